Context: an optimization exercise on an open-source flow, tuned for small area and a short achievable clock period. The choices shown serve that exercise and are no tape-out recipe. Where RTL was checked, it was by simulation tests only, not by an equivalence proof against the original. Order is by start time. A run may have started before the one above it ended, and the first run may already hold edits. Not every run is shown, and edits may drop behaviour that the tests do not exercise. Function not checked in runs 2 to 4, 11, 18, 22, 23 and 28: the RTL went through the layout flow alone. The clock cells of runs 8 to 29 come from the design's own scripts or RTL, not from TritonCTS. The flow treats the clock pin as an ideal source. Dropping or thinning the clock tree relies on that and would not hold on a real chip. No activity file was given, so power comes from the tool's default toggle rates.

==> flow/design.v <==
`timescale 1ns / 1ps
module CLA #(
    parameter DATA_WIDTH = 8
    )
    (   
    input [DATA_WIDTH-1:0] a,
    input [DATA_WIDTH-1:0] b,
    input  cin,
    output [DATA_WIDTH-1:0] sum,
    output cout
    );
    wire [DATA_WIDTH-1:0] g;
    wire [DATA_WIDTH-1:0] p;
    wire [DATA_WIDTH:0]   c;
    assign c[0] = cin;
    genvar i;
    generate
     for(i=0;i<DATA_WIDTH;i=i+1) begin
            assign sum[i] = a[i] ^ b[i] ^ c[i];
            assign p[i] = a[i] | b[i];
            assign g[i] = a[i] & b[i];
            assign c[i+1] = g[i] | (p[i] & c[i]);
            end
     endgenerate
     assign cout  = c[DATA_WIDTH];       
endmodule
`timescale 1ns / 1ps
module mul2x2(
    input [1:0] a,
    input [1:0] b,
    output [3:0] p
    );
  wire pp0, pp1, pp2, pp3;        
    wire sum1, carry1;
    assign pp0 = a[0] & b[0];       
    assign pp1 = a[1] & b[0];       
    assign pp2 = a[0] & b[1];       
    assign pp3 = a[1] & b[1];       
    assign sum1   = pp1 ^ pp2;
    assign carry1 = pp1 & pp2;
    assign p[0] = pp0;
    assign p[1] = sum1;
    assign p[2] = carry1 ^ pp3;
    assign p[3] = carry1 & pp3;
endmodule
`timescale 1ns / 1ps
module mul4x4 #(parameter N = 4)(
    input  [N-1:0] a,
    input  [N-1:0] b,
    output [2*N-1:0] p
);
    wire [3:0] pp_ah_bh, pp_al_bh, pp_ah_bl, pp_al_bl;
    wire [7:0] shifted_pp1, shifted_pp2, shifted_pp3, shifted_pp4;
    wire [7:0] sum1, sum2;
    wire c1, c2;
    mul2x2 u1(.a(a[3:2]), .b(b[3:2]), .p(pp_ah_bh));
    mul2x2 u2(.a(a[1:0]), .b(b[3:2]), .p(pp_al_bh));
    mul2x2 u3(.a(a[3:2]), .b(b[1:0]), .p(pp_ah_bl));
    mul2x2 u4(.a(a[1:0]), .b(b[1:0]), .p(pp_al_bl));
    assign shifted_pp1 = {pp_ah_bh, 4'b0000};
    assign shifted_pp2 = {2'b00, pp_al_bh, 2'b00};
    assign shifted_pp3 = {2'b00, pp_ah_bl, 2'b00};
    assign shifted_pp4 = {4'b0000, pp_al_bl};
    CLA #(.DATA_WIDTH(8)) cla1(.a(shifted_pp3), .b(shifted_pp4), .cin(1'b0), .sum(sum1), .cout(c1));
    CLA #(.DATA_WIDTH(8)) cla2(.a(shifted_pp1), .b(shifted_pp2), .cin(c1), .sum(sum2), .cout(c2));
    CLA #(.DATA_WIDTH(8)) cla3(.a(sum1), .b(sum2), .cin(c2), .sum(p), .cout());
endmodule
`timescale 1ns / 1ps
module mul8x8 (
    input  [7:0]  a,
    input  [7:0]  b,
    output [15:0] p
);
    wire [7:0] pp_hh;  
    wire [7:0] pp_lh;  
    wire [7:0] pp_hl;  
    wire [7:0] pp_ll;  
    wire [15:0] sum1, sum2;
    wire carry1, carry2;
    mul4x4 u_hh (.a(a[7:4]), .b(b[7:4]), .p(pp_hh));  
    mul4x4 u_lh (.a(a[3:0]), .b(b[7:4]), .p(pp_lh));
    mul4x4 u_hl (.a(a[7:4]), .b(b[3:0]), .p(pp_hl));
    mul4x4 u_ll (.a(a[3:0]), .b(b[3:0]), .p(pp_ll));  
    CLA #(.DATA_WIDTH(16)) cla1 (
        .a({4'b0000, pp_hl, 4'b0000}), 
        .b({8'b00000000, pp_ll}), 
        .cin(1'b0), 
        .sum(sum1), 
        .cout(carry1)
    );
    CLA #(.DATA_WIDTH(16)) cla2 (
        .a({pp_hh, 8'b00000000}), 
        .b({4'b0000, pp_lh, 4'b0000}), 
        .cin(carry1), 
        .sum(sum2), 
        .cout(carry2)
    );
    CLA #(.DATA_WIDTH(16)) cla3 (
        .a(sum1), 
        .b(sum2), 
        .cin(carry2), 
        .sum(p), 
        .cout()  
    );
endmodule
`timescale 1ns / 1ps
module mul16x16 (
    input  [15:0] a,
    input  [15:0] b,
    output [31:0] p
);
    wire [7:0] a_high = a[15:8];
    wire [7:0] a_low  = a[7:0];
    wire [7:0] b_high = b[15:8];
    wire [7:0] b_low  = b[7:0];
    wire [15:0] pp_hh, pp_lh, pp_hl, pp_ll;
    mul8x8 u_hh (.a(a_high), .b(b_high), .p(pp_hh));
    mul8x8 u_lh (.a(a_low),  .b(b_high), .p(pp_lh));
    mul8x8 u_hl (.a(a_high), .b(b_low),  .p(pp_hl));
    mul8x8 u_ll (.a(a_low),  .b(b_low),  .p(pp_ll));
    wire [31:0] term_ll = {16'b0, pp_ll};                 
    wire [31:0] term_lh = {8'b0, pp_lh, 8'b0};            
    wire [31:0] term_hl = {8'b0, pp_hl, 8'b0};            
    wire [31:0] term_hh = {pp_hh, 16'b0};                 
    assign p = term_ll + term_lh + term_hl + term_hh;
endmodule
    `timescale 1ns / 1ps
    module mac16 (
        input         clk,
        input         rst_n,
        input  [15:0] a,      
        input  [15:0] b,      
        input  [31:0] acc,    
        output reg [31:0] out  
    );
        wire [31:0] prod;
        mul16x16 mul_inst (
            .a(a),
            .b(b),
            .p(prod)   
        );
        reg [31:0] prod_d;
        always @(posedge clk or negedge rst_n) begin
            if (!rst_n)
                prod_d <= 0;
            else
                prod_d <= prod;
        end
        reg [31:0] reg_prod;
        always @(posedge clk or negedge rst_n) begin
            if (!rst_n)
                reg_prod <= 0;
            else
                reg_prod <= prod_d;   
        end
        reg [31:0] acc_d1, acc_d2;
        always @(posedge clk or negedge rst_n) begin
            if (!rst_n) begin
                acc_d1 <= 0;
                acc_d2 <= 0;
            end else begin
                acc_d1 <= acc;
                acc_d2 <= acc_d1;
            end
        end
        wire [31:0] sum;
        wire cout_dummy;
        CLA #(.DATA_WIDTH(32)) adder (
            .a(reg_prod),
            .b(acc_d2),
            .cin(1'b0),
            .sum(sum),
            .cout(cout_dummy)
        );
        always @(posedge clk or negedge rst_n) begin
            if (!rst_n)
                out <= 0;
            else
                out <= sum;
        end
    endmodule
==> flow/run.sh <==
#!/bin/bash
# synth_recipe.tcl (not shown) runs the flow's synth.tcl, then flattens the netlist and writes it again
# the make line also repeats each setting of config.mk as NAME=value (left out here)
make -C /OpenROAD-flow-scripts/flow DESIGN_CONFIG=/design/flow/config.mk WORK_HOME=/design/flow/orfs CLKGATE_MAP_FILE= SYNTH_SCRIPT=/design/flow/synth_recipe.tcl finish
==> flow/config.mk <==
export PLATFORM = sky130hd
export DESIGN_NAME = mac16
export DESIGN_NICKNAME = mac16
export VERILOG_FILES = /design/flow/design.v
export SDC_FILE = /design/flow/constraint.sdc
export NUM_CORES = 4
export LEC_CHECK = 0
export CAP_MARGIN = 20
export CORE_MARGIN = 2
export CORE_UTILIZATION = 40
export SLEW_MARGIN = 20
==> flow/constraint.sdc <==
create_clock -name core_clock -period 15.0 [get_ports {clk}]
set_input_delay 3.0000 -clock core_clock [delete_from_list [all_inputs] [get_ports {clk}]]
set_output_delay 3.0000 -clock core_clock [all_outputs]
set_load 0.01 [all_outputs]
==> impl_metrics.py, run 1 <==
metrics = {
    "drt": {
        "routedWlPerCell_um": 14.74,
        "route.detailed.drc": 0,
        "num_vias": 10972,
        "ant_nets": 0,
        "drt-total-wl_um": 35670,
        "via_per_inst": 4.534,
        "drt_iter0_markers": 397,
        "drt-pass1-iter-count": 4,
    },
    "floorplan": {
        "initial_core_util_pct": 40.69,
        "die_x_um": 213.8,
        "core.rowCount": 76,
        "io_pins": 98,
        "dieArea_um2": 45710,
        "die_h_um": 213.8,
        "core_area_um2": 43270,
    },
    "critical_path": {
        "slowest_stage": "fa_1",
        "crit_family": "adder cells",
        "worstSetupStartpointType": "input pin",
        "crit_fanout": 4,
        "r2r-end": "out[31]",
        "regToRegStartpoint": "acc_d2[0]",
        "required_ns": 15.30,
        "end_kind": "flop",
        "criticalPathCategory": "in2reg",
        "crit_buf_inv": 11,
        "rrSetupSlack_ns": 1.27,
        "worst_path_most_repeated_cell": "fa_2",
        "reg2reg_depth": 34,
        "cpPeakStageDelay_ns": 0.53,
        "cp.arrival_ns": 14.91,
    },
    "timing": {
        "finalCriticalPeriod_ns": 14.60,
        "maxSlewViolCount": 0,
        "hold_viol_final": 0,
        "clock.fmax_ghz": 0.06848,
        "final.period_utilization_pct": 97.36,
        "worst_slew_pin_slew_ns": 0.9531,
        "setup_violations": 0,
        "final.setup.tns_ns": 0,
        "relSlewSlack_pct": 36.46,
        "worst_clock_skew_ns": 0.01050,
    },
    "grt": {
        "grt_start_max_net_pins": 107,
        "grt_pass1_vias": 12357,
        "grtUsageMet1_pct": 21.47,
        "grt_util_all_layers_pct": 16.98,
        "grtUsageMet3_pct": 1.757,
        "grt_use_met2_pct": 30.75,
        "grt_overflow": 0,
        "grt-busiest-layer": "met2",
        "antenna_found_initial": 2,
        "grt_pass1_wl_um": 60280,
    },
    "cts": {
        "clkSlewWorstSetupHoldPaths_ns": 0.06,
        "cts-root-buf": "clkbuf_16",
        "cts.htree.levels": 4,
        "clock_sinks": 160,
        "clock_latency_ns": 0.42,
        "cts_tree": "yes",
        "cts_made_buffers": 17,
        "cts_max_path_buffers": 2,
    },
    "logic_synthesis": {
        "async_flop_share_pct": 100.0,
        "synth.area.top_cells": "fa_1 26%, ha_1 24%, dfrtp_1 23%, inv_1 8.5%, and2_1 8.2%",
        "yosys-top-cells-count": "399 x inv_1, 339 x ha_1, 232 x and2_1",
        "yosysMostFrequentCell": "inv_1",
        "netlist_instances": 1644,
        "synth_enable_flop_cells": 0,
        "ys_types": 47,
        "synth_flop_cell": "dfrtp_1",
        "ys_ff_latch": 160,
        "synth_area_leader_cell": "fa_1",
        "yosysTopAreaCellShare_pct": 26.04,
        "ys_warn_count": 1,
        "yosysSeqAreaShare_pct": 22.74,
        "syn_area_um2": 17610,
        "syn_avg_cell_area_um2": 10.71,
    },
    "flow_run": {
        "maxCapViolations": 0,
    },
    "final_layout": {
        "n_antenna_cell": 0,
        "fin_nets": 2458,
        "nFillCells": 3979,
        "drive_gt1_share_pct": 10.74,
        "areaGrowthSynthToFinish_pct": 18.05,
        "design_area_um2": 20780,
    },
    "outcome": {
        "status": "finished clean",
    },
    "worst_hold_path": {
        "min_path_cells": 0,
        "hold_end": "reg_prod[12]",
        "min_from": "prod_d[12]",
        "hp-class": "reg2reg",
    },
    "place": {
        "dpl.hpwl_um": 30070,
        "place_congestion": 0.8464,
        "place_area_um2": 19930,
        "portBuffers": 97,
    },
}
-- cells by family after synthesis --
logic type / synth area share, %
xor+xnor: 3.582
compound gates: 2.203
flops: 22.74
fa+ha+maj: 50.87
simple gates: 11.24
buf+inv: 9.360
-- layout by cell type, fill, tap and decap left out, drive strengths merged, types with 15 or more instances in the layout --
master / n
a21oi: 18
and2: 232
and3: 18
buf: 106
clkbuf: 19
clkdlybuf4s50: 88
dfrtp: 160
fa: 229
ha: 339
inv: 406
nand2: 40
nor2: 15
xnor2: 28
xor2: 44
-- what timing repair did --
| item | in CTS | in global routing |
|---|---|---|
| setup buffers | 1 | 1 |
| endpoints found under the hold margin | 0 | 0 |
| hold buffers | 0 | 0 |
| pin swaps | 7 | 27 |
| setup endpoints to repair | 14 | 15 |
| resized for setup | 22 | 51 |
-- metal layers --
metal / share of wire, % / vias to the layer above
met1: 45 / 5514
met4: 2.0 / 0
met2: 51 / 118
met5: 0 / -
li1: - / 5305
met3: 2.2 / 35
-- layout make-up --
type | count | area, µm² | share of cell area [%]
multi-input combinational | 1045 | 12240 | 58.88
tap | 585 | 732.0 | 3.522
timing repair buffer | 201 | 1758 | 8.458
clock inverter | 13 | 128.9 | 0.6201
inverter | 399 | 1498 | 7.206
clock buffer | 17 | 425.4 | 2.047
sequential | 160 | 4004 | 19.26
-- registers in the layout, summed over array words and instances, names as in the netlist --
signal / cells
acc_d1: 32
acc_d2: 32
out: 32
prod_d: 32
reg_prod: 32
-- how the worst max path moves through the flow --
stage,to,from,slack (ns),cells past startpoint
2_1_floorplan,prod_d[30],a[0],0.24,59
3_3_place_gp,prod_d[30],a[1],-0.69,60
3_5_place_dp,prod_d[30],a[0],-0.90,60
4_1_cts,prod_d[28],b[7],0.04,60
5_1_grt,prod_d[30],b[7],-0.05,61
6_report,prod_d[30],a[0],0.40,60
-- per-stage QoR --
stage / worst slack [ns] / cells / hold WS (ns) / utilization (%)
2_1_floorplan: 0.2352 / 1644 / 0.3312 / -
3_3_place_gp: -0.6851 / 2388 / 0.3314 / 46.05
3_5_place_dp: -0.8950 / 2388 / 0.3347 / 46.05
4_1_cts: 0.03529 / 2419 / 0.3454 / 47.58
5_1_grt: -0.05087 / 2420 / 0.3553 / 48.04
6_report: 0.3962 / 2420 / 0.3441 / 48.04
Power of run 1 is not shown: the default activity estimate is doubtful for this run.
==> run 2, diff against run 1 <==
==> flow/design.v (replaced) <==
`timescale 1ns / 1ps
module mac16 (
    input             clk,
    input             rst_n,
    input      [15:0] a,
    input      [15:0] b,
    input      [31:0] acc,
    output reg [31:0] out
);
    reg v1, v2;
    always @(posedge clk or negedge rst_n) begin
        if (!rst_n) begin
            v1 <= 1'b0;
            v2 <= 1'b0;
        end else begin
            v1 <= 1'b1;
            v2 <= v1;
        end
    end
    reg [15:0] a_r, b_r;
    reg [31:0] acc_r;
    always @(posedge clk) begin
        a_r   <= a;
        b_r   <= b;
        acc_r <= acc;
    end
    wire pp_0_0 = a_r[0] & b_r[0];
    wire pp_0_1 = a_r[0] & b_r[1];
    wire pp_0_2 = a_r[0] & b_r[2];
    wire pp_0_3 = a_r[0] & b_r[3];
    wire pp_0_4 = a_r[0] & b_r[4];
    wire pp_0_5 = a_r[0] & b_r[5];
    wire pp_0_6 = a_r[0] & b_r[6];
    wire pp_0_7 = a_r[0] & b_r[7];
    wire pp_0_8 = a_r[0] & b_r[8];
    wire pp_0_9 = a_r[0] & b_r[9];
    wire pp_0_10 = a_r[0] & b_r[10];
    wire pp_0_11 = a_r[0] & b_r[11];
    wire pp_0_12 = a_r[0] & b_r[12];
    wire pp_0_13 = a_r[0] & b_r[13];
    wire pp_0_14 = a_r[0] & b_r[14];
    wire pp_0_15 = a_r[0] & b_r[15];
    wire pp_1_0 = a_r[1] & b_r[0];
    wire pp_1_1 = a_r[1] & b_r[1];
    wire pp_1_2 = a_r[1] & b_r[2];
    wire pp_1_3 = a_r[1] & b_r[3];
    wire pp_1_4 = a_r[1] & b_r[4];
    wire pp_1_5 = a_r[1] & b_r[5];
    wire pp_1_6 = a_r[1] & b_r[6];
    wire pp_1_7 = a_r[1] & b_r[7];
    wire pp_1_8 = a_r[1] & b_r[8];
    wire pp_1_9 = a_r[1] & b_r[9];
    wire pp_1_10 = a_r[1] & b_r[10];
    wire pp_1_11 = a_r[1] & b_r[11];
    wire pp_1_12 = a_r[1] & b_r[12];
    wire pp_1_13 = a_r[1] & b_r[13];
    wire pp_1_14 = a_r[1] & b_r[14];
    wire pp_1_15 = a_r[1] & b_r[15];
    wire pp_2_0 = a_r[2] & b_r[0];
    wire pp_2_1 = a_r[2] & b_r[1];
    wire pp_2_2 = a_r[2] & b_r[2];
    wire pp_2_3 = a_r[2] & b_r[3];
    wire pp_2_4 = a_r[2] & b_r[4];
    wire pp_2_5 = a_r[2] & b_r[5];
    wire pp_2_6 = a_r[2] & b_r[6];
    wire pp_2_7 = a_r[2] & b_r[7];
    wire pp_2_8 = a_r[2] & b_r[8];
    wire pp_2_9 = a_r[2] & b_r[9];
    wire pp_2_10 = a_r[2] & b_r[10];
    wire pp_2_11 = a_r[2] & b_r[11];
    wire pp_2_12 = a_r[2] & b_r[12];
    wire pp_2_13 = a_r[2] & b_r[13];
    wire pp_2_14 = a_r[2] & b_r[14];
    wire pp_2_15 = a_r[2] & b_r[15];
    wire pp_3_0 = a_r[3] & b_r[0];
    wire pp_3_1 = a_r[3] & b_r[1];
    wire pp_3_2 = a_r[3] & b_r[2];
    wire pp_3_3 = a_r[3] & b_r[3];
    wire pp_3_4 = a_r[3] & b_r[4];
    wire pp_3_5 = a_r[3] & b_r[5];
    wire pp_3_6 = a_r[3] & b_r[6];
    wire pp_3_7 = a_r[3] & b_r[7];
    wire pp_3_8 = a_r[3] & b_r[8];
    wire pp_3_9 = a_r[3] & b_r[9];
    wire pp_3_10 = a_r[3] & b_r[10];
    wire pp_3_11 = a_r[3] & b_r[11];
    wire pp_3_12 = a_r[3] & b_r[12];
    wire pp_3_13 = a_r[3] & b_r[13];
    wire pp_3_14 = a_r[3] & b_r[14];
    wire pp_3_15 = a_r[3] & b_r[15];
    wire pp_4_0 = a_r[4] & b_r[0];
    wire pp_4_1 = a_r[4] & b_r[1];
    wire pp_4_2 = a_r[4] & b_r[2];
    wire pp_4_3 = a_r[4] & b_r[3];
    wire pp_4_4 = a_r[4] & b_r[4];
    wire pp_4_5 = a_r[4] & b_r[5];
    wire pp_4_6 = a_r[4] & b_r[6];
    wire pp_4_7 = a_r[4] & b_r[7];
    wire pp_4_8 = a_r[4] & b_r[8];
    wire pp_4_9 = a_r[4] & b_r[9];
    wire pp_4_10 = a_r[4] & b_r[10];
    wire pp_4_11 = a_r[4] & b_r[11];
    wire pp_4_12 = a_r[4] & b_r[12];
    wire pp_4_13 = a_r[4] & b_r[13];
    wire pp_4_14 = a_r[4] & b_r[14];
    wire pp_4_15 = a_r[4] & b_r[15];
    wire pp_5_0 = a_r[5] & b_r[0];
    wire pp_5_1 = a_r[5] & b_r[1];
    wire pp_5_2 = a_r[5] & b_r[2];
    wire pp_5_3 = a_r[5] & b_r[3];
    wire pp_5_4 = a_r[5] & b_r[4];
    wire pp_5_5 = a_r[5] & b_r[5];
    wire pp_5_6 = a_r[5] & b_r[6];
    wire pp_5_7 = a_r[5] & b_r[7];
    wire pp_5_8 = a_r[5] & b_r[8];
    wire pp_5_9 = a_r[5] & b_r[9];
    wire pp_5_10 = a_r[5] & b_r[10];
    wire pp_5_11 = a_r[5] & b_r[11];
    wire pp_5_12 = a_r[5] & b_r[12];
    wire pp_5_13 = a_r[5] & b_r[13];
    wire pp_5_14 = a_r[5] & b_r[14];
    wire pp_5_15 = a_r[5] & b_r[15];
    wire pp_6_0 = a_r[6] & b_r[0];
    wire pp_6_1 = a_r[6] & b_r[1];
    wire pp_6_2 = a_r[6] & b_r[2];
    wire pp_6_3 = a_r[6] & b_r[3];
    wire pp_6_4 = a_r[6] & b_r[4];
    wire pp_6_5 = a_r[6] & b_r[5];
    wire pp_6_6 = a_r[6] & b_r[6];
    wire pp_6_7 = a_r[6] & b_r[7];
    wire pp_6_8 = a_r[6] & b_r[8];
    wire pp_6_9 = a_r[6] & b_r[9];
    wire pp_6_10 = a_r[6] & b_r[10];
    wire pp_6_11 = a_r[6] & b_r[11];
    wire pp_6_12 = a_r[6] & b_r[12];
    wire pp_6_13 = a_r[6] & b_r[13];
    wire pp_6_14 = a_r[6] & b_r[14];
    wire pp_6_15 = a_r[6] & b_r[15];
    wire pp_7_0 = a_r[7] & b_r[0];
    wire pp_7_1 = a_r[7] & b_r[1];
    wire pp_7_2 = a_r[7] & b_r[2];
    wire pp_7_3 = a_r[7] & b_r[3];
    wire pp_7_4 = a_r[7] & b_r[4];
    wire pp_7_5 = a_r[7] & b_r[5];
    wire pp_7_6 = a_r[7] & b_r[6];
    wire pp_7_7 = a_r[7] & b_r[7];
    wire pp_7_8 = a_r[7] & b_r[8];
    wire pp_7_9 = a_r[7] & b_r[9];
    wire pp_7_10 = a_r[7] & b_r[10];
    wire pp_7_11 = a_r[7] & b_r[11];
    wire pp_7_12 = a_r[7] & b_r[12];
    wire pp_7_13 = a_r[7] & b_r[13];
    wire pp_7_14 = a_r[7] & b_r[14];
    wire pp_7_15 = a_r[7] & b_r[15];
    wire pp_8_0 = a_r[8] & b_r[0];
    wire pp_8_1 = a_r[8] & b_r[1];
    wire pp_8_2 = a_r[8] & b_r[2];
    wire pp_8_3 = a_r[8] & b_r[3];
    wire pp_8_4 = a_r[8] & b_r[4];
    wire pp_8_5 = a_r[8] & b_r[5];
    wire pp_8_6 = a_r[8] & b_r[6];
    wire pp_8_7 = a_r[8] & b_r[7];
    wire pp_8_8 = a_r[8] & b_r[8];
    wire pp_8_9 = a_r[8] & b_r[9];
    wire pp_8_10 = a_r[8] & b_r[10];
    wire pp_8_11 = a_r[8] & b_r[11];
    wire pp_8_12 = a_r[8] & b_r[12];
    wire pp_8_13 = a_r[8] & b_r[13];
    wire pp_8_14 = a_r[8] & b_r[14];
    wire pp_8_15 = a_r[8] & b_r[15];
    wire pp_9_0 = a_r[9] & b_r[0];
    wire pp_9_1 = a_r[9] & b_r[1];
    wire pp_9_2 = a_r[9] & b_r[2];
    wire pp_9_3 = a_r[9] & b_r[3];
    wire pp_9_4 = a_r[9] & b_r[4];
    wire pp_9_5 = a_r[9] & b_r[5];
    wire pp_9_6 = a_r[9] & b_r[6];
    wire pp_9_7 = a_r[9] & b_r[7];
    wire pp_9_8 = a_r[9] & b_r[8];
    wire pp_9_9 = a_r[9] & b_r[9];
    wire pp_9_10 = a_r[9] & b_r[10];
    wire pp_9_11 = a_r[9] & b_r[11];
    wire pp_9_12 = a_r[9] & b_r[12];
    wire pp_9_13 = a_r[9] & b_r[13];
    wire pp_9_14 = a_r[9] & b_r[14];
    wire pp_9_15 = a_r[9] & b_r[15];
    wire pp_10_0 = a_r[10] & b_r[0];
    wire pp_10_1 = a_r[10] & b_r[1];
    wire pp_10_2 = a_r[10] & b_r[2];
    wire pp_10_3 = a_r[10] & b_r[3];
    wire pp_10_4 = a_r[10] & b_r[4];
    wire pp_10_5 = a_r[10] & b_r[5];
    wire pp_10_6 = a_r[10] & b_r[6];
    wire pp_10_7 = a_r[10] & b_r[7];
    wire pp_10_8 = a_r[10] & b_r[8];
    wire pp_10_9 = a_r[10] & b_r[9];
    wire pp_10_10 = a_r[10] & b_r[10];
    wire pp_10_11 = a_r[10] & b_r[11];
    wire pp_10_12 = a_r[10] & b_r[12];
    wire pp_10_13 = a_r[10] & b_r[13];
    wire pp_10_14 = a_r[10] & b_r[14];
    wire pp_10_15 = a_r[10] & b_r[15];
    wire pp_11_0 = a_r[11] & b_r[0];
    wire pp_11_1 = a_r[11] & b_r[1];
    wire pp_11_2 = a_r[11] & b_r[2];
    wire pp_11_3 = a_r[11] & b_r[3];
    wire pp_11_4 = a_r[11] & b_r[4];
    wire pp_11_5 = a_r[11] & b_r[5];
    wire pp_11_6 = a_r[11] & b_r[6];
    wire pp_11_7 = a_r[11] & b_r[7];
    wire pp_11_8 = a_r[11] & b_r[8];
    wire pp_11_9 = a_r[11] & b_r[9];
    wire pp_11_10 = a_r[11] & b_r[10];
    wire pp_11_11 = a_r[11] & b_r[11];
    wire pp_11_12 = a_r[11] & b_r[12];
    wire pp_11_13 = a_r[11] & b_r[13];
    wire pp_11_14 = a_r[11] & b_r[14];
    wire pp_11_15 = a_r[11] & b_r[15];
    wire pp_12_0 = a_r[12] & b_r[0];
    wire pp_12_1 = a_r[12] & b_r[1];
    wire pp_12_2 = a_r[12] & b_r[2];
    wire pp_12_3 = a_r[12] & b_r[3];
    wire pp_12_4 = a_r[12] & b_r[4];
    wire pp_12_5 = a_r[12] & b_r[5];
    wire pp_12_6 = a_r[12] & b_r[6];
    wire pp_12_7 = a_r[12] & b_r[7];
    wire pp_12_8 = a_r[12] & b_r[8];
    wire pp_12_9 = a_r[12] & b_r[9];
    wire pp_12_10 = a_r[12] & b_r[10];
    wire pp_12_11 = a_r[12] & b_r[11];
    wire pp_12_12 = a_r[12] & b_r[12];
    wire pp_12_13 = a_r[12] & b_r[13];
    wire pp_12_14 = a_r[12] & b_r[14];
    wire pp_12_15 = a_r[12] & b_r[15];
    wire pp_13_0 = a_r[13] & b_r[0];
    wire pp_13_1 = a_r[13] & b_r[1];
    wire pp_13_2 = a_r[13] & b_r[2];
    wire pp_13_3 = a_r[13] & b_r[3];
    wire pp_13_4 = a_r[13] & b_r[4];
    wire pp_13_5 = a_r[13] & b_r[5];
    wire pp_13_6 = a_r[13] & b_r[6];
    wire pp_13_7 = a_r[13] & b_r[7];
    wire pp_13_8 = a_r[13] & b_r[8];
    wire pp_13_9 = a_r[13] & b_r[9];
    wire pp_13_10 = a_r[13] & b_r[10];
    wire pp_13_11 = a_r[13] & b_r[11];
    wire pp_13_12 = a_r[13] & b_r[12];
    wire pp_13_13 = a_r[13] & b_r[13];
    wire pp_13_14 = a_r[13] & b_r[14];
    wire pp_13_15 = a_r[13] & b_r[15];
    wire pp_14_0 = a_r[14] & b_r[0];
    wire pp_14_1 = a_r[14] & b_r[1];
    wire pp_14_2 = a_r[14] & b_r[2];
    wire pp_14_3 = a_r[14] & b_r[3];
    wire pp_14_4 = a_r[14] & b_r[4];
    wire pp_14_5 = a_r[14] & b_r[5];
    wire pp_14_6 = a_r[14] & b_r[6];
    wire pp_14_7 = a_r[14] & b_r[7];
    wire pp_14_8 = a_r[14] & b_r[8];
    wire pp_14_9 = a_r[14] & b_r[9];
    wire pp_14_10 = a_r[14] & b_r[10];
    wire pp_14_11 = a_r[14] & b_r[11];
    wire pp_14_12 = a_r[14] & b_r[12];
    wire pp_14_13 = a_r[14] & b_r[13];
    wire pp_14_14 = a_r[14] & b_r[14];
    wire pp_14_15 = a_r[14] & b_r[15];
    wire pp_15_0 = a_r[15] & b_r[0];
    wire pp_15_1 = a_r[15] & b_r[1];
    wire pp_15_2 = a_r[15] & b_r[2];
    wire pp_15_3 = a_r[15] & b_r[3];
    wire pp_15_4 = a_r[15] & b_r[4];
    wire pp_15_5 = a_r[15] & b_r[5];
    wire pp_15_6 = a_r[15] & b_r[6];
    wire pp_15_7 = a_r[15] & b_r[7];
    wire pp_15_8 = a_r[15] & b_r[8];
    wire pp_15_9 = a_r[15] & b_r[9];
    wire pp_15_10 = a_r[15] & b_r[10];
    wire pp_15_11 = a_r[15] & b_r[11];
    wire pp_15_12 = a_r[15] & b_r[12];
    wire pp_15_13 = a_r[15] & b_r[13];
    wire pp_15_14 = a_r[15] & b_r[14];
    wire pp_15_15 = a_r[15] & b_r[15];
    wire s1, c2;
    mac16_ha us1 (.a(acc_r[0]), .b(pp_0_0), .s(s1), .co(c2));
    wire s3, c4;
    mac16_fa us3 (.a(acc_r[1]), .b(pp_0_1), .c(pp_1_0), .s(s3), .co(c4));
    wire s5, c6;
    mac16_ha us5 (.a(c2), .b(s3), .s(s5), .co(c6));
    wire s7, c8;
    mac16_fa us7 (.a(acc_r[2]), .b(pp_0_2), .c(pp_1_1), .s(s7), .co(c8));
    wire s9, c10;
    mac16_fa us9 (.a(pp_2_0), .b(c4), .c(s7), .s(s9), .co(c10));
    wire s11, c12;
    mac16_ha us11 (.a(c6), .b(s9), .s(s11), .co(c12));
    wire s13, c14;
    mac16_fa us13 (.a(acc_r[3]), .b(pp_0_3), .c(pp_1_2), .s(s13), .co(c14));
    wire s15, c16;
    mac16_fa us15 (.a(pp_2_1), .b(pp_3_0), .c(c8), .s(s15), .co(c16));
    wire s17, c18;
    mac16_fa us17 (.a(s13), .b(c10), .c(s15), .s(s17), .co(c18));
    wire s19, c20;
    mac16_ha us19 (.a(c12), .b(s17), .s(s19), .co(c20));
    wire s21, c22;
    mac16_fa us21 (.a(acc_r[4]), .b(pp_0_4), .c(pp_1_3), .s(s21), .co(c22));
    wire s23, c24;
    mac16_fa us23 (.a(pp_2_2), .b(pp_3_1), .c(pp_4_0), .s(s23), .co(c24));
    wire s25, c26;
    mac16_fa us25 (.a(c14), .b(s21), .c(s23), .s(s25), .co(c26));
    wire s27, c28;
    mac16_fa us27 (.a(c16), .b(s25), .c(c18), .s(s27), .co(c28));
    wire s29, c30;
    mac16_ha us29 (.a(c20), .b(s27), .s(s29), .co(c30));
    wire s31, c32;
    mac16_fa us31 (.a(acc_r[5]), .b(pp_0_5), .c(pp_1_4), .s(s31), .co(c32));
    wire s33, c34;
    mac16_fa us33 (.a(pp_2_3), .b(pp_3_2), .c(pp_4_1), .s(s33), .co(c34));
    wire s35, c36;
    mac16_fa us35 (.a(pp_5_0), .b(c22), .c(c24), .s(s35), .co(c36));
    wire s37, c38;
    mac16_fa us37 (.a(s31), .b(s33), .c(c26), .s(s37), .co(c38));
    wire s39, c40;
    mac16_fa us39 (.a(s35), .b(s37), .c(c28), .s(s39), .co(c40));
    wire s41, c42;
    mac16_ha us41 (.a(c30), .b(s39), .s(s41), .co(c42));
    wire s43, c44;
    mac16_fa us43 (.a(acc_r[6]), .b(pp_0_6), .c(pp_1_5), .s(s43), .co(c44));
    wire s45, c46;
    mac16_fa us45 (.a(pp_2_4), .b(pp_3_3), .c(pp_4_2), .s(s45), .co(c46));
    wire s47, c48;
    mac16_fa us47 (.a(pp_5_1), .b(pp_6_0), .c(c32), .s(s47), .co(c48));
    wire s49, c50;
    mac16_fa us49 (.a(c34), .b(s43), .c(s45), .s(s49), .co(c50));
    wire s51, c52;
    mac16_fa us51 (.a(c36), .b(s47), .c(s49), .s(s51), .co(c52));
    wire s53, c54;
    mac16_fa us53 (.a(c38), .b(s51), .c(c40), .s(s53), .co(c54));
    wire s55, c56;
    mac16_ha us55 (.a(c42), .b(s53), .s(s55), .co(c56));
    wire s57, c58;
    mac16_fa us57 (.a(acc_r[7]), .b(pp_0_7), .c(pp_1_6), .s(s57), .co(c58));
    wire s59, c60;
    mac16_fa us59 (.a(pp_2_5), .b(pp_3_4), .c(pp_4_3), .s(s59), .co(c60));
    wire s61, c62;
    mac16_fa us61 (.a(pp_5_2), .b(pp_6_1), .c(pp_7_0), .s(s61), .co(c62));
    wire s63, c64;
    mac16_fa us63 (.a(c44), .b(c46), .c(s57), .s(s63), .co(c64));
    wire s65, c66;
    mac16_fa us65 (.a(s59), .b(s61), .c(c48), .s(s65), .co(c66));
    wire s67, c68;
    mac16_fa us67 (.a(c50), .b(s63), .c(s65), .s(s67), .co(c68));
    wire s69, c70;
    mac16_fa us69 (.a(c52), .b(s67), .c(c54), .s(s69), .co(c70));
    wire s71, c72;
    mac16_fa us71 (.a(acc_r[8]), .b(pp_0_8), .c(pp_1_7), .s(s71), .co(c72));
    wire s73, c74;
    mac16_fa us73 (.a(pp_2_6), .b(pp_3_5), .c(pp_4_4), .s(s73), .co(c74));
    wire s75, c76;
    mac16_fa us75 (.a(pp_5_3), .b(pp_6_2), .c(pp_7_1), .s(s75), .co(c76));
    wire s77, c78;
    mac16_fa us77 (.a(pp_8_0), .b(c58), .c(c60), .s(s77), .co(c78));
    wire s79, c80;
    mac16_fa us79 (.a(c62), .b(s71), .c(s73), .s(s79), .co(c80));
    wire s81, c82;
    mac16_fa us81 (.a(s75), .b(c64), .c(s77), .s(s81), .co(c82));
    wire s83, c84;
    mac16_fa us83 (.a(s79), .b(c66), .c(s81), .s(s83), .co(c84));
    wire s85, c86;
    mac16_ha us85 (.a(c68), .b(s83), .s(s85), .co(c86));
    wire s87, c88;
    mac16_fa us87 (.a(acc_r[9]), .b(pp_0_9), .c(pp_1_8), .s(s87), .co(c88));
    wire s89, c90;
    mac16_fa us89 (.a(pp_2_7), .b(pp_3_6), .c(pp_4_5), .s(s89), .co(c90));
    wire s91, c92;
    mac16_fa us91 (.a(pp_5_4), .b(pp_6_3), .c(pp_7_2), .s(s91), .co(c92));
    wire s93, c94;
    mac16_fa us93 (.a(pp_8_1), .b(pp_9_0), .c(c72), .s(s93), .co(c94));
    wire s95, c96;
    mac16_fa us95 (.a(c74), .b(c76), .c(s87), .s(s95), .co(c96));
    wire s97, c98;
    mac16_fa us97 (.a(s89), .b(s91), .c(c78), .s(s97), .co(c98));
    wire s99, c100;
    mac16_fa us99 (.a(s93), .b(c80), .c(s95), .s(s99), .co(c100));
    wire s101, c102;
    mac16_fa us101 (.a(c82), .b(s97), .c(s99), .s(s101), .co(c102));
    wire s103, c104;
    mac16_fa us103 (.a(c84), .b(s101), .c(c86), .s(s103), .co(c104));
    wire s105, c106;
    mac16_fa us105 (.a(acc_r[10]), .b(pp_0_10), .c(pp_10_0), .s(s105), .co(c106));
    wire s107, c108;
    mac16_fa us107 (.a(pp_1_9), .b(pp_2_8), .c(pp_3_7), .s(s107), .co(c108));
    wire s109, c110;
    mac16_fa us109 (.a(pp_4_6), .b(pp_5_5), .c(pp_6_4), .s(s109), .co(c110));
    wire s111, c112;
    mac16_fa us111 (.a(pp_7_3), .b(pp_8_2), .c(pp_9_1), .s(s111), .co(c112));
    wire s113, c114;
    mac16_fa us113 (.a(c88), .b(c90), .c(c92), .s(s113), .co(c114));
    wire s115, c116;
    mac16_fa us115 (.a(s105), .b(s107), .c(s109), .s(s115), .co(c116));
    wire s117, c118;
    mac16_fa us117 (.a(s111), .b(c94), .c(c96), .s(s117), .co(c118));
    wire s119, c120;
    mac16_fa us119 (.a(s113), .b(s115), .c(c98), .s(s119), .co(c120));
    wire s121, c122;
    mac16_fa us121 (.a(c100), .b(s117), .c(s119), .s(s121), .co(c122));
    wire s123, c124;
    mac16_fa us123 (.a(c102), .b(s121), .c(c104), .s(s123), .co(c124));
    wire s125, c126;
    mac16_fa us125 (.a(acc_r[11]), .b(pp_0_11), .c(pp_10_1), .s(s125), .co(c126));
    wire s127, c128;
    mac16_fa us127 (.a(pp_11_0), .b(pp_1_10), .c(pp_2_9), .s(s127), .co(c128));
    wire s129, c130;
    mac16_fa us129 (.a(pp_3_8), .b(pp_4_7), .c(pp_5_6), .s(s129), .co(c130));
    wire s131, c132;
    mac16_fa us131 (.a(pp_6_5), .b(pp_7_4), .c(pp_8_3), .s(s131), .co(c132));
    wire s133, c134;
    mac16_fa us133 (.a(pp_9_2), .b(c106), .c(c108), .s(s133), .co(c134));
    wire s135, c136;
    mac16_fa us135 (.a(c110), .b(c112), .c(s125), .s(s135), .co(c136));
    wire s137, c138;
    mac16_fa us137 (.a(s127), .b(s129), .c(s131), .s(s137), .co(c138));
    wire s139, c140;
    mac16_fa us139 (.a(c114), .b(s133), .c(c116), .s(s139), .co(c140));
    wire s141, c142;
    mac16_fa us141 (.a(s135), .b(s137), .c(c118), .s(s141), .co(c142));
    wire s143, c144;
    mac16_fa us143 (.a(s139), .b(c120), .c(s141), .s(s143), .co(c144));
    wire s145, c146;
    mac16_ha us145 (.a(c122), .b(s143), .s(s145), .co(c146));
    wire s147, c148;
    mac16_fa us147 (.a(acc_r[12]), .b(pp_0_12), .c(pp_10_2), .s(s147), .co(c148));
    wire s149, c150;
    mac16_fa us149 (.a(pp_11_1), .b(pp_12_0), .c(pp_1_11), .s(s149), .co(c150));
    wire s151, c152;
    mac16_fa us151 (.a(pp_2_10), .b(pp_3_9), .c(pp_4_8), .s(s151), .co(c152));
    wire s153, c154;
    mac16_fa us153 (.a(pp_5_7), .b(pp_6_6), .c(pp_7_5), .s(s153), .co(c154));
    wire s155, c156;
    mac16_fa us155 (.a(pp_8_4), .b(pp_9_3), .c(c126), .s(s155), .co(c156));
    wire s157, c158;
    mac16_fa us157 (.a(c128), .b(c130), .c(c132), .s(s157), .co(c158));
    wire s159, c160;
    mac16_fa us159 (.a(s147), .b(s149), .c(s151), .s(s159), .co(c160));
    wire s161, c162;
    mac16_fa us161 (.a(s153), .b(c134), .c(s155), .s(s161), .co(c162));
    wire s163, c164;
    mac16_fa us163 (.a(c136), .b(c138), .c(s157), .s(s163), .co(c164));
    wire s165, c166;
    mac16_fa us165 (.a(s159), .b(c140), .c(s161), .s(s165), .co(c166));
    wire s167, c168;
    mac16_fa us167 (.a(s163), .b(c142), .c(s165), .s(s167), .co(c168));
    wire s169, c170;
    mac16_fa us169 (.a(c144), .b(s167), .c(c146), .s(s169), .co(c170));
    wire s171, c172;
    mac16_fa us171 (.a(acc_r[13]), .b(pp_0_13), .c(pp_10_3), .s(s171), .co(c172));
    wire s173, c174;
    mac16_fa us173 (.a(pp_11_2), .b(pp_12_1), .c(pp_13_0), .s(s173), .co(c174));
    wire s175, c176;
    mac16_fa us175 (.a(pp_1_12), .b(pp_2_11), .c(pp_3_10), .s(s175), .co(c176));
    wire s177, c178;
    mac16_fa us177 (.a(pp_4_9), .b(pp_5_8), .c(pp_6_7), .s(s177), .co(c178));
    wire s179, c180;
    mac16_fa us179 (.a(pp_7_6), .b(pp_8_5), .c(pp_9_4), .s(s179), .co(c180));
    wire s181, c182;
    mac16_fa us181 (.a(c148), .b(c150), .c(c152), .s(s181), .co(c182));
    wire s183, c184;
    mac16_fa us183 (.a(c154), .b(s171), .c(s173), .s(s183), .co(c184));
    wire s185, c186;
    mac16_fa us185 (.a(s175), .b(s177), .c(s179), .s(s185), .co(c186));
    wire s187, c188;
    mac16_fa us187 (.a(c156), .b(c158), .c(c160), .s(s187), .co(c188));
    wire s189, c190;
    mac16_fa us189 (.a(s181), .b(s183), .c(s185), .s(s189), .co(c190));
    wire s191, c192;
    mac16_fa us191 (.a(c162), .b(c164), .c(s187), .s(s191), .co(c192));
    wire s193, c194;
    mac16_fa us193 (.a(s189), .b(c166), .c(s191), .s(s193), .co(c194));
    wire s195, c196;
    mac16_ha us195 (.a(c168), .b(s193), .s(s195), .co(c196));
    wire s197, c198;
    mac16_fa us197 (.a(acc_r[14]), .b(pp_0_14), .c(pp_10_4), .s(s197), .co(c198));
    wire s199, c200;
    mac16_fa us199 (.a(pp_11_3), .b(pp_12_2), .c(pp_13_1), .s(s199), .co(c200));
    wire s201, c202;
    mac16_fa us201 (.a(pp_14_0), .b(pp_1_13), .c(pp_2_12), .s(s201), .co(c202));
    wire s203, c204;
    mac16_fa us203 (.a(pp_3_11), .b(pp_4_10), .c(pp_5_9), .s(s203), .co(c204));
    wire s205, c206;
    mac16_fa us205 (.a(pp_6_8), .b(pp_7_7), .c(pp_8_6), .s(s205), .co(c206));
    wire s207, c208;
    mac16_fa us207 (.a(pp_9_5), .b(c172), .c(c174), .s(s207), .co(c208));
    wire s209, c210;
    mac16_fa us209 (.a(c176), .b(c178), .c(c180), .s(s209), .co(c210));
    wire s211, c212;
    mac16_fa us211 (.a(s197), .b(s199), .c(s201), .s(s211), .co(c212));
    wire s213, c214;
    mac16_fa us213 (.a(s203), .b(s205), .c(c182), .s(s213), .co(c214));
    wire s215, c216;
    mac16_fa us215 (.a(c184), .b(s207), .c(c186), .s(s215), .co(c216));
    wire s217, c218;
    mac16_fa us217 (.a(s209), .b(s211), .c(c188), .s(s217), .co(c218));
    wire s219, c220;
    mac16_fa us219 (.a(s213), .b(c190), .c(s215), .s(s219), .co(c220));
    wire s221, c222;
    mac16_fa us221 (.a(s217), .b(c192), .c(s219), .s(s221), .co(c222));
    wire s223, c224;
    mac16_ha us223 (.a(c194), .b(s221), .s(s223), .co(c224));
    wire s225, c226;
    mac16_ha us225 (.a(c196), .b(s223), .s(s225), .co(c226));
    wire s227, c228;
    mac16_fa us227 (.a(acc_r[15]), .b(pp_0_15), .c(pp_10_5), .s(s227), .co(c228));
    wire s229, c230;
    mac16_fa us229 (.a(pp_11_4), .b(pp_12_3), .c(pp_13_2), .s(s229), .co(c230));
    wire s231, c232;
    mac16_fa us231 (.a(pp_14_1), .b(pp_15_0), .c(pp_1_14), .s(s231), .co(c232));
    wire s233, c234;
    mac16_fa us233 (.a(pp_2_13), .b(pp_3_12), .c(pp_4_11), .s(s233), .co(c234));
    wire s235, c236;
    mac16_fa us235 (.a(pp_5_10), .b(pp_6_9), .c(pp_7_8), .s(s235), .co(c236));
    wire s237, c238;
    mac16_fa us237 (.a(pp_8_7), .b(pp_9_6), .c(c198), .s(s237), .co(c238));
    wire s239, c240;
    mac16_fa us239 (.a(c200), .b(c202), .c(c204), .s(s239), .co(c240));
    wire s241, c242;
    mac16_fa us241 (.a(c206), .b(s227), .c(s229), .s(s241), .co(c242));
    wire s243, c244;
    mac16_fa us243 (.a(s231), .b(s233), .c(s235), .s(s243), .co(c244));
    wire s245, c246;
    mac16_fa us245 (.a(c208), .b(s237), .c(c210), .s(s245), .co(c246));
    wire s247, c248;
    mac16_fa us247 (.a(c212), .b(s239), .c(s241), .s(s247), .co(c248));
    wire s249, c250;
    mac16_fa us249 (.a(s243), .b(c214), .c(c216), .s(s249), .co(c250));
    wire s251, c252;
    mac16_fa us251 (.a(s245), .b(s247), .c(c218), .s(s251), .co(c252));
    wire s253, c254;
    mac16_fa us253 (.a(c220), .b(s249), .c(s251), .s(s253), .co(c254));
    wire s255, c256;
    mac16_fa us255 (.a(c222), .b(s253), .c(c224), .s(s255), .co(c256));
    wire s257, c258;
    mac16_fa us257 (.a(acc_r[16]), .b(pp_10_6), .c(pp_11_5), .s(s257), .co(c258));
    wire s259, c260;
    mac16_fa us259 (.a(pp_12_4), .b(pp_13_3), .c(pp_14_2), .s(s259), .co(c260));
    wire s261, c262;
    mac16_fa us261 (.a(pp_15_1), .b(pp_1_15), .c(pp_2_14), .s(s261), .co(c262));
    wire s263, c264;
    mac16_fa us263 (.a(pp_3_13), .b(pp_4_12), .c(pp_5_11), .s(s263), .co(c264));
    wire s265, c266;
    mac16_fa us265 (.a(pp_6_10), .b(pp_7_9), .c(pp_8_8), .s(s265), .co(c266));
    wire s267, c268;
    mac16_fa us267 (.a(pp_9_7), .b(c228), .c(c230), .s(s267), .co(c268));
    wire s269, c270;
    mac16_fa us269 (.a(c232), .b(c234), .c(c236), .s(s269), .co(c270));
    wire s271, c272;
    mac16_fa us271 (.a(s257), .b(s259), .c(s261), .s(s271), .co(c272));
    wire s273, c274;
    mac16_fa us273 (.a(s263), .b(s265), .c(c238), .s(s273), .co(c274));
    wire s275, c276;
    mac16_fa us275 (.a(c240), .b(c242), .c(s267), .s(s275), .co(c276));
    wire s277, c278;
    mac16_fa us277 (.a(c244), .b(s269), .c(s271), .s(s277), .co(c278));
    wire s279, c280;
    mac16_fa us279 (.a(s273), .b(c246), .c(c248), .s(s279), .co(c280));
    wire s281, c282;
    mac16_fa us281 (.a(s275), .b(s277), .c(c250), .s(s281), .co(c282));
    wire s283, c284;
    mac16_fa us283 (.a(s279), .b(c252), .c(s281), .s(s283), .co(c284));
    wire s285, c286;
    mac16_ha us285 (.a(c254), .b(s283), .s(s285), .co(c286));
    wire s287, c288;
    mac16_fa us287 (.a(acc_r[17]), .b(pp_10_7), .c(pp_11_6), .s(s287), .co(c288));
    wire s289, c290;
    mac16_fa us289 (.a(pp_12_5), .b(pp_13_4), .c(pp_14_3), .s(s289), .co(c290));
    wire s291, c292;
    mac16_fa us291 (.a(pp_15_2), .b(pp_2_15), .c(pp_3_14), .s(s291), .co(c292));
    wire s293, c294;
    mac16_fa us293 (.a(pp_4_13), .b(pp_5_12), .c(pp_6_11), .s(s293), .co(c294));
    wire s295, c296;
    mac16_fa us295 (.a(pp_7_10), .b(pp_8_9), .c(pp_9_8), .s(s295), .co(c296));
    wire s297, c298;
    mac16_fa us297 (.a(c258), .b(c260), .c(c262), .s(s297), .co(c298));
    wire s299, c300;
    mac16_fa us299 (.a(c264), .b(c266), .c(s287), .s(s299), .co(c300));
    wire s301, c302;
    mac16_fa us301 (.a(s289), .b(s291), .c(s293), .s(s301), .co(c302));
    wire s303, c304;
    mac16_fa us303 (.a(s295), .b(c268), .c(c270), .s(s303), .co(c304));
    wire s305, c306;
    mac16_fa us305 (.a(c272), .b(s297), .c(s299), .s(s305), .co(c306));
    wire s307, c308;
    mac16_fa us307 (.a(s301), .b(c274), .c(c276), .s(s307), .co(c308));
    wire s309, c310;
    mac16_fa us309 (.a(s303), .b(c278), .c(s305), .s(s309), .co(c310));
    wire s311, c312;
    mac16_fa us311 (.a(c280), .b(s307), .c(s309), .s(s311), .co(c312));
    wire s313, c314;
    mac16_fa us313 (.a(c282), .b(s311), .c(c284), .s(s313), .co(c314));
    wire s315, c316;
    mac16_fa us315 (.a(acc_r[18]), .b(pp_10_8), .c(pp_11_7), .s(s315), .co(c316));
    wire s317, c318;
    mac16_fa us317 (.a(pp_12_6), .b(pp_13_5), .c(pp_14_4), .s(s317), .co(c318));
    wire s319, c320;
    mac16_fa us319 (.a(pp_15_3), .b(pp_3_15), .c(pp_4_14), .s(s319), .co(c320));
    wire s321, c322;
    mac16_fa us321 (.a(pp_5_13), .b(pp_6_12), .c(pp_7_11), .s(s321), .co(c322));
    wire s323, c324;
    mac16_fa us323 (.a(pp_8_10), .b(pp_9_9), .c(c288), .s(s323), .co(c324));
    wire s325, c326;
    mac16_fa us325 (.a(c290), .b(c292), .c(c294), .s(s325), .co(c326));
    wire s327, c328;
    mac16_fa us327 (.a(c296), .b(s315), .c(s317), .s(s327), .co(c328));
    wire s329, c330;
    mac16_fa us329 (.a(s319), .b(s321), .c(c298), .s(s329), .co(c330));
    wire s331, c332;
    mac16_fa us331 (.a(s323), .b(c300), .c(c302), .s(s331), .co(c332));
    wire s333, c334;
    mac16_fa us333 (.a(s325), .b(s327), .c(c304), .s(s333), .co(c334));
    wire s335, c336;
    mac16_fa us335 (.a(s329), .b(c306), .c(s331), .s(s335), .co(c336));
    wire s337, c338;
    mac16_fa us337 (.a(c308), .b(s333), .c(c310), .s(s337), .co(c338));
    wire s339, c340;
    mac16_fa us339 (.a(s335), .b(c312), .c(s337), .s(s339), .co(c340));
    wire s341, c342;
    mac16_fa us341 (.a(acc_r[19]), .b(pp_10_9), .c(pp_11_8), .s(s341), .co(c342));
    wire s343, c344;
    mac16_fa us343 (.a(pp_12_7), .b(pp_13_6), .c(pp_14_5), .s(s343), .co(c344));
    wire s345, c346;
    mac16_fa us345 (.a(pp_15_4), .b(pp_4_15), .c(pp_5_14), .s(s345), .co(c346));
    wire s347, c348;
    mac16_fa us347 (.a(pp_6_13), .b(pp_7_12), .c(pp_8_11), .s(s347), .co(c348));
    wire s349, c350;
    mac16_fa us349 (.a(pp_9_10), .b(c316), .c(c318), .s(s349), .co(c350));
    wire s351, c352;
    mac16_fa us351 (.a(c320), .b(c322), .c(s341), .s(s351), .co(c352));
    wire s353, c354;
    mac16_fa us353 (.a(s343), .b(s345), .c(s347), .s(s353), .co(c354));
    wire s355, c356;
    mac16_fa us355 (.a(c324), .b(c326), .c(c328), .s(s355), .co(c356));
    wire s357, c358;
    mac16_fa us357 (.a(s349), .b(s351), .c(s353), .s(s357), .co(c358));
    wire s359, c360;
    mac16_fa us359 (.a(c330), .b(c332), .c(s355), .s(s359), .co(c360));
    wire s361, c362;
    mac16_fa us361 (.a(s357), .b(c334), .c(c336), .s(s361), .co(c362));
    wire s363, c364;
    mac16_fa us363 (.a(s359), .b(c338), .c(s361), .s(s363), .co(c364));
    wire s365, c366;
    mac16_fa us365 (.a(acc_r[20]), .b(pp_10_10), .c(pp_11_9), .s(s365), .co(c366));
    wire s367, c368;
    mac16_fa us367 (.a(pp_12_8), .b(pp_13_7), .c(pp_14_6), .s(s367), .co(c368));
    wire s369, c370;
    mac16_fa us369 (.a(pp_15_5), .b(pp_5_15), .c(pp_6_14), .s(s369), .co(c370));
    wire s371, c372;
    mac16_fa us371 (.a(pp_7_13), .b(pp_8_12), .c(pp_9_11), .s(s371), .co(c372));
    wire s373, c374;
    mac16_fa us373 (.a(c342), .b(c344), .c(c346), .s(s373), .co(c374));
    wire s375, c376;
    mac16_fa us375 (.a(c348), .b(s365), .c(s367), .s(s375), .co(c376));
    wire s377, c378;
    mac16_fa us377 (.a(s369), .b(s371), .c(c350), .s(s377), .co(c378));
    wire s379, c380;
    mac16_fa us379 (.a(c352), .b(s373), .c(c354), .s(s379), .co(c380));
    wire s381, c382;
    mac16_fa us381 (.a(s375), .b(s377), .c(c356), .s(s381), .co(c382));
    wire s383, c384;
    mac16_fa us383 (.a(c358), .b(s379), .c(c360), .s(s383), .co(c384));
    wire s385, c386;
    mac16_fa us385 (.a(s381), .b(c362), .c(s383), .s(s385), .co(c386));
    wire s387, c388;
    mac16_ha us387 (.a(c364), .b(s385), .s(s387), .co(c388));
    wire s389, c390;
    mac16_fa us389 (.a(acc_r[21]), .b(pp_10_11), .c(pp_11_10), .s(s389), .co(c390));
    wire s391, c392;
    mac16_fa us391 (.a(pp_12_9), .b(pp_13_8), .c(pp_14_7), .s(s391), .co(c392));
    wire s393, c394;
    mac16_fa us393 (.a(pp_15_6), .b(pp_6_15), .c(pp_7_14), .s(s393), .co(c394));
    wire s395, c396;
    mac16_fa us395 (.a(pp_8_13), .b(pp_9_12), .c(c366), .s(s395), .co(c396));
    wire s397, c398;
    mac16_fa us397 (.a(c368), .b(c370), .c(c372), .s(s397), .co(c398));
    wire s399, c400;
    mac16_fa us399 (.a(s389), .b(s391), .c(s393), .s(s399), .co(c400));
    wire s401, c402;
    mac16_fa us401 (.a(c374), .b(s395), .c(c376), .s(s401), .co(c402));
    wire s403, c404;
    mac16_fa us403 (.a(s397), .b(s399), .c(c378), .s(s403), .co(c404));
    wire s405, c406;
    mac16_fa us405 (.a(c380), .b(s401), .c(s403), .s(s405), .co(c406));
    wire s407, c408;
    mac16_fa us407 (.a(c382), .b(s405), .c(c384), .s(s407), .co(c408));
    wire s409, c410;
    mac16_ha us409 (.a(c386), .b(s407), .s(s409), .co(c410));
    wire s411, c412;
    mac16_fa us411 (.a(acc_r[22]), .b(pp_10_12), .c(pp_11_11), .s(s411), .co(c412));
    wire s413, c414;
    mac16_fa us413 (.a(pp_12_10), .b(pp_13_9), .c(pp_14_8), .s(s413), .co(c414));
    wire s415, c416;
    mac16_fa us415 (.a(pp_15_7), .b(pp_7_15), .c(pp_8_14), .s(s415), .co(c416));
    wire s417, c418;
    mac16_fa us417 (.a(pp_9_13), .b(c390), .c(c392), .s(s417), .co(c418));
    wire s419, c420;
    mac16_fa us419 (.a(c394), .b(s411), .c(s413), .s(s419), .co(c420));
    wire s421, c422;
    mac16_fa us421 (.a(s415), .b(c396), .c(c398), .s(s421), .co(c422));
    wire s423, c424;
    mac16_fa us423 (.a(s417), .b(c400), .c(s419), .s(s423), .co(c424));
    wire s425, c426;
    mac16_fa us425 (.a(c402), .b(s421), .c(s423), .s(s425), .co(c426));
    wire s427, c428;
    mac16_fa us427 (.a(c404), .b(s425), .c(c406), .s(s427), .co(c428));
    wire s429, c430;
    mac16_ha us429 (.a(s427), .b(c408), .s(s429), .co(c430));
    wire s431, c432;
    mac16_fa us431 (.a(acc_r[23]), .b(pp_10_13), .c(pp_11_12), .s(s431), .co(c432));
    wire s433, c434;
    mac16_fa us433 (.a(pp_12_11), .b(pp_13_10), .c(pp_14_9), .s(s433), .co(c434));
    wire s435, c436;
    mac16_fa us435 (.a(pp_15_8), .b(pp_8_15), .c(pp_9_14), .s(s435), .co(c436));
    wire s437, c438;
    mac16_fa us437 (.a(c412), .b(c414), .c(c416), .s(s437), .co(c438));
    wire s439, c440;
    mac16_fa us439 (.a(s431), .b(s433), .c(s435), .s(s439), .co(c440));
    wire s441, c442;
    mac16_fa us441 (.a(c418), .b(c420), .c(s437), .s(s441), .co(c442));
    wire s443, c444;
    mac16_fa us443 (.a(s439), .b(c422), .c(c424), .s(s443), .co(c444));
    wire s445, c446;
    mac16_fa us445 (.a(s441), .b(c426), .c(s443), .s(s445), .co(c446));
    wire s447, c448;
    mac16_ha us447 (.a(s445), .b(c428), .s(s447), .co(c448));
    wire s449, c450;
    mac16_fa us449 (.a(acc_r[24]), .b(pp_10_14), .c(pp_11_13), .s(s449), .co(c450));
    wire s451, c452;
    mac16_fa us451 (.a(pp_12_12), .b(pp_13_11), .c(pp_14_10), .s(s451), .co(c452));
    wire s453, c454;
    mac16_fa us453 (.a(pp_15_9), .b(pp_9_15), .c(c432), .s(s453), .co(c454));
    wire s455, c456;
    mac16_fa us455 (.a(c434), .b(c436), .c(s449), .s(s455), .co(c456));
    wire s457, c458;
    mac16_fa us457 (.a(s451), .b(c438), .c(s453), .s(s457), .co(c458));
    wire s459, c460;
    mac16_fa us459 (.a(c440), .b(s455), .c(c442), .s(s459), .co(c460));
    wire s461, c462;
    mac16_fa us461 (.a(s457), .b(c444), .c(s459), .s(s461), .co(c462));
    wire s463, c464;
    mac16_ha us463 (.a(c446), .b(s461), .s(s463), .co(c464));
    wire s465, c466;
    mac16_fa us465 (.a(acc_r[25]), .b(pp_10_15), .c(pp_11_14), .s(s465), .co(c466));
    wire s467, c468;
    mac16_fa us467 (.a(pp_12_13), .b(pp_13_12), .c(pp_14_11), .s(s467), .co(c468));
    wire s469, c470;
    mac16_fa us469 (.a(pp_15_10), .b(c450), .c(c452), .s(s469), .co(c470));
    wire s471, c472;
    mac16_fa us471 (.a(s465), .b(s467), .c(c454), .s(s471), .co(c472));
    wire s473, c474;
    mac16_fa us473 (.a(c456), .b(s469), .c(s471), .s(s473), .co(c474));
    wire s475, c476;
    mac16_fa us475 (.a(c458), .b(c460), .c(s473), .s(s475), .co(c476));
    wire s477, c478;
    mac16_fa us477 (.a(c462), .b(s475), .c(c464), .s(s477), .co(c478));
    wire s479, c480;
    mac16_fa us479 (.a(acc_r[26]), .b(pp_11_15), .c(pp_12_14), .s(s479), .co(c480));
    wire s481, c482;
    mac16_fa us481 (.a(pp_13_13), .b(pp_14_12), .c(pp_15_11), .s(s481), .co(c482));
    wire s483, c484;
    mac16_fa us483 (.a(c466), .b(c468), .c(s479), .s(s483), .co(c484));
    wire s485, c486;
    mac16_fa us485 (.a(s481), .b(c470), .c(s483), .s(s485), .co(c486));
    wire s487, c488;
    mac16_fa us487 (.a(c472), .b(s485), .c(c474), .s(s487), .co(c488));
    wire s489, c490;
    mac16_ha us489 (.a(s487), .b(c476), .s(s489), .co(c490));
    wire s491, c492;
    mac16_fa us491 (.a(acc_r[27]), .b(pp_12_15), .c(pp_13_14), .s(s491), .co(c492));
    wire s493, c494;
    mac16_fa us493 (.a(pp_14_13), .b(pp_15_12), .c(c480), .s(s493), .co(c494));
    wire s495, c496;
    mac16_fa us495 (.a(c482), .b(s491), .c(c484), .s(s495), .co(c496));
    wire s497, c498;
    mac16_fa us497 (.a(s493), .b(c486), .c(s495), .s(s497), .co(c498));
    wire s499, c500;
    mac16_fa us499 (.a(s497), .b(c488), .c(c490), .s(s499), .co(c500));
    wire s501, c502;
    mac16_fa us501 (.a(acc_r[28]), .b(pp_13_15), .c(pp_14_14), .s(s501), .co(c502));
    wire s503, c504;
    mac16_fa us503 (.a(pp_15_13), .b(c492), .c(s501), .s(s503), .co(c504));
    wire s505, c506;
    mac16_fa us505 (.a(c494), .b(s503), .c(c496), .s(s505), .co(c506));
    wire s507, c508;
    mac16_ha us507 (.a(s505), .b(c498), .s(s507), .co(c508));
    wire s509, c510;
    mac16_fa us509 (.a(acc_r[29]), .b(pp_14_15), .c(pp_15_14), .s(s509), .co(c510));
    wire s511, c512;
    mac16_fa us511 (.a(c502), .b(s509), .c(c504), .s(s511), .co(c512));
    wire s513, c514;
    mac16_fa us513 (.a(s511), .b(c506), .c(c508), .s(s513), .co(c514));
    wire s515, c516;
    mac16_fa us515 (.a(acc_r[30]), .b(pp_15_15), .c(c510), .s(s515), .co(c516));
    wire s517, c518;
    mac16_fa us517 (.a(s515), .b(c512), .c(c514), .s(s517), .co(c518));
    wire s519 = acc_r[31] ^ c516 ^ c518;
    reg [31:0] x_r;
    reg [31:0] y_r;
    always @(posedge clk) begin
        x_r[0] <= s1;
        x_r[1] <= s5;
        x_r[2] <= s11;
        x_r[3] <= s19;
        x_r[4] <= s29;
        x_r[5] <= s41;
        x_r[6] <= s55;
        x_r[7] <= c56;
        x_r[8] <= s85;
        x_r[9] <= s103;
        x_r[10] <= s123;
        x_r[11] <= s145;
        x_r[12] <= s169;
        x_r[13] <= s195;
        x_r[14] <= s225;
        x_r[15] <= c226;
        x_r[16] <= s285;
        x_r[17] <= c286;
        x_r[18] <= s339;
        x_r[19] <= c340;
        x_r[20] <= s387;
        x_r[21] <= s409;
        x_r[22] <= s429;
        x_r[23] <= s447;
        x_r[24] <= s463;
        x_r[25] <= s477;
        x_r[26] <= s489;
        x_r[27] <= s499;
        x_r[28] <= s507;
        x_r[29] <= s513;
        x_r[30] <= s517;
        x_r[31] <= s519;
        y_r[7] <= s69;
        y_r[8] <= c70;
        y_r[11] <= c124;
        y_r[13] <= c170;
        y_r[15] <= s255;
        y_r[16] <= c256;
        y_r[17] <= s313;
        y_r[18] <= c314;
        y_r[19] <= s363;
        y_r[21] <= c388;
        y_r[22] <= c410;
        y_r[23] <= c430;
        y_r[24] <= c448;
        y_r[26] <= c478;
        y_r[28] <= c500;
    end
    wire [31:0] y_v = {1'b0, 1'b0, 1'b0, y_r[28], 1'b0, y_r[26], 1'b0, y_r[24], y_r[23], y_r[22], y_r[21], 1'b0, y_r[19], y_r[18], y_r[17], y_r[16], y_r[15], 1'b0, y_r[13], 1'b0, y_r[11], 1'b0, 1'b0, y_r[8], y_r[7], 1'b0, 1'b0, 1'b0, 1'b0, 1'b0, 1'b0, 1'b0};
    wire [31:0] sum = x_r + y_v;
    always @(posedge clk or negedge rst_n) begin
        if (!rst_n)
            out <= 32'd0;
        else
            out <= v2 ? sum : 32'd0;
    end
endmodule
module mac16_fa (input a, input b, input c, output s, output co);
    assign s  = a ^ b ^ c;
    assign co = (a & b) | (a & c) | (b & c);
endmodule
module mac16_ha (input a, input b, output s, output co);
    assign s  = a ^ b;
    assign co = a & b;
endmodule
--- a/flow/config.mk
+++ b/flow/config.mk
@@ -9,3 +9,5 @@
 export CORE_MARGIN = 2
 export CORE_UTILIZATION = 40
 export SLEW_MARGIN = 20
+export SYNTH_HIERARCHICAL = 1
+export SYNTH_MINIMUM_KEEP_SIZE = 0
==> impl_metrics.py, run 2 <==
metrics = {
    "outcome": {
        "status": "finished clean",
    },
    "critical_path": {
        "cp.arrival_ns": 4.62,
        "cpPeakStageDelay_ns": 0.78,
        "criticalPathCategory": "reg2reg",
        "crit_end": "y_r[17]",
        "worstSetupStartpointType": "flop",
        "end_kind": "flop",
        "reg2reg_depth": 8,
        "setup.worst_path.start": "a_r[0]",
        "crit_fanout": 16,
        "crit_chain": "and2_1 -> fa_1 -> fa_1 -> fa_1 -> fa_1 -> fa_1 -> fa_1 -> fa_1",
        "r2r-end": "y_r[17]",
        "worst_path_most_repeated_cell": "fa_1",
        "rrSetupSlack_ns": 10.68,
        "slowest_stage": "dfxtp_1",
        "required_ns": 15.31,
        "regToRegStartpoint": "a_r[0]",
    },
    "place": {
        "place_inst": 1266,
        "place_congestion": 0.8505,
        "dpl.hpwl_um": 18800,
        "place_area_um2": 12300,
        "portBuffers": 97,
    },
    "cts": {
        "clkSlewWorstSetupHoldPaths_ns": 0.07,
        "cts_max_path_buffers": 2,
        "cts_made_buffers": 17,
        "cts_resized": 0,
        "clock_latency_ns": 0.43,
        "cts.htree.levels": 4,
        "cts-root-buf": "clkbuf_16",
        "cts_tree": "yes",
        "clock_sinks": 145,
        "cts_hold_buf": 0,
        "cts_setup_buffers": 0,
    },
    "drt": {
        "route.detailed.drc": 0,
        "via_per_inst": 4.983,
        "drt_iter0_markers": 422,
        "drt-pass1-iter-count": 5,
        "num_vias": 6468,
        "ant_nets": 0,
        "routedWlPerCell_um": 19.60,
        "drt-total-wl_um": 25440,
    },
    "logic_synthesis": {
        "yosysMostFrequentCell": "and2_1",
        "netlist_instances": 862,
        "ys_ff_latch": 145,
        "synth.area.top_cells": "fa_1 44%, dfxtp_1 20%, and2_1 16%, dfrtp_1 7.7%, ha_1 4.0%",
        "syn_avg_cell_area_um2": 12.80,
        "yosysTopAreaCellShare_pct": 43.56,
        "yosys-top-cells-count": "277 x and2_1, 240 x fa_1, 111 x dfxtp_1",
        "yosysSeqAreaShare_pct": 27.86,
        "synth_area_leader_cell": "fa_1",
        "synth_flop_cell": "dfxtp_1",
        "ys_warn_count": 7,
        "syn_area_um2": 11030,
        "ys_types": 48,
        "synth_enable_flop_cells": 0,
        "async_flop_share_pct": 23.45,
    },
    "final_layout": {
        "drive_gt1_share_pct": 4.493,
        "final_common_cell": "and2_1",
        "areaGrowthSynthToFinish_pct": 16.79,
        "instances_no_fill": 1298,
        "design_area_um2": 12880,
        "n_antenna_cell": 0,
        "top_regs": "acc_r x32, out x32, x_r x32",
        "fin_nets": 1285,
        "most-common-layout-cells": "277 x and2_1, 240 x fa_1, 111 x dfxtp_1",
    },
    "floorplan": {
        "die_h_um": 170.1,
        "core_area_um2": 27030,
        "dieArea_um2": 28920,
        "core.rowCount": 60,
        "initial_core_util_pct": 40.81,
        "io_pins": 98,
        "die_x_um": 170.1,
    },
    "grt": {
        "grt_util_all_layers_pct": 18.70,
        "grt_pass1_vias": 7210,
        "grt-busiest-layer": "met2",
        "grtUsageMet3_pct": 4.907,
        "grt_start_max_net_pins": 43,
        "antenna_found_initial": 0,
        "grt_pass1_wl_um": 40590,
        "grt_use_met2_pct": 29.57,
        "grt_overflow": 0,
        "grtUsageMet1_pct": 25.87,
    },
    "timing": {
        "maxSlewViolCount": 0,
        "worst_slew_pin_slew_ns": 0.8033,
        "hold_ws_ns": 0.3497,
        "final.period_utilization_pct": 28.78,
        "rsz0062_at_grt": "false",
        "setup_violations": 0,
        "final.setup.tns_ns": 0,
        "relSlewSlack_pct": 46.37,
        "hold_viol_final": 0,
        "clock.fmax_ghz": 0.2317,
        "finalCriticalPeriod_ns": 4.316,
        "worst_clock_skew_ns": 0.01360,
    },
    "pwr": {
        "p_sw_mw": 0.7930,
        "powerDensity_nw_per_um2": 160.5,
        "power.total_mw": 2.067,
        "ir_drop_mv": 0.09928,
        "power_leakage_nw": 5.499,
        "seqPwrFrac_pct": 28.0,
        "p_int_mw": 1.274,
        "p_comb_share_pct": 51.7,
        "clockPowerShare_pct": 20.4,
        "swShare_pct": 38.36,
    },
    "worst_hold_path": {
        "hp-class": "reg2reg",
    },
    "flow_run": {
        "maxCapViolations": 0,
    },
}
==> run 2: cell types whose count changed in the layout (fill, tap and decap cells not counted), moves of 12 or more <==
cell / change
and2_1: +46
and3_1: -13
buf_4: -100
dfrtp_1: -126
dfxtp_1: +111
fa_1: +25
fa_2: -14
ha_1: -289
ha_4: -12
inv_1: -391
maj3_1: -13
nand2_1: -23
xnor2_1: -16
xor2_1: -39
==> run 2: worst min-delay path by stage <==
stage          start  endpoint  slack [ns]  cells after the start
2_1_floorplan     v1        v2        0.33                      0
3_3_place_gp      v1        v2        0.33                      0
3_5_place_dp      v1        v2        0.34                      0
4_1_cts           v1        v2        0.35                      0
5_1_grt           v1        v2        0.36                      0
6_report          v1        v2        0.35                      0
==> run 2: through the flow <==
stage | utilization (%) | setup slack [ns]
finish | 47.67 | 10.68
global route | 47.67 | 10.51
CTS | 47.67 | 10.66
detailed placement | 45.52 | 10.72
global placement | 45.52 | 10.76
floorplan | - | 11.16
==> run 2: area by class of cell <==
class | count | area (µm²)
clock buffer | 17 | 425.4
inverter | 6 | 22.52
timing repair buffer | 99 | 980.9
tap | 341 | 426.7
fill | 2456 | 14140
clock inverter | 15 | 153.9
sequential | 145 | 3073
multi-input combinational | 675 | 7800
==> run 2: power by group through the flow <==
stage | sequential (mW) | clock [mW] | combinational [mW]
2_1_floorplan | 0.573 | 0 | 0.733
3_3_place_gp | 0.588 | 0 | 1.05
3_5_place_dp | 0.588 | 0 | 1.08
4_1_cts | 0.580 | 0.434 | 1.09
5_1_grt | 0.592 | 0.451 | 1.23
6_report | 0.578 | 0.421 | 1.07
==> run 2: metal layers <==
metal | vias up | wire, µm
met2 | 229 | 11800
li1 | 2876 | -
met5 | - | 0
met4 | 0 | 385
met1 | 3331 | 11630
met3 | 32 | 1621
==> run 2: cells by family (layout without fill, tap and decap cells) <==
logic type                 after synthesis  in the layout  share of synthesized area (%)
DFF                                    145            145                          27.86
muxes                                    5              5                         0.4537
xor gates and xnor gates                15             15                          1.191
adders and majority gates              275            275                          47.53
other                                    1              1                        0.03400
AOI/OAI and AO/OA                       42             42                          2.620
and+or+nand+nor                        337            337                          18.89
buffers and inverters                   42            137                          1.429
==> run 2: modules after synthesis, one instance, submodules excluded <==
module	times used	area, µm²	flops+latches	cells inside
mac16	1	5996	145	603
mac16_fa	239	20.02	0	1
mac16_ha	20	12.51	0	1
==> run 2: critical path: cells and delay by family, from the launching register on <==
family,cells,cell delay [ns]
adder cells (fa/ha/maj),7,3.15
AND/OR/NAND/NOR,1,0.25
flip-flops,1,0.78
==> run 3: too many edits to list; what changed since run 2 <==
flow/design.v: 869 -> 1158 lines; modules unchanged: 2
  mac16: edited, 860 -> 1146 lines, shown in part
  mac16_pp: new, 3 lines
==> module mac16 as of run 3, first 57 of 1146 lines <==
module mac16 (
    input             clk,
    input             rst_n,
    input      [15:0] a,
    input      [15:0] b,
    input      [31:0] acc,
    output reg [31:0] out
);
    reg v1, v2;
    always @(posedge clk or negedge rst_n) begin
        if (!rst_n) begin
            v1 <= 1'b0;
            v2 <= 1'b0;
        end else begin
            v1 <= 1'b1;
            v2 <= v1;
        end
    end
    reg [15:0] a_r, b_r;
    reg [31:0] acc_r;
    always @(posedge clk) begin
        a_r   <= ~a;   
        b_r   <= ~b;
        acc_r <= acc;
    end
    wire pp_0_0;
    mac16_pp upp_0_0 (.a(a_r[0]), .b(b_r[0]), .p(pp_0_0));
    wire pp_0_1;
    mac16_pp upp_0_1 (.a(a_r[0]), .b(b_r[1]), .p(pp_0_1));
    wire pp_0_2;
    mac16_pp upp_0_2 (.a(a_r[0]), .b(b_r[2]), .p(pp_0_2));
    wire pp_0_3;
    mac16_pp upp_0_3 (.a(a_r[0]), .b(b_r[3]), .p(pp_0_3));
    wire pp_0_4;
    mac16_pp upp_0_4 (.a(a_r[0]), .b(b_r[4]), .p(pp_0_4));
    wire pp_0_5;
    mac16_pp upp_0_5 (.a(a_r[0]), .b(b_r[5]), .p(pp_0_5));
    wire pp_0_6;
    mac16_pp upp_0_6 (.a(a_r[0]), .b(b_r[6]), .p(pp_0_6));
    wire pp_0_7;
    mac16_pp upp_0_7 (.a(a_r[0]), .b(b_r[7]), .p(pp_0_7));
    wire pp_0_8;
    mac16_pp upp_0_8 (.a(a_r[0]), .b(b_r[8]), .p(pp_0_8));
    wire pp_0_9;
    mac16_pp upp_0_9 (.a(a_r[0]), .b(b_r[9]), .p(pp_0_9));
    wire pp_0_10;
    mac16_pp upp_0_10 (.a(a_r[0]), .b(b_r[10]), .p(pp_0_10));
    wire pp_0_11;
    mac16_pp upp_0_11 (.a(a_r[0]), .b(b_r[11]), .p(pp_0_11));
    wire pp_0_12;
    mac16_pp upp_0_12 (.a(a_r[0]), .b(b_r[12]), .p(pp_0_12));
    wire pp_0_13;
    mac16_pp upp_0_13 (.a(a_r[0]), .b(b_r[13]), .p(pp_0_13));
    wire pp_0_14;
    mac16_pp upp_0_14 (.a(a_r[0]), .b(b_r[14]), .p(pp_0_14));
    wire pp_0_15;
    mac16_pp upp_0_15 (.a(a_r[0]), .b(b_r[15]), .p(pp_0_15));
==> module mac16_pp as of run 3 <==
module mac16_pp (input a, input b, output p);
    assign p = ~(a | b);
endmodule
==> impl_metrics.py, run 3 <==
metrics = {
    "cts": {
        "cts_setup_buffers": 0,
        "cts.htree.levels": 4,
        "cts_hold_buf": 0,
        "cts_max_path_buffers": 2,
        "clkSlewWorstSetupHoldPaths_ns": 0.07,
        "cts_tree": "yes",
        "clock_sinks": 151,
        "cts-root-buf": "clkbuf_16",
        "cts_resized": 0,
        "cts_made_buffers": 17,
        "clock_latency_ns": 0.44,
    },
    "final_layout": {
        "most-common-layout-cells": "279 x nor2_1, 233 x fa_1, 117 x dfxtp_1",
        "top_regs": "acc_r x32, out x32, x_r x32",
        "final_common_cell": "nor2_1",
        "finalCoreUtilization_pct": 47.85,
        "fin_nets": 1397,
        "areaGrowthSynthToFinish_pct": 18.13,
        "n_antenna_cell": 0,
        "drive_gt1_share_pct": 4.091,
    },
    "timing": {
        "rsz0062_at_grt": "false",
        "clock.fmax_ghz": 0.2322,
        "finalCriticalPeriod_ns": 4.306,
        "setup_violations": 0,
        "relSlewSlack_pct": 35.46,
        "maxSlewViolCount": 0,
        "worst_clock_skew_ns": 0.01244,
        "final.setup.tns_ns": 0,
        "final.period_utilization_pct": 28.71,
        "worst_slew_pin_slew_ns": 0.9668,
        "finalWorstSetupSlack_ns": 10.69,
        "hold_viol_final": 0,
    },
    "critical_path": {
        "criticalPathCategory": "reg2out",
        "crit_chain": "clkdlybuf4s50_1",
        "cpPeakStageDelay_ns": 0.53,
        "regToRegStartpoint": "b_r[4]",
        "slowest_stage": "clkdlybuf4s50_1",
        "crit_buf_inv": 1,
        "worstSetupStartpointType": "flop",
        "crit_fanout": 1,
        "end_kind": "output port",
        "setup.worst_path.start": "out[5]",
        "cp.arrival_ns": 1.31,
        "required_ns": 12.00,
        "crit_family": "buffers and inverters",
    },
    "floorplan": {
        "core_area_um2": 26800,
        "dieArea_um2": 28470,
        "die_h_um": 168.7,
        "die_x_um": 168.7,
        "core.rowCount": 60,
        "io_pins": 98,
        "initial_core_util_pct": 40.50,
    },
    "logic_synthesis": {
        "ys_ff_latch": 151,
        "synth_flop_cell": "dfxtp_1",
        "yosysSeqAreaShare_pct": 29.41,
        "yosysTopAreaCellShare_pct": 42.97,
        "ys_types": 46,
        "synth.area.top_cells": "fa_1 43%, dfxtp_1 22%, nor2_1 9.6%, dfrtp_1 7.8%, ha_1 6.9%",
        "async_flop_share_pct": 22.52,
        "syn_avg_cell_area_um2": 11.67,
        "syn_area_um2": 10860,
        "yosys-top-cells-count": "279 x nor2_1, 233 x fa_1, 117 x dfxtp_1",
        "ys_warn_count": 7,
        "netlist_instances": 930,
        "synth_area_leader_cell": "fa_1",
        "synth_enable_flop_cells": 0,
        "yosysMostFrequentCell": "nor2_1",
    },
    "pwr": {
        "ir_drop_mv": 0.06863,
        "power_leakage_nw": 5.761,
        "powerDensity_nw_per_um2": 172.6,
    },
    "grt": {
        "grt_overflow": 0,
        "grt_start_max_net_pins": 35,
        "antenna_found_initial": 0,
        "grt_util_all_layers_pct": 19.88,
        "grt_pass1_vias": 7863,
        "grt_pass1_wl_um": 42890,
    },
    "flow_run": {
        "maxCapViolations": 0,
    },
    "drt": {
        "num_vias": 7122,
        "routedWlPerCell_um": 19.05,
        "drt_iter0_markers": 470,
        "drt-total-wl_um": 26520,
        "route.detailed.drc": 0,
        "ant_nets": 0,
        "drt-pass1-iter-count": 5,
        "via_per_inst": 5.116,
    },
    "place": {
        "portBuffers": 97,
        "place_congestion": 0.9299,
        "dpl.hpwl_um": 19840,
        "pre_cts_slack_ns": 10.77,
    },
    "worst_hold_path": {
        "hp-class": "reg2reg",
        "min_from": "v1",
    },
    "outcome": {
        "status": "finished clean",
    },
}
-- run 3: kinds of logic after synthesis --
group / after synthesis / synth area share, %
compound gates: 68 / 4.149
xor+xnor: 19 / 1.533
fa+ha+maj: 293 / 49.88
buf+inv: 48 / 1.706
flops: 151 / 29.41
mux: 3 / 0.2766
other cells: 1 / 0.03454
simple gates: 347 / 13.00
-- run 3: path summary, 6_finish.rpt --
path | endpoint | slack (ns) | depth (start not counted)
max | out[5] | 10.69 | 1
min | v2 | 0.35 | 0
max reg2reg | y_r[17] | 10.71 | 8
min reg2reg | v2 | 0.35 | 0
max in group asynchronous | out[27] | 11.91 | 1
min in group asynchronous | out[2] | 2.61 | 1
-- run 3: metal layers --
metal | part of all wire (%) | track usage (%) | up-vias
met4 | 2.3 | 6.934 | 0
met1 | 44 | 27.38 | 3595
met3 | 8.4 | 5.565 | 48
li1 | - | - | 3174
met5 | 0 | 0 | -
met2 | 45 | 30.36 | 305
-- run 3: area by class of cell --
| type | count | area, µm² |
|---|---|---|
| clock buffer | 17 | 425.4 |
| clock inverter | 15 | 181.4 |
| fill | 2431 | 13980 |
| inverter | 39 | 146.4 |
| multi-input combinational | 731 | 7477 |
| sequential | 151 | 3193 |
| tap | 341 | 426.7 |
| timing repair buffer | 98 | 973.4 |
-- run 3: through the flow --
stage	std cells	hold WS, ns	power [mW]	instance area (µm²)
floorplan	930	0.3312	1.386	10860
global placement	1360	0.3326	1.750	12220
detailed placement	1360	0.3410	1.777	12220
CTS	1392	0.3581	2.233	12820
global route	1392	0.3626	2.434	12820
finish	1392	0.3546	2.214	12820
-- run 3: report_power, final --
| part | internal [mW] | total [mW] | switching, mW |
|---|---|---|---|
| Sequential | 0.531 | 0.595 | 0.0640 |
| Combinational | 0.548 | 1.18 | 0.630 |
| Clock | 0.240 | 0.441 | 0.201 |
-- run 3: Yosys stat by module (local to each module, per instance) --
module    copies in the design  cells  flip-flops and latches
mac16_ha                    38      1                       0
mac16_pp                   256      1                       0
mac16_fa                   233      1                       0
mac16                        1    403                     151
==> run 4, diff against run 3 <==
==> flow/flow/run.sh (new file) <==
#!/bin/bash
# Own layout flow: the standard ORFS flow (standard.sh), with one hook before
# the placement resizer step (flow/resize_hook.tcl) that picks the port buffer
# cells and the drive strength of the operand flip-flops.  Everything else,
# synthesis included, is the standard flow.
set -euo pipefail
here=$(pwd)
export PRE_RESIZE_TCL=$here/flow/resize_hook.tcl
bash standard.sh > $here/standard_flow.log 2>&1
==> flow/flow/resize_hook.tcl (new file) <==
# Port buffers: a small buffer on inputs, a faster one on outputs (out[*] drives
# the 10 fF load and sits on the output timing path).
set n_in 0
set n_out 0
foreach inst [get_cells *] {
  set name [get_property $inst name]
  set ref [get_property $inst ref_name]
  if {[regexp {^input[0-9]+$} $name] && [string match "*buf*" $ref]
      && [get_property [get_nets -of_objects [get_pins $name/A]] name] ne "rst_n"} {
    replace_cell $inst sky130_fd_sc_hd__buf_1
    incr n_in
  } elseif {[regexp {^output[0-9]+$} $name] && [string match "*buf*" $ref]} {
    replace_cell $inst sky130_fd_sc_hd__buf_2
    incr n_out
  } elseif {[regexp {^[ab]_r\[[0-9]+\]} $name] && $ref eq "sky130_fd_sc_hd__dfxtp_1"} {
    replace_cell $inst sky130_fd_sc_hd__dfxtp_4
  }
}
puts "resize_hook: $n_in input and $n_out output buffers replaced"
==> flow/standard.sh (new file) <==
#!/bin/bash
# synth_recipe.tcl (not shown) runs the flow's synth.tcl, then flattens the netlist and writes it again
# the make line also repeats each setting of config.mk as NAME=value (left out here)
make -C /OpenROAD-flow-scripts/flow DESIGN_CONFIG=/design/flow/config.mk WORK_HOME=/design/flow/orfs CLKGATE_MAP_FILE= SYNTH_SCRIPT=/design/flow/synth_recipe.tcl "${@:-finish}"
removed: flow/run.sh
==> impl_metrics.py, run 4 <==
metrics = {
    "cts": {
        "cts_made_buffers": 17,
        "clock_sinks": 151,
        "cts_hold_buf": 0,
        "cts_resized": 0,
        "cts_setup_buffers": 0,
        "clkSlewWorstSetupHoldPaths_ns": 0.07,
        "cts-root-buf": "clkbuf_16",
        "cts_max_path_buffers": 2,
        "cts_tree": "yes",
        "clock_latency_ns": 0.44,
        "cts.htree.levels": 4,
    },
    "floorplan": {
        "dieArea_um2": 28470,
        "die_x_um": 168.7,
        "io_pins": 98,
        "die_h_um": 168.7,
        "core.rowCount": 60,
        "core_area_um2": 26800,
        "initial_core_util_pct": 40.50,
    },
    "place": {
        "dpl.hpwl_um": 19900,
        "portBuffers": 97,
        "place_congestion": 0.9299,
        "place_inst": 1360,
    },
    "timing": {
        "setup_violations": 0,
        "rsz0062_at_grt": "false",
        "clock.fmax_ghz": 0.2540,
        "hold_viol_final": 0,
        "final.setup.tns_ns": 0,
        "finalCriticalPeriod_ns": 3.936,
        "maxSlewViolCount": 0,
        "worst_clock_skew_ns": 0.01606,
        "worst_slew_pin_slew_ns": 0.7361,
        "final.period_utilization_pct": 26.24,
        "relSlewSlack_pct": 50.93,
        "hold_ws_ns": 0.3539,
    },
    "final_layout": {
        "drive_gt1_share_pct": 10.18,
        "fin_nets": 1397,
        "instances_no_fill": 1392,
        "nFillCells": 2493,
        "areaGrowthSynthToFinish_pct": 13.59,
        "finalCoreUtilization_pct": 46.01,
        "n_antenna_cell": 0,
        "most-common-layout-cells": "279 x nor2_1, 233 x fa_1, 85 x dfxtp_1",
        "top_regs": "acc_r x32, out x32, x_r x32",
        "final_common_cell": "nor2_1",
    },
    "worst_hold_path": {
        "min_from": "v1",
        "hold_end": "v2",
        "hp-class": "reg2reg",
        "min_path_cells": 0,
    },
    "pwr": {
        "powerDensity_nw_per_um2": 173.7,
        "ir_drop_mv": 0.06249,
        "power.total_mw": 2.142,
        "power_leakage_nw": 5.606,
    },
    "logic_synthesis": {
        "synth_area_leader_cell": "fa_1",
        "syn_area_um2": 10860,
        "yosysTopAreaCellShare_pct": 42.97,
        "ys_types": 46,
        "syn_avg_cell_area_um2": 11.67,
        "synth_enable_flop_cells": 0,
        "netlist_instances": 930,
        "yosysMostFrequentCell": "nor2_1",
        "yosysSeqAreaShare_pct": 29.41,
        "ys_warn_count": 7,
        "yosys-top-cells-count": "279 x nor2_1, 233 x fa_1, 117 x dfxtp_1",
        "async_flop_share_pct": 22.52,
        "synth_flop_cell": "dfxtp_1",
        "synth.area.top_cells": "fa_1 43%, dfxtp_1 22%, nor2_1 9.6%, dfrtp_1 7.8%, ha_1 6.9%",
        "ys_ff_latch": 151,
    },
    "grt": {
        "grt_pass1_wl_um": 42910,
        "antenna_found_initial": 0,
        "grt_overflow": 0,
        "grt_start_max_net_pins": 35,
        "grt_pass1_vias": 7849,
        "grt_util_all_layers_pct": 19.94,
    },
    "critical_path": {
        "crit_buf_inv": 1,
        "rrSetupSlack_ns": 11.13,
        "worstSetupStartpointType": "flop",
        "crit_family": "flip-flops",
        "crit_chain": "buf_2",
        "reg2reg_depth": 8,
        "regToRegStartpoint": "b_r[4]",
        "end_kind": "output port",
        "criticalPathCategory": "reg2out",
        "r2r-end": "y_r[17]",
        "required_ns": 12.00,
        "crit_fanout": 1,
        "slowest_stage": "dfrtp_1",
        "cp.arrival_ns": 0.94,
        "cpPeakStageDelay_ns": 0.37,
    },
    "drt": {
        "ant_nets": 0,
        "drt-total-wl_um": 26600,
        "route.detailed.drc": 0,
        "routedWlPerCell_um": 19.11,
        "drt-pass1-iter-count": 5,
        "via_per_inst": 5.029,
        "num_vias": 7000,
        "drt_iter0_markers": 475,
    },
    "outcome": {
        "status": "finished clean",
    },
    "flow_run": {
        "maxCapViolations": 0,
    },
}
==> run 4: cell types whose count changed in the layout (fill, tap and decap cells not counted), sizes merged <==
| cell | previous run | this run |
|---|---|---|
| clkdlybuf4s50 | 96 | 0 |
| clkinv | 4 | 1 |
| bufinv | 1 | 0 |
| clkinvlp | 1 | 3 |
| inv | 48 | 50 |
| buf | 2 | 98 |
==> run 4: per-layer routing <==
layer / wire length [µm] / up-vias / global-route usage (%)
met4: 520 / 0 / 6.597
li1: - / 3170 / -
met1: 11740 / 3516 / 27.08
met3: 2410 / 40 / 6.383
met2: 11930 / 274 / 30.47
met5: 0 / - / 0
==> run 4: Yosys stat by module, one instance, submodules excluded <==
| module | copies in the design | cells | cell area, µm² | flops+latches |
|---|---|---|---|---|
| mac16_fa | 233 | 1 | 20.02 | 0 |
| mac16 | 1 | 403 | 4755 | 151 |
| mac16_ha | 38 | 1 | 12.51 | 0 |
| mac16_pp | 256 | 1 | 3.754 | 0 |
==> run 4: how the worst max path moves through the flow <==
stage,from,to,depth (start not counted)
floorplan,b_r[3],y_r[16],8
global placement,b_r[5],y_r[19],8
detailed placement,b_r[5],y_r[19],8
CTS,out[5],out[5],1
global route,out[5],out[5],1
finish,out[5],out[5],1
==> run 4: cell type report <==
cell class,count,area [µm²],share of cell area [%]
flip-flops and latches,151,3313,26.87
multi-input cells,731,7477,60.64
repair buffers,98,412.9,3.349
inverters,39,146.4,1.187
clock buffers,17,425.4,3.450
clock inverters,15,128.9,1.045
well taps,341,426.7,3.460
==> run 4: logic make-up after synthesis <==
| kind of cell | Yosys count | synth area share, % |
|---|---|---|
| flip-flops | 151 | 29.41 |
| adder cells (fa/ha/maj) | 293 | 49.88 |
| multiplexers | 3 | 0.2766 |
| AO/OA/AOI/OAI | 68 | 4.149 |
| XOR/XNOR | 19 | 1.533 |
| buffers and inverters | 48 | 1.706 |
| AND/OR/NAND/NOR | 347 | 13.00 |
| other | 1 | 0.03454 |
==> run 4: through the flow <==
stage	area (µm²)	setup WS, ns
after floorplan	10860	11.25
after CTS	12330	11.03
final	12330	11.06
after global placement	12220	10.82
after detailed placement	11780	11.19
after global routing	12330	11.02
==> run 4: power breakdown <==
part / internal, mW / switching (mW)
clock network: 0.218 / 0.194
registers: 0.529 / 0.0641
logic: 0.507 / 0.630
==> run 5, diff against run 4 <==
--- a/flow/design.v
+++ b/flow/design.v
@@ -1028,116 +1028,74 @@
     mac16_fa us489 (.a(c426), .b(s427), .c(c488), .s(s489), .co(c490));
     wire s491, c492;
     mac16_fa us491 (.a(c428), .b(s429), .c(c490), .s(s491), .co(c492));
-    wire s493, c494;
-    mac16_ha us493 (.a(c430), .b(s431), .s(s493), .co(c494));
-    wire s495, c496;
-    mac16_fa us495 (.a(c432), .b(s433), .c(c494), .s(s495), .co(c496));
-    wire s497, c498;
-    mac16_fa us497 (.a(c434), .b(s435), .c(c496), .s(s497), .co(c498));
-    wire s499, c500;
-    mac16_ha us499 (.a(c436), .b(s437), .s(s499), .co(c500));
-    wire s501, c502;
-    mac16_fa us501 (.a(c438), .b(s439), .c(c500), .s(s501), .co(c502));
-    wire s503, c504;
-    mac16_ha us503 (.a(c440), .b(s441), .s(s503), .co(c504));
-    wire s505, c506;
-    mac16_ha us505 (.a(c442), .b(s443), .s(s505), .co(c506));
-    wire s507, c508;
-    mac16_ha us507 (.a(c444), .b(s445), .s(s507), .co(c508));
-    wire s509, c510;
-    mac16_ha us509 (.a(c446), .b(s447), .s(s509), .co(c510));
-    wire s511, c512;
-    mac16_ha us511 (.a(c448), .b(s449), .s(s511), .co(c512));
-    wire s513, c514;
-    mac16_ha us513 (.a(c450), .b(s451), .s(s513), .co(c514));
-    wire s515, c516;
-    mac16_ha us515 (.a(c452), .b(s453), .s(s515), .co(c516));
-    wire s517, c518;
-    mac16_ha us517 (.a(c454), .b(s455), .s(s517), .co(c518));
-    wire s519, c520;
-    mac16_ha us519 (.a(c456), .b(s457), .s(s519), .co(c520));
-    wire s521, c522;
-    mac16_ha us521 (.a(c458), .b(s459), .s(s521), .co(c522));
-    wire s523, c524;
-    mac16_ha us523 (.a(s461), .b(c460), .s(s523), .co(c524));
-    wire s525, c526;
-    mac16_ha us525 (.a(s463), .b(c462), .s(s525), .co(c526));
-    wire s527, c528;
-    mac16_ha us527 (.a(s465), .b(c464), .s(s527), .co(c528));
-    wire s529, c530;
-    mac16_ha us529 (.a(c466), .b(s467), .s(s529), .co(c530));
-    wire s531, c532;
-    mac16_ha us531 (.a(s469), .b(c468), .s(s531), .co(c532));
-    wire s533, c534;
-    mac16_ha us533 (.a(s471), .b(c470), .s(s533), .co(c534));
-    wire s535, c536;
-    mac16_ha us535 (.a(s473), .b(c472), .s(s535), .co(c536));
-    wire s537, c538;
-    mac16_ha us537 (.a(s475), .b(c474), .s(s537), .co(c538));
-    wire s539, c540;
-    mac16_fa us539 (.a(s477), .b(c476), .c(c538), .s(s539), .co(c540));
-    wire s541, c542;
-    mac16_ha us541 (.a(s479), .b(c478), .s(s541), .co(c542));
-    wire s543 = acc_r[31] ^ c480 ^ c542;
-    reg [31:0] x_r;
-    reg [31:0] y_r;
+    reg [5:0] lo_r;
+    reg [31:6] x_r;
+    reg [31:6] y_r;
+    reg z_r;
     always @(posedge clk) begin
-        x_r[0] <= s481;
-        x_r[1] <= s483;
-        x_r[2] <= s485;
-        x_r[3] <= s487;
-        x_r[4] <= s489;
-        x_r[5] <= s491;
-        x_r[6] <= c492;
-        x_r[7] <= s495;
-        x_r[8] <= s497;
-        x_r[9] <= c498;
-        x_r[10] <= s501;
-        x_r[11] <= c502;
-        x_r[12] <= c504;
-        x_r[13] <= c506;
-        x_r[14] <= c508;
-        x_r[15] <= c510;
-        x_r[16] <= c512;
-        x_r[17] <= c514;
-        x_r[18] <= c516;
-        x_r[19] <= c518;
-        x_r[20] <= c520;
-        x_r[21] <= c522;
-        x_r[22] <= c524;
-        x_r[23] <= c526;
-        x_r[24] <= c528;
-        x_r[25] <= c530;
-        x_r[26] <= c532;
-        x_r[27] <= c534;
-        x_r[28] <= c536;
-        x_r[29] <= s539;
-        x_r[30] <= c540;
-        x_r[31] <= s543;
-        y_r[6] <= s493;
-        y_r[9] <= s499;
-        y_r[11] <= s503;
-        y_r[12] <= s505;
-        y_r[13] <= s507;
-        y_r[14] <= s509;
-        y_r[15] <= s511;
-        y_r[16] <= s513;
-        y_r[17] <= s515;
-        y_r[18] <= s517;
-        y_r[19] <= s519;
-        y_r[20] <= s521;
-        y_r[21] <= s523;
-        y_r[22] <= s525;
-        y_r[23] <= s527;
-        y_r[24] <= s529;
-        y_r[25] <= s531;
-        y_r[26] <= s533;
-        y_r[27] <= s535;
-        y_r[28] <= s537;
-        y_r[30] <= s541;
+        lo_r[0] <= s481;
+        lo_r[1] <= s483;
+        lo_r[2] <= s485;
+        lo_r[3] <= s487;
+        lo_r[4] <= s489;
+        lo_r[5] <= s491;
+        x_r[6] <= c430;
+        x_r[7] <= s433;
+        x_r[8] <= s435;
+        x_r[9] <= s437;
+        x_r[10] <= s439;
+        x_r[11] <= s441;
+        x_r[12] <= s443;
+        x_r[13] <= s445;
+        x_r[14] <= s447;
+        x_r[15] <= s449;
+        x_r[16] <= s451;
+        x_r[17] <= s453;
+        x_r[18] <= s455;
+        x_r[19] <= s457;
+        x_r[20] <= s459;
+        x_r[21] <= s461;
+        x_r[22] <= s463;
+        x_r[23] <= s465;
+        x_r[24] <= s467;
+        x_r[25] <= s469;
+        x_r[26] <= s471;
+        x_r[27] <= s473;
+        x_r[28] <= s475;
+        x_r[29] <= s477;
+        x_r[30] <= s479;
+        x_r[31] <= acc_r[31];
+        y_r[6] <= s431;
+        y_r[7] <= c432;
+        y_r[8] <= c434;
+        y_r[9] <= c436;
+        y_r[10] <= c438;
+        y_r[11] <= c440;
+        y_r[12] <= c442;
+        y_r[13] <= c444;
+        y_r[14] <= c446;
+        y_r[15] <= c448;
+        y_r[16] <= c450;
+        y_r[17] <= c452;
+        y_r[18] <= c454;
+        y_r[19] <= c456;
+        y_r[20] <= c458;
+        y_r[21] <= c460;
+        y_r[22] <= c462;
+        y_r[23] <= c464;
+        y_r[24] <= c466;
+        y_r[25] <= c468;
+        y_r[26] <= c470;
+        y_r[27] <= c472;
+        y_r[28] <= c474;
+        y_r[29] <= c476;
+        y_r[30] <= c478;
+        y_r[31] <= c480;
+        z_r <= c492;
     end
-    wire [31:0] y_v = {1'b0, y_r[30], 1'b0, y_r[28], y_r[27], y_r[26], y_r[25], y_r[24], y_r[23], y_r[22], y_r[21], y_r[20], y_r[19], y_r[18], y_r[17], y_r[16], y_r[15], y_r[14], y_r[13], y_r[12], y_r[11], 1'b0, y_r[9], 1'b0, 1'b0, y_r[6], 1'b0, 1'b0, 1'b0, 1'b0, 1'b0, 1'b0};
-    wire [31:0] sum = x_r + y_v;
+    wire [31:6] y_v = {y_r[31], y_r[30], y_r[29], y_r[28], y_r[27], y_r[26], y_r[25], y_r[24], y_r[23], y_r[22], y_r[21], y_r[20], y_r[19], y_r[18], y_r[17], y_r[16], y_r[15], y_r[14], y_r[13], y_r[12], y_r[11], y_r[10], y_r[9], y_r[8], y_r[7], y_r[6]};
+    wire [31:6] hi = x_r + y_v + z_r;
+    wire [31:0] sum = {hi, lo_r};
     always @(posedge clk or negedge rst_n) begin
         if (!rst_n)
             out <= 32'd0;
--- a/flow/config.mk
+++ b/flow/config.mk
@@ -8,6 +8,8 @@
 export CAP_MARGIN = 20
 export CORE_MARGIN = 2
 export CORE_UTILIZATION = 40
+export CTS_CLUSTER_DIAMETER = 150
+export CTS_CLUSTER_SIZE = 40
 export SLEW_MARGIN = 20
 export SYNTH_HIERARCHICAL = 1
 export SYNTH_MINIMUM_KEEP_SIZE = 0
==> impl_metrics.py, run 5 <==
metrics = {
    "critical_path": {
        "required_ns": 12.00,
        "crit_family": "flip-flops",
        "crit_buf_inv": 1,
        "cp.arrival_ns": 0.94,
        "slowest_stage": "dfrtp_1",
        "criticalPathCategory": "reg2out",
        "crit_fanout": 1,
        "end_kind": "output port",
        "crit_chain": "buf_2",
        "cpPeakStageDelay_ns": 0.37,
        "worstSetupStartpointType": "flop",
    },
    "pwr": {
        "p_comb_share_pct": 53.4,
        "p_int_mw": 1.305,
        "clockPowerShare_pct": 19.3,
        "ir_drop_mv": 0.06823,
        "p_sw_mw": 0.9307,
        "swShare_pct": 41.63,
        "powerDensity_nw_per_um2": 180.0,
        "power.total_mw": 2.236,
        "power_leakage_nw": 5.646,
        "seqPwrFrac_pct": 27.3,
    },
    "floorplan": {
        "dieArea_um2": 28660,
        "core_area_um2": 26880,
        "die_x_um": 169.3,
        "initial_core_util_pct": 40.66,
        "core.rowCount": 60,
        "io_pins": 98,
        "die_h_um": 169.3,
    },
    "grt": {
        "grt_start_max_net_pins": 35,
        "grt_pass1_vias": 7719,
        "grt_util_all_layers_pct": 19.57,
        "antenna_found_initial": 0,
        "grt_pass1_wl_um": 42500,
        "grt_overflow": 0,
    },
    "drt": {
        "routedWlPerCell_um": 18.97,
        "via_per_inst": 5.133,
        "num_vias": 7166,
        "ant_nets": 0,
        "drt-pass1-iter-count": 6,
        "route.detailed.drc": 0,
        "drt_iter0_markers": 477,
        "drt-total-wl_um": 26490,
    },
    "logic_synthesis": {
        "async_flop_share_pct": 21.66,
        "ys_ff_latch": 157,
        "ys_warn_count": 7,
        "yosysTopAreaCellShare_pct": 42.32,
        "yosysMostFrequentCell": "nor2_1",
        "synth_enable_flop_cells": 0,
        "yosysSeqAreaShare_pct": 30.32,
        "synth_flop_cell": "dfxtp_1",
        "ys_types": 54,
        "yosys-top-cells-count": "275 x nor2_1, 231 x fa_1, 123 x dfxtp_1",
        "syn_area_um2": 10930,
        "synth.area.top_cells": "fa_1 42%, dfxtp_1 23%, nor2_1 9.4%, dfrtp_1 7.8%, ha_1 4.7%",
        "synth_area_leader_cell": "fa_1",
        "netlist_instances": 935,
        "syn_avg_cell_area_um2": 11.69,
    },
    "cts": {
        "cts_setup_buffers": 0,
        "cts_max_path_buffers": 2,
        "cts.htree.levels": 4,
        "cts_made_buffers": 17,
        "cts_resized": 0,
        "clock_sinks": 157,
        "clock_latency_ns": 0.43,
        "cts-root-buf": "clkbuf_16",
        "cts_tree": "yes",
        "cts_hold_buf": 0,
        "clkSlewWorstSetupHoldPaths_ns": 0.07,
    },
    "place": {
        "dpl.hpwl_um": 19160,
        "place_congestion": 0.8619,
        "portBuffers": 97,
    },
    "final_layout": {
        "most-common-layout-cells": "275 x nor2_1, 231 x fa_1, 91 x dfxtp_1",
        "n_antenna_cell": 0,
        "areaGrowthSynthToFinish_pct": 13.65,
        "top_regs": "acc_r x32, out x32",
        "fin_nets": 1380,
        "nFillCells": 2489,
        "drive_gt1_share_pct": 11.37,
        "final_common_cell": "nor2_1",
    },
    "timing": {
        "finalCriticalPeriod_ns": 3.939,
        "final.period_utilization_pct": 26.26,
        "worst_slew_pin_slew_ns": 0.7081,
        "worst_clock_skew_ns": 0.01399,
        "rsz0062_at_grt": "false",
        "hold_viol_final": 0,
        "relSlewSlack_pct": 52.80,
        "maxSlewViolCount": 0,
        "setup_violations": 0,
        "final.setup.tns_ns": 0,
        "clock.fmax_ghz": 0.2539,
    },
    "worst_hold_path": {
        "hp-class": "reg2reg",
    },
    "outcome": {
        "status": "finished clean",
    },
    "flow_run": {
        "maxCapViolations": 0,
    },
}
[run 5: cell count changes after synthesis, moves of 4 or more]
cell	delta
nand2b_1	+5
a21o_1	+5
ha_1	-19
dfxtp_1	+6
o21ai_0	-12
nor2_1	-4
mux2i_1	+6
nand2_1	+8
[run 5: metal layers]
metal  share of wire [%]  up-vias  track usage (%)
met1                  44     3612            27.01
met3                 8.2       51            5.434
met5                   0        -                0
met4                 2.8        0            7.172
li1                    -     3189                -
met2                  45      314            29.71
[run 5: stage by stage]
step                      worst slack [ns]  utilization [%]  hold slack, ns  cell area, µm²  cells
final                                11.06            46.21          0.3390           12420   1396
after global routing                 11.02            46.21          0.3567           12420   1396
after CTS                            11.04            46.21          0.3403           12420   1396
after detailed placement             11.39            44.03          0.3229           11830   1364
after global placement               11.12            45.67          0.3137           12270   1364
after floorplan                      11.52                -          0.3096           10930    935
[run 5: power by group through the flow]
stage	Combinational [mW]	Clock [mW]	Sequential, mW
floorplan	0.877	0	0.616
global placement	1.20	0	0.623
detailed placement	1.18	0	0.621
CTS	1.19	0.444	0.612
global route	1.35	0.459	0.624
finish	1.19	0.431	0.611
[run 5: layout make-up]
| class | count | area, µm² | area share, % |
|---|---|---|---|
| Inverter | 37 | 138.9 | 1.118 |
| Multi-Input combinational cell | 728 | 7400 | 59.59 |
| Timing Repair Buffer | 101 | 435.4 | 3.506 |
| Clock inverter | 14 | 155.1 | 1.249 |
| Tap cell | 341 | 426.7 | 3.436 |
| Clock buffer | 18 | 429.2 | 3.456 |
| Sequential cell | 157 | 3433 | 27.65 |
[run 5: cells by family (layout without fill, tap and decap cells)]
family	Yosys count	after routing	share of synthesized area [%]
AND/OR/NAND/NOR	351	351	12.93
adder cells (fa/ha/maj)	272	272	47.02
flip-flops	157	157	30.32
AO/OA/AOI/OAI	82	82	5.874
buffers and inverters	50	170	1.958
XOR/XNOR	13	13	1.042
multiplexers	9	9	0.8245
other	1	1	0.03432
[run 5: path summary, 6_finish.rpt]
check / endpoint / depth (start not counted) / slack, ns / start
worst max register to register: x_r[17] / 8 / 11.37 / b_r[6]
min in group asynchronous: out[29] / 1 / 2.61 / rst_n
max in group asynchronous: out[3] / 1 / 11.92 / rst_n
worst min-delay path: x_r[31] / 0 / 0.34 / acc_r[31]
worst min register to register: x_r[31] / 0 / 0.34 / acc_r[31]
worst max-delay path: out[6] / 1 / 11.06 / out[6]
[run 5: Yosys stat by module (local to each module, per instance)]
module	flip-flops and latches	cell area, µm²	copies in the design	cells
mac16_fa	0	20.02	229	1
mac16_ha	0	12.51	17	1
mac16_pp	0	3.754	256	1
mac16	157	5169	1	433
==> run 6, diff against run 5 <==
--- a/flow/config.mk
+++ b/flow/config.mk
@@ -8,8 +8,9 @@
 export CAP_MARGIN = 20
 export CORE_MARGIN = 2
 export CORE_UTILIZATION = 40
+export CTS_BUF_LIST = sky130_fd_sc_hd__clkbuf_8
 export CTS_CLUSTER_DIAMETER = 150
-export CTS_CLUSTER_SIZE = 40
+export CTS_CLUSTER_SIZE = 30
 export SLEW_MARGIN = 20
 export SYNTH_HIERARCHICAL = 1
 export SYNTH_MINIMUM_KEEP_SIZE = 0
==> impl_metrics.py, run 6 <==
metrics = {
    "logic_synthesis": {
        "ys_warn_count": 7,
        "synth_enable_flop_cells": 0,
        "netlist_instances": 935,
        "synth_flop_cell": "dfxtp_1",
        "syn_avg_cell_area_um2": 11.69,
        "yosysSeqAreaShare_pct": 30.32,
        "ys_types": 54,
        "async_flop_share_pct": 21.66,
        "synth_area_leader_cell": "fa_1",
        "syn_area_um2": 10930,
        "synth.area.top_cells": "fa_1 42%, dfxtp_1 23%, nor2_1 9.4%, dfrtp_1 7.8%, ha_1 4.7%",
        "yosysTopAreaCellShare_pct": 42.32,
        "ys_ff_latch": 157,
        "yosysMostFrequentCell": "nor2_1",
        "yosys-top-cells-count": "275 x nor2_1, 231 x fa_1, 123 x dfxtp_1",
    },
    "final_layout": {
        "nFillCells": 2511,
        "multi_input_area_um2": 7400,
        "drive_gt1_share_pct": 11.37,
        "n_antenna_cell": 0,
        "regArea_um2": 3433,
        "instances_no_fill": 1396,
        "finalCoreUtilization_pct": 45.49,
        "areaGrowthSynthToFinish_pct": 11.90,
        "top_regs": "acc_r x32, out x32",
        "most-common-layout-cells": "275 x nor2_1, 231 x fa_1, 91 x dfxtp_1",
        "final_common_cell": "nor2_1",
        "design_area_um2": 12230,
        "fin_nets": 1380,
    },
    "place": {
        "dpl.hpwl_um": 19160,
        "portBuffers": 97,
        "place_inst": 1364,
        "place_congestion": 0.8619,
        "place_area_um2": 11830,
        "pre_cts_slack_ns": 11.39,
    },
    "cts": {
        "cts_max_path_buffers": 2,
        "cts_made_buffers": 17,
        "clock_latency_ns": 0.47,
        "cts_hold_buf": 0,
        "clkSlewWorstSetupHoldPaths_ns": 0.10,
        "clock_sinks": 157,
        "cts-root-buf": "clkbuf_8",
        "cts_setup_buffers": 0,
        "cts_resized": 0,
        "cts.htree.levels": 4,
        "cts_tree": "yes",
    },
    "timing": {
        "clock.fmax_ghz": 0.2507,
        "finalCriticalPeriod_ns": 3.988,
        "rsz0062_at_grt": "false",
        "worst_slew_pin_slew_ns": 0.7079,
        "setup_violations": 0,
        "hold_ws_ns": 0.3464,
        "final.setup.tns_ns": 0,
        "worst_clock_skew_ns": 0.02338,
        "maxSlewViolCount": 0,
        "hold_viol_final": 0,
        "finalWorstSetupSlack_ns": 11.01,
        "relSlewSlack_pct": 52.81,
        "final.period_utilization_pct": 26.59,
    },
    "floorplan": {
        "dieArea_um2": 28660,
        "initial_core_util_pct": 40.66,
        "core_area_um2": 26880,
        "die_x_um": 169.3,
        "die_h_um": 169.3,
        "core.rowCount": 60,
        "io_pins": 98,
    },
    "drt": {
        "route.detailed.drc": 0,
        "drt_iter0_markers": 482,
        "drt-total-wl_um": 26210,
        "routedWlPerCell_um": 18.77,
        "ant_nets": 0,
        "via_per_inst": 5.110,
        "num_vias": 7134,
        "drt-pass1-iter-count": 5,
    },
    "pwr": {
        "powerDensity_nw_per_um2": 173.3,
        "p_int_mw": 1.206,
        "clockPowerShare_pct": 15.0,
        "seqPwrFrac_pct": 28.8,
        "p_comb_share_pct": 56.1,
        "power.total_mw": 2.119,
        "p_sw_mw": 0.9133,
        "power_leakage_nw": 5.562,
        "swShare_pct": 43.10,
        "ir_drop_mv": 0.06363,
    },
    "critical_path": {
        "required_ns": 12.00,
        "reg2reg_depth": 8,
        "slowest_stage": "dfrtp_1",
        "rrSetupSlack_ns": 11.37,
        "r2r-end": "x_r[20]",
        "worstSetupStartpointType": "flop",
        "cpPeakStageDelay_ns": 0.38,
        "crit_buf_inv": 1,
        "criticalPathCategory": "reg2out",
        "crit_fanout": 1,
        "crit_family": "flip-flops",
        "cp.arrival_ns": 0.99,
        "cp.depth": 1,
        "regToRegStartpoint": "b_r[6]",
        "end_kind": "output port",
        "crit_chain": "buf_2",
    },
    "flow_run": {
        "maxCapViolations": 0,
    },
    "grt": {
        "grt_overflow": 0,
        "grt_util_all_layers_pct": 19.39,
        "grt_pass1_vias": 7626,
        "antenna_found_initial": 0,
        "grt_start_max_net_pins": 35,
        "grt_pass1_wl_um": 42130,
    },
    "outcome": {
        "status": "finished clean",
    },
    "worst_hold_path": {
        "hold_end": "x_r[31]",
        "hp-class": "reg2reg",
        "min_path_cells": 0,
        "min_from": "acc_r[31]",
    },
}
run 6: changes by cell type in the layout (fill, tap and decap cells not counted), sizes merged:
cell,previous run,this run
inv,42,43
clkbuf,18,17
run 6: power by group through the flow:
stage | clock [mW] | combinational [mW] | sequential [mW]
4_1_cts | 0.330 | 1.19 | 0.612
3_3_place_gp | 0 | 1.20 | 0.623
2_1_floorplan | 0 | 0.877 | 0.616
6_report | 0.318 | 1.19 | 0.611
3_5_place_dp | 0 | 1.18 | 0.621
5_1_grt | 0.345 | 1.35 | 0.623
run 6: modules after synthesis (local to each module, per instance):
| module | times used | flip-flops and latches |
|---|---|---|
| mac16_ha | 17 | 0 |
| mac16_pp | 256 | 0 |
| mac16_fa | 229 | 0 |
| mac16 | 1 | 157 |
run 6: layout make-up:
type | instances | share of cell area, %
Clock buffer | 17 | 1.914
Clock inverter | 15 | 1.300
Inverter | 37 | 1.136
Multi-Input combinational cell | 728 | 60.52
Sequential cell | 157 | 28.08
Tap cell | 341 | 3.490
Timing Repair Buffer | 101 | 3.561
run 6: kinds of logic after synthesis:
| group | Yosys count | synth area share, % |
|---|---|---|
| multiplexers | 9 | 0.8245 |
| buffers and inverters | 50 | 1.958 |
| AO/OA/AOI/OAI | 82 | 5.874 |
| flip-flops | 157 | 30.32 |
| adder cells (fa/ha/maj) | 272 | 47.02 |
| AND/OR/NAND/NOR | 351 | 12.93 |
| XOR/XNOR | 13 | 1.042 |
| other | 1 | 0.03432 |
run 6: worst max-delay path by stage:
stage               slack [ns]  endpoint   start
floorplan                11.52   x_r[16]  b_r[3]
global placement         11.12   x_r[17]  b_r[4]
detailed placement       11.39    out[0]   rst_n
CTS                      10.98    out[6]  out[6]
global route             10.96    out[5]  out[5]
finish                   11.01    out[6]  out[6]
run 6: metal layers:
layer	up-vias	global-route usage, %	part of all wire (%)
met3	47	4.361	7.3
met4	0	7.321	2.6
met5	-	0	0
li1	3183	-	-
met1	3582	27.25	45
met2	322	29.53	45
==> run 7, diff against run 6 <==
==> flow/flow/run.sh (replaced) <==
#!/bin/bash
# Own layout flow: the standard ORFS flow (standard.sh, synthesis included)
# with two hooks:
#  - flow/resize_hook.tcl, before the placement resizer: port buffer cells and
#    the drive strength of the operand flip-flops;
#  - flow/cts_hook3.tcl, at the start of CTS: a one-level clock tree of four
#    clkbuf_16 (instead of TritonCTS's two-level H-tree).
set -euo pipefail
here=$(pwd)
export PRE_RESIZE_TCL=$here/flow/resize_hook.tcl
export PRE_CTS_TCL=$here/flow/cts_hook3.tcl
bash standard.sh > $here/standard_flow.log 2>&1
==> flow/flow/cts_hook.tcl (new file) <==
# Clock tree: the clock port drives four clkbuf_16 buffers, each placed at the
# centre of one quarter of the flip-flops (split at the median x, then at the
# median y within each half) and driving that quarter's clock pins.  This
# replaces TritonCTS's two-level H-tree; the tree stays balanced (one buffer
# between the port and every flip-flop).
set db [ord::get_db]
set block [ord::get_db_block]
set clk_net [$block findNet clk]
set master [$db findMaster sky130_fd_sc_hd__clkbuf_16]

set sinks {}
foreach it [$clk_net getITerms] {
  if {[$it isInputSignal]} {
    set loc [[$it getInst] getLocation]
    lappend sinks [list $it [lindex $loc 0] [lindex $loc 1]]
  }
}
proc split_half {items idx} {
  set s [lsort -real -index $idx $items]
  set h [expr {[llength $s] / 2}]
  return [list [lrange $s 0 [expr {$h - 1}]] [lrange $s $h end]]
}
set groups {}
foreach half [split_half $sinks 1] {
  foreach q [split_half $half 2] { lappend groups $q }
}
set i 0
foreach g $groups {
  set sx 0; set sy 0
  foreach s $g { set sx [expr {$sx + [lindex $s 1]}]; set sy [expr {$sy + [lindex $s 2]}] }
  set n [llength $g]
  set cx [expr {int($sx / $n)}]
  set cy [expr {int($sy / $n)}]
  set inst [odb::dbInst_create $block $master "clkbuf_q${i}"]
  set net [odb::dbNet_create $block "clknet_q${i}"]
  $net setSigType CLOCK
  [$inst findITerm A] connect $clk_net
  [$inst findITerm X] connect $net
  foreach s $g {
    set it [lindex $s 0]
    $it disconnect
    $it connect $net
  }
  $inst setLocation $cx $cy
  $inst setPlacementStatus PLACED
  puts "cts_hook: clkbuf_q${i} drives $n clock pins"
  incr i
}
$clk_net setSigType CLOCK

# cts.tcl calls clock_tree_synthesis next; the tree is already built.
rename clock_tree_synthesis my_unused_clock_tree_synthesis
proc clock_tree_synthesis {args} { puts "cts_hook: clock tree built by flow/cts_hook.tcl" }
==> flow/flow/cts_hook2.tcl (new file) <==
# Clock tree, two levels: the clock port drives four root buffers; each drives
# two leaf buffers, and each leaf buffer drives the clock pins of one eighth of
# the flip-flops (recursive halving at the median, alternating x and y).  Every
# flip-flop sees the same two buffers between it and the port.
set db [ord::get_db]
set block [ord::get_db_block]
set clk_net [$block findNet clk]
set leaf_master [$db findMaster sky130_fd_sc_hd__clkbuf_16]
set root_master [$db findMaster sky130_fd_sc_hd__clkbuf_8]

set sinks {}
foreach it [$clk_net getITerms] {
  if {[$it isInputSignal]} {
    set loc [[$it getInst] getLocation]
    lappend sinks [list $it [lindex $loc 0] [lindex $loc 1]]
  }
}
proc bisect {items idx depth} {
  if {$depth == 0} { return [list $items] }
  set s [lsort -real -index $idx $items]
  set h [expr {[llength $s] / 2}]
  set nidx [expr {$idx == 1 ? 2 : 1}]
  return [concat [bisect [lrange $s 0 [expr {$h - 1}]] $nidx [expr {$depth - 1}]] \
                 [bisect [lrange $s $h end] $nidx [expr {$depth - 1}]]]
}
proc centre {items} {
  set sx 0; set sy 0
  foreach s $items { set sx [expr {$sx + [lindex $s 1]}]; set sy [expr {$sy + [lindex $s 2]}] }
  set n [llength $items]
  return [list [expr {int($sx / $n)}] [expr {int($sy / $n)}]]
}
set groups [bisect $sinks 1 3]
for {set r 0} {$r < 4} {incr r} {
  set rinst [odb::dbInst_create $block $root_master "clkbuf_r${r}"]
  set rnet [odb::dbNet_create $block "clknet_r${r}"]
  $rnet setSigType CLOCK
  [$rinst findITerm A] connect $clk_net
  [$rinst findITerm X] connect $rnet
  set both [concat [lindex $groups [expr {2 * $r}]] [lindex $groups [expr {2 * $r + 1}]]]
  lassign [centre $both] cx cy
  $rinst setLocation $cx $cy
  $rinst setPlacementStatus PLACED
  foreach k {0 1} {
    set l [expr {2 * $r + $k}]
    set g [lindex $groups $l]
    set inst [odb::dbInst_create $block $leaf_master "clkbuf_l${l}"]
    set net [odb::dbNet_create $block "clknet_l${l}"]
    $net setSigType CLOCK
    [$inst findITerm A] connect $rnet
    [$inst findITerm X] connect $net
    foreach s $g {
      set it [lindex $s 0]
      $it disconnect
      $it connect $net
    }
    lassign [centre $g] cx cy
    $inst setLocation $cx $cy
    $inst setPlacementStatus PLACED
    puts "cts_hook: clkbuf_l${l} drives [llength $g] clock pins"
  }
}
$clk_net setSigType CLOCK

# cts.tcl calls clock_tree_synthesis next; the tree is already built.
rename clock_tree_synthesis my_unused_clock_tree_synthesis
proc clock_tree_synthesis {args} { puts "cts_hook: clock tree built by flow/cts_hook2.tcl" }
==> flow/flow/cts_hook3.tcl (new file) <==
# Clock tree of inverter pairs: the clock port drives four small clock
# inverters; each drives one clkinv_16, which drives the clock pins of one
# quarter of the flip-flops (halved at the median x, then at the median y).
# Every flip-flop sees the same two inverters between it and the port, so the
# clock keeps its polarity and the tree is balanced.
set db [ord::get_db]
set block [ord::get_db_block]
set clk_net [$block findNet clk]
set leaf_master [$db findMaster sky130_fd_sc_hd__clkinv_16]
set root_master [$db findMaster sky130_fd_sc_hd__clkinv_4]

set sinks {}
foreach it [$clk_net getITerms] {
  if {[$it isInputSignal]} {
    set loc [[$it getInst] getLocation]
    lappend sinks [list $it [lindex $loc 0] [lindex $loc 1]]
  }
}
proc bisect {items idx depth} {
  if {$depth == 0} { return [list $items] }
  set s [lsort -real -index $idx $items]
  set h [expr {[llength $s] / 2}]
  set nidx [expr {$idx == 1 ? 2 : 1}]
  return [concat [bisect [lrange $s 0 [expr {$h - 1}]] $nidx [expr {$depth - 1}]] \
                 [bisect [lrange $s $h end] $nidx [expr {$depth - 1}]]]
}
proc centre {items} {
  set sx 0; set sy 0
  foreach s $items { set sx [expr {$sx + [lindex $s 1]}]; set sy [expr {$sy + [lindex $s 2]}] }
  set n [llength $items]
  return [list [expr {int($sx / $n)}] [expr {int($sy / $n)}]]
}
set i 0
foreach g [bisect $sinks 1 2] {
  lassign [centre $g] cx cy
  set rinst [odb::dbInst_create $block $root_master "clkinv_r${i}"]
  set rnet [odb::dbNet_create $block "clknet_r${i}"]
  $rnet setSigType CLOCK
  [$rinst findITerm A] connect $clk_net
  [$rinst findITerm Y] connect $rnet
  $rinst setLocation $cx $cy
  $rinst setPlacementStatus PLACED
  set inst [odb::dbInst_create $block $leaf_master "clkinv_l${i}"]
  set net [odb::dbNet_create $block "clknet_l${i}"]
  $net setSigType CLOCK
  [$inst findITerm A] connect $rnet
  [$inst findITerm Y] connect $net
  foreach s $g {
    set it [lindex $s 0]
    $it disconnect
    $it connect $net
  }
  $inst setLocation $cx $cy
  $inst setPlacementStatus PLACED
  puts "cts_hook: clkinv_l${i} drives [llength $g] clock pins"
  incr i
}
$clk_net setSigType CLOCK

# cts.tcl calls clock_tree_synthesis next; the tree is already built.
rename clock_tree_synthesis my_unused_clock_tree_synthesis
proc clock_tree_synthesis {args} { puts "cts_hook: clock tree built by flow/cts_hook3.tcl" }
==> flow/config.mk (replaced) <==
export PLATFORM = sky130hd
export DESIGN_NAME = mac16
export DESIGN_NICKNAME = mac16
export VERILOG_FILES = /design/flow/design.v
export SDC_FILE = /design/flow/constraint.sdc
export NUM_CORES = 4
export LEC_CHECK = 0
export CAP_MARGIN = 20
export CORE_MARGIN = 2
export CORE_UTILIZATION = 65
export SLEW_MARGIN = 20
export SYNTH_HIERARCHICAL = 1
export SYNTH_MINIMUM_KEEP_SIZE = 0
==> impl_metrics.py, run 7 <==
metrics = {
    "logic_synthesis": {
        "yosysMostFrequentCell": "nor2_1",
        "ys_types": 54,
        "async_flop_share_pct": 21.66,
        "synth.area.top_cells": "fa_1 42%, dfxtp_1 23%, nor2_1 9.4%, dfrtp_1 7.8%, ha_1 4.7%",
        "syn_area_um2": 10930,
        "ys_warn_count": 7,
        "synth_flop_cell": "dfxtp_1",
        "syn_avg_cell_area_um2": 11.69,
        "ys_ff_latch": 157,
        "synth_area_leader_cell": "fa_1",
        "synth_enable_flop_cells": 0,
        "yosysSeqAreaShare_pct": 30.32,
        "yosysTopAreaCellShare_pct": 42.32,
        "yosys-top-cells-count": "275 x nor2_1, 231 x fa_1, 123 x dfxtp_1",
        "netlist_instances": 935,
    },
    "cts": {
        "cts_hold_buf": 0,
        "cts_resized": 0,
        "cts_setup_buffers": 0,
    },
    "floorplan": {
        "core.rowCount": 47,
        "die_h_um": 133.7,
        "die_x_um": 133.7,
        "io_pins": 98,
        "initial_core_util_pct": 66.12,
    },
    "place": {
        "portBuffers": 97,
        "place_congestion": 0.9662,
        "dpl.hpwl_um": 17990,
    },
    "outcome": {
        "error_line": "[ERROR DPL-0033] detailed placement checks failed during check placement.",
        "status": "did not finish",
        "stop_stage": "clock tree synthesis (4_1_cts)",
    },
}
[run 7: cell counts after synthesis]
Identical to the previous run, type by type.
[run 7: per-stage QoR]
| stage | area [µm²] | hold WS, ns | instances | utilization, % | setup slack, ns |
|---|---|---|---|---|---|
| after detailed placement | 11660 | 0.3307 | 1240 | 70.59 | 11.28 |
| after global placement | 12110 | 0.3163 | 1240 | 73.26 | 11.15 |
| after floorplan | 10930 | 0.3096 | 935 | - | 11.52 |
[run 7: per-module statistics from Yosys (local to each module, per instance)]
module    cells  times used
mac16_fa      1         229
mac16_ha      1          17
mac16_pp      1         256
mac16       433           1
[run 7: cells by family after synthesis]
group | count (synthesis) | share of synthesized area, %
DFF | 157 | 30.32
buffers and inverters | 50 | 1.958
muxes | 9 | 0.8245
and+or+nand+nor | 351 | 12.93
other | 1 | 0.03432
AOI/OAI and AO/OA | 82 | 5.874
adders and majority gates | 272 | 47.02
xor gates and xnor gates | 13 | 1.042
[run 7: how the worst max path moves through the flow]
| stage | endpoint | depth (start not counted) | start |
|---|---|---|---|
| 2_1_floorplan | x_r[16] | 7 | b_r[3] |
| 3_3_place_gp | x_r[16] | 7 | b_r[15] |
| 3_5_place_dp | out[2] | 2 | rst_n |
==> run 8, diff against run 7 <==
==> flow/flow/run.sh (replaced) <==
#!/bin/bash
# Own layout flow: the standard ORFS flow (standard.sh, synthesis included)
# with two hooks:
#  - flow/resize_hook.tcl, before the placement resizer: port buffer cells and
#    the drive strength of the operand flip-flops;
#  - flow/cts_hook2.tcl, at the start of CTS: a one-level clock tree of four
#    clkbuf_16 (instead of TritonCTS's two-level H-tree).
set -euo pipefail
here=$(pwd)
export PRE_RESIZE_TCL=$here/flow/resize_hook.tcl
export PRE_CTS_TCL=$here/flow/cts_hook2.tcl
bash standard.sh > $here/standard_flow.log 2>&1
==> impl_metrics.py, run 8 <==
metrics = {
    "logic_synthesis": {
        "yosysSeqAreaShare_pct": 30.32,
        "yosysTopAreaCellShare_pct": 42.32,
        "ys_types": 54,
        "ys_ff_latch": 157,
        "yosysMostFrequentCell": "nor2_1",
        "synth_enable_flop_cells": 0,
        "syn_area_um2": 10930,
        "async_flop_share_pct": 21.66,
        "synth.area.top_cells": "fa_1 42%, dfxtp_1 23%, nor2_1 9.4%, dfrtp_1 7.8%, ha_1 4.7%",
        "syn_avg_cell_area_um2": 11.69,
        "netlist_instances": 935,
        "synth_area_leader_cell": "fa_1",
        "synth_flop_cell": "dfxtp_1",
        "yosys-top-cells-count": "275 x nor2_1, 231 x fa_1, 123 x dfxtp_1",
        "ys_warn_count": 7,
    },
    "place": {
        "portBuffers": 97,
        "place_congestion": 0.9662,
        "dpl.hpwl_um": 17990,
    },
    "critical_path": {
        "end_kind": "output port",
        "rrSetupSlack_ns": 11.43,
        "slowest_stage": "dfrtp_1",
        "crit_chain": "buf_2",
        "cpPeakStageDelay_ns": 0.37,
        "criticalPathCategory": "reg2out",
        "crit_family": "flip-flops",
        "crit_fanout": 1,
        "crit_buf_inv": 1,
        "worstSetupStartpointType": "flop",
        "required_ns": 12.00,
        "cp.arrival_ns": 0.79,
    },
    "floorplan": {
        "core.rowCount": 47,
        "die_h_um": 133.7,
        "dieArea_um2": 17860,
        "io_pins": 98,
        "initial_core_util_pct": 66.12,
        "core_area_um2": 16520,
        "die_x_um": 133.7,
    },
    "timing": {
        "maxSlewViolCount": 0,
        "worst_slew_pin_slew_ns": 0.8416,
        "final.period_utilization_pct": 25.24,
        "rsz0062_at_grt": "false",
        "clock.fmax_ghz": 0.2641,
        "hold_viol_final": 0,
        "setup_violations": 0,
        "relSlewSlack_pct": 43.89,
        "finalCriticalPeriod_ns": 3.787,
        "worst_clock_skew_ns": 0.02758,
        "final.setup.tns_ns": 0,
    },
    "cts": {
        "clkSlewWorstSetupHoldPaths_ns": 0.07,
        "clock_latency_ns": 0.30,
        "cts_resized": 0,
        "cts_hold_buf": 0,
        "cts_setup_buffers": 0,
    },
    "drt": {
        "drt-total-wl_um": 24210,
        "num_vias": 7272,
        "routedWlPerCell_um": 19.32,
        "via_per_inst": 5.804,
        "drt-pass1-iter-count": 7,
        "route.detailed.drc": 0,
        "drt_iter0_markers": 748,
        "ant_nets": 0,
    },
    "grt": {
        "grt_util_all_layers_pct": 27.92,
        "grt_start_max_net_pins": 35,
        "antenna_found_initial": 1,
        "grt_overflow": 0,
        "grt_pass1_wl_um": 38580,
        "grt_pass1_vias": 7433,
    },
    "outcome": {
        "status": "finished clean",
    },
    "final_layout": {
        "areaGrowthSynthToFinish_pct": 9.115,
        "most-common-layout-cells": "275 x nor2_1, 231 x fa_1, 91 x dfxtp_1",
        "top_regs": "acc_r x32, out x32",
        "drive_gt1_share_pct": 9.399,
        "finalCoreUtilization_pct": 72.15,
        "final_common_cell": "nor2_1",
        "fin_nets": 1372,
    },
    "pwr": {
        "power_leakage_nw": 5.479,
        "powerDensity_nw_per_um2": 171.6,
        "ir_drop_mv": 0.1280,
    },
    "worst_hold_path": {
        "hp-class": "reg2reg",
    },
    "flow_run": {
        "maxCapViolations": 0,
    },
}
run 8: cell counts after synthesis:
No cell type changed its count.
run 8: power breakdown:
| group | leakage (nW) | switching, mW | internal [mW] | total (mW) |
|---|---|---|---|---|
| logic | 3.87 | 0.662 | 0.530 | 1.19 |
| clock network | 0.127 | 0.122 | 0.120 | 0.242 |
| registers | 1.48 | 0.0663 | 0.546 | 0.612 |
run 8: final timing paths:
kind / from / to / cells after the start
setup / recovery: out[5] / out[5] / 1
hold / removal: acc_r[31] / x_r[31] / 0
min in group asynchronous: rst_n / out[25] / 2
max in group asynchronous: rst_n / out[11] / 2
hold reg to reg: acc_r[31] / x_r[31] / 0
setup reg to reg: b_r[15] / x_r[17] / 7
run 8: logic make-up (layout without fill, tap and decap cells):
| kind of cell | count (synthesis) | in the layout | share of synthesized area [%] |
|---|---|---|---|
| AND/OR/NAND/NOR | 351 | 351 | 12.93 |
| adder cells (fa/ha/maj) | 272 | 272 | 47.02 |
| flip-flops | 157 | 157 | 30.32 |
| AO/OA/AOI/OAI | 82 | 82 | 5.874 |
| buffers and inverters | 50 | 147 | 1.958 |
| XOR/XNOR | 13 | 13 | 1.042 |
| multiplexers | 9 | 9 | 0.8245 |
| other | 1 | 2 | 0.03432 |
run 8: layout make-up:
class,instances,area (µm²)
multi-input combinational,728,7400
fill,1229,4602
sequential,157,3433
timing repair buffer,98,417.9
tap,220,275.3
buffer,12,255.2
inverter,37,138.9
antenna,1,2.502
run 8: metal layers:
layer  global-route usage, %  up-vias  share of wire [%]
li1                        -     3159                  -
met1                   41.39     3597                 41
met5                       0        -                  0
met4                   6.678        0                2.7
met3                   5.213       71                 10
met2                   43.81      445                 46
run 8: metrics by stage:
step	total power, mW	worst slack (ns)	cells	hold slack, ns	area (µm²)
3_5_place_dp	1.799	11.28	1240	0.3307	11660
6_report	2.046	11.21	1253	0.3465	11920
2_1_floorplan	1.493	11.52	935	0.3096	10930
3_3_place_gp	1.797	11.15	1240	0.3163	12110
5_1_grt	2.222	11.18	1252	0.3627	11920
4_1_cts	2.004	11.27	1252	0.3347	11920
run 8: per-module statistics from Yosys, one instance, submodules excluded:
module / flip-flops and latches / cell area (µm²)
mac16: 157 / 5169
mac16_fa: 0 / 20.02
mac16_ha: 0 / 12.51
mac16_pp: 0 / 3.754
==> run 9, diff against run 8 <==
==> flow/flow/run.sh (replaced) <==
#!/bin/bash
# Own layout flow: the standard ORFS flow (standard.sh, synthesis included)
# with two hooks:
#  - flow/resize_hook.tcl, before the placement resizer: port buffer cells and
#    the drive strength of the operand flip-flops;
#  - flow/cts_hook3.tcl, at the start of CTS: a one-level clock tree of four
#    clkbuf_16 (instead of TritonCTS's two-level H-tree).
set -euo pipefail
here=$(pwd)
export PRE_RESIZE_TCL=$here/flow/resize_hook.tcl
export PRE_CTS_TCL=$here/flow/cts_hook3.tcl
bash standard.sh > $here/standard_flow.log 2>&1
--- a/flow/flow/cts_hook3.tcl
+++ b/flow/flow/cts_hook3.tcl
@@ -57,6 +57,9 @@
 }
 $clk_net setSigType CLOCK
 
-# cts.tcl calls clock_tree_synthesis next; the tree is already built.
+# cts.tcl calls repair_clock_inverters and clock_tree_synthesis next; the tree
+# is already built (and its inverters must not be cloned per flip-flop).
+rename repair_clock_inverters my_unused_repair_clock_inverters
+proc repair_clock_inverters {args} { puts "cts_hook: clock inverters kept as built" }
 rename clock_tree_synthesis my_unused_clock_tree_synthesis
 proc clock_tree_synthesis {args} { puts "cts_hook: clock tree built by flow/cts_hook3.tcl" }
==> impl_metrics.py, run 9 <==
metrics = {
    "outcome": {
        "status": "finished clean",
    },
    "grt": {
        "antenna_found_initial": 1,
        "grt_pass1_wl_um": 38250,
        "grt_pass1_vias": 7427,
        "grt_util_all_layers_pct": 27.60,
        "grt_overflow": 0,
        "grt_start_max_net_pins": 41,
    },
    "critical_path": {
        "reg2reg_depth": 7,
        "slowest_stage": "dfrtp_1",
        "end_kind": "output port",
        "crit_family": "flip-flops",
        "r2r-end": "x_r[17]",
        "cp.arrival_ns": 0.68,
        "required_ns": 12.00,
        "regToRegStartpoint": "b_r[15]",
        "worstSetupStartpointType": "flop",
        "crit_fanout": 1,
        "cpPeakStageDelay_ns": 0.37,
        "setup.worst_path.start": "out[13]",
        "crit_buf_inv": 1,
        "criticalPathCategory": "reg2out",
        "crit_chain": "buf_2",
        "rrSetupSlack_ns": 11.44,
    },
    "pwr": {
        "p_comb_share_pct": 60.4,
        "p_sw_mw": 0.8614,
        "powerDensity_nw_per_um2": 166.1,
        "ir_drop_mv": 0.09839,
        "swShare_pct": 43.87,
        "seqPwrFrac_pct": 31.2,
        "p_int_mw": 1.102,
        "clockPowerShare_pct": 8.4,
        "power_leakage_nw": 5.414,
    },
    "final_layout": {
        "design_area_um2": 11820,
        "drive_gt1_share_pct": 9.047,
        "most-common-layout-cells": "275 x nor2_1, 231 x fa_1, 91 x dfxtp_1",
        "top_regs": "acc_r x32, out x32",
        "fin_nets": 1368,
        "finalCoreUtilization_pct": 71.55,
        "areaGrowthSynthToFinish_pct": 8.199,
        "nFillCells": 1229,
        "final_common_cell": "nor2_1",
    },
    "place": {
        "portBuffers": 97,
        "place_area_um2": 11660,
        "dpl.hpwl_um": 17990,
        "pre_cts_slack_ns": 11.28,
        "place_congestion": 0.9662,
    },
    "worst_hold_path": {
        "min_path_cells": 0,
        "min_from": "acc_r[31]",
        "hp-class": "reg2reg",
        "hold_end": "x_r[31]",
    },
    "drt": {
        "route.detailed.drc": 0,
        "drt-pass1-iter-count": 7,
        "drt-total-wl_um": 23940,
        "ant_nets": 0,
        "routedLengthMet1_um": 9925,
        "top_layer_used": "met4",
        "via_per_inst": 5.762,
        "num_vias": 7197,
        "wl_met2_um": 10950,
        "routedWlPerCell_um": 19.17,
        "drt_iter0_markers": 643,
        "met3WireLength_um": 2457,
    },
    "logic_synthesis": {
        "synth_flop_cell": "dfxtp_1",
        "yosysMostFrequentCell": "nor2_1",
        "synth.area.top_cells": "fa_1 42%, dfxtp_1 23%, nor2_1 9.4%, dfrtp_1 7.8%, ha_1 4.7%",
        "yosysSeqAreaShare_pct": 30.32,
        "yosys-top-cells-count": "275 x nor2_1, 231 x fa_1, 123 x dfxtp_1",
        "netlist_instances": 935,
        "ys_types": 54,
        "async_flop_share_pct": 21.66,
        "syn_avg_cell_area_um2": 11.69,
        "synth_enable_flop_cells": 0,
        "syn_area_um2": 10930,
        "ys_ff_latch": 157,
        "synth_area_leader_cell": "fa_1",
        "yosysTopAreaCellShare_pct": 42.32,
        "ys_warn_count": 7,
    },
    "floorplan": {
        "die_x_um": 133.7,
        "io_pins": 98,
        "dieArea_um2": 17860,
        "initial_core_util_pct": 66.12,
        "core_area_um2": 16520,
        "core.rowCount": 47,
        "die_h_um": 133.7,
    },
    "timing": {
        "worst_clock_skew_ns": 0.01461,
        "relSlewSlack_pct": 43.27,
        "final.setup.tns_ns": 0,
        "clock.fmax_ghz": 0.2719,
        "hold_viol_final": 0,
        "setup_violations": 0,
        "finalCriticalPeriod_ns": 3.678,
        "final.period_utilization_pct": 24.52,
        "finalWorstSetupSlack_ns": 11.32,
        "worst_slew_pin_slew_ns": 0.8510,
        "hold_ws_ns": 0.3497,
        "rsz0062_at_grt": "false",
        "maxSlewViolCount": 0,
    },
    "cts": {
        "cts_setup_buffers": 0,
        "cts_hold_buf": 0,
        "clkSlewWorstSetupHoldPaths_ns": 0.08,
        "clock_latency_ns": 0.18,
        "cts_resized": 0,
    },
    "flow_run": {
        "maxCapViolations": 0,
    },
}
==> run 9: cell counts after synthesis <==
No cell type changed its count.
==> run 9: metal layers <==
metal  vias up  track usage [%]
met1      3553            40.71
met5         -                0
li1       3145                -
met2       441            43.38
met3        58            5.594
met4         0            6.206
==> run 9: through the flow <==
step | total power [mW] | cells
after floorplan | 1.493 | 935
after global placement | 1.797 | 1240
after detailed placement | 1.799 | 1240
after CTS | 1.936 | 1248
after global routing | 2.144 | 1248
final | 1.964 | 1249
==> run 9: worst max path at each step <==
stage / slack, ns / cells after the start / end
after floorplan: 11.52 / 7 / x_r[16]
after global placement: 11.15 / 7 / x_r[16]
after detailed placement: 11.28 / 2 / out[2]
after CTS: 11.27 / 2 / out[2]
after global routing: 11.28 / 1 / out[13]
final: 11.32 / 1 / out[13]
==> run 9: power groups by stage <==
stage / combinational [mW] / sequential (mW) / clock [mW]
final: 1.19 / 0.612 / 0.166
after global routing: 1.33 / 0.623 / 0.188
after CTS: 1.18 / 0.622 / 0.131
after detailed placement: 1.18 / 0.621 / 0
after global placement: 1.18 / 0.622 / 0
after floorplan: 0.877 / 0.616 / 0
==> run 9: per-module statistics from Yosys (local to each module, per instance) <==
module,cells inside,times used
mac16_pp,1,256
mac16_ha,1,17
mac16,433,1
mac16_fa,1,229
==> run 9: layout make-up <==
type,instances,area (µm²),area share [%]
diodes,1,2.502,0.02117
multi-input cells,728,7400,62.59
flip-flops and latches,157,3433,29.04
repair buffers,98,417.9,3.535
inverters,45,294.0,2.487
well taps,220,275.3,2.328
==> run 9: logic make-up after synthesis <==
family	count (synthesis)	synth area share, %
simple gates	351	12.93
fa+ha+maj	272	47.02
flops	157	30.32
compound gates	82	5.874
buf+inv	50	1.958
xor+xnor	13	1.042
mux	9	0.8245
other cells	1	0.03432
==> run 10, diff against run 9 <==
--- a/flow/design.v
+++ b/flow/design.v
@@ -739,19 +739,19 @@
     wire s201, c202;
     mac16_fa us201 (.a(s85), .b(s87), .c(c82), .s(s201), .co(c202));
     wire s203, c204;
-    mac16_fa us203 (.a(c84), .b(s89), .c(s91), .s(s203), .co(c204));
+    mac16_fa us203 (.a(s89), .b(c84), .c(s91), .s(s203), .co(c204));
     wire s205, c206;
     mac16_fa us205 (.a(c86), .b(c88), .c(s25), .s(s205), .co(c206));
     wire s207, c208;
     mac16_fa us207 (.a(s93), .b(s95), .c(c90), .s(s207), .co(c208));
     wire s209, c210;
-    mac16_fa us209 (.a(s97), .b(c92), .c(s99), .s(s209), .co(c210));
+    mac16_fa us209 (.a(c92), .b(s97), .c(s99), .s(s209), .co(c210));
     wire s211, c212;
     mac16_fa us211 (.a(c94), .b(s101), .c(s103), .s(s211), .co(c212));
     wire s213, c214;
     mac16_fa us213 (.a(s33), .b(c96), .c(c98), .s(s213), .co(c214));
     wire s215, c216;
-    mac16_fa us215 (.a(s105), .b(c100), .c(s107), .s(s215), .co(c216));
+    mac16_fa us215 (.a(c100), .b(s105), .c(s107), .s(s215), .co(c216));
     wire s217, c218;
     mac16_fa us217 (.a(c102), .b(c104), .c(s109), .s(s217), .co(c218));
     wire s219, c220;
@@ -759,11 +759,11 @@
     wire s221, c222;
     mac16_fa us221 (.a(s113), .b(c108), .c(s115), .s(s221), .co(c222));
     wire s223, c224;
-    mac16_fa us223 (.a(c110), .b(c112), .c(s39), .s(s223), .co(c224));
+    mac16_fa us223 (.a(c110), .b(c112), .c(s117), .s(s223), .co(c224));
     wire s225, c226;
-    mac16_fa us225 (.a(s117), .b(s119), .c(s121), .s(s225), .co(c226));
+    mac16_fa us225 (.a(s119), .b(s121), .c(s39), .s(s225), .co(c226));
     wire s227, c228;
-    mac16_fa us227 (.a(c114), .b(s123), .c(c116), .s(s227), .co(c228));
+    mac16_fa us227 (.a(c114), .b(c116), .c(s123), .s(s227), .co(c228));
     wire s229, c230;
     mac16_fa us229 (.a(c40), .b(c118), .c(c120), .s(s229), .co(c230));
     wire s231, c232;
@@ -867,17 +867,17 @@
     wire s329, c330;
     mac16_fa us329 (.a(c220), .b(c222), .c(s227), .s(s329), .co(c330));
     wire s331, c332;
-    mac16_fa us331 (.a(c224), .b(s229), .c(c226), .s(s331), .co(c332));
+    mac16_fa us331 (.a(c224), .b(c226), .c(s229), .s(s331), .co(c332));
     wire s333, c334;
     mac16_fa us333 (.a(s231), .b(s233), .c(c228), .s(s333), .co(c334));
     wire s335, c336;
-    mac16_fa us335 (.a(s235), .b(c230), .c(c232), .s(s335), .co(c336));
+    mac16_fa us335 (.a(c230), .b(s235), .c(c232), .s(s335), .co(c336));
     wire s337, c338;
     mac16_fa us337 (.a(s237), .b(s239), .c(c234), .s(s337), .co(c338));
     wire s339, c340;
-    mac16_fa us339 (.a(s241), .b(c236), .c(s243), .s(s339), .co(c340));
+    mac16_fa us339 (.a(s241), .b(c236), .c(c238), .s(s339), .co(c340));
     wire s341, c342;
-    mac16_fa us341 (.a(c238), .b(c240), .c(s245), .s(s341), .co(c342));
+    mac16_fa us341 (.a(s243), .b(c240), .c(s245), .s(s341), .co(c342));
     wire s343, c344;
     mac16_fa us343 (.a(c242), .b(s247), .c(s249), .s(s343), .co(c344));
     wire s345, c346;
@@ -939,15 +939,15 @@
     wire s401, c402;
     mac16_fa us401 (.a(c328), .b(s331), .c(s333), .s(s401), .co(c402));
     wire s403, c404;
-    mac16_fa us403 (.a(s335), .b(c332), .c(s337), .s(s403), .co(c404));
+    mac16_fa us403 (.a(c332), .b(s335), .c(s337), .s(s403), .co(c404));
     wire s405, c406;
     mac16_fa us405 (.a(c336), .b(s339), .c(s341), .s(s405), .co(c406));
     wire s407, c408;
     mac16_fa us407 (.a(s343), .b(c340), .c(c342), .s(s407), .co(c408));
     wire s409, c410;
-    mac16_fa us409 (.a(c344), .b(s347), .c(s349), .s(s409), .co(c410));
+    mac16_fa us409 (.a(c344), .b(s347), .c(c346), .s(s409), .co(c410));
     wire s411, c412;
-    mac16_fa us411 (.a(s351), .b(c348), .c(s353), .s(s411), .co(c412));
+    mac16_fa us411 (.a(c348), .b(s351), .c(s353), .s(s411), .co(c412));
     wire s413, c414;
     mac16_fa us413 (.a(s355), .b(c352), .c(s357), .s(s413), .co(c414));
     wire s415, c416;
@@ -983,7 +983,7 @@
     wire s445, c446;
     mac16_fa us445 (.a(s305), .b(c386), .c(s387), .s(s445), .co(c446));
     wire s447, c448;
-    mac16_fa us447 (.a(s309), .b(c388), .c(s389), .s(s447), .co(c448));
+    mac16_fa us447 (.a(c388), .b(s309), .c(s389), .s(s447), .co(c448));
     wire s449, c450;
     mac16_fa us449 (.a(s313), .b(c390), .c(s391), .s(s449), .co(c450));
     wire s451, c452;
@@ -1003,13 +1003,13 @@
     wire s465, c466;
     mac16_fa us465 (.a(s345), .b(c406), .c(s407), .s(s465), .co(c466));
     wire s467, c468;
-    mac16_fa us467 (.a(c346), .b(c408), .c(s409), .s(s467), .co(c468));
+    mac16_fa us467 (.a(s349), .b(c408), .c(s409), .s(s467), .co(c468));
     wire s469, c470;
     mac16_fa us469 (.a(c350), .b(s411), .c(c410), .s(s469), .co(c470));
     wire s471, c472;
     mac16_fa us471 (.a(c354), .b(s413), .c(c412), .s(s471), .co(c472));
     wire s473, c474;
-    mac16_fa us473 (.a(c358), .b(c414), .c(s415), .s(s473), .co(c474));
+    mac16_fa us473 (.a(c358), .b(s415), .c(c414), .s(s473), .co(c474));
     wire s475, c476;
     mac16_fa us475 (.a(c362), .b(s417), .c(c416), .s(s475), .co(c476));
     wire s477, c478;
@@ -1094,7 +1094,129 @@
         z_r <= c492;
     end
     wire [31:6] y_v = {y_r[31], y_r[30], y_r[29], y_r[28], y_r[27], y_r[26], y_r[25], y_r[24], y_r[23], y_r[22], y_r[21], y_r[20], y_r[19], y_r[18], y_r[17], y_r[16], y_r[15], y_r[14], y_r[13], y_r[12], y_r[11], y_r[10], y_r[9], y_r[8], y_r[7], y_r[6]};
-    wire [31:6] hi = x_r + y_v + z_r;
+    wire [31:6] g = x_r & y_v;
+    wire [31:6] p = x_r ^ y_v;
+    wire pg1 = g[6] | (p[6] & z_r);
+    wire pg2 = g[8] | (p[8] & g[7]);
+    wire pp2 = p[8] & p[7];
+    wire pg3 = g[10] | (p[10] & g[9]);
+    wire pp3 = p[10] & p[9];
+    wire pg4 = g[12] | (p[12] & g[11]);
+    wire pp4 = p[12] & p[11];
+    wire pg5 = g[14] | (p[14] & g[13]);
+    wire pp5 = p[14] & p[13];
+    wire pg6 = g[16] | (p[16] & g[15]);
+    wire pp6 = p[16] & p[15];
+    wire pg7 = g[18] | (p[18] & g[17]);
+    wire pp7 = p[18] & p[17];
+    wire pg8 = g[20] | (p[20] & g[19]);
+    wire pp8 = p[20] & p[19];
+    wire pg9 = g[22] | (p[22] & g[21]);
+    wire pp9 = p[22] & p[21];
+    wire pg10 = g[24] | (p[24] & g[23]);
+    wire pp10 = p[24] & p[23];
+    wire pg11 = g[26] | (p[26] & g[25]);
+    wire pp11 = p[26] & p[25];
+    wire pg12 = g[28] | (p[28] & g[27]);
+    wire pp12 = p[28] & p[27];
+    wire pg13 = g[30] | (p[30] & g[29]);
+    wire pp13 = p[30] & p[29];
+    wire pg14 = g[7] | (p[7] & pg1);
+    wire pg15 = pg2 | (pp2 & pg1);
+    wire pg16 = g[11] | (p[11] & pg3);
+    wire pp16 = p[11] & pp3;
+    wire pg17 = pg4 | (pp4 & pg3);
+    wire pp17 = pp4 & pp3;
+    wire pg18 = g[15] | (p[15] & pg5);
+    wire pp18 = p[15] & pp5;
+    wire pg19 = pg6 | (pp6 & pg5);
+    wire pp19 = pp6 & pp5;
+    wire pg20 = g[19] | (p[19] & pg7);
+    wire pp20 = p[19] & pp7;
+    wire pg21 = pg8 | (pp8 & pg7);
+    wire pp21 = pp8 & pp7;
+    wire pg22 = g[23] | (p[23] & pg9);
+    wire pp22 = p[23] & pp9;
+    wire pg23 = pg10 | (pp10 & pg9);
+    wire pp23 = pp10 & pp9;
+    wire pg24 = g[27] | (p[27] & pg11);
+    wire pp24 = p[27] & pp11;
+    wire pg25 = pg12 | (pp12 & pg11);
+    wire pp25 = pp12 & pp11;
+    wire pg26 = g[31] | (p[31] & pg13);
+    wire pp26 = p[31] & pp13;
+    wire pg27 = g[9] | (p[9] & pg15);
+    wire pg28 = pg3 | (pp3 & pg15);
+    wire pg29 = pg16 | (pp16 & pg15);
+    wire pg30 = pg17 | (pp17 & pg15);
+    wire pg31 = g[17] | (p[17] & pg19);
+    wire pp31 = p[17] & pp19;
+    wire pg32 = pg7 | (pp7 & pg19);
+    wire pp32 = pp7 & pp19;
+    wire pg33 = pg20 | (pp20 & pg19);
+    wire pp33 = pp20 & pp19;
+    wire pg34 = pg21 | (pp21 & pg19);
+    wire pp34 = pp21 & pp19;
+    wire pg35 = g[25] | (p[25] & pg23);
+    wire pp35 = p[25] & pp23;
+    wire pg36 = pg11 | (pp11 & pg23);
+    wire pp36 = pp11 & pp23;
+    wire pg37 = pg24 | (pp24 & pg23);
+    wire pp37 = pp24 & pp23;
+    wire pg38 = pg25 | (pp25 & pg23);
+    wire pp38 = pp25 & pp23;
+    wire pg39 = g[13] | (p[13] & pg30);
+    wire pg40 = pg5 | (pp5 & pg30);
+    wire pg41 = pg18 | (pp18 & pg30);
+    wire pg42 = pg19 | (pp19 & pg30);
+    wire pg43 = pg31 | (pp31 & pg30);
+    wire pg44 = pg32 | (pp32 & pg30);
+    wire pg45 = pg33 | (pp33 & pg30);
+    wire pg46 = pg34 | (pp34 & pg30);
+    wire pg47 = g[29] | (p[29] & pg38);
+    wire pp47 = p[29] & pp38;
+    wire pg48 = pg13 | (pp13 & pg38);
+    wire pp48 = pp13 & pp38;
+    wire pg49 = pg26 | (pp26 & pg38);
+    wire pp49 = pp26 & pp38;
+    wire pg50 = g[21] | (p[21] & pg46);
+    wire pg51 = pg9 | (pp9 & pg46);
+    wire pg52 = pg22 | (pp22 & pg46);
+    wire pg53 = pg23 | (pp23 & pg46);
+    wire pg54 = pg35 | (pp35 & pg46);
+    wire pg55 = pg36 | (pp36 & pg46);
+    wire pg56 = pg37 | (pp37 & pg46);
+    wire pg57 = pg38 | (pp38 & pg46);
+    wire pg58 = pg47 | (pp47 & pg46);
+    wire pg59 = pg48 | (pp48 & pg46);
+    wire pg60 = pg49 | (pp49 & pg46);
+    wire [31:6] hi;
+    assign hi[6] = p[6] ^ z_r;
+    assign hi[7] = p[7] ^ pg1;
+    assign hi[8] = p[8] ^ pg14;
+    assign hi[9] = p[9] ^ pg15;
+    assign hi[10] = p[10] ^ pg27;
+    assign hi[11] = p[11] ^ pg28;
+    assign hi[12] = p[12] ^ pg29;
+    assign hi[13] = p[13] ^ pg30;
+    assign hi[14] = p[14] ^ pg39;
+    assign hi[15] = p[15] ^ pg40;
+    assign hi[16] = p[16] ^ pg41;
+    assign hi[17] = p[17] ^ pg42;
+    assign hi[18] = p[18] ^ pg43;
+    assign hi[19] = p[19] ^ pg44;
+    assign hi[20] = p[20] ^ pg45;
+    assign hi[21] = p[21] ^ pg46;
+    assign hi[22] = p[22] ^ pg50;
+    assign hi[23] = p[23] ^ pg51;
+    assign hi[24] = p[24] ^ pg52;
+    assign hi[25] = p[25] ^ pg53;
+    assign hi[26] = p[26] ^ pg54;
+    assign hi[27] = p[27] ^ pg55;
+    assign hi[28] = p[28] ^ pg56;
+    assign hi[29] = p[29] ^ pg57;
+    assign hi[30] = p[30] ^ pg58;
+    assign hi[31] = p[31] ^ pg59;
     wire [31:0] sum = {hi, lo_r};
     always @(posedge clk or negedge rst_n) begin
         if (!rst_n)
==> flow/flow/run.sh (replaced) <==
#!/bin/bash
# Own layout flow: the standard ORFS flow (standard.sh, synthesis included)
# with two hooks:
#  - flow/resize_hook.tcl, before the placement resizer: port buffer cells and
#    the drive strength of the operand flip-flops;
#  - flow/cts_hook3.tcl, at the start of CTS: a balanced clock tree of
#    inverter pairs (port -> 4 x clkinv_4 -> 4 x clkinv_16 -> flip-flops)
#    instead of TritonCTS's two-level H-tree of buffers.
set -euo pipefail
here=$(pwd)
export PRE_RESIZE_TCL=$here/flow/resize_hook.tcl
export PRE_CTS_TCL=$here/flow/cts_hook3.tcl
bash standard.sh > $here/standard_flow.log 2>&1
removed: flow/flow/cts_hook.tcl
removed: flow/flow/cts_hook2.tcl
==> impl_metrics.py, run 10 <==
metrics = {
    "outcome": {
        "status": "finished clean",
    },
    "pwr": {
        "powerDensity_nw_per_um2": 157.0,
        "power_leakage_nw": 5.286,
        "ir_drop_mv": 0.07295,
        "power.total_mw": 1.806,
    },
    "drt": {
        "wl_met2_um": 11260,
        "met3WireLength_um": 2343,
        "num_vias": 6903,
        "routedWlPerCell_um": 20.06,
        "drt-total-wl_um": 23950,
        "routedLengthMet1_um": 9609,
        "route.detailed.drc": 0,
        "via_per_inst": 5.781,
        "drt-pass1-iter-count": 4,
        "ant_nets": 0,
        "drt_iter0_markers": 562,
        "top_layer_used": "met4",
    },
    "critical_path": {
        "cpPeakStageDelay_ns": 0.37,
        "cp.arrival_ns": 0.67,
        "crit_buf_inv": 1,
        "required_ns": 12.00,
        "worstSetupStartpointType": "flop",
        "crit_chain": "buf_2",
        "crit_family": "flip-flops",
        "end_kind": "output port",
        "criticalPathCategory": "reg2out",
        "crit_fanout": 1,
        "slowest_stage": "dfrtp_1",
    },
    "logic_synthesis": {
        "netlist_instances": 875,
        "yosysMostFrequentCell": "nor2_1",
        "yosys-top-cells-count": "276 x nor2_1, 234 x fa_1, 123 x dfxtp_1",
        "syn_avg_cell_area_um2": 12.06,
        "synthAdderAreaFrac_pct": 49.26,
        "ys_types": 39,
        "synth_area_leader_cell": "fa_1",
        "ys_ff_latch": 157,
        "synth_top_family_by_area": "adder cells",
        "async_flop_share_pct": 21.66,
        "ys_warn_count": 7,
        "synth_flop_cell": "dfxtp_1",
        "yosysSeqAreaShare_pct": 31.40,
        "synth.area.top_cells": "fa_1 44%, dfxtp_1 23%, nor2_1 9.8%, dfrtp_1 8.1%, ha_1 4.9%",
        "syn_area_um2": 10550,
        "yosysTopAreaCellShare_pct": 44.40,
        "synthSimpleGateAreaFrac_pct": 12.71,
        "synth-xor-area-share_pct": 0.9132,
        "synth.area.mux_share_pct": 0.4744,
        "synth_enable_flop_cells": 0,
        "synth-compound-area-share_pct": 3.416,
    },
    "timing": {
        "clock.fmax_ghz": 0.2726,
        "final.setup.tns_ns": 0,
        "maxSlewViolCount": 0,
        "finalCriticalPeriod_ns": 3.669,
        "finalWorstSetupSlack_ns": 11.33,
        "relSlewSlack_pct": 55.27,
        "worst_clock_skew_ns": 0.01539,
        "rsz0062_at_grt": "false",
        "final.period_utilization_pct": 24.46,
        "setup_violations": 0,
        "hold_viol_final": 0,
        "worst_slew_pin_slew_ns": 0.6709,
    },
    "grt": {
        "grt_start_max_net_pins": 41,
        "grt_pass1_vias": 7581,
        "grt_pass1_wl_um": 38830,
        "grt_util_all_layers_pct": 28.79,
        "grt_overflow": 0,
        "antenna_found_initial": 0,
    },
    "final_layout": {
        "fin_nets": 1321,
        "drive_gt1_share_pct": 8.282,
        "top_regs": "acc_r x32, out x32",
        "final_common_cell": "nor2_1",
        "n_antenna_cell": 0,
        "areaGrowthSynthToFinish_pct": 9.025,
        "most-common-layout-cells": "276 x nor2_1, 234 x fa_1, 91 x dfxtp_1",
    },
    "cts": {
        "clkSlewWorstSetupHoldPaths_ns": 0.08,
        "cts_hold_buf": 0,
        "cts_resized": 0,
        "clock_latency_ns": 0.18,
        "cts_setup_buffers": 0,
    },
    "floorplan": {
        "io_pins": 98,
        "initial_core_util_pct": 66.41,
        "core_area_um2": 15890,
        "die_h_um": 131.4,
        "die_x_um": 131.4,
        "dieArea_um2": 17270,
        "core.rowCount": 46,
    },
    "place": {
        "portBuffers": 97,
        "dpl.hpwl_um": 18230,
        "place_congestion": 0.9301,
        "pre_cts_slack_ns": 11.28,
    },
    "worst_hold_path": {
        "hp-class": "reg2reg",
    },
    "flow_run": {
        "maxCapViolations": 0,
    },
}
[run 10: cell count changes after synthesis, moves of 3 or more]
cell / change
o21a_1: -3
o21ai_2: -3
inv_1: +9
nand2_1: -22
xnor2_1: -3
buf_2: -3
mux2i_1: -4
fa_1: +3
and2_1: -3
a21oi_1: -16
clkbuf_2: -3
[run 10: final cells by class]
| class | count | area, µm² |
|---|---|---|
| multi-input combinational | 668 | 7049 |
| fill | 1196 | 4383 |
| sequential | 157 | 3433 |
| timing repair buffer | 98 | 417.9 |
| inverter | 55 | 331.6 |
| tap | 216 | 270.3 |
[run 10: path summary, 6_finish.rpt]
| check | slack [ns] | depth (start not counted) | end | from |
|---|---|---|---|---|
| min | 0.34 | 0 | x_r[31] | acc_r[31] |
| min in group asynchronous | 3.21 | 2 | out[0] | rst_n |
| max reg2reg | 11.45 | 7 | x_r[18] | b_r[5] |
| max in group asynchronous | 11.51 | 2 | out[26] | rst_n |
| max | 11.33 | 1 | out[18] | out[18] |
| min reg2reg | 0.34 | 0 | x_r[31] | acc_r[31] |
[run 10: kinds of logic after synthesis]
group                      after synthesis
adders and majority gates              275
muxes                                    5
buffers and inverters                   50
xor gates and xnor gates                11
and+or+nand+nor                        327
DFF                                    157
AOI/OAI and AO/OA                       49
other                                    1
[run 10: metrics by stage]
step	cells	utilization, %	area, µm²	hold slack (ns)
5_1_grt	1194	72.41	11500	0.3427
3_3_place_gp	1186	74.20	11790	0.3178
3_5_place_dp	1186	71.43	11350	0.3229
6_report	1194	72.41	11500	0.3357
4_1_cts	1194	72.41	11500	0.3193
2_1_floorplan	875	-	10550	0.3096
[run 10: per-layer routing]
layer | global-route usage (%) | up-vias
li1 | - | 2936
met1 | 40.69 | 3451
met2 | 46.07 | 453
met3 | 5.440 | 63
met4 | 9.239 | 0
met5 | 0 | -
[run 10: power by group]
part           internal [mW]  total [mW]  switching (mW)  leakage, nW
sequential             0.546       0.616          0.0697         1.48
combinational          0.470        1.03           0.559         3.74
clock                 0.0283       0.161           0.133       0.0621
total                   1.04        1.81           0.762         5.29
[run 10: Yosys stat by module (local to each module, per instance)]
module,copies in the design,flip-flops and latches,cells,cell area (µm²)
mac16_fa,229,0,1,20.02
mac16,1,157,373,4792
mac16_pp,256,0,1,3.754
mac16_ha,17,0,1,12.51
==> run 11, diff against run 10 <==
--- a/flow/design.v
+++ b/flow/design.v
@@ -1028,9 +1028,14 @@
     mac16_fa us489 (.a(c426), .b(s427), .c(c488), .s(s489), .co(c490));
     wire s491, c492;
     mac16_fa us491 (.a(c428), .b(s429), .c(c490), .s(s491), .co(c492));
-    reg [5:0] lo_r;
-    reg [31:6] x_r;
-    reg [31:6] y_r;
+    wire s493, c494;
+    mac16_fa us493 (.a(c430), .b(s431), .c(c492), .s(s493), .co(c494));
+    wire s495, c496;
+    mac16_ha us495 (.a(s479), .b(c478), .s(s495), .co(c496));
+    wire s497 = acc_r[31] ^ c480 ^ c496;
+    reg [6:0] lo_r;
+    reg [31:7] x_r;
+    reg [29:7] y_r;
     reg z_r;
     always @(posedge clk) begin
         lo_r[0] <= s481;
@@ -1039,8 +1044,8 @@
         lo_r[3] <= s487;
         lo_r[4] <= s489;
         lo_r[5] <= s491;
-        x_r[6] <= c430;
-        x_r[7] <= s433;
+        lo_r[6] <= s493;
+        x_r[7] <= c432;
         x_r[8] <= s435;
         x_r[9] <= s437;
         x_r[10] <= s439;
@@ -1063,10 +1068,9 @@
         x_r[27] <= s473;
         x_r[28] <= s475;
         x_r[29] <= s477;
-        x_r[30] <= s479;
-        x_r[31] <= acc_r[31];
-        y_r[6] <= s431;
-        y_r[7] <= c432;
+        x_r[30] <= s495;
+        x_r[31] <= s497;
+        y_r[7] <= s433;
         y_r[8] <= c434;
         y_r[9] <= c436;
         y_r[10] <= c438;
@@ -1089,134 +1093,100 @@
         y_r[27] <= c472;
         y_r[28] <= c474;
         y_r[29] <= c476;
-        y_r[30] <= c478;
-        y_r[31] <= c480;
-        z_r <= c492;
+        z_r <= c494;
     end
-    wire [31:6] y_v = {y_r[31], y_r[30], y_r[29], y_r[28], y_r[27], y_r[26], y_r[25], y_r[24], y_r[23], y_r[22], y_r[21], y_r[20], y_r[19], y_r[18], y_r[17], y_r[16], y_r[15], y_r[14], y_r[13], y_r[12], y_r[11], y_r[10], y_r[9], y_r[8], y_r[7], y_r[6]};
-    wire [31:6] g = x_r & y_v;
-    wire [31:6] p = x_r ^ y_v;
-    wire pg1 = g[6] | (p[6] & z_r);
-    wire pg2 = g[8] | (p[8] & g[7]);
-    wire pp2 = p[8] & p[7];
-    wire pg3 = g[10] | (p[10] & g[9]);
-    wire pp3 = p[10] & p[9];
-    wire pg4 = g[12] | (p[12] & g[11]);
-    wire pp4 = p[12] & p[11];
-    wire pg5 = g[14] | (p[14] & g[13]);
-    wire pp5 = p[14] & p[13];
-    wire pg6 = g[16] | (p[16] & g[15]);
-    wire pp6 = p[16] & p[15];
-    wire pg7 = g[18] | (p[18] & g[17]);
-    wire pp7 = p[18] & p[17];
-    wire pg8 = g[20] | (p[20] & g[19]);
-    wire pp8 = p[20] & p[19];
-    wire pg9 = g[22] | (p[22] & g[21]);
-    wire pp9 = p[22] & p[21];
-    wire pg10 = g[24] | (p[24] & g[23]);
-    wire pp10 = p[24] & p[23];
-    wire pg11 = g[26] | (p[26] & g[25]);
-    wire pp11 = p[26] & p[25];
-    wire pg12 = g[28] | (p[28] & g[27]);
-    wire pp12 = p[28] & p[27];
-    wire pg13 = g[30] | (p[30] & g[29]);
-    wire pp13 = p[30] & p[29];
-    wire pg14 = g[7] | (p[7] & pg1);
-    wire pg15 = pg2 | (pp2 & pg1);
-    wire pg16 = g[11] | (p[11] & pg3);
-    wire pp16 = p[11] & pp3;
-    wire pg17 = pg4 | (pp4 & pg3);
-    wire pp17 = pp4 & pp3;
-    wire pg18 = g[15] | (p[15] & pg5);
-    wire pp18 = p[15] & pp5;
-    wire pg19 = pg6 | (pp6 & pg5);
-    wire pp19 = pp6 & pp5;
-    wire pg20 = g[19] | (p[19] & pg7);
-    wire pp20 = p[19] & pp7;
-    wire pg21 = pg8 | (pp8 & pg7);
-    wire pp21 = pp8 & pp7;
-    wire pg22 = g[23] | (p[23] & pg9);
-    wire pp22 = p[23] & pp9;
-    wire pg23 = pg10 | (pp10 & pg9);
-    wire pp23 = pp10 & pp9;
-    wire pg24 = g[27] | (p[27] & pg11);
-    wire pp24 = p[27] & pp11;
-    wire pg25 = pg12 | (pp12 & pg11);
-    wire pp25 = pp12 & pp11;
-    wire pg26 = g[31] | (p[31] & pg13);
-    wire pp26 = p[31] & pp13;
-    wire pg27 = g[9] | (p[9] & pg15);
-    wire pg28 = pg3 | (pp3 & pg15);
-    wire pg29 = pg16 | (pp16 & pg15);
-    wire pg30 = pg17 | (pp17 & pg15);
-    wire pg31 = g[17] | (p[17] & pg19);
-    wire pp31 = p[17] & pp19;
-    wire pg32 = pg7 | (pp7 & pg19);
-    wire pp32 = pp7 & pp19;
-    wire pg33 = pg20 | (pp20 & pg19);
-    wire pp33 = pp20 & pp19;
-    wire pg34 = pg21 | (pp21 & pg19);
-    wire pp34 = pp21 & pp19;
-    wire pg35 = g[25] | (p[25] & pg23);
-    wire pp35 = p[25] & pp23;
-    wire pg36 = pg11 | (pp11 & pg23);
-    wire pp36 = pp11 & pp23;
-    wire pg37 = pg24 | (pp24 & pg23);
-    wire pp37 = pp24 & pp23;
-    wire pg38 = pg25 | (pp25 & pg23);
-    wire pp38 = pp25 & pp23;
-    wire pg39 = g[13] | (p[13] & pg30);
-    wire pg40 = pg5 | (pp5 & pg30);
-    wire pg41 = pg18 | (pp18 & pg30);
-    wire pg42 = pg19 | (pp19 & pg30);
-    wire pg43 = pg31 | (pp31 & pg30);
-    wire pg44 = pg32 | (pp32 & pg30);
-    wire pg45 = pg33 | (pp33 & pg30);
-    wire pg46 = pg34 | (pp34 & pg30);
-    wire pg47 = g[29] | (p[29] & pg38);
-    wire pp47 = p[29] & pp38;
-    wire pg48 = pg13 | (pp13 & pg38);
-    wire pp48 = pp13 & pp38;
-    wire pg49 = pg26 | (pp26 & pg38);
-    wire pp49 = pp26 & pp38;
-    wire pg50 = g[21] | (p[21] & pg46);
-    wire pg51 = pg9 | (pp9 & pg46);
-    wire pg52 = pg22 | (pp22 & pg46);
-    wire pg53 = pg23 | (pp23 & pg46);
-    wire pg54 = pg35 | (pp35 & pg46);
-    wire pg55 = pg36 | (pp36 & pg46);
-    wire pg56 = pg37 | (pp37 & pg46);
-    wire pg57 = pg38 | (pp38 & pg46);
-    wire pg58 = pg47 | (pp47 & pg46);
-    wire pg59 = pg48 | (pp48 & pg46);
-    wire pg60 = pg49 | (pp49 & pg46);
-    wire [31:6] hi;
-    assign hi[6] = p[6] ^ z_r;
-    assign hi[7] = p[7] ^ pg1;
-    assign hi[8] = p[8] ^ pg14;
-    assign hi[9] = p[9] ^ pg15;
-    assign hi[10] = p[10] ^ pg27;
-    assign hi[11] = p[11] ^ pg28;
-    assign hi[12] = p[12] ^ pg29;
-    assign hi[13] = p[13] ^ pg30;
-    assign hi[14] = p[14] ^ pg39;
-    assign hi[15] = p[15] ^ pg40;
-    assign hi[16] = p[16] ^ pg41;
-    assign hi[17] = p[17] ^ pg42;
-    assign hi[18] = p[18] ^ pg43;
-    assign hi[19] = p[19] ^ pg44;
-    assign hi[20] = p[20] ^ pg45;
-    assign hi[21] = p[21] ^ pg46;
-    assign hi[22] = p[22] ^ pg50;
-    assign hi[23] = p[23] ^ pg51;
-    assign hi[24] = p[24] ^ pg52;
-    assign hi[25] = p[25] ^ pg53;
-    assign hi[26] = p[26] ^ pg54;
-    assign hi[27] = p[27] ^ pg55;
-    assign hi[28] = p[28] ^ pg56;
-    assign hi[29] = p[29] ^ pg57;
-    assign hi[30] = p[30] ^ pg58;
-    assign hi[31] = p[31] ^ pg59;
+    wire [31:7] y_v = {1'b0, 1'b0, y_r[29], y_r[28], y_r[27], y_r[26], y_r[25], y_r[24], y_r[23], y_r[22], y_r[21], y_r[20], y_r[19], y_r[18], y_r[17], y_r[16], y_r[15], y_r[14], y_r[13], y_r[12], y_r[11], y_r[10], y_r[9], y_r[8], y_r[7]};
+    wire [31:7] g = x_r & y_v;
+    wire [31:7] p = x_r ^ y_v;
+    wire pg1 = g[7] | (p[7] & z_r);
+    wire pg2 = g[9] | (p[9] & g[8]);
+    wire pp2 = p[9] & p[8];
+    wire pg3 = g[11] | (p[11] & g[10]);
+    wire pp3 = p[11] & p[10];
+    wire pg4 = g[13] | (p[13] & g[12]);
+    wire pp4 = p[13] & p[12];
+    wire pg5 = g[15] | (p[15] & g[14]);
+    wire pp5 = p[15] & p[14];
+    wire pg6 = g[17] | (p[17] & g[16]);
+    wire pp6 = p[17] & p[16];
+    wire pg7 = g[19] | (p[19] & g[18]);
+    wire pp7 = p[19] & p[18];
+    wire pg8 = g[21] | (p[21] & g[20]);
+    wire pp8 = p[21] & p[20];
+    wire pg9 = g[23] | (p[23] & g[22]);
+    wire pp9 = p[23] & p[22];
+    wire pg10 = g[25] | (p[25] & g[24]);
+    wire pp10 = p[25] & p[24];
+    wire pg11 = g[27] | (p[27] & g[26]);
+    wire pp11 = p[27] & p[26];
+    wire pg12 = g[29] | (p[29] & g[28]);
+    wire pp12 = p[29] & p[28];
+    wire pg13 = g[31] | (p[31] & g[30]);
+    wire pp13 = p[31] & p[30];
+    wire pg14 = pg2 | (pp2 & pg1);
+    wire pg15 = pg4 | (pp4 & pg3);
+    wire pp15 = pp4 & pp3;
+    wire pg16 = pg6 | (pp6 & pg5);
+    wire pp16 = pp6 & pp5;
+    wire pg17 = pg8 | (pp8 & pg7);
+    wire pp17 = pp8 & pp7;
+    wire pg18 = pg10 | (pp10 & pg9);
+    wire pp18 = pp10 & pp9;
+    wire pg19 = pg12 | (pp12 & pg11);
+    wire pp19 = pp12 & pp11;
+    wire pg20 = pg15 | (pp15 & pg14);
+    wire pg21 = pg17 | (pp17 & pg16);
+    wire pp21 = pp17 & pp16;
+    wire pg22 = pg19 | (pp19 & pg18);
+    wire pp22 = pp19 & pp18;
+    wire pg23 = pg21 | (pp21 & pg20);
+    wire pg24 = pg22 | (pp22 & pg23);
+    wire pg25 = pg16 | (pp16 & pg20);
+    wire pg26 = pg18 | (pp18 & pg23);
+    wire pg27 = pg3 | (pp3 & pg14);
+    wire pg28 = pg5 | (pp5 & pg20);
+    wire pg29 = pg7 | (pp7 & pg25);
+    wire pg30 = pg9 | (pp9 & pg23);
+    wire pg31 = pg11 | (pp11 & pg26);
+    wire pg32 = pg13 | (pp13 & pg24);
+    wire pg33 = g[8] | (p[8] & pg1);
+    wire pg34 = g[10] | (p[10] & pg14);
+    wire pg35 = g[12] | (p[12] & pg27);
+    wire pg36 = g[14] | (p[14] & pg20);
+    wire pg37 = g[16] | (p[16] & pg28);
+    wire pg38 = g[18] | (p[18] & pg25);
+    wire pg39 = g[20] | (p[20] & pg29);
+    wire pg40 = g[22] | (p[22] & pg23);
+    wire pg41 = g[24] | (p[24] & pg30);
+    wire pg42 = g[26] | (p[26] & pg26);
+    wire pg43 = g[28] | (p[28] & pg31);
+    wire pg44 = g[30] | (p[30] & pg24);
+    wire [31:7] hi;
+    assign hi[7] = p[7] ^ z_r;
+    assign hi[8] = p[8] ^ pg1;
+    assign hi[9] = p[9] ^ pg33;
+    assign hi[10] = p[10] ^ pg14;
+    assign hi[11] = p[11] ^ pg34;
+    assign hi[12] = p[12] ^ pg27;
+    assign hi[13] = p[13] ^ pg35;
+    assign hi[14] = p[14] ^ pg20;
+    assign hi[15] = p[15] ^ pg36;
+    assign hi[16] = p[16] ^ pg28;
+    assign hi[17] = p[17] ^ pg37;
+    assign hi[18] = p[18] ^ pg25;
+    assign hi[19] = p[19] ^ pg38;
+    assign hi[20] = p[20] ^ pg29;
+    assign hi[21] = p[21] ^ pg39;
+    assign hi[22] = p[22] ^ pg23;
+    assign hi[23] = p[23] ^ pg40;
+    assign hi[24] = p[24] ^ pg30;
+    assign hi[25] = p[25] ^ pg41;
+    assign hi[26] = p[26] ^ pg26;
+    assign hi[27] = p[27] ^ pg42;
+    assign hi[28] = p[28] ^ pg31;
+    assign hi[29] = p[29] ^ pg43;
+    assign hi[30] = p[30] ^ pg24;
+    assign hi[31] = p[31] ^ pg44;
     wire [31:0] sum = {hi, lo_r};
     always @(posedge clk or negedge rst_n) begin
         if (!rst_n)
--- a/flow/config.mk
+++ b/flow/config.mk
@@ -5,6 +5,7 @@
 export SDC_FILE = /design/flow/constraint.sdc
 export NUM_CORES = 4
 export LEC_CHECK = 0
+export ABC_AREA = 1
 export CAP_MARGIN = 20
 export CORE_MARGIN = 2
 export CORE_UTILIZATION = 65
==> impl_metrics.py, run 11 <==
metrics = {
    "logic_synthesis": {
        "synth_top_family_by_area": "adder cells",
        "ys_ff_latch": 154,
        "synthAdderAreaFrac_pct": 51.47,
        "synth.area.mux_share_pct": 0,
        "synthSimpleGateAreaFrac_pct": 12.26,
        "synth_flop_cell": "dfxtp_1",
        "yosysSeqAreaShare_pct": 31.25,
        "yosysMostFrequentCell": "nor2_1",
        "synth_area_leader_cell": "fa_1",
        "async_flop_share_pct": 22.08,
        "synth_enable_flop_cells": 0,
        "synth.area.top_cells": "fa_1 47%, dfxtp_1 23%, nor2_1 10%, dfrtp_1 8.2%, ha_1 4.9%",
        "yosys-top-cells-count": "281 x nor2_1, 242 x fa_1, 120 x dfxtp_1",
        "ys_warn_count": 7,
        "syn_area_um2": 10410,
        "ys_types": 26,
        "syn_avg_cell_area_um2": 11.87,
        "yosysTopAreaCellShare_pct": 46.54,
        "synth-xor-area-share_pct": 0.8413,
        "netlist_instances": 877,
        "synth-compound-area-share_pct": 1.334,
    },
    "place": {
        "place_area_um2": 11230,
        "dpl.hpwl_um": 17480,
        "place_congestion": 0.9477,
        "portBuffers": 97,
        "pre_cts_slack_ns": 11.25,
    },
    "floorplan": {
        "io_pins": 98,
        "core.rowCount": 46,
        "initial_core_util_pct": 66.01,
        "core_area_um2": 15770,
        "die_x_um": 130.6,
        "die_h_um": 130.6,
        "dieArea_um2": 17040,
    },
    "final_layout": {
        "nFillCells": 1144,
        "drive_gt1_share_pct": 9.359,
        "design_area_um2": 11380,
        "areaGrowthSynthToFinish_pct": 9.363,
        "finalCoreUtilization_pct": 72.19,
        "fin_nets": 1334,
        "final_common_cell": "nor2_1",
        "top_regs": "acc_r x32, out x32, x_r x25",
        "most-common-layout-cells": "281 x nor2_1, 242 x fa_1, 88 x dfxtp_1",
        "n_antenna_cell": 0,
    },
    "timing": {
        "rsz0062_at_grt": "false",
        "relSlewSlack_pct": 65.06,
        "final.period_utilization_pct": 24.52,
        "worst_clock_skew_ns": 0.008322,
        "final.setup.tns_ns": 0,
        "finalCriticalPeriod_ns": 3.677,
        "hold_viol_final": 0,
        "hold_ws_ns": 0.3585,
        "clock.fmax_ghz": 0.2719,
        "setup_violations": 0,
        "worst_slew_pin_slew_ns": 0.5240,
        "maxSlewViolCount": 0,
        "finalWorstSetupSlack_ns": 11.32,
    },
    "grt": {
        "grt_overflow": 0,
        "grt_pass1_wl_um": 37010,
        "grt_util_all_layers_pct": 28.73,
        "grt_start_max_net_pins": 40,
        "antenna_found_initial": 0,
        "grt_pass1_vias": 7468,
    },
    "worst_hold_path": {
        "min_from": "v1",
        "hold_end": "v2",
        "hp-class": "reg2reg",
        "min_path_cells": 0,
    },
    "critical_path": {
        "reg2reg_depth": 8,
        "regToRegStartpoint": "b_r[1]",
        "crit_chain": "buf_2",
        "criticalPathCategory": "reg2out",
        "cp.arrival_ns": 0.68,
        "r2r-end": "x_r[18]",
        "cpPeakStageDelay_ns": 0.37,
        "slowest_stage": "dfrtp_1",
        "end_kind": "output port",
        "cp.depth": 1,
        "crit_family": "flip-flops",
        "worstSetupStartpointType": "flop",
        "crit_buf_inv": 1,
        "crit_fanout": 1,
        "rrSetupSlack_ns": 11.37,
        "required_ns": 12.00,
    },
    "drt": {
        "drt-total-wl_um": 23310,
        "drt-pass1-iter-count": 5,
        "route.detailed.drc": 0,
        "ant_nets": 0,
        "drt_iter0_markers": 589,
        "num_vias": 6695,
        "via_per_inst": 5.584,
        "routedWlPerCell_um": 19.44,
    },
    "pwr": {
        "powerDensity_nw_per_um2": 150.6,
        "power_leakage_nw": 5.381,
        "ir_drop_mv": 0.1058,
    },
    "cts": {
        "clkSlewWorstSetupHoldPaths_ns": 0.08,
        "clock_latency_ns": 0.17,
        "cts_setup_buffers": 0,
        "cts_resized": 0,
        "cts_hold_buf": 0,
    },
    "outcome": {
        "status": "finished clean",
    },
    "flow_run": {
        "maxCapViolations": 0,
    },
}
run 11: area by class of cell:
class | instances | area [µm²] | area share, %
Multi-Input combinational cell | 645 | 6864 | 60.29
Timing Repair Buffer | 101 | 440.4 | 3.869
Tap cell | 216 | 270.3 | 2.374
Sequential cell | 154 | 3373 | 29.63
Inverter | 83 | 436.7 | 3.836
run 11: kinds of logic after synthesis:
group,after synthesis
simple gates,331
xor+xnor,10
compound gates,20
buf+inv,78
other cells,1
flops,154
fa+ha+maj,283
run 11: through the flow:
stage | power (mW) | instances
floorplan | 1.263 | 877
global placement | 1.539 | 1191
detailed placement | 1.556 | 1191
CTS | 1.690 | 1199
global route | 1.879 | 1199
finish | 1.714 | 1199
run 11: layer usage:
layer	GRT usage (%)	up-vias	routed length, µm
li1	-	2838	-
met1	37.33	3422	8780
met2	49.82	371	11520
met3	5.822	64	2286
met4	8.323	0	729
met5	0	-	0
run 11: worst max-delay path by stage:
stage / startpoint / endpoint / slack, ns
after global routing: b_r[1] / x_r[18] / 11.25
after CTS: rst_n / out[25] / 11.25
final: out[8] / out[8] / 11.32
after detailed placement: rst_n / out[25] / 11.25
after floorplan: b_r[3] / x_r[16] / 11.52
after global placement: a_r[11] / x_r[16] / 11.11
run 11: modules after synthesis, one instance, submodules excluded:
module | flops+latches | cell area, µm² | copies in the design | cells
mac16 | 154 | 4619 | 1 | 373
mac16_fa | 0 | 20.02 | 230 | 1
mac16_ha | 0 | 12.51 | 18 | 1
mac16_pp | 0 | 3.754 | 256 | 1
run 11: power breakdown:
| group | internal (mW) | switching (mW) |
|---|---|---|
| Sequential | 0.538 | 0.0712 |
| Combinational | 0.420 | 0.520 |
| Clock | 0.0284 | 0.136 |
| Total | 0.987 | 0.728 |
==> run 12, diff against run 11 <==
--- a/flow/design.v
+++ b/flow/design.v
@@ -1123,70 +1123,96 @@
     wire pp12 = p[29] & p[28];
     wire pg13 = g[31] | (p[31] & g[30]);
     wire pp13 = p[31] & p[30];
-    wire pg14 = pg2 | (pp2 & pg1);
-    wire pg15 = pg4 | (pp4 & pg3);
-    wire pp15 = pp4 & pp3;
-    wire pg16 = pg6 | (pp6 & pg5);
-    wire pp16 = pp6 & pp5;
-    wire pg17 = pg8 | (pp8 & pg7);
-    wire pp17 = pp8 & pp7;
-    wire pg18 = pg10 | (pp10 & pg9);
-    wire pp18 = pp10 & pp9;
-    wire pg19 = pg12 | (pp12 & pg11);
-    wire pp19 = pp12 & pp11;
-    wire pg20 = pg15 | (pp15 & pg14);
-    wire pg21 = pg17 | (pp17 & pg16);
-    wire pp21 = pp17 & pp16;
-    wire pg22 = pg19 | (pp19 & pg18);
-    wire pp22 = pp19 & pp18;
-    wire pg23 = pg21 | (pp21 & pg20);
-    wire pg24 = pg22 | (pp22 & pg23);
-    wire pg25 = pg16 | (pp16 & pg20);
-    wire pg26 = pg18 | (pp18 & pg23);
-    wire pg27 = pg3 | (pp3 & pg14);
-    wire pg28 = pg5 | (pp5 & pg20);
-    wire pg29 = pg7 | (pp7 & pg25);
-    wire pg30 = pg9 | (pp9 & pg23);
-    wire pg31 = pg11 | (pp11 & pg26);
-    wire pg32 = pg13 | (pp13 & pg24);
-    wire pg33 = g[8] | (p[8] & pg1);
-    wire pg34 = g[10] | (p[10] & pg14);
-    wire pg35 = g[12] | (p[12] & pg27);
-    wire pg36 = g[14] | (p[14] & pg20);
-    wire pg37 = g[16] | (p[16] & pg28);
-    wire pg38 = g[18] | (p[18] & pg25);
-    wire pg39 = g[20] | (p[20] & pg29);
-    wire pg40 = g[22] | (p[22] & pg23);
-    wire pg41 = g[24] | (p[24] & pg30);
-    wire pg42 = g[26] | (p[26] & pg26);
-    wire pg43 = g[28] | (p[28] & pg31);
-    wire pg44 = g[30] | (p[30] & pg24);
+    wire pg14 = g[8] | (p[8] & pg1);
+    wire pg15 = pg2 | (pp2 & pg1);
+    wire pg16 = g[12] | (p[12] & pg3);
+    wire pp16 = p[12] & pp3;
+    wire pg17 = pg4 | (pp4 & pg3);
+    wire pp17 = pp4 & pp3;
+    wire pg18 = g[16] | (p[16] & pg5);
+    wire pp18 = p[16] & pp5;
+    wire pg19 = pg6 | (pp6 & pg5);
+    wire pp19 = pp6 & pp5;
+    wire pg20 = g[20] | (p[20] & pg7);
+    wire pp20 = p[20] & pp7;
+    wire pg21 = pg8 | (pp8 & pg7);
+    wire pp21 = pp8 & pp7;
+    wire pg22 = g[24] | (p[24] & pg9);
+    wire pp22 = p[24] & pp9;
+    wire pg23 = pg10 | (pp10 & pg9);
+    wire pp23 = pp10 & pp9;
+    wire pg24 = g[28] | (p[28] & pg11);
+    wire pp24 = p[28] & pp11;
+    wire pg25 = pg12 | (pp12 & pg11);
+    wire pp25 = pp12 & pp11;
+    wire pg26 = g[10] | (p[10] & pg15);
+    wire pg27 = pg3 | (pp3 & pg15);
+    wire pg28 = pg16 | (pp16 & pg15);
+    wire pg29 = pg17 | (pp17 & pg15);
+    wire pg30 = g[18] | (p[18] & pg19);
+    wire pp30 = p[18] & pp19;
+    wire pg31 = pg7 | (pp7 & pg19);
+    wire pp31 = pp7 & pp19;
+    wire pg32 = pg20 | (pp20 & pg19);
+    wire pp32 = pp20 & pp19;
+    wire pg33 = pg21 | (pp21 & pg19);
+    wire pp33 = pp21 & pp19;
+    wire pg34 = g[26] | (p[26] & pg23);
+    wire pp34 = p[26] & pp23;
+    wire pg35 = pg11 | (pp11 & pg23);
+    wire pp35 = pp11 & pp23;
+    wire pg36 = pg24 | (pp24 & pg23);
+    wire pp36 = pp24 & pp23;
+    wire pg37 = pg25 | (pp25 & pg23);
+    wire pp37 = pp25 & pp23;
+    wire pg38 = g[14] | (p[14] & pg29);
+    wire pg39 = pg5 | (pp5 & pg29);
+    wire pg40 = pg18 | (pp18 & pg29);
+    wire pg41 = pg19 | (pp19 & pg29);
+    wire pg42 = pg30 | (pp30 & pg29);
+    wire pg43 = pg31 | (pp31 & pg29);
+    wire pg44 = pg32 | (pp32 & pg29);
+    wire pg45 = pg33 | (pp33 & pg29);
+    wire pg46 = g[30] | (p[30] & pg37);
+    wire pp46 = p[30] & pp37;
+    wire pg47 = pg13 | (pp13 & pg37);
+    wire pp47 = pp13 & pp37;
+    wire pg48 = g[22] | (p[22] & pg45);
+    wire pg49 = pg9 | (pp9 & pg45);
+    wire pg50 = pg22 | (pp22 & pg45);
+    wire pg51 = pg23 | (pp23 & pg45);
+    wire pg52 = pg34 | (pp34 & pg45);
+    wire pg53 = pg35 | (pp35 & pg45);
+    wire pg54 = pg36 | (pp36 & pg45);
+    wire pg55 = pg37 | (pp37 & pg45);
+    wire pg56 = pg46 | (pp46 & pg45);
+    wire pg57 = pg47 | (pp47 & pg45);
     wire [31:7] hi;
     assign hi[7] = p[7] ^ z_r;
     assign hi[8] = p[8] ^ pg1;
-    assign hi[9] = p[9] ^ pg33;
-    assign hi[10] = p[10] ^ pg14;
-    assign hi[11] = p[11] ^ pg34;
+    assign hi[9] = p[9] ^ pg14;
+    assign hi[10] = p[10] ^ pg15;
+    assign hi[11] = p[11] ^ pg26;
     assign hi[12] = p[12] ^ pg27;
-    assign hi[13] = p[13] ^ pg35;
-    assign hi[14] = p[14] ^ pg20;
-    assign hi[15] = p[15] ^ pg36;
-    assign hi[16] = p[16] ^ pg28;
-    assign hi[17] = p[17] ^ pg37;
-    assign hi[18] = p[18] ^ pg25;
-    assign hi[19] = p[19] ^ pg38;
-    assign hi[20] = p[20] ^ pg29;
-    assign hi[21] = p[21] ^ pg39;
-    assign hi[22] = p[22] ^ pg23;
-    assign hi[23] = p[23] ^ pg40;
-    assign hi[24] = p[24] ^ pg30;
-    assign hi[25] = p[25] ^ pg41;
-    assign hi[26] = p[26] ^ pg26;
-    assign hi[27] = p[27] ^ pg42;
-    assign hi[28] = p[28] ^ pg31;
-    assign hi[29] = p[29] ^ pg43;
-    assign hi[30] = p[30] ^ pg24;
-    assign hi[31] = p[31] ^ pg44;
+    assign hi[13] = p[13] ^ pg28;
+    assign hi[14] = p[14] ^ pg29;
+    assign hi[15] = p[15] ^ pg38;
+    assign hi[16] = p[16] ^ pg39;
+    assign hi[17] = p[17] ^ pg40;
+    assign hi[18] = p[18] ^ pg41;
+    assign hi[19] = p[19] ^ pg42;
+    assign hi[20] = p[20] ^ pg43;
+    assign hi[21] = p[21] ^ pg44;
+    assign hi[22] = p[22] ^ pg45;
+    assign hi[23] = p[23] ^ pg48;
+    assign hi[24] = p[24] ^ pg49;
+    assign hi[25] = p[25] ^ pg50;
+    assign hi[26] = p[26] ^ pg51;
+    assign hi[27] = p[27] ^ pg52;
+    assign hi[28] = p[28] ^ pg53;
+    assign hi[29] = p[29] ^ pg54;
+    assign hi[30] = p[30] ^ pg55;
+    assign hi[31] = p[31] ^ pg56;
     wire [31:0] sum = {hi, lo_r};
     always @(posedge clk or negedge rst_n) begin
         if (!rst_n)
--- a/flow/flow/resize_hook.tcl
+++ b/flow/flow/resize_hook.tcl
@@ -13,7 +13,7 @@
     replace_cell $inst sky130_fd_sc_hd__buf_2
     incr n_out
   } elseif {[regexp {^[ab]_r\[[0-9]+\]} $name] && $ref eq "sky130_fd_sc_hd__dfxtp_1"} {
-    replace_cell $inst sky130_fd_sc_hd__dfxtp_4
+    replace_cell $inst sky130_fd_sc_hd__dfxtp_2
   }
 }
 puts "resize_hook: $n_in input and $n_out output buffers replaced"
--- a/flow/config.mk
+++ b/flow/config.mk
@@ -5,7 +5,6 @@
 export SDC_FILE = /design/flow/constraint.sdc
 export NUM_CORES = 4
 export LEC_CHECK = 0
-export ABC_AREA = 1
 export CAP_MARGIN = 20
 export CORE_MARGIN = 2
 export CORE_UTILIZATION = 65
==> impl_metrics.py, run 12 <==
metrics = {
    "outcome": {
        "status": "finished clean",
    },
    "pwr": {
        "power_leakage_nw": 5.151,
        "ir_drop_mv": 0.08255,
        "power.total_mw": 1.778,
        "powerDensity_nw_per_um2": 157.3,
    },
    "flow_run": {
        "maxCapViolations": 0,
    },
    "critical_path": {
        "end_kind": "flop",
        "cp.arrival_ns": 3.77,
        "required_ns": 15.06,
        "crit_fanout": 16,
        "r2r-end": "x_r[18]",
        "worstSetupStartpointType": "flop",
        "regToRegStartpoint": "a_r[14]",
        "reg2reg_depth": 7,
        "rrSetupSlack_ns": 11.30,
        "criticalPathCategory": "reg2reg",
    },
    "logic_synthesis": {
        "yosys-top-cells-count": "260 x nor2_1, 235 x fa_1, 120 x dfxtp_1",
        "synthSimpleGateAreaFrac_pct": 12.75,
        "ys_warn_count": 7,
        "ys_types": 40,
        "syn_area_um2": 10430,
        "async_flop_share_pct": 22.08,
        "synth.area.top_cells": "fa_1 45%, dfxtp_1 23%, nor2_1 9.4%, dfrtp_1 8.2%, ha_1 4.8%",
        "yosysSeqAreaShare_pct": 31.19,
        "ys_ff_latch": 154,
        "synth_flop_cell": "dfxtp_1",
        "synth.area.mux_share_pct": 0.1919,
        "yosysTopAreaCellShare_pct": 45.11,
        "syn_avg_cell_area_um2": 12.18,
        "netlist_instances": 856,
        "yosysMostFrequentCell": "nor2_1",
        "synth-xor-area-share_pct": 1.512,
        "synth-compound-area-share_pct": 2.759,
        "synth_enable_flop_cells": 0,
        "synthAdderAreaFrac_pct": 49.90,
        "synth_area_leader_cell": "fa_1",
        "synth_top_family_by_area": "adder cells",
    },
    "place": {
        "place_congestion": 0.9274,
        "pre_cts_slack_ns": 11.29,
        "portBuffers": 97,
        "dpl.hpwl_um": 17620,
    },
    "drt": {
        "drt_iter0_markers": 594,
        "num_vias": 6637,
        "drt-pass1-iter-count": 5,
        "route.detailed.drc": 0,
        "routedWlPerCell_um": 19.76,
        "ant_nets": 0,
        "drt-total-wl_um": 23220,
        "via_per_inst": 5.649,
    },
    "timing": {
        "relSlewSlack_pct": 47.29,
        "maxSlewViolCount": 0,
        "worst_clock_skew_ns": 0.01536,
        "finalWorstSetupSlack_ns": 11.30,
        "finalCriticalPeriod_ns": 3.703,
        "setup_violations": 0,
        "rsz0062_at_grt": "false",
        "final.setup.tns_ns": 0,
        "hold_viol_final": 0,
        "worst_slew_pin_slew_ns": 0.7906,
        "clock.fmax_ghz": 0.2700,
        "final.period_utilization_pct": 24.69,
    },
    "final_layout": {
        "n_antenna_cell": 0,
        "areaGrowthSynthToFinish_pct": 8.361,
        "most-common-layout-cells": "260 x nor2_1, 235 x fa_1, 88 x dfxtp_1",
        "nFillCells": 1191,
        "final_common_cell": "nor2_1",
        "fin_nets": 1302,
        "top_regs": "acc_r x32, out x32, x_r x25",
        "drive_gt1_share_pct": 9.176,
    },
    "grt": {
        "grt_overflow": 0,
        "grt_pass1_wl_um": 36990,
        "grt_start_max_net_pins": 40,
        "antenna_found_initial": 0,
        "grt_pass1_vias": 7145,
        "grt_util_all_layers_pct": 28.56,
    },
    "floorplan": {
        "dieArea_um2": 17080,
        "io_pins": 98,
        "core_area_um2": 15770,
        "core.rowCount": 46,
        "die_x_um": 130.7,
        "initial_core_util_pct": 66.14,
        "die_h_um": 130.7,
    },
    "cts": {
        "cts_setup_buffers": 0,
        "clkSlewWorstSetupHoldPaths_ns": 0.09,
        "clock_latency_ns": 0.18,
        "cts_hold_buf": 0,
        "cts_resized": 0,
    },
    "worst_hold_path": {
        "hp-class": "reg2reg",
        "hold_end": "v2",
        "min_from": "v1",
        "min_path_cells": 0,
    },
}
## run 12: Yosys stat by module, one instance, submodules excluded
module	flops+latches	cell area [µm²]	copies in the design	cells
mac16_ha	0	12.51	18	1
mac16	154	4639	1	352
mac16_pp	0	3.754	256	1
mac16_fa	0	20.02	230	1
## run 12: how the worst max path moves through the flow
| stage | startpoint | end | slack (ns) | cells after the start |
|---|---|---|---|---|
| 2_1_floorplan | b_r[3] | x_r[16] | 11.52 | 7 |
| 3_3_place_gp | b_r[2] | lo_r[6] | 11.15 | 8 |
| 3_5_place_dp | rst_n | v1 | 11.29 | 2 |
| 4_1_cts | rst_n | v2 | 11.29 | 2 |
| 5_1_grt | a_r[14] | x_r[18] | 11.20 | 7 |
| 6_report | a_r[14] | x_r[18] | 11.30 | 7 |
## run 12: layout make-up
| class | count | area [µm²] | share of cell area (%) |
|---|---|---|---|
| Timing Repair Buffer | 98 | 417.9 | 3.698 |
| Inverter | 51 | 316.6 | 2.801 |
| Multi-Input combinational cell | 656 | 7004 | 61.97 |
| Tap cell | 216 | 270.3 | 2.391 |
| Sequential cell | 154 | 3293 | 29.14 |
## run 12: cells by family (layout without fill, tap and decap cells)
kind of cell	count (synthesis)	in the layout
AO/OA/AOI/OAI	40	40
XOR/XNOR	18	18
adder cells (fa/ha/maj)	275	275
buffers and inverters	46	149
flip-flops	154	154
multiplexers	2	2
other	1	1
AND/OR/NAND/NOR	320	320
## run 12: metal layers
| metal | part of all wire (%) | track usage (%) | vias up |
|---|---|---|---|
| met5 | 0 | 0 | - |
| met4 | 2.6 | 6.508 | 0 |
| met3 | 10 | 4.235 | 64 |
| met2 | 46 | 46.38 | 430 |
| met1 | 41 | 41.92 | 3307 |
| li1 | - | - | 2836 |
## run 12: metrics by stage
stage / utilization [%] / cell area [µm²] / hold slack [ns] / instances
after CTS: 71.67 / 11300 / 0.3478 / 1175
after floorplan: - / 10430 / 0.3312 / 856
final: 71.67 / 11300 / 0.3590 / 1175
after detailed placement: 70.68 / 11150 / 0.3378 / 1167
after global routing: 71.67 / 11300 / 0.3763 / 1175
after global placement: 73.98 / 11670 / 0.3420 / 1167
## run 12: report_power, final
| part | switching, mW | internal, mW | leakage (nW) |
|---|---|---|---|
| clock | 0.133 | 0.0284 | 0.0621 |
| sequential | 0.0699 | 0.541 | 1.45 |
| combinational | 0.530 | 0.475 | 3.64 |
| total | 0.733 | 1.05 | 5.15 |
## run 12: critical path: stages (launching register included)
cell and delay [ns]:
dfxtp_2 0.61, nor2_1 0.13, fa_1 0.48, fa_1 0.48
fa_1 0.52, fa_1 0.41, fa_1 0.53, fa_1 0.42
==> run 13, diff against run 12 <==
--- a/flow/flow/resize_hook.tcl
+++ b/flow/flow/resize_hook.tcl
@@ -13,7 +13,7 @@
     replace_cell $inst sky130_fd_sc_hd__buf_2
     incr n_out
   } elseif {[regexp {^[ab]_r\[[0-9]+\]} $name] && $ref eq "sky130_fd_sc_hd__dfxtp_1"} {
-    replace_cell $inst sky130_fd_sc_hd__dfxtp_2
+    replace_cell $inst sky130_fd_sc_hd__dfxtp_4
   }
 }
 puts "resize_hook: $n_in input and $n_out output buffers replaced"
--- a/flow/config.mk
+++ b/flow/config.mk
@@ -7,7 +7,7 @@
 export LEC_CHECK = 0
 export CAP_MARGIN = 20
 export CORE_MARGIN = 2
-export CORE_UTILIZATION = 65
+export CORE_UTILIZATION = 75
 export SLEW_MARGIN = 20
 export SYNTH_HIERARCHICAL = 1
 export SYNTH_MINIMUM_KEEP_SIZE = 0
==> impl_metrics.py, run 13 <==
metrics = {
    "logic_synthesis": {
        "async_flop_share_pct": 22.08,
        "ys_ff_latch": 154,
        "synth_area_leader_cell": "fa_1",
        "syn_area_um2": 10430,
        "yosysSeqAreaShare_pct": 31.19,
        "synth.area.top_cells": "fa_1 45%, dfxtp_1 23%, nor2_1 9.4%, dfrtp_1 8.2%, ha_1 4.8%",
        "yosys-top-cells-count": "260 x nor2_1, 235 x fa_1, 120 x dfxtp_1",
        "netlist_instances": 856,
        "yosysTopAreaCellShare_pct": 45.11,
        "synth_flop_cell": "dfxtp_1",
        "yosysMostFrequentCell": "nor2_1",
        "ys_types": 40,
        "synth_enable_flop_cells": 0,
        "syn_avg_cell_area_um2": 12.18,
        "ys_warn_count": 7,
    },
    "drt": {
        "drt_iter0_markers": 718,
        "route.detailed.drc": 0,
        "ant_nets": 0,
        "drt-total-wl_um": 24310,
        "routedWlPerCell_um": 21.34,
        "drt-pass1-iter-count": 6,
        "num_vias": 6937,
        "via_per_inst": 6.090,
    },
    "grt": {
        "grtUsageMet3_pct": 9.504,
        "grt_pass1_wl_um": 39370,
        "grt_overflow": 0,
        "grt_util_all_layers_pct": 35.27,
        "grtUsageMet1_pct": 45.83,
        "antenna_found_initial": 0,
        "grt_start_max_net_pins": 40,
        "grt-busiest-layer": "met2",
        "grt_pass1_vias": 7955,
        "grt_use_met2_pct": 57.54,
    },
    "place": {
        "place_area_um2": 11180,
        "place_inst": 1131,
        "place_congestion": 0.9307,
        "portBuffers": 97,
        "dpl.hpwl_um": 18110,
    },
    "critical_path": {
        "end_kind": "output port",
        "worstSetupStartpointType": "flop",
        "slowest_stage": "dfrtp_1",
        "crit_chain": "buf_2",
        "crit_fanout": 1,
        "required_ns": 12.00,
        "crit_buf_inv": 1,
        "cp.arrival_ns": 0.68,
        "criticalPathCategory": "reg2out",
        "crit_family": "flip-flops",
        "cpPeakStageDelay_ns": 0.38,
    },
    "pwr": {
        "powerDensity_nw_per_um2": 160.7,
        "ir_drop_mv": 0.09483,
        "p_int_mw": 1.055,
        "clockPowerShare_pct": 8.7,
        "p_comb_share_pct": 57.9,
        "p_sw_mw": 0.7666,
        "power_leakage_nw": 5.161,
        "swShare_pct": 42.08,
        "seqPwrFrac_pct": 33.4,
    },
    "cts": {
        "cts_resized": 0,
        "clock_latency_ns": 0.18,
        "clkSlewWorstSetupHoldPaths_ns": 0.08,
        "cts_hold_buf": 0,
        "cts_setup_buffers": 0,
    },
    "timing": {
        "final.period_utilization_pct": 24.53,
        "worst_slew_pin_slew_ns": 0.7679,
        "worst_clock_skew_ns": 0.01150,
        "finalCriticalPeriod_ns": 3.680,
        "rsz0062_at_grt": "false",
        "hold_viol_final": 0,
        "maxSlewViolCount": 0,
        "final.setup.tns_ns": 0,
        "relSlewSlack_pct": 48.81,
        "hold_ws_ns": 0.3686,
        "clock.fmax_ghz": 0.2718,
        "setup_violations": 0,
    },
    "floorplan": {
        "die_h_um": 121.9,
        "initial_core_util_pct": 76.02,
        "core.rowCount": 43,
        "core_area_um2": 13720,
        "die_x_um": 121.9,
        "dieArea_um2": 14870,
        "io_pins": 98,
    },
    "final_layout": {
        "design_area_um2": 11340,
        "most-common-layout-cells": "260 x nor2_1, 235 x fa_1, 88 x dfxtp_1",
        "fin_nets": 1302,
        "final_common_cell": "nor2_1",
        "top_regs": "acc_r x32, out x32, x_r x25",
        "drive_gt1_share_pct": 9.176,
        "areaGrowthSynthToFinish_pct": 8.697,
        "instances_no_fill": 1139,
        "n_antenna_cell": 0,
    },
    "outcome": {
        "status": "finished clean",
    },
    "flow_run": {
        "maxCapViolations": 0,
    },
    "worst_hold_path": {
        "hp-class": "reg2reg",
    },
}
==> run 13: cell count changes in the layout (fill, tap and decap cells not counted) <==
cell | previous run | this run
dfxtp_2 | 32 | 0
dfxtp_4 | 0 | 32
==> run 13: cells by family (layout without fill, tap and decap cells) <==
group | Yosys count | in the layout | synth area share (%)
xor+xnor | 18 | 18 | 1.512
buf+inv | 46 | 149 | 1.655
mux | 2 | 2 | 0.1919
flops | 154 | 154 | 31.19
other cells | 1 | 1 | 0.03595
simple gates | 320 | 320 | 12.75
compound gates | 40 | 40 | 2.759
fa+ha+maj | 275 | 275 | 49.90
==> run 13: modules after synthesis, one instance, submodules excluded <==
module	times used	flip-flops and latches	cell area, µm²
mac16	1	154	4639
mac16_fa	230	0	20.02
mac16_ha	18	0	12.51
mac16_pp	256	0	3.754
==> run 13: area by class of cell <==
class	count	area (µm²)
inverter	51	316.6
fill	729	2382
sequential	154	3373
timing repair buffer	98	417.9
tap	180	225.2
multi-input combinational	656	7004
==> run 13: path summary, 6_finish.rpt <==
kind	from	end	slack [ns]	cells past startpoint
min in group asynchronous	rst_n	out[7]	3.22	2
worst min-delay path	v1	v2	0.37	0
worst min register to register	v1	v2	0.37	0
worst max-delay path	out[8]	out[8]	11.32	1
max in group asynchronous	rst_n	out[24]	11.50	2
worst max register to register	b_r[1]	x_r[18]	11.44	7
==> run 13: worst reg2reg max path, delay by kind of cell (launching register included) <==
kind                     cells  cell delay, ns
adder cells (fa/ha/maj)      6            2.83
flip-flops                   1            0.49
AND/OR/NAND/NOR              1            0.12
==> run 13: stage by stage <==
step                worst slack (ns)  util [%]  total power [mW]
floorplan                      11.52         -             1.314
global placement               11.15     84.71             1.594
detailed placement             11.29     81.50             1.636
CTS                            11.28     82.64             1.777
global route                   11.28     82.64             1.971
finish                         11.32     82.64             1.822
==> run 13: power groups by stage <==
stage	Clock [mW]	Sequential (mW)	Combinational, mW
after detailed placement	0	0.615	1.02
after global routing	0.181	0.617	1.17
after floorplan	0	0.609	0.705
final	0.159	0.608	1.05
after CTS	0.130	0.616	1.03
after global placement	0	0.612	0.981
==> run 13: per-layer routing <==
metal  share of wire [%]  up-vias
li1                    -     2850
met1                  36     3401
met2                  48      564
met3                  12      122
met4                 4.8        0
met5                   0        -
==> run 14, diff against run 13 <==
--- a/flow/config.mk
+++ b/flow/config.mk
@@ -7,7 +7,7 @@
 export LEC_CHECK = 0
 export CAP_MARGIN = 20
 export CORE_MARGIN = 2
-export CORE_UTILIZATION = 75
+export CORE_UTILIZATION = 65
 export SLEW_MARGIN = 20
 export SYNTH_HIERARCHICAL = 1
 export SYNTH_MINIMUM_KEEP_SIZE = 0
==> impl_metrics.py, run 14 <==
metrics = {
    "outcome": {
        "status": "finished clean",
    },
    "critical_path": {
        "cpPeakStageDelay_ns": 0.37,
        "regToRegStartpoint": "b_r[5]",
        "end_kind": "output port",
        "crit_buf_inv": 1,
        "cp.arrival_ns": 0.67,
        "crit_fanout": 1,
        "crit_chain": "buf_2",
        "crit_family": "flip-flops",
        "r2r-end": "x_r[18]",
        "criticalPathCategory": "reg2out",
        "slowest_stage": "dfrtp_1",
        "rrSetupSlack_ns": 11.44,
        "required_ns": 12.00,
        "reg2reg_depth": 7,
        "worstSetupStartpointType": "flop",
    },
    "place": {
        "place_congestion": 0.9274,
        "pre_cts_slack_ns": 11.29,
        "dpl.hpwl_um": 17700,
        "place_area_um2": 11230,
        "portBuffers": 97,
    },
    "logic_synthesis": {
        "yosys-top-cells-count": "260 x nor2_1, 235 x fa_1, 120 x dfxtp_1",
        "synth-compound-area-share_pct": 2.759,
        "yosysTopAreaCellShare_pct": 45.11,
        "syn_avg_cell_area_um2": 12.18,
        "ys_ff_latch": 154,
        "syn_area_um2": 10430,
        "synth_top_family_by_area": "adder cells",
        "ys_warn_count": 7,
        "synth_enable_flop_cells": 0,
        "ys_types": 40,
        "synth.area.top_cells": "fa_1 45%, dfxtp_1 23%, nor2_1 9.4%, dfrtp_1 8.2%, ha_1 4.8%",
        "yosysSeqAreaShare_pct": 31.19,
        "synth_area_leader_cell": "fa_1",
        "synth_flop_cell": "dfxtp_1",
        "synth-xor-area-share_pct": 1.512,
        "async_flop_share_pct": 22.08,
        "synthSimpleGateAreaFrac_pct": 12.75,
        "synthAdderAreaFrac_pct": 49.90,
        "synth.area.mux_share_pct": 0.1919,
        "netlist_instances": 856,
        "yosysMostFrequentCell": "nor2_1",
    },
    "final_layout": {
        "fin_nets": 1302,
        "multi_input_area_um2": 7004,
        "most-common-layout-cells": "260 x nor2_1, 235 x fa_1, 88 x dfxtp_1",
        "top_regs": "acc_r x32, out x32, x_r x25",
        "nFillCells": 1164,
        "n_antenna_cell": 0,
        "final_common_cell": "nor2_1",
        "areaGrowthSynthToFinish_pct": 9.129,
        "regArea_um2": 3373,
        "design_area_um2": 11380,
        "drive_gt1_share_pct": 9.176,
    },
    "timing": {
        "final.period_utilization_pct": 24.48,
        "finalCriticalPeriod_ns": 3.672,
        "rsz0062_at_grt": "false",
        "maxSlewViolCount": 0,
        "relSlewSlack_pct": 47.04,
        "finalWorstSetupSlack_ns": 11.33,
        "final.setup.tns_ns": 0,
        "hold_viol_final": 0,
        "clock.fmax_ghz": 0.2723,
        "setup_violations": 0,
        "worst_slew_pin_slew_ns": 0.7943,
        "worst_clock_skew_ns": 0.01531,
    },
    "floorplan": {
        "core_area_um2": 15770,
        "die_h_um": 130.7,
        "initial_core_util_pct": 66.14,
        "io_pins": 98,
        "die_x_um": 130.7,
        "core.rowCount": 46,
        "dieArea_um2": 17080,
    },
    "worst_hold_path": {
        "hold_end": "v2",
        "min_path_cells": 0,
        "min_from": "v1",
        "hp-class": "reg2reg",
    },
    "drt": {
        "via_per_inst": 5.703,
        "num_vias": 6701,
        "routedWlPerCell_um": 19.91,
        "route.detailed.drc": 0,
        "drt-pass1-iter-count": 5,
        "drt_iter0_markers": 614,
        "ant_nets": 0,
        "drt-total-wl_um": 23400,
    },
    "cts": {
        "cts_hold_buf": 0,
        "cts_resized": 0,
        "clock_latency_ns": 0.18,
        "clkSlewWorstSetupHoldPaths_ns": 0.08,
        "cts_setup_buffers": 0,
    },
    "grt": {
        "grt_overflow": 0,
        "grt_pass1_vias": 7330,
        "grt_util_all_layers_pct": 28.82,
        "grt_pass1_wl_um": 37140,
        "grt_start_max_net_pins": 40,
        "antenna_found_initial": 0,
    },
    "flow_run": {
        "maxCapViolations": 0,
    },
    "pwr": {
        "power_leakage_nw": 5.161,
        "ir_drop_mv": 0.08751,
        "powerDensity_nw_per_um2": 156.2,
    },
}
-- run 14: cell counts in the layout (fill, tap and decap cells not counted) --
No cell type changed its count.
-- run 14: cell families after synthesis --
logic type	Yosys count
other cells	1
mux	2
buf+inv	46
fa+ha+maj	275
compound gates	40
flops	154
simple gates	320
xor+xnor	18
-- run 14: modules after synthesis, one instance, submodules excluded --
module | cells inside | flops+latches | cell area, µm²
mac16 | 352 | 154 | 4639
mac16_fa | 1 | 0 | 20.02
mac16_ha | 1 | 0 | 12.51
mac16_pp | 1 | 0 | 3.754
-- run 14: per-layer routing --
layer	routed length (µm)	GRT usage, %	vias up	part of all wire [%]
met3	2517	5.090	53	11
met5	0	0	-	0
li1	-	-	2843	-
met4	658	7.760	0	2.8
met2	10780	46.17	432	46
met1	9440	41.75	3373	40
-- run 14: how the worst max path moves through the flow --
stage / from / endpoint / slack [ns] / cells after the start
after floorplan: b_r[3] / x_r[16] / 11.52 / 7
after global placement: b_r[2] / lo_r[6] / 11.15 / 8
after detailed placement: rst_n / v1 / 11.29 / 2
after CTS: rst_n / v1 / 11.29 / 2
after global routing: out[24] / out[24] / 11.29 / 1
final: out[22] / out[22] / 11.33 / 1
-- run 14: layout make-up --
type | instances | area share, %
Multi-Input combinational cell | 656 | 61.54
Sequential cell | 154 | 29.64
Timing Repair Buffer | 98 | 3.672
Inverter | 51 | 2.781
Tap cell | 216 | 2.374
-- run 14: power by group --
group / total, mW / switching [mW] / internal (mW)
Combinational: 1.01 / 0.532 / 0.477
Clock: 0.161 / 0.133 / 0.0283
Sequential: 0.608 / 0.0694 / 0.538
-- run 14: through the flow --
step | hold WS (ns) | total power [mW] | utilization (%) | cells
global route | 0.3765 | 1.948 | 72.18 | 1175
detailed placement | 0.3378 | 1.616 | 71.19 | 1167
floorplan | 0.3312 | 1.314 | - | 856
CTS | 0.3478 | 1.750 | 72.18 | 1175
finish | 0.3592 | 1.777 | 72.18 | 1175
global placement | 0.3420 | 1.604 | 73.98 | 1167
==> run 15, diff against run 14 <==
--- a/flow/flow/run.sh
+++ b/flow/flow/run.sh
@@ -4,7 +4,7 @@
 #  - flow/resize_hook.tcl, before the placement resizer: port buffer cells and
 #    the drive strength of the operand flip-flops;
 #  - flow/cts_hook3.tcl, at the start of CTS: a balanced clock tree of
-#    inverter pairs (port -> 4 x clkinv_4 -> 4 x clkinv_16 -> flip-flops)
+#    inverter pairs (port -> 4 x clkinv_8 -> 4 x clkinv_16 -> flip-flops)
 #    instead of TritonCTS's two-level H-tree of buffers.
 set -euo pipefail
 here=$(pwd)
--- a/flow/flow/cts_hook3.tcl
+++ b/flow/flow/cts_hook3.tcl
@@ -1,4 +1,4 @@
-# Clock tree of inverter pairs: the clock port drives four small clock
+# Clock tree of inverter pairs: the clock port drives four clkinv_8 clock
 # inverters; each drives one clkinv_16, which drives the clock pins of one
 # quarter of the flip-flops (halved at the median x, then at the median y).
 # Every flip-flop sees the same two inverters between it and the port, so the
@@ -7,7 +7,7 @@
 set block [ord::get_db_block]
 set clk_net [$block findNet clk]
 set leaf_master [$db findMaster sky130_fd_sc_hd__clkinv_16]
-set root_master [$db findMaster sky130_fd_sc_hd__clkinv_4]
+set root_master [$db findMaster sky130_fd_sc_hd__clkinv_8]
 
 set sinks {}
 foreach it [$clk_net getITerms] {
==> impl_metrics.py, run 15 <==
metrics = {
    "timing": {
        "worst_slew_pin_slew_ns": 0.7759,
        "setup_violations": 0,
        "final.setup.tns_ns": 0,
        "hold_viol_final": 0,
        "finalCriticalPeriod_ns": 3.638,
        "maxSlewViolCount": 0,
        "clock.fmax_ghz": 0.2749,
        "relSlewSlack_pct": 48.27,
        "worst_clock_skew_ns": 0.01630,
        "rsz0062_at_grt": "false",
        "final.period_utilization_pct": 24.25,
    },
    "worst_hold_path": {
        "min_path_cells": 0,
        "hp-class": "reg2reg",
    },
    "final_layout": {
        "top_regs": "acc_r x32, out x32, x_r x25",
        "final_common_cell": "nor2_1",
        "drive_gt1_share_pct": 9.176,
        "n_antenna_cell": 0,
        "regArea_um2": 3373,
        "instances_no_fill": 1175,
        "areaGrowthSynthToFinish_pct": 9.417,
        "nFillCells": 1157,
        "most-common-layout-cells": "260 x nor2_1, 235 x fa_1, 88 x dfxtp_1",
        "fin_nets": 1302,
        "multi_input_area_um2": 7004,
    },
    "pwr": {
        "ir_drop_mv": 0.08782,
        "power_leakage_nw": 5.172,
        "powerDensity_nw_per_um2": 156.0,
        "power.total_mw": 1.780,
    },
    "logic_synthesis": {
        "synth_flop_cell": "dfxtp_1",
        "netlist_instances": 856,
        "syn_area_um2": 10430,
        "synth_area_leader_cell": "fa_1",
        "yosysTopAreaCellShare_pct": 45.11,
        "ys_ff_latch": 154,
        "synth.area.top_cells": "fa_1 45%, dfxtp_1 23%, nor2_1 9.4%, dfrtp_1 8.2%, ha_1 4.8%",
        "yosysSeqAreaShare_pct": 31.19,
        "syn_avg_cell_area_um2": 12.18,
        "ys_warn_count": 7,
        "synth_enable_flop_cells": 0,
        "ys_types": 40,
        "yosysMostFrequentCell": "nor2_1",
        "yosys-top-cells-count": "260 x nor2_1, 235 x fa_1, 120 x dfxtp_1",
        "async_flop_share_pct": 22.08,
    },
    "critical_path": {
        "reg2reg_depth": 7,
        "end_kind": "output port",
        "cp.depth": 1,
        "crit_buf_inv": 1,
        "cpPeakStageDelay_ns": 0.37,
        "crit_chain": "buf_2",
        "crit_fanout": 1,
        "required_ns": 12.00,
        "criticalPathCategory": "reg2out",
        "cp.arrival_ns": 0.64,
        "worstSetupStartpointType": "flop",
        "crit_family": "flip-flops",
        "slowest_stage": "dfrtp_1",
    },
    "floorplan": {
        "initial_core_util_pct": 66.14,
        "io_pins": 98,
        "dieArea_um2": 17080,
        "die_h_um": 130.7,
        "die_x_um": 130.7,
        "core.rowCount": 46,
        "core_area_um2": 15770,
    },
    "drt": {
        "drt-total-wl_um": 23360,
        "ant_nets": 0,
        "via_per_inst": 5.687,
        "drt-pass1-iter-count": 5,
        "route.detailed.drc": 0,
        "drt_iter0_markers": 584,
        "routedWlPerCell_um": 19.88,
        "num_vias": 6682,
    },
    "grt": {
        "grt_pass1_wl_um": 37110,
        "grt_start_max_net_pins": 40,
        "antenna_found_initial": 0,
        "grt_pass1_vias": 7301,
        "grt_util_all_layers_pct": 28.78,
        "grt_overflow": 0,
    },
    "cts": {
        "clock_latency_ns": 0.15,
        "cts_setup_buffers": 0,
        "cts_hold_buf": 0,
        "cts_resized": 0,
        "clkSlewWorstSetupHoldPaths_ns": 0.08,
    },
    "place": {
        "dpl.hpwl_um": 17700,
        "place_inst": 1167,
        "place_congestion": 0.9274,
        "portBuffers": 97,
    },
    "outcome": {
        "status": "finished clean",
    },
    "flow_run": {
        "maxCapViolations": 0,
    },
}
==> run 15: cell counts after synthesis <==
Identical to the previous run, type by type.
==> run 15: path summary, 6_finish.rpt <==
kind | startpoint | end | slack [ns]
max | out[22] | out[22] | 11.36
min | v1 | v2 | 0.36
max reg2reg | b_r[5] | x_r[18] | 11.42
min reg2reg | v1 | v2 | 0.36
max in group asynchronous | rst_n | out[24] | 11.48
min in group asynchronous | rst_n | out[8] | 3.24
==> run 15: Yosys stat by module, one instance, submodules excluded <==
| module | cells inside | flip-flops and latches | times used | area [µm²] |
|---|---|---|---|---|
| mac16 | 352 | 154 | 1 | 4639 |
| mac16_fa | 1 | 0 | 230 | 20.02 |
| mac16_ha | 1 | 0 | 18 | 12.51 |
| mac16_pp | 1 | 0 | 256 | 3.754 |
==> run 15: per-stage QoR <==
stage / cell area [µm²] / setup WS (ns) / hold WS [ns] / util, %
after CTS: 11410 / 11.29 / 0.3478 / 72.37
final: 11410 / 11.36 / 0.3588 / 72.37
after global placement: 11670 / 11.15 / 0.3420 / 73.98
after global routing: 11410 / 11.33 / 0.3761 / 72.37
after detailed placement: 11230 / 11.29 / 0.3378 / 71.19
after floorplan: 10430 / 11.52 / 0.3312 / -
==> run 15: where the power goes <==
group	internal (mW)	total (mW)	switching, mW	leakage, nW
clock network	0.0360	0.169	0.133	0.0732
logic	0.475	1.00	0.528	3.64
registers	0.538	0.608	0.0694	1.46
total	1.05	1.78	0.731	5.17
==> run 15: cell type report <==
class,count,share of cell area (%)
Inverter,51,3.037
Multi-Input combinational cell,656,61.37
Sequential cell,154,29.56
Tap cell,216,2.368
Timing Repair Buffer,98,3.662
==> run 15: logic make-up after synthesis <==
group / synth area share, %
buffers and inverters: 1.655
XOR/XNOR: 1.512
multiplexers: 0.1919
flip-flops: 31.19
other: 0.03595
AO/OA/AOI/OAI: 2.759
AND/OR/NAND/NOR: 12.75
adder cells (fa/ha/maj): 49.90
==> run 15: layer usage <==
layer	up-vias	wire, µm	share of wire [%]	global-route usage (%)
met5	-	0	0	0
met4	0	729	3.1	7.572
met3	77	2411	10	4.805
met2	440	10730	46	46.26
met1	3322	9480	41	41.82
li1	2843	-	-	-
==> run 16, diff against run 15 <==
--- a/flow/config.mk
+++ b/flow/config.mk
@@ -7,7 +7,7 @@
 export LEC_CHECK = 0
 export CAP_MARGIN = 20
 export CORE_MARGIN = 2
-export CORE_UTILIZATION = 65
+export CORE_UTILIZATION = 72
 export SLEW_MARGIN = 20
 export SYNTH_HIERARCHICAL = 1
 export SYNTH_MINIMUM_KEEP_SIZE = 0
==> impl_metrics.py, run 16 <==
metrics = {
    "outcome": {
        "status": "finished clean",
    },
    "final_layout": {
        "most-common-layout-cells": "260 x nor2_1, 235 x fa_1, 88 x dfxtp_1",
        "nFillCells": 819,
        "design_area_um2": 11370,
        "fin_nets": 1302,
        "n_antenna_cell": 0,
        "areaGrowthSynthToFinish_pct": 8.986,
        "final_common_cell": "nor2_1",
        "drive_gt1_share_pct": 9.176,
        "top_regs": "acc_r x32, out x32, x_r x25",
    },
    "critical_path": {
        "crit_family": "flip-flops",
        "regToRegStartpoint": "b_r[1]",
        "cpPeakStageDelay_ns": 0.37,
        "setup.worst_path.start": "out[22]",
        "criticalPathCategory": "reg2out",
        "cp.arrival_ns": 0.64,
        "crit_chain": "buf_2",
        "required_ns": 12.00,
        "end_kind": "output port",
        "worstSetupStartpointType": "flop",
        "crit_buf_inv": 1,
        "r2r-end": "x_r[18]",
        "crit_end": "out[22]",
        "rrSetupSlack_ns": 11.45,
        "cp.depth": 1,
        "reg2reg_depth": 7,
        "crit_fanout": 1,
        "slowest_stage": "dfrtp_1",
    },
    "floorplan": {
        "core_area_um2": 14040,
        "initial_core_util_pct": 74.28,
        "die_h_um": 124.4,
        "dieArea_um2": 15470,
        "io_pins": 98,
        "core.rowCount": 43,
        "die_x_um": 124.4,
    },
    "flow_run": {
        "maxCapViolations": 0,
    },
    "cts": {
        "clock_latency_ns": 0.14,
        "clkSlewWorstSetupHoldPaths_ns": 0.08,
        "cts_hold_buf": 0,
        "cts_resized": 0,
        "cts_setup_buffers": 0,
    },
    "logic_synthesis": {
        "syn_avg_cell_area_um2": 12.18,
        "netlist_instances": 856,
        "syn_area_um2": 10430,
        "yosysTopAreaCellShare_pct": 45.11,
        "yosysMostFrequentCell": "nor2_1",
        "synth_flop_cell": "dfxtp_1",
        "synth_area_leader_cell": "fa_1",
        "ys_types": 40,
        "yosysSeqAreaShare_pct": 31.19,
        "ys_warn_count": 7,
        "synth.area.top_cells": "fa_1 45%, dfxtp_1 23%, nor2_1 9.4%, dfrtp_1 8.2%, ha_1 4.8%",
        "synth_enable_flop_cells": 0,
        "async_flop_share_pct": 22.08,
        "ys_ff_latch": 154,
        "yosys-top-cells-count": "260 x nor2_1, 235 x fa_1, 120 x dfxtp_1",
    },
    "timing": {
        "clock.fmax_ghz": 0.2744,
        "worst_clock_skew_ns": 0.01007,
        "finalCriticalPeriod_ns": 3.644,
        "hold_ws_ns": 0.3571,
        "maxSlewViolCount": 0,
        "finalWorstSetupSlack_ns": 11.36,
        "setup_violations": 0,
        "hold_viol_final": 0,
        "final.setup.tns_ns": 0,
        "relSlewSlack_pct": 48.94,
        "final.period_utilization_pct": 24.29,
        "rsz0062_at_grt": "false",
        "worst_slew_pin_slew_ns": 0.7660,
    },
    "drt": {
        "routedWlPerCell_um": 20.65,
        "num_vias": 6844,
        "drt_iter0_markers": 692,
        "ant_nets": 0,
        "route.detailed.drc": 0,
        "drt-total-wl_um": 23520,
        "drt-pass1-iter-count": 6,
        "via_per_inst": 6.009,
    },
    "pwr": {
        "ir_drop_mv": 0.08964,
        "power.total_mw": 1.798,
        "power_leakage_nw": 5.172,
        "powerDensity_nw_per_um2": 158.2,
    },
    "grt": {
        "grt_pass1_wl_um": 39120,
        "grt_overflow": 0,
        "grt_pass1_vias": 7829,
        "antenna_found_initial": 0,
        "grt_start_max_net_pins": 40,
        "grt_util_all_layers_pct": 32.06,
    },
    "place": {
        "place_congestion": 0.9172,
        "pre_cts_slack_ns": 11.27,
        "dpl.hpwl_um": 17950,
        "place_area_um2": 11180,
        "portBuffers": 97,
    },
    "worst_hold_path": {
        "hp-class": "reg2reg",
    },
}
run 16: cell counts after synthesis:
Identical to the previous run, type by type.
run 16: logic make-up after synthesis:
logic type	synth area share, %
AND/OR/NAND/NOR	12.75
adder cells (fa/ha/maj)	49.90
flip-flops	31.19
buffers and inverters	1.655
AO/OA/AOI/OAI	2.759
XOR/XNOR	1.512
multiplexers	0.1919
other	0.03595
run 16: area by class of cell:
type	instances	area (µm²)	area share [%]
Timing Repair Buffer	98	417.9	3.676
Tap cell	180	225.2	1.981
Multi-Input combinational cell	656	7004	61.62
Inverter	51	346.6	3.049
Sequential cell	154	3373	29.68
run 16: worst min-delay path by stage:
stage / slack [ns] / depth (start not counted) / from / end
global route: 0.36 / 0 / v1 / v2
floorplan: 0.33 / 0 / v1 / v2
global placement: 0.34 / 0 / v1 / v2
CTS: 0.34 / 0 / v1 / v2
finish: 0.36 / 0 / v1 / v2
detailed placement: 0.34 / 0 / v1 / v2
run 16: per-module statistics from Yosys (local to each module, per instance):
module,flops+latches,times used
mac16_ha,0,18
mac16_pp,0,256
mac16,154,1
mac16_fa,0,230
run 16: report_power, final:
| group | switching, mW | internal [mW] | leakage [nW] | total (mW) |
|---|---|---|---|---|
| combinational | 0.544 | 0.479 | 3.64 | 1.02 |
| sequential | 0.0681 | 0.538 | 1.46 | 0.607 |
| clock | 0.133 | 0.0358 | 0.0732 | 0.169 |
run 16: per-layer routing:
| metal | track usage [%] | vias up | part of all wire, % |
|---|---|---|---|
| li1 | - | 2848 | - |
| met1 | 44.00 | 3377 | 37 |
| met2 | 52.14 | 535 | 47 |
| met3 | 7.259 | 84 | 12 |
| met4 | 10.11 | 0 | 3.3 |
| met5 | 0 | - | 0 |
run 16: per-stage QoR:
| step | cells | utilization [%] |
|---|---|---|
| after floorplan | 856 | - |
| after global placement | 1131 | 82.77 |
| after detailed placement | 1131 | 79.63 |
| after CTS | 1139 | 80.95 |
| after global routing | 1139 | 80.95 |
| final | 1139 | 80.95 |
==> run 17, diff against run 16 <==
--- a/flow/config.mk
+++ b/flow/config.mk
@@ -7,7 +7,7 @@
 export LEC_CHECK = 0
 export CAP_MARGIN = 20
 export CORE_MARGIN = 2
-export CORE_UTILIZATION = 72
+export CORE_UTILIZATION = 58
 export SLEW_MARGIN = 20
 export SYNTH_HIERARCHICAL = 1
 export SYNTH_MINIMUM_KEEP_SIZE = 0
==> impl_metrics.py, run 17 <==
metrics = {
    "outcome": {
        "status": "finished clean",
    },
    "floorplan": {
        "core.rowCount": 49,
        "initial_core_util_pct": 58.66,
        "io_pins": 98,
        "die_x_um": 138.1,
        "die_h_um": 138.1,
        "dieArea_um2": 19070,
        "core_area_um2": 17780,
    },
    "final_layout": {
        "instances_no_fill": 1189,
        "finalCoreUtilization_pct": 64.29,
        "areaGrowthSynthToFinish_pct": 9.597,
        "top_regs": "acc_r x32, out x32, x_r x25",
        "most-common-layout-cells": "260 x nor2_1, 235 x fa_1, 88 x dfxtp_1",
        "design_area_um2": 11430,
        "nFillCells": 1402,
        "drive_gt1_share_pct": 9.176,
        "fin_nets": 1302,
        "final_common_cell": "nor2_1",
    },
    "critical_path": {
        "end_kind": "output port",
        "worstSetupStartpointType": "flop",
        "crit_buf_inv": 1,
        "cpPeakStageDelay_ns": 0.37,
        "crit_chain": "buf_2",
        "slowest_stage": "dfrtp_1",
        "crit_fanout": 1,
        "crit_family": "flip-flops",
        "cp.arrival_ns": 0.64,
        "required_ns": 12.00,
        "criticalPathCategory": "reg2out",
    },
    "drt": {
        "num_vias": 6463,
        "via_per_inst": 5.436,
        "drt_iter0_markers": 412,
        "met3WireLength_um": 2273,
        "routedWlPerCell_um": 19.34,
        "ant_nets": 0,
        "top_layer_used": "met4",
        "drt-total-wl_um": 23000,
        "drt-pass1-iter-count": 7,
        "routedLengthMet1_um": 9651,
        "route.detailed.drc": 0,
        "wl_met2_um": 10440,
    },
    "cts": {
        "clkSlewWorstSetupHoldPaths_ns": 0.08,
        "cts_hold_buf": 0,
        "cts_setup_buffers": 0,
        "cts_resized": 0,
        "clock_latency_ns": 0.15,
    },
    "grt": {
        "antenna_found_initial": 1,
        "grt_start_max_net_pins": 40,
        "grt_pass1_vias": 7293,
        "grt_overflow": 0,
        "grt_util_all_layers_pct": 24.66,
        "grt_pass1_wl_um": 37390,
    },
    "logic_synthesis": {
        "yosysMostFrequentCell": "nor2_1",
        "yosys-top-cells-count": "260 x nor2_1, 235 x fa_1, 120 x dfxtp_1",
        "async_flop_share_pct": 22.08,
        "synth_flop_cell": "dfxtp_1",
        "yosysSeqAreaShare_pct": 31.19,
        "syn_area_um2": 10430,
        "ys_types": 40,
        "synth.area.top_cells": "fa_1 45%, dfxtp_1 23%, nor2_1 9.4%, dfrtp_1 8.2%, ha_1 4.8%",
        "yosysTopAreaCellShare_pct": 45.11,
        "netlist_instances": 856,
        "synth_enable_flop_cells": 0,
        "ys_warn_count": 7,
        "ys_ff_latch": 154,
        "syn_avg_cell_area_um2": 12.18,
        "synth_area_leader_cell": "fa_1",
    },
    "timing": {
        "hold_ws_ns": 0.3670,
        "relSlewSlack_pct": 47.13,
        "setup_violations": 0,
        "clock.fmax_ghz": 0.2746,
        "final.setup.tns_ns": 0,
        "final.period_utilization_pct": 24.28,
        "rsz0062_at_grt": "false",
        "finalWorstSetupSlack_ns": 11.36,
        "maxSlewViolCount": 0,
        "worst_clock_skew_ns": 0.01550,
        "hold_viol_final": 0,
        "finalCriticalPeriod_ns": 3.642,
        "worst_slew_pin_slew_ns": 0.7930,
    },
    "worst_hold_path": {
        "hp-class": "reg2reg",
    },
    "pwr": {
        "power_leakage_nw": 5.172,
        "power.total_mw": 1.776,
        "ir_drop_mv": 0.08891,
        "powerDensity_nw_per_um2": 155.4,
    },
    "place": {
        "place_inst": 1180,
        "place_area_um2": 11240,
        "place_congestion": 0.8804,
        "portBuffers": 97,
        "pre_cts_slack_ns": 11.27,
        "dpl.hpwl_um": 17670,
    },
    "flow_run": {
        "maxCapViolations": 0,
    },
}
==> run 17: cell counts after synthesis <==
No cell type changed its count.
==> run 17: worst register-to-register path, stage by stage, from the launching register on <==
cell	delay (ns)
dfxtp_4	0.51
nor2_1	0.11
fa_1	0.47
fa_1	0.59
fa_1	0.43
fa_1	0.40
fa_1	0.52
fa_1	0.42
==> run 17: cells by family after synthesis <==
logic type      after synthesis  synth area share [%]
buf+inv                      46                 1.655
flops                       154                 31.19
xor+xnor                     18                 1.512
other cells                   1               0.03595
compound gates               40                 2.759
simple gates                320                 12.75
mux                           2                0.1919
fa+ha+maj                   275                 49.90
==> run 17: layout make-up <==
cell class / instances / area [µm²] / share of cell area [%]
Antenna cell: 1 / 2.502 / 0.02189
Inverter: 51 / 346.6 / 3.032
Multi-Input combinational cell: 656 / 7004 / 61.27
Sequential cell: 154 / 3373 / 29.51
Tap cell: 229 / 286.5 / 2.507
Timing Repair Buffer: 98 / 417.9 / 3.656
==> run 17: final timing paths <==
path,startpoint,endpoint,slack [ns],cells past startpoint
worst max-delay path,out[8],out[8],11.36,1
worst min-delay path,v1,v2,0.37,0
worst max register to register,a_r[14],x_r[17],11.43,7
worst min register to register,v1,v2,0.37,0
max in group asynchronous,rst_n,out[23],11.46,2
min in group asynchronous,rst_n,out[8],3.26,2
==> run 17: Yosys stat by module (local to each module, per instance) <==
module    flip-flops and latches  cells inside  area (µm²)  copies in the design
mac16                        154           352        4639                     1
mac16_fa                       0             1       20.02                   230
mac16_ha                       0             1       12.51                    18
mac16_pp                       0             1       3.754                   256
==> run 17: report_power, final <==
group          switching, mW  internal, mW
Sequential            0.0686         0.538
Clock                  0.133        0.0359
Combinational          0.524         0.476
Total                  0.726          1.05
==> run 17: routing by layer <==
layer	up-vias	GRT usage, %
met5	-	0
met4	0	6.015
met3	37	6.062
met2	346	39.27
met1	3237	34.99
li1	2843	-
==> run 18, diff against run 17 <==
==> flow/design.v: back to that of run 11 <==
--- a/flow/flow/resize_hook.tcl
+++ b/flow/flow/resize_hook.tcl
@@ -17,3 +17,23 @@
   }
 }
 puts "resize_hook: $n_in input and $n_out output buffers replaced"
+
+# Logic cells that synthesis sized up (_2, _4, ...) go back to their smallest
+# drive strength: the clock period leaves every such path far from critical.
+set n_down 0
+foreach inst [get_cells *] {
+  set ref [get_property $inst ref_name]
+  if {[regexp {^(sky130_fd_sc_hd__([a-z0-9]+))_([0-9]+)$} $ref -> base func drive]
+      && $drive > 1
+      && ![regexp {^(df|sdf|edf|dl|buf|clk|inv|bufinv|conb|tap|fill|decap|fa|ha)} $func]} {
+    foreach small {1 0} {
+      set lib_cell [get_lib_cells -quiet */${base}_${small}]
+      if {$lib_cell ne ""} {
+        replace_cell $inst [get_property $lib_cell name]
+        incr n_down
+        break
+      }
+    }
+  }
+}
+puts "resize_hook: $n_down logic cells set to their smallest size"
--- a/flow/config.mk
+++ b/flow/config.mk
@@ -5,9 +5,10 @@
 export SDC_FILE = /design/flow/constraint.sdc
 export NUM_CORES = 4
 export LEC_CHECK = 0
+export ABC_AREA = 1
 export CAP_MARGIN = 20
 export CORE_MARGIN = 2
-export CORE_UTILIZATION = 58
+export CORE_UTILIZATION = 65
 export SLEW_MARGIN = 20
 export SYNTH_HIERARCHICAL = 1
 export SYNTH_MINIMUM_KEEP_SIZE = 0
==> impl_metrics.py, run 18 <==
metrics = {
    "timing": {
        "final.setup.tns_ns": 0,
        "clock.fmax_ghz": 0.2739,
        "finalCriticalPeriod_ns": 3.651,
        "maxSlewViolCount": 0,
        "hold_viol_final": 0,
        "final.period_utilization_pct": 24.34,
        "worst_clock_skew_ns": 0.01272,
        "relSlewSlack_pct": 63.87,
        "rsz0062_at_grt": "false",
        "worst_slew_pin_slew_ns": 0.5420,
        "setup_violations": 0,
    },
    "final_layout": {
        "fin_nets": 1334,
        "areaGrowthSynthToFinish_pct": 9.122,
        "most-common-layout-cells": "283 x nor2_1, 242 x fa_1, 88 x dfxtp_1",
        "nFillCells": 1167,
        "top_regs": "acc_r x32, out x32, x_r x25",
        "n_antenna_cell": 0,
        "drive_gt1_share_pct": 8.240,
        "final_common_cell": "nor2_1",
        "multi_input_area_um2": 6809,
        "regArea_um2": 3373,
    },
    "floorplan": {
        "io_pins": 98,
        "core.rowCount": 46,
        "die_h_um": 130.6,
        "die_x_um": 130.6,
        "dieArea_um2": 17040,
        "core_area_um2": 15770,
        "initial_core_util_pct": 66.01,
    },
    "critical_path": {
        "slowest_stage": "dfrtp_1",
        "cpPeakStageDelay_ns": 0.37,
        "crit_chain": "buf_2",
        "crit_fanout": 1,
        "criticalPathCategory": "reg2out",
        "end_kind": "output port",
        "setup.worst_path.start": "out[25]",
        "crit_buf_inv": 1,
        "crit_family": "flip-flops",
        "cp.arrival_ns": 0.65,
        "regToRegStartpoint": "b_r[1]",
        "worstSetupStartpointType": "flop",
        "required_ns": 12.00,
    },
    "logic_synthesis": {
        "yosys-top-cells-count": "281 x nor2_1, 242 x fa_1, 120 x dfxtp_1",
        "synth.area.top_cells": "fa_1 47%, dfxtp_1 23%, nor2_1 10%, dfrtp_1 8.2%, ha_1 4.9%",
        "async_flop_share_pct": 22.08,
        "synth_area_leader_cell": "fa_1",
        "ys_ff_latch": 154,
        "ys_warn_count": 7,
        "yosysMostFrequentCell": "nor2_1",
        "synth_enable_flop_cells": 0,
        "synth_flop_cell": "dfxtp_1",
        "netlist_instances": 877,
        "ys_types": 26,
        "syn_area_um2": 10410,
        "syn_avg_cell_area_um2": 11.87,
        "yosysTopAreaCellShare_pct": 46.54,
        "yosysSeqAreaShare_pct": 31.25,
    },
    "grt": {
        "grtUsageMet3_pct": 4.479,
        "grt_util_all_layers_pct": 29.13,
        "grt_pass1_wl_um": 37650,
        "grt_pass1_vias": 7504,
        "grt_overflow": 0,
        "grt_use_met2_pct": 50.00,
        "grt-busiest-layer": "met2",
        "grtUsageMet1_pct": 39.03,
        "antenna_found_initial": 0,
        "grt_start_max_net_pins": 40,
    },
    "place": {
        "dpl.hpwl_um": 17490,
        "portBuffers": 97,
        "place_congestion": 0.9477,
    },
    "worst_hold_path": {
        "min_from": "v1",
        "hp-class": "reg2reg",
    },
    "cts": {
        "clkSlewWorstSetupHoldPaths_ns": 0.08,
        "cts_resized": 0,
        "clock_latency_ns": 0.15,
        "cts_setup_buffers": 0,
        "cts_hold_buf": 0,
    },
    "drt": {
        "drt_iter0_markers": 494,
        "drt-total-wl_um": 23490,
        "ant_nets": 0,
        "via_per_inst": 5.616,
        "route.detailed.drc": 0,
        "drt-pass1-iter-count": 7,
        "routedWlPerCell_um": 19.59,
        "num_vias": 6734,
    },
    "pwr": {
        "power.total_mw": 1.699,
        "ir_drop_mv": 0.06273,
        "powerDensity_nw_per_um2": 149.6,
        "power_leakage_nw": 5.384,
    },
    "flow_run": {
        "maxCapViolations": 0,
    },
    "outcome": {
        "status": "finished clean",
    },
}
## run 18: cell count changes after synthesis, moves of 4 or more
cell / before / now
a21oi_2: 6 / 1
and2_1: 25 / 0
fa_1: 235 / 242
inv_1: 43 / 70
inv_2: 0 / 5
nand2_1: 10 / 39
nand2_2: 0 / 4
nor2_1: 260 / 281
nor2b_1: 6 / 0
xnor2_1: 14 / 3
## run 18: report_power, final
part / internal (mW) / leakage (nW) / total, mW / switching, mW
registers: 0.538 / 1.46 / 0.609 / 0.0713
clock network: 0.0360 / 0.0732 / 0.173 / 0.137
logic: 0.411 / 3.85 / 0.917 / 0.506
## run 18: path summary, 6_finish.rpt
| kind | end | slack (ns) | depth (start not counted) |
|---|---|---|---|
| setup / recovery | out[25] | 11.35 | 1 |
| hold / removal | v2 | 0.36 | 0 |
| setup reg to reg | x_r[18] | 11.36 | 8 |
| hold reg to reg | v2 | 0.36 | 0 |
| max in group asynchronous | v1 | 11.43 | 2 |
| min in group asynchronous | out[13] | 3.25 | 2 |
## run 18: kinds of logic after synthesis
group                      share of synthesized area (%)
DFF                                                31.25
adders and majority gates                          51.47
buffers and inverters                              2.812
AOI/OAI and AO/OA                                  1.334
other                                            0.03602
xor gates and xnor gates                          0.8414
and+or+nand+nor                                    12.26
## run 18: per-layer routing
layer	wire length (µm)	vias to the layer above
met5	0	-
met4	705	0
met3	2078	58
met2	11770	416
met1	8933	3427
li1	-	2833
## run 18: layout make-up
type | instances | share of cell area (%)
well taps | 216 | 2.379
multi-input cells | 645 | 59.94
inverters | 83 | 4.108
repair buffers | 101 | 3.877
flip-flops and latches | 154 | 29.70
## run 18: worst reg2reg max path: cells and delay by family (launching register included)
family / cells / cell delay (ns)
buf+inv: 1 / 0.24
fa+ha+maj: 6 / 2.83
flops: 1 / 0.34
simple gates: 1 / 0.11
## run 18: metrics by stage
step	setup slack, ns	cells	hold WS [ns]	area, µm²	utilization, %
finish	11.35	1199	0.3566	11360	72.03
global route	11.26	1199	0.3720	11360	72.03
CTS	11.24	1199	0.3450	11360	72.03
detailed placement	11.24	1191	0.3471	11170	70.86
global placement	11.11	1191	0.3420	11670	74.00
floorplan	11.52	877	0.3312	10410	-
## run 18: modules after synthesis, one instance, submodules excluded
module / cells / cell area [µm²]
mac16_pp: 1 / 3.754
mac16: 373 / 4619
mac16_fa: 1 / 20.02
mac16_ha: 1 / 12.51
==> run 19, diff against run 18 <==
==> flow/design.v: back to that of run 12 <==
==> impl_metrics.py, run 19 <==
metrics = {
    "logic_synthesis": {
        "netlist_instances": 928,
        "ys_types": 32,
        "synth_flop_cell": "dfxtp_1",
        "syn_area_um2": 10580,
        "syn_avg_cell_area_um2": 11.40,
        "ys_warn_count": 7,
        "synth_enable_flop_cells": 0,
        "synth_area_leader_cell": "fa_1",
        "ys_ff_latch": 154,
        "synth.area.top_cells": "fa_1 44%, dfxtp_1 23%, nor2_1 10%, dfrtp_1 8.0%, ha_1 4.7%",
        "yosysTopAreaCellShare_pct": 44.48,
        "yosys-top-cells-count": "287 x nor2_1, 235 x fa_1, 120 x dfxtp_1",
        "yosysMostFrequentCell": "nor2_1",
        "yosysSeqAreaShare_pct": 30.75,
        "async_flop_share_pct": 22.08,
    },
    "critical_path": {
        "r2r-end": "x_r[18]",
        "required_ns": 12.00,
        "crit_buf_inv": 1,
        "end_kind": "output port",
        "rrSetupSlack_ns": 11.46,
        "setup.worst_path.start": "out[25]",
        "crit_fanout": 1,
        "crit_family": "flip-flops",
        "cp.depth": 1,
        "crit_end": "out[25]",
        "criticalPathCategory": "reg2out",
        "regToRegStartpoint": "a_r[1]",
        "cpPeakStageDelay_ns": 0.37,
        "slowest_stage": "dfrtp_1",
        "cp.arrival_ns": 0.63,
        "worstSetupStartpointType": "flop",
        "crit_chain": "buf_2",
        "reg2reg_depth": 8,
    },
    "grt": {
        "grt-busiest-layer": "met2",
        "grt_pass1_wl_um": 36140,
        "grt_pass1_vias": 7021,
        "antenna_found_initial": 0,
        "grt_use_met2_pct": 40.55,
        "grtUsageMet3_pct": 6.096,
        "grt_util_all_layers_pct": 26.52,
        "grt_start_max_net_pins": 40,
        "grt_overflow": 0,
        "grtUsageMet1_pct": 39.84,
    },
    "timing": {
        "relSlewSlack_pct": 59.22,
        "hold_ws_ns": 0.3734,
        "worst_clock_skew_ns": 0.01027,
        "rsz0062_at_grt": "false",
        "clock.fmax_ghz": 0.2753,
        "worst_slew_pin_slew_ns": 0.6117,
        "finalCriticalPeriod_ns": 3.632,
        "setup_violations": 0,
        "maxSlewViolCount": 0,
        "final.setup.tns_ns": 0,
        "hold_viol_final": 0,
        "final.period_utilization_pct": 24.22,
    },
    "floorplan": {
        "dieArea_um2": 17310,
        "initial_core_util_pct": 66.59,
        "io_pins": 98,
        "die_h_um": 131.6,
        "die_x_um": 131.6,
        "core_area_um2": 15890,
        "core.rowCount": 46,
    },
    "final_layout": {
        "instances_no_fill": 1248,
        "final_common_cell": "nor2_1",
        "areaGrowthSynthToFinish_pct": 8.138,
        "most-common-layout-cells": "289 x nor2_1, 235 x fa_1, 88 x dfxtp_1",
        "top_regs": "acc_r x32, out x32, x_r x25",
        "n_antenna_cell": 0,
        "design_area_um2": 11440,
        "drive_gt1_share_pct": 7.364,
        "fin_nets": 1375,
    },
    "drt": {
        "ant_nets": 0,
        "via_per_inst": 5.314,
        "drt-pass1-iter-count": 5,
        "num_vias": 6632,
        "routedWlPerCell_um": 17.38,
        "drt_iter0_markers": 387,
        "drt-total-wl_um": 21700,
        "route.detailed.drc": 0,
    },
    "cts": {
        "cts_setup_buffers": 0,
        "cts_hold_buf": 0,
        "cts_resized": 0,
        "clkSlewWorstSetupHoldPaths_ns": 0.08,
        "clock_latency_ns": 0.15,
    },
    "worst_hold_path": {
        "hp-class": "reg2reg",
    },
    "pwr": {
        "power_leakage_nw": 5.455,
        "p_comb_share_pct": 55.0,
        "swShare_pct": 42.26,
        "seqPwrFrac_pct": 35.3,
        "ir_drop_mv": 0.07605,
        "powerDensity_nw_per_um2": 149.5,
        "p_int_mw": 0.9872,
        "clockPowerShare_pct": 9.8,
        "p_sw_mw": 0.7224,
    },
    "outcome": {
        "status": "finished clean",
    },
    "flow_run": {
        "maxCapViolations": 0,
    },
    "place": {
        "place_area_um2": 11250,
        "place_congestion": 0.9003,
        "place_inst": 1240,
        "portBuffers": 97,
        "dpl.hpwl_um": 16320,
    },
}
run 19: power groups by stage:
stage | Combinational [mW] | Sequential (mW) | Clock [mW]
5_1_grt | 1.09 | 0.617 | 0.196
3_5_place_dp | 0.935 | 0.611 | 0
6_report | 0.940 | 0.603 | 0.167
3_3_place_gp | 1.00 | 0.612 | 0
4_1_cts | 0.938 | 0.612 | 0.137
2_1_floorplan | 0.711 | 0.609 | 0
run 19: layout make-up:
type	instances	area (µm²)
well taps	216	270.3
repair buffers	99	425.4
flip-flops and latches	154	3373
fillers	1181	4447
inverters	89	489.2
multi-input cells	690	6880
run 19: routing by layer:
metal,up-vias,share of wire (%)
met5,-,0
met3,31,11
met4,0,2.0
met2,356,45
li1,3002,-
met1,3243,42
run 19: logic make-up (layout without fill, tap and decap cells):
logic type,count (synthesis),count (layout),share of synthesized area [%]
simple gates,371,371,14.44
other cells,1,1,0.03545
compound gates,36,36,1.975
xor+xnor,7,7,0.5796
flops,154,154,30.75
buf+inv,84,188,3.004
fa+ha+maj,275,275,49.21
run 19: how the worst min path moves through the flow:
stage | slack (ns) | endpoint | cells after the start | start
floorplan | 0.33 | v2 | 0 | v1
global placement | 0.33 | v2 | 0 | v1
detailed placement | 0.36 | v2 | 0 | v1
CTS | 0.36 | v2 | 0 | v1
global route | 0.39 | v2 | 0 | v1
finish | 0.37 | v2 | 0 | v1
run 19: through the flow:
step                      setup slack [ns]  power, mW  utilization [%]
final                                11.37      1.710            72.01
after global routing                 11.31      1.899            72.01
after CTS                            11.27      1.687            72.01
after detailed placement             11.27      1.546            70.84
after global placement               11.14      1.614            74.41
after floorplan                      11.52      1.320                -
run 19: modules after synthesis (local to each module, per instance):
module,flip-flops and latches,copies in the design,cell area [µm²]
mac16_fa,0,230,20.02
mac16_ha,0,18,12.51
mac16_pp,0,256,3.754
mac16,154,1,4787
==> run 20, diff against run 19 <==
--- a/flow/config.mk
+++ b/flow/config.mk
@@ -5,7 +5,6 @@
 export SDC_FILE = /design/flow/constraint.sdc
 export NUM_CORES = 4
 export LEC_CHECK = 0
-export ABC_AREA = 1
 export CAP_MARGIN = 20
 export CORE_MARGIN = 2
 export CORE_UTILIZATION = 65
==> impl_metrics.py, run 20 <==
metrics = {
    "outcome": {
        "status": "finished clean",
    },
    "drt": {
        "route.detailed.drc": 0,
        "drt_iter0_markers": 504,
        "drt-total-wl_um": 23340,
        "num_vias": 6611,
        "via_per_inst": 5.626,
        "ant_nets": 0,
        "routedWlPerCell_um": 19.86,
        "drt-pass1-iter-count": 6,
    },
    "critical_path": {
        "rrSetupSlack_ns": 11.44,
        "crit_family": "flip-flops",
        "r2r-end": "x_r[18]",
        "crit_fanout": 1,
        "regToRegStartpoint": "b_r[5]",
        "worstSetupStartpointType": "flop",
        "crit_end": "out[9]",
        "crit_buf_inv": 1,
        "end_kind": "output port",
        "reg2reg_depth": 7,
        "cp.depth": 1,
        "cp.arrival_ns": 0.63,
        "required_ns": 12.00,
        "crit_chain": "buf_2",
        "cpPeakStageDelay_ns": 0.36,
        "slowest_stage": "dfrtp_1",
        "criticalPathCategory": "reg2out",
        "setup.worst_path.start": "out[9]",
    },
    "pwr": {
        "ir_drop_mv": 0.08515,
        "powerDensity_nw_per_um2": 154.9,
        "p_sw_mw": 0.7166,
        "power_leakage_nw": 5.160,
        "clockPowerShare_pct": 9.6,
        "seqPwrFrac_pct": 34.6,
        "swShare_pct": 40.76,
        "p_int_mw": 1.041,
        "p_comb_share_pct": 55.8,
        "power.total_mw": 1.758,
    },
    "floorplan": {
        "core_area_um2": 15770,
        "io_pins": 98,
        "die_h_um": 130.7,
        "core.rowCount": 46,
        "dieArea_um2": 17080,
        "die_x_um": 130.7,
        "initial_core_util_pct": 66.14,
    },
    "place": {
        "place_congestion": 0.9274,
        "place_area_um2": 11160,
        "portBuffers": 97,
        "dpl.hpwl_um": 17540,
    },
    "logic_synthesis": {
        "yosysSeqAreaShare_pct": 31.19,
        "syn_avg_cell_area_um2": 12.18,
        "synth_flop_cell": "dfxtp_1",
        "yosysTopAreaCellShare_pct": 45.11,
        "ys_ff_latch": 154,
        "yosysMostFrequentCell": "nor2_1",
        "ys_types": 40,
        "synth_area_leader_cell": "fa_1",
        "yosys-top-cells-count": "260 x nor2_1, 235 x fa_1, 120 x dfxtp_1",
        "synth.area.top_cells": "fa_1 45%, dfxtp_1 23%, nor2_1 9.4%, dfrtp_1 8.2%, ha_1 4.8%",
        "async_flop_share_pct": 22.08,
        "netlist_instances": 856,
        "ys_warn_count": 7,
        "syn_area_um2": 10430,
        "synth_enable_flop_cells": 0,
    },
    "timing": {
        "worst_clock_skew_ns": 0.01605,
        "maxSlewViolCount": 0,
        "rsz0062_at_grt": "false",
        "final.setup.tns_ns": 0,
        "finalCriticalPeriod_ns": 3.631,
        "worst_slew_pin_slew_ns": 0.7916,
        "clock.fmax_ghz": 0.2754,
        "setup_violations": 0,
        "final.period_utilization_pct": 24.21,
        "hold_ws_ns": 0.3593,
        "hold_viol_final": 0,
        "relSlewSlack_pct": 47.23,
    },
    "flow_run": {
        "maxCapViolations": 0,
    },
    "grt": {
        "grt_pass1_vias": 7201,
        "grt_util_all_layers_pct": 28.78,
        "antenna_found_initial": 0,
        "grt_start_max_net_pins": 40,
        "grt_overflow": 0,
        "grt_pass1_wl_um": 37140,
    },
    "final_layout": {
        "fin_nets": 1302,
        "areaGrowthSynthToFinish_pct": 8.793,
        "most-common-layout-cells": "261 x nor2_1, 235 x fa_1, 88 x dfxtp_1",
        "final_common_cell": "nor2_1",
        "drive_gt1_share_pct": 7.612,
        "n_antenna_cell": 0,
        "top_regs": "acc_r x32, out x32, x_r x25",
        "design_area_um2": 11350,
    },
    "cts": {
        "clkSlewWorstSetupHoldPaths_ns": 0.08,
        "cts_hold_buf": 0,
        "cts_resized": 0,
        "cts_setup_buffers": 0,
        "clock_latency_ns": 0.14,
    },
    "worst_hold_path": {
        "hp-class": "reg2reg",
    },
}
-- run 20: changes by cell type in the layout (fill, tap and decap cells not counted), moves of 3 or more --
cell and change:
nor2_1 -28, and2_1 +25, xnor2_1 +12, nand3_1 -6, nand2_1 -54, a21oi_1 -11
nor2b_1 +6, inv_1 -36, nand2b_1 +3, o21ai_1 +4
-- run 20: cell type report --
class                   instances  area (µm²)
multi-input cells             656        6939
fillers                      1163        4423
flip-flops and latches        154        3373
repair buffers                 98       417.9
inverters                      51       346.6
well taps                     216       270.3
-- run 20: power by group through the flow --
stage	clock network, mW	logic, mW	registers, mW
2_1_floorplan	0	0.705	0.609
3_3_place_gp	0	0.989	0.615
3_5_place_dp	0	0.969	0.616
4_1_cts	0.137	0.975	0.617
5_1_grt	0.192	1.12	0.620
6_report	0.169	0.981	0.609
-- run 20: how the worst min path moves through the flow --
stage	from	to	cells past startpoint
2_1_floorplan	v1	v2	0
3_3_place_gp	v1	v2	0
3_5_place_dp	v1	v2	0
4_1_cts	v1	v2	0
5_1_grt	v1	v2	0
6_report	v1	v2	0
-- run 20: stage by stage --
| stage | utilization (%) | setup WS [ns] | std cells |
|---|---|---|---|
| after detailed placement | 70.78 | 11.29 | 1167 |
| after floorplan | - | 11.52 | 856 |
| after CTS | 71.95 | 11.29 | 1175 |
| after global routing | 71.95 | 11.33 | 1175 |
| after global placement | 73.98 | 11.15 | 1167 |
| final | 71.95 | 11.37 | 1175 |
-- run 20: layer usage --
metal  wire [µm]  part of all wire (%)  GRT usage [%]
met5           0                     0              0
met2       10800                    46          46.20
met3        2388                    10          6.759
met4         638                   2.7          7.447
met1        9507                    41          40.51
-- run 20: worst reg2reg max path: stages (launching register included) --
cell and delay, ns:
dfxtp_4 0.50, nor2_1 0.12, fa_1 0.57, fa_1 0.43, fa_1 0.47, fa_1 0.41, fa_1 0.53, fa_1 0.42
-- run 20: kinds of logic (layout without fill, tap and decap cells) --
logic type | after synthesis | count (layout) | synth area share (%)
mux | 2 | 2 | 0.1919
xor+xnor | 18 | 18 | 1.512
other cells | 1 | 1 | 0.03595
fa+ha+maj | 275 | 275 | 49.90
flops | 154 | 154 | 31.19
buf+inv | 46 | 149 | 1.655
compound gates | 40 | 40 | 2.759
simple gates | 320 | 320 | 12.75
-- run 20: modules after synthesis (local to each module, per instance) --
module	times used	cells inside	area [µm²]	flip-flops and latches
mac16	1	352	4639	154
mac16_pp	256	1	3.754	0
mac16_ha	18	1	12.51	0
mac16_fa	230	1	20.02	0
==> run 21, diff against run 20 <==
--- a/flow/design.v
+++ b/flow/design.v
@@ -7,14 +7,14 @@
     input      [31:0] acc,
     output reg [31:0] out
 );
-    reg v1, v2;
+    reg v1, v2n;
     always @(posedge clk or negedge rst_n) begin
         if (!rst_n) begin
-            v1 <= 1'b0;
-            v2 <= 1'b0;
+            v1  <= 1'b0;
+            v2n <= 1'b1;
         end else begin
-            v1 <= 1'b1;
-            v2 <= v1;
+            v1  <= 1'b1;
+            v2n <= ~v1;
         end
     end
     reg [15:0] a_r, b_r;
@@ -1218,7 +1218,7 @@
         if (!rst_n)
             out <= 32'd0;
         else
-            out <= v2 ? sum : 32'd0;
+            out <= ~(~sum | {32{v2n}});
     end
 endmodule
 module mac16_fa (input a, input b, input c, output s, output co);
==> impl_metrics.py, run 21 <==
metrics = {
    "drt": {
        "drt-total-wl_um": 24090,
        "num_vias": 6834,
        "drt-pass1-iter-count": 5,
        "routedWlPerCell_um": 20.58,
        "via_per_inst": 5.836,
        "drt_iter0_markers": 549,
        "ant_nets": 0,
        "route.detailed.drc": 0,
    },
    "final_layout": {
        "areaGrowthSynthToFinish_pct": 8.571,
        "fin_nets": 1298,
        "drive_gt1_share_pct": 7.749,
        "top_regs": "acc_r x32, out x32, x_r x25",
        "nFillCells": 1144,
        "n_antenna_cell": 0,
        "most-common-layout-cells": "283 x nor2_1, 235 x fa_1, 88 x dfxtp_1",
        "final_common_cell": "nor2_1",
    },
    "floorplan": {
        "die_h_um": 130.5,
        "die_x_um": 130.5,
        "core_area_um2": 15770,
        "initial_core_util_pct": 65.91,
        "io_pins": 98,
        "core.rowCount": 46,
        "dieArea_um2": 17020,
    },
    "timing": {
        "hold_ws_ns": 0.3534,
        "relSlewSlack_pct": 61.46,
        "rsz0062_at_grt": "false",
        "worst_clock_skew_ns": 0.01164,
        "hold_viol_final": 0,
        "final.setup.tns_ns": 0,
        "finalWorstSetupSlack_ns": 11.35,
        "setup_violations": 0,
        "maxSlewViolCount": 0,
        "final.period_utilization_pct": 24.31,
        "finalCriticalPeriod_ns": 3.647,
        "clock.fmax_ghz": 0.2742,
        "worst_slew_pin_slew_ns": 0.5782,
    },
    "grt": {
        "grt_start_max_net_pins": 40,
        "grt_use_met2_pct": 48.54,
        "grtUsageMet1_pct": 42.97,
        "grtUsageMet3_pct": 5.660,
        "grt_pass1_vias": 7451,
        "antenna_found_initial": 0,
        "grt_overflow": 0,
        "grt_pass1_wl_um": 38520,
        "grt-busiest-layer": "met2",
        "grt_util_all_layers_pct": 29.97,
    },
    "logic_synthesis": {
        "syn_avg_cell_area_um2": 12.18,
        "synth_enable_flop_cells": 0,
        "synth.area.top_cells": "fa_1 45%, dfxtp_1 23%, nor2_1 10%, dfrtp_1 7.9%, ha_1 4.8%",
        "netlist_instances": 853,
        "async_flop_share_pct": 22.08,
        "ys_warn_count": 7,
        "yosysTopAreaCellShare_pct": 45.26,
        "yosysMostFrequentCell": "nor2_1",
        "synth_flop_cell": "dfxtp_1",
        "ys_ff_latch": 154,
        "ys_types": 42,
        "yosysSeqAreaShare_pct": 31.31,
        "syn_area_um2": 10390,
        "synth_area_leader_cell": "fa_1",
        "yosys-top-cells-count": "283 x nor2_1, 235 x fa_1, 120 x dfxtp_1",
    },
    "pwr": {
        "powerDensity_nw_per_um2": 153.0,
        "ir_drop_mv": 0.08244,
        "power_leakage_nw": 5.162,
    },
    "flow_run": {
        "maxCapViolations": 0,
    },
    "worst_hold_path": {
        "hp-class": "reg2reg",
    },
    "critical_path": {
        "rrSetupSlack_ns": 11.37,
        "crit_fanout": 1,
        "crit_chain": "buf_2",
        "required_ns": 12.00,
        "cp.arrival_ns": 0.65,
        "end_kind": "output port",
        "crit_family": "flip-flops",
        "criticalPathCategory": "reg2out",
        "crit_buf_inv": 1,
        "worstSetupStartpointType": "flop",
        "slowest_stage": "dfrtp_1",
        "cpPeakStageDelay_ns": 0.37,
    },
    "outcome": {
        "status": "finished clean",
    },
    "cts": {
        "cts_hold_buf": 0,
        "clkSlewWorstSetupHoldPaths_ns": 0.08,
        "cts_resized": 0,
        "cts_setup_buffers": 0,
        "clock_latency_ns": 0.15,
    },
    "place": {
        "place_congestion": 0.9349,
        "portBuffers": 97,
        "pre_cts_slack_ns": 11.24,
        "dpl.hpwl_um": 17770,
    },
}
run 21: layout make-up:
type | count | area (µm²) | area share (%)
multi-input cells | 650 | 6868 | 60.86
flip-flops and latches | 154 | 3374 | 29.90
repair buffers | 98 | 417.9 | 3.703
inverters | 53 | 354.1 | 3.138
well taps | 216 | 270.3 | 2.395
run 21: per-stage QoR:
stage / power (mW) / utilization (%) / instance area [µm²] / std cells
floorplan: 1.304 / - / 10390 / 853
global placement: 1.569 / 73.72 / 11630 / 1163
detailed placement: 1.556 / 70.38 / 11100 / 1163
CTS: 1.699 / 71.56 / 11280 / 1171
global route: 1.889 / 71.56 / 11280 / 1171
finish: 1.726 / 71.56 / 11280 / 1171
run 21: final timing paths:
| check | from | endpoint | cells past startpoint |
|---|---|---|---|
| min | v1 | v2n | 1 |
| min reg2reg | v1 | v2n | 1 |
| max in group asynchronous | rst_n | v2n | 2 |
| max | out[17] | out[17] | 1 |
| min in group asynchronous | rst_n | out[5] | 2 |
| max reg2reg | b_r[2] | lo_r[6] | 8 |
run 21: cells by family after synthesis:
kind of cell,count (synthesis),synth area share [%]
AO/OA/AOI/OAI,40,3.009
buffers and inverters,49,1.782
XOR/XNOR,20,1.685
flip-flops,154,31.31
adder cells (fa/ha/maj),275,50.08
other,1,0.03608
AND/OR/NAND/NOR,314,12.10
run 21: report_power, final:
part	internal, mW	leakage, nW	total, mW	switching, mW
Combinational	0.431	3.63	0.944	0.512
Clock	0.0361	0.0732	0.173	0.137
Sequential	0.538	1.46	0.610	0.0718
Total	1.01	5.16	1.73	0.720
run 21: layer usage:
| metal | vias up | share of wire (%) |
|---|---|---|
| met1 | 3441 | 39 |
| met2 | 479 | 47 |
| li1 | 2832 | - |
| met5 | - | 0 |
| met4 | 0 | 2.9 |
| met3 | 82 | 11 |
run 21: Yosys stat by module, one instance, submodules excluded:
module / flip-flops and latches / copies in the design / cells inside
mac16_fa: 0 / 230 / 1
mac16: 154 / 1 / 349
mac16_ha: 0 / 18 / 1
mac16_pp: 0 / 256 / 1
==> run 22, diff against run 21 <==
--- a/flow/design.v
+++ b/flow/design.v
@@ -1029,13 +1029,11 @@
     wire s491, c492;
     mac16_fa us491 (.a(c428), .b(s429), .c(c490), .s(s491), .co(c492));
     wire s493, c494;
-    mac16_fa us493 (.a(c430), .b(s431), .c(c492), .s(s493), .co(c494));
-    wire s495, c496;
-    mac16_ha us495 (.a(s479), .b(c478), .s(s495), .co(c496));
-    wire s497 = acc_r[31] ^ c480 ^ c496;
-    reg [6:0] lo_r;
-    reg [31:7] x_r;
-    reg [29:7] y_r;
+    mac16_ha us493 (.a(s479), .b(c478), .s(s493), .co(c494));
+    wire s495 = acc_r[31] ^ c480 ^ c494;
+    reg [5:0] lo_r;
+    reg [31:6] x_r;
+    reg [29:6] y_r;
     reg z_r;
     always @(posedge clk) begin
         lo_r[0] <= s481;
@@ -1044,8 +1042,8 @@
         lo_r[3] <= s487;
         lo_r[4] <= s489;
         lo_r[5] <= s491;
-        lo_r[6] <= s493;
-        x_r[7] <= c432;
+        x_r[6] <= c430;
+        x_r[7] <= s433;
         x_r[8] <= s435;
         x_r[9] <= s437;
         x_r[10] <= s439;
@@ -1068,9 +1066,10 @@
         x_r[27] <= s473;
         x_r[28] <= s475;
         x_r[29] <= s477;
-        x_r[30] <= s495;
-        x_r[31] <= s497;
-        y_r[7] <= s433;
+        x_r[30] <= s493;
+        x_r[31] <= s495;
+        y_r[6] <= s431;
+        y_r[7] <= c432;
         y_r[8] <= c434;
         y_r[9] <= c436;
         y_r[10] <= c438;
@@ -1093,126 +1092,132 @@
         y_r[27] <= c472;
         y_r[28] <= c474;
         y_r[29] <= c476;
-        z_r <= c494;
+        z_r <= c492;
     end
-    wire [31:7] y_v = {1'b0, 1'b0, y_r[29], y_r[28], y_r[27], y_r[26], y_r[25], y_r[24], y_r[23], y_r[22], y_r[21], y_r[20], y_r[19], y_r[18], y_r[17], y_r[16], y_r[15], y_r[14], y_r[13], y_r[12], y_r[11], y_r[10], y_r[9], y_r[8], y_r[7]};
-    wire [31:7] g = x_r & y_v;
-    wire [31:7] p = x_r ^ y_v;
-    wire pg1 = g[7] | (p[7] & z_r);
-    wire pg2 = g[9] | (p[9] & g[8]);
-    wire pp2 = p[9] & p[8];
-    wire pg3 = g[11] | (p[11] & g[10]);
-    wire pp3 = p[11] & p[10];
-    wire pg4 = g[13] | (p[13] & g[12]);
-    wire pp4 = p[13] & p[12];
-    wire pg5 = g[15] | (p[15] & g[14]);
-    wire pp5 = p[15] & p[14];
-    wire pg6 = g[17] | (p[17] & g[16]);
-    wire pp6 = p[17] & p[16];
-    wire pg7 = g[19] | (p[19] & g[18]);
-    wire pp7 = p[19] & p[18];
-    wire pg8 = g[21] | (p[21] & g[20]);
-    wire pp8 = p[21] & p[20];
-    wire pg9 = g[23] | (p[23] & g[22]);
-    wire pp9 = p[23] & p[22];
-    wire pg10 = g[25] | (p[25] & g[24]);
-    wire pp10 = p[25] & p[24];
-    wire pg11 = g[27] | (p[27] & g[26]);
-    wire pp11 = p[27] & p[26];
-    wire pg12 = g[29] | (p[29] & g[28]);
-    wire pp12 = p[29] & p[28];
-    wire pg13 = g[31] | (p[31] & g[30]);
-    wire pp13 = p[31] & p[30];
-    wire pg14 = g[8] | (p[8] & pg1);
+    wire [31:6] y_v = {1'b0, 1'b0, y_r[29], y_r[28], y_r[27], y_r[26], y_r[25], y_r[24], y_r[23], y_r[22], y_r[21], y_r[20], y_r[19], y_r[18], y_r[17], y_r[16], y_r[15], y_r[14], y_r[13], y_r[12], y_r[11], y_r[10], y_r[9], y_r[8], y_r[7], y_r[6]};
+    wire [31:6] g = x_r & y_v;
+    wire [31:6] p = x_r ^ y_v;
+    wire pg1 = g[6] | (p[6] & z_r);
+    wire pg2 = g[8] | (p[8] & g[7]);
+    wire pp2 = p[8] & p[7];
+    wire pg3 = g[10] | (p[10] & g[9]);
+    wire pp3 = p[10] & p[9];
+    wire pg4 = g[12] | (p[12] & g[11]);
+    wire pp4 = p[12] & p[11];
+    wire pg5 = g[14] | (p[14] & g[13]);
+    wire pp5 = p[14] & p[13];
+    wire pg6 = g[16] | (p[16] & g[15]);
+    wire pp6 = p[16] & p[15];
+    wire pg7 = g[18] | (p[18] & g[17]);
+    wire pp7 = p[18] & p[17];
+    wire pg8 = g[20] | (p[20] & g[19]);
+    wire pp8 = p[20] & p[19];
+    wire pg9 = g[22] | (p[22] & g[21]);
+    wire pp9 = p[22] & p[21];
+    wire pg10 = g[24] | (p[24] & g[23]);
+    wire pp10 = p[24] & p[23];
+    wire pg11 = g[26] | (p[26] & g[25]);
+    wire pp11 = p[26] & p[25];
+    wire pg12 = g[28] | (p[28] & g[27]);
+    wire pp12 = p[28] & p[27];
+    wire pg13 = g[30] | (p[30] & g[29]);
+    wire pp13 = p[30] & p[29];
+    wire pg14 = g[7] | (p[7] & pg1);
     wire pg15 = pg2 | (pp2 & pg1);
-    wire pg16 = g[12] | (p[12] & pg3);
-    wire pp16 = p[12] & pp3;
+    wire pg16 = g[11] | (p[11] & pg3);
+    wire pp16 = p[11] & pp3;
     wire pg17 = pg4 | (pp4 & pg3);
     wire pp17 = pp4 & pp3;
-    wire pg18 = g[16] | (p[16] & pg5);
-    wire pp18 = p[16] & pp5;
+    wire pg18 = g[15] | (p[15] & pg5);
+    wire pp18 = p[15] & pp5;
     wire pg19 = pg6 | (pp6 & pg5);
     wire pp19 = pp6 & pp5;
-    wire pg20 = g[20] | (p[20] & pg7);
-    wire pp20 = p[20] & pp7;
+    wire pg20 = g[19] | (p[19] & pg7);
+    wire pp20 = p[19] & pp7;
     wire pg21 = pg8 | (pp8 & pg7);
     wire pp21 = pp8 & pp7;
-    wire pg22 = g[24] | (p[24] & pg9);
-    wire pp22 = p[24] & pp9;
+    wire pg22 = g[23] | (p[23] & pg9);
+    wire pp22 = p[23] & pp9;
     wire pg23 = pg10 | (pp10 & pg9);
     wire pp23 = pp10 & pp9;
-    wire pg24 = g[28] | (p[28] & pg11);
-    wire pp24 = p[28] & pp11;
+    wire pg24 = g[27] | (p[27] & pg11);
+    wire pp24 = p[27] & pp11;
     wire pg25 = pg12 | (pp12 & pg11);
     wire pp25 = pp12 & pp11;
-    wire pg26 = g[10] | (p[10] & pg15);
-    wire pg27 = pg3 | (pp3 & pg15);
-    wire pg28 = pg16 | (pp16 & pg15);
-    wire pg29 = pg17 | (pp17 & pg15);
-    wire pg30 = g[18] | (p[18] & pg19);
-    wire pp30 = p[18] & pp19;
-    wire pg31 = pg7 | (pp7 & pg19);
-    wire pp31 = pp7 & pp19;
-    wire pg32 = pg20 | (pp20 & pg19);
-    wire pp32 = pp20 & pp19;
-    wire pg33 = pg21 | (pp21 & pg19);
-    wire pp33 = pp21 & pp19;
-    wire pg34 = g[26] | (p[26] & pg23);
-    wire pp34 = p[26] & pp23;
-    wire pg35 = pg11 | (pp11 & pg23);
-    wire pp35 = pp11 & pp23;
-    wire pg36 = pg24 | (pp24 & pg23);
-    wire pp36 = pp24 & pp23;
-    wire pg37 = pg25 | (pp25 & pg23);
-    wire pp37 = pp25 & pp23;
-    wire pg38 = g[14] | (p[14] & pg29);
-    wire pg39 = pg5 | (pp5 & pg29);
-    wire pg40 = pg18 | (pp18 & pg29);
-    wire pg41 = pg19 | (pp19 & pg29);
-    wire pg42 = pg30 | (pp30 & pg29);
-    wire pg43 = pg31 | (pp31 & pg29);
-    wire pg44 = pg32 | (pp32 & pg29);
-    wire pg45 = pg33 | (pp33 & pg29);
-    wire pg46 = g[30] | (p[30] & pg37);
-    wire pp46 = p[30] & pp37;
-    wire pg47 = pg13 | (pp13 & pg37);
-    wire pp47 = pp13 & pp37;
-    wire pg48 = g[22] | (p[22] & pg45);
-    wire pg49 = pg9 | (pp9 & pg45);
-    wire pg50 = pg22 | (pp22 & pg45);
-    wire pg51 = pg23 | (pp23 & pg45);
-    wire pg52 = pg34 | (pp34 & pg45);
-    wire pg53 = pg35 | (pp35 & pg45);
-    wire pg54 = pg36 | (pp36 & pg45);
-    wire pg55 = pg37 | (pp37 & pg45);
-    wire pg56 = pg46 | (pp46 & pg45);
-    wire pg57 = pg47 | (pp47 & pg45);
-    wire [31:7] hi;
-    assign hi[7] = p[7] ^ z_r;
-    assign hi[8] = p[8] ^ pg1;
-    assign hi[9] = p[9] ^ pg14;
-    assign hi[10] = p[10] ^ pg15;
-    assign hi[11] = p[11] ^ pg26;
-    assign hi[12] = p[12] ^ pg27;
-    assign hi[13] = p[13] ^ pg28;
-    assign hi[14] = p[14] ^ pg29;
-    assign hi[15] = p[15] ^ pg38;
-    assign hi[16] = p[16] ^ pg39;
-    assign hi[17] = p[17] ^ pg40;
-    assign hi[18] = p[18] ^ pg41;
-    assign hi[19] = p[19] ^ pg42;
-    assign hi[20] = p[20] ^ pg43;
-    assign hi[21] = p[21] ^ pg44;
-    assign hi[22] = p[22] ^ pg45;
-    assign hi[23] = p[23] ^ pg48;
-    assign hi[24] = p[24] ^ pg49;
-    assign hi[25] = p[25] ^ pg50;
-    assign hi[26] = p[26] ^ pg51;
-    assign hi[27] = p[27] ^ pg52;
-    assign hi[28] = p[28] ^ pg53;
-    assign hi[29] = p[29] ^ pg54;
-    assign hi[30] = p[30] ^ pg55;
-    assign hi[31] = p[31] ^ pg56;
+    wire pg26 = g[31] | (p[31] & pg13);
+    wire pp26 = p[31] & pp13;
+    wire pg27 = g[9] | (p[9] & pg15);
+    wire pg28 = pg3 | (pp3 & pg15);
+    wire pg29 = pg16 | (pp16 & pg15);
+    wire pg30 = pg17 | (pp17 & pg15);
+    wire pg31 = g[17] | (p[17] & pg19);
+    wire pp31 = p[17] & pp19;
+    wire pg32 = pg7 | (pp7 & pg19);
+    wire pp32 = pp7 & pp19;
+    wire pg33 = pg20 | (pp20 & pg19);
+    wire pp33 = pp20 & pp19;
+    wire pg34 = pg21 | (pp21 & pg19);
+    wire pp34 = pp21 & pp19;
+    wire pg35 = g[25] | (p[25] & pg23);
+    wire pp35 = p[25] & pp23;
+    wire pg36 = pg11 | (pp11 & pg23);
+    wire pp36 = pp11 & pp23;
+    wire pg37 = pg24 | (pp24 & pg23);
+    wire pp37 = pp24 & pp23;
+    wire pg38 = pg25 | (pp25 & pg23);
+    wire pp38 = pp25 & pp23;
+    wire pg39 = g[13] | (p[13] & pg30);
+    wire pg40 = pg5 | (pp5 & pg30);
+    wire pg41 = pg18 | (pp18 & pg30);
+    wire pg42 = pg19 | (pp19 & pg30);
+    wire pg43 = pg31 | (pp31 & pg30);
+    wire pg44 = pg32 | (pp32 & pg30);
+    wire pg45 = pg33 | (pp33 & pg30);
+    wire pg46 = pg34 | (pp34 & pg30);
+    wire pg47 = g[29] | (p[29] & pg38);
+    wire pp47 = p[29] & pp38;
+    wire pg48 = pg13 | (pp13 & pg38);
+    wire pp48 = pp13 & pp38;
+    wire pg49 = pg26 | (pp26 & pg38);
+    wire pp49 = pp26 & pp38;
+    wire pg50 = g[21] | (p[21] & pg46);
+    wire pg51 = pg9 | (pp9 & pg46);
+    wire pg52 = pg22 | (pp22 & pg46);
+    wire pg53 = pg23 | (pp23 & pg46);
+    wire pg54 = pg35 | (pp35 & pg46);
+    wire pg55 = pg36 | (pp36 & pg46);
+    wire pg56 = pg37 | (pp37 & pg46);
+    wire pg57 = pg38 | (pp38 & pg46);
+    wire pg58 = pg47 | (pp47 & pg46);
+    wire pg59 = pg48 | (pp48 & pg46);
+    wire pg60 = pg49 | (pp49 & pg46);
+    wire [31:6] hi;
+    assign hi[6] = p[6] ^ z_r;
+    assign hi[7] = p[7] ^ pg1;
+    assign hi[8] = p[8] ^ pg14;
+    assign hi[9] = p[9] ^ pg15;
+    assign hi[10] = p[10] ^ pg27;
+    assign hi[11] = p[11] ^ pg28;
+    assign hi[12] = p[12] ^ pg29;
+    assign hi[13] = p[13] ^ pg30;
+    assign hi[14] = p[14] ^ pg39;
+    assign hi[15] = p[15] ^ pg40;
+    assign hi[16] = p[16] ^ pg41;
+    assign hi[17] = p[17] ^ pg42;
+    assign hi[18] = p[18] ^ pg43;
+    assign hi[19] = p[19] ^ pg44;
+    assign hi[20] = p[20] ^ pg45;
+    assign hi[21] = p[21] ^ pg46;
+    assign hi[22] = p[22] ^ pg50;
+    assign hi[23] = p[23] ^ pg51;
+    assign hi[24] = p[24] ^ pg52;
+    assign hi[25] = p[25] ^ pg53;
+    assign hi[26] = p[26] ^ pg54;
+    assign hi[27] = p[27] ^ pg55;
+    assign hi[28] = p[28] ^ pg56;
+    assign hi[29] = p[29] ^ pg57;
+    assign hi[30] = p[30] ^ pg58;
+    assign hi[31] = p[31] ^ pg59;
     wire [31:0] sum = {hi, lo_r};
     always @(posedge clk or negedge rst_n) begin
         if (!rst_n)
==> impl_metrics.py, run 22 <==
metrics = {
    "outcome": {
        "status": "finished clean",
    },
    "logic_synthesis": {
        "ys_warn_count": 7,
        "async_flop_share_pct": 21.94,
        "netlist_instances": 862,
        "synth_enable_flop_cells": 0,
        "synth_top_family_by_area": "adder cells",
        "synth.area.top_cells": "fa_1 45%, dfxtp_1 23%, nor2_1 10%, dfrtp_1 7.9%, ha_1 4.9%",
        "synth.area.mux_share_pct": 0.5402,
        "synthSimpleGateAreaFrac_pct": 11.98,
        "synth_flop_cell": "dfxtp_1",
        "syn_area_um2": 10420,
        "ys_ff_latch": 155,
        "synthAdderAreaFrac_pct": 49.87,
        "synth-compound-area-share_pct": 3.061,
        "yosysTopAreaCellShare_pct": 44.95,
        "synth-xor-area-share_pct": 1.261,
        "yosys-top-cells-count": "283 x nor2_1, 234 x fa_1, 121 x dfxtp_1",
        "synth_area_leader_cell": "fa_1",
        "yosysSeqAreaShare_pct": 31.42,
        "yosysMostFrequentCell": "nor2_1",
        "syn_avg_cell_area_um2": 12.09,
        "ys_types": 41,
    },
    "critical_path": {
        "cp.depth": 1,
        "worstSetupStartpointType": "flop",
        "reg2reg_depth": 7,
        "criticalPathCategory": "reg2out",
        "crit_buf_inv": 1,
        "crit_chain": "buf_2",
        "rrSetupSlack_ns": 11.45,
        "r2r-end": "x_r[17]",
        "crit_family": "flip-flops",
        "cp.arrival_ns": 0.65,
        "end_kind": "output port",
        "required_ns": 12.00,
        "crit_end": "out[19]",
        "regToRegStartpoint": "b_r[4]",
        "setup.worst_path.start": "out[19]",
        "slowest_stage": "dfrtp_1",
        "cpPeakStageDelay_ns": 0.38,
        "crit_fanout": 1,
    },
    "grt": {
        "grt_start_max_net_pins": 40,
        "grt_util_all_layers_pct": 29.22,
        "grt_pass1_vias": 7389,
        "antenna_found_initial": 0,
        "grt_overflow": 0,
        "grt_pass1_wl_um": 37830,
    },
    "final_layout": {
        "nFillCells": 1178,
        "drive_gt1_share_pct": 7.676,
        "areaGrowthSynthToFinish_pct": 9.076,
        "regArea_um2": 3395,
        "final_common_cell": "nor2_1",
        "finalCoreUtilization_pct": 72.09,
        "top_regs": "acc_r x32, out x32, x_r x26",
        "multi_input_area_um2": 6924,
        "most-common-layout-cells": "283 x nor2_1, 234 x fa_1, 89 x dfxtp_1",
        "n_antenna_cell": 0,
        "fin_nets": 1307,
    },
    "floorplan": {
        "core_area_um2": 15770,
        "dieArea_um2": 17060,
        "core.rowCount": 46,
        "die_h_um": 130.6,
        "io_pins": 98,
        "initial_core_util_pct": 66.09,
        "die_x_um": 130.6,
    },
    "cts": {
        "cts_hold_buf": 0,
        "clock_latency_ns": 0.14,
        "clkSlewWorstSetupHoldPaths_ns": 0.08,
        "cts_setup_buffers": 0,
        "cts_resized": 0,
    },
    "pwr": {
        "swShare_pct": 41.47,
        "clockPowerShare_pct": 9.8,
        "p_int_mw": 1.017,
        "p_sw_mw": 0.7203,
        "power_leakage_nw": 5.236,
        "ir_drop_mv": 0.08513,
        "seqPwrFrac_pct": 35.2,
        "power.total_mw": 1.737,
        "powerDensity_nw_per_um2": 152.8,
        "p_comb_share_pct": 55.0,
    },
    "timing": {
        "clock.fmax_ghz": 0.2740,
        "maxSlewViolCount": 0,
        "final.setup.tns_ns": 0,
        "finalCriticalPeriod_ns": 3.649,
        "relSlewSlack_pct": 57.57,
        "hold_viol_final": 0,
        "setup_violations": 0,
        "worst_clock_skew_ns": 0.01014,
        "rsz0062_at_grt": "false",
        "final.period_utilization_pct": 24.33,
        "worst_slew_pin_slew_ns": 0.6365,
        "hold_ws_ns": 0.3613,
    },
    "flow_run": {
        "maxCapViolations": 0,
    },
    "drt": {
        "via_per_inst": 5.720,
        "drt-total-wl_um": 23440,
        "drt-pass1-iter-count": 5,
        "drt_iter0_markers": 692,
        "ant_nets": 0,
        "routedWlPerCell_um": 19.86,
        "route.detailed.drc": 0,
        "num_vias": 6750,
    },
    "worst_hold_path": {
        "hp-class": "reg2reg",
    },
    "place": {
        "place_congestion": 0.9247,
        "portBuffers": 97,
        "dpl.hpwl_um": 17510,
    },
}
==> run 22: cell types whose count changed after synthesis, moves of 3 or more <==
cell     change
mux2_1       +3
xor2_1       -7
a21oi_2      -4
nand3_1      +3
nor2b_1      +3
nand2_1      -3
a21oi_1      +5
==> run 22: cell type report <==
class / count / area share [%]
inverters: 55 / 3.181
multi-input cells: 656 / 60.91
flip-flops and latches: 155 / 29.86
well taps: 216 / 2.377
repair buffers: 98 / 3.676
==> run 22: stage by stage <==
stage                     setup slack [ns]  area [µm²]  instances
after floorplan                      11.52       10420        862
after global placement               11.13       11660       1172
after detailed placement             11.24       11180       1172
after CTS                            11.25       11370       1180
after global routing                 11.31       11370       1180
final                                11.35       11370       1180
==> run 22: kinds of logic after synthesis <==
kind of cell / after synthesis
AOI/OAI and AO/OA: 44
DFF: 155
muxes: 5
buffers and inverters: 51
xor gates and xnor gates: 15
and+or+nand+nor: 316
adders and majority gates: 275
other: 1
==> run 22: layer usage <==
layer,GRT usage [%],up-vias,wire length (µm)
li1,-,2876,-
met1,40.77,3376,9309
met2,47.18,431,10980
met3,7.044,67,2514
met4,7.697,0,639
met5,0,-,0
==> run 22: worst min-delay path by stage <==
stage          slack (ns)  startpoint  cells past startpoint  end
6_report             0.36          v1                      1  v2n
5_1_grt              0.39          v1                      1  v2n
3_3_place_gp         0.35          v1                      1  v2n
3_5_place_dp         0.35          v1                      1  v2n
2_1_floorplan        0.34          v1                      1  v2n
4_1_cts              0.36          v1                      1  v2n
==> run 22: power groups by stage <==
| stage | clock network (mW) | logic (mW) | registers, mW |
|---|---|---|---|
| 2_1_floorplan | 0 | 0.690 | 0.612 |
| 4_1_cts | 0.137 | 0.955 | 0.621 |
| 3_3_place_gp | 0 | 0.956 | 0.620 |
| 6_report | 0.170 | 0.955 | 0.612 |
| 3_5_place_dp | 0 | 0.951 | 0.621 |
| 5_1_grt | 0.191 | 1.09 | 0.625 |
==> run 22: Yosys stat by module (local to each module, per instance) <==
module    cells  flops+latches  times used  cell area [µm²]
mac16       359            155           1             4652
mac16_fa      1              0         229            20.02
mac16_ha      1              0          18            12.51
mac16_pp      1              0         256            3.754
==> run 23, diff against run 22 <==
--- a/flow/design.v
+++ b/flow/design.v
@@ -1029,11 +1029,13 @@
     wire s491, c492;
     mac16_fa us491 (.a(c428), .b(s429), .c(c490), .s(s491), .co(c492));
     wire s493, c494;
-    mac16_ha us493 (.a(s479), .b(c478), .s(s493), .co(c494));
-    wire s495 = acc_r[31] ^ c480 ^ c494;
-    reg [5:0] lo_r;
-    reg [31:6] x_r;
-    reg [29:6] y_r;
+    mac16_fa us493 (.a(c430), .b(s431), .c(c492), .s(s493), .co(c494));
+    wire s495, c496;
+    mac16_ha us495 (.a(s479), .b(c478), .s(s495), .co(c496));
+    wire s497 = acc_r[31] ^ c480 ^ c496;
+    reg [6:0] lo_r;
+    reg [31:7] x_r;
+    reg [29:7] y_r;
     reg z_r;
     always @(posedge clk) begin
         lo_r[0] <= s481;
@@ -1042,8 +1044,8 @@
         lo_r[3] <= s487;
         lo_r[4] <= s489;
         lo_r[5] <= s491;
-        x_r[6] <= c430;
-        x_r[7] <= s433;
+        lo_r[6] <= s493;
+        x_r[7] <= c432;
         x_r[8] <= s435;
         x_r[9] <= s437;
         x_r[10] <= s439;
@@ -1066,10 +1068,9 @@
         x_r[27] <= s473;
         x_r[28] <= s475;
         x_r[29] <= s477;
-        x_r[30] <= s493;
-        x_r[31] <= s495;
-        y_r[6] <= s431;
-        y_r[7] <= c432;
+        x_r[30] <= s495;
+        x_r[31] <= s497;
+        y_r[7] <= s433;
         y_r[8] <= c434;
         y_r[9] <= c436;
         y_r[10] <= c438;
@@ -1092,133 +1093,226 @@
         y_r[27] <= c472;
         y_r[28] <= c474;
         y_r[29] <= c476;
-        z_r <= c492;
+        z_r <= c494;
     end
-    wire [31:6] y_v = {1'b0, 1'b0, y_r[29], y_r[28], y_r[27], y_r[26], y_r[25], y_r[24], y_r[23], y_r[22], y_r[21], y_r[20], y_r[19], y_r[18], y_r[17], y_r[16], y_r[15], y_r[14], y_r[13], y_r[12], y_r[11], y_r[10], y_r[9], y_r[8], y_r[7], y_r[6]};
-    wire [31:6] g = x_r & y_v;
-    wire [31:6] p = x_r ^ y_v;
-    wire pg1 = g[6] | (p[6] & z_r);
-    wire pg2 = g[8] | (p[8] & g[7]);
-    wire pp2 = p[8] & p[7];
-    wire pg3 = g[10] | (p[10] & g[9]);
-    wire pp3 = p[10] & p[9];
-    wire pg4 = g[12] | (p[12] & g[11]);
-    wire pp4 = p[12] & p[11];
-    wire pg5 = g[14] | (p[14] & g[13]);
-    wire pp5 = p[14] & p[13];
-    wire pg6 = g[16] | (p[16] & g[15]);
-    wire pp6 = p[16] & p[15];
-    wire pg7 = g[18] | (p[18] & g[17]);
-    wire pp7 = p[18] & p[17];
-    wire pg8 = g[20] | (p[20] & g[19]);
-    wire pp8 = p[20] & p[19];
-    wire pg9 = g[22] | (p[22] & g[21]);
-    wire pp9 = p[22] & p[21];
-    wire pg10 = g[24] | (p[24] & g[23]);
-    wire pp10 = p[24] & p[23];
-    wire pg11 = g[26] | (p[26] & g[25]);
-    wire pp11 = p[26] & p[25];
-    wire pg12 = g[28] | (p[28] & g[27]);
-    wire pp12 = p[28] & p[27];
-    wire pg13 = g[30] | (p[30] & g[29]);
-    wire pp13 = p[30] & p[29];
-    wire pg14 = g[7] | (p[7] & pg1);
-    wire pg15 = pg2 | (pp2 & pg1);
-    wire pg16 = g[11] | (p[11] & pg3);
-    wire pp16 = p[11] & pp3;
-    wire pg17 = pg4 | (pp4 & pg3);
-    wire pp17 = pp4 & pp3;
-    wire pg18 = g[15] | (p[15] & pg5);
-    wire pp18 = p[15] & pp5;
-    wire pg19 = pg6 | (pp6 & pg5);
-    wire pp19 = pp6 & pp5;
-    wire pg20 = g[19] | (p[19] & pg7);
-    wire pp20 = p[19] & pp7;
-    wire pg21 = pg8 | (pp8 & pg7);
-    wire pp21 = pp8 & pp7;
-    wire pg22 = g[23] | (p[23] & pg9);
-    wire pp22 = p[23] & pp9;
-    wire pg23 = pg10 | (pp10 & pg9);
-    wire pp23 = pp10 & pp9;
-    wire pg24 = g[27] | (p[27] & pg11);
-    wire pp24 = p[27] & pp11;
-    wire pg25 = pg12 | (pp12 & pg11);
-    wire pp25 = pp12 & pp11;
-    wire pg26 = g[31] | (p[31] & pg13);
-    wire pp26 = p[31] & pp13;
-    wire pg27 = g[9] | (p[9] & pg15);
-    wire pg28 = pg3 | (pp3 & pg15);
-    wire pg29 = pg16 | (pp16 & pg15);
-    wire pg30 = pg17 | (pp17 & pg15);
-    wire pg31 = g[17] | (p[17] & pg19);
-    wire pp31 = p[17] & pp19;
-    wire pg32 = pg7 | (pp7 & pg19);
-    wire pp32 = pp7 & pp19;
-    wire pg33 = pg20 | (pp20 & pg19);
-    wire pp33 = pp20 & pp19;
-    wire pg34 = pg21 | (pp21 & pg19);
-    wire pp34 = pp21 & pp19;
-    wire pg35 = g[25] | (p[25] & pg23);
-    wire pp35 = p[25] & pp23;
-    wire pg36 = pg11 | (pp11 & pg23);
-    wire pp36 = pp11 & pp23;
-    wire pg37 = pg24 | (pp24 & pg23);
-    wire pp37 = pp24 & pp23;
-    wire pg38 = pg25 | (pp25 & pg23);
-    wire pp38 = pp25 & pp23;
-    wire pg39 = g[13] | (p[13] & pg30);
-    wire pg40 = pg5 | (pp5 & pg30);
-    wire pg41 = pg18 | (pp18 & pg30);
-    wire pg42 = pg19 | (pp19 & pg30);
-    wire pg43 = pg31 | (pp31 & pg30);
-    wire pg44 = pg32 | (pp32 & pg30);
-    wire pg45 = pg33 | (pp33 & pg30);
-    wire pg46 = pg34 | (pp34 & pg30);
-    wire pg47 = g[29] | (p[29] & pg38);
-    wire pp47 = p[29] & pp38;
-    wire pg48 = pg13 | (pp13 & pg38);
-    wire pp48 = pp13 & pp38;
-    wire pg49 = pg26 | (pp26 & pg38);
-    wire pp49 = pp26 & pp38;
-    wire pg50 = g[21] | (p[21] & pg46);
-    wire pg51 = pg9 | (pp9 & pg46);
-    wire pg52 = pg22 | (pp22 & pg46);
-    wire pg53 = pg23 | (pp23 & pg46);
-    wire pg54 = pg35 | (pp35 & pg46);
-    wire pg55 = pg36 | (pp36 & pg46);
-    wire pg56 = pg37 | (pp37 & pg46);
-    wire pg57 = pg38 | (pp38 & pg46);
-    wire pg58 = pg47 | (pp47 & pg46);
-    wire pg59 = pg48 | (pp48 & pg46);
-    wire pg60 = pg49 | (pp49 & pg46);
-    wire [31:6] hi;
-    assign hi[6] = p[6] ^ z_r;
-    assign hi[7] = p[7] ^ pg1;
-    assign hi[8] = p[8] ^ pg14;
-    assign hi[9] = p[9] ^ pg15;
-    assign hi[10] = p[10] ^ pg27;
-    assign hi[11] = p[11] ^ pg28;
-    assign hi[12] = p[12] ^ pg29;
-    assign hi[13] = p[13] ^ pg30;
-    assign hi[14] = p[14] ^ pg39;
-    assign hi[15] = p[15] ^ pg40;
-    assign hi[16] = p[16] ^ pg41;
-    assign hi[17] = p[17] ^ pg42;
-    assign hi[18] = p[18] ^ pg43;
-    assign hi[19] = p[19] ^ pg44;
-    assign hi[20] = p[20] ^ pg45;
-    assign hi[21] = p[21] ^ pg46;
-    assign hi[22] = p[22] ^ pg50;
-    assign hi[23] = p[23] ^ pg51;
-    assign hi[24] = p[24] ^ pg52;
-    assign hi[25] = p[25] ^ pg53;
-    assign hi[26] = p[26] ^ pg54;
-    assign hi[27] = p[27] ^ pg55;
-    assign hi[28] = p[28] ^ pg56;
-    assign hi[29] = p[29] ^ pg57;
-    assign hi[30] = p[30] ^ pg58;
-    assign hi[31] = p[31] ^ pg59;
-    wire [31:0] sum = {hi, lo_r};
+    wire [31:7] y_v = {1'b0, 1'b0, y_r[29], y_r[28], y_r[27], y_r[26], y_r[25], y_r[24], y_r[23], y_r[22], y_r[21], y_r[20], y_r[19], y_r[18], y_r[17], y_r[16], y_r[15], y_r[14], y_r[13], y_r[12], y_r[11], y_r[10], y_r[9], y_r[8], y_r[7]};
+    wire g1, p2;
+    mac16_ha ug1 (.a(x_r[7]), .b(y_r[7]), .s(p2), .co(g1));
+    wire g3, p4;
+    mac16_ha ug3 (.a(x_r[8]), .b(y_r[8]), .s(p4), .co(g3));
+    wire g5, p6;
+    mac16_ha ug5 (.a(x_r[9]), .b(y_r[9]), .s(p6), .co(g5));
+    wire g7, p8;
+    mac16_ha ug7 (.a(x_r[10]), .b(y_r[10]), .s(p8), .co(g7));
+    wire g9, p10;
+    mac16_ha ug9 (.a(x_r[11]), .b(y_r[11]), .s(p10), .co(g9));
+    wire g11, p12;
+    mac16_ha ug11 (.a(x_r[12]), .b(y_r[12]), .s(p12), .co(g11));
+    wire g13, p14;
+    mac16_ha ug13 (.a(x_r[13]), .b(y_r[13]), .s(p14), .co(g13));
+    wire g15, p16;
+    mac16_ha ug15 (.a(x_r[14]), .b(y_r[14]), .s(p16), .co(g15));
+    wire g17, p18;
+    mac16_ha ug17 (.a(x_r[15]), .b(y_r[15]), .s(p18), .co(g17));
+    wire g19, p20;
+    mac16_ha ug19 (.a(x_r[16]), .b(y_r[16]), .s(p20), .co(g19));
+    wire g21, p22;
+    mac16_ha ug21 (.a(x_r[17]), .b(y_r[17]), .s(p22), .co(g21));
+    wire g23, p24;
+    mac16_ha ug23 (.a(x_r[18]), .b(y_r[18]), .s(p24), .co(g23));
+    wire g25, p26;
+    mac16_ha ug25 (.a(x_r[19]), .b(y_r[19]), .s(p26), .co(g25));
+    wire g27, p28;
+    mac16_ha ug27 (.a(x_r[20]), .b(y_r[20]), .s(p28), .co(g27));
+    wire g29, p30;
+    mac16_ha ug29 (.a(x_r[21]), .b(y_r[21]), .s(p30), .co(g29));
+    wire g31, p32;
+    mac16_ha ug31 (.a(x_r[22]), .b(y_r[22]), .s(p32), .co(g31));
+    wire g33, p34;
+    mac16_ha ug33 (.a(x_r[23]), .b(y_r[23]), .s(p34), .co(g33));
+    wire g35, p36;
+    mac16_ha ug35 (.a(x_r[24]), .b(y_r[24]), .s(p36), .co(g35));
+    wire g37, p38;
+    mac16_ha ug37 (.a(x_r[25]), .b(y_r[25]), .s(p38), .co(g37));
+    wire g39, p40;
+    mac16_ha ug39 (.a(x_r[26]), .b(y_r[26]), .s(p40), .co(g39));
+    wire g41, p42;
+    mac16_ha ug41 (.a(x_r[27]), .b(y_r[27]), .s(p42), .co(g41));
+    wire g43, p44;
+    mac16_ha ug43 (.a(x_r[28]), .b(y_r[28]), .s(p44), .co(g43));
+    wire g45, p46;
+    mac16_ha ug45 (.a(x_r[29]), .b(y_r[29]), .s(p46), .co(g45));
+    wire G47;
+    mac16_aoi uG47 (.a(g1), .b(p2), .c(z_r), .y(G47));
+    wire G48;
+    mac16_aoi uG48 (.a(g5), .b(p6), .c(g3), .y(G48));
+    wire P49;
+    mac16_nand uP49 (.a(p6), .b(p4), .y(P49));
+    wire G50;
+    mac16_aoi uG50 (.a(g9), .b(p10), .c(g7), .y(G50));
+    wire P51;
+    mac16_nand uP51 (.a(p10), .b(p8), .y(P51));
+    wire G52;
+    mac16_aoi uG52 (.a(g13), .b(p14), .c(g11), .y(G52));
+    wire P53;
+    mac16_nand uP53 (.a(p14), .b(p12), .y(P53));
+    wire G54;
+    mac16_aoi uG54 (.a(g17), .b(p18), .c(g15), .y(G54));
+    wire P55;
+    mac16_nand uP55 (.a(p18), .b(p16), .y(P55));
+    wire G56;
+    mac16_aoi uG56 (.a(g21), .b(p22), .c(g19), .y(G56));
+    wire P57;
+    mac16_nand uP57 (.a(p22), .b(p20), .y(P57));
+    wire G58;
+    mac16_aoi uG58 (.a(g25), .b(p26), .c(g23), .y(G58));
+    wire P59;
+    mac16_nand uP59 (.a(p26), .b(p24), .y(P59));
+    wire G60;
+    mac16_aoi uG60 (.a(g29), .b(p30), .c(g27), .y(G60));
+    wire P61;
+    mac16_nand uP61 (.a(p30), .b(p28), .y(P61));
+    wire G62;
+    mac16_aoi uG62 (.a(g33), .b(p34), .c(g31), .y(G62));
+    wire P63;
+    mac16_nand uP63 (.a(p34), .b(p32), .y(P63));
+    wire G64;
+    mac16_aoi uG64 (.a(g37), .b(p38), .c(g35), .y(G64));
+    wire P65;
+    mac16_nand uP65 (.a(p38), .b(p36), .y(P65));
+    wire G66;
+    mac16_aoi uG66 (.a(g41), .b(p42), .c(g39), .y(G66));
+    wire P67;
+    mac16_nand uP67 (.a(p42), .b(p40), .y(P67));
+    wire G68;
+    mac16_aoi uG68 (.a(g45), .b(p46), .c(g43), .y(G68));
+    wire P69;
+    mac16_nand uP69 (.a(p46), .b(p44), .y(P69));
+    wire G70;
+    mac16_aoi uG70 (.a(1'b0), .b(x_r[31]), .c(1'b0), .y(G70));
+    wire P71;
+    mac16_nand uP71 (.a(x_r[31]), .b(x_r[30]), .y(P71));
+    wire G72;
+    mac16_oai uG72 (.a(G48), .b(P49), .c(G47), .y(G72));
+    wire G73;
+    mac16_oai uG73 (.a(G52), .b(P53), .c(G50), .y(G73));
+    wire P74;
+    mac16_nor uP74 (.a(P53), .b(P51), .y(P74));
+    wire G75;
+    mac16_oai uG75 (.a(G56), .b(P57), .c(G54), .y(G75));
+    wire P76;
+    mac16_nor uP76 (.a(P57), .b(P55), .y(P76));
+    wire G77;
+    mac16_oai uG77 (.a(G60), .b(P61), .c(G58), .y(G77));
+    wire P78;
+    mac16_nor uP78 (.a(P61), .b(P59), .y(P78));
+    wire G79;
+    mac16_oai uG79 (.a(G64), .b(P65), .c(G62), .y(G79));
+    wire P80;
+    mac16_nor uP80 (.a(P65), .b(P63), .y(P80));
+    wire G81;
+    mac16_oai uG81 (.a(G68), .b(P69), .c(G66), .y(G81));
+    wire P82;
+    mac16_nor uP82 (.a(P69), .b(P67), .y(P82));
+    wire G83;
+    mac16_aoi uG83 (.a(G73), .b(P74), .c(G72), .y(G83));
+    wire G84;
+    mac16_aoi uG84 (.a(G77), .b(P78), .c(G75), .y(G84));
+    wire P85;
+    mac16_nand uP85 (.a(P78), .b(P76), .y(P85));
+    wire G86;
+    mac16_aoi uG86 (.a(G81), .b(P82), .c(G79), .y(G86));
+    wire P87;
+    mac16_nand uP87 (.a(P82), .b(P80), .y(P87));
+    wire G88;
+    mac16_oai uG88 (.a(G84), .b(P85), .c(G83), .y(G88));
+    wire n89;
+    mac16_inv un89 (.a(G88), .y(n89));
+    wire G90;
+    mac16_oai uG90 (.a(G86), .b(P87), .c(n89), .y(G90));
+    wire n91;
+    mac16_inv un91 (.a(G83), .y(n91));
+    wire G92;
+    mac16_aoi uG92 (.a(G75), .b(P76), .c(n91), .y(G92));
+    wire G93;
+    mac16_aoi uG93 (.a(G79), .b(P80), .c(G88), .y(G93));
+    wire n94;
+    mac16_inv un94 (.a(G72), .y(n94));
+    wire G95;
+    mac16_oai uG95 (.a(G50), .b(P51), .c(n94), .y(G95));
+    wire G96;
+    mac16_oai uG96 (.a(G54), .b(P55), .c(G83), .y(G96));
+    wire G97;
+    mac16_oai uG97 (.a(G58), .b(P59), .c(G92), .y(G97));
+    wire n98;
+    mac16_inv un98 (.a(G88), .y(n98));
+    wire G99;
+    mac16_oai uG99 (.a(G62), .b(P63), .c(n98), .y(G99));
+    wire G100;
+    mac16_oai uG100 (.a(G66), .b(P67), .c(G93), .y(G100));
+    wire n101;
+    mac16_inv un101 (.a(G90), .y(n101));
+    wire G102;
+    mac16_oai uG102 (.a(G70), .b(P71), .c(n101), .y(G102));
+    wire n103;
+    mac16_inv un103 (.a(G47), .y(n103));
+    wire G104;
+    mac16_aoi uG104 (.a(g3), .b(p4), .c(n103), .y(G104));
+    wire G105;
+    mac16_aoi uG105 (.a(g7), .b(p8), .c(G72), .y(G105));
+    wire G106;
+    mac16_aoi uG106 (.a(g11), .b(p12), .c(G95), .y(G106));
+    wire n107;
+    mac16_inv un107 (.a(G83), .y(n107));
+    wire G108;
+    mac16_aoi uG108 (.a(g15), .b(p16), .c(n107), .y(G108));
+    wire G109;
+    mac16_aoi uG109 (.a(g19), .b(p20), .c(G96), .y(G109));
+    wire n110;
+    mac16_inv un110 (.a(G92), .y(n110));
+    wire G111;
+    mac16_aoi uG111 (.a(g23), .b(p24), .c(n110), .y(G111));
+    wire G112;
+    mac16_aoi uG112 (.a(g27), .b(p28), .c(G97), .y(G112));
+    wire G113;
+    mac16_aoi uG113 (.a(g31), .b(p32), .c(G88), .y(G113));
+    wire G114;
+    mac16_aoi uG114 (.a(g35), .b(p36), .c(G99), .y(G114));
+    wire n115;
+    mac16_inv un115 (.a(G93), .y(n115));
+    wire G116;
+    mac16_aoi uG116 (.a(g39), .b(p40), .c(n115), .y(G116));
+    wire G117;
+    mac16_aoi uG117 (.a(g43), .b(p44), .c(G100), .y(G117));
+    wire G118;
+    mac16_aoi uG118 (.a(1'b0), .b(x_r[30]), .c(G90), .y(G118));
+    wire [31:7] sum_n;
+    mac16_xnor ux7 (.a(p2), .b(z_r), .y(sum_n[7]));
+    mac16_xor ux8 (.a(p4), .b(G47), .y(sum_n[8]));
+    mac16_xor ux9 (.a(p6), .b(G104), .y(sum_n[9]));
+    mac16_xnor ux10 (.a(p8), .b(G72), .y(sum_n[10]));
+    mac16_xor ux11 (.a(p10), .b(G105), .y(sum_n[11]));
+    mac16_xnor ux12 (.a(p12), .b(G95), .y(sum_n[12]));
+    mac16_xor ux13 (.a(p14), .b(G106), .y(sum_n[13]));
+    mac16_xor ux14 (.a(p16), .b(G83), .y(sum_n[14]));
+    mac16_xor ux15 (.a(p18), .b(G108), .y(sum_n[15]));
+    mac16_xnor ux16 (.a(p20), .b(G96), .y(sum_n[16]));
+    mac16_xor ux17 (.a(p22), .b(G109), .y(sum_n[17]));
+    mac16_xor ux18 (.a(p24), .b(G92), .y(sum_n[18]));
+    mac16_xor ux19 (.a(p26), .b(G111), .y(sum_n[19]));
+    mac16_xnor ux20 (.a(p28), .b(G97), .y(sum_n[20]));
+    mac16_xor ux21 (.a(p30), .b(G112), .y(sum_n[21]));
+    mac16_xnor ux22 (.a(p32), .b(G88), .y(sum_n[22]));
+    mac16_xor ux23 (.a(p34), .b(G113), .y(sum_n[23]));
+    mac16_xnor ux24 (.a(p36), .b(G99), .y(sum_n[24]));
+    mac16_xor ux25 (.a(p38), .b(G114), .y(sum_n[25]));
+    mac16_xor ux26 (.a(p40), .b(G93), .y(sum_n[26]));
+    mac16_xor ux27 (.a(p42), .b(G116), .y(sum_n[27]));
+    mac16_xnor ux28 (.a(p44), .b(G100), .y(sum_n[28]));
+    mac16_xor ux29 (.a(p46), .b(G117), .y(sum_n[29]));
+    mac16_xnor ux30 (.a(x_r[30]), .b(G90), .y(sum_n[30]));
+    mac16_xor ux31 (.a(x_r[31]), .b(G118), .y(sum_n[31]));
+    wire [31:0] sum = {~sum_n, lo_r};
     always @(posedge clk or negedge rst_n) begin
         if (!rst_n)
             out <= 32'd0;
@@ -1233,6 +1327,27 @@
 module mac16_pp (input a, input b, output p);
     assign p = ~(a | b);
 endmodule
+module mac16_aoi (input a, input b, input c, output y);
+    assign y = ~(a | (b & c));
+endmodule
+module mac16_oai (input a, input b, input c, output y);
+    assign y = ~(a & (b | c));
+endmodule
+module mac16_nand (input a, input b, output y);
+    assign y = ~(a & b);
+endmodule
+module mac16_nor (input a, input b, output y);
+    assign y = ~(a | b);
+endmodule
+module mac16_xor (input a, input b, output y);
+    assign y = a ^ b;
+endmodule
+module mac16_xnor (input a, input b, output y);
+    assign y = ~(a ^ b);
+endmodule
+module mac16_inv (input a, output y);
+    assign y = ~a;
+endmodule
 module mac16_ha (input a, input b, output s, output co);
     assign s  = a ^ b;
     assign co = a & b;
==> impl_metrics.py, run 23 <==
metrics = {
    "floorplan": {
        "io_pins": 98,
        "core_area_um2": 15310,
        "initial_core_util_pct": 67.15,
        "dieArea_um2": 16840,
        "die_x_um": 129.8,
        "die_h_um": 129.8,
        "core.rowCount": 45,
    },
    "pwr": {
        "swShare_pct": 41.53,
        "clockPowerShare_pct": 9.9,
        "ir_drop_mv": 0.1073,
        "seqPwrFrac_pct": 34.9,
        "p_int_mw": 0.9995,
        "p_comb_share_pct": 55.2,
        "power_leakage_nw": 5.122,
        "powerDensity_nw_per_um2": 153.0,
        "p_sw_mw": 0.7099,
    },
    "cts": {
        "cts_setup_buffers": 0,
        "cts_resized": 0,
        "clkSlewWorstSetupHoldPaths_ns": 0.08,
        "clock_latency_ns": 0.14,
        "cts_hold_buf": 0,
    },
    "drt": {
        "ant_nets": 0,
        "drt-total-wl_um": 23200,
        "routedWlPerCell_um": 19.95,
        "num_vias": 6631,
        "via_per_inst": 5.702,
        "drt-pass1-iter-count": 5,
        "route.detailed.drc": 0,
        "drt_iter0_markers": 453,
    },
    "place": {
        "place_congestion": 0.9277,
        "dpl.hpwl_um": 17340,
        "portBuffers": 97,
        "place_area_um2": 10980,
    },
    "grt": {
        "grt_pass1_wl_um": 37150,
        "antenna_found_initial": 0,
        "grt_util_all_layers_pct": 29.07,
        "grt_overflow": 0,
        "grt_pass1_vias": 7446,
        "grt_start_max_net_pins": 40,
    },
    "timing": {
        "worst_clock_skew_ns": 0.009854,
        "finalCriticalPeriod_ns": 3.653,
        "worst_slew_pin_slew_ns": 0.6443,
        "relSlewSlack_pct": 57.05,
        "final.period_utilization_pct": 24.35,
        "final.setup.tns_ns": 0,
        "hold_viol_final": 0,
        "clock.fmax_ghz": 0.2737,
        "maxSlewViolCount": 0,
        "rsz0062_at_grt": "false",
        "setup_violations": 0,
    },
    "logic_synthesis": {
        "synth_area_leader_cell": "fa_1",
        "synth.area.top_cells": "fa_1 45%, dfxtp_1 23%, nor2_1 10%, dfrtp_1 8.0%, ha_1 5.0%",
        "yosysMostFrequentCell": "nor2_1",
        "ys_warn_count": 7,
        "yosys-top-cells-count": "286 x nor2_1, 230 x fa_1, 120 x dfxtp_1",
        "synth_enable_flop_cells": 0,
        "syn_area_um2": 10280,
        "ys_ff_latch": 154,
        "netlist_instances": 845,
        "async_flop_share_pct": 22.08,
        "yosysSeqAreaShare_pct": 31.65,
        "synth_flop_cell": "dfxtp_1",
        "ys_types": 16,
        "syn_avg_cell_area_um2": 12.17,
        "yosysTopAreaCellShare_pct": 44.77,
    },
    "worst_hold_path": {
        "hold_end": "v2n",
        "hp-class": "reg2reg",
        "min_path_cells": 1,
        "min_from": "v1",
    },
    "final_layout": {
        "fin_nets": 1291,
        "final_common_cell": "nor2_1",
        "top_regs": "acc_r x32, out x32, x_r x25",
        "design_area_um2": 11170,
        "areaGrowthSynthToFinish_pct": 8.615,
        "most-common-layout-cells": "286 x nor2_1, 230 x fa_1, 88 x dfxtp_1",
        "n_antenna_cell": 0,
        "drive_gt1_share_pct": 8.193,
    },
    "critical_path": {
        "rrSetupSlack_ns": 11.35,
        "end_kind": "output port",
        "regToRegStartpoint": "b_r[1]",
        "criticalPathCategory": "reg2out",
        "crit_family": "flip-flops",
        "crit_chain": "buf_2",
        "cp.arrival_ns": 0.65,
        "cpPeakStageDelay_ns": 0.38,
        "r2r-end": "x_r[17]",
        "crit_fanout": 1,
        "slowest_stage": "dfrtp_1",
        "worstSetupStartpointType": "flop",
        "crit_buf_inv": 1,
        "reg2reg_depth": 8,
        "required_ns": 12.00,
    },
    "outcome": {
        "status": "finished clean",
    },
    "flow_run": {
        "maxCapViolations": 0,
    },
}
[run 23: changes by cell type in the layout (fill, tap and decap cells not counted), sizes merged, moves of 6 or more]
cell   previous run  this run
a21oi            14        29
xor2              7        16
nand2             5        13
a21o              6         0
inv              47        41
o21ai             7        13
[run 23: layer usage]
layer / GRT usage (%) / wire, µm / vias up
li1: - / - / 2794
met1: 39.06 / 9099 / 3298
met2: 48.48 / 11160 / 450
met3: 4.387 / 2046 / 89
met4: 11.83 / 896 / 0
met5: 0 / 0 / -
[run 23: power by group through the flow]
stage	Combinational [mW]	Clock (mW)	Sequential, mW
6_report	0.943	0.169	0.597
5_1_grt	1.07	0.192	0.608
4_1_cts	0.939	0.137	0.606
3_5_place_dp	0.934	0	0.606
3_3_place_gp	0.974	0	0.607
2_1_floorplan	0.710	0	0.606
[run 23: per-stage QoR]
step / utilization, % / power, mW / cells / hold slack (ns) / setup slack [ns]
global placement: 75.31 / 1.582 / 1155 / 0.3488 / 11.14
CTS: 72.93 / 1.682 / 1163 / 0.3578 / 11.23
detailed placement: 71.72 / 1.539 / 1155 / 0.3516 / 11.22
finish: 72.93 / 1.709 / 1163 / 0.3601 / 11.35
floorplan: - / 1.316 / 845 / 0.3367 / 11.52
global route: 72.93 / 1.867 / 1163 / 0.3906 / 11.27
[run 23: area by class of cell]
type                            count  area [µm²]
Multi-Input combinational cell    647        6744
Fill cell                        1124        4145
Sequential cell                   154        3374
Timing Repair Buffer              102       447.9
Inverter                           49       339.1
Tap cell                          211       264.0
[run 23: worst register-to-register path, stage by stage (launching register included)]
cell and delay [ns]:
dfxtp_4 0.34, buf_4 0.23, nor2_1 0.11, fa_1 0.49
fa_1 0.59, fa_1 0.46, fa_1 0.41, fa_1 0.51
fa_1 0.41
[run 23: kinds of logic after synthesis]
| group | share of synthesized area, % |
|---|---|
| AOI/OAI and AO/OA | 3.103 |
| xor gates and xnor gates | 2.360 |
| adders and majority gates | 49.76 |
| buffers and inverters | 1.716 |
| DFF | 31.65 |
| other | 0.07303 |
| and+or+nand+nor | 11.34 |
[run 23: modules after synthesis, one instance, submodules excluded]
| module | cell area (µm²) | copies in the design | cells | flops+latches |
|---|---|---|---|---|
| mac16_fa | 20.02 | 230 | 1 | 0 |
| mac16_aoi | 8.758 | 29 | 1 | 0 |
| mac16_nand | 3.754 | 13 | 1 | 0 |
| mac16_pp | 3.754 | 256 | 1 | 0 |
| mac16_inv | 3.754 | 8 | 1 | 0 |
| mac16_xnor | 8.758 | 9 | 1 | 0 |
| mac16_oai | 5.005 | 13 | 1 | 0 |
| mac16 | 3570 | 1 | 225 | 154 |
| mac16_ha | 12.51 | 41 | 1 | 0 |
| mac16_xor | 8.758 | 16 | 1 | 0 |
| mac16_nor | 3.754 | 5 | 1 | 0 |
[run 23: how the worst max path moves through the flow]
stage	startpoint	to	slack, ns	cells past startpoint
after floorplan	b_r[3]	x_r[16]	11.52	7
after global placement	b_r[15]	x_r[16]	11.14	7
after detailed placement	rst_n	v2n	11.22	2
after CTS	rst_n	v2n	11.23	2
after global routing	b_r[1]	x_r[17]	11.27	8
final	out[26]	out[26]	11.35	1
==> run 24, diff against run 23 <==
--- a/flow/design.v
+++ b/flow/design.v
@@ -1029,13 +1029,11 @@
     wire s491, c492;
     mac16_fa us491 (.a(c428), .b(s429), .c(c490), .s(s491), .co(c492));
     wire s493, c494;
-    mac16_fa us493 (.a(c430), .b(s431), .c(c492), .s(s493), .co(c494));
-    wire s495, c496;
-    mac16_ha us495 (.a(s479), .b(c478), .s(s495), .co(c496));
-    wire s497 = acc_r[31] ^ c480 ^ c496;
-    reg [6:0] lo_r;
-    reg [31:7] x_r;
-    reg [29:7] y_r;
+    mac16_ha us493 (.a(s479), .b(c478), .s(s493), .co(c494));
+    wire s495 = acc_r[31] ^ c480 ^ c494;
+    reg [5:0] lo_r;
+    reg [31:6] x_r;
+    reg [29:6] y_r;
     reg z_r;
     always @(posedge clk) begin
         lo_r[0] <= s481;
@@ -1044,8 +1042,8 @@
         lo_r[3] <= s487;
         lo_r[4] <= s489;
         lo_r[5] <= s491;
-        lo_r[6] <= s493;
-        x_r[7] <= c432;
+        x_r[6] <= c430;
+        x_r[7] <= s433;
         x_r[8] <= s435;
         x_r[9] <= s437;
         x_r[10] <= s439;
@@ -1068,9 +1066,10 @@
         x_r[27] <= s473;
         x_r[28] <= s475;
         x_r[29] <= s477;
-        x_r[30] <= s495;
-        x_r[31] <= s497;
-        y_r[7] <= s433;
+        x_r[30] <= s493;
+        x_r[31] <= s495;
+        y_r[6] <= s431;
+        y_r[7] <= c432;
         y_r[8] <= c434;
         y_r[9] <= c436;
         y_r[10] <= c438;
@@ -1093,225 +1092,230 @@
         y_r[27] <= c472;
         y_r[28] <= c474;
         y_r[29] <= c476;
-        z_r <= c494;
+        z_r <= c492;
     end
-    wire [31:7] y_v = {1'b0, 1'b0, y_r[29], y_r[28], y_r[27], y_r[26], y_r[25], y_r[24], y_r[23], y_r[22], y_r[21], y_r[20], y_r[19], y_r[18], y_r[17], y_r[16], y_r[15], y_r[14], y_r[13], y_r[12], y_r[11], y_r[10], y_r[9], y_r[8], y_r[7]};
+    wire [31:6] y_v = {1'b0, 1'b0, y_r[29], y_r[28], y_r[27], y_r[26], y_r[25], y_r[24], y_r[23], y_r[22], y_r[21], y_r[20], y_r[19], y_r[18], y_r[17], y_r[16], y_r[15], y_r[14], y_r[13], y_r[12], y_r[11], y_r[10], y_r[9], y_r[8], y_r[7], y_r[6]};
     wire g1, p2;
-    mac16_ha ug1 (.a(x_r[7]), .b(y_r[7]), .s(p2), .co(g1));
+    mac16_ha ug1 (.a(x_r[6]), .b(y_r[6]), .s(p2), .co(g1));
     wire g3, p4;
-    mac16_ha ug3 (.a(x_r[8]), .b(y_r[8]), .s(p4), .co(g3));
+    mac16_ha ug3 (.a(x_r[7]), .b(y_r[7]), .s(p4), .co(g3));
     wire g5, p6;
-    mac16_ha ug5 (.a(x_r[9]), .b(y_r[9]), .s(p6), .co(g5));
+    mac16_ha ug5 (.a(x_r[8]), .b(y_r[8]), .s(p6), .co(g5));
     wire g7, p8;
-    mac16_ha ug7 (.a(x_r[10]), .b(y_r[10]), .s(p8), .co(g7));
+    mac16_ha ug7 (.a(x_r[9]), .b(y_r[9]), .s(p8), .co(g7));
     wire g9, p10;
-    mac16_ha ug9 (.a(x_r[11]), .b(y_r[11]), .s(p10), .co(g9));
+    mac16_ha ug9 (.a(x_r[10]), .b(y_r[10]), .s(p10), .co(g9));
     wire g11, p12;
-    mac16_ha ug11 (.a(x_r[12]), .b(y_r[12]), .s(p12), .co(g11));
+    mac16_ha ug11 (.a(x_r[11]), .b(y_r[11]), .s(p12), .co(g11));
     wire g13, p14;
-    mac16_ha ug13 (.a(x_r[13]), .b(y_r[13]), .s(p14), .co(g13));
+    mac16_ha ug13 (.a(x_r[12]), .b(y_r[12]), .s(p14), .co(g13));
     wire g15, p16;
-    mac16_ha ug15 (.a(x_r[14]), .b(y_r[14]), .s(p16), .co(g15));
+    mac16_ha ug15 (.a(x_r[13]), .b(y_r[13]), .s(p16), .co(g15));
     wire g17, p18;
-    mac16_ha ug17 (.a(x_r[15]), .b(y_r[15]), .s(p18), .co(g17));
+    mac16_ha ug17 (.a(x_r[14]), .b(y_r[14]), .s(p18), .co(g17));
     wire g19, p20;
-    mac16_ha ug19 (.a(x_r[16]), .b(y_r[16]), .s(p20), .co(g19));
+    mac16_ha ug19 (.a(x_r[15]), .b(y_r[15]), .s(p20), .co(g19));
     wire g21, p22;
-    mac16_ha ug21 (.a(x_r[17]), .b(y_r[17]), .s(p22), .co(g21));
+    mac16_ha ug21 (.a(x_r[16]), .b(y_r[16]), .s(p22), .co(g21));
     wire g23, p24;
-    mac16_ha ug23 (.a(x_r[18]), .b(y_r[18]), .s(p24), .co(g23));
+    mac16_ha ug23 (.a(x_r[17]), .b(y_r[17]), .s(p24), .co(g23));
     wire g25, p26;
-    mac16_ha ug25 (.a(x_r[19]), .b(y_r[19]), .s(p26), .co(g25));
+    mac16_ha ug25 (.a(x_r[18]), .b(y_r[18]), .s(p26), .co(g25));
     wire g27, p28;
-    mac16_ha ug27 (.a(x_r[20]), .b(y_r[20]), .s(p28), .co(g27));
+    mac16_ha ug27 (.a(x_r[19]), .b(y_r[19]), .s(p28), .co(g27));
     wire g29, p30;
-    mac16_ha ug29 (.a(x_r[21]), .b(y_r[21]), .s(p30), .co(g29));
+    mac16_ha ug29 (.a(x_r[20]), .b(y_r[20]), .s(p30), .co(g29));
     wire g31, p32;
-    mac16_ha ug31 (.a(x_r[22]), .b(y_r[22]), .s(p32), .co(g31));
+    mac16_ha ug31 (.a(x_r[21]), .b(y_r[21]), .s(p32), .co(g31));
     wire g33, p34;
-    mac16_ha ug33 (.a(x_r[23]), .b(y_r[23]), .s(p34), .co(g33));
+    mac16_ha ug33 (.a(x_r[22]), .b(y_r[22]), .s(p34), .co(g33));
     wire g35, p36;
-    mac16_ha ug35 (.a(x_r[24]), .b(y_r[24]), .s(p36), .co(g35));
+    mac16_ha ug35 (.a(x_r[23]), .b(y_r[23]), .s(p36), .co(g35));
     wire g37, p38;
-    mac16_ha ug37 (.a(x_r[25]), .b(y_r[25]), .s(p38), .co(g37));
+    mac16_ha ug37 (.a(x_r[24]), .b(y_r[24]), .s(p38), .co(g37));
     wire g39, p40;
-    mac16_ha ug39 (.a(x_r[26]), .b(y_r[26]), .s(p40), .co(g39));
+    mac16_ha ug39 (.a(x_r[25]), .b(y_r[25]), .s(p40), .co(g39));
     wire g41, p42;
-    mac16_ha ug41 (.a(x_r[27]), .b(y_r[27]), .s(p42), .co(g41));
+    mac16_ha ug41 (.a(x_r[26]), .b(y_r[26]), .s(p42), .co(g41));
     wire g43, p44;
-    mac16_ha ug43 (.a(x_r[28]), .b(y_r[28]), .s(p44), .co(g43));
+    mac16_ha ug43 (.a(x_r[27]), .b(y_r[27]), .s(p44), .co(g43));
     wire g45, p46;
-    mac16_ha ug45 (.a(x_r[29]), .b(y_r[29]), .s(p46), .co(g45));
-    wire G47;
-    mac16_aoi uG47 (.a(g1), .b(p2), .c(z_r), .y(G47));
-    wire G48;
-    mac16_aoi uG48 (.a(g5), .b(p6), .c(g3), .y(G48));
-    wire P49;
-    mac16_nand uP49 (.a(p6), .b(p4), .y(P49));
+    mac16_ha ug45 (.a(x_r[28]), .b(y_r[28]), .s(p46), .co(g45));
+    wire g47, p48;
+    mac16_ha ug47 (.a(x_r[29]), .b(y_r[29]), .s(p48), .co(g47));
+    wire G49;
+    mac16_aoi uG49 (.a(g1), .b(p2), .c(z_r), .y(G49));
     wire G50;
-    mac16_aoi uG50 (.a(g9), .b(p10), .c(g7), .y(G50));
+    mac16_aoi uG50 (.a(g5), .b(p6), .c(g3), .y(G50));
     wire P51;
-    mac16_nand uP51 (.a(p10), .b(p8), .y(P51));
+    mac16_nand uP51 (.a(p6), .b(p4), .y(P51));
     wire G52;
-    mac16_aoi uG52 (.a(g13), .b(p14), .c(g11), .y(G52));
+    mac16_aoi uG52 (.a(g9), .b(p10), .c(g7), .y(G52));
     wire P53;
-    mac16_nand uP53 (.a(p14), .b(p12), .y(P53));
+    mac16_nand uP53 (.a(p10), .b(p8), .y(P53));
     wire G54;
-    mac16_aoi uG54 (.a(g17), .b(p18), .c(g15), .y(G54));
+    mac16_aoi uG54 (.a(g13), .b(p14), .c(g11), .y(G54));
     wire P55;
-    mac16_nand uP55 (.a(p18), .b(p16), .y(P55));
+    mac16_nand uP55 (.a(p14), .b(p12), .y(P55));
     wire G56;
-    mac16_aoi uG56 (.a(g21), .b(p22), .c(g19), .y(G56));
+    mac16_aoi uG56 (.a(g17), .b(p18), .c(g15), .y(G56));
     wire P57;
-    mac16_nand uP57 (.a(p22), .b(p20), .y(P57));
+    mac16_nand uP57 (.a(p18), .b(p16), .y(P57));
     wire G58;
-    mac16_aoi uG58 (.a(g25), .b(p26), .c(g23), .y(G58));
+    mac16_aoi uG58 (.a(g21), .b(p22), .c(g19), .y(G58));
     wire P59;
-    mac16_nand uP59 (.a(p26), .b(p24), .y(P59));
+    mac16_nand uP59 (.a(p22), .b(p20), .y(P59));
     wire G60;
-    mac16_aoi uG60 (.a(g29), .b(p30), .c(g27), .y(G60));
+    mac16_aoi uG60 (.a(g25), .b(p26), .c(g23), .y(G60));
     wire P61;
-    mac16_nand uP61 (.a(p30), .b(p28), .y(P61));
+    mac16_nand uP61 (.a(p26), .b(p24), .y(P61));
     wire G62;
-    mac16_aoi uG62 (.a(g33), .b(p34), .c(g31), .y(G62));
+    mac16_aoi uG62 (.a(g29), .b(p30), .c(g27), .y(G62));
     wire P63;
-    mac16_nand uP63 (.a(p34), .b(p32), .y(P63));
+    mac16_nand uP63 (.a(p30), .b(p28), .y(P63));
     wire G64;
-    mac16_aoi uG64 (.a(g37), .b(p38), .c(g35), .y(G64));
+    mac16_aoi uG64 (.a(g33), .b(p34), .c(g31), .y(G64));
     wire P65;
-    mac16_nand uP65 (.a(p38), .b(p36), .y(P65));
+    mac16_nand uP65 (.a(p34), .b(p32), .y(P65));
     wire G66;
-    mac16_aoi uG66 (.a(g41), .b(p42), .c(g39), .y(G66));
+    mac16_aoi uG66 (.a(g37), .b(p38), .c(g35), .y(G66));
     wire P67;
-    mac16_nand uP67 (.a(p42), .b(p40), .y(P67));
+    mac16_nand uP67 (.a(p38), .b(p36), .y(P67));
     wire G68;
-    mac16_aoi uG68 (.a(g45), .b(p46), .c(g43), .y(G68));
+    mac16_aoi uG68 (.a(g41), .b(p42), .c(g39), .y(G68));
     wire P69;
-    mac16_nand uP69 (.a(p46), .b(p44), .y(P69));
+    mac16_nand uP69 (.a(p42), .b(p40), .y(P69));
     wire G70;
-    mac16_aoi uG70 (.a(1'b0), .b(x_r[31]), .c(1'b0), .y(G70));
+    mac16_aoi uG70 (.a(g45), .b(p46), .c(g43), .y(G70));
     wire P71;
-    mac16_nand uP71 (.a(x_r[31]), .b(x_r[30]), .y(P71));
+    mac16_nand uP71 (.a(p46), .b(p44), .y(P71));
     wire G72;
-    mac16_oai uG72 (.a(G48), .b(P49), .c(G47), .y(G72));
-    wire G73;
-    mac16_oai uG73 (.a(G52), .b(P53), .c(G50), .y(G73));
-    wire P74;
-    mac16_nor uP74 (.a(P53), .b(P51), .y(P74));
+    mac16_aoi uG72 (.a(1'b0), .b(x_r[30]), .c(g47), .y(G72));
+    wire P73;
+    mac16_nand uP73 (.a(x_r[30]), .b(p48), .y(P73));
+    wire G74;
+    mac16_oai uG74 (.a(G50), .b(P51), .c(G49), .y(G74));
     wire G75;
-    mac16_oai uG75 (.a(G56), .b(P57), .c(G54), .y(G75));
+    mac16_oai uG75 (.a(G54), .b(P55), .c(G52), .y(G75));
     wire P76;
-    mac16_nor uP76 (.a(P57), .b(P55), .y(P76));
+    mac16_nor uP76 (.a(P55), .b(P53), .y(P76));
     wire G77;
-    mac16_oai uG77 (.a(G60), .b(P61), .c(G58), .y(G77));
+    mac16_oai uG77 (.a(G58), .b(P59), .c(G56), .y(G77));
     wire P78;
-    mac16_nor uP78 (.a(P61), .b(P59), .y(P78));
+    mac16_nor uP78 (.a(P59), .b(P57), .y(P78));
     wire G79;
-    mac16_oai uG79 (.a(G64), .b(P65), .c(G62), .y(G79));
+    mac16_oai uG79 (.a(G62), .b(P63), .c(G60), .y(G79));
     wire P80;
-    mac16_nor uP80 (.a(P65), .b(P63), .y(P80));
+    mac16_nor uP80 (.a(P63), .b(P61), .y(P80));
     wire G81;
-    mac16_oai uG81 (.a(G68), .b(P69), .c(G66), .y(G81));
+    mac16_oai uG81 (.a(G66), .b(P67), .c(G64), .y(G81));
     wire P82;
-    mac16_nor uP82 (.a(P69), .b(P67), .y(P82));
+    mac16_nor uP82 (.a(P67), .b(P65), .y(P82));
     wire G83;
-    mac16_aoi uG83 (.a(G73), .b(P74), .c(G72), .y(G83));
-    wire G84;
-    mac16_aoi uG84 (.a(G77), .b(P78), .c(G75), .y(G84));
-    wire P85;
-    mac16_nand uP85 (.a(P78), .b(P76), .y(P85));
+    mac16_oai uG83 (.a(G70), .b(P71), .c(G68), .y(G83));
+    wire P84;
+    mac16_nor uP84 (.a(P71), .b(P69), .y(P84));
+    wire G85;
+    mac16_aoi uG85 (.a(G75), .b(P76), .c(G74), .y(G85));
     wire G86;
-    mac16_aoi uG86 (.a(G81), .b(P82), .c(G79), .y(G86));
+    mac16_aoi uG86 (.a(G79), .b(P80), .c(G77), .y(G86));
     wire P87;
-    mac16_nand uP87 (.a(P82), .b(P80), .y(P87));
+    mac16_nand uP87 (.a(P80), .b(P78), .y(P87));
     wire G88;
-    mac16_oai uG88 (.a(G84), .b(P85), .c(G83), .y(G88));
-    wire n89;
-    mac16_inv un89 (.a(G88), .y(n89));
+    mac16_aoi uG88 (.a(G83), .b(P84), .c(G81), .y(G88));
+    wire P89;
+    mac16_nand uP89 (.a(P84), .b(P82), .y(P89));
     wire G90;
-    mac16_oai uG90 (.a(G86), .b(P87), .c(n89), .y(G90));
+    mac16_oai uG90 (.a(G86), .b(P87), .c(G85), .y(G90));
     wire n91;
-    mac16_inv un91 (.a(G83), .y(n91));
+    mac16_inv un91 (.a(G90), .y(n91));
     wire G92;
-    mac16_aoi uG92 (.a(G75), .b(P76), .c(n91), .y(G92));
-    wire G93;
-    mac16_aoi uG93 (.a(G79), .b(P80), .c(G88), .y(G93));
-    wire n94;
-    mac16_inv un94 (.a(G72), .y(n94));
+    mac16_oai uG92 (.a(G88), .b(P89), .c(n91), .y(G92));
+    wire n93;
+    mac16_inv un93 (.a(G85), .y(n93));
+    wire G94;
+    mac16_aoi uG94 (.a(G77), .b(P78), .c(n93), .y(G94));
     wire G95;
-    mac16_oai uG95 (.a(G50), .b(P51), .c(n94), .y(G95));
-    wire G96;
-    mac16_oai uG96 (.a(G54), .b(P55), .c(G83), .y(G96));
+    mac16_aoi uG95 (.a(G81), .b(P82), .c(G90), .y(G95));
+    wire n96;
+    mac16_inv un96 (.a(G74), .y(n96));
     wire G97;
-    mac16_oai uG97 (.a(G58), .b(P59), .c(G92), .y(G97));
-    wire n98;
-    mac16_inv un98 (.a(G88), .y(n98));
+    mac16_oai uG97 (.a(G52), .b(P53), .c(n96), .y(G97));
+    wire G98;
+    mac16_oai uG98 (.a(G56), .b(P57), .c(G85), .y(G98));
     wire G99;
-    mac16_oai uG99 (.a(G62), .b(P63), .c(n98), .y(G99));
-    wire G100;
-    mac16_oai uG100 (.a(G66), .b(P67), .c(G93), .y(G100));
-    wire n101;
-    mac16_inv un101 (.a(G90), .y(n101));
+    mac16_oai uG99 (.a(G60), .b(P61), .c(G94), .y(G99));
+    wire n100;
+    mac16_inv un100 (.a(G90), .y(n100));
+    wire G101;
+    mac16_oai uG101 (.a(G64), .b(P65), .c(n100), .y(G101));
     wire G102;
-    mac16_oai uG102 (.a(G70), .b(P71), .c(n101), .y(G102));
+    mac16_oai uG102 (.a(G68), .b(P69), .c(G95), .y(G102));
     wire n103;
-    mac16_inv un103 (.a(G47), .y(n103));
+    mac16_inv un103 (.a(G92), .y(n103));
     wire G104;
-    mac16_aoi uG104 (.a(g3), .b(p4), .c(n103), .y(G104));
-    wire G105;
-    mac16_aoi uG105 (.a(g7), .b(p8), .c(G72), .y(G105));
+    mac16_oai uG104 (.a(G72), .b(P73), .c(n103), .y(G104));
+    wire n105;
+    mac16_inv un105 (.a(G49), .y(n105));
     wire G106;
-    mac16_aoi uG106 (.a(g11), .b(p12), .c(G95), .y(G106));
-    wire n107;
-    mac16_inv un107 (.a(G83), .y(n107));
+    mac16_aoi uG106 (.a(g3), .b(p4), .c(n105), .y(G106));
+    wire G107;
+    mac16_aoi uG107 (.a(g7), .b(p8), .c(G74), .y(G107));
     wire G108;
-    mac16_aoi uG108 (.a(g15), .b(p16), .c(n107), .y(G108));
-    wire G109;
-    mac16_aoi uG109 (.a(g19), .b(p20), .c(G96), .y(G109));
-    wire n110;
-    mac16_inv un110 (.a(G92), .y(n110));
+    mac16_aoi uG108 (.a(g11), .b(p12), .c(G97), .y(G108));
+    wire n109;
+    mac16_inv un109 (.a(G85), .y(n109));
+    wire G110;
+    mac16_aoi uG110 (.a(g15), .b(p16), .c(n109), .y(G110));
     wire G111;
-    mac16_aoi uG111 (.a(g23), .b(p24), .c(n110), .y(G111));
-    wire G112;
-    mac16_aoi uG112 (.a(g27), .b(p28), .c(G97), .y(G112));
+    mac16_aoi uG111 (.a(g19), .b(p20), .c(G98), .y(G111));
+    wire n112;
+    mac16_inv un112 (.a(G94), .y(n112));
     wire G113;
-    mac16_aoi uG113 (.a(g31), .b(p32), .c(G88), .y(G113));
+    mac16_aoi uG113 (.a(g23), .b(p24), .c(n112), .y(G113));
     wire G114;
-    mac16_aoi uG114 (.a(g35), .b(p36), .c(G99), .y(G114));
-    wire n115;
-    mac16_inv un115 (.a(G93), .y(n115));
+    mac16_aoi uG114 (.a(g27), .b(p28), .c(G99), .y(G114));
+    wire G115;
+    mac16_aoi uG115 (.a(g31), .b(p32), .c(G90), .y(G115));
     wire G116;
-    mac16_aoi uG116 (.a(g39), .b(p40), .c(n115), .y(G116));
-    wire G117;
-    mac16_aoi uG117 (.a(g43), .b(p44), .c(G100), .y(G117));
+    mac16_aoi uG116 (.a(g35), .b(p36), .c(G101), .y(G116));
+    wire n117;
+    mac16_inv un117 (.a(G95), .y(n117));
     wire G118;
-    mac16_aoi uG118 (.a(1'b0), .b(x_r[30]), .c(G90), .y(G118));
-    wire [31:7] sum_n;
-    mac16_xnor ux7 (.a(p2), .b(z_r), .y(sum_n[7]));
-    mac16_xor ux8 (.a(p4), .b(G47), .y(sum_n[8]));
-    mac16_xor ux9 (.a(p6), .b(G104), .y(sum_n[9]));
-    mac16_xnor ux10 (.a(p8), .b(G72), .y(sum_n[10]));
-    mac16_xor ux11 (.a(p10), .b(G105), .y(sum_n[11]));
-    mac16_xnor ux12 (.a(p12), .b(G95), .y(sum_n[12]));
-    mac16_xor ux13 (.a(p14), .b(G106), .y(sum_n[13]));
-    mac16_xor ux14 (.a(p16), .b(G83), .y(sum_n[14]));
-    mac16_xor ux15 (.a(p18), .b(G108), .y(sum_n[15]));
-    mac16_xnor ux16 (.a(p20), .b(G96), .y(sum_n[16]));
-    mac16_xor ux17 (.a(p22), .b(G109), .y(sum_n[17]));
-    mac16_xor ux18 (.a(p24), .b(G92), .y(sum_n[18]));
-    mac16_xor ux19 (.a(p26), .b(G111), .y(sum_n[19]));
-    mac16_xnor ux20 (.a(p28), .b(G97), .y(sum_n[20]));
-    mac16_xor ux21 (.a(p30), .b(G112), .y(sum_n[21]));
-    mac16_xnor ux22 (.a(p32), .b(G88), .y(sum_n[22]));
-    mac16_xor ux23 (.a(p34), .b(G113), .y(sum_n[23]));
-    mac16_xnor ux24 (.a(p36), .b(G99), .y(sum_n[24]));
-    mac16_xor ux25 (.a(p38), .b(G114), .y(sum_n[25]));
-    mac16_xor ux26 (.a(p40), .b(G93), .y(sum_n[26]));
-    mac16_xor ux27 (.a(p42), .b(G116), .y(sum_n[27]));
-    mac16_xnor ux28 (.a(p44), .b(G100), .y(sum_n[28]));
-    mac16_xor ux29 (.a(p46), .b(G117), .y(sum_n[29]));
-    mac16_xnor ux30 (.a(x_r[30]), .b(G90), .y(sum_n[30]));
-    mac16_xor ux31 (.a(x_r[31]), .b(G118), .y(sum_n[31]));
+    mac16_aoi uG118 (.a(g39), .b(p40), .c(n117), .y(G118));
+    wire G119;
+    mac16_aoi uG119 (.a(g43), .b(p44), .c(G102), .y(G119));
+    wire G120;
+    mac16_aoi uG120 (.a(g47), .b(p48), .c(G92), .y(G120));
+    wire G121;
+    mac16_aoi uG121 (.a(1'b0), .b(x_r[31]), .c(G104), .y(G121));
+    wire [31:6] sum_n;
+    mac16_xnor ux6 (.a(p2), .b(z_r), .y(sum_n[6]));
+    mac16_xor ux7 (.a(p4), .b(G49), .y(sum_n[7]));
+    mac16_xor ux8 (.a(p6), .b(G106), .y(sum_n[8]));
+    mac16_xnor ux9 (.a(p8), .b(G74), .y(sum_n[9]));
+    mac16_xor ux10 (.a(p10), .b(G107), .y(sum_n[10]));
+    mac16_xnor ux11 (.a(p12), .b(G97), .y(sum_n[11]));
+    mac16_xor ux12 (.a(p14), .b(G108), .y(sum_n[12]));
+    mac16_xor ux13 (.a(p16), .b(G85), .y(sum_n[13]));
+    mac16_xor ux14 (.a(p18), .b(G110), .y(sum_n[14]));
+    mac16_xnor ux15 (.a(p20), .b(G98), .y(sum_n[15]));
+    mac16_xor ux16 (.a(p22), .b(G111), .y(sum_n[16]));
+    mac16_xor ux17 (.a(p24), .b(G94), .y(sum_n[17]));
+    mac16_xor ux18 (.a(p26), .b(G113), .y(sum_n[18]));
+    mac16_xnor ux19 (.a(p28), .b(G99), .y(sum_n[19]));
+    mac16_xor ux20 (.a(p30), .b(G114), .y(sum_n[20]));
+    mac16_xnor ux21 (.a(p32), .b(G90), .y(sum_n[21]));
+    mac16_xor ux22 (.a(p34), .b(G115), .y(sum_n[22]));
+    mac16_xnor ux23 (.a(p36), .b(G101), .y(sum_n[23]));
+    mac16_xor ux24 (.a(p38), .b(G116), .y(sum_n[24]));
+    mac16_xor ux25 (.a(p40), .b(G95), .y(sum_n[25]));
+    mac16_xor ux26 (.a(p42), .b(G118), .y(sum_n[26]));
+    mac16_xnor ux27 (.a(p44), .b(G102), .y(sum_n[27]));
+    mac16_xor ux28 (.a(p46), .b(G119), .y(sum_n[28]));
+    mac16_xnor ux29 (.a(p48), .b(G92), .y(sum_n[29]));
+    mac16_xor ux30 (.a(x_r[30]), .b(G120), .y(sum_n[30]));
+    mac16_xnor ux31 (.a(x_r[31]), .b(G104), .y(sum_n[31]));
     wire [31:0] sum = {~sum_n, lo_r};
     always @(posedge clk or negedge rst_n) begin
         if (!rst_n)
==> impl_metrics.py, run 24 <==
metrics = {
    "logic_synthesis": {
        "synthAdderAreaFrac_pct": 49.50,
        "ys_warn_count": 7,
        "synth.area.top_cells": "fa_1 44%, dfxtp_1 23%, nor2_1 10%, dfrtp_1 8.0%, ha_1 5.1%",
        "syn_area_um2": 10320,
        "syn_avg_cell_area_um2": 12.13,
        "yosys-top-cells-count": "287 x nor2_1, 229 x fa_1, 121 x dfxtp_1",
        "synth_area_leader_cell": "fa_1",
        "synth_flop_cell": "dfxtp_1",
        "synth_enable_flop_cells": 0,
        "synth-xor-area-share_pct": 2.436,
        "synth_top_family_by_area": "adder cells",
        "yosysSeqAreaShare_pct": 31.72,
        "ys_ff_latch": 155,
        "netlist_instances": 851,
        "synth-compound-area-share_pct": 3.224,
        "synth.area.mux_share_pct": 0,
        "yosysTopAreaCellShare_pct": 44.41,
        "ys_types": 16,
        "yosysMostFrequentCell": "nor2_1",
        "synthSimpleGateAreaFrac_pct": 11.31,
        "async_flop_share_pct": 21.94,
    },
    "grt": {
        "grt_start_max_net_pins": 40,
        "grt_pass1_wl_um": 37780,
        "antenna_found_initial": 0,
        "grt_util_all_layers_pct": 29.60,
        "grt_pass1_vias": 7381,
        "grt_overflow": 0,
    },
    "final_layout": {
        "nFillCells": 1125,
        "design_area_um2": 11200,
        "n_antenna_cell": 0,
        "areaGrowthSynthToFinish_pct": 8.460,
        "top_regs": "acc_r x32, out x32, x_r x26",
        "drive_gt1_share_pct": 7.950,
        "final_common_cell": "nor2_1",
        "most-common-layout-cells": "287 x nor2_1, 229 x fa_1, 89 x dfxtp_1",
        "fin_nets": 1295,
    },
    "floorplan": {
        "initial_core_util_pct": 65.70,
        "core_area_um2": 15710,
        "dieArea_um2": 16910,
        "die_h_um": 130.0,
        "core.rowCount": 46,
        "die_x_um": 130.0,
        "io_pins": 98,
    },
    "timing": {
        "clock.fmax_ghz": 0.2734,
        "finalCriticalPeriod_ns": 3.658,
        "setup_violations": 0,
        "worst_slew_pin_slew_ns": 0.6013,
        "hold_viol_final": 0,
        "worst_clock_skew_ns": 0.01238,
        "final.period_utilization_pct": 24.39,
        "rsz0062_at_grt": "false",
        "final.setup.tns_ns": 0,
        "maxSlewViolCount": 0,
        "relSlewSlack_pct": 59.91,
    },
    "critical_path": {
        "end_kind": "output port",
        "crit_family": "flip-flops",
        "required_ns": 12.00,
        "crit_buf_inv": 1,
        "crit_chain": "buf_2",
        "worstSetupStartpointType": "flop",
        "crit_fanout": 1,
        "criticalPathCategory": "reg2out",
        "slowest_stage": "dfrtp_1",
        "cpPeakStageDelay_ns": 0.37,
        "cp.arrival_ns": 0.66,
    },
    "pwr": {
        "clockPowerShare_pct": 10.0,
        "p_sw_mw": 0.7187,
        "swShare_pct": 41.75,
        "p_int_mw": 1.003,
        "ir_drop_mv": 0.08613,
        "seqPwrFrac_pct": 35.1,
        "p_comb_share_pct": 54.9,
        "power_leakage_nw": 5.130,
        "powerDensity_nw_per_um2": 153.8,
    },
    "drt": {
        "num_vias": 6724,
        "drt-total-wl_um": 23900,
        "route.detailed.drc": 0,
        "drt-pass1-iter-count": 8,
        "via_per_inst": 5.737,
        "ant_nets": 0,
        "routedWlPerCell_um": 20.39,
        "drt_iter0_markers": 635,
    },
    "place": {
        "place_area_um2": 11010,
        "place_congestion": 0.8948,
        "portBuffers": 97,
        "dpl.hpwl_um": 17660,
    },
    "flow_run": {
        "maxCapViolations": 0,
    },
    "cts": {
        "cts_setup_buffers": 0,
        "cts_hold_buf": 0,
        "cts_resized": 0,
        "clock_latency_ns": 0.15,
        "clkSlewWorstSetupHoldPaths_ns": 0.09,
    },
    "outcome": {
        "status": "finished clean",
    },
    "worst_hold_path": {
        "hp-class": "reg2reg",
    },
}
run 24: changes by cell type in the layout (fill, tap and decap cells not counted):
| cell | change |
|---|---|
| nor2b_1 | -1 |
| dfxtp_1 | +1 |
| inv_1 | +1 |
| a21oi_1 | +1 |
| nand2_1 | +1 |
| nor2_1 | +1 |
| buf_4 | -2 |
| ha_1 | +1 |
| o21ai_1 | +1 |
| fa_1 | -1 |
| xnor2_1 | +1 |
run 24: path summary, 6_finish.rpt:
check | start | end | slack (ns) | cells past startpoint
max | out[23] | out[23] | 11.34 | 1
min | v1 | v2n | 0.36 | 1
min in group asynchronous | rst_n | out[24] | 3.25 | 2
min reg2reg | v1 | v2n | 0.36 | 1
max reg2reg | b_r[1] | x_r[18] | 11.39 | 8
max in group asynchronous | rst_n | v2n | 11.42 | 2
run 24: power by group through the flow:
| stage | registers [mW] | logic, mW | clock network (mW) |
|---|---|---|---|
| after global routing | 0.615 | 1.08 | 0.196 |
| after detailed placement | 0.612 | 0.938 | 0 |
| after floorplan | 0.610 | 0.718 | 0 |
| final | 0.604 | 0.945 | 0.173 |
| after global placement | 0.613 | 0.976 | 0 |
| after CTS | 0.614 | 0.948 | 0.137 |
run 24: final cells by class:
type	count	area, µm²	area share [%]
multi-input cells	651	6756	60.34
flip-flops and latches	155	3395	30.32
repair buffers	100	432.9	3.866
inverters	50	342.8	3.062
well taps	216	270.3	2.414
run 24: kinds of logic after synthesis:
kind of cell / after synthesis
fa+ha+maj: 271
simple gates: 307
other cells: 2
flops: 155
buf+inv: 45
xor+xnor: 27
compound gates: 44
run 24: Yosys stat by module, one instance, submodules excluded:
| module | area [µm²] | copies in the design | flops+latches |
|---|---|---|---|
| mac16_ha | 12.51 | 42 | 0 |
| mac16_xor | 8.758 | 16 | 0 |
| mac16_aoi | 8.758 | 30 | 0 |
| mac16 | 3587 | 1 | 155 |
| mac16_nor | 3.754 | 5 | 0 |
| mac16_oai | 5.005 | 14 | 0 |
| mac16_nand | 3.754 | 14 | 0 |
| mac16_fa | 20.02 | 229 | 0 |
| mac16_inv | 3.754 | 9 | 0 |
| mac16_pp | 3.754 | 256 | 0 |
| mac16_xnor | 8.758 | 10 | 0 |
run 24: through the flow:
step | hold slack [ns] | util (%) | worst slack, ns | power [mW] | cells
4_1_cts | 0.3589 | 71.26 | 11.23 | 1.698 | 1172
3_5_place_dp | 0.3593 | 70.08 | 11.23 | 1.550 | 1164
5_1_grt | 0.3882 | 71.26 | 11.29 | 1.893 | 1172
6_report | 0.3626 | 71.26 | 11.34 | 1.722 | 1172
2_1_floorplan | 0.3367 | - | 11.52 | 1.328 | 851
3_3_place_gp | 0.3518 | 73.60 | 11.16 | 1.589 | 1164
run 24: per-layer routing:
metal | up-vias | routed length [µm] | track usage, %
li1 | 2806 | - | -
met5 | - | 0 | 0
met1 | 3349 | 9203 | 41.17
met3 | 94 | 2323 | 4.182
met2 | 475 | 11440 | 49.03
met4 | 0 | 928 | 9.994
==> run 25, diff against run 24 <==
==> flow/flow/run.sh (replaced) <==
#!/bin/bash
# Own layout flow: the standard ORFS flow (standard.sh, synthesis included)
# with two hooks:
#  - flow/resize_hook.tcl, before the placement resizer: port buffer cells,
#    the drive strength of the operand flip-flops, and logic cells that
#    synthesis sized up set back to their smallest drive strength;
#  - flow/cts_hook3.tcl, at the start of CTS: a balanced clock tree of
#    inverter pairs (port -> 4 x clkinv_8 -> 4 x clkinv_16 -> flip-flops)
#    instead of TritonCTS's two-level H-tree of buffers.
set -euo pipefail
here=$(pwd)
export PRE_RESIZE_TCL=$here/flow/resize_hook.tcl
export PRE_CTS_TCL=$here/flow/cts_hook3.tcl
bash standard.sh > $here/standard_flow.log 2>&1
==> impl_metrics.py, run 25 <==
metrics = {
    "outcome": {
        "status": "finished clean",
    },
    "logic_synthesis": {
        "synth_area_leader_cell": "fa_1",
        "yosysSeqAreaShare_pct": 31.72,
        "yosys-top-cells-count": "287 x nor2_1, 229 x fa_1, 121 x dfxtp_1",
        "ys_ff_latch": 155,
        "netlist_instances": 851,
        "yosysMostFrequentCell": "nor2_1",
        "async_flop_share_pct": 21.94,
        "synth.area.top_cells": "fa_1 44%, dfxtp_1 23%, nor2_1 10%, dfrtp_1 8.0%, ha_1 5.1%",
        "synth_flop_cell": "dfxtp_1",
        "syn_avg_cell_area_um2": 12.13,
        "ys_warn_count": 7,
        "synth_enable_flop_cells": 0,
        "ys_types": 16,
        "yosysTopAreaCellShare_pct": 44.41,
        "syn_area_um2": 10320,
    },
    "floorplan": {
        "initial_core_util_pct": 65.70,
        "core.rowCount": 46,
        "die_h_um": 130.0,
        "io_pins": 98,
        "die_x_um": 130.0,
        "dieArea_um2": 16910,
        "core_area_um2": 15710,
    },
    "drt": {
        "drt_iter0_markers": 635,
        "via_per_inst": 5.737,
        "ant_nets": 0,
        "routedWlPerCell_um": 20.39,
        "drt-pass1-iter-count": 8,
        "drt-total-wl_um": 23900,
        "num_vias": 6724,
        "route.detailed.drc": 0,
    },
    "final_layout": {
        "fin_nets": 1295,
        "n_antenna_cell": 0,
        "instances_no_fill": 1172,
        "design_area_um2": 11200,
        "multi_input_area_um2": 6756,
        "final_common_cell": "nor2_1",
        "regArea_um2": 3395,
        "drive_gt1_share_pct": 7.950,
        "most-common-layout-cells": "287 x nor2_1, 229 x fa_1, 89 x dfxtp_1",
        "nFillCells": 1125,
        "areaGrowthSynthToFinish_pct": 8.460,
        "top_regs": "acc_r x32, out x32, x_r x26",
    },
    "cts": {
        "clock_latency_ns": 0.15,
        "cts_setup_buffers": 0,
        "clkSlewWorstSetupHoldPaths_ns": 0.09,
        "cts_resized": 0,
        "cts_hold_buf": 0,
    },
    "timing": {
        "setup_violations": 0,
        "relSlewSlack_pct": 59.91,
        "clock.fmax_ghz": 0.2734,
        "finalCriticalPeriod_ns": 3.658,
        "worst_slew_pin_slew_ns": 0.6013,
        "final.period_utilization_pct": 24.39,
        "rsz0062_at_grt": "false",
        "final.setup.tns_ns": 0,
        "hold_ws_ns": 0.3626,
        "worst_clock_skew_ns": 0.01238,
        "maxSlewViolCount": 0,
        "hold_viol_final": 0,
    },
    "place": {
        "place_congestion": 0.8948,
        "portBuffers": 97,
        "place_inst": 1164,
        "dpl.hpwl_um": 17660,
        "place_area_um2": 11010,
    },
    "critical_path": {
        "crit_fanout": 1,
        "criticalPathCategory": "reg2out",
        "crit_chain": "buf_2",
        "cpPeakStageDelay_ns": 0.37,
        "reg2reg_depth": 8,
        "rrSetupSlack_ns": 11.39,
        "slowest_stage": "dfrtp_1",
        "crit_buf_inv": 1,
        "crit_family": "flip-flops",
        "cp.arrival_ns": 0.66,
        "cp.depth": 1,
        "end_kind": "output port",
        "required_ns": 12.00,
        "worstSetupStartpointType": "flop",
    },
    "pwr": {
        "powerDensity_nw_per_um2": 153.8,
        "power_leakage_nw": 5.130,
        "seqPwrFrac_pct": 35.1,
        "power.total_mw": 1.722,
        "ir_drop_mv": 0.08613,
        "p_sw_mw": 0.7187,
        "p_int_mw": 1.003,
        "clockPowerShare_pct": 10.0,
        "p_comb_share_pct": 54.9,
        "swShare_pct": 41.75,
    },
    "grt": {
        "antenna_found_initial": 0,
        "grt_start_max_net_pins": 40,
        "grt_overflow": 0,
        "grt_util_all_layers_pct": 29.60,
        "grt_pass1_vias": 7381,
        "grt_pass1_wl_um": 37780,
    },
    "worst_hold_path": {
        "min_path_cells": 1,
        "hp-class": "reg2reg",
    },
    "flow_run": {
        "maxCapViolations": 0,
    },
}
## run 25: cell counts after synthesis
Identical to the previous run, type by type.
## run 25: per-stage QoR
step	util [%]	worst slack (ns)
finish	71.26	11.34
global route	71.26	11.29
CTS	71.26	11.23
detailed placement	70.08	11.23
global placement	73.60	11.16
floorplan	-	11.52
## run 25: path summary, 6_finish.rpt
path                       endpoint     from
hold reg to reg                 v2n       v1
hold / removal                  v2n       v1
max in group asynchronous       v2n    rst_n
setup reg to reg            x_r[18]   b_r[1]
min in group asynchronous   out[24]    rst_n
setup / recovery            out[23]  out[23]
## run 25: final cells by class
| class | instances | share of cell area (%) |
|---|---|---|
| well taps | 216 | 2.414 |
| repair buffers | 100 | 3.866 |
| inverters | 50 | 3.062 |
| multi-input cells | 651 | 60.34 |
| flip-flops and latches | 155 | 30.32 |
## run 25: power by group through the flow
| stage | Combinational [mW] | Sequential (mW) | Clock (mW) |
|---|---|---|---|
| floorplan | 0.718 | 0.610 | 0 |
| global placement | 0.976 | 0.613 | 0 |
| detailed placement | 0.938 | 0.612 | 0 |
| CTS | 0.948 | 0.614 | 0.137 |
| global route | 1.08 | 0.615 | 0.196 |
| finish | 0.945 | 0.604 | 0.173 |
## run 25: layer usage
metal,share of wire [%],global-route usage [%],up-vias,wire [µm]
li1,-,-,2806,-
met1,39,41.17,3349,9203
met2,48,49.03,475,11440
met3,9.7,4.182,94,2323
met4,3.9,9.994,0,928
met5,0,0,-,0
## run 25: cells by family after synthesis
logic type | synth area share (%)
AND/OR/NAND/NOR | 11.31
adder cells (fa/ha/maj) | 49.50
flip-flops | 31.72
buffers and inverters | 1.745
AO/OA/AOI/OAI | 3.224
XOR/XNOR | 2.436
other | 0.07275
## run 25: Yosys stat by module, one instance, submodules excluded, excerpt
module      cells inside  copies in the design
mac16_nand             1                    14
mac16                226                     1
mac16_inv              1                     9
mac16_oai              1                    14
mac16_xnor             1                    10
mac16_fa               1                   229
mac16_ha               1                    42
mac16_aoi              1                    30
mac16_nor              1                     5
mac16_pp               1                   256
==> run 26, diff against run 25 <==
--- a/flow/config.mk
+++ b/flow/config.mk
@@ -8,6 +8,7 @@
 export CAP_MARGIN = 20
 export CORE_MARGIN = 2
 export CORE_UTILIZATION = 65
+export PLACE_DENSITY = 0.8
 export SLEW_MARGIN = 20
 export SYNTH_HIERARCHICAL = 1
 export SYNTH_MINIMUM_KEEP_SIZE = 0
==> impl_metrics.py, run 26 <==
metrics = {
    "outcome": {
        "status": "finished clean",
    },
    "grt": {
        "grt_start_max_net_pins": 40,
        "grt_util_all_layers_pct": 27.51,
        "antenna_found_initial": 0,
        "grt_pass1_vias": 6940,
        "grt_overflow": 0,
        "grt_pass1_wl_um": 35450,
    },
    "drt": {
        "via_per_inst": 5.542,
        "drt_iter0_markers": 534,
        "route.detailed.drc": 0,
        "num_vias": 6484,
        "drt-pass1-iter-count": 5,
        "routedWlPerCell_um": 18.84,
        "drt-total-wl_um": 22040,
        "ant_nets": 0,
    },
    "worst_hold_path": {
        "hp-class": "reg2reg",
    },
    "floorplan": {
        "initial_core_util_pct": 65.70,
        "die_x_um": 130.0,
        "core.rowCount": 46,
        "dieArea_um2": 16910,
        "core_area_um2": 15710,
        "io_pins": 98,
        "die_h_um": 130.0,
    },
    "logic_synthesis": {
        "yosysMostFrequentCell": "nor2_1",
        "synth_enable_flop_cells": 0,
        "ys_types": 16,
        "synth_flop_cell": "dfxtp_1",
        "syn_avg_cell_area_um2": 12.13,
        "yosysSeqAreaShare_pct": 31.72,
        "syn_area_um2": 10320,
        "ys_ff_latch": 155,
        "synth.area.top_cells": "fa_1 44%, dfxtp_1 23%, nor2_1 10%, dfrtp_1 8.0%, ha_1 5.1%",
        "netlist_instances": 851,
        "yosys-top-cells-count": "287 x nor2_1, 229 x fa_1, 121 x dfxtp_1",
        "ys_warn_count": 7,
        "async_flop_share_pct": 21.94,
        "synth_area_leader_cell": "fa_1",
        "yosysTopAreaCellShare_pct": 44.41,
    },
    "critical_path": {
        "end_kind": "output port",
        "cp.arrival_ns": 0.66,
        "crit_buf_inv": 1,
        "cpPeakStageDelay_ns": 0.38,
        "crit_fanout": 1,
        "criticalPathCategory": "reg2out",
        "crit_chain": "buf_2",
        "slowest_stage": "dfrtp_1",
        "worstSetupStartpointType": "flop",
        "crit_family": "flip-flops",
        "required_ns": 12.00,
    },
    "place": {
        "dpl.hpwl_um": 16300,
        "place_congestion": 0.9064,
        "place_inst": 1162,
        "place_area_um2": 11000,
        "pre_cts_slack_ns": 11.22,
        "portBuffers": 97,
    },
    "final_layout": {
        "instances_no_fill": 1170,
        "areaGrowthSynthToFinish_pct": 8.314,
        "most-common-layout-cells": "287 x nor2_1, 229 x fa_1, 89 x dfxtp_1",
        "n_antenna_cell": 0,
        "finalCoreUtilization_pct": 71.17,
        "final_common_cell": "nor2_1",
        "nFillCells": 1102,
        "fin_nets": 1293,
        "drive_gt1_share_pct": 7.757,
        "top_regs": "acc_r x32, out x32, x_r x26",
        "design_area_um2": 11180,
        "multi_input_area_um2": 6756,
        "regArea_um2": 3395,
    },
    "pwr": {
        "powerDensity_nw_per_um2": 150.9,
        "ir_drop_mv": 0.08195,
        "power_leakage_nw": 5.120,
        "power.total_mw": 1.688,
    },
    "cts": {
        "clkSlewWorstSetupHoldPaths_ns": 0.08,
        "clock_latency_ns": 0.14,
        "cts_resized": 0,
        "cts_hold_buf": 0,
        "cts_setup_buffers": 0,
    },
    "timing": {
        "hold_viol_final": 0,
        "final.period_utilization_pct": 24.39,
        "relSlewSlack_pct": 60.17,
        "rsz0062_at_grt": "false",
        "worst_slew_pin_slew_ns": 0.5975,
        "maxSlewViolCount": 0,
        "finalCriticalPeriod_ns": 3.658,
        "clock.fmax_ghz": 0.2733,
        "hold_ws_ns": 0.3598,
        "final.setup.tns_ns": 0,
        "finalWorstSetupSlack_ns": 11.34,
        "worst_clock_skew_ns": 0.01246,
        "setup_violations": 0,
    },
    "flow_run": {
        "maxCapViolations": 0,
    },
}
-- run 26: routing by layer --
layer	part of all wire (%)	track usage [%]	vias to the layer above
li1	-	-	2801
met1	39	39.75	3155
met2	46	42.56	452
met3	12	6.683	76
met4	3.7	8.033	0
met5	0	0	-
-- run 26: kinds of logic (layout without fill, tap and decap cells) --
group           count (synthesis)  after routing  synth area share [%]
compound gates                 44             44                 3.224
other cells                     2              2               0.07275
simple gates                  307            307                 11.31
xor+xnor                       27             27                 2.436
buf+inv                        45            148                 1.745
fa+ha+maj                     271            271                 49.50
flops                         155            155                 31.72
-- run 26: final timing paths --
kind	start	depth (start not counted)	endpoint	slack, ns
min in group asynchronous	rst_n	2	out[30]	3.23
worst max-delay path	out[28]	1	out[28]	11.34
worst min-delay path	v1	1	v2n	0.36
worst min register to register	v1	1	v2n	0.36
worst max register to register	b_r[15]	7	x_r[16]	11.45
max in group asynchronous	rst_n	2	v2n	11.41
-- run 26: area by class of cell --
class / count / share of cell area [%]
multi-input combinational: 651 / 60.42
sequential: 155 / 30.36
timing repair buffer: 98 / 3.737
inverter: 50 / 3.066
tap: 216 / 2.417
-- run 26: modules after synthesis (local to each module, per instance), a selection --
| module | copies in the design | flops+latches | area, µm² |
|---|---|---|---|
| mac16_aoi | 30 | 0 | 8.758 |
| mac16_oai | 14 | 0 | 5.005 |
| mac16_inv | 9 | 0 | 3.754 |
| mac16_nor | 5 | 0 | 3.754 |
| mac16_fa | 229 | 0 | 20.02 |
| mac16_ha | 42 | 0 | 12.51 |
| mac16 | 1 | 155 | 3587 |
| mac16_xnor | 10 | 0 | 8.758 |
-- run 26: report_power, final --
part           switching [mW]  internal, mW
Clock                   0.135        0.0360
Sequential             0.0671         0.541
Combinational           0.492         0.416
==> run 27, diff against run 26 <==
--- a/flow/config.mk
+++ b/flow/config.mk
@@ -8,7 +8,7 @@
 export CAP_MARGIN = 20
 export CORE_MARGIN = 2
 export CORE_UTILIZATION = 65
-export PLACE_DENSITY = 0.8
+export PLACE_DENSITY = 0.92
 export SLEW_MARGIN = 20
 export SYNTH_HIERARCHICAL = 1
 export SYNTH_MINIMUM_KEEP_SIZE = 0
==> impl_metrics.py, run 27 <==
metrics = {
    "critical_path": {
        "crit_family": "flip-flops",
        "crit_chain": "buf_2",
        "end_kind": "output port",
        "crit_fanout": 1,
        "rrSetupSlack_ns": 11.39,
        "required_ns": 12.00,
        "regToRegStartpoint": "b_r[15]",
        "cp.depth": 1,
        "cpPeakStageDelay_ns": 0.38,
        "setup.worst_path.start": "out[23]",
        "slowest_stage": "dfrtp_1",
        "cp.arrival_ns": 0.65,
        "crit_buf_inv": 1,
        "r2r-end": "x_r[16]",
        "reg2reg_depth": 7,
        "criticalPathCategory": "reg2out",
        "worstSetupStartpointType": "flop",
        "crit_end": "out[23]",
    },
    "logic_synthesis": {
        "syn_area_um2": 10320,
        "synth_enable_flop_cells": 0,
        "yosysTopAreaCellShare_pct": 44.41,
        "syn_avg_cell_area_um2": 12.13,
        "ys_warn_count": 7,
        "netlist_instances": 851,
        "yosysMostFrequentCell": "nor2_1",
        "async_flop_share_pct": 21.94,
        "yosys-top-cells-count": "287 x nor2_1, 229 x fa_1, 121 x dfxtp_1",
        "ys_types": 16,
        "synth_flop_cell": "dfxtp_1",
        "synth.area.top_cells": "fa_1 44%, dfxtp_1 23%, nor2_1 10%, dfrtp_1 8.0%, ha_1 5.1%",
        "synth_area_leader_cell": "fa_1",
        "ys_ff_latch": 155,
        "yosysSeqAreaShare_pct": 31.72,
    },
    "cts": {
        "cts_hold_buf": 0,
        "cts_setup_buffers": 0,
        "clkSlewWorstSetupHoldPaths_ns": 0.08,
        "clock_latency_ns": 0.14,
        "cts_resized": 0,
    },
    "floorplan": {
        "die_h_um": 130.0,
        "dieArea_um2": 16910,
        "core_area_um2": 15710,
        "core.rowCount": 46,
        "io_pins": 98,
        "initial_core_util_pct": 65.70,
        "die_x_um": 130.0,
    },
    "grt": {
        "grt_overflow": 0,
        "grt_start_max_net_pins": 40,
        "antenna_found_initial": 1,
        "grt_pass1_wl_um": 36190,
        "grt_util_all_layers_pct": 27.96,
        "grt_pass1_vias": 7465,
    },
    "drt": {
        "via_per_inst": 5.804,
        "ant_nets": 0,
        "routedWlPerCell_um": 19.48,
        "drt-pass1-iter-count": 8,
        "drt_iter0_markers": 674,
        "route.detailed.drc": 0,
        "drt-total-wl_um": 22770,
        "num_vias": 6785,
    },
    "timing": {
        "hold_viol_final": 0,
        "finalCriticalPeriod_ns": 3.652,
        "hold_ws_ns": 0.3662,
        "final.setup.tns_ns": 0,
        "clock.fmax_ghz": 0.2738,
        "final.period_utilization_pct": 24.34,
        "rsz0062_at_grt": "false",
        "worst_slew_pin_slew_ns": 0.7356,
        "relSlewSlack_pct": 50.96,
        "worst_clock_skew_ns": 0.007095,
        "maxSlewViolCount": 0,
        "setup_violations": 0,
    },
    "pwr": {
        "power_leakage_nw": 5.115,
        "ir_drop_mv": 0.08172,
        "powerDensity_nw_per_um2": 152.6,
    },
    "worst_hold_path": {
        "hp-class": "reg2reg",
    },
    "outcome": {
        "status": "finished clean",
    },
    "final_layout": {
        "nFillCells": 1068,
        "n_antenna_cell": 0,
        "top_regs": "acc_r x32, out x32, x_r x26",
        "final_common_cell": "nor2_1",
        "drive_gt1_share_pct": 7.765,
        "instances_no_fill": 1169,
        "most-common-layout-cells": "287 x nor2_1, 229 x fa_1, 89 x dfxtp_1",
        "fin_nets": 1292,
        "areaGrowthSynthToFinish_pct": 8.193,
    },
    "flow_run": {
        "maxCapViolations": 0,
    },
    "place": {
        "place_congestion": 0.9249,
        "dpl.hpwl_um": 16960,
        "place_inst": 1161,
        "portBuffers": 97,
    },
}
-- run 27: cell counts after synthesis --
Identical to the previous run, type by type.
-- run 27: kinds of logic (layout without fill, tap and decap cells) --
logic type / count (synthesis) / count (layout) / share of synthesized area (%)
AND/OR/NAND/NOR: 307 / 307 / 11.31
flip-flops: 155 / 155 / 31.72
buffers and inverters: 45 / 147 / 1.745
AO/OA/AOI/OAI: 44 / 44 / 3.224
other: 2 / 2 / 0.07275
adder cells (fa/ha/maj): 271 / 271 / 49.50
XOR/XNOR: 27 / 27 / 2.436
-- run 27: metrics by stage --
| step | worst slack, ns | instance area, µm² | utilization (%) | power (mW) |
|---|---|---|---|---|
| detailed placement | 11.37 | 10980 | 69.91 | 1.542 |
| floorplan | 11.52 | 10320 | - | 1.328 |
| global placement | 11.16 | 11540 | 73.43 | 1.571 |
| finish | 11.35 | 11170 | 71.09 | 1.705 |
| CTS | 11.37 | 11170 | 71.09 | 1.685 |
| global route | 11.32 | 11170 | 71.09 | 1.850 |
-- run 27: worst min-delay path by stage --
stage,startpoint,end,slack (ns),depth (start not counted)
after CTS,v1,v2n,0.36,1
after floorplan,v1,v2n,0.34,1
final,v1,v2n,0.37,1
after global placement,v1,v2n,0.34,1
after global routing,v1,v2n,0.38,1
after detailed placement,v1,v2n,0.36,1
-- run 27: final cells by class --
| class | count | area, µm² | area share (%) |
|---|---|---|---|
| inverter | 50 | 342.8 | 3.069 |
| tap | 216 | 270.3 | 2.420 |
| multi-input combinational | 651 | 6756 | 60.49 |
| timing repair buffer | 97 | 405.4 | 3.629 |
| sequential | 155 | 3395 | 30.39 |
-- run 27: modules after synthesis (local to each module, per instance), a selection --
module / area [µm²] / copies in the design / cells / flip-flops and latches
mac16_nand: 3.754 / 14 / 1 / 0
mac16_ha: 12.51 / 42 / 1 / 0
mac16_pp: 3.754 / 256 / 1 / 0
mac16_oai: 5.005 / 14 / 1 / 0
mac16_inv: 3.754 / 9 / 1 / 0
mac16_fa: 20.02 / 229 / 1 / 0
-- run 27: report_power, final --
part | total (mW) | switching [mW] | leakage, nW | internal (mW)
logic | 0.930 | 0.511 | 3.58 | 0.419
clock network | 0.166 | 0.131 | 0.0732 | 0.0358
registers | 0.608 | 0.0661 | 1.47 | 0.542
-- run 27: metal layers --
layer | part of all wire (%) | up-vias | track usage [%]
li1 | - | 2804 | -
met1 | 36 | 3375 | 36.02
met2 | 50 | 499 | 47.43
met3 | 9.7 | 107 | 4.920
met4 | 4.6 | 0 | 12.02
met5 | 0 | - | 0
==> run 28, diff against run 27 <==
--- a/flow/design.v
+++ b/flow/design.v
@@ -537,504 +537,503 @@
     wire pp_15_15;
     mac16_pp upp_15_15 (.a(a_r[15]), .b(b_r[15]), .p(pp_15_15));
     wire s1, c2;
-    mac16_ha us1 (.a(acc_r[12]), .b(pp_0_12), .s(s1), .co(c2));
+    mac16_fa us1 (.a(acc_r[1]), .b(pp_0_1), .c(pp_1_0), .s(s1), .co(c2));
     wire s3, c4;
-    mac16_fa us3 (.a(acc_r[13]), .b(pp_0_13), .c(pp_10_3), .s(s3), .co(c4));
+    mac16_fa us3 (.a(acc_r[2]), .b(pp_0_2), .c(pp_1_1), .s(s3), .co(c4));
     wire s5, c6;
-    mac16_ha us5 (.a(pp_11_2), .b(pp_12_1), .s(s5), .co(c6));
+    mac16_fa us5 (.a(acc_r[3]), .b(pp_0_3), .c(pp_1_2), .s(s5), .co(c6));
     wire s7, c8;
-    mac16_fa us7 (.a(acc_r[14]), .b(pp_0_14), .c(pp_10_4), .s(s7), .co(c8));
+    mac16_fa us7 (.a(acc_r[4]), .b(pp_0_4), .c(pp_1_3), .s(s7), .co(c8));
     wire s9, c10;
-    mac16_fa us9 (.a(pp_11_3), .b(pp_12_2), .c(pp_13_1), .s(s9), .co(c10));
+    mac16_fa us9 (.a(pp_2_2), .b(pp_3_1), .c(pp_4_0), .s(s9), .co(c10));
     wire s11, c12;
-    mac16_ha us11 (.a(pp_14_0), .b(pp_1_13), .s(s11), .co(c12));
+    mac16_fa us11 (.a(acc_r[5]), .b(pp_0_5), .c(pp_1_4), .s(s11), .co(c12));
     wire s13, c14;
-    mac16_fa us13 (.a(acc_r[15]), .b(pp_0_15), .c(pp_10_5), .s(s13), .co(c14));
+    mac16_fa us13 (.a(pp_2_3), .b(pp_3_2), .c(pp_4_1), .s(s13), .co(c14));
     wire s15, c16;
-    mac16_fa us15 (.a(pp_11_4), .b(pp_12_3), .c(pp_13_2), .s(s15), .co(c16));
+    mac16_fa us15 (.a(acc_r[6]), .b(pp_0_6), .c(pp_1_5), .s(s15), .co(c16));
     wire s17, c18;
-    mac16_fa us17 (.a(pp_14_1), .b(pp_15_0), .c(pp_1_14), .s(s17), .co(c18));
+    mac16_fa us17 (.a(pp_2_4), .b(pp_3_3), .c(pp_4_2), .s(s17), .co(c18));
     wire s19, c20;
-    mac16_ha us19 (.a(pp_2_13), .b(pp_3_12), .s(s19), .co(c20));
+    mac16_fa us19 (.a(acc_r[7]), .b(pp_0_7), .c(pp_1_6), .s(s19), .co(c20));
     wire s21, c22;
-    mac16_fa us21 (.a(acc_r[16]), .b(pp_10_6), .c(pp_11_5), .s(s21), .co(c22));
+    mac16_fa us21 (.a(pp_2_5), .b(pp_3_4), .c(pp_4_3), .s(s21), .co(c22));
     wire s23, c24;
-    mac16_fa us23 (.a(pp_12_4), .b(pp_13_3), .c(pp_14_2), .s(s23), .co(c24));
+    mac16_fa us23 (.a(pp_5_2), .b(pp_6_1), .c(pp_7_0), .s(s23), .co(c24));
     wire s25, c26;
-    mac16_fa us25 (.a(pp_15_1), .b(pp_1_15), .c(pp_2_14), .s(s25), .co(c26));
+    mac16_fa us25 (.a(acc_r[8]), .b(pp_0_8), .c(pp_1_7), .s(s25), .co(c26));
     wire s27, c28;
-    mac16_ha us27 (.a(pp_3_13), .b(pp_4_12), .s(s27), .co(c28));
+    mac16_fa us27 (.a(pp_2_6), .b(pp_3_5), .c(pp_4_4), .s(s27), .co(c28));
     wire s29, c30;
-    mac16_fa us29 (.a(acc_r[17]), .b(pp_10_7), .c(pp_11_6), .s(s29), .co(c30));
+    mac16_fa us29 (.a(pp_5_3), .b(pp_6_2), .c(pp_7_1), .s(s29), .co(c30));
     wire s31, c32;
-    mac16_fa us31 (.a(pp_12_5), .b(pp_13_4), .c(pp_14_3), .s(s31), .co(c32));
+    mac16_fa us31 (.a(acc_r[9]), .b(pp_0_9), .c(pp_1_8), .s(s31), .co(c32));
     wire s33, c34;
-    mac16_fa us33 (.a(pp_15_2), .b(pp_2_15), .c(pp_3_14), .s(s33), .co(c34));
+    mac16_fa us33 (.a(pp_2_7), .b(pp_3_6), .c(pp_4_5), .s(s33), .co(c34));
     wire s35, c36;
-    mac16_fa us35 (.a(acc_r[18]), .b(pp_10_8), .c(pp_11_7), .s(s35), .co(c36));
+    mac16_fa us35 (.a(pp_5_4), .b(pp_6_3), .c(pp_7_2), .s(s35), .co(c36));
     wire s37, c38;
-    mac16_fa us37 (.a(pp_12_6), .b(pp_13_5), .c(pp_14_4), .s(s37), .co(c38));
+    mac16_fa us37 (.a(acc_r[10]), .b(pp_0_10), .c(pp_10_0), .s(s37), .co(c38));
     wire s39, c40;
-    mac16_fa us39 (.a(acc_r[19]), .b(pp_10_9), .c(pp_11_8), .s(s39), .co(c40));
+    mac16_fa us39 (.a(pp_1_9), .b(pp_2_8), .c(pp_3_7), .s(s39), .co(c40));
     wire s41, c42;
-    mac16_ha us41 (.a(acc_r[8]), .b(pp_0_8), .s(s41), .co(c42));
+    mac16_fa us41 (.a(pp_4_6), .b(pp_5_5), .c(pp_6_4), .s(s41), .co(c42));
     wire s43, c44;
-    mac16_fa us43 (.a(acc_r[9]), .b(pp_0_9), .c(pp_1_8), .s(s43), .co(c44));
+    mac16_fa us43 (.a(pp_7_3), .b(pp_8_2), .c(pp_9_1), .s(s43), .co(c44));
     wire s45, c46;
-    mac16_ha us45 (.a(pp_2_7), .b(pp_3_6), .s(s45), .co(c46));
+    mac16_fa us45 (.a(acc_r[11]), .b(pp_0_11), .c(pp_10_1), .s(s45), .co(c46));
     wire s47, c48;
-    mac16_fa us47 (.a(acc_r[10]), .b(pp_0_10), .c(pp_10_0), .s(s47), .co(c48));
+    mac16_fa us47 (.a(pp_11_0), .b(pp_1_10), .c(pp_2_9), .s(s47), .co(c48));
     wire s49, c50;
-    mac16_fa us49 (.a(pp_1_9), .b(pp_2_8), .c(pp_3_7), .s(s49), .co(c50));
+    mac16_fa us49 (.a(pp_3_8), .b(pp_4_7), .c(pp_5_6), .s(s49), .co(c50));
     wire s51, c52;
-    mac16_ha us51 (.a(pp_4_6), .b(pp_5_5), .s(s51), .co(c52));
+    mac16_fa us51 (.a(pp_6_5), .b(pp_7_4), .c(pp_8_3), .s(s51), .co(c52));
     wire s53, c54;
-    mac16_fa us53 (.a(acc_r[11]), .b(pp_0_11), .c(pp_10_1), .s(s53), .co(c54));
+    mac16_fa us53 (.a(acc_r[12]), .b(pp_0_12), .c(pp_10_2), .s(s53), .co(c54));
     wire s55, c56;
-    mac16_fa us55 (.a(pp_11_0), .b(pp_1_10), .c(pp_2_9), .s(s55), .co(c56));
+    mac16_fa us55 (.a(pp_11_1), .b(pp_12_0), .c(pp_1_11), .s(s55), .co(c56));
     wire s57, c58;
-    mac16_fa us57 (.a(pp_3_8), .b(pp_4_7), .c(pp_5_6), .s(s57), .co(c58));
+    mac16_fa us57 (.a(pp_2_10), .b(pp_3_9), .c(pp_4_8), .s(s57), .co(c58));
     wire s59, c60;
-    mac16_ha us59 (.a(pp_6_5), .b(pp_7_4), .s(s59), .co(c60));
+    mac16_fa us59 (.a(pp_5_7), .b(pp_6_6), .c(pp_7_5), .s(s59), .co(c60));
     wire s61, c62;
-    mac16_fa us61 (.a(pp_10_2), .b(pp_11_1), .c(pp_12_0), .s(s61), .co(c62));
+    mac16_fa us61 (.a(acc_r[13]), .b(pp_0_13), .c(pp_10_3), .s(s61), .co(c62));
     wire s63, c64;
-    mac16_fa us63 (.a(pp_1_11), .b(pp_2_10), .c(pp_3_9), .s(s63), .co(c64));
+    mac16_fa us63 (.a(pp_11_2), .b(pp_12_1), .c(pp_13_0), .s(s63), .co(c64));
     wire s65, c66;
-    mac16_fa us65 (.a(pp_4_8), .b(pp_5_7), .c(pp_6_6), .s(s65), .co(c66));
+    mac16_fa us65 (.a(pp_1_12), .b(pp_2_11), .c(pp_3_10), .s(s65), .co(c66));
     wire s67, c68;
-    mac16_fa us67 (.a(pp_7_5), .b(pp_8_4), .c(pp_9_3), .s(s67), .co(c68));
+    mac16_fa us67 (.a(pp_4_9), .b(pp_5_8), .c(pp_6_7), .s(s67), .co(c68));
     wire s69, c70;
-    mac16_fa us69 (.a(pp_13_0), .b(pp_1_12), .c(pp_2_11), .s(s69), .co(c70));
+    mac16_fa us69 (.a(pp_7_6), .b(pp_8_5), .c(pp_9_4), .s(s69), .co(c70));
     wire s71, c72;
-    mac16_fa us71 (.a(pp_3_10), .b(pp_4_9), .c(pp_5_8), .s(s71), .co(c72));
+    mac16_fa us71 (.a(acc_r[14]), .b(pp_0_14), .c(pp_10_4), .s(s71), .co(c72));
     wire s73, c74;
-    mac16_fa us73 (.a(pp_6_7), .b(pp_7_6), .c(pp_8_5), .s(s73), .co(c74));
+    mac16_fa us73 (.a(pp_11_3), .b(pp_12_2), .c(pp_13_1), .s(s73), .co(c74));
     wire s75, c76;
-    mac16_fa us75 (.a(pp_9_4), .b(c2), .c(s5), .s(s75), .co(c76));
+    mac16_fa us75 (.a(pp_14_0), .b(pp_1_13), .c(pp_2_12), .s(s75), .co(c76));
     wire s77, c78;
-    mac16_fa us77 (.a(pp_2_12), .b(pp_3_11), .c(pp_4_10), .s(s77), .co(c78));
+    mac16_fa us77 (.a(pp_3_11), .b(pp_4_10), .c(pp_5_9), .s(s77), .co(c78));
     wire s79, c80;
-    mac16_fa us79 (.a(pp_5_9), .b(pp_6_8), .c(pp_7_7), .s(s79), .co(c80));
+    mac16_fa us79 (.a(pp_6_8), .b(pp_7_7), .c(pp_8_6), .s(s79), .co(c80));
     wire s81, c82;
-    mac16_fa us81 (.a(pp_8_6), .b(pp_9_5), .c(c6), .s(s81), .co(c82));
+    mac16_fa us81 (.a(acc_r[15]), .b(pp_0_15), .c(pp_10_5), .s(s81), .co(c82));
     wire s83, c84;
-    mac16_fa us83 (.a(s11), .b(c4), .c(s7), .s(s83), .co(c84));
+    mac16_fa us83 (.a(pp_11_4), .b(pp_12_3), .c(pp_13_2), .s(s83), .co(c84));
     wire s85, c86;
-    mac16_fa us85 (.a(pp_4_11), .b(pp_5_10), .c(pp_6_9), .s(s85), .co(c86));
+    mac16_fa us85 (.a(pp_14_1), .b(pp_15_0), .c(pp_1_14), .s(s85), .co(c86));
     wire s87, c88;
-    mac16_fa us87 (.a(pp_7_8), .b(pp_8_7), .c(pp_9_6), .s(s87), .co(c88));
+    mac16_fa us87 (.a(pp_2_13), .b(pp_3_12), .c(pp_4_11), .s(s87), .co(c88));
     wire s89, c90;
-    mac16_fa us89 (.a(c12), .b(s19), .c(c8), .s(s89), .co(c90));
+    mac16_fa us89 (.a(pp_5_10), .b(pp_6_9), .c(pp_7_8), .s(s89), .co(c90));
     wire s91, c92;
-    mac16_fa us91 (.a(c10), .b(s13), .c(s15), .s(s91), .co(c92));
+    mac16_fa us91 (.a(acc_r[16]), .b(pp_10_6), .c(pp_11_5), .s(s91), .co(c92));
     wire s93, c94;
-    mac16_fa us93 (.a(pp_5_11), .b(pp_6_10), .c(pp_7_9), .s(s93), .co(c94));
+    mac16_fa us93 (.a(pp_12_4), .b(pp_13_3), .c(pp_14_2), .s(s93), .co(c94));
     wire s95, c96;
-    mac16_fa us95 (.a(pp_8_8), .b(pp_9_7), .c(c20), .s(s95), .co(c96));
+    mac16_fa us95 (.a(pp_15_1), .b(pp_1_15), .c(pp_2_14), .s(s95), .co(c96));
     wire s97, c98;
-    mac16_fa us97 (.a(s27), .b(c14), .c(c16), .s(s97), .co(c98));
+    mac16_fa us97 (.a(pp_3_13), .b(pp_4_12), .c(pp_5_11), .s(s97), .co(c98));
     wire s99, c100;
-    mac16_fa us99 (.a(c18), .b(s21), .c(s23), .s(s99), .co(c100));
+    mac16_fa us99 (.a(pp_6_10), .b(pp_7_9), .c(pp_8_8), .s(s99), .co(c100));
     wire s101, c102;
-    mac16_fa us101 (.a(pp_4_13), .b(pp_5_12), .c(pp_6_11), .s(s101), .co(c102));
+    mac16_fa us101 (.a(acc_r[17]), .b(pp_10_7), .c(pp_11_6), .s(s101), .co(c102));
     wire s103, c104;
-    mac16_fa us103 (.a(pp_7_10), .b(pp_8_9), .c(pp_9_8), .s(s103), .co(c104));
+    mac16_fa us103 (.a(pp_12_5), .b(pp_13_4), .c(pp_14_3), .s(s103), .co(c104));
     wire s105, c106;
-    mac16_fa us105 (.a(c28), .b(c22), .c(c24), .s(s105), .co(c106));
+    mac16_fa us105 (.a(pp_15_2), .b(pp_2_15), .c(pp_3_14), .s(s105), .co(c106));
     wire s107, c108;
-    mac16_fa us107 (.a(c26), .b(s29), .c(s31), .s(s107), .co(c108));
+    mac16_fa us107 (.a(pp_4_13), .b(pp_5_12), .c(pp_6_11), .s(s107), .co(c108));
     wire s109, c110;
-    mac16_fa us109 (.a(pp_15_3), .b(pp_3_15), .c(pp_4_14), .s(s109), .co(c110));
+    mac16_fa us109 (.a(pp_7_10), .b(pp_8_9), .c(pp_9_8), .s(s109), .co(c110));
     wire s111, c112;
-    mac16_fa us111 (.a(pp_5_13), .b(pp_6_12), .c(pp_7_11), .s(s111), .co(c112));
+    mac16_fa us111 (.a(acc_r[18]), .b(pp_10_8), .c(pp_11_7), .s(s111), .co(c112));
     wire s113, c114;
-    mac16_fa us113 (.a(pp_8_10), .b(pp_9_9), .c(c30), .s(s113), .co(c114));
+    mac16_fa us113 (.a(pp_12_6), .b(pp_13_5), .c(pp_14_4), .s(s113), .co(c114));
     wire s115, c116;
-    mac16_fa us115 (.a(c32), .b(c34), .c(s35), .s(s115), .co(c116));
+    mac16_fa us115 (.a(pp_15_3), .b(pp_3_15), .c(pp_4_14), .s(s115), .co(c116));
     wire s117, c118;
-    mac16_fa us117 (.a(pp_12_7), .b(pp_13_6), .c(pp_14_5), .s(s117), .co(c118));
+    mac16_fa us117 (.a(pp_5_13), .b(pp_6_12), .c(pp_7_11), .s(s117), .co(c118));
     wire s119, c120;
-    mac16_fa us119 (.a(pp_15_4), .b(pp_4_15), .c(pp_5_14), .s(s119), .co(c120));
+    mac16_fa us119 (.a(acc_r[19]), .b(pp_10_9), .c(pp_11_8), .s(s119), .co(c120));
     wire s121, c122;
-    mac16_fa us121 (.a(pp_6_13), .b(pp_7_12), .c(pp_8_11), .s(s121), .co(c122));
+    mac16_fa us121 (.a(pp_12_7), .b(pp_13_6), .c(pp_14_5), .s(s121), .co(c122));
     wire s123, c124;
-    mac16_fa us123 (.a(pp_9_10), .b(c36), .c(c38), .s(s123), .co(c124));
+    mac16_fa us123 (.a(pp_15_4), .b(pp_4_15), .c(pp_5_14), .s(s123), .co(c124));
     wire s125, c126;
-    mac16_fa us125 (.a(acc_r[20]), .b(pp_10_10), .c(pp_11_9), .s(s125), .co(c126));
+    mac16_fa us125 (.a(pp_6_13), .b(pp_7_12), .c(pp_8_11), .s(s125), .co(c126));
     wire s127, c128;
-    mac16_fa us127 (.a(pp_12_8), .b(pp_13_7), .c(pp_14_6), .s(s127), .co(c128));
+    mac16_fa us127 (.a(acc_r[20]), .b(pp_10_10), .c(pp_11_9), .s(s127), .co(c128));
     wire s129, c130;
-    mac16_fa us129 (.a(pp_15_5), .b(pp_5_15), .c(pp_6_14), .s(s129), .co(c130));
+    mac16_fa us129 (.a(pp_12_8), .b(pp_13_7), .c(pp_14_6), .s(s129), .co(c130));
     wire s131, c132;
-    mac16_fa us131 (.a(pp_7_13), .b(pp_8_12), .c(pp_9_11), .s(s131), .co(c132));
+    mac16_fa us131 (.a(pp_15_5), .b(pp_5_15), .c(pp_6_14), .s(s131), .co(c132));
     wire s133, c134;
-    mac16_fa us133 (.a(acc_r[21]), .b(pp_10_11), .c(pp_11_10), .s(s133), .co(c134));
+    mac16_fa us133 (.a(pp_7_13), .b(pp_8_12), .c(pp_9_11), .s(s133), .co(c134));
     wire s135, c136;
-    mac16_fa us135 (.a(pp_12_9), .b(pp_13_8), .c(pp_14_7), .s(s135), .co(c136));
+    mac16_fa us135 (.a(acc_r[21]), .b(pp_10_11), .c(pp_11_10), .s(s135), .co(c136));
     wire s137, c138;
-    mac16_fa us137 (.a(pp_15_6), .b(pp_6_15), .c(pp_7_14), .s(s137), .co(c138));
+    mac16_fa us137 (.a(pp_12_9), .b(pp_13_8), .c(pp_14_7), .s(s137), .co(c138));
     wire s139, c140;
-    mac16_fa us139 (.a(acc_r[22]), .b(pp_10_12), .c(pp_11_11), .s(s139), .co(c140));
+    mac16_fa us139 (.a(pp_15_6), .b(pp_6_15), .c(pp_7_14), .s(s139), .co(c140));
     wire s141, c142;
-    mac16_fa us141 (.a(pp_12_10), .b(pp_13_9), .c(pp_14_8), .s(s141), .co(c142));
+    mac16_fa us141 (.a(acc_r[22]), .b(pp_10_12), .c(pp_11_11), .s(s141), .co(c142));
     wire s143, c144;
-    mac16_fa us143 (.a(acc_r[23]), .b(pp_10_13), .c(pp_11_12), .s(s143), .co(c144));
+    mac16_fa us143 (.a(pp_12_10), .b(pp_13_9), .c(pp_14_8), .s(s143), .co(c144));
     wire s145, c146;
-    mac16_ha us145 (.a(acc_r[5]), .b(pp_0_5), .s(s145), .co(c146));
+    mac16_fa us145 (.a(pp_15_7), .b(pp_7_15), .c(pp_8_14), .s(s145), .co(c146));
     wire s147, c148;
-    mac16_fa us147 (.a(acc_r[6]), .b(pp_0_6), .c(pp_1_5), .s(s147), .co(c148));
+    mac16_fa us147 (.a(acc_r[23]), .b(pp_10_13), .c(pp_11_12), .s(s147), .co(c148));
     wire s149, c150;
-    mac16_ha us149 (.a(pp_2_4), .b(pp_3_3), .s(s149), .co(c150));
+    mac16_fa us149 (.a(pp_12_11), .b(pp_13_10), .c(pp_14_9), .s(s149), .co(c150));
     wire s151, c152;
-    mac16_fa us151 (.a(acc_r[7]), .b(pp_0_7), .c(pp_1_6), .s(s151), .co(c152));
+    mac16_fa us151 (.a(pp_15_8), .b(pp_8_15), .c(pp_9_14), .s(s151), .co(c152));
     wire s153, c154;
-    mac16_fa us153 (.a(pp_2_5), .b(pp_3_4), .c(pp_4_3), .s(s153), .co(c154));
+    mac16_fa us153 (.a(acc_r[24]), .b(pp_10_14), .c(pp_11_13), .s(s153), .co(c154));
     wire s155, c156;
-    mac16_ha us155 (.a(pp_5_2), .b(pp_6_1), .s(s155), .co(c156));
+    mac16_fa us155 (.a(pp_12_12), .b(pp_13_11), .c(pp_14_10), .s(s155), .co(c156));
     wire s157, c158;
-    mac16_fa us157 (.a(pp_1_7), .b(pp_2_6), .c(pp_3_5), .s(s157), .co(c158));
+    mac16_fa us157 (.a(acc_r[25]), .b(pp_10_15), .c(pp_11_14), .s(s157), .co(c158));
     wire s159, c160;
-    mac16_fa us159 (.a(pp_4_4), .b(pp_5_3), .c(pp_6_2), .s(s159), .co(c160));
+    mac16_fa us159 (.a(pp_12_13), .b(pp_13_12), .c(pp_14_11), .s(s159), .co(c160));
     wire s161, c162;
-    mac16_fa us161 (.a(pp_7_1), .b(pp_8_0), .c(s41), .s(s161), .co(c162));
+    mac16_fa us161 (.a(acc_r[26]), .b(pp_11_15), .c(pp_12_14), .s(s161), .co(c162));
     wire s163, c164;
-    mac16_fa us163 (.a(pp_4_5), .b(pp_5_4), .c(pp_6_3), .s(s163), .co(c164));
+    mac16_fa us163 (.a(pp_13_13), .b(pp_14_12), .c(pp_15_11), .s(s163), .co(c164));
     wire s165, c166;
-    mac16_fa us165 (.a(pp_7_2), .b(pp_8_1), .c(pp_9_0), .s(s165), .co(c166));
+    mac16_fa us165 (.a(acc_r[27]), .b(pp_12_15), .c(pp_13_14), .s(s165), .co(c166));
     wire s167, c168;
-    mac16_fa us167 (.a(c42), .b(s45), .c(s43), .s(s167), .co(c168));
+    mac16_fa us167 (.a(acc_r[28]), .b(pp_13_15), .c(pp_14_14), .s(s167), .co(c168));
     wire s169, c170;
-    mac16_fa us169 (.a(pp_6_4), .b(pp_7_3), .c(pp_8_2), .s(s169), .co(c170));
+    mac16_fa us169 (.a(acc_r[29]), .b(pp_14_15), .c(pp_15_14), .s(s169), .co(c170));
     wire s171, c172;
-    mac16_fa us171 (.a(pp_9_1), .b(c46), .c(s51), .s(s171), .co(c172));
+    mac16_fa us171 (.a(pp_2_0), .b(c2), .c(s3), .s(s171), .co(c172));
     wire s173, c174;
-    mac16_fa us173 (.a(c44), .b(s47), .c(s49), .s(s173), .co(c174));
+    mac16_fa us173 (.a(pp_2_1), .b(pp_3_0), .c(c4), .s(s173), .co(c174));
     wire s175, c176;
-    mac16_fa us175 (.a(pp_8_3), .b(pp_9_2), .c(c52), .s(s175), .co(c176));
+    mac16_fa us175 (.a(c6), .b(s7), .c(s9), .s(s175), .co(c176));
     wire s177, c178;
-    mac16_fa us177 (.a(s59), .b(c48), .c(c50), .s(s177), .co(c178));
+    mac16_fa us177 (.a(pp_5_0), .b(c8), .c(c10), .s(s177), .co(c178));
     wire s179, c180;
-    mac16_fa us179 (.a(s53), .b(s55), .c(s57), .s(s179), .co(c180));
+    mac16_fa us179 (.a(pp_5_1), .b(pp_6_0), .c(c12), .s(s179), .co(c180));
     wire s181, c182;
-    mac16_fa us181 (.a(c60), .b(s1), .c(c54), .s(s181), .co(c182));
+    mac16_fa us181 (.a(c14), .b(s15), .c(s17), .s(s181), .co(c182));
     wire s183, c184;
-    mac16_fa us183 (.a(c56), .b(c58), .c(s61), .s(s183), .co(c184));
+    mac16_fa us183 (.a(c16), .b(c18), .c(s19), .s(s183), .co(c184));
     wire s185, c186;
-    mac16_fa us185 (.a(s63), .b(s65), .c(s67), .s(s185), .co(c186));
+    mac16_fa us185 (.a(pp_8_0), .b(c20), .c(c22), .s(s185), .co(c186));
     wire s187, c188;
-    mac16_fa us187 (.a(c62), .b(c64), .c(c66), .s(s187), .co(c188));
+    mac16_fa us187 (.a(c24), .b(s25), .c(s27), .s(s187), .co(c188));
     wire s189, c190;
-    mac16_fa us189 (.a(c68), .b(s3), .c(s69), .s(s189), .co(c190));
+    mac16_fa us189 (.a(pp_8_1), .b(pp_9_0), .c(c26), .s(s189), .co(c190));
     wire s191, c192;
-    mac16_fa us191 (.a(s71), .b(s73), .c(s75), .s(s191), .co(c192));
+    mac16_fa us191 (.a(c28), .b(c30), .c(s31), .s(s191), .co(c192));
     wire s193, c194;
-    mac16_fa us193 (.a(c70), .b(c72), .c(c74), .s(s193), .co(c194));
+    mac16_fa us193 (.a(c32), .b(c34), .c(c36), .s(s193), .co(c194));
     wire s195, c196;
-    mac16_fa us195 (.a(s77), .b(s79), .c(s9), .s(s195), .co(c196));
+    mac16_fa us195 (.a(s37), .b(s39), .c(s41), .s(s195), .co(c196));
     wire s197, c198;
-    mac16_fa us197 (.a(s81), .b(c76), .c(s83), .s(s197), .co(c198));
+    mac16_fa us197 (.a(pp_9_2), .b(c38), .c(c40), .s(s197), .co(c198));
     wire s199, c200;
-    mac16_fa us199 (.a(c78), .b(c80), .c(s17), .s(s199), .co(c200));
+    mac16_fa us199 (.a(c42), .b(c44), .c(s45), .s(s199), .co(c200));
     wire s201, c202;
-    mac16_fa us201 (.a(s85), .b(s87), .c(c82), .s(s201), .co(c202));
+    mac16_fa us201 (.a(s47), .b(s49), .c(s51), .s(s201), .co(c202));
     wire s203, c204;
-    mac16_fa us203 (.a(s89), .b(c84), .c(s91), .s(s203), .co(c204));
+    mac16_fa us203 (.a(pp_8_4), .b(pp_9_3), .c(c46), .s(s203), .co(c204));
     wire s205, c206;
-    mac16_fa us205 (.a(c86), .b(c88), .c(s25), .s(s205), .co(c206));
+    mac16_fa us205 (.a(c48), .b(c50), .c(c52), .s(s205), .co(c206));
     wire s207, c208;
-    mac16_fa us207 (.a(s93), .b(s95), .c(c90), .s(s207), .co(c208));
+    mac16_fa us207 (.a(s53), .b(s55), .c(s57), .s(s207), .co(c208));
     wire s209, c210;
-    mac16_fa us209 (.a(c92), .b(s97), .c(s99), .s(s209), .co(c210));
+    mac16_fa us209 (.a(c54), .b(c56), .c(c58), .s(s209), .co(c210));
     wire s211, c212;
-    mac16_fa us211 (.a(c94), .b(s101), .c(s103), .s(s211), .co(c212));
+    mac16_fa us211 (.a(c60), .b(s61), .c(s63), .s(s211), .co(c212));
     wire s213, c214;
-    mac16_fa us213 (.a(s33), .b(c96), .c(c98), .s(s213), .co(c214));
+    mac16_fa us213 (.a(s65), .b(s67), .c(s69), .s(s213), .co(c214));
     wire s215, c216;
-    mac16_fa us215 (.a(c100), .b(s105), .c(s107), .s(s215), .co(c216));
+    mac16_fa us215 (.a(pp_9_5), .b(c62), .c(c64), .s(s215), .co(c216));
     wire s217, c218;
-    mac16_fa us217 (.a(c102), .b(c104), .c(s109), .s(s217), .co(c218));
+    mac16_fa us217 (.a(c66), .b(c68), .c(c70), .s(s217), .co(c218));
     wire s219, c220;
-    mac16_fa us219 (.a(s111), .b(s37), .c(c106), .s(s219), .co(c220));
+    mac16_fa us219 (.a(s71), .b(s73), .c(s75), .s(s219), .co(c220));
     wire s221, c222;
-    mac16_fa us221 (.a(s113), .b(c108), .c(s115), .s(s221), .co(c222));
+    mac16_fa us221 (.a(pp_8_7), .b(pp_9_6), .c(c72), .s(s221), .co(c222));
     wire s223, c224;
-    mac16_fa us223 (.a(c110), .b(c112), .c(s117), .s(s223), .co(c224));
+    mac16_fa us223 (.a(c74), .b(c76), .c(c78), .s(s223), .co(c224));
     wire s225, c226;
-    mac16_fa us225 (.a(s119), .b(s121), .c(s39), .s(s225), .co(c226));
+    mac16_fa us225 (.a(c80), .b(s81), .c(s83), .s(s225), .co(c226));
     wire s227, c228;
-    mac16_fa us227 (.a(c114), .b(c116), .c(s123), .s(s227), .co(c228));
+    mac16_fa us227 (.a(s85), .b(s87), .c(s89), .s(s227), .co(c228));
     wire s229, c230;
-    mac16_fa us229 (.a(c40), .b(c118), .c(c120), .s(s229), .co(c230));
+    mac16_fa us229 (.a(pp_9_7), .b(c82), .c(c84), .s(s229), .co(c230));
     wire s231, c232;
-    mac16_fa us231 (.a(c122), .b(s125), .c(s127), .s(s231), .co(c232));
+    mac16_fa us231 (.a(c86), .b(c88), .c(c90), .s(s231), .co(c232));
     wire s233, c234;
-    mac16_fa us233 (.a(s129), .b(s131), .c(c124), .s(s233), .co(c234));
+    mac16_fa us233 (.a(s91), .b(s93), .c(s95), .s(s233), .co(c234));
     wire s235, c236;
-    mac16_fa us235 (.a(pp_8_13), .b(pp_9_12), .c(c126), .s(s235), .co(c236));
+    mac16_fa us235 (.a(c92), .b(c100), .c(c94), .s(s235), .co(c236));
     wire s237, c238;
-    mac16_fa us237 (.a(c128), .b(c130), .c(c132), .s(s237), .co(c238));
+    mac16_fa us237 (.a(c96), .b(c98), .c(s101), .s(s237), .co(c238));
     wire s239, c240;
-    mac16_fa us239 (.a(s133), .b(s135), .c(s137), .s(s239), .co(c240));
+    mac16_fa us239 (.a(s103), .b(s105), .c(s107), .s(s239), .co(c240));
     wire s241, c242;
-    mac16_fa us241 (.a(pp_15_7), .b(pp_7_15), .c(pp_8_14), .s(s241), .co(c242));
+    mac16_fa us241 (.a(pp_8_10), .b(pp_9_9), .c(c102), .s(s241), .co(c242));
     wire s243, c244;
-    mac16_fa us243 (.a(pp_9_13), .b(c134), .c(c136), .s(s243), .co(c244));
+    mac16_fa us243 (.a(c104), .b(c106), .c(c108), .s(s243), .co(c244));
     wire s245, c246;
-    mac16_fa us245 (.a(c138), .b(s139), .c(s141), .s(s245), .co(c246));
+    mac16_fa us245 (.a(c110), .b(s111), .c(s113), .s(s245), .co(c246));
     wire s247, c248;
-    mac16_fa us247 (.a(pp_12_11), .b(pp_13_10), .c(pp_14_9), .s(s247), .co(c248));
+    mac16_fa us247 (.a(pp_9_10), .b(c112), .c(c114), .s(s247), .co(c248));
     wire s249, c250;
-    mac16_fa us249 (.a(pp_15_8), .b(pp_8_15), .c(pp_9_14), .s(s249), .co(c250));
+    mac16_fa us249 (.a(c116), .b(c118), .c(s119), .s(s249), .co(c250));
     wire s251, c252;
-    mac16_fa us251 (.a(c140), .b(c142), .c(s143), .s(s251), .co(c252));
+    mac16_fa us251 (.a(s121), .b(s123), .c(s125), .s(s251), .co(c252));
     wire s253, c254;
-    mac16_fa us253 (.a(acc_r[24]), .b(pp_10_14), .c(pp_11_13), .s(s253), .co(c254));
+    mac16_fa us253 (.a(c120), .b(c122), .c(c124), .s(s253), .co(c254));
     wire s255, c256;
-    mac16_fa us255 (.a(pp_12_12), .b(pp_13_11), .c(pp_14_10), .s(s255), .co(c256));
+    mac16_fa us255 (.a(c126), .b(s127), .c(s129), .s(s255), .co(c256));
     wire s257, c258;
-    mac16_fa us257 (.a(pp_15_9), .b(pp_9_15), .c(c144), .s(s257), .co(c258));
+    mac16_fa us257 (.a(pp_8_13), .b(pp_9_12), .c(c128), .s(s257), .co(c258));
     wire s259, c260;
-    mac16_fa us259 (.a(acc_r[25]), .b(pp_10_15), .c(pp_11_14), .s(s259), .co(c260));
+    mac16_fa us259 (.a(c130), .b(c132), .c(c134), .s(s259), .co(c260));
     wire s261, c262;
-    mac16_fa us261 (.a(pp_12_13), .b(pp_13_12), .c(pp_14_11), .s(s261), .co(c262));
+    mac16_fa us261 (.a(s135), .b(s137), .c(s139), .s(s261), .co(c262));
     wire s263, c264;
-    mac16_fa us263 (.a(acc_r[26]), .b(pp_11_15), .c(pp_12_14), .s(s263), .co(c264));
+    mac16_fa us263 (.a(pp_9_13), .b(c136), .c(c138), .s(s263), .co(c264));
     wire s265, c266;
-    mac16_ha us265 (.a(acc_r[3]), .b(pp_0_3), .s(s265), .co(c266));
+    mac16_fa us265 (.a(c140), .b(s141), .c(s143), .s(s265), .co(c266));
     wire s267, c268;
-    mac16_fa us267 (.a(acc_r[4]), .b(pp_0_4), .c(pp_1_3), .s(s267), .co(c268));
+    mac16_fa us267 (.a(c142), .b(c144), .c(c146), .s(s267), .co(c268));
     wire s269, c270;
-    mac16_ha us269 (.a(pp_2_2), .b(pp_3_1), .s(s269), .co(c270));
+    mac16_fa us269 (.a(s147), .b(s149), .c(s151), .s(s269), .co(c270));
     wire s271, c272;
-    mac16_fa us271 (.a(pp_1_4), .b(pp_2_3), .c(pp_3_2), .s(s271), .co(c272));
+    mac16_fa us271 (.a(pp_15_9), .b(pp_9_15), .c(c148), .s(s271), .co(c272));
     wire s273, c274;
-    mac16_fa us273 (.a(pp_4_1), .b(pp_5_0), .c(s145), .s(s273), .co(c274));
+    mac16_fa us273 (.a(c150), .b(c152), .c(s153), .s(s273), .co(c274));
     wire s275, c276;
-    mac16_fa us275 (.a(pp_4_2), .b(pp_5_1), .c(pp_6_0), .s(s275), .co(c276));
+    mac16_fa us275 (.a(pp_15_10), .b(c154), .c(c156), .s(s275), .co(c276));
     wire s277, c278;
-    mac16_fa us277 (.a(c146), .b(s149), .c(s147), .s(s277), .co(c278));
+    mac16_fa us277 (.a(c158), .b(c160), .c(s161), .s(s277), .co(c278));
     wire s279, c280;
-    mac16_fa us279 (.a(pp_7_0), .b(c150), .c(s155), .s(s279), .co(c280));
+    mac16_fa us279 (.a(pp_14_13), .b(pp_15_12), .c(c162), .s(s279), .co(c280));
     wire s281, c282;
-    mac16_fa us281 (.a(c148), .b(s151), .c(s153), .s(s281), .co(c282));
+    mac16_fa us281 (.a(pp_15_13), .b(c166), .c(s167), .s(s281), .co(c282));
     wire s283, c284;
-    mac16_fa us283 (.a(c156), .b(c152), .c(c154), .s(s283), .co(c284));
+    mac16_fa us283 (.a(acc_r[30]), .b(pp_15_15), .c(c170), .s(s283), .co(c284));
     wire s285, c286;
-    mac16_fa us285 (.a(s157), .b(s159), .c(s161), .s(s285), .co(c286));
+    mac16_fa us285 (.a(s5), .b(s173), .c(c172), .s(s285), .co(c286));
     wire s287, c288;
-    mac16_fa us287 (.a(c158), .b(c160), .c(s163), .s(s287), .co(c288));
+    mac16_fa us287 (.a(s11), .b(s13), .c(c176), .s(s287), .co(c288));
     wire s289, c290;
-    mac16_fa us289 (.a(s165), .b(c162), .c(s167), .s(s289), .co(c290));
+    mac16_fa us289 (.a(c178), .b(s179), .c(s181), .s(s289), .co(c290));
     wire s291, c292;
-    mac16_fa us291 (.a(c164), .b(c166), .c(s169), .s(s291), .co(c292));
+    mac16_fa us291 (.a(s21), .b(s23), .c(c180), .s(s291), .co(c292));
     wire s293, c294;
-    mac16_fa us293 (.a(s171), .b(c168), .c(s173), .s(s293), .co(c294));
+    mac16_fa us293 (.a(s29), .b(c184), .c(s185), .s(s293), .co(c294));
     wire s295, c296;
-    mac16_fa us295 (.a(c170), .b(s175), .c(c172), .s(s295), .co(c296));
+    mac16_fa us295 (.a(s33), .b(s35), .c(c186), .s(s295), .co(c296));
     wire s297, c298;
-    mac16_fa us297 (.a(c174), .b(s177), .c(s179), .s(s297), .co(c298));
+    mac16_fa us297 (.a(s189), .b(c188), .c(s191), .s(s297), .co(c298));
     wire s299, c300;
-    mac16_fa us299 (.a(c176), .b(c178), .c(s181), .s(s299), .co(c300));
+    mac16_fa us299 (.a(s43), .b(c190), .c(c192), .s(s299), .co(c300));
     wire s301, c302;
-    mac16_fa us301 (.a(c180), .b(s183), .c(s185), .s(s301), .co(c302));
+    mac16_fa us301 (.a(c194), .b(s197), .c(c196), .s(s301), .co(c302));
     wire s303, c304;
-    mac16_fa us303 (.a(c182), .b(c184), .c(c186), .s(s303), .co(c304));
+    mac16_fa us303 (.a(s59), .b(c198), .c(s203), .s(s303), .co(c304));
     wire s305, c306;
-    mac16_fa us305 (.a(s187), .b(s189), .c(s191), .s(s305), .co(c306));
+    mac16_fa us305 (.a(c200), .b(c202), .c(s205), .s(s305), .co(c306));
     wire s307, c308;
-    mac16_fa us307 (.a(c188), .b(c190), .c(s193), .s(s307), .co(c308));
+    mac16_fa us307 (.a(c204), .b(c206), .c(c208), .s(s307), .co(c308));
     wire s309, c310;
-    mac16_fa us309 (.a(s195), .b(c192), .c(s197), .s(s309), .co(c310));
+    mac16_fa us309 (.a(s209), .b(s211), .c(s213), .s(s309), .co(c310));
     wire s311, c312;
-    mac16_fa us311 (.a(c194), .b(c196), .c(s199), .s(s311), .co(c312));
+    mac16_fa us311 (.a(s77), .b(s79), .c(c210), .s(s311), .co(c312));
     wire s313, c314;
-    mac16_fa us313 (.a(s201), .b(c198), .c(s203), .s(s313), .co(c314));
+    mac16_fa us313 (.a(c212), .b(s215), .c(c214), .s(s313), .co(c314));
     wire s315, c316;
-    mac16_fa us315 (.a(c200), .b(s205), .c(c202), .s(s315), .co(c316));
+    mac16_fa us315 (.a(c216), .b(s221), .c(c218), .s(s315), .co(c316));
     wire s317, c318;
-    mac16_fa us317 (.a(s207), .b(c204), .c(s209), .s(s317), .co(c318));
+    mac16_fa us317 (.a(c220), .b(s223), .c(s225), .s(s317), .co(c318));
     wire s319, c320;
-    mac16_fa us319 (.a(c206), .b(s211), .c(c208), .s(s319), .co(c320));
+    mac16_fa us319 (.a(s97), .b(s99), .c(c222), .s(s319), .co(c320));
     wire s321, c322;
-    mac16_fa us321 (.a(s213), .b(c210), .c(s215), .s(s321), .co(c322));
+    mac16_fa us321 (.a(c224), .b(c226), .c(s229), .s(s321), .co(c322));
     wire s323, c324;
-    mac16_fa us323 (.a(c212), .b(s217), .c(c214), .s(s323), .co(c324));
+    mac16_fa us323 (.a(c228), .b(s231), .c(s233), .s(s323), .co(c324));
     wire s325, c326;
-    mac16_fa us325 (.a(s219), .b(c216), .c(s221), .s(s325), .co(c326));
+    mac16_fa us325 (.a(s109), .b(c230), .c(c232), .s(s325), .co(c326));
     wire s327, c328;
-    mac16_fa us327 (.a(c218), .b(s223), .c(s225), .s(s327), .co(c328));
+    mac16_fa us327 (.a(c234), .b(s235), .c(s237), .s(s327), .co(c328));
     wire s329, c330;
-    mac16_fa us329 (.a(c220), .b(c222), .c(s227), .s(s329), .co(c330));
+    mac16_fa us329 (.a(s115), .b(s117), .c(c236), .s(s329), .co(c330));
     wire s331, c332;
-    mac16_fa us331 (.a(c224), .b(c226), .c(s229), .s(s331), .co(c332));
+    mac16_fa us331 (.a(s241), .b(c238), .c(c240), .s(s331), .co(c332));
     wire s333, c334;
-    mac16_fa us333 (.a(s231), .b(s233), .c(c228), .s(s333), .co(c334));
+    mac16_fa us333 (.a(c242), .b(c244), .c(c246), .s(s333), .co(c334));
     wire s335, c336;
-    mac16_fa us335 (.a(c230), .b(s235), .c(c232), .s(s335), .co(c336));
+    mac16_fa us335 (.a(s247), .b(s249), .c(s251), .s(s335), .co(c336));
     wire s337, c338;
-    mac16_fa us337 (.a(s237), .b(s239), .c(c234), .s(s337), .co(c338));
+    mac16_fa us337 (.a(s131), .b(s133), .c(c248), .s(s337), .co(c338));
     wire s339, c340;
-    mac16_fa us339 (.a(s241), .b(c236), .c(c238), .s(s339), .co(c340));
+    mac16_fa us339 (.a(c250), .b(c252), .c(s253), .s(s339), .co(c340));
     wire s341, c342;
-    mac16_fa us341 (.a(s243), .b(c240), .c(s245), .s(s341), .co(c342));
+    mac16_fa us341 (.a(c254), .b(s257), .c(c256), .s(s341), .co(c342));
     wire s343, c344;
-    mac16_fa us343 (.a(c242), .b(s247), .c(s249), .s(s343), .co(c344));
+    mac16_fa us343 (.a(s145), .b(c258), .c(c260), .s(s343), .co(c344));
     wire s345, c346;
-    mac16_fa us345 (.a(c244), .b(c246), .c(s251), .s(s345), .co(c346));
+    mac16_fa us345 (.a(s263), .b(c262), .c(s265), .s(s345), .co(c346));
     wire s347, c348;
-    mac16_fa us347 (.a(c248), .b(c250), .c(s253), .s(s347), .co(c348));
+    mac16_fa us347 (.a(c264), .b(c266), .c(s267), .s(s347), .co(c348));
     wire s349, c350;
-    mac16_fa us349 (.a(s255), .b(s257), .c(c252), .s(s349), .co(c350));
+    mac16_fa us349 (.a(s155), .b(c268), .c(s271), .s(s349), .co(c350));
     wire s351, c352;
-    mac16_fa us351 (.a(pp_15_10), .b(c254), .c(c256), .s(s351), .co(c352));
+    mac16_fa us351 (.a(s157), .b(s159), .c(c272), .s(s351), .co(c352));
     wire s353, c354;
-    mac16_fa us353 (.a(s259), .b(s261), .c(c258), .s(s353), .co(c354));
+    mac16_fa us353 (.a(s163), .b(c276), .c(s277), .s(s353), .co(c354));
     wire s355, c356;
-    mac16_fa us355 (.a(pp_13_13), .b(pp_14_12), .c(pp_15_11), .s(s355), .co(c356));
+    mac16_fa us355 (.a(c164), .b(s165), .c(s279), .s(s355), .co(c356));
     wire s357, c358;
-    mac16_fa us357 (.a(c260), .b(c262), .c(s263), .s(s357), .co(c358));
+    mac16_fa us357 (.a(c168), .b(s169), .c(c282), .s(s357), .co(c358));
     wire s359, c360;
-    mac16_fa us359 (.a(acc_r[27]), .b(pp_12_15), .c(pp_13_14), .s(s359), .co(c360));
+    mac16_fa us359 (.a(c174), .b(s175), .c(c286), .s(s359), .co(c360));
     wire s361, c362;
-    mac16_fa us361 (.a(pp_14_13), .b(pp_15_12), .c(c264), .s(s361), .co(c362));
+    mac16_fa us361 (.a(c182), .b(s183), .c(s291), .s(s361), .co(c362));
     wire s363, c364;
-    mac16_fa us363 (.a(acc_r[28]), .b(pp_13_15), .c(pp_14_14), .s(s363), .co(c364));
+    mac16_fa us363 (.a(s187), .b(c292), .c(s293), .s(s363), .co(c364));
     wire s365, c366;
-    mac16_ha us365 (.a(acc_r[2]), .b(pp_0_2), .s(s365), .co(c366));
+    mac16_fa us365 (.a(s295), .b(c294), .c(s297), .s(s365), .co(c366));
     wire s367, c368;
-    mac16_fa us367 (.a(pp_1_2), .b(pp_2_1), .c(pp_3_0), .s(s367), .co(c368));
+    mac16_fa us367 (.a(s193), .b(s195), .c(c296), .s(s367), .co(c368));
     wire s369, c370;
-    mac16_fa us369 (.a(pp_4_0), .b(c266), .c(s269), .s(s369), .co(c370));
+    mac16_fa us369 (.a(s199), .b(s201), .c(c300), .s(s369), .co(c370));
     wire s371, c372;
-    mac16_fa us371 (.a(c270), .b(c268), .c(s271), .s(s371), .co(c372));
+    mac16_fa us371 (.a(s207), .b(c302), .c(s303), .s(s371), .co(c372));
     wire s373, c374;
-    mac16_fa us373 (.a(c272), .b(s275), .c(c274), .s(s373), .co(c374));
+    mac16_fa us373 (.a(c304), .b(c306), .c(s307), .s(s373), .co(c374));
     wire s375, c376;
-    mac16_fa us375 (.a(c276), .b(s279), .c(c278), .s(s375), .co(c376));
+    mac16_fa us375 (.a(s217), .b(s219), .c(s311), .s(s375), .co(c376));
     wire s377, c378;
-    mac16_fa us377 (.a(c280), .b(c282), .c(s283), .s(s377), .co(c378));
+    mac16_fa us377 (.a(c308), .b(c310), .c(s313), .s(s377), .co(c378));
     wire s379, c380;
-    mac16_fa us379 (.a(c284), .b(s287), .c(c286), .s(s379), .co(c380));
+    mac16_fa us379 (.a(s227), .b(c312), .c(c314), .s(s379), .co(c380));
     wire s381, c382;
-    mac16_fa us381 (.a(c288), .b(s291), .c(c290), .s(s381), .co(c382));
+    mac16_ha us381 (.a(s315), .b(s317), .s(s381), .co(c382));
     wire s383, c384;
-    mac16_fa us383 (.a(c292), .b(s295), .c(c294), .s(s383), .co(c384));
+    mac16_fa us383 (.a(s319), .b(c316), .c(c318), .s(s383), .co(c384));
     wire s385, c386;
-    mac16_fa us385 (.a(c296), .b(s299), .c(c298), .s(s385), .co(c386));
+    mac16_ha us385 (.a(s321), .b(s323), .s(s385), .co(c386));
     wire s387, c388;
-    mac16_fa us387 (.a(c300), .b(c302), .c(s303), .s(s387), .co(c388));
+    mac16_fa us387 (.a(s239), .b(c320), .c(c322), .s(s387), .co(c388));
     wire s389, c390;
-    mac16_fa us389 (.a(c304), .b(s307), .c(c306), .s(s389), .co(c390));
+    mac16_fa us389 (.a(s325), .b(c324), .c(s327), .s(s389), .co(c390));
     wire s391, c392;
-    mac16_fa us391 (.a(c308), .b(s311), .c(c310), .s(s391), .co(c392));
+    mac16_fa us391 (.a(s243), .b(s245), .c(c326), .s(s391), .co(c392));
     wire s393, c394;
-    mac16_fa us393 (.a(c312), .b(s315), .c(c314), .s(s393), .co(c394));
+    mac16_fa us393 (.a(s329), .b(c328), .c(s331), .s(s393), .co(c394));
     wire s395, c396;
-    mac16_fa us395 (.a(c316), .b(s319), .c(c318), .s(s395), .co(c396));
+    mac16_fa us395 (.a(c330), .b(c332), .c(s333), .s(s395), .co(c396));
     wire s397, c398;
-    mac16_fa us397 (.a(c320), .b(s323), .c(c322), .s(s397), .co(c398));
+    mac16_fa us397 (.a(s255), .b(s337), .c(c334), .s(s397), .co(c398));
     wire s399, c400;
-    mac16_fa us399 (.a(s327), .b(c324), .c(c326), .s(s399), .co(c400));
+    mac16_fa us399 (.a(s259), .b(s261), .c(c338), .s(s399), .co(c400));
     wire s401, c402;
-    mac16_fa us401 (.a(c328), .b(s331), .c(s333), .s(s401), .co(c402));
+    mac16_fa us401 (.a(c342), .b(s343), .c(s345), .s(s401), .co(c402));
     wire s403, c404;
-    mac16_fa us403 (.a(c332), .b(s335), .c(s337), .s(s403), .co(c404));
+    mac16_fa us403 (.a(s269), .b(c344), .c(c346), .s(s403), .co(c404));
     wire s405, c406;
-    mac16_fa us405 (.a(c336), .b(s339), .c(s341), .s(s405), .co(c406));
+    mac16_fa us405 (.a(c270), .b(s273), .c(c348), .s(s405), .co(c406));
     wire s407, c408;
-    mac16_fa us407 (.a(s343), .b(c340), .c(c342), .s(s407), .co(c408));
+    mac16_fa us407 (.a(c274), .b(s275), .c(s351), .s(s407), .co(c408));
     wire s409, c410;
-    mac16_fa us409 (.a(c344), .b(s347), .c(c346), .s(s409), .co(c410));
+    mac16_fa us409 (.a(c278), .b(s355), .c(c354), .s(s409), .co(c410));
     wire s411, c412;
-    mac16_fa us411 (.a(c348), .b(s351), .c(s353), .s(s411), .co(c412));
+    mac16_fa us411 (.a(c280), .b(s281), .c(c356), .s(s411), .co(c412));
     wire s413, c414;
-    mac16_fa us413 (.a(s355), .b(c352), .c(s357), .s(s413), .co(c414));
+    mac16_fa us413 (.a(s177), .b(s287), .c(c360), .s(s413), .co(c414));
     wire s415, c416;
-    mac16_fa us415 (.a(c356), .b(s359), .c(s361), .s(s415), .co(c416));
+    mac16_fa us415 (.a(c298), .b(s299), .c(s367), .s(s415), .co(c416));
     wire s417, c418;
-    mac16_fa us417 (.a(pp_15_13), .b(c360), .c(s363), .s(s417), .co(c418));
+    mac16_fa us417 (.a(s301), .b(c368), .c(s369), .s(s417), .co(c418));
     wire s419, c420;
-    mac16_fa us419 (.a(acc_r[29]), .b(pp_14_15), .c(pp_15_14), .s(s419), .co(c420));
+    mac16_fa us419 (.a(s305), .b(c370), .c(s371), .s(s419), .co(c420));
     wire s421, c422;
-    mac16_ha us421 (.a(acc_r[1]), .b(pp_0_1), .s(s421), .co(c422));
+    mac16_fa us421 (.a(s309), .b(c372), .c(s373), .s(s421), .co(c422));
     wire s423, c424;
-    mac16_fa us423 (.a(pp_1_1), .b(pp_2_0), .c(s365), .s(s423), .co(c424));
+    mac16_fa us423 (.a(s375), .b(c374), .c(s377), .s(s423), .co(c424));
     wire s425, c426;
-    mac16_fa us425 (.a(c366), .b(s265), .c(s367), .s(s425), .co(c426));
+    mac16_fa us425 (.a(s381), .b(c376), .c(s379), .s(s425), .co(c426));
     wire s427, c428;
-    mac16_fa us427 (.a(c368), .b(s267), .c(s369), .s(s427), .co(c428));
+    mac16_fa us427 (.a(c382), .b(s385), .c(c380), .s(s427), .co(c428));
     wire s429, c430;
-    mac16_fa us429 (.a(c370), .b(s273), .c(s371), .s(s429), .co(c430));
+    mac16_fa us429 (.a(c386), .b(c384), .c(s387), .s(s429), .co(c430));
     wire s431, c432;
-    mac16_fa us431 (.a(c372), .b(s277), .c(s373), .s(s431), .co(c432));
+    mac16_fa us431 (.a(s391), .b(c388), .c(c390), .s(s431), .co(c432));
     wire s433, c434;
-    mac16_fa us433 (.a(s281), .b(c374), .c(s375), .s(s433), .co(c434));
+    mac16_fa us433 (.a(s335), .b(c392), .c(c394), .s(s433), .co(c434));
     wire s435, c436;
-    mac16_fa us435 (.a(s285), .b(c376), .c(s377), .s(s435), .co(c436));
+    mac16_fa us435 (.a(c336), .b(s339), .c(s397), .s(s435), .co(c436));
     wire s437, c438;
-    mac16_fa us437 (.a(c378), .b(s289), .c(s379), .s(s437), .co(c438));
+    mac16_fa us437 (.a(c340), .b(s341), .c(s399), .s(s437), .co(c438));
     wire s439, c440;
-    mac16_fa us439 (.a(s293), .b(c380), .c(s381), .s(s439), .co(c440));
+    mac16_fa us439 (.a(s347), .b(c402), .c(s403), .s(s439), .co(c440));
     wire s441, c442;
-    mac16_fa us441 (.a(s297), .b(c382), .c(s383), .s(s441), .co(c442));
+    mac16_fa us441 (.a(s349), .b(c404), .c(s405), .s(s441), .co(c442));
     wire s443, c444;
-    mac16_fa us443 (.a(s301), .b(c384), .c(s385), .s(s443), .co(c444));
+    mac16_fa us443 (.a(c350), .b(s407), .c(c406), .s(s443), .co(c444));
     wire s445, c446;
-    mac16_fa us445 (.a(s305), .b(c386), .c(s387), .s(s445), .co(c446));
+    mac16_fa us445 (.a(c352), .b(s353), .c(c408), .s(s445), .co(c446));
     wire s447, c448;
-    mac16_fa us447 (.a(c388), .b(s309), .c(s389), .s(s447), .co(c448));
+    mac16_fa us447 (.a(c288), .b(s289), .c(c414), .s(s447), .co(c448));
     wire s449, c450;
-    mac16_fa us449 (.a(s313), .b(c390), .c(s391), .s(s449), .co(c450));
+    mac16_ha us449 (.a(c290), .b(s361), .s(s449), .co(c450));
     wire s451, c452;
-    mac16_fa us451 (.a(s317), .b(c392), .c(s393), .s(s451), .co(c452));
+    mac16_ha us451 (.a(c362), .b(s363), .s(s451), .co(c452));
     wire s453, c454;
-    mac16_fa us453 (.a(s321), .b(c394), .c(s395), .s(s453), .co(c454));
+    mac16_ha us453 (.a(c364), .b(s365), .s(s453), .co(c454));
     wire s455, c456;
-    mac16_fa us455 (.a(s325), .b(c396), .c(s397), .s(s455), .co(c456));
+    mac16_ha us455 (.a(c366), .b(s415), .s(s455), .co(c456));
     wire s457, c458;
-    mac16_fa us457 (.a(s329), .b(c398), .c(s399), .s(s457), .co(c458));
+    mac16_ha us457 (.a(c416), .b(s417), .s(s457), .co(c458));
     wire s459, c460;
-    mac16_fa us459 (.a(c330), .b(c400), .c(s401), .s(s459), .co(c460));
+    mac16_ha us459 (.a(c418), .b(s419), .s(s459), .co(c460));
     wire s461, c462;
-    mac16_fa us461 (.a(c334), .b(s403), .c(c402), .s(s461), .co(c462));
+    mac16_ha us461 (.a(c420), .b(s421), .s(s461), .co(c462));
     wire s463, c464;
-    mac16_fa us463 (.a(c338), .b(s405), .c(c404), .s(s463), .co(c464));
+    mac16_ha us463 (.a(c422), .b(s423), .s(s463), .co(c464));
     wire s465, c466;
-    mac16_fa us465 (.a(s345), .b(c406), .c(s407), .s(s465), .co(c466));
+    mac16_fa us465 (.a(c378), .b(s425), .c(c424), .s(s465), .co(c466));
     wire s467, c468;
-    mac16_fa us467 (.a(s349), .b(c408), .c(s409), .s(s467), .co(c468));
+    mac16_fa us467 (.a(s383), .b(c426), .c(s427), .s(s467), .co(c468));
     wire s469, c470;
-    mac16_fa us469 (.a(c350), .b(s411), .c(c410), .s(s469), .co(c470));
+    mac16_fa us469 (.a(s389), .b(c428), .c(s429), .s(s469), .co(c470));
     wire s471, c472;
-    mac16_fa us471 (.a(c354), .b(s413), .c(c412), .s(s471), .co(c472));
+    mac16_fa us471 (.a(s393), .b(c430), .c(s431), .s(s471), .co(c472));
     wire s473, c474;
-    mac16_fa us473 (.a(c358), .b(s415), .c(c414), .s(s473), .co(c474));
+    mac16_fa us473 (.a(s395), .b(c432), .c(s433), .s(s473), .co(c474));
     wire s475, c476;
-    mac16_fa us475 (.a(c362), .b(s417), .c(c416), .s(s475), .co(c476));
+    mac16_fa us475 (.a(c396), .b(c434), .c(s435), .s(s475), .co(c476));
     wire s477, c478;
-    mac16_fa us477 (.a(c364), .b(s419), .c(c418), .s(s477), .co(c478));
+    mac16_fa us477 (.a(c398), .b(s437), .c(c436), .s(s477), .co(c478));
     wire s479, c480;
-    mac16_fa us479 (.a(acc_r[30]), .b(pp_15_15), .c(c420), .s(s479), .co(c480));
+    mac16_fa us479 (.a(c400), .b(s401), .c(c438), .s(s479), .co(c480));
     wire s481, c482;
     mac16_ha us481 (.a(acc_r[0]), .b(pp_0_0), .s(s481), .co(c482));
     wire s483, c484;
-    mac16_fa us483 (.a(pp_1_0), .b(c482), .c(s421), .s(s483), .co(c484));
+    mac16_ha us483 (.a(c482), .b(s1), .s(s483), .co(c484));
     wire s485, c486;
-    mac16_fa us485 (.a(c422), .b(c484), .c(s423), .s(s485), .co(c486));
+    mac16_ha us485 (.a(c484), .b(s171), .s(s485), .co(c486));
     wire s487, c488;
-    mac16_fa us487 (.a(c424), .b(s425), .c(c486), .s(s487), .co(c488));
+    mac16_ha us487 (.a(c486), .b(s285), .s(s487), .co(c488));
     wire s489, c490;
-    mac16_fa us489 (.a(c426), .b(s427), .c(c488), .s(s489), .co(c490));
+    mac16_ha us489 (.a(c488), .b(s359), .s(s489), .co(c490));
     wire s491, c492;
-    mac16_fa us491 (.a(c428), .b(s429), .c(c490), .s(s491), .co(c492));
+    mac16_ha us491 (.a(c490), .b(s413), .s(s491), .co(c492));
     wire s493, c494;
-    mac16_ha us493 (.a(s479), .b(c478), .s(s493), .co(c494));
-    wire s495 = acc_r[31] ^ c480 ^ c494;
+    mac16_ha us493 (.a(s283), .b(c358), .s(s493), .co(c494));
+    wire s495 = acc_r[31] ^ c284 ^ c494;
     reg [5:0] lo_r;
     reg [31:6] x_r;
     reg [29:6] y_r;
-    reg z_r;
     always @(posedge clk) begin
         lo_r[0] <= s481;
         lo_r[1] <= s483;
@@ -1042,57 +1041,56 @@
         lo_r[3] <= s487;
         lo_r[4] <= s489;
         lo_r[5] <= s491;
-        x_r[6] <= c430;
-        x_r[7] <= s433;
-        x_r[8] <= s435;
-        x_r[9] <= s437;
-        x_r[10] <= s439;
-        x_r[11] <= s441;
-        x_r[12] <= s443;
-        x_r[13] <= s445;
-        x_r[14] <= s447;
-        x_r[15] <= s449;
-        x_r[16] <= s451;
-        x_r[17] <= s453;
-        x_r[18] <= s455;
-        x_r[19] <= s457;
-        x_r[20] <= s459;
-        x_r[21] <= s461;
-        x_r[22] <= s463;
-        x_r[23] <= s465;
-        x_r[24] <= s467;
-        x_r[25] <= s469;
-        x_r[26] <= s471;
-        x_r[27] <= s473;
-        x_r[28] <= s475;
-        x_r[29] <= s477;
+        x_r[6] <= c492;
+        x_r[7] <= s449;
+        x_r[8] <= s451;
+        x_r[9] <= s453;
+        x_r[10] <= s455;
+        x_r[11] <= s457;
+        x_r[12] <= s459;
+        x_r[13] <= s461;
+        x_r[14] <= s463;
+        x_r[15] <= s465;
+        x_r[16] <= s467;
+        x_r[17] <= s469;
+        x_r[18] <= s471;
+        x_r[19] <= s473;
+        x_r[20] <= s475;
+        x_r[21] <= s477;
+        x_r[22] <= s479;
+        x_r[23] <= s439;
+        x_r[24] <= c440;
+        x_r[25] <= c442;
+        x_r[26] <= s445;
+        x_r[27] <= s409;
+        x_r[28] <= s411;
+        x_r[29] <= s357;
         x_r[30] <= s493;
         x_r[31] <= s495;
-        y_r[6] <= s431;
-        y_r[7] <= c432;
-        y_r[8] <= c434;
-        y_r[9] <= c436;
-        y_r[10] <= c438;
-        y_r[11] <= c440;
-        y_r[12] <= c442;
-        y_r[13] <= c444;
-        y_r[14] <= c446;
-        y_r[15] <= c448;
-        y_r[16] <= c450;
-        y_r[17] <= c452;
-        y_r[18] <= c454;
-        y_r[19] <= c456;
-        y_r[20] <= c458;
-        y_r[21] <= c460;
-        y_r[22] <= c462;
-        y_r[23] <= c464;
-        y_r[24] <= c466;
-        y_r[25] <= c468;
-        y_r[26] <= c470;
-        y_r[27] <= c472;
-        y_r[28] <= c474;
-        y_r[29] <= c476;
-        z_r <= c492;
+        y_r[6] <= s447;
+        y_r[7] <= c448;
+        y_r[8] <= c450;
+        y_r[9] <= c452;
+        y_r[10] <= c454;
+        y_r[11] <= c456;
+        y_r[12] <= c458;
+        y_r[13] <= c460;
+        y_r[14] <= c462;
+        y_r[15] <= c464;
+        y_r[16] <= c466;
+        y_r[17] <= c468;
+        y_r[18] <= c470;
+        y_r[19] <= c472;
+        y_r[20] <= c474;
+        y_r[21] <= c476;
+        y_r[22] <= c478;
+        y_r[23] <= c480;
+        y_r[24] <= s441;
+        y_r[25] <= s443;
+        y_r[26] <= c444;
+        y_r[27] <= c446;
+        y_r[28] <= c410;
+        y_r[29] <= c412;
     end
     wire [31:6] y_v = {1'b0, 1'b0, y_r[29], y_r[28], y_r[27], y_r[26], y_r[25], y_r[24], y_r[23], y_r[22], y_r[21], y_r[20], y_r[19], y_r[18], y_r[17], y_r[16], y_r[15], y_r[14], y_r[13], y_r[12], y_r[11], y_r[10], y_r[9], y_r[8], y_r[7], y_r[6]};
     wire g1, p2;
@@ -1144,7 +1142,7 @@
     wire g47, p48;
     mac16_ha ug47 (.a(x_r[29]), .b(y_r[29]), .s(p48), .co(g47));
     wire G49;
-    mac16_aoi uG49 (.a(g1), .b(p2), .c(z_r), .y(G49));
+    mac16_aoi uG49 (.a(g1), .b(p2), .c(1'b0), .y(G49));
     wire G50;
     mac16_aoi uG50 (.a(g5), .b(p6), .c(g3), .y(G50));
     wire P51;
@@ -1290,7 +1288,7 @@
     wire G121;
     mac16_aoi uG121 (.a(1'b0), .b(x_r[31]), .c(G104), .y(G121));
     wire [31:6] sum_n;
-    mac16_xnor ux6 (.a(p2), .b(z_r), .y(sum_n[6]));
+    assign sum_n[6] = ~p2;
     mac16_xor ux7 (.a(p4), .b(G49), .y(sum_n[7]));
     mac16_xor ux8 (.a(p6), .b(G106), .y(sum_n[8]));
     mac16_xnor ux9 (.a(p8), .b(G74), .y(sum_n[9]));
==> impl_metrics.py, run 28 <==
metrics = {
    "outcome": {
        "status": "finished clean",
    },
    "timing": {
        "relSlewSlack_pct": 52.87,
        "worst_clock_skew_ns": 0.01089,
        "hold_viol_final": 0,
        "final.setup.tns_ns": 0,
        "worst_slew_pin_slew_ns": 0.7070,
        "final.period_utilization_pct": 24.33,
        "setup_violations": 0,
        "clock.fmax_ghz": 0.2740,
        "finalCriticalPeriod_ns": 3.650,
        "maxSlewViolCount": 0,
        "rsz0062_at_grt": "false",
    },
    "critical_path": {
        "crit_chain": "buf_4 -> nor2_1 -> fa_1 -> fa_1 -> fa_1 -> fa_1 -> fa_1 -> fa_1",
        "criticalPathCategory": "reg2reg",
        "worst_path_most_repeated_cell": "fa_1",
        "worstSetupStartpointType": "flop",
        "end_kind": "flop",
        "required_ns": 15.03,
        "cp.arrival_ns": 3.68,
        "cpPeakStageDelay_ns": 0.52,
        "crit_fanout": 16,
        "slowest_stage": "fa_1",
    },
    "flow_run": {
        "maxCapViolations": 0,
    },
    "drt": {
        "route.detailed.drc": 0,
        "drt-pass1-iter-count": 7,
        "drt_iter0_markers": 765,
        "routedWlPerCell_um": 19.63,
        "ant_nets": 0,
        "num_vias": 6723,
        "via_per_inst": 5.751,
        "drt-total-wl_um": 22950,
    },
    "grt": {
        "grt_pass1_vias": 7216,
        "antenna_found_initial": 0,
        "grt_pass1_wl_um": 36340,
        "grt_start_max_net_pins": 40,
        "grt_util_all_layers_pct": 28.15,
        "grt_overflow": 0,
    },
    "final_layout": {
        "final_common_cell": "nor2_1",
        "top_regs": "acc_r x32, out x32, x_r x26",
        "nFillCells": 1050,
        "n_antenna_cell": 0,
        "fin_nets": 1292,
        "most-common-layout-cells": "286 x nor2_1, 230 x fa_1, 88 x dfxtp_1",
        "drive_gt1_share_pct": 7.870,
        "areaGrowthSynthToFinish_pct": 8.318,
        "finalCoreUtilization_pct": 71.04,
    },
    "logic_synthesis": {
        "ys_ff_latch": 154,
        "yosysTopAreaCellShare_pct": 44.68,
        "netlist_instances": 849,
        "synth_flop_cell": "dfxtp_1",
        "yosysMostFrequentCell": "nor2_1",
        "async_flop_share_pct": 22.08,
        "yosys-top-cells-count": "286 x nor2_1, 230 x fa_1, 120 x dfxtp_1",
        "ys_types": 16,
        "syn_avg_cell_area_um2": 12.14,
        "syn_area_um2": 10300,
        "synth_area_leader_cell": "fa_1",
        "synth.area.top_cells": "fa_1 45%, dfxtp_1 23%, nor2_1 10%, dfrtp_1 8.0%, ha_1 5.0%",
        "yosysSeqAreaShare_pct": 31.58,
        "ys_warn_count": 7,
        "synth_enable_flop_cells": 0,
    },
    "pwr": {
        "powerDensity_nw_per_um2": 155.2,
        "ir_drop_mv": 0.08138,
        "power_leakage_nw": 5.105,
    },
    "floorplan": {
        "core_area_um2": 15710,
        "die_x_um": 129.9,
        "initial_core_util_pct": 65.58,
        "io_pins": 98,
        "die_h_um": 129.9,
        "core.rowCount": 46,
        "dieArea_um2": 16880,
    },
    "cts": {
        "cts_hold_buf": 0,
        "cts_setup_buffers": 0,
        "clkSlewWorstSetupHoldPaths_ns": 0.08,
        "cts_resized": 0,
        "clock_latency_ns": 0.15,
    },
    "place": {
        "place_congestion": 0.9475,
        "dpl.hpwl_um": 17240,
        "portBuffers": 97,
    },
    "worst_hold_path": {
        "hp-class": "reg2reg",
    },
}
run 28: area by class of cell:
class | instances | area (µm²) | area share, %
inverter | 50 | 342.8 | 3.071
multi-input combinational | 651 | 6761 | 60.58
sequential | 154 | 3374 | 30.23
tap | 216 | 270.3 | 2.421
timing repair buffer | 98 | 412.9 | 3.699
run 28: worst max-delay path, delay by kind of cell (launching register included):
kind / cells / cell delay [ns]
flip-flops: 1 / 0.34
AND/OR/NAND/NOR: 1 / 0.16
buffers and inverters: 1 / 0.20
adder cells (fa/ha/maj): 6 / 2.82
run 28: Yosys stat by module (local to each module, per instance), excerpt:
module / flops+latches / area (µm²)
mac16_nor: 0 / 3.754
mac16_ha: 0 / 12.51
mac16: 154 / 3570
mac16_fa: 0 / 20.02
mac16_xor: 0 / 8.758
mac16_xnor: 0 / 8.758
run 28: metal layers:
layer / part of all wire, % / GRT usage [%] / vias up
met5: 0 / 0 / -
li1: - / - / 2798
met3: 12 / 7.667 / 129
met4: 4.4 / 9.804 / 0
met2: 48 / 46.94 / 548
met1: 35 / 36.16 / 3248
run 28: path summary, 6_finish.rpt:
path	from	endpoint	slack, ns	cells past startpoint
min in group asynchronous	rst_n	out[27]	2.90	1
max in group asynchronous	rst_n	out[1]	11.65	1
setup reg to reg	b_r[0]	x_r[15]	11.35	8
hold / removal	v1	v2n	0.35	1
hold reg to reg	v1	v2n	0.35	1
setup / recovery	b_r[0]	x_r[15]	11.35	8
run 28: logic make-up (layout without fill, tap and decap cells):
logic type | after synthesis | in the layout | synth area share [%]
compound gates | 44 | 44 | 3.230
xor+xnor | 26 | 26 | 2.355
fa+ha+maj | 271 | 271 | 49.66
buf+inv | 45 | 148 | 1.748
flops | 154 | 154 | 31.58
other cells | 2 | 3 | 0.07288
simple gates | 307 | 307 | 11.35
run 28: power breakdown:
part | internal, mW | leakage (nW) | switching, mW
registers | 0.536 | 1.46 | 0.0641
logic | 0.437 | 3.58 | 0.524
clock network | 0.0357 | 0.0732 | 0.135
total | 1.01 | 5.10 | 0.723
run 28: stage by stage:
step	setup WS, ns	hold WS, ns	total power [mW]	area [µm²]	std cells
finish	11.35	0.3510	1.732	11160	1169
global route	11.29	0.3700	1.883	11160	1169
CTS	11.40	0.3398	1.697	11160	1169
detailed placement	11.41	0.3398	1.555	10980	1161
global placement	11.16	0.3376	1.563	11530	1161
floorplan	11.51	0.3367	1.324	10310	850
==> run 29, diff against run 28 <==
==> flow/design.v: back to that of run 24 <==
--- a/flow/flow/resize_hook.tcl
+++ b/flow/flow/resize_hook.tcl
@@ -10,7 +10,7 @@
     replace_cell $inst sky130_fd_sc_hd__buf_1
     incr n_in
   } elseif {[regexp {^output[0-9]+$} $name] && [string match "*buf*" $ref]} {
-    replace_cell $inst sky130_fd_sc_hd__buf_2
+    replace_cell $inst sky130_fd_sc_hd__clkbuf_2
     incr n_out
   } elseif {[regexp {^[ab]_r\[[0-9]+\]} $name] && $ref eq "sky130_fd_sc_hd__dfxtp_1"} {
     replace_cell $inst sky130_fd_sc_hd__dfxtp_4
==> impl_metrics.py, run 29 <==
metrics = {
    "critical_path": {
        "cpPeakStageDelay_ns": 0.39,
        "crit_chain": "clkbuf_2",
        "slowest_stage": "dfrtp_1",
        "rrSetupSlack_ns": 11.41,
        "criticalPathCategory": "reg2out",
        "worstSetupStartpointType": "flop",
        "r2r-end": "x_r[19]",
        "crit_fanout": 1,
        "regToRegStartpoint": "a_r[12]",
        "crit_family": "flip-flops",
        "end_kind": "output port",
        "required_ns": 12.00,
        "cp.arrival_ns": 0.65,
        "crit_buf_inv": 1,
        "reg2reg_depth": 7,
    },
    "final_layout": {
        "most-common-layout-cells": "287 x nor2_1, 229 x fa_1, 89 x dfxtp_1",
        "top_regs": "acc_r x32, out x32, x_r x26",
        "finalCoreUtilization_pct": 71.09,
        "regArea_um2": 3395,
        "areaGrowthSynthToFinish_pct": 8.193,
        "n_antenna_cell": 0,
        "nFillCells": 1057,
        "multi_input_area_um2": 6756,
        "drive_gt1_share_pct": 7.765,
        "fin_nets": 1292,
        "final_common_cell": "nor2_1",
    },
    "place": {
        "portBuffers": 97,
        "place_congestion": 0.9249,
        "dpl.hpwl_um": 16970,
    },
    "cts": {
        "cts_resized": 0,
        "cts_hold_buf": 0,
        "clkSlewWorstSetupHoldPaths_ns": 0.08,
        "cts_setup_buffers": 0,
        "clock_latency_ns": 0.14,
    },
    "timing": {
        "clock.fmax_ghz": 0.2739,
        "final.setup.tns_ns": 0,
        "finalCriticalPeriod_ns": 3.651,
        "worst_slew_pin_slew_ns": 0.7413,
        "hold_ws_ns": 0.3662,
        "hold_viol_final": 0,
        "maxSlewViolCount": 0,
        "relSlewSlack_pct": 50.58,
        "worst_clock_skew_ns": 0.01035,
        "rsz0062_at_grt": "false",
        "final.period_utilization_pct": 24.34,
        "setup_violations": 0,
    },
    "floorplan": {
        "dieArea_um2": 16910,
        "io_pins": 98,
        "die_h_um": 130.0,
        "core_area_um2": 15710,
        "die_x_um": 130.0,
        "core.rowCount": 46,
        "initial_core_util_pct": 65.70,
    },
    "drt": {
        "drt_iter0_markers": 566,
        "via_per_inst": 5.802,
        "drt-pass1-iter-count": 7,
        "route.detailed.drc": 0,
        "routedWlPerCell_um": 19.30,
        "ant_nets": 0,
        "num_vias": 6783,
        "drt-total-wl_um": 22570,
    },
    "worst_hold_path": {
        "hold_end": "v2n",
        "min_from": "v1",
        "hp-class": "reg2reg",
        "min_path_cells": 1,
    },
    "pwr": {
        "powerDensity_nw_per_um2": 152.1,
        "power_leakage_nw": 5.103,
        "ir_drop_mv": 0.08239,
    },
    "logic_synthesis": {
        "yosysTopAreaCellShare_pct": 44.41,
        "yosysSeqAreaShare_pct": 31.72,
        "synth_area_leader_cell": "fa_1",
        "syn_avg_cell_area_um2": 12.13,
        "yosys-top-cells-count": "287 x nor2_1, 229 x fa_1, 121 x dfxtp_1",
        "yosysMostFrequentCell": "nor2_1",
        "syn_area_um2": 10320,
        "ys_warn_count": 7,
        "synth_enable_flop_cells": 0,
        "synth.area.top_cells": "fa_1 44%, dfxtp_1 23%, nor2_1 10%, dfrtp_1 8.0%, ha_1 5.1%",
        "synth_flop_cell": "dfxtp_1",
        "async_flop_share_pct": 21.94,
        "ys_types": 16,
        "ys_ff_latch": 155,
        "netlist_instances": 851,
    },
    "flow_run": {
        "maxCapViolations": 0,
    },
    "grt": {
        "grt_start_max_net_pins": 40,
        "grt_pass1_vias": 7506,
        "grt_pass1_wl_um": 36090,
        "antenna_found_initial": 0,
        "grt_overflow": 0,
        "grt_util_all_layers_pct": 27.89,
    },
    "outcome": {
        "status": "finished clean",
    },
}
[run 29: through the flow]
step                      setup WS [ns]  cells  total power, mW  instance area [µm²]
after global placement            11.16   1161            1.571                11540
after global routing              11.32   1169            1.851                11170
after floorplan                   11.52    851            1.328                10320
after detailed placement          11.37   1161            1.543                10980
after CTS                         11.37   1169            1.686                11170
final                             11.35   1169            1.699                11170
[run 29: per-module statistics from Yosys, one instance, submodules excluded]
module / cells / cell area (µm²) / flops+latches / copies in the design
mac16: 226 / 3587 / 155 / 1
mac16_pp: 1 / 3.754 / 0 / 256
mac16_aoi: 1 / 8.758 / 0 / 30
mac16_fa: 1 / 20.02 / 0 / 229
mac16_inv: 1 / 3.754 / 0 / 9
mac16_xnor: 1 / 8.758 / 0 / 10
mac16_nor: 1 / 3.754 / 0 / 5
mac16_xor: 1 / 8.758 / 0 / 16
mac16_nand: 1 / 3.754 / 0 / 14
mac16_ha: 1 / 12.51 / 0 / 42
mac16_oai: 1 / 5.005 / 0 / 14
[run 29: final cells by class]
class                           count  share of cell area (%)
Multi-Input combinational cell    651                   60.49
Tap cell                          216                   2.420
Timing Repair Buffer               97                   3.629
Inverter                           50                   3.069
Sequential cell                   155                   30.39
[run 29: cells by family after synthesis]
| family | after synthesis | share of synthesized area (%) |
|---|---|---|
| simple gates | 307 | 11.31 |
| fa+ha+maj | 271 | 49.50 |
| flops | 155 | 31.72 |
| buf+inv | 45 | 1.745 |
| compound gates | 44 | 3.224 |
| xor+xnor | 27 | 2.436 |
| other cells | 2 | 0.07275 |
[run 29: per-layer routing]
| layer | GRT usage, % | wire length (µm) |
|---|---|---|
| met1 | 34.58 | 7813 |
| met2 | 47.49 | 11230 |
| met5 | 0 | 0 |
| met3 | 5.781 | 2419 |
| met4 | 13.22 | 1103 |
[run 29: worst max-delay path by stage]
stage               cells past startpoint     from  endpoint
floorplan                               7   b_r[3]   x_r[16]
global placement                        1  out[26]   out[26]
detailed placement                      1    rst_n   out[11]
CTS                                     1    rst_n   out[10]
global route                            1   out[1]    out[1]
finish                                  1  out[23]   out[23]
[run 29: report_power, final]
| part | switching, mW | internal (mW) |
|---|---|---|
| combinational | 0.506 | 0.417 |
| sequential | 0.0673 | 0.542 |
| clock | 0.131 | 0.0358 |

## separate check: timing with driven ports
The results above use ideal ports. As a check the final layouts listed here were re-extracted and re-timed, cells and wires unchanged.
Step 1: set_driving_cell puts a clkbuf_16 on clk and a buf_2 on each other input, an assumption about the parent block.
Step 2 moves the port delays by t, midway between the first and last clock arrival at a register: inputs arrive t later, outputs are due t later. That takes back most of the time a late clock gives input paths.
Slacks: ideal / step 1 / step 2; pairs: ideal / step 1.
run | t, ns | setup slack, ns | pins driven straight from the clock port
run 1 | 0.467 | 0.396 / 0.419 / -0.047 | 1
run 2 | 0.477 | 10.684 / 10.657 / 10.684 | 1
run 3 | 0.480 | 10.694 / 10.645 / 10.707 | 1
run 4 | 0.474 | 11.064 / 11.017 / 11.135 | 1
run 5 | 0.472 | 11.061 / 11.015 / 11.368 | 1
run 6 | 0.504 | 11.012 / 10.969 / 11.367 | 1
run 8 | 0.369 | 11.213 / 11.130 / 11.295 | 4
run 9 | 0.288 | 11.322 / 11.209 / 11.305 | 4
run 10 | 0.288 | 11.331 / 11.217 / 11.308 | 4
run 11 | 0.286 | 11.323 / 11.208 / 11.283 | 4
run 12 | 0.291 | 11.297 / 11.213 / 11.297 | 4
run 13 | 0.280 | 11.320 / 11.211 / 11.300 | 4
run 14 | 0.289 | 11.328 / 11.209 / 11.306 | 4
run 15 | 0.294 | 11.362 / 11.204 / 11.305 | 4
run 16 | 0.294 | 11.356 / 11.200 / 11.296 | 4
run 17 | 0.300 | 11.358 / 11.198 / 11.290 | 4
run 18 | 0.289 | 11.349 / 11.199 / 11.268 | 4
run 19 | 0.297 | 11.368 / 11.210 / 11.298 | 4
run 20 | 0.298 | 11.369 / 11.207 / 11.307 | 4
run 21 | 0.288 | 11.353 / 11.205 / 11.266 | 4
run 22 | 0.295 | 11.351 / 11.192 / 11.264 | 4
run 23 | 0.289 | 11.347 / 11.195 / 11.252 | 4
run 24 | 0.291 | 11.342 / 11.191 / 11.250 | 4
run 25 | 0.291 | 11.342 / 11.191 / 11.250 | 4
run 26 | 0.297 | 11.342 / 11.184 / 11.246 | 4
run 27 | 0.284 | 11.348 / 11.199 / 11.394 | 4
run 28 | 0.289 | 11.350 / 11.208 / 11.350 | 4
run 29 | 0.286 | 11.349 / 11.198 / 11.405 | 4
With both steps, setup timing fails in run 1, where it was met with ideal ports. For run 1, which loses most, drivers alone change the setup slack by +0.023 ns; drivers and shift together by -0.443 ns. Setup slack includes reset recovery checks.
